This design comes from an exercise in tuning for small area on the open sky130 flow, not from production work.
Where RTL was checked, it was by simulation tests only, not by an equivalence proof against the original.
The runs stand in the order in which they began. Some may have run side by side, so a run need not build on the results above it, and the first need not be the original design.
Some runs may be left out. An edit can pass the tests and still lose a function that they never use.
No functional check of the RTL was part of runs 2 to 5.
Power figures rest on the tool's default switching activity, not on a simulated workload.

## flow/run.sh

```bash
#!/bin/bash
# synth_recipe.tcl (not shown) runs the flow's synth.tcl, then flattens the netlist and writes it again
# the make line also repeats each setting of config.mk as NAME=value (left out here)
make -C /OpenROAD-flow-scripts/flow DESIGN_CONFIG=/design/flow/config.mk WORK_HOME=/design/flow/orfs CLKGATE_MAP_FILE= SYNTH_SCRIPT=/design/flow/synth_recipe.tcl finish
```

## flow/config.mk

```make
export PLATFORM = sky130hd
export DESIGN_NAME = Graficos
export DESIGN_NICKNAME = Graficos
export VERILOG_FILES = /design/flow/design.v
export SDC_FILE = /design/flow/constraint.sdc
export NUM_CORES = 4
export LEC_CHECK = 0
export ABC_AREA = 1
export CAP_MARGIN = 20
export CORE_MARGIN = 2
export CORE_UTILIZATION = 25
export PLACE_DENSITY = 0.35
export SLEW_MARGIN = 20
export SYNTH_MEMORY_MAX_BITS = 262144
```

## flow/constraint.sdc

```tcl
create_clock -name core_clock -period 10.0 [get_ports {reloj}]
set_input_delay 2.0000 -clock core_clock [delete_from_list [all_inputs] [get_ports {reloj}]]
set_output_delay 2.0000 -clock core_clock [all_outputs]
set_load 0.01 [all_outputs]
```

## flow/design.v

```verilog
`timescale 1ns / 1ps
module Graficos(
    input [1:0] Contador_pos_f,
    input [1:0] Contador_pos_h,
    input [1:0] Contador_pos_cr,
    input bit_alarma,
    input [23:0] ALARMA,
    input [7:0] DIR_DATO,
    input [3:0] POSICION,
    input READ,
    input P_FECHA,
    input P_HORA,
    input P_CRONO,
    input reloj,
    input resetM,
    output reg H_Syncreg,
    output reg V_Syncreg,
    output [3:0] R,
    output [3:0] G,
    output [3:0] B
    );
  reg [1:0] ph;         
  reg [9:0] Qh, Qv;
  reg       enV;
  reg       E;          
  always @(posedge reloj) begin
    enV <= 1'b0;
    if (resetM) begin
      ph <= 2'd0;
      Qh <= 10'd0;
    end else begin
      ph <= ph + 2'd1;
      if (Qh == 10'd800) begin
        Qh <= 10'd0;
        enV <= 1'b1;
      end else if (ph == 2'd3)
        Qh <= Qh + 10'd1;
    end
    if (resetM)
      Qv <= 10'd0;
    else if (Qv == 10'd525)
      Qv <= 10'd0;
    else if (enV)
      Qv <= Qv + 10'd1;
    H_Syncreg <= (Qh <= 10'd704);
    V_Syncreg <= (Qv <= 10'd523);
    E <= (Qh >= 10'd49) && (Qh <= 10'd688) && (Qv >= 10'd34) && (Qv <= 10'd513);
  end
  wire st = (ph != 2'd3);    
  reg B123, BVH;
  always @(posedge reloj) begin
    B123 <= ((Qv >= 10'd39 && Qv < 10'd240) && ((Qh >= 10'd260 && Qh < 10'd262) || (Qh >= 10'd464 && Qh < 10'd466)))
          | ((Qv >= 10'd240 && Qv < 10'd242) && ((Qh >= 10'd48 && Qh < 10'd262) || (Qh >= 10'd464 && Qh < 10'd688)))
          | ((Qv >= 10'd330 && Qv < 10'd332) && (Qh >= 10'd48 && Qh < 10'd688));
    BVH <= E & (((Qh >= 10'd48 && Qh < 10'd52) || (Qh >= 10'd684 && Qh < 10'd688))
             | ((Qv >= 10'd35 && Qv < 10'd39) || (Qv >= 10'd511 && Qv < 10'd514)));
  end
  reg [3:0] DC, UNI;
  reg [6:0] P1, P2, P3, P4, P5, P6, P7, P8, P9, PC1, PC2, PC3;
  wire src_al = P_CRONO & ((POSICION == 4'd6) | (POSICION == 4'd7) | (POSICION == 4'd8));
  wire [7:0] src = ~src_al ? {DC, UNI} :
                   (POSICION == 4'd8) ? ALARMA[23:16] : (POSICION == 4'd7) ? ALARMA[15:8] : ALARMA[7:0];
  wire [6:0] ecode;
  pair_enc u_enc(.d(src), .c(ecode));
  wire [6:0] nb = resetM ? 7'd0 : ecode;
  wire rd = READ & ~resetM;
  always @(posedge reloj) begin
    if (resetM | READ) {DC, UNI} <= resetM ? 8'h00 : DIR_DATO;
    if (resetM | (rd & POSICION == 4'd5)) P1 <= nb;
    if (resetM | (rd & POSICION == 4'd4)) P2 <= nb;
    if (resetM | (rd & POSICION == 4'd3)) P3 <= nb;
    if (resetM | (rd & POSICION == 4'd8 & ~P_CRONO)) P4 <= nb;
    if (resetM | (rd & POSICION == 4'd7 & ~P_CRONO)) P5 <= nb;
    if (resetM | (rd & POSICION == 4'd6 & ~P_CRONO)) P6 <= nb;
    if (resetM | (rd & POSICION == 4'd0)) P7 <= nb;
    if (resetM | (rd & POSICION == 4'd1)) P8 <= nb;
    if (resetM | (rd & POSICION == 4'd2)) P9 <= nb;
    if (resetM | (rd & POSICION == 4'd8 & P_CRONO)) PC1 <= nb;
    if (resetM | (rd & POSICION == 4'd7 & P_CRONO)) PC2 <= nb;
    if (resetM | (rd & POSICION == 4'd6 & P_CRONO)) PC3 <= nb;
  end
  wire [6:0] Mh = Qh[9:3];
  wire [5:0] Mv = Qv[9:4];
  reg [6:0] psel;
  reg       pon;        
  reg       tens;       
  reg [3:0] cval;       
  always @* begin
    psel = 7'd0; pon = 1'b1; tens = 1'b0; cval = 4'd10;
    if (Mv == 6'd12) begin
      case (Mh)
        7'd10, 7'd11: begin psel = P1; tens = 1'b1; end
        7'd12, 7'd13: psel = P1;
        7'd16, 7'd17: begin psel = P2; tens = 1'b1; end
        7'd18, 7'd19: psel = P2;
        7'd22, 7'd23: begin psel = P3; tens = 1'b1; end
        7'd24, 7'd25: psel = P3;
        7'd66, 7'd67: begin psel = P_CRONO ? PC1 : P4; tens = 1'b1; end
        7'd68, 7'd69: psel = P_CRONO ? PC1 : P4;
        7'd72, 7'd73: begin psel = P_CRONO ? PC2 : P5; tens = 1'b1; end
        7'd74, 7'd75: psel = P_CRONO ? PC2 : P5;
        7'd78, 7'd79: begin psel = P_CRONO ? PC3 : P6; tens = 1'b1; end
        7'd80, 7'd81: psel = P_CRONO ? PC3 : P6;
        default: pon = 1'b0;
      endcase
    end else if (Mv == 6'd17) begin
      case (Mh)
        7'd34, 7'd35: begin psel = P7; tens = 1'b1; end
        7'd36, 7'd37: psel = P7;
        7'd42, 7'd43: begin psel = P8; tens = 1'b1; end
        7'd44, 7'd45: psel = P8;
        7'd52, 7'd53: begin psel = P9; tens = 1'b1; end
        7'd54, 7'd55: psel = P9;
        7'd48, 7'd49: begin pon = 1'b0; cval = 4'd2; end
        7'd50, 7'd51: begin pon = 1'b0; cval = 4'd0; end
        default: pon = 1'b0;
      endcase
    end else
      pon = 1'b0;
  end
  wire [7:0] pdig;
  pair_dec u_dec(.c(psel), .d(pdig));
  wire [3:0] dsel = pon ? (tens ? pdig[7:4] : pdig[3:0]) : cval;
  reg [3:0] g1, g2, g3;
  always @(posedge reloj) begin
    g1 <= dsel;
    g2 <= g1;
    g3 <= g2;
  end
  wire npix;
  n_fn u_n(.g(g3), .r(Qv[3:0]), .c(Qh[3:0]), .o(npix));
  reg hl;
  always @(posedge reloj)
    hl <= ((Mv == 6'd12) && (
             (Mh >= 7'd10 && Mh < 7'd14 && Contador_pos_h == 2'd2 && P_HORA) ||
             (Mh >= 7'd16 && Mh < 7'd20 && Contador_pos_h == 2'd1 && P_HORA) ||
             (Mh >= 7'd22 && Mh < 7'd26 && Contador_pos_h == 2'd0 && P_HORA) ||
             (Mh >= 7'd66 && Mh < 7'd70 && Contador_pos_cr == 2'd2 && P_CRONO) ||
             (Mh >= 7'd72 && Mh < 7'd76 && Contador_pos_cr == 2'd1 && P_CRONO) ||
             (Mh >= 7'd78 && Mh < 7'd82 && Contador_pos_cr == 2'd0 && P_CRONO)))
        || ((Mv == 6'd17) && (
             (Mh >= 7'd34 && Mh < 7'd38 && Contador_pos_f == 2'd0 && P_FECHA) ||
             (Mh >= 7'd42 && Mh < 7'd46 && Contador_pos_f == 2'd1 && P_FECHA) ||
             (Mh >= 7'd52 && Mh < 7'd56 && Contador_pos_f == 2'd2 && P_FECHA)));
  wire CamCo = hl & ((P_HORA & ~P_FECHA & ~P_CRONO) | (~P_HORA & P_FECHA & ~P_CRONO) | (~P_HORA & ~P_FECHA & P_CRONO));
  wire spix;
  s_fn u_s(.Qh(Qh), .Qv(Qv), .st(st), .o(spix));
  reg ad;
  always @(posedge reloj)
    ad <= bit_alarma & ~resetM & (Qh[9:8] == 2'b01) & (Qv[9:8] == 2'b00);
  wire ipix;
  img_fn u_img(.x(Qh[7:0]), .y(Qv[7:0]), .o(ipix));
  wire apix = ad & ipix;
  reg [19:0] cnt;
  reg cambio;
  wire [19:0] cnt_step = {cnt[18:0], ~(cnt[19] ^ cnt[16])};
  localparam [19:0] LFSR_HALF = 20'hb2514, LFSR_FULL = 20'h875ea;
  always @(posedge reloj) begin
    if (cnt == LFSR_FULL) begin
      cnt <= 20'd0;
      cambio <= 1'b0;
    end else begin
      cnt <= bit_alarma ? cnt_step : 20'd0;
      if (cnt == LFSR_HALF)
        cambio <= 1'b1;
      else if (!bit_alarma)
        cambio <= 1'b0;
    end
  end
  wire BF = bit_alarma ? apix : (spix | npix);
  wire Bordes = B123 | BVH;
  reg [11:0] color;
  reg [11:0] rgb;
  always @(posedge reloj) begin
    if (resetM)
      color <= 12'h000;
    else if (!E)
      color <= 12'h000;
    else if (!bit_alarma)
      case ({Bordes, BF, CamCo})
        3'b000, 3'b001: color <= 12'h001;
        3'b010: color <= 12'h063;
        3'b011: color <= 12'hcfc;
        3'b100, 3'b101: color <= 12'h066;
        default: color <= 12'h000;
      endcase
    else
      case ({BVH, BF, cambio})
        3'b000, 3'b011, 3'b101: color <= 12'hfff;
        3'b001, 3'b010, 3'b100: color <= 12'h007;
        default: ;
      endcase
    if (!resetM)
      rgb <= color;
  end
  assign R = rgb[11:8];
  assign G = rgb[7:4];
  assign B = rgb[3:0];
endmodule
module s_fn(input [9:0] Qh, input [9:0] Qv, input st, output o);
  wire w_new_n100;
  wire w_new_n1000;
  wire w_new_n1001;
  wire w_new_n1002;
  wire w_new_n1003;
  wire w_new_n1004;
  wire w_new_n1005;
  wire w_new_n1006;
  wire w_new_n1007;
  wire w_new_n1008;
  wire w_new_n1009;
  wire w_new_n101;
  wire w_new_n1010;
  wire w_new_n1011;
  wire w_new_n1012;
  wire w_new_n1013;
  wire w_new_n1014;
  wire w_new_n1015;
  wire w_new_n1016;
  wire w_new_n1017;
  wire w_new_n1018;
  wire w_new_n1019;
  wire w_new_n102;
  wire w_new_n1020;
  wire w_new_n1021;
  wire w_new_n1022;
  wire w_new_n1023;
  wire w_new_n1024;
  wire w_new_n1025;
  wire w_new_n1026;
  wire w_new_n1027;
  wire w_new_n1028;
  wire w_new_n1029;
  wire w_new_n103;
  wire w_new_n1030;
  wire w_new_n1031;
  wire w_new_n1032;
  wire w_new_n1033;
  wire w_new_n1034;
  wire w_new_n1035;
  wire w_new_n1036;
  wire w_new_n1037;
  wire w_new_n1038;
  wire w_new_n1039;
  wire w_new_n104;
  wire w_new_n1040;
  wire w_new_n1041;
  wire w_new_n1042;
  wire w_new_n1043;
  wire w_new_n1044;
  wire w_new_n1045;
  wire w_new_n1046;
  wire w_new_n1047;
  wire w_new_n1048;
  wire w_new_n1049;
  wire w_new_n105;
  wire w_new_n1050;
  wire w_new_n1051;
  wire w_new_n1052;
  wire w_new_n1053;
  wire w_new_n1054;
  wire w_new_n1055;
  wire w_new_n1056;
  wire w_new_n1057;
  wire w_new_n1058;
  wire w_new_n1059;
  wire w_new_n106;
  wire w_new_n1060;
  wire w_new_n1061;
  wire w_new_n1062;
  wire w_new_n1063;
  wire w_new_n1064;
  wire w_new_n1065;
  wire w_new_n1066;
  wire w_new_n1067;
  wire w_new_n1068;
  wire w_new_n1069;
  wire w_new_n107;
  wire w_new_n1070;
  wire w_new_n1071;
  wire w_new_n1072;
  wire w_new_n1073;
  wire w_new_n1074;
  wire w_new_n1075;
  wire w_new_n1076;
  wire w_new_n1077;
  wire w_new_n1078;
  wire w_new_n1079;
  wire w_new_n108;
  wire w_new_n1080;
  wire w_new_n1081;
  wire w_new_n1082;
  wire w_new_n1083;
  wire w_new_n1084;
  wire w_new_n1085;
  wire w_new_n1086;
  wire w_new_n1087;
  wire w_new_n1088;
  wire w_new_n1089;
  wire w_new_n109;
  wire w_new_n1090;
  wire w_new_n1091;
  wire w_new_n1092;
  wire w_new_n1093;
  wire w_new_n1094;
  wire w_new_n1095;
  wire w_new_n1096;
  wire w_new_n1097;
  wire w_new_n1098;
  wire w_new_n1099;
  wire w_new_n110;
  wire w_new_n1100;
  wire w_new_n1101;
  wire w_new_n1102;
  wire w_new_n1103;
  wire w_new_n1104;
  wire w_new_n1105;
  wire w_new_n1106;
  wire w_new_n1107;
  wire w_new_n1108;
  wire w_new_n1109;
  wire w_new_n111;
  wire w_new_n1110;
  wire w_new_n1111;
  wire w_new_n1112;
  wire w_new_n1113;
  wire w_new_n1114;
  wire w_new_n1115;
  wire w_new_n1116;
  wire w_new_n1117;
  wire w_new_n1118;
  wire w_new_n1119;
  wire w_new_n112;
  wire w_new_n1120;
  wire w_new_n1121;
  wire w_new_n1122;
  wire w_new_n1123;
  wire w_new_n1124;
  wire w_new_n1125;
  wire w_new_n1126;
  wire w_new_n1127;
  wire w_new_n1128;
  wire w_new_n1129;
  wire w_new_n113;
  wire w_new_n1130;
  wire w_new_n1131;
  wire w_new_n1132;
  wire w_new_n1133;
  wire w_new_n1134;
  wire w_new_n1135;
  wire w_new_n1136;
  wire w_new_n1137;
  wire w_new_n1138;
  wire w_new_n1139;
  wire w_new_n114;
  wire w_new_n1140;
  wire w_new_n1141;
  wire w_new_n1142;
  wire w_new_n1143;
  wire w_new_n1144;
  wire w_new_n1145;
  wire w_new_n1146;
  wire w_new_n1147;
  wire w_new_n1148;
  wire w_new_n1149;
  wire w_new_n115;
  wire w_new_n1150;
  wire w_new_n1151;
  wire w_new_n1152;
  wire w_new_n1153;
  wire w_new_n1154;
  wire w_new_n1155;
  wire w_new_n1156;
  wire w_new_n1157;
  wire w_new_n1158;
  wire w_new_n1159;
  wire w_new_n116;
  wire w_new_n1160;
  wire w_new_n1161;
  wire w_new_n1162;
  wire w_new_n1163;
  wire w_new_n1164;
  wire w_new_n1165;
  wire w_new_n1166;
  wire w_new_n1167;
  wire w_new_n1168;
  wire w_new_n1169;
  wire w_new_n117;
  wire w_new_n1170;
  wire w_new_n1171;
  wire w_new_n1172;
  wire w_new_n1173;
  wire w_new_n1174;
  wire w_new_n1175;
  wire w_new_n1176;
  wire w_new_n1177;
  wire w_new_n1178;
  wire w_new_n1179;
  wire w_new_n118;
  wire w_new_n1180;
  wire w_new_n1181;
  wire w_new_n1182;
  wire w_new_n1183;
  wire w_new_n1184;
  wire w_new_n1185;
  wire w_new_n1186;
  wire w_new_n1187;
  wire w_new_n1188;
  wire w_new_n1189;
  wire w_new_n119;
  wire w_new_n1190;
  wire w_new_n1191;
  wire w_new_n1192;
  wire w_new_n1193;
  wire w_new_n1194;
  wire w_new_n1195;
  wire w_new_n1196;
  wire w_new_n1197;
  wire w_new_n1198;
  wire w_new_n1199;
  wire w_new_n120;
  wire w_new_n1200;
  wire w_new_n1201;
  wire w_new_n1202;
  wire w_new_n1203;
  wire w_new_n1204;
  wire w_new_n1205;
  wire w_new_n1206;
  wire w_new_n1207;
  wire w_new_n1208;
  wire w_new_n1209;
  wire w_new_n121;
  wire w_new_n1210;
  wire w_new_n1211;
  wire w_new_n1212;
  wire w_new_n1213;
  wire w_new_n1214;
  wire w_new_n1215;
  wire w_new_n1216;
  wire w_new_n1217;
  wire w_new_n1218;
  wire w_new_n1219;
  wire w_new_n122;
  wire w_new_n1220;
  wire w_new_n1221;
  wire w_new_n1222;
  wire w_new_n1223;
  wire w_new_n1224;
  wire w_new_n1225;
  wire w_new_n1226;
  wire w_new_n1227;
  wire w_new_n1228;
  wire w_new_n1229;
  wire w_new_n123;
  wire w_new_n1230;
  wire w_new_n1231;
  wire w_new_n1232;
  wire w_new_n1233;
  wire w_new_n1234;
  wire w_new_n1235;
  wire w_new_n1236;
  wire w_new_n1237;
  wire w_new_n1238;
  wire w_new_n1239;
  wire w_new_n124;
  wire w_new_n1240;
  wire w_new_n1241;
  wire w_new_n1242;
  wire w_new_n1243;
  wire w_new_n1244;
  wire w_new_n1245;
  wire w_new_n1246;
  wire w_new_n1247;
  wire w_new_n1248;
  wire w_new_n1249;
  wire w_new_n125;
  wire w_new_n1250;
  wire w_new_n1251;
  wire w_new_n1252;
  wire w_new_n1253;
  wire w_new_n1254;
  wire w_new_n1255;
  wire w_new_n1256;
  wire w_new_n1257;
  wire w_new_n1258;
  wire w_new_n1259;
  wire w_new_n126;
  wire w_new_n1260;
  wire w_new_n1261;
  wire w_new_n1262;
  wire w_new_n1263;
  wire w_new_n1264;
  wire w_new_n1265;
  wire w_new_n1266;
  wire w_new_n1267;
  wire w_new_n1268;
  wire w_new_n1269;
  wire w_new_n127;
  wire w_new_n1270;
  wire w_new_n1271;
  wire w_new_n1272;
  wire w_new_n1273;
  wire w_new_n1274;
  wire w_new_n1275;
  wire w_new_n1276;
  wire w_new_n1277;
  wire w_new_n1278;
  wire w_new_n1279;
  wire w_new_n128;
  wire w_new_n1280;
  wire w_new_n1281;
  wire w_new_n1282;
  wire w_new_n1283;
  wire w_new_n1284;
  wire w_new_n1285;
  wire w_new_n1286;
  wire w_new_n1287;
  wire w_new_n1288;
  wire w_new_n1289;
  wire w_new_n129;
  wire w_new_n1290;
  wire w_new_n1291;
  wire w_new_n1292;
  wire w_new_n1293;
  wire w_new_n1294;
  wire w_new_n1295;
  wire w_new_n1296;
  wire w_new_n1297;
  wire w_new_n1298;
  wire w_new_n1299;
  wire w_new_n130;
  wire w_new_n1300;
  wire w_new_n1301;
  wire w_new_n1302;
  wire w_new_n1303;
  wire w_new_n1304;
  wire w_new_n1305;
  wire w_new_n1306;
  wire w_new_n1307;
  wire w_new_n1308;
  wire w_new_n1309;
  wire w_new_n131;
  wire w_new_n1310;
  wire w_new_n1311;
  wire w_new_n1312;
  wire w_new_n1313;
  wire w_new_n1314;
  wire w_new_n1315;
  wire w_new_n1316;
  wire w_new_n1317;
  wire w_new_n1318;
  wire w_new_n1319;
  wire w_new_n132;
  wire w_new_n1320;
  wire w_new_n1321;
  wire w_new_n1322;
  wire w_new_n1323;
  wire w_new_n1324;
  wire w_new_n1325;
  wire w_new_n1326;
  wire w_new_n1327;
  wire w_new_n1328;
  wire w_new_n1329;
  wire w_new_n133;
  wire w_new_n1330;
  wire w_new_n1331;
  wire w_new_n1332;
  wire w_new_n1333;
  wire w_new_n1334;
  wire w_new_n1335;
  wire w_new_n1336;
  wire w_new_n1337;
  wire w_new_n1338;
  wire w_new_n1339;
  wire w_new_n134;
  wire w_new_n1340;
  wire w_new_n1341;
  wire w_new_n1342;
  wire w_new_n1343;
  wire w_new_n1344;
  wire w_new_n1345;
  wire w_new_n1346;
  wire w_new_n1347;
  wire w_new_n1348;
  wire w_new_n1349;
  wire w_new_n135;
  wire w_new_n1350;
  wire w_new_n1351;
  wire w_new_n1352;
  wire w_new_n1353;
  wire w_new_n1354;
  wire w_new_n1355;
  wire w_new_n1356;
  wire w_new_n1357;
  wire w_new_n1358;
  wire w_new_n1359;
  wire w_new_n136;
  wire w_new_n1360;
  wire w_new_n1361;
  wire w_new_n1362;
  wire w_new_n1363;
  wire w_new_n1364;
  wire w_new_n1365;
  wire w_new_n1366;
  wire w_new_n1367;
  wire w_new_n1368;
  wire w_new_n1369;
  wire w_new_n137;
  wire w_new_n1370;
  wire w_new_n1371;
  wire w_new_n1372;
  wire w_new_n1373;
  wire w_new_n1374;
  wire w_new_n1375;
  wire w_new_n1376;
  wire w_new_n1377;
  wire w_new_n1378;
  wire w_new_n1379;
  wire w_new_n138;
  wire w_new_n1380;
  wire w_new_n1381;
  wire w_new_n1382;
  wire w_new_n1383;
  wire w_new_n1384;
  wire w_new_n1385;
  wire w_new_n1386;
  wire w_new_n1387;
  wire w_new_n1388;
  wire w_new_n1389;
  wire w_new_n139;
  wire w_new_n1390;
  wire w_new_n1391;
  wire w_new_n1392;
  wire w_new_n1393;
  wire w_new_n1394;
  wire w_new_n1395;
  wire w_new_n1396;
  wire w_new_n1397;
  wire w_new_n1398;
  wire w_new_n1399;
  wire w_new_n140;
  wire w_new_n1400;
  wire w_new_n1401;
  wire w_new_n1402;
  wire w_new_n1403;
  wire w_new_n1404;
  wire w_new_n1405;
  wire w_new_n1406;
  wire w_new_n1407;
  wire w_new_n1408;
  wire w_new_n1409;
  wire w_new_n141;
  wire w_new_n1410;
  wire w_new_n1411;
  wire w_new_n1412;
  wire w_new_n1413;
  wire w_new_n1414;
  wire w_new_n1415;
  wire w_new_n1416;
  wire w_new_n1417;
  wire w_new_n142;
  wire w_new_n143;
  wire w_new_n144;
  wire w_new_n145;
  wire w_new_n146;
  wire w_new_n147;
  wire w_new_n148;
  wire w_new_n149;
  wire w_new_n150;
  wire w_new_n151;
  wire w_new_n152;
  wire w_new_n153;
  wire w_new_n154;
  wire w_new_n155;
  wire w_new_n156;
  wire w_new_n157;
  wire w_new_n158;
  wire w_new_n159;
  wire w_new_n160;
  wire w_new_n161;
  wire w_new_n162;
  wire w_new_n163;
  wire w_new_n164;
  wire w_new_n165;
  wire w_new_n166;
  wire w_new_n167;
  wire w_new_n168;
  wire w_new_n169;
  wire w_new_n170;
  wire w_new_n171;
  wire w_new_n172;
  wire w_new_n173;
  wire w_new_n174;
  wire w_new_n175;
  wire w_new_n176;
  wire w_new_n177;
  wire w_new_n178;
  wire w_new_n179;
  wire w_new_n180;
  wire w_new_n181;
  wire w_new_n182;
  wire w_new_n183;
  wire w_new_n184;
  wire w_new_n185;
  wire w_new_n186;
  wire w_new_n187;
  wire w_new_n188;
  wire w_new_n189;
  wire w_new_n190;
  wire w_new_n191;
  wire w_new_n192;
  wire w_new_n193;
  wire w_new_n194;
  wire w_new_n195;
  wire w_new_n196;
  wire w_new_n197;
  wire w_new_n198;
  wire w_new_n199;
  wire w_new_n200;
  wire w_new_n201;
  wire w_new_n202;
  wire w_new_n203;
  wire w_new_n204;
  wire w_new_n205;
  wire w_new_n206;
  wire w_new_n207;
  wire w_new_n208;
  wire w_new_n209;
  wire w_new_n210;
  wire w_new_n211;
  wire w_new_n212;
  wire w_new_n213;
  wire w_new_n214;
  wire w_new_n215;
  wire w_new_n216;
  wire w_new_n217;
  wire w_new_n218;
  wire w_new_n219;
  wire w_new_n220;
  wire w_new_n221;
  wire w_new_n222;
  wire w_new_n223;
  wire w_new_n224;
  wire w_new_n225;
  wire w_new_n226;
  wire w_new_n227;
  wire w_new_n228;
  wire w_new_n229;
  wire w_new_n23;
  wire w_new_n230;
  wire w_new_n231;
  wire w_new_n232;
  wire w_new_n233;
  wire w_new_n234;
  wire w_new_n235;
  wire w_new_n236;
  wire w_new_n237;
  wire w_new_n238;
  wire w_new_n239;
  wire w_new_n24;
  wire w_new_n240;
  wire w_new_n241;
  wire w_new_n242;
  wire w_new_n243;
  wire w_new_n244;
  wire w_new_n245;
  wire w_new_n246;
  wire w_new_n247;
  wire w_new_n248;
  wire w_new_n249;
  wire w_new_n25;
  wire w_new_n250;
  wire w_new_n251;
  wire w_new_n252;
  wire w_new_n253;
  wire w_new_n254;
  wire w_new_n255;
  wire w_new_n256;
  wire w_new_n257;
  wire w_new_n258;
  wire w_new_n259;
  wire w_new_n26;
  wire w_new_n260;
  wire w_new_n261;
  wire w_new_n262;
  wire w_new_n263;
  wire w_new_n264;
  wire w_new_n265;
  wire w_new_n266;
  wire w_new_n267;
  wire w_new_n268;
  wire w_new_n269;
  wire w_new_n27;
  wire w_new_n270;
  wire w_new_n271;
  wire w_new_n272;
  wire w_new_n273;
  wire w_new_n274;
  wire w_new_n275;
  wire w_new_n276;
  wire w_new_n277;
  wire w_new_n278;
  wire w_new_n279;
  wire w_new_n28;
  wire w_new_n280;
  wire w_new_n281;
  wire w_new_n282;
  wire w_new_n283;
  wire w_new_n284;
  wire w_new_n285;
  wire w_new_n286;
  wire w_new_n287;
  wire w_new_n288;
  wire w_new_n289;
  wire w_new_n29;
  wire w_new_n290;
  wire w_new_n291;
  wire w_new_n292;
  wire w_new_n293;
  wire w_new_n294;
  wire w_new_n295;
  wire w_new_n296;
  wire w_new_n297;
  wire w_new_n298;
  wire w_new_n299;
  wire w_new_n30;
  wire w_new_n300;
  wire w_new_n301;
  wire w_new_n302;
  wire w_new_n303;
  wire w_new_n304;
  wire w_new_n305;
  wire w_new_n306;
  wire w_new_n307;
  wire w_new_n308;
  wire w_new_n309;
  wire w_new_n31;
  wire w_new_n310;
  wire w_new_n311;
  wire w_new_n312;
  wire w_new_n313;
  wire w_new_n314;
  wire w_new_n315;
  wire w_new_n316;
  wire w_new_n317;
  wire w_new_n318;
  wire w_new_n319;
  wire w_new_n32;
  wire w_new_n320;
  wire w_new_n321;
  wire w_new_n322;
  wire w_new_n323;
  wire w_new_n324;
  wire w_new_n325;
  wire w_new_n326;
  wire w_new_n327;
  wire w_new_n328;
  wire w_new_n329;
  wire w_new_n33;
  wire w_new_n330;
  wire w_new_n331;
  wire w_new_n332;
  wire w_new_n333;
  wire w_new_n334;
  wire w_new_n335;
  wire w_new_n336;
  wire w_new_n337;
  wire w_new_n338;
  wire w_new_n339;
  wire w_new_n34;
  wire w_new_n340;
  wire w_new_n341;
  wire w_new_n342;
  wire w_new_n343;
  wire w_new_n344;
  wire w_new_n345;
  wire w_new_n346;
  wire w_new_n347;
  wire w_new_n348;
  wire w_new_n349;
  wire w_new_n35;
  wire w_new_n350;
  wire w_new_n351;
  wire w_new_n352;
  wire w_new_n353;
  wire w_new_n354;
  wire w_new_n355;
  wire w_new_n356;
  wire w_new_n357;
  wire w_new_n358;
  wire w_new_n359;
  wire w_new_n36;
  wire w_new_n360;
  wire w_new_n361;
  wire w_new_n362;
  wire w_new_n363;
  wire w_new_n364;
  wire w_new_n365;
  wire w_new_n366;
  wire w_new_n367;
  wire w_new_n368;
  wire w_new_n369;
  wire w_new_n37;
  wire w_new_n370;
  wire w_new_n371;
  wire w_new_n372;
  wire w_new_n373;
  wire w_new_n374;
  wire w_new_n375;
  wire w_new_n376;
  wire w_new_n377;
  wire w_new_n378;
  wire w_new_n379;
  wire w_new_n38;
  wire w_new_n380;
  wire w_new_n381;
  wire w_new_n382;
  wire w_new_n383;
  wire w_new_n384;
  wire w_new_n385;
  wire w_new_n386;
  wire w_new_n387;
  wire w_new_n388;
  wire w_new_n389;
  wire w_new_n39;
  wire w_new_n390;
  wire w_new_n391;
  wire w_new_n392;
  wire w_new_n393;
  wire w_new_n394;
  wire w_new_n395;
  wire w_new_n396;
  wire w_new_n397;
  wire w_new_n398;
  wire w_new_n399;
  wire w_new_n40;
  wire w_new_n400;
  wire w_new_n401;
  wire w_new_n402;
  wire w_new_n403;
  wire w_new_n404;
  wire w_new_n405;
  wire w_new_n406;
  wire w_new_n407;
  wire w_new_n408;
  wire w_new_n409;
  wire w_new_n41;
  wire w_new_n410;
  wire w_new_n411;
  wire w_new_n412;
  wire w_new_n413;
  wire w_new_n414;
  wire w_new_n415;
  wire w_new_n416;
  wire w_new_n417;
  wire w_new_n418;
  wire w_new_n419;
  wire w_new_n42;
  wire w_new_n420;
  wire w_new_n421;
  wire w_new_n422;
  wire w_new_n423;
  wire w_new_n424;
  wire w_new_n425;
  wire w_new_n426;
  wire w_new_n427;
  wire w_new_n428;
  wire w_new_n429;
  wire w_new_n43;
  wire w_new_n430;
  wire w_new_n431;
  wire w_new_n432;
  wire w_new_n433;
  wire w_new_n434;
  wire w_new_n435;
  wire w_new_n436;
  wire w_new_n437;
  wire w_new_n438;
  wire w_new_n439;
  wire w_new_n44;
  wire w_new_n440;
  wire w_new_n441;
  wire w_new_n442;
  wire w_new_n443;
  wire w_new_n444;
  wire w_new_n445;
  wire w_new_n446;
  wire w_new_n447;
  wire w_new_n448;
  wire w_new_n449;
  wire w_new_n45;
  wire w_new_n450;
  wire w_new_n451;
  wire w_new_n452;
  wire w_new_n453;
  wire w_new_n454;
  wire w_new_n455;
  wire w_new_n456;
  wire w_new_n457;
  wire w_new_n458;
  wire w_new_n459;
  wire w_new_n46;
  wire w_new_n460;
  wire w_new_n461;
  wire w_new_n462;
  wire w_new_n463;
  wire w_new_n464;
  wire w_new_n465;
  wire w_new_n466;
  wire w_new_n467;
  wire w_new_n468;
  wire w_new_n469;
  wire w_new_n47;
  wire w_new_n470;
  wire w_new_n471;
  wire w_new_n472;
  wire w_new_n473;
  wire w_new_n474;
  wire w_new_n475;
  wire w_new_n476;
  wire w_new_n477;
  wire w_new_n478;
  wire w_new_n479;
  wire w_new_n48;
  wire w_new_n480;
  wire w_new_n481;
  wire w_new_n482;
  wire w_new_n483;
  wire w_new_n484;
  wire w_new_n485;
  wire w_new_n486;
  wire w_new_n487;
  wire w_new_n488;
  wire w_new_n489;
  wire w_new_n49;
  wire w_new_n490;
  wire w_new_n491;
  wire w_new_n492;
  wire w_new_n493;
  wire w_new_n494;
  wire w_new_n495;
  wire w_new_n496;
  wire w_new_n497;
  wire w_new_n498;
  wire w_new_n499;
  wire w_new_n50;
  wire w_new_n500;
  wire w_new_n501;
  wire w_new_n502;
  wire w_new_n503;
  wire w_new_n504;
  wire w_new_n505;
  wire w_new_n506;
  wire w_new_n507;
  wire w_new_n508;
  wire w_new_n509;
  wire w_new_n51;
  wire w_new_n510;
  wire w_new_n511;
  wire w_new_n512;
  wire w_new_n513;
  wire w_new_n514;
  wire w_new_n515;
  wire w_new_n516;
  wire w_new_n517;
  wire w_new_n518;
  wire w_new_n519;
  wire w_new_n52;
  wire w_new_n520;
  wire w_new_n521;
  wire w_new_n522;
  wire w_new_n523;
  wire w_new_n524;
  wire w_new_n525;
  wire w_new_n526;
  wire w_new_n527;
  wire w_new_n528;
  wire w_new_n529;
  wire w_new_n53;
  wire w_new_n530;
  wire w_new_n531;
  wire w_new_n532;
  wire w_new_n533;
  wire w_new_n534;
  wire w_new_n535;
  wire w_new_n536;
  wire w_new_n537;
  wire w_new_n538;
  wire w_new_n539;
  wire w_new_n54;
  wire w_new_n540;
  wire w_new_n541;
  wire w_new_n542;
  wire w_new_n543;
  wire w_new_n544;
  wire w_new_n545;
  wire w_new_n546;
  wire w_new_n547;
  wire w_new_n548;
  wire w_new_n549;
  wire w_new_n55;
  wire w_new_n550;
  wire w_new_n551;
  wire w_new_n552;
  wire w_new_n553;
  wire w_new_n554;
  wire w_new_n555;
  wire w_new_n556;
  wire w_new_n557;
  wire w_new_n558;
  wire w_new_n559;
  wire w_new_n56;
  wire w_new_n560;
  wire w_new_n561;
  wire w_new_n562;
  wire w_new_n563;
  wire w_new_n564;
  wire w_new_n565;
  wire w_new_n566;
  wire w_new_n567;
  wire w_new_n568;
  wire w_new_n569;
  wire w_new_n57;
  wire w_new_n570;
  wire w_new_n571;
  wire w_new_n572;
  wire w_new_n573;
  wire w_new_n574;
  wire w_new_n575;
  wire w_new_n576;
  wire w_new_n577;
  wire w_new_n578;
  wire w_new_n579;
  wire w_new_n58;
  wire w_new_n580;
  wire w_new_n581;
  wire w_new_n582;
  wire w_new_n583;
  wire w_new_n584;
  wire w_new_n585;
  wire w_new_n586;
  wire w_new_n587;
  wire w_new_n588;
  wire w_new_n589;
  wire w_new_n59;
  wire w_new_n590;
  wire w_new_n591;
  wire w_new_n592;
  wire w_new_n593;
  wire w_new_n594;
  wire w_new_n595;
  wire w_new_n596;
  wire w_new_n597;
  wire w_new_n598;
  wire w_new_n599;
  wire w_new_n60;
  wire w_new_n600;
  wire w_new_n601;
  wire w_new_n602;
  wire w_new_n603;
  wire w_new_n604;
  wire w_new_n605;
  wire w_new_n606;
  wire w_new_n607;
  wire w_new_n608;
  wire w_new_n609;
  wire w_new_n61;
  wire w_new_n610;
  wire w_new_n611;
  wire w_new_n612;
  wire w_new_n613;
  wire w_new_n614;
  wire w_new_n615;
  wire w_new_n616;
  wire w_new_n617;
  wire w_new_n618;
  wire w_new_n619;
  wire w_new_n62;
  wire w_new_n620;
  wire w_new_n621;
  wire w_new_n622;
  wire w_new_n623;
  wire w_new_n624;
  wire w_new_n625;
  wire w_new_n626;
  wire w_new_n627;
  wire w_new_n628;
  wire w_new_n629;
  wire w_new_n63;
  wire w_new_n630;
  wire w_new_n631;
  wire w_new_n632;
  wire w_new_n633;
  wire w_new_n634;
  wire w_new_n635;
  wire w_new_n636;
  wire w_new_n637;
  wire w_new_n638;
  wire w_new_n639;
  wire w_new_n64;
  wire w_new_n640;
  wire w_new_n641;
  wire w_new_n642;
  wire w_new_n643;
  wire w_new_n644;
  wire w_new_n645;
  wire w_new_n646;
  wire w_new_n647;
  wire w_new_n648;
  wire w_new_n649;
  wire w_new_n65;
  wire w_new_n650;
  wire w_new_n651;
  wire w_new_n652;
  wire w_new_n653;
  wire w_new_n654;
  wire w_new_n655;
  wire w_new_n656;
  wire w_new_n657;
  wire w_new_n658;
  wire w_new_n659;
  wire w_new_n66;
  wire w_new_n660;
  wire w_new_n661;
  wire w_new_n662;
  wire w_new_n663;
  wire w_new_n664;
  wire w_new_n665;
  wire w_new_n666;
  wire w_new_n667;
  wire w_new_n668;
  wire w_new_n669;
  wire w_new_n67;
  wire w_new_n670;
  wire w_new_n671;
  wire w_new_n672;
  wire w_new_n673;
  wire w_new_n674;
  wire w_new_n675;
  wire w_new_n676;
  wire w_new_n677;
  wire w_new_n678;
  wire w_new_n679;
  wire w_new_n68;
  wire w_new_n680;
  wire w_new_n681;
  wire w_new_n682;
  wire w_new_n683;
  wire w_new_n684;
  wire w_new_n685;
  wire w_new_n686;
  wire w_new_n687;
  wire w_new_n688;
  wire w_new_n689;
  wire w_new_n69;
  wire w_new_n690;
  wire w_new_n691;
  wire w_new_n692;
  wire w_new_n693;
  wire w_new_n694;
  wire w_new_n695;
  wire w_new_n696;
  wire w_new_n697;
  wire w_new_n698;
  wire w_new_n699;
  wire w_new_n70;
  wire w_new_n700;
  wire w_new_n701;
  wire w_new_n702;
  wire w_new_n703;
  wire w_new_n704;
  wire w_new_n705;
  wire w_new_n706;
  wire w_new_n707;
  wire w_new_n708;
  wire w_new_n709;
  wire w_new_n71;
  wire w_new_n710;
  wire w_new_n711;
  wire w_new_n712;
  wire w_new_n713;
  wire w_new_n714;
  wire w_new_n715;
  wire w_new_n716;
  wire w_new_n717;
  wire w_new_n718;
  wire w_new_n719;
  wire w_new_n72;
  wire w_new_n720;
  wire w_new_n721;
  wire w_new_n722;
  wire w_new_n723;
  wire w_new_n724;
  wire w_new_n725;
  wire w_new_n726;
  wire w_new_n727;
  wire w_new_n728;
  wire w_new_n729;
  wire w_new_n73;
  wire w_new_n730;
  wire w_new_n731;
  wire w_new_n732;
  wire w_new_n733;
  wire w_new_n734;
  wire w_new_n735;
  wire w_new_n736;
  wire w_new_n737;
  wire w_new_n738;
  wire w_new_n739;
  wire w_new_n74;
  wire w_new_n740;
  wire w_new_n741;
  wire w_new_n742;
  wire w_new_n743;
  wire w_new_n744;
  wire w_new_n745;
  wire w_new_n746;
  wire w_new_n747;
  wire w_new_n748;
  wire w_new_n749;
  wire w_new_n75;
  wire w_new_n750;
  wire w_new_n751;
  wire w_new_n752;
  wire w_new_n753;
  wire w_new_n754;
  wire w_new_n755;
  wire w_new_n756;
  wire w_new_n757;
  wire w_new_n758;
  wire w_new_n759;
  wire w_new_n76;
  wire w_new_n760;
  wire w_new_n761;
  wire w_new_n762;
  wire w_new_n763;
  wire w_new_n764;
  wire w_new_n765;
  wire w_new_n766;
  wire w_new_n767;
  wire w_new_n768;
  wire w_new_n769;
  wire w_new_n77;
  wire w_new_n770;
  wire w_new_n771;
  wire w_new_n772;
  wire w_new_n773;
  wire w_new_n774;
  wire w_new_n775;
  wire w_new_n776;
  wire w_new_n777;
  wire w_new_n778;
  wire w_new_n779;
  wire w_new_n78;
  wire w_new_n780;
  wire w_new_n781;
  wire w_new_n782;
  wire w_new_n783;
  wire w_new_n784;
  wire w_new_n785;
  wire w_new_n786;
  wire w_new_n787;
  wire w_new_n788;
  wire w_new_n789;
  wire w_new_n79;
  wire w_new_n790;
  wire w_new_n791;
  wire w_new_n792;
  wire w_new_n793;
  wire w_new_n794;
  wire w_new_n795;
  wire w_new_n796;
  wire w_new_n797;
  wire w_new_n798;
  wire w_new_n799;
  wire w_new_n80;
  wire w_new_n800;
  wire w_new_n801;
  wire w_new_n802;
  wire w_new_n803;
  wire w_new_n804;
  wire w_new_n805;
  wire w_new_n806;
  wire w_new_n807;
  wire w_new_n808;
  wire w_new_n809;
  wire w_new_n81;
  wire w_new_n810;
  wire w_new_n811;
  wire w_new_n812;
  wire w_new_n813;
  wire w_new_n814;
  wire w_new_n815;
  wire w_new_n816;
  wire w_new_n817;
  wire w_new_n818;
  wire w_new_n819;
  wire w_new_n82;
  wire w_new_n820;
  wire w_new_n821;
  wire w_new_n822;
  wire w_new_n823;
  wire w_new_n824;
  wire w_new_n825;
  wire w_new_n826;
  wire w_new_n827;
  wire w_new_n828;
  wire w_new_n829;
  wire w_new_n83;
  wire w_new_n830;
  wire w_new_n831;
  wire w_new_n832;
  wire w_new_n833;
  wire w_new_n834;
  wire w_new_n835;
  wire w_new_n836;
  wire w_new_n837;
  wire w_new_n838;
  wire w_new_n839;
  wire w_new_n84;
  wire w_new_n840;
  wire w_new_n841;
  wire w_new_n842;
  wire w_new_n843;
  wire w_new_n844;
  wire w_new_n845;
  wire w_new_n846;
  wire w_new_n847;
  wire w_new_n848;
  wire w_new_n849;
  wire w_new_n85;
  wire w_new_n850;
  wire w_new_n851;
  wire w_new_n852;
  wire w_new_n853;
  wire w_new_n854;
  wire w_new_n855;
  wire w_new_n856;
  wire w_new_n857;
  wire w_new_n858;
  wire w_new_n859;
  wire w_new_n86;
  wire w_new_n860;
  wire w_new_n861;
  wire w_new_n862;
  wire w_new_n863;
  wire w_new_n864;
  wire w_new_n865;
  wire w_new_n866;
  wire w_new_n867;
  wire w_new_n868;
  wire w_new_n869;
  wire w_new_n87;
  wire w_new_n870;
  wire w_new_n871;
  wire w_new_n872;
  wire w_new_n873;
  wire w_new_n874;
  wire w_new_n875;
  wire w_new_n876;
  wire w_new_n877;
  wire w_new_n878;
  wire w_new_n879;
  wire w_new_n88;
  wire w_new_n880;
  wire w_new_n881;
  wire w_new_n882;
  wire w_new_n883;
  wire w_new_n884;
  wire w_new_n885;
  wire w_new_n886;
  wire w_new_n887;
  wire w_new_n888;
  wire w_new_n889;
  wire w_new_n89;
  wire w_new_n890;
  wire w_new_n891;
  wire w_new_n892;
  wire w_new_n893;
  wire w_new_n894;
  wire w_new_n895;
  wire w_new_n896;
  wire w_new_n897;
  wire w_new_n898;
  wire w_new_n899;
  wire w_new_n90;
  wire w_new_n900;
  wire w_new_n901;
  wire w_new_n902;
  wire w_new_n903;
  wire w_new_n904;
  wire w_new_n905;
  wire w_new_n906;
  wire w_new_n907;
  wire w_new_n908;
  wire w_new_n909;
  wire w_new_n91;
  wire w_new_n910;
  wire w_new_n911;
  wire w_new_n912;
  wire w_new_n913;
  wire w_new_n914;
  wire w_new_n915;
  wire w_new_n916;
  wire w_new_n917;
  wire w_new_n918;
  wire w_new_n919;
  wire w_new_n92;
  wire w_new_n920;
  wire w_new_n921;
  wire w_new_n922;
  wire w_new_n923;
  wire w_new_n924;
  wire w_new_n925;
  wire w_new_n926;
  wire w_new_n927;
  wire w_new_n928;
  wire w_new_n929;
  wire w_new_n93;
  wire w_new_n930;
  wire w_new_n931;
  wire w_new_n932;
  wire w_new_n933;
  wire w_new_n934;
  wire w_new_n935;
  wire w_new_n936;
  wire w_new_n937;
  wire w_new_n938;
  wire w_new_n939;
  wire w_new_n94;
  wire w_new_n940;
  wire w_new_n941;
  wire w_new_n942;
  wire w_new_n943;
  wire w_new_n944;
  wire w_new_n945;
  wire w_new_n946;
  wire w_new_n947;
  wire w_new_n948;
  wire w_new_n949;
  wire w_new_n95;
  wire w_new_n950;
  wire w_new_n951;
  wire w_new_n952;
  wire w_new_n953;
  wire w_new_n954;
  wire w_new_n955;
  wire w_new_n956;
  wire w_new_n957;
  wire w_new_n958;
  wire w_new_n959;
  wire w_new_n96;
  wire w_new_n960;
  wire w_new_n961;
  wire w_new_n962;
  wire w_new_n963;
  wire w_new_n964;
  wire w_new_n965;
  wire w_new_n966;
  wire w_new_n967;
  wire w_new_n968;
  wire w_new_n969;
  wire w_new_n97;
  wire w_new_n970;
  wire w_new_n971;
  wire w_new_n972;
  wire w_new_n973;
  wire w_new_n974;
  wire w_new_n975;
  wire w_new_n976;
  wire w_new_n977;
  wire w_new_n978;
  wire w_new_n979;
  wire w_new_n98;
  wire w_new_n980;
  wire w_new_n981;
  wire w_new_n982;
  wire w_new_n983;
  wire w_new_n984;
  wire w_new_n985;
  wire w_new_n986;
  wire w_new_n987;
  wire w_new_n988;
  wire w_new_n989;
  wire w_new_n99;
  wire w_new_n990;
  wire w_new_n991;
  wire w_new_n992;
  wire w_new_n993;
  wire w_new_n994;
  wire w_new_n995;
  wire w_new_n996;
  wire w_new_n997;
  wire w_new_n998;
  wire w_new_n999;
  assign w_new_n23 = (~Qv[1] & ~Qv[2]);
  assign w_new_n24 = (Qv[3] & ~w_new_n23);
  assign w_new_n25 = (Qv[4] & ~w_new_n24);
  assign w_new_n26 = (Qv[3] & ~Qv[4]);
  assign w_new_n27 = (~w_new_n23 & w_new_n26);
  assign w_new_n28 = (~w_new_n25 & ~w_new_n27);
  assign w_new_n29 = (~Qh[6] & Qh[7]);
  assign w_new_n30 = (~Qh[5] & w_new_n29);
  assign w_new_n31 = (Qv[7] & ~Qv[9]);
  assign w_new_n32 = (Qv[5] & ~Qv[8]);
  assign w_new_n33 = (w_new_n31 & w_new_n32);
  assign w_new_n34 = (~Qh[8] & ~Qv[6]);
  assign w_new_n35 = (w_new_n33 & w_new_n34);
  assign w_new_n36 = (w_new_n30 & w_new_n35);
  assign w_new_n37 = (Qh[9] & w_new_n36);
  assign w_new_n38 = (Qh[6] & Qh[7]);
  assign w_new_n39 = (Qh[8] & ~Qh[9]);
  assign w_new_n40 = (~Qv[6] & Qv[8]);
  assign w_new_n41 = (Qv[5] & w_new_n40);
  assign w_new_n42 = (w_new_n39 & w_new_n41);
  assign w_new_n43 = (~Qv[7] & ~Qv[9]);
  assign w_new_n44 = (w_new_n42 & w_new_n43);
  assign w_new_n45 = (~w_new_n38 & w_new_n44);
  assign w_new_n46 = (~w_new_n37 & ~w_new_n45);
  assign w_new_n47 = (~Qh[4] & ~w_new_n46);
  assign w_new_n48 = (Qh[6] & ~Qh[7]);
  assign w_new_n49 = (Qh[5] & w_new_n48);
  assign w_new_n50 = (Qh[4] & w_new_n49);
  assign w_new_n51 = (~Qh[4] & ~Qh[9]);
  assign w_new_n52 = (Qh[5] & ~w_new_n51);
  assign w_new_n53 = (w_new_n29 & ~w_new_n52);
  assign w_new_n54 = (~w_new_n50 & ~w_new_n53);
  assign w_new_n55 = (w_new_n35 & ~w_new_n54);
  assign w_new_n56 = (~Qh[5] & Qh[6]);
  assign w_new_n57 = (Qh[4] & w_new_n56);
  assign w_new_n58 = (Qh[5] & ~Qh[6]);
  assign w_new_n59 = (~w_new_n56 & ~w_new_n58);
  assign w_new_n60 = (~Qh[4] & w_new_n59);
  assign w_new_n61 = (~w_new_n57 & ~w_new_n60);
  assign w_new_n62 = (~Qh[7] & ~Qh[8]);
  assign w_new_n63 = (Qh[9] & w_new_n62);
  assign w_new_n64 = (w_new_n35 & w_new_n63);
  assign w_new_n65 = (w_new_n61 & w_new_n64);
  assign w_new_n66 = (Qh[7] & w_new_n58);
  assign w_new_n67 = (w_new_n44 & w_new_n66);
  assign w_new_n68 = (~w_new_n65 & ~w_new_n67);
  assign w_new_n69 = (~w_new_n55 & w_new_n68);
  assign w_new_n70 = (Qh[4] & ~Qh[6]);
  assign w_new_n71 = (w_new_n55 & ~w_new_n68);
  assign w_new_n72 = (~w_new_n70 & ~w_new_n71);
  assign w_new_n73 = (~w_new_n69 & w_new_n72);
  assign w_new_n74 = (w_new_n46 & ~w_new_n73);
  assign w_new_n75 = (~w_new_n47 & ~w_new_n74);
  assign w_new_n76 = (~Qh[7] & w_new_n44);
  assign w_new_n77 = (~w_new_n64 & ~w_new_n76);
  assign w_new_n78 = (w_new_n57 & ~w_new_n77);
  assign w_new_n79 = (~w_new_n75 & ~w_new_n78);
  assign w_new_n80 = (Qv[1] & Qv[2]);
  assign w_new_n81 = (w_new_n26 & ~w_new_n80);
  assign w_new_n82 = (~Qv[0] & ~Qv[1]);
  assign w_new_n83 = (Qv[2] & ~Qv[3]);
  assign w_new_n84 = (~Qv[4] & w_new_n83);
  assign w_new_n85 = (~w_new_n82 & w_new_n84);
  assign w_new_n86 = (~w_new_n81 & ~w_new_n85);
  assign w_new_n87 = (~w_new_n79 & ~w_new_n86);
  assign w_new_n88 = (Qh[4] & Qh[5]);
  assign w_new_n89 = (~Qh[6] & w_new_n88);
  assign w_new_n90 = (w_new_n64 & w_new_n89);
  assign w_new_n91 = (Qh[6] & Qv[4]);
  assign w_new_n92 = (~Qh[6] & ~Qv[4]);
  assign w_new_n93 = (~w_new_n91 & ~w_new_n92);
  assign w_new_n94 = (~w_new_n77 & ~w_new_n93);
  assign w_new_n95 = (~w_new_n75 & ~w_new_n94);
  assign w_new_n96 = (w_new_n44 & w_new_n58);
  assign w_new_n97 = (w_new_n95 & w_new_n96);
  assign w_new_n98 = (~w_new_n78 & ~w_new_n97);
  assign w_new_n99 = (~w_new_n90 & w_new_n98);
  assign w_new_n100 = (~Qv[4] & ~w_new_n99);
  assign w_new_n101 = (Qh[5] & Qh[6]);
  assign w_new_n102 = (~Qv[4] & ~w_new_n101);
  assign w_new_n103 = (Qh[5] & Qv[4]);
  assign w_new_n104 = (~w_new_n102 & ~w_new_n103);
  assign w_new_n105 = (~w_new_n75 & w_new_n104);
  assign w_new_n106 = (w_new_n59 & ~w_new_n77);
  assign w_new_n107 = (w_new_n75 & w_new_n106);
  assign w_new_n108 = (~w_new_n105 & ~w_new_n107);
  assign w_new_n109 = (~Qh[4] & ~Qh[5]);
  assign w_new_n110 = (~w_new_n46 & ~w_new_n109);
  assign w_new_n111 = (~w_new_n55 & ~w_new_n64);
  assign w_new_n112 = (~w_new_n110 & w_new_n111);
  assign w_new_n113 = (~w_new_n108 & ~w_new_n112);
  assign w_new_n114 = (~Qh[7] & ~w_new_n98);
  assign w_new_n115 = (~w_new_n113 & ~w_new_n114);
  assign w_new_n116 = (~w_new_n100 & w_new_n115);
  assign w_new_n117 = (w_new_n25 & w_new_n79);
  assign w_new_n118 = (~w_new_n116 & ~w_new_n117);
  assign w_new_n119 = (~w_new_n87 & w_new_n118);
  assign w_new_n120 = (~Qv[2] & ~Qv[3]);
  assign w_new_n121 = (~Qv[4] & ~w_new_n79);
  assign w_new_n122 = (~w_new_n120 & w_new_n121);
  assign w_new_n123 = (w_new_n116 & ~w_new_n122);
  assign w_new_n124 = (Qv[0] & Qv[1]);
  assign w_new_n125 = (Qv[2] & w_new_n124);
  assign w_new_n126 = (Qv[3] & w_new_n125);
  assign w_new_n127 = (~w_new_n123 & ~w_new_n126);
  assign w_new_n128 = (Qv[4] & w_new_n79);
  assign w_new_n129 = (~w_new_n112 & ~w_new_n128);
  assign w_new_n130 = (Qv[0] & ~Qv[1]);
  assign w_new_n131 = (~Qv[2] & Qv[3]);
  assign w_new_n132 = (w_new_n130 & w_new_n131);
  assign w_new_n133 = (~w_new_n129 & w_new_n132);
  assign w_new_n134 = (~w_new_n127 & ~w_new_n133);
  assign w_new_n135 = (~w_new_n119 & ~w_new_n134);
  assign w_new_n136 = (Qv[2] & ~Qv[4]);
  assign w_new_n137 = (Qv[1] & w_new_n136);
  assign w_new_n138 = (~Qv[3] & Qv[4]);
  assign w_new_n139 = (~w_new_n26 & ~w_new_n138);
  assign w_new_n140 = (~w_new_n137 & w_new_n139);
  assign w_new_n141 = (~w_new_n112 & ~w_new_n140);
  assign w_new_n142 = (~w_new_n135 & w_new_n141);
  assign w_new_n143 = (w_new_n28 & ~w_new_n142);
  assign w_new_n144 = (w_new_n120 & ~w_new_n124);
  assign w_new_n145 = (~w_new_n24 & ~w_new_n144);
  assign w_new_n146 = (~w_new_n79 & w_new_n145);
  assign w_new_n147 = (~w_new_n99 & ~w_new_n146);
  assign w_new_n148 = (~w_new_n143 & w_new_n147);
  assign w_new_n149 = (~Qh[6] & w_new_n75);
  assign w_new_n150 = (Qh[5] & ~w_new_n95);
  assign w_new_n151 = (~w_new_n149 & w_new_n150);
  assign w_new_n152 = (~w_new_n113 & w_new_n151);
  assign w_new_n153 = (w_new_n98 & ~w_new_n152);
  assign w_new_n154 = (~Qv[2] & w_new_n138);
  assign w_new_n155 = (w_new_n130 & w_new_n154);
  assign w_new_n156 = (w_new_n75 & w_new_n155);
  assign w_new_n157 = (w_new_n123 & ~w_new_n156);
  assign w_new_n158 = (~w_new_n121 & w_new_n129);
  assign w_new_n159 = (~Qv[0] & ~Qv[2]);
  assign w_new_n160 = (~Qv[1] & w_new_n159);
  assign w_new_n161 = (Qv[3] & Qv[4]);
  assign w_new_n162 = (w_new_n160 & w_new_n161);
  assign w_new_n163 = (w_new_n125 & w_new_n138);
  assign w_new_n164 = (w_new_n26 & w_new_n80);
  assign w_new_n165 = (~Qv[0] & w_new_n164);
  assign w_new_n166 = (~w_new_n163 & ~w_new_n165);
  assign w_new_n167 = (~w_new_n162 & w_new_n166);
  assign w_new_n168 = (w_new_n158 & ~w_new_n167);
  assign w_new_n169 = (~w_new_n133 & ~w_new_n168);
  assign w_new_n170 = (~w_new_n116 & w_new_n169);
  assign w_new_n171 = (~w_new_n157 & ~w_new_n170);
  assign w_new_n172 = (w_new_n82 & w_new_n84);
  assign w_new_n173 = (~w_new_n112 & w_new_n172);
  assign w_new_n174 = (~w_new_n171 & ~w_new_n173);
  assign w_new_n175 = (w_new_n153 & ~w_new_n174);
  assign w_new_n176 = (w_new_n44 & w_new_n50);
  assign w_new_n177 = (~w_new_n36 & ~w_new_n176);
  assign w_new_n178 = (w_new_n68 & w_new_n177);
  assign w_new_n179 = (~w_new_n100 & ~w_new_n178);
  assign w_new_n180 = (~Qh[0] & ~w_new_n179);
  assign w_new_n181 = (~Qv[4] & ~w_new_n120);
  assign w_new_n182 = (w_new_n79 & w_new_n181);
  assign w_new_n183 = (~w_new_n133 & ~w_new_n182);
  assign w_new_n184 = (~w_new_n165 & w_new_n183);
  assign w_new_n185 = (w_new_n68 & w_new_n152);
  assign w_new_n186 = (~w_new_n184 & w_new_n185);
  assign w_new_n187 = (w_new_n180 & ~w_new_n186);
  assign w_new_n188 = (~w_new_n175 & w_new_n187);
  assign w_new_n189 = (~w_new_n148 & w_new_n188);
  assign w_new_n190 = (w_new_n82 & w_new_n83);
  assign w_new_n191 = (~w_new_n25 & ~w_new_n190);
  assign w_new_n192 = (~w_new_n122 & w_new_n191);
  assign w_new_n193 = (~Qv[1] & w_new_n161);
  assign w_new_n194 = (~Qv[2] & w_new_n193);
  assign w_new_n195 = (~w_new_n172 & ~w_new_n194);
  assign w_new_n196 = (w_new_n119 & w_new_n195);
  assign w_new_n197 = (Qv[3] & ~w_new_n160);
  assign w_new_n198 = (Qv[4] & ~w_new_n197);
  assign w_new_n199 = (~w_new_n79 & w_new_n198);
  assign w_new_n200 = (~w_new_n182 & ~w_new_n199);
  assign w_new_n201 = (w_new_n116 & w_new_n200);
  assign w_new_n202 = (~w_new_n196 & ~w_new_n201);
  assign w_new_n203 = (~w_new_n164 & ~w_new_n194);
  assign w_new_n204 = (Qv[0] & ~w_new_n203);
  assign w_new_n205 = (w_new_n158 & w_new_n204);
  assign w_new_n206 = (~w_new_n172 & ~w_new_n205);
  assign w_new_n207 = (~w_new_n120 & ~w_new_n129);
  assign w_new_n208 = (w_new_n206 & ~w_new_n207);
  assign w_new_n209 = (~w_new_n202 & ~w_new_n208);
  assign w_new_n210 = (~w_new_n118 & ~w_new_n209);
  assign w_new_n211 = (~w_new_n192 & ~w_new_n210);
  assign w_new_n212 = (w_new_n121 & w_new_n197);
  assign w_new_n213 = (w_new_n116 & ~w_new_n212);
  assign w_new_n214 = (w_new_n84 & ~w_new_n124);
  assign w_new_n215 = (~w_new_n154 & ~w_new_n214);
  assign w_new_n216 = (w_new_n213 & w_new_n215);
  assign w_new_n217 = (~w_new_n211 & w_new_n216);
  assign w_new_n218 = (w_new_n99 & ~w_new_n151);
  assign w_new_n219 = (~w_new_n158 & w_new_n213);
  assign w_new_n220 = (w_new_n218 & ~w_new_n219);
  assign w_new_n221 = (~w_new_n194 & ~w_new_n214);
  assign w_new_n222 = (~w_new_n158 & ~w_new_n221);
  assign w_new_n223 = (~w_new_n23 & ~w_new_n159);
  assign w_new_n224 = (~w_new_n139 & w_new_n223);
  assign w_new_n225 = (w_new_n158 & w_new_n224);
  assign w_new_n226 = (~w_new_n163 & ~w_new_n225);
  assign w_new_n227 = (~w_new_n222 & w_new_n226);
  assign w_new_n228 = (~w_new_n116 & ~w_new_n172);
  assign w_new_n229 = (w_new_n227 & w_new_n228);
  assign w_new_n230 = (w_new_n220 & ~w_new_n229);
  assign w_new_n231 = (~w_new_n217 & w_new_n230);
  assign w_new_n232 = (Qv[2] & ~w_new_n82);
  assign w_new_n233 = (Qv[3] & w_new_n232);
  assign w_new_n234 = (w_new_n116 & ~w_new_n233);
  assign w_new_n235 = (~w_new_n23 & ~w_new_n125);
  assign w_new_n236 = (w_new_n128 & ~w_new_n235);
  assign w_new_n237 = (~w_new_n121 & ~w_new_n236);
  assign w_new_n238 = (~w_new_n234 & w_new_n237);
  assign w_new_n239 = (~w_new_n143 & w_new_n238);
  assign w_new_n240 = (w_new_n186 & ~w_new_n239);
  assign w_new_n241 = (Qv[3] & ~w_new_n82);
  assign w_new_n242 = (w_new_n79 & ~w_new_n241);
  assign w_new_n243 = (~w_new_n131 & ~w_new_n242);
  assign w_new_n244 = (~w_new_n133 & ~w_new_n243);
  assign w_new_n245 = (w_new_n148 & ~w_new_n244);
  assign w_new_n246 = (w_new_n23 & w_new_n138);
  assign w_new_n247 = (w_new_n151 & w_new_n246);
  assign w_new_n248 = (~w_new_n158 & w_new_n247);
  assign w_new_n249 = (Qh[0] & ~w_new_n179);
  assign w_new_n250 = (~w_new_n248 & w_new_n249);
  assign w_new_n251 = (~w_new_n245 & w_new_n250);
  assign w_new_n252 = (~w_new_n240 & w_new_n251);
  assign w_new_n253 = (~w_new_n231 & w_new_n252);
  assign w_new_n254 = (~w_new_n25 & ~w_new_n75);
  assign w_new_n255 = (~w_new_n26 & ~w_new_n85);
  assign w_new_n256 = (w_new_n75 & w_new_n255);
  assign w_new_n257 = (~w_new_n254 & ~w_new_n256);
  assign w_new_n258 = (w_new_n116 & w_new_n257);
  assign w_new_n259 = (~w_new_n204 & ~w_new_n214);
  assign w_new_n260 = (~w_new_n258 & ~w_new_n259);
  assign w_new_n261 = (w_new_n138 & w_new_n258);
  assign w_new_n262 = (~w_new_n260 & ~w_new_n261);
  assign w_new_n263 = (~w_new_n239 & w_new_n262);
  assign w_new_n264 = (Qh[0] & ~w_new_n263);
  assign w_new_n265 = (~w_new_n24 & w_new_n152);
  assign w_new_n266 = (w_new_n179 & ~w_new_n265);
  assign w_new_n267 = (~w_new_n113 & ~w_new_n120);
  assign w_new_n268 = (w_new_n206 & w_new_n267);
  assign w_new_n269 = (w_new_n138 & ~w_new_n232);
  assign w_new_n270 = (w_new_n79 & w_new_n269);
  assign w_new_n271 = (~w_new_n79 & w_new_n194);
  assign w_new_n272 = (~Qv[3] & ~w_new_n80);
  assign w_new_n273 = (~w_new_n241 & ~w_new_n272);
  assign w_new_n274 = (w_new_n136 & ~w_new_n273);
  assign w_new_n275 = (~w_new_n271 & ~w_new_n274);
  assign w_new_n276 = (~w_new_n270 & w_new_n275);
  assign w_new_n277 = (w_new_n183 & w_new_n276);
  assign w_new_n278 = (~Qh[0] & ~w_new_n277);
  assign w_new_n279 = (~w_new_n268 & w_new_n278);
  assign w_new_n280 = (w_new_n266 & ~w_new_n279);
  assign w_new_n281 = (~w_new_n264 & w_new_n280);
  assign w_new_n282 = (~Qh[3] & ~w_new_n281);
  assign w_new_n283 = (~w_new_n253 & w_new_n282);
  assign w_new_n284 = (~w_new_n189 & ~w_new_n283);
  assign w_new_n285 = (Qv[8] & w_new_n31);
  assign w_new_n286 = (~Qh[8] & ~Qh[9]);
  assign w_new_n287 = (~Qv[3] & w_new_n286);
  assign w_new_n288 = (w_new_n285 & w_new_n287);
  assign w_new_n289 = (~Qv[4] & ~Qv[5]);
  assign w_new_n290 = (Qv[6] & w_new_n289);
  assign w_new_n291 = (w_new_n288 & w_new_n290);
  assign w_new_n292 = (Qh[7] & w_new_n291);
  assign w_new_n293 = (~w_new_n89 & ~w_new_n109);
  assign w_new_n294 = (w_new_n292 & ~w_new_n293);
  assign w_new_n295 = (~Qv[3] & ~Qv[4]);
  assign w_new_n296 = (w_new_n31 & w_new_n295);
  assign w_new_n297 = (~Qh[6] & ~Qh[7]);
  assign w_new_n298 = (w_new_n42 & w_new_n297);
  assign w_new_n299 = (~Qv[6] & w_new_n288);
  assign w_new_n300 = (~Qv[5] & w_new_n38);
  assign w_new_n301 = (w_new_n299 & w_new_n300);
  assign w_new_n302 = (~w_new_n298 & ~w_new_n301);
  assign w_new_n303 = (w_new_n296 & ~w_new_n302);
  assign w_new_n304 = (~w_new_n61 & w_new_n303);
  assign w_new_n305 = (~w_new_n294 & ~w_new_n304);
  assign w_new_n306 = (~Qv[5] & ~Qv[6]);
  assign w_new_n307 = (w_new_n285 & w_new_n306);
  assign w_new_n308 = (w_new_n63 & w_new_n138);
  assign w_new_n309 = (w_new_n307 & w_new_n308);
  assign w_new_n310 = (~w_new_n291 & ~w_new_n299);
  assign w_new_n311 = (w_new_n48 & ~w_new_n310);
  assign w_new_n312 = (~w_new_n309 & ~w_new_n311);
  assign w_new_n313 = (w_new_n88 & ~w_new_n312);
  assign w_new_n314 = (Qh[7] & w_new_n299);
  assign w_new_n315 = (w_new_n56 & w_new_n314);
  assign w_new_n316 = (~Qh[4] & ~Qv[5]);
  assign w_new_n317 = (w_new_n315 & w_new_n316);
  assign w_new_n318 = (Qv[4] & Qv[5]);
  assign w_new_n319 = (w_new_n30 & w_new_n318);
  assign w_new_n320 = (w_new_n299 & w_new_n319);
  assign w_new_n321 = (~w_new_n317 & ~w_new_n320);
  assign w_new_n322 = (~w_new_n313 & w_new_n321);
  assign w_new_n323 = (w_new_n305 & w_new_n322);
  assign w_new_n324 = (~w_new_n56 & w_new_n314);
  assign w_new_n325 = (~w_new_n323 & ~w_new_n324);
  assign w_new_n326 = (~Qh[6] & w_new_n314);
  assign w_new_n327 = (~Qh[3] & Qh[4]);
  assign w_new_n328 = (Qh[5] & w_new_n311);
  assign w_new_n329 = (~Qh[4] & w_new_n328);
  assign w_new_n330 = (~Qv[4] & Qv[5]);
  assign w_new_n331 = (w_new_n314 & w_new_n330);
  assign w_new_n332 = (w_new_n101 & w_new_n331);
  assign w_new_n333 = (w_new_n30 & w_new_n291);
  assign w_new_n334 = (Qh[3] & ~w_new_n333);
  assign w_new_n335 = (~w_new_n332 & w_new_n334);
  assign w_new_n336 = (~w_new_n329 & w_new_n335);
  assign w_new_n337 = (~w_new_n327 & ~w_new_n336);
  assign w_new_n338 = (Qh[4] & Qh[6]);
  assign w_new_n339 = (w_new_n331 & w_new_n338);
  assign w_new_n340 = (w_new_n321 & ~w_new_n339);
  assign w_new_n341 = (w_new_n56 & w_new_n309);
  assign w_new_n342 = (~Qh[3] & ~w_new_n341);
  assign w_new_n343 = (w_new_n49 & w_new_n299);
  assign w_new_n344 = (~Qv[4] & w_new_n343);
  assign w_new_n345 = (w_new_n342 & ~w_new_n344);
  assign w_new_n346 = (~w_new_n318 & w_new_n326);
  assign w_new_n347 = (w_new_n345 & ~w_new_n346);
  assign w_new_n348 = (w_new_n340 & w_new_n347);
  assign w_new_n349 = (~w_new_n315 & ~w_new_n343);
  assign w_new_n350 = (w_new_n318 & ~w_new_n349);
  assign w_new_n351 = (w_new_n66 & w_new_n291);
  assign w_new_n352 = (~w_new_n350 & ~w_new_n351);
  assign w_new_n353 = (w_new_n348 & ~w_new_n352);
  assign w_new_n354 = (~w_new_n337 & w_new_n353);
  assign w_new_n355 = (w_new_n337 & ~w_new_n348);
  assign w_new_n356 = (~w_new_n354 & ~w_new_n355);
  assign w_new_n357 = (Qh[3] & w_new_n315);
  assign w_new_n358 = (w_new_n323 & w_new_n357);
  assign w_new_n359 = (~Qv[5] & w_new_n358);
  assign w_new_n360 = (Qh[3] & ~Qh[4]);
  assign w_new_n361 = (~w_new_n327 & ~w_new_n360);
  assign w_new_n362 = (Qh[7] & w_new_n361);
  assign w_new_n363 = (~w_new_n338 & ~w_new_n362);
  assign w_new_n364 = (~w_new_n38 & w_new_n291);
  assign w_new_n365 = (~w_new_n363 & w_new_n364);
  assign w_new_n366 = (w_new_n40 & w_new_n63);
  assign w_new_n367 = (w_new_n296 & w_new_n366);
  assign w_new_n368 = (~w_new_n331 & ~w_new_n367);
  assign w_new_n369 = (~Qh[3] & ~Qh[4]);
  assign w_new_n370 = (Qh[6] & w_new_n369);
  assign w_new_n371 = (~w_new_n368 & w_new_n370);
  assign w_new_n372 = (~w_new_n365 & ~w_new_n371);
  assign w_new_n373 = (Qh[5] & ~w_new_n372);
  assign w_new_n374 = (w_new_n56 & w_new_n327);
  assign w_new_n375 = (w_new_n331 & w_new_n374);
  assign w_new_n376 = (~Qh[4] & w_new_n309);
  assign w_new_n377 = (~w_new_n61 & ~w_new_n327);
  assign w_new_n378 = (~w_new_n360 & w_new_n367);
  assign w_new_n379 = (w_new_n377 & w_new_n378);
  assign w_new_n380 = (~w_new_n376 & ~w_new_n379);
  assign w_new_n381 = (Qh[6] & ~w_new_n380);
  assign w_new_n382 = (w_new_n109 & w_new_n303);
  assign w_new_n383 = (~w_new_n381 & ~w_new_n382);
  assign w_new_n384 = (Qh[3] & ~w_new_n383);
  assign w_new_n385 = (~w_new_n375 & ~w_new_n384);
  assign w_new_n386 = (~w_new_n373 & w_new_n385);
  assign w_new_n387 = (~w_new_n359 & w_new_n386);
  assign w_new_n388 = (w_new_n356 & w_new_n387);
  assign w_new_n389 = (w_new_n326 & w_new_n388);
  assign w_new_n390 = (~w_new_n325 & ~w_new_n389);
  assign w_new_n391 = (~Qh[3] & ~w_new_n390);
  assign w_new_n392 = (w_new_n50 & w_new_n299);
  assign w_new_n393 = (~w_new_n381 & ~w_new_n392);
  assign w_new_n394 = (~Qh[3] & ~Qv[5]);
  assign w_new_n395 = (~w_new_n318 & ~w_new_n394);
  assign w_new_n396 = (~w_new_n393 & w_new_n395);
  assign w_new_n397 = (~w_new_n91 & w_new_n369);
  assign w_new_n398 = (w_new_n56 & ~w_new_n289);
  assign w_new_n399 = (~w_new_n88 & ~w_new_n398);
  assign w_new_n400 = (~w_new_n397 & w_new_n399);
  assign w_new_n401 = (~w_new_n318 & ~w_new_n400);
  assign w_new_n402 = (w_new_n314 & ~w_new_n401);
  assign w_new_n403 = (w_new_n89 & w_new_n402);
  assign w_new_n404 = (Qh[3] & ~w_new_n403);
  assign w_new_n405 = (~w_new_n342 & ~w_new_n404);
  assign w_new_n406 = (Qh[3] & ~w_new_n292);
  assign w_new_n407 = (Qh[6] & w_new_n109);
  assign w_new_n408 = (~w_new_n406 & w_new_n407);
  assign w_new_n409 = (~w_new_n345 & w_new_n408);
  assign w_new_n410 = (~w_new_n56 & ~w_new_n327);
  assign w_new_n411 = (~w_new_n360 & ~w_new_n410);
  assign w_new_n412 = (w_new_n318 & ~w_new_n411);
  assign w_new_n413 = (~w_new_n58 & ~w_new_n361);
  assign w_new_n414 = (~w_new_n412 & ~w_new_n413);
  assign w_new_n415 = (w_new_n402 & w_new_n414);
  assign w_new_n416 = (w_new_n327 & w_new_n333);
  assign w_new_n417 = (Qh[3] & w_new_n89);
  assign w_new_n418 = (w_new_n367 & w_new_n417);
  assign w_new_n419 = (~w_new_n416 & ~w_new_n418);
  assign w_new_n420 = (~w_new_n415 & w_new_n419);
  assign w_new_n421 = (~w_new_n409 & w_new_n420);
  assign w_new_n422 = (~w_new_n405 & w_new_n421);
  assign w_new_n423 = (~w_new_n396 & w_new_n422);
  assign w_new_n424 = (~w_new_n358 & w_new_n423);
  assign w_new_n425 = (~w_new_n391 & w_new_n424);
  assign w_new_n426 = (Qv[1] & ~Qv[2]);
  assign w_new_n427 = (~Qv[2] & w_new_n124);
  assign w_new_n428 = (Qh[4] & w_new_n405);
  assign w_new_n429 = (~w_new_n61 & w_new_n346);
  assign w_new_n430 = (~Qh[3] & ~w_new_n306);
  assign w_new_n431 = (w_new_n328 & w_new_n430);
  assign w_new_n432 = (~w_new_n429 & ~w_new_n431);
  assign w_new_n433 = (~Qv[5] & w_new_n417);
  assign w_new_n434 = (w_new_n367 & w_new_n433);
  assign w_new_n435 = (~w_new_n318 & w_new_n398);
  assign w_new_n436 = (w_new_n314 & w_new_n435);
  assign w_new_n437 = (~w_new_n392 & ~w_new_n436);
  assign w_new_n438 = (~Qh[3] & ~w_new_n437);
  assign w_new_n439 = (~w_new_n434 & ~w_new_n438);
  assign w_new_n440 = (w_new_n432 & w_new_n439);
  assign w_new_n441 = (~w_new_n428 & w_new_n440);
  assign w_new_n442 = (w_new_n386 & w_new_n441);
  assign w_new_n443 = (~Qh[4] & w_new_n321);
  assign w_new_n444 = (w_new_n58 & w_new_n309);
  assign w_new_n445 = (~w_new_n410 & ~w_new_n444);
  assign w_new_n446 = (~w_new_n335 & ~w_new_n445);
  assign w_new_n447 = (~w_new_n443 & w_new_n446);
  assign w_new_n448 = (w_new_n442 & ~w_new_n447);
  assign w_new_n449 = (~w_new_n388 & w_new_n448);
  assign w_new_n450 = (~w_new_n427 & w_new_n449);
  assign w_new_n451 = (~Qv[1] & Qv[2]);
  assign w_new_n452 = (w_new_n311 & w_new_n374);
  assign w_new_n453 = (w_new_n388 & ~w_new_n452);
  assign w_new_n454 = (~w_new_n433 & w_new_n453);
  assign w_new_n455 = (~w_new_n316 & ~w_new_n318);
  assign w_new_n456 = (w_new_n343 & ~w_new_n455);
  assign w_new_n457 = (w_new_n340 & ~w_new_n456);
  assign w_new_n458 = (~w_new_n418 & w_new_n457);
  assign w_new_n459 = (w_new_n454 & ~w_new_n458);
  assign w_new_n460 = (~w_new_n309 & ~w_new_n459);
  assign w_new_n461 = (w_new_n451 & ~w_new_n460);
  assign w_new_n462 = (~Qv[0] & w_new_n451);
  assign w_new_n463 = (w_new_n448 & w_new_n462);
  assign w_new_n464 = (~Qv[2] & w_new_n130);
  assign w_new_n465 = (Qh[7] & w_new_n464);
  assign w_new_n466 = (w_new_n311 & w_new_n377);
  assign w_new_n467 = (w_new_n421 & ~w_new_n466);
  assign w_new_n468 = (~w_new_n447 & w_new_n467);
  assign w_new_n469 = (~w_new_n465 & ~w_new_n468);
  assign w_new_n470 = (~w_new_n463 & w_new_n469);
  assign w_new_n471 = (~w_new_n449 & w_new_n470);
  assign w_new_n472 = (~w_new_n461 & w_new_n471);
  assign w_new_n473 = (~w_new_n450 & ~w_new_n472);
  assign w_new_n474 = (~Qh[3] & w_new_n456);
  assign w_new_n475 = (~w_new_n447 & ~w_new_n474);
  assign w_new_n476 = (~w_new_n381 & w_new_n475);
  assign w_new_n477 = (~w_new_n405 & w_new_n457);
  assign w_new_n478 = (w_new_n453 & ~w_new_n477);
  assign w_new_n479 = (w_new_n476 & ~w_new_n478);
  assign w_new_n480 = (w_new_n124 & w_new_n479);
  assign w_new_n481 = (~Qv[2] & ~w_new_n82);
  assign w_new_n482 = (~w_new_n448 & w_new_n481);
  assign w_new_n483 = (~w_new_n480 & w_new_n482);
  assign w_new_n484 = (~w_new_n473 & ~w_new_n483);
  assign w_new_n485 = (~w_new_n160 & ~w_new_n457);
  assign w_new_n486 = (w_new_n468 & w_new_n485);
  assign w_new_n487 = (w_new_n454 & w_new_n486);
  assign w_new_n488 = (~w_new_n484 & ~w_new_n487);
  assign w_new_n489 = (w_new_n426 & ~w_new_n488);
  assign w_new_n490 = (~w_new_n388 & w_new_n476);
  assign w_new_n491 = (~w_new_n453 & ~w_new_n490);
  assign w_new_n492 = (~Qv[0] & w_new_n80);
  assign w_new_n493 = (~w_new_n448 & ~w_new_n492);
  assign w_new_n494 = (~w_new_n426 & ~w_new_n451);
  assign w_new_n495 = (~Qv[0] & w_new_n494);
  assign w_new_n496 = (~w_new_n427 & ~w_new_n495);
  assign w_new_n497 = (~w_new_n493 & ~w_new_n496);
  assign w_new_n498 = (w_new_n491 & w_new_n497);
  assign w_new_n499 = (w_new_n468 & ~w_new_n498);
  assign w_new_n500 = (w_new_n449 & w_new_n464);
  assign w_new_n501 = (w_new_n499 & ~w_new_n500);
  assign w_new_n502 = (w_new_n478 & ~w_new_n496);
  assign w_new_n503 = (~w_new_n367 & w_new_n495);
  assign w_new_n504 = (~w_new_n448 & w_new_n503);
  assign w_new_n505 = (~w_new_n502 & ~w_new_n504);
  assign w_new_n506 = (w_new_n501 & w_new_n505);
  assign w_new_n507 = (w_new_n425 & ~w_new_n506);
  assign w_new_n508 = (~Qv[0] & w_new_n507);
  assign w_new_n509 = (~Qv[0] & Qv[2]);
  assign w_new_n510 = (w_new_n432 & w_new_n458);
  assign w_new_n511 = (w_new_n509 & ~w_new_n510);
  assign w_new_n512 = (w_new_n453 & w_new_n511);
  assign w_new_n513 = (~w_new_n508 & ~w_new_n512);
  assign w_new_n514 = (w_new_n499 & w_new_n513);
  assign w_new_n515 = (~w_new_n489 & w_new_n514);
  assign w_new_n516 = (~w_new_n448 & ~w_new_n496);
  assign w_new_n517 = (~w_new_n468 & ~w_new_n516);
  assign w_new_n518 = (~w_new_n80 & ~w_new_n448);
  assign w_new_n519 = (~w_new_n492 & ~w_new_n518);
  assign w_new_n520 = (~w_new_n475 & ~w_new_n519);
  assign w_new_n521 = (w_new_n517 & ~w_new_n520);
  assign w_new_n522 = (w_new_n453 & w_new_n458);
  assign w_new_n523 = (~w_new_n80 & w_new_n448);
  assign w_new_n524 = (w_new_n522 & w_new_n523);
  assign w_new_n525 = (w_new_n223 & w_new_n524);
  assign w_new_n526 = (w_new_n505 & ~w_new_n525);
  assign w_new_n527 = (w_new_n521 & w_new_n526);
  assign w_new_n528 = (~w_new_n515 & ~w_new_n527);
  assign w_new_n529 = (w_new_n425 & ~w_new_n528);
  assign w_new_n530 = (~w_new_n367 & ~w_new_n474);
  assign w_new_n531 = (~w_new_n432 & w_new_n509);
  assign w_new_n532 = (w_new_n432 & ~w_new_n509);
  assign w_new_n533 = (~w_new_n531 & ~w_new_n532);
  assign w_new_n534 = (~w_new_n530 & ~w_new_n533);
  assign w_new_n535 = (~w_new_n529 & w_new_n534);
  assign w_new_n536 = (w_new_n159 & ~w_new_n432);
  assign w_new_n537 = (w_new_n522 & w_new_n536);
  assign w_new_n538 = (~w_new_n468 & ~w_new_n490);
  assign w_new_n539 = (~w_new_n517 & ~w_new_n538);
  assign w_new_n540 = (~w_new_n537 & ~w_new_n539);
  assign w_new_n541 = (~w_new_n535 & w_new_n540);
  assign w_new_n542 = (Qh[7] & w_new_n235);
  assign w_new_n543 = (~w_new_n427 & ~w_new_n542);
  assign w_new_n544 = (w_new_n541 & ~w_new_n543);
  assign w_new_n545 = (Qh[5] & ~w_new_n530);
  assign w_new_n546 = (w_new_n427 & ~w_new_n545);
  assign w_new_n547 = (~w_new_n478 & w_new_n546);
  assign w_new_n548 = (~w_new_n476 & w_new_n495);
  assign w_new_n549 = (w_new_n468 & ~w_new_n548);
  assign w_new_n550 = (~w_new_n547 & w_new_n549);
  assign w_new_n551 = (~w_new_n426 & ~w_new_n462);
  assign w_new_n552 = (~w_new_n448 & ~w_new_n551);
  assign w_new_n553 = (w_new_n490 & w_new_n552);
  assign w_new_n554 = (w_new_n550 & ~w_new_n553);
  assign w_new_n555 = (~Qv[2] & w_new_n478);
  assign w_new_n556 = (Qv[2] & w_new_n479);
  assign w_new_n557 = (~w_new_n555 & ~w_new_n556);
  assign w_new_n558 = (w_new_n554 & w_new_n557);
  assign w_new_n559 = (~w_new_n442 & ~w_new_n558);
  assign w_new_n560 = (~w_new_n125 & w_new_n468);
  assign w_new_n561 = (~w_new_n559 & w_new_n560);
  assign w_new_n562 = (w_new_n82 & ~w_new_n448);
  assign w_new_n563 = (Qv[0] & ~Qv[2]);
  assign w_new_n564 = (~Qv[1] & ~w_new_n563);
  assign w_new_n565 = (~w_new_n427 & ~w_new_n564);
  assign w_new_n566 = (w_new_n479 & ~w_new_n565);
  assign w_new_n567 = (~w_new_n562 & ~w_new_n566);
  assign w_new_n568 = (w_new_n453 & ~w_new_n567);
  assign w_new_n569 = (w_new_n130 & w_new_n545);
  assign w_new_n570 = (w_new_n441 & ~w_new_n545);
  assign w_new_n571 = (~w_new_n550 & w_new_n570);
  assign w_new_n572 = (~w_new_n569 & ~w_new_n571);
  assign w_new_n573 = (~w_new_n453 & w_new_n567);
  assign w_new_n574 = (~w_new_n572 & w_new_n573);
  assign w_new_n575 = (~w_new_n568 & ~w_new_n574);
  assign w_new_n576 = (w_new_n561 & w_new_n575);
  assign w_new_n577 = (~w_new_n544 & ~w_new_n576);
  assign w_new_n578 = (~w_new_n425 & ~w_new_n577);
  assign w_new_n579 = (w_new_n457 & ~w_new_n491);
  assign w_new_n580 = (~Qv[1] & ~w_new_n579);
  assign w_new_n581 = (w_new_n514 & w_new_n580);
  assign w_new_n582 = (~w_new_n453 & ~w_new_n494);
  assign w_new_n583 = (~w_new_n130 & ~w_new_n582);
  assign w_new_n584 = (~w_new_n442 & ~w_new_n583);
  assign w_new_n585 = (w_new_n468 & ~w_new_n584);
  assign w_new_n586 = (w_new_n453 & w_new_n531);
  assign w_new_n587 = (w_new_n23 & w_new_n449);
  assign w_new_n588 = (~w_new_n478 & ~w_new_n587);
  assign w_new_n589 = (w_new_n495 & ~w_new_n588);
  assign w_new_n590 = (~w_new_n586 & ~w_new_n589);
  assign w_new_n591 = (w_new_n585 & w_new_n590);
  assign w_new_n592 = (~w_new_n581 & w_new_n591);
  assign w_new_n593 = (w_new_n23 & ~w_new_n448);
  assign w_new_n594 = (w_new_n491 & w_new_n593);
  assign w_new_n595 = (~w_new_n468 & ~w_new_n594);
  assign w_new_n596 = (~w_new_n517 & ~w_new_n595);
  assign w_new_n597 = (~Qv[0] & Qv[1]);
  assign w_new_n598 = (~w_new_n130 & ~w_new_n597);
  assign w_new_n599 = (w_new_n448 & ~w_new_n598);
  assign w_new_n600 = (w_new_n453 & w_new_n599);
  assign w_new_n601 = (~Qv[4] & ~w_new_n82);
  assign w_new_n602 = (~w_new_n509 & ~w_new_n601);
  assign w_new_n603 = (~w_new_n80 & ~w_new_n602);
  assign w_new_n604 = (~w_new_n432 & w_new_n603);
  assign w_new_n605 = (~w_new_n539 & w_new_n604);
  assign w_new_n606 = (~w_new_n600 & ~w_new_n605);
  assign w_new_n607 = (~w_new_n524 & ~w_new_n606);
  assign w_new_n608 = (~w_new_n596 & ~w_new_n607);
  assign w_new_n609 = (w_new_n425 & ~w_new_n608);
  assign w_new_n610 = (~w_new_n592 & w_new_n609);
  assign w_new_n611 = (w_new_n189 & ~w_new_n610);
  assign w_new_n612 = (~w_new_n578 & w_new_n611);
  assign w_new_n613 = (~w_new_n284 & ~w_new_n612);
  assign w_new_n614 = (~w_new_n524 & w_new_n595);
  assign w_new_n615 = (Qh[0] & w_new_n425);
  assign w_new_n616 = (~w_new_n125 & w_new_n449);
  assign w_new_n617 = (w_new_n468 & ~w_new_n616);
  assign w_new_n618 = (w_new_n615 & ~w_new_n617);
  assign w_new_n619 = (~w_new_n614 & w_new_n618);
  assign w_new_n620 = (Qh[1] & ~w_new_n619);
  assign w_new_n621 = (~w_new_n613 & w_new_n620);
  assign w_new_n622 = (~w_new_n127 & ~w_new_n156);
  assign w_new_n623 = (~Qv[3] & w_new_n239);
  assign w_new_n624 = (Qv[3] & ~w_new_n239);
  assign w_new_n625 = (w_new_n80 & ~w_new_n624);
  assign w_new_n626 = (~w_new_n623 & w_new_n625);
  assign w_new_n627 = (~Qv[1] & w_new_n131);
  assign w_new_n628 = (w_new_n113 & ~w_new_n627);
  assign w_new_n629 = (~w_new_n626 & w_new_n628);
  assign w_new_n630 = (~w_new_n622 & ~w_new_n629);
  assign w_new_n631 = (w_new_n84 & ~w_new_n112);
  assign w_new_n632 = (w_new_n153 & ~w_new_n631);
  assign w_new_n633 = (~w_new_n630 & w_new_n632);
  assign w_new_n634 = (~w_new_n153 & ~w_new_n182);
  assign w_new_n635 = (~w_new_n135 & w_new_n634);
  assign w_new_n636 = (~w_new_n633 & ~w_new_n635);
  assign w_new_n637 = (~w_new_n179 & ~w_new_n636);
  assign w_new_n638 = (Qv[3] & w_new_n509);
  assign w_new_n639 = (~w_new_n451 & ~w_new_n638);
  assign w_new_n640 = (w_new_n121 & ~w_new_n639);
  assign w_new_n641 = (w_new_n128 & w_new_n144);
  assign w_new_n642 = (~w_new_n640 & ~w_new_n641);
  assign w_new_n643 = (w_new_n206 & w_new_n642);
  assign w_new_n644 = (~w_new_n116 & ~w_new_n643);
  assign w_new_n645 = (~w_new_n163 & w_new_n221);
  assign w_new_n646 = (w_new_n75 & ~w_new_n645);
  assign w_new_n647 = (w_new_n182 & ~w_new_n205);
  assign w_new_n648 = (~w_new_n646 & ~w_new_n647);
  assign w_new_n649 = (w_new_n116 & ~w_new_n648);
  assign w_new_n650 = (w_new_n266 & ~w_new_n649);
  assign w_new_n651 = (~w_new_n644 & w_new_n650);
  assign w_new_n652 = (~Qh[3] & ~w_new_n651);
  assign w_new_n653 = (~w_new_n637 & w_new_n652);
  assign w_new_n654 = (w_new_n80 & ~w_new_n360);
  assign w_new_n655 = (w_new_n595 & ~w_new_n654);
  assign w_new_n656 = (~Qv[0] & ~w_new_n655);
  assign w_new_n657 = (w_new_n541 & ~w_new_n656);
  assign w_new_n658 = (~w_new_n461 & ~w_new_n513);
  assign w_new_n659 = (w_new_n501 & ~w_new_n658);
  assign w_new_n660 = (w_new_n425 & ~w_new_n659);
  assign w_new_n661 = (~w_new_n657 & w_new_n660);
  assign w_new_n662 = (~w_new_n82 & ~w_new_n478);
  assign w_new_n663 = (~w_new_n458 & w_new_n495);
  assign w_new_n664 = (w_new_n453 & ~w_new_n663);
  assign w_new_n665 = (w_new_n448 & ~w_new_n664);
  assign w_new_n666 = (~w_new_n491 & w_new_n665);
  assign w_new_n667 = (~Qh[9] & w_new_n598);
  assign w_new_n668 = (~w_new_n492 & ~w_new_n667);
  assign w_new_n669 = (~w_new_n453 & w_new_n668);
  assign w_new_n670 = (~w_new_n552 & ~w_new_n669);
  assign w_new_n671 = (~w_new_n666 & w_new_n670);
  assign w_new_n672 = (~w_new_n662 & w_new_n671);
  assign w_new_n673 = (w_new_n479 & w_new_n672);
  assign w_new_n674 = (w_new_n525 & ~w_new_n673);
  assign w_new_n675 = (~w_new_n525 & w_new_n673);
  assign w_new_n676 = (~w_new_n405 & w_new_n427);
  assign w_new_n677 = (w_new_n405 & w_new_n492);
  assign w_new_n678 = (~w_new_n676 & ~w_new_n677);
  assign w_new_n679 = (w_new_n468 & w_new_n678);
  assign w_new_n680 = (w_new_n453 & ~w_new_n679);
  assign w_new_n681 = (w_new_n572 & ~w_new_n680);
  assign w_new_n682 = (~w_new_n675 & w_new_n681);
  assign w_new_n683 = (~w_new_n674 & w_new_n682);
  assign w_new_n684 = (~Qh[7] & Qv[0]);
  assign w_new_n685 = (w_new_n454 & ~w_new_n684);
  assign w_new_n686 = (w_new_n426 & ~w_new_n685);
  assign w_new_n687 = (w_new_n470 & ~w_new_n686);
  assign w_new_n688 = (~w_new_n425 & ~w_new_n687);
  assign w_new_n689 = (~w_new_n683 & w_new_n688);
  assign w_new_n690 = (Qh[0] & ~Qh[1]);
  assign w_new_n691 = (~w_new_n689 & w_new_n690);
  assign w_new_n692 = (~w_new_n661 & w_new_n691);
  assign w_new_n693 = (~w_new_n653 & w_new_n692);
  assign w_new_n694 = (w_new_n478 & ~w_new_n597);
  assign w_new_n695 = (w_new_n672 & ~w_new_n694);
  assign w_new_n696 = (w_new_n554 & ~w_new_n695);
  assign w_new_n697 = (~w_new_n461 & ~w_new_n672);
  assign w_new_n698 = (w_new_n448 & ~w_new_n697);
  assign w_new_n699 = (Qv[4] & ~w_new_n598);
  assign w_new_n700 = (w_new_n483 & ~w_new_n699);
  assign w_new_n701 = (~w_new_n453 & w_new_n481);
  assign w_new_n702 = (~w_new_n468 & ~w_new_n701);
  assign w_new_n703 = (~w_new_n700 & w_new_n702);
  assign w_new_n704 = (~w_new_n698 & w_new_n703);
  assign w_new_n705 = (~w_new_n696 & ~w_new_n704);
  assign w_new_n706 = (~w_new_n425 & ~w_new_n705);
  assign w_new_n707 = (~w_new_n529 & ~w_new_n706);
  assign w_new_n708 = (Qv[4] & ~w_new_n120);
  assign w_new_n709 = (~Qv[4] & w_new_n120);
  assign w_new_n710 = (~w_new_n708 & ~w_new_n709);
  assign w_new_n711 = (~w_new_n202 & ~w_new_n710);
  assign w_new_n712 = (w_new_n116 & w_new_n172);
  assign w_new_n713 = (~w_new_n133 & ~w_new_n712);
  assign w_new_n714 = (~Qv[0] & w_new_n271);
  assign w_new_n715 = (w_new_n713 & ~w_new_n714);
  assign w_new_n716 = (w_new_n220 & w_new_n715);
  assign w_new_n717 = (~w_new_n711 & w_new_n716);
  assign w_new_n718 = (~w_new_n133 & ~w_new_n181);
  assign w_new_n719 = (~w_new_n99 & ~w_new_n718);
  assign w_new_n720 = (w_new_n152 & ~w_new_n192);
  assign w_new_n721 = (~w_new_n719 & ~w_new_n720);
  assign w_new_n722 = (w_new_n207 & ~w_new_n563);
  assign w_new_n723 = (~w_new_n721 & ~w_new_n722);
  assign w_new_n724 = (~w_new_n179 & ~w_new_n723);
  assign w_new_n725 = (~w_new_n717 & w_new_n724);
  assign w_new_n726 = (~w_new_n133 & w_new_n179);
  assign w_new_n727 = (~w_new_n202 & ~w_new_n258);
  assign w_new_n728 = (~w_new_n152 & ~w_new_n727);
  assign w_new_n729 = (w_new_n726 & ~w_new_n728);
  assign w_new_n730 = (~Qh[3] & ~w_new_n729);
  assign w_new_n731 = (~w_new_n725 & w_new_n730);
  assign w_new_n732 = (~Qh[0] & ~Qh[1]);
  assign w_new_n733 = (~w_new_n731 & w_new_n732);
  assign w_new_n734 = (~w_new_n707 & w_new_n733);
  assign w_new_n735 = (~w_new_n693 & ~w_new_n734);
  assign w_new_n736 = (~w_new_n621 & w_new_n735);
  assign w_new_n737 = (w_new_n129 & ~w_new_n153);
  assign w_new_n738 = (w_new_n211 & w_new_n737);
  assign w_new_n739 = (w_new_n83 & w_new_n277);
  assign w_new_n740 = (w_new_n26 & ~w_new_n232);
  assign w_new_n741 = (~Qv[3] & w_new_n125);
  assign w_new_n742 = (~w_new_n740 & ~w_new_n741);
  assign w_new_n743 = (~w_new_n739 & w_new_n742);
  assign w_new_n744 = (~w_new_n148 & w_new_n743);
  assign w_new_n745 = (~w_new_n152 & w_new_n179);
  assign w_new_n746 = (~Qh[0] & ~w_new_n113);
  assign w_new_n747 = (w_new_n745 & w_new_n746);
  assign w_new_n748 = (~w_new_n744 & w_new_n747);
  assign w_new_n749 = (~w_new_n738 & ~w_new_n748);
  assign w_new_n750 = (~w_new_n241 & ~w_new_n295);
  assign w_new_n751 = (~w_new_n601 & ~w_new_n750);
  assign w_new_n752 = (Qh[0] & Qh[5]);
  assign w_new_n753 = (~Qh[1] & Qh[3]);
  assign w_new_n754 = (~w_new_n752 & w_new_n753);
  assign w_new_n755 = (w_new_n751 & w_new_n754);
  assign w_new_n756 = (~w_new_n749 & w_new_n755);
  assign w_new_n757 = (Qh[0] & Qh[1]);
  assign w_new_n758 = (~w_new_n83 & ~w_new_n131);
  assign w_new_n759 = (Qv[4] & ~w_new_n758);
  assign w_new_n760 = (Qv[1] & w_new_n138);
  assign w_new_n761 = (~Qh[6] & ~w_new_n760);
  assign w_new_n762 = (~w_new_n759 & w_new_n761);
  assign w_new_n763 = (~Qv[2] & Qv[4]);
  assign w_new_n764 = (~Qv[1] & w_new_n763);
  assign w_new_n765 = (~w_new_n136 & ~w_new_n764);
  assign w_new_n766 = (w_new_n82 & w_new_n765);
  assign w_new_n767 = (~w_new_n295 & ~w_new_n766);
  assign w_new_n768 = (~w_new_n124 & w_new_n295);
  assign w_new_n769 = (~w_new_n767 & ~w_new_n768);
  assign w_new_n770 = (w_new_n82 & w_new_n138);
  assign w_new_n771 = (Qh[6] & ~w_new_n770);
  assign w_new_n772 = (~w_new_n769 & w_new_n771);
  assign w_new_n773 = (~w_new_n762 & ~w_new_n772);
  assign w_new_n774 = (w_new_n161 & w_new_n427);
  assign w_new_n775 = (w_new_n92 & w_new_n451);
  assign w_new_n776 = (~w_new_n190 & ~w_new_n775);
  assign w_new_n777 = (~w_new_n774 & w_new_n776);
  assign w_new_n778 = (Qv[4] & w_new_n462);
  assign w_new_n779 = (~Qh[6] & ~Qv[0]);
  assign w_new_n780 = (Qv[1] & ~Qv[4]);
  assign w_new_n781 = (w_new_n120 & w_new_n780);
  assign w_new_n782 = (~w_new_n779 & w_new_n781);
  assign w_new_n783 = (~w_new_n778 & ~w_new_n782);
  assign w_new_n784 = (w_new_n777 & w_new_n783);
  assign w_new_n785 = (~w_new_n773 & w_new_n784);
  assign w_new_n786 = (~w_new_n757 & w_new_n785);
  assign w_new_n787 = (Qv[6] & w_new_n32);
  assign w_new_n788 = (w_new_n43 & w_new_n787);
  assign w_new_n789 = (w_new_n30 & w_new_n286);
  assign w_new_n790 = (w_new_n788 & w_new_n789);
  assign w_new_n791 = (w_new_n56 & w_new_n63);
  assign w_new_n792 = (w_new_n788 & w_new_n791);
  assign w_new_n793 = (~w_new_n790 & ~w_new_n792);
  assign w_new_n794 = (Qv[2] & w_new_n26);
  assign w_new_n795 = (~w_new_n138 & ~w_new_n794);
  assign w_new_n796 = (~Qh[6] & ~w_new_n795);
  assign w_new_n797 = (~Qv[0] & w_new_n154);
  assign w_new_n798 = (~w_new_n796 & ~w_new_n797);
  assign w_new_n799 = (Qh[1] & ~w_new_n798);
  assign w_new_n800 = (~w_new_n793 & ~w_new_n799);
  assign w_new_n801 = (w_new_n786 & ~w_new_n800);
  assign w_new_n802 = (w_new_n39 & w_new_n49);
  assign w_new_n803 = (w_new_n307 & w_new_n802);
  assign w_new_n804 = (Qv[4] & ~w_new_n760);
  assign w_new_n805 = (Qv[0] & ~w_new_n804);
  assign w_new_n806 = (~w_new_n193 & ~w_new_n780);
  assign w_new_n807 = (w_new_n758 & w_new_n806);
  assign w_new_n808 = (~w_new_n805 & w_new_n807);
  assign w_new_n809 = (w_new_n803 & ~w_new_n808);
  assign w_new_n810 = (~w_new_n690 & ~w_new_n809);
  assign w_new_n811 = (~w_new_n786 & w_new_n810);
  assign w_new_n812 = (~w_new_n763 & ~w_new_n794);
  assign w_new_n813 = (~w_new_n598 & ~w_new_n812);
  assign w_new_n814 = (~Qv[3] & w_new_n451);
  assign w_new_n815 = (w_new_n790 & ~w_new_n814);
  assign w_new_n816 = (~w_new_n233 & w_new_n708);
  assign w_new_n817 = (~Qv[3] & w_new_n427);
  assign w_new_n818 = (~Qv[4] & w_new_n817);
  assign w_new_n819 = (~w_new_n816 & ~w_new_n818);
  assign w_new_n820 = (w_new_n815 & w_new_n819);
  assign w_new_n821 = (~w_new_n813 & w_new_n820);
  assign w_new_n822 = (~w_new_n154 & ~w_new_n781);
  assign w_new_n823 = (w_new_n792 & w_new_n822);
  assign w_new_n824 = (~w_new_n769 & w_new_n823);
  assign w_new_n825 = (~w_new_n821 & ~w_new_n824);
  assign w_new_n826 = (Qh[0] & ~w_new_n803);
  assign w_new_n827 = (w_new_n825 & w_new_n826);
  assign w_new_n828 = (~w_new_n811 & ~w_new_n827);
  assign w_new_n829 = (w_new_n203 & w_new_n820);
  assign w_new_n830 = (w_new_n125 & w_new_n295);
  assign w_new_n831 = (w_new_n792 & ~w_new_n830);
  assign w_new_n832 = (~w_new_n829 & ~w_new_n831);
  assign w_new_n833 = (w_new_n269 & w_new_n792);
  assign w_new_n834 = (Qv[3] & w_new_n451);
  assign w_new_n835 = (~Qh[6] & w_new_n427);
  assign w_new_n836 = (~w_new_n834 & ~w_new_n835);
  assign w_new_n837 = (~Qh[6] & w_new_n834);
  assign w_new_n838 = (Qv[4] & ~w_new_n837);
  assign w_new_n839 = (~w_new_n836 & w_new_n838);
  assign w_new_n840 = (Qh[1] & ~w_new_n839);
  assign w_new_n841 = (~w_new_n833 & w_new_n840);
  assign w_new_n842 = (~w_new_n832 & w_new_n841);
  assign w_new_n843 = (~w_new_n828 & ~w_new_n842);
  assign w_new_n844 = (~w_new_n801 & ~w_new_n843);
  assign w_new_n845 = (Qv[6] & w_new_n33);
  assign w_new_n846 = (w_new_n802 & w_new_n845);
  assign w_new_n847 = (~Qv[1] & w_new_n846);
  assign w_new_n848 = (w_new_n26 & w_new_n847);
  assign w_new_n849 = (~w_new_n809 & ~w_new_n848);
  assign w_new_n850 = (w_new_n26 & w_new_n451);
  assign w_new_n851 = (~w_new_n849 & ~w_new_n850);
  assign w_new_n852 = (Qv[2] & Qv[3]);
  assign w_new_n853 = (~Qv[1] & ~w_new_n295);
  assign w_new_n854 = (~w_new_n852 & w_new_n853);
  assign w_new_n855 = (~w_new_n80 & ~w_new_n854);
  assign w_new_n856 = (~w_new_n164 & ~w_new_n855);
  assign w_new_n857 = (w_new_n795 & ~w_new_n856);
  assign w_new_n858 = (~w_new_n139 & ~w_new_n494);
  assign w_new_n859 = (Qv[4] & ~w_new_n131);
  assign w_new_n860 = (~w_new_n858 & w_new_n859);
  assign w_new_n861 = (w_new_n846 & ~w_new_n860);
  assign w_new_n862 = (~w_new_n857 & w_new_n861);
  assign w_new_n863 = (~Qh[1] & w_new_n862);
  assign w_new_n864 = (w_new_n84 & w_new_n846);
  assign w_new_n865 = (w_new_n360 & ~w_new_n864);
  assign w_new_n866 = (~w_new_n863 & w_new_n865);
  assign w_new_n867 = (~w_new_n851 & w_new_n866);
  assign w_new_n868 = (~w_new_n844 & w_new_n867);
  assign w_new_n869 = (Qv[4] & w_new_n803);
  assign w_new_n870 = (Qv[3] & w_new_n80);
  assign w_new_n871 = (w_new_n82 & w_new_n120);
  assign w_new_n872 = (~w_new_n870 & ~w_new_n871);
  assign w_new_n873 = (w_new_n869 & w_new_n872);
  assign w_new_n874 = (Qh[1] & ~w_new_n862);
  assign w_new_n875 = (~w_new_n83 & ~w_new_n763);
  assign w_new_n876 = (~w_new_n82 & ~w_new_n875);
  assign w_new_n877 = (~w_new_n131 & ~w_new_n759);
  assign w_new_n878 = (~w_new_n876 & w_new_n877);
  assign w_new_n879 = (Qv[3] & w_new_n699);
  assign w_new_n880 = (w_new_n803 & ~w_new_n879);
  assign w_new_n881 = (~w_new_n878 & w_new_n880);
  assign w_new_n882 = (~w_new_n131 & ~w_new_n269);
  assign w_new_n883 = (~w_new_n214 & w_new_n882);
  assign w_new_n884 = (w_new_n792 & ~w_new_n883);
  assign w_new_n885 = (~w_new_n881 & ~w_new_n884);
  assign w_new_n886 = (w_new_n874 & w_new_n885);
  assign w_new_n887 = (~Qh[0] & ~w_new_n886);
  assign w_new_n888 = (~w_new_n873 & ~w_new_n887);
  assign w_new_n889 = (~w_new_n125 & ~w_new_n233);
  assign w_new_n890 = (Qv[1] & ~w_new_n120);
  assign w_new_n891 = (w_new_n889 & w_new_n890);
  assign w_new_n892 = (w_new_n861 & ~w_new_n891);
  assign w_new_n893 = (w_new_n760 & w_new_n803);
  assign w_new_n894 = (w_new_n732 & ~w_new_n893);
  assign w_new_n895 = (~w_new_n28 & w_new_n792);
  assign w_new_n896 = (w_new_n803 & w_new_n816);
  assign w_new_n897 = (~w_new_n895 & ~w_new_n896);
  assign w_new_n898 = (w_new_n894 & w_new_n897);
  assign w_new_n899 = (~w_new_n892 & w_new_n898);
  assign w_new_n900 = (~w_new_n888 & ~w_new_n899);
  assign w_new_n901 = (w_new_n136 & w_new_n846);
  assign w_new_n902 = (Qv[4] & ~w_new_n130);
  assign w_new_n903 = (w_new_n24 & w_new_n902);
  assign w_new_n904 = (~w_new_n124 & w_new_n709);
  assign w_new_n905 = (w_new_n872 & ~w_new_n904);
  assign w_new_n906 = (~w_new_n903 & w_new_n905);
  assign w_new_n907 = (w_new_n803 & w_new_n906);
  assign w_new_n908 = (~w_new_n901 & ~w_new_n907);
  assign w_new_n909 = (~w_new_n794 & w_new_n889);
  assign w_new_n910 = (~w_new_n601 & ~w_new_n909);
  assign w_new_n911 = (~w_new_n120 & ~w_new_n124);
  assign w_new_n912 = (~w_new_n80 & w_new_n911);
  assign w_new_n913 = (~Qv[4] & ~w_new_n912);
  assign w_new_n914 = (w_new_n889 & w_new_n913);
  assign w_new_n915 = (~w_new_n194 & w_new_n792);
  assign w_new_n916 = (~w_new_n914 & w_new_n915);
  assign w_new_n917 = (~w_new_n910 & w_new_n916);
  assign w_new_n918 = (w_new_n908 & ~w_new_n917);
  assign w_new_n919 = (w_new_n874 & w_new_n918);
  assign w_new_n920 = (Qh[0] & ~w_new_n919);
  assign w_new_n921 = (~w_new_n790 & ~w_new_n920);
  assign w_new_n922 = (w_new_n85 & ~w_new_n793);
  assign w_new_n923 = (~Qh[1] & ~w_new_n922);
  assign w_new_n924 = (Qh[6] & ~w_new_n163);
  assign w_new_n925 = (w_new_n161 & ~w_new_n223);
  assign w_new_n926 = (w_new_n81 & ~w_new_n160);
  assign w_new_n927 = (~w_new_n925 & ~w_new_n926);
  assign w_new_n928 = (w_new_n924 & w_new_n927);
  assign w_new_n929 = (~w_new_n793 & ~w_new_n928);
  assign w_new_n930 = (~w_new_n892 & ~w_new_n929);
  assign w_new_n931 = (w_new_n923 & w_new_n930);
  assign w_new_n932 = (~w_new_n921 & ~w_new_n931);
  assign w_new_n933 = (w_new_n369 & ~w_new_n932);
  assign w_new_n934 = (~w_new_n900 & w_new_n933);
  assign w_new_n935 = (w_new_n26 & w_new_n124);
  assign w_new_n936 = (w_new_n138 & w_new_n232);
  assign w_new_n937 = (~w_new_n137 & ~w_new_n834);
  assign w_new_n938 = (~w_new_n273 & w_new_n937);
  assign w_new_n939 = (~w_new_n936 & w_new_n938);
  assign w_new_n940 = (~w_new_n935 & w_new_n939);
  assign w_new_n941 = (w_new_n792 & ~w_new_n940);
  assign w_new_n942 = (Qv[3] & w_new_n869);
  assign w_new_n943 = (~w_new_n565 & w_new_n942);
  assign w_new_n944 = (~Qh[0] & Qh[1]);
  assign w_new_n945 = (~w_new_n943 & w_new_n944);
  assign w_new_n946 = (~w_new_n941 & w_new_n945);
  assign w_new_n947 = (Qv[1] & ~w_new_n509);
  assign w_new_n948 = (w_new_n942 & ~w_new_n947);
  assign w_new_n949 = (~Qv[3] & w_new_n939);
  assign w_new_n950 = (w_new_n26 & ~w_new_n426);
  assign w_new_n951 = (~w_new_n834 & ~w_new_n950);
  assign w_new_n952 = (~w_new_n936 & w_new_n951);
  assign w_new_n953 = (w_new_n136 & w_new_n598);
  assign w_new_n954 = (~w_new_n774 & ~w_new_n953);
  assign w_new_n955 = (w_new_n952 & w_new_n954);
  assign w_new_n956 = (w_new_n792 & ~w_new_n955);
  assign w_new_n957 = (~w_new_n949 & w_new_n956);
  assign w_new_n958 = (w_new_n83 & w_new_n846);
  assign w_new_n959 = (w_new_n757 & ~w_new_n790);
  assign w_new_n960 = (~w_new_n958 & w_new_n959);
  assign w_new_n961 = (~w_new_n957 & w_new_n960);
  assign w_new_n962 = (~w_new_n948 & w_new_n961);
  assign w_new_n963 = (~w_new_n946 & ~w_new_n962);
  assign w_new_n964 = (w_new_n83 & w_new_n869);
  assign w_new_n965 = (~w_new_n124 & ~w_new_n601);
  assign w_new_n966 = (w_new_n83 & ~w_new_n965);
  assign w_new_n967 = (w_new_n790 & ~w_new_n966);
  assign w_new_n968 = (~w_new_n964 & ~w_new_n967);
  assign w_new_n969 = (w_new_n131 & w_new_n965);
  assign w_new_n970 = (~w_new_n968 & ~w_new_n969);
  assign w_new_n971 = (w_new_n846 & w_new_n856);
  assign w_new_n972 = (~w_new_n893 & ~w_new_n971);
  assign w_new_n973 = (~w_new_n970 & w_new_n972);
  assign w_new_n974 = (~w_new_n963 & w_new_n973);
  assign w_new_n975 = (~w_new_n144 & ~w_new_n233);
  assign w_new_n976 = (Qv[4] & w_new_n846);
  assign w_new_n977 = (~w_new_n975 & w_new_n976);
  assign w_new_n978 = (~w_new_n83 & w_new_n130);
  assign w_new_n979 = (w_new_n873 & ~w_new_n978);
  assign w_new_n980 = (~w_new_n977 & ~w_new_n979);
  assign w_new_n981 = (Qh[0] & ~w_new_n980);
  assign w_new_n982 = (w_new_n793 & ~w_new_n881);
  assign w_new_n983 = (w_new_n598 & w_new_n858);
  assign w_new_n984 = (w_new_n975 & ~w_new_n983);
  assign w_new_n985 = (~Qh[6] & ~w_new_n984);
  assign w_new_n986 = (Qh[0] & ~w_new_n985);
  assign w_new_n987 = (~w_new_n982 & ~w_new_n986);
  assign w_new_n988 = (Qv[4] & w_new_n82);
  assign w_new_n989 = (~w_new_n232 & ~w_new_n988);
  assign w_new_n990 = (w_new_n28 & w_new_n989);
  assign w_new_n991 = (w_new_n124 & w_new_n161);
  assign w_new_n992 = (w_new_n792 & ~w_new_n991);
  assign w_new_n993 = (~w_new_n770 & w_new_n992);
  assign w_new_n994 = (~w_new_n990 & w_new_n993);
  assign w_new_n995 = (w_new_n699 & w_new_n852);
  assign w_new_n996 = (w_new_n120 & ~w_new_n598);
  assign w_new_n997 = (~Qv[4] & ~w_new_n597);
  assign w_new_n998 = (~w_new_n24 & w_new_n997);
  assign w_new_n999 = (~w_new_n996 & ~w_new_n998);
  assign w_new_n1000 = (~w_new_n995 & w_new_n999);
  assign w_new_n1001 = (w_new_n846 & ~w_new_n1000);
  assign w_new_n1002 = (~Qh[1] & ~w_new_n1001);
  assign w_new_n1003 = (~w_new_n994 & w_new_n1002);
  assign w_new_n1004 = (~w_new_n987 & w_new_n1003);
  assign w_new_n1005 = (~w_new_n981 & w_new_n1004);
  assign w_new_n1006 = (~w_new_n767 & ~w_new_n876);
  assign w_new_n1007 = (w_new_n992 & ~w_new_n996);
  assign w_new_n1008 = (~w_new_n1006 & w_new_n1007);
  assign w_new_n1009 = (~Qv[4] & w_new_n494);
  assign w_new_n1010 = (~Qv[0] & w_new_n120);
  assign w_new_n1011 = (~w_new_n154 & ~w_new_n1010);
  assign w_new_n1012 = (~w_new_n233 & w_new_n1011);
  assign w_new_n1013 = (~w_new_n1009 & w_new_n1012);
  assign w_new_n1014 = (~Qh[9] & ~w_new_n1013);
  assign w_new_n1015 = (w_new_n732 & ~w_new_n793);
  assign w_new_n1016 = (~w_new_n1014 & w_new_n1015);
  assign w_new_n1017 = (~w_new_n1008 & w_new_n1016);
  assign w_new_n1018 = (~w_new_n1005 & ~w_new_n1017);
  assign w_new_n1019 = (~w_new_n974 & w_new_n1018);
  assign w_new_n1020 = (w_new_n327 & ~w_new_n1019);
  assign w_new_n1021 = (Qh[3] & Qh[4]);
  assign w_new_n1022 = (~w_new_n223 & w_new_n942);
  assign w_new_n1023 = (w_new_n792 & ~w_new_n795);
  assign w_new_n1024 = (~w_new_n269 & ~w_new_n935);
  assign w_new_n1025 = (w_new_n1023 & ~w_new_n1024);
  assign w_new_n1026 = (~w_new_n494 & w_new_n976);
  assign w_new_n1027 = (Qh[0] & ~w_new_n1026);
  assign w_new_n1028 = (~w_new_n1025 & w_new_n1027);
  assign w_new_n1029 = (~w_new_n1022 & w_new_n1028);
  assign w_new_n1030 = (w_new_n481 & w_new_n942);
  assign w_new_n1031 = (w_new_n161 & ~w_new_n639);
  assign w_new_n1032 = (~w_new_n82 & w_new_n154);
  assign w_new_n1033 = (~w_new_n1031 & ~w_new_n1032);
  assign w_new_n1034 = (w_new_n846 & ~w_new_n1033);
  assign w_new_n1035 = (w_new_n732 & ~w_new_n1023);
  assign w_new_n1036 = (~w_new_n1034 & w_new_n1035);
  assign w_new_n1037 = (~w_new_n1030 & w_new_n1036);
  assign w_new_n1038 = (w_new_n627 & w_new_n869);
  assign w_new_n1039 = (w_new_n975 & w_new_n976);
  assign w_new_n1040 = (Qh[1] & ~w_new_n1039);
  assign w_new_n1041 = (~w_new_n1038 & w_new_n1040);
  assign w_new_n1042 = (~w_new_n1037 & ~w_new_n1041);
  assign w_new_n1043 = (~w_new_n1029 & w_new_n1042);
  assign w_new_n1044 = (~w_new_n790 & ~w_new_n1043);
  assign w_new_n1045 = (~w_new_n757 & ~w_new_n1044);
  assign w_new_n1046 = (w_new_n1021 & ~w_new_n1045);
  assign w_new_n1047 = (~w_new_n1020 & ~w_new_n1046);
  assign w_new_n1048 = (~w_new_n934 & w_new_n1047);
  assign w_new_n1049 = (~w_new_n868 & w_new_n1048);
  assign w_new_n1050 = (Qh[2] & ~w_new_n1049);
  assign w_new_n1051 = (~w_new_n756 & w_new_n1050);
  assign w_new_n1052 = (~w_new_n736 & w_new_n1051);
  assign w_new_n1053 = (~Qv[3] & w_new_n23);
  assign w_new_n1054 = (~w_new_n870 & ~w_new_n1053);
  assign w_new_n1055 = (~w_new_n165 & ~w_new_n1054);
  assign w_new_n1056 = (w_new_n803 & ~w_new_n1055);
  assign w_new_n1057 = (~w_new_n797 & w_new_n1056);
  assign w_new_n1058 = (Qh[0] & ~w_new_n1057);
  assign w_new_n1059 = (~w_new_n941 & w_new_n1058);
  assign w_new_n1060 = (~Qh[0] & ~w_new_n1056);
  assign w_new_n1061 = (~w_new_n956 & w_new_n1060);
  assign w_new_n1062 = (~w_new_n1059 & ~w_new_n1061);
  assign w_new_n1063 = (Qh[0] & ~w_new_n858);
  assign w_new_n1064 = (w_new_n975 & w_new_n1063);
  assign w_new_n1065 = (w_new_n790 & ~w_new_n1064);
  assign w_new_n1066 = (w_new_n131 & w_new_n847);
  assign w_new_n1067 = (~Qh[1] & ~w_new_n1066);
  assign w_new_n1068 = (~w_new_n1065 & w_new_n1067);
  assign w_new_n1069 = (~w_new_n1062 & w_new_n1068);
  assign w_new_n1070 = (~w_new_n82 & w_new_n131);
  assign w_new_n1071 = (w_new_n820 & ~w_new_n1070);
  assign w_new_n1072 = (~w_new_n994 & ~w_new_n1071);
  assign w_new_n1073 = (~Qh[0] & ~w_new_n1072);
  assign w_new_n1074 = (~w_new_n427 & ~w_new_n462);
  assign w_new_n1075 = (~w_new_n759 & w_new_n1074);
  assign w_new_n1076 = (w_new_n815 & w_new_n1075);
  assign w_new_n1077 = (~w_new_n1008 & ~w_new_n1076);
  assign w_new_n1078 = (Qh[0] & ~w_new_n1077);
  assign w_new_n1079 = (~w_new_n809 & w_new_n874);
  assign w_new_n1080 = (~w_new_n1078 & w_new_n1079);
  assign w_new_n1081 = (~w_new_n1073 & w_new_n1080);
  assign w_new_n1082 = (~w_new_n1069 & ~w_new_n1081);
  assign w_new_n1083 = (w_new_n865 & ~w_new_n1082);
  assign w_new_n1084 = (~w_new_n551 & w_new_n942);
  assign w_new_n1085 = (~w_new_n598 & w_new_n977);
  assign w_new_n1086 = (w_new_n757 & ~w_new_n895);
  assign w_new_n1087 = (~w_new_n1085 & w_new_n1086);
  assign w_new_n1088 = (~w_new_n1084 & w_new_n1087);
  assign w_new_n1089 = (~w_new_n768 & w_new_n917);
  assign w_new_n1090 = (w_new_n869 & w_new_n911);
  assign w_new_n1091 = (Qv[0] & w_new_n893);
  assign w_new_n1092 = (w_new_n732 & ~w_new_n1091);
  assign w_new_n1093 = (~w_new_n1090 & w_new_n1092);
  assign w_new_n1094 = (~w_new_n1089 & w_new_n1093);
  assign w_new_n1095 = (~Qv[1] & w_new_n942);
  assign w_new_n1096 = (w_new_n792 & ~w_new_n882);
  assign w_new_n1097 = (w_new_n690 & ~w_new_n1096);
  assign w_new_n1098 = (~w_new_n964 & w_new_n1097);
  assign w_new_n1099 = (~w_new_n1095 & w_new_n1098);
  assign w_new_n1100 = (~w_new_n1094 & ~w_new_n1099);
  assign w_new_n1101 = (~w_new_n1088 & w_new_n1100);
  assign w_new_n1102 = (~w_new_n790 & ~w_new_n1101);
  assign w_new_n1103 = (Qv[1] & w_new_n964);
  assign w_new_n1104 = (~w_new_n929 & ~w_new_n977);
  assign w_new_n1105 = (~w_new_n1103 & w_new_n1104);
  assign w_new_n1106 = (w_new_n945 & w_new_n1105);
  assign w_new_n1107 = (~w_new_n1102 & ~w_new_n1106);
  assign w_new_n1108 = (~w_new_n26 & ~w_new_n870);
  assign w_new_n1109 = (w_new_n765 & w_new_n1108);
  assign w_new_n1110 = (~Qh[1] & ~w_new_n164);
  assign w_new_n1111 = (~w_new_n1109 & w_new_n1110);
  assign w_new_n1112 = (~w_new_n194 & ~w_new_n1111);
  assign w_new_n1113 = (Qh[0] & w_new_n190);
  assign w_new_n1114 = (w_new_n846 & ~w_new_n1113);
  assign w_new_n1115 = (~w_new_n1112 & w_new_n1114);
  assign w_new_n1116 = (w_new_n1021 & ~w_new_n1115);
  assign w_new_n1117 = (~w_new_n1107 & w_new_n1116);
  assign w_new_n1118 = (~w_new_n1083 & ~w_new_n1117);
  assign w_new_n1119 = (~w_new_n260 & ~w_new_n729);
  assign w_new_n1120 = (w_new_n199 & ~w_new_n871);
  assign w_new_n1121 = (~w_new_n116 & w_new_n1120);
  assign w_new_n1122 = (~w_new_n272 & ~w_new_n852);
  assign w_new_n1123 = (~Qv[4] & w_new_n1122);
  assign w_new_n1124 = (~w_new_n1121 & ~w_new_n1123);
  assign w_new_n1125 = (Qh[0] & w_new_n1124);
  assign w_new_n1126 = (~w_new_n1119 & w_new_n1125);
  assign w_new_n1127 = (w_new_n79 & w_new_n172);
  assign w_new_n1128 = (~w_new_n648 & ~w_new_n1127);
  assign w_new_n1129 = (~w_new_n75 & ~w_new_n139);
  assign w_new_n1130 = (~Qh[0] & ~w_new_n194);
  assign w_new_n1131 = (~w_new_n1129 & w_new_n1130);
  assign w_new_n1132 = (~w_new_n1128 & w_new_n1131);
  assign w_new_n1133 = (~w_new_n1126 & ~w_new_n1132);
  assign w_new_n1134 = (w_new_n116 & ~w_new_n1133);
  assign w_new_n1135 = (~w_new_n84 & ~w_new_n1121);
  assign w_new_n1136 = (Qh[0] & ~Qv[1]);
  assign w_new_n1137 = (w_new_n84 & ~w_new_n1136);
  assign w_new_n1138 = (~w_new_n627 & ~w_new_n1137);
  assign w_new_n1139 = (w_new_n26 & w_new_n159);
  assign w_new_n1140 = (~w_new_n741 & ~w_new_n1139);
  assign w_new_n1141 = (w_new_n1138 & w_new_n1140);
  assign w_new_n1142 = (~w_new_n1135 & w_new_n1141);
  assign w_new_n1143 = (~w_new_n172 & ~w_new_n936);
  assign w_new_n1144 = (~w_new_n199 & w_new_n1143);
  assign w_new_n1145 = (~Qh[0] & ~w_new_n1144);
  assign w_new_n1146 = (~w_new_n158 & ~w_new_n1141);
  assign w_new_n1147 = (~w_new_n1145 & ~w_new_n1146);
  assign w_new_n1148 = (~w_new_n116 & w_new_n1147);
  assign w_new_n1149 = (~w_new_n1142 & w_new_n1148);
  assign w_new_n1150 = (w_new_n745 & ~w_new_n1149);
  assign w_new_n1151 = (~w_new_n1134 & w_new_n1150);
  assign w_new_n1152 = (~w_new_n213 & w_new_n870);
  assign w_new_n1153 = (~w_new_n116 & ~w_new_n212);
  assign w_new_n1154 = (Qh[5] & ~w_new_n1053);
  assign w_new_n1155 = (~w_new_n158 & w_new_n1154);
  assign w_new_n1156 = (Qh[9] & ~w_new_n1154);
  assign w_new_n1157 = (w_new_n158 & w_new_n1156);
  assign w_new_n1158 = (~w_new_n1155 & ~w_new_n1157);
  assign w_new_n1159 = (~w_new_n1153 & w_new_n1158);
  assign w_new_n1160 = (~w_new_n1152 & ~w_new_n1159);
  assign w_new_n1161 = (~w_new_n136 & w_new_n139);
  assign w_new_n1162 = (~w_new_n116 & ~w_new_n1161);
  assign w_new_n1163 = (~w_new_n142 & ~w_new_n1162);
  assign w_new_n1164 = (w_new_n218 & ~w_new_n1163);
  assign w_new_n1165 = (w_new_n25 & ~w_new_n79);
  assign w_new_n1166 = (w_new_n721 & ~w_new_n1165);
  assign w_new_n1167 = (~w_new_n1164 & w_new_n1166);
  assign w_new_n1168 = (~w_new_n1160 & ~w_new_n1167);
  assign w_new_n1169 = (w_new_n172 & ~w_new_n227);
  assign w_new_n1170 = (w_new_n218 & ~w_new_n1169);
  assign w_new_n1171 = (~w_new_n132 & ~w_new_n1139);
  assign w_new_n1172 = (~w_new_n85 & w_new_n1171);
  assign w_new_n1173 = (w_new_n158 & ~w_new_n1172);
  assign w_new_n1174 = (~w_new_n170 & ~w_new_n1173);
  assign w_new_n1175 = (~Qh[4] & w_new_n160);
  assign w_new_n1176 = (~w_new_n1070 & ~w_new_n1161);
  assign w_new_n1177 = (~w_new_n1175 & w_new_n1176);
  assign w_new_n1178 = (w_new_n227 & ~w_new_n1177);
  assign w_new_n1179 = (~w_new_n1174 & ~w_new_n1178);
  assign w_new_n1180 = (w_new_n1170 & w_new_n1179);
  assign w_new_n1181 = (~w_new_n1168 & ~w_new_n1180);
  assign w_new_n1182 = (w_new_n180 & ~w_new_n1181);
  assign w_new_n1183 = (w_new_n116 & ~w_new_n1173);
  assign w_new_n1184 = (~w_new_n190 & ~w_new_n1032);
  assign w_new_n1185 = (~Qh[4] & ~w_new_n1184);
  assign w_new_n1186 = (Qh[4] & w_new_n246);
  assign w_new_n1187 = (~w_new_n1185 & ~w_new_n1186);
  assign w_new_n1188 = (w_new_n1153 & w_new_n1187);
  assign w_new_n1189 = (~w_new_n1183 & ~w_new_n1188);
  assign w_new_n1190 = (w_new_n153 & ~w_new_n1189);
  assign w_new_n1191 = (w_new_n199 & w_new_n267);
  assign w_new_n1192 = (~Qh[4] & ~w_new_n83);
  assign w_new_n1193 = (Qh[4] & ~w_new_n26);
  assign w_new_n1194 = (~w_new_n137 & w_new_n1193);
  assign w_new_n1195 = (~w_new_n269 & w_new_n1194);
  assign w_new_n1196 = (~w_new_n1192 & ~w_new_n1195);
  assign w_new_n1197 = (w_new_n113 & w_new_n1196);
  assign w_new_n1198 = (~w_new_n1191 & ~w_new_n1197);
  assign w_new_n1199 = (w_new_n1190 & w_new_n1198);
  assign w_new_n1200 = (~w_new_n133 & ~w_new_n249);
  assign w_new_n1201 = (w_new_n25 & ~w_new_n120);
  assign w_new_n1202 = (w_new_n139 & w_new_n765);
  assign w_new_n1203 = (~w_new_n79 & ~w_new_n1202);
  assign w_new_n1204 = (~w_new_n1201 & ~w_new_n1203);
  assign w_new_n1205 = (w_new_n152 & w_new_n1204);
  assign w_new_n1206 = (w_new_n99 & w_new_n1205);
  assign w_new_n1207 = (~w_new_n99 & ~w_new_n182);
  assign w_new_n1208 = (~w_new_n205 & w_new_n1207);
  assign w_new_n1209 = (w_new_n1124 & w_new_n1208);
  assign w_new_n1210 = (~w_new_n1206 & ~w_new_n1209);
  assign w_new_n1211 = (w_new_n249 & ~w_new_n1210);
  assign w_new_n1212 = (~w_new_n1200 & ~w_new_n1211);
  assign w_new_n1213 = (~w_new_n1199 & w_new_n1212);
  assign w_new_n1214 = (~Qh[1] & ~w_new_n1213);
  assign w_new_n1215 = (~w_new_n1182 & w_new_n1214);
  assign w_new_n1216 = (~w_new_n1151 & w_new_n1215);
  assign w_new_n1217 = (w_new_n180 & w_new_n1210);
  assign w_new_n1218 = (~w_new_n1190 & w_new_n1217);
  assign w_new_n1219 = (w_new_n75 & w_new_n269);
  assign w_new_n1220 = (~w_new_n133 & ~w_new_n1219);
  assign w_new_n1221 = (w_new_n213 & w_new_n1220);
  assign w_new_n1222 = (~w_new_n183 & ~w_new_n852);
  assign w_new_n1223 = (~w_new_n116 & ~w_new_n1222);
  assign w_new_n1224 = (w_new_n745 & ~w_new_n1223);
  assign w_new_n1225 = (~w_new_n1221 & w_new_n1224);
  assign w_new_n1226 = (Qh[1] & ~w_new_n1225);
  assign w_new_n1227 = (~w_new_n1218 & w_new_n1226);
  assign w_new_n1228 = (w_new_n749 & w_new_n1227);
  assign w_new_n1229 = (~w_new_n1216 & ~w_new_n1228);
  assign w_new_n1230 = (~w_new_n1118 & ~w_new_n1229);
  assign w_new_n1231 = (~w_new_n893 & ~w_new_n1023);
  assign w_new_n1232 = (Qh[0] & ~w_new_n1231);
  assign w_new_n1233 = (~w_new_n1025 & ~w_new_n1091);
  assign w_new_n1234 = (~w_new_n1232 & w_new_n1233);
  assign w_new_n1235 = (Qh[1] & ~w_new_n1234);
  assign w_new_n1236 = (~Qh[1] & ~w_new_n1161);
  assign w_new_n1237 = (w_new_n1138 & ~w_new_n1236);
  assign w_new_n1238 = (w_new_n846 & ~w_new_n1237);
  assign w_new_n1239 = (~w_new_n790 & ~w_new_n896);
  assign w_new_n1240 = (~w_new_n1238 & w_new_n1239);
  assign w_new_n1241 = (~w_new_n732 & ~w_new_n1240);
  assign w_new_n1242 = (w_new_n369 & ~w_new_n1241);
  assign w_new_n1243 = (~w_new_n1235 & w_new_n1242);
  assign w_new_n1244 = (~w_new_n793 & ~w_new_n817);
  assign w_new_n1245 = (w_new_n785 & w_new_n1244);
  assign w_new_n1246 = (w_new_n757 & ~w_new_n1034);
  assign w_new_n1247 = (~w_new_n1245 & w_new_n1246);
  assign w_new_n1248 = (~w_new_n847 & ~w_new_n908);
  assign w_new_n1249 = (w_new_n1247 & ~w_new_n1248);
  assign w_new_n1250 = (w_new_n699 & w_new_n792);
  assign w_new_n1251 = (w_new_n1010 & w_new_n1250);
  assign w_new_n1252 = (~Qv[2] & w_new_n792);
  assign w_new_n1253 = (w_new_n988 & ~w_new_n1252);
  assign w_new_n1254 = (~w_new_n1251 & ~w_new_n1253);
  assign w_new_n1255 = (~w_new_n832 & w_new_n1254);
  assign w_new_n1256 = (~w_new_n839 & w_new_n1255);
  assign w_new_n1257 = (w_new_n1039 & w_new_n1074);
  assign w_new_n1258 = (w_new_n732 & ~w_new_n809);
  assign w_new_n1259 = (~w_new_n1257 & w_new_n1258);
  assign w_new_n1260 = (~w_new_n1256 & w_new_n1259);
  assign w_new_n1261 = (~w_new_n155 & w_new_n1255);
  assign w_new_n1262 = (~Qh[1] & ~w_new_n1039);
  assign w_new_n1263 = (w_new_n1058 & w_new_n1262);
  assign w_new_n1264 = (~w_new_n1261 & w_new_n1263);
  assign w_new_n1265 = (Qh[1] & ~w_new_n1250);
  assign w_new_n1266 = (~w_new_n1026 & w_new_n1265);
  assign w_new_n1267 = (w_new_n1060 & w_new_n1266);
  assign w_new_n1268 = (w_new_n825 & w_new_n1267);
  assign w_new_n1269 = (~w_new_n1264 & ~w_new_n1268);
  assign w_new_n1270 = (~w_new_n1260 & w_new_n1269);
  assign w_new_n1271 = (~w_new_n1249 & w_new_n1270);
  assign w_new_n1272 = (w_new_n901 & ~w_new_n1247);
  assign w_new_n1273 = (w_new_n327 & ~w_new_n848);
  assign w_new_n1274 = (~w_new_n1272 & w_new_n1273);
  assign w_new_n1275 = (~w_new_n1271 & w_new_n1274);
  assign w_new_n1276 = (~w_new_n1243 & ~w_new_n1275);
  assign w_new_n1277 = (~w_new_n1230 & w_new_n1276);
  assign w_new_n1278 = (~Qh[4] & ~Qv[1]);
  assign w_new_n1279 = (~w_new_n545 & ~w_new_n1278);
  assign w_new_n1280 = (~w_new_n544 & ~w_new_n1279);
  assign w_new_n1281 = (~w_new_n232 & w_new_n453);
  assign w_new_n1282 = (~w_new_n1280 & w_new_n1281);
  assign w_new_n1283 = (w_new_n130 & ~w_new_n665);
  assign w_new_n1284 = (w_new_n521 & w_new_n1283);
  assign w_new_n1285 = (~Qh[3] & w_new_n597);
  assign w_new_n1286 = (w_new_n665 & w_new_n1285);
  assign w_new_n1287 = (w_new_n595 & ~w_new_n1286);
  assign w_new_n1288 = (~w_new_n1284 & w_new_n1287);
  assign w_new_n1289 = (~w_new_n1282 & w_new_n1288);
  assign w_new_n1290 = (~w_new_n125 & ~w_new_n671);
  assign w_new_n1291 = (w_new_n468 & ~w_new_n1290);
  assign w_new_n1292 = (w_new_n615 & ~w_new_n1291);
  assign w_new_n1293 = (~w_new_n1289 & w_new_n1292);
  assign w_new_n1294 = (~Qh[0] & ~w_new_n56);
  assign w_new_n1295 = (w_new_n79 & ~w_new_n713);
  assign w_new_n1296 = (~w_new_n1121 & ~w_new_n1295);
  assign w_new_n1297 = (w_new_n745 & ~w_new_n1296);
  assign w_new_n1298 = (~w_new_n276 & ~w_new_n601);
  assign w_new_n1299 = (~w_new_n116 & w_new_n1298);
  assign w_new_n1300 = (~w_new_n27 & ~w_new_n1201);
  assign w_new_n1301 = (~Qh[6] & ~w_new_n1300);
  assign w_new_n1302 = (w_new_n158 & w_new_n1301);
  assign w_new_n1303 = (w_new_n218 & ~w_new_n1302);
  assign w_new_n1304 = (~w_new_n1299 & w_new_n1303);
  assign w_new_n1305 = (~w_new_n179 & ~w_new_n1304);
  assign w_new_n1306 = (w_new_n211 & w_new_n1305);
  assign w_new_n1307 = (~w_new_n1297 & ~w_new_n1306);
  assign w_new_n1308 = (~w_new_n745 & ~w_new_n751);
  assign w_new_n1309 = (~Qh[3] & ~w_new_n1308);
  assign w_new_n1310 = (~w_new_n1307 & w_new_n1309);
  assign w_new_n1311 = (~w_new_n1294 & w_new_n1310);
  assign w_new_n1312 = (~w_new_n80 & ~w_new_n340);
  assign w_new_n1313 = (w_new_n453 & w_new_n1312);
  assign w_new_n1314 = (~w_new_n495 & ~w_new_n1313);
  assign w_new_n1315 = (w_new_n617 & w_new_n1314);
  assign w_new_n1316 = (w_new_n586 & w_new_n1314);
  assign w_new_n1317 = (~w_new_n484 & ~w_new_n551);
  assign w_new_n1318 = (~w_new_n468 & w_new_n543);
  assign w_new_n1319 = (~w_new_n1317 & w_new_n1318);
  assign w_new_n1320 = (Qh[0] & ~w_new_n425);
  assign w_new_n1321 = (~w_new_n1319 & w_new_n1320);
  assign w_new_n1322 = (~w_new_n1316 & ~w_new_n1321);
  assign w_new_n1323 = (~w_new_n1315 & ~w_new_n1322);
  assign w_new_n1324 = (~Qh[1] & ~w_new_n1323);
  assign w_new_n1325 = (~w_new_n1311 & w_new_n1324);
  assign w_new_n1326 = (~w_new_n1293 & w_new_n1325);
  assign w_new_n1327 = (w_new_n218 & w_new_n1305);
  assign w_new_n1328 = (~w_new_n218 & ~w_new_n427);
  assign w_new_n1329 = (w_new_n179 & w_new_n1328);
  assign w_new_n1330 = (~w_new_n1124 & w_new_n1329);
  assign w_new_n1331 = (~w_new_n1225 & ~w_new_n1330);
  assign w_new_n1332 = (~w_new_n1327 & w_new_n1331);
  assign w_new_n1333 = (w_new_n1307 & w_new_n1332);
  assign w_new_n1334 = (~Qh[3] & ~w_new_n1333);
  assign w_new_n1335 = (~Qv[0] & ~w_new_n457);
  assign w_new_n1336 = (w_new_n517 & w_new_n1335);
  assign w_new_n1337 = (~w_new_n489 & w_new_n1336);
  assign w_new_n1338 = (w_new_n457 & w_new_n585);
  assign w_new_n1339 = (~w_new_n448 & w_new_n564);
  assign w_new_n1340 = (~w_new_n509 & ~w_new_n1339);
  assign w_new_n1341 = (w_new_n457 & ~w_new_n462);
  assign w_new_n1342 = (~w_new_n1340 & w_new_n1341);
  assign w_new_n1343 = (~w_new_n561 & ~w_new_n1342);
  assign w_new_n1344 = (~w_new_n1338 & ~w_new_n1343);
  assign w_new_n1345 = (w_new_n453 & ~w_new_n1344);
  assign w_new_n1346 = (~w_new_n1337 & w_new_n1345);
  assign w_new_n1347 = (w_new_n499 & ~w_new_n587);
  assign w_new_n1348 = (~w_new_n130 & ~w_new_n595);
  assign w_new_n1349 = (w_new_n494 & ~w_new_n598);
  assign w_new_n1350 = (w_new_n545 & w_new_n1349);
  assign w_new_n1351 = (~w_new_n1348 & ~w_new_n1350);
  assign w_new_n1352 = (~w_new_n1347 & ~w_new_n1351);
  assign w_new_n1353 = (~w_new_n447 & w_new_n504);
  assign w_new_n1354 = (~w_new_n453 & ~w_new_n1353);
  assign w_new_n1355 = (~w_new_n1352 & w_new_n1354);
  assign w_new_n1356 = (w_new_n425 & ~w_new_n1355);
  assign w_new_n1357 = (~w_new_n1346 & w_new_n1356);
  assign w_new_n1358 = (~w_new_n125 & ~w_new_n425);
  assign w_new_n1359 = (w_new_n488 & w_new_n1358);
  assign w_new_n1360 = (~Qh[0] & ~w_new_n1359);
  assign w_new_n1361 = (~w_new_n1357 & w_new_n1360);
  assign w_new_n1362 = (~w_new_n1334 & w_new_n1361);
  assign w_new_n1363 = (~w_new_n726 & ~w_new_n1167);
  assign w_new_n1364 = (Qh[8] & ~Qv[0]);
  assign w_new_n1365 = (~w_new_n627 & ~w_new_n850);
  assign w_new_n1366 = (w_new_n1364 & ~w_new_n1365);
  assign w_new_n1367 = (~w_new_n763 & w_new_n1122);
  assign w_new_n1368 = (w_new_n84 & ~w_new_n1364);
  assign w_new_n1369 = (~w_new_n1367 & ~w_new_n1368);
  assign w_new_n1370 = (~w_new_n1366 & w_new_n1369);
  assign w_new_n1371 = (w_new_n118 & ~w_new_n1370);
  assign w_new_n1372 = (~w_new_n75 & ~w_new_n765);
  assign w_new_n1373 = (w_new_n140 & ~w_new_n1372);
  assign w_new_n1374 = (~w_new_n118 & ~w_new_n1373);
  assign w_new_n1375 = (w_new_n745 & w_new_n1374);
  assign w_new_n1376 = (~w_new_n1371 & ~w_new_n1375);
  assign w_new_n1377 = (~w_new_n1363 & w_new_n1376);
  assign w_new_n1378 = (~Qh[3] & ~w_new_n1377);
  assign w_new_n1379 = (~Qv[0] & w_new_n417);
  assign w_new_n1380 = (~w_new_n80 & w_new_n684);
  assign w_new_n1381 = (~w_new_n1379 & ~w_new_n1380);
  assign w_new_n1382 = (~w_new_n468 & w_new_n1381);
  assign w_new_n1383 = (~w_new_n673 & w_new_n1382);
  assign w_new_n1384 = (w_new_n494 & ~w_new_n665);
  assign w_new_n1385 = (~w_new_n1314 & w_new_n1384);
  assign w_new_n1386 = (w_new_n550 & ~w_new_n1385);
  assign w_new_n1387 = (~w_new_n425 & ~w_new_n1386);
  assign w_new_n1388 = (~w_new_n1383 & w_new_n1387);
  assign w_new_n1389 = (~Qv[2] & Qv[5]);
  assign w_new_n1390 = (Qv[0] & ~w_new_n1389);
  assign w_new_n1391 = (Qv[5] & w_new_n159);
  assign w_new_n1392 = (~Qv[1] & ~w_new_n1391);
  assign w_new_n1393 = (~w_new_n1390 & w_new_n1392);
  assign w_new_n1394 = (w_new_n348 & w_new_n1393);
  assign w_new_n1395 = (~w_new_n80 & ~w_new_n475);
  assign w_new_n1396 = (w_new_n598 & ~w_new_n1395);
  assign w_new_n1397 = (w_new_n449 & ~w_new_n1396);
  assign w_new_n1398 = (~w_new_n1394 & ~w_new_n1397);
  assign w_new_n1399 = (~w_new_n539 & w_new_n1398);
  assign w_new_n1400 = (~w_new_n656 & w_new_n1399);
  assign w_new_n1401 = (w_new_n507 & ~w_new_n1400);
  assign w_new_n1402 = (w_new_n757 & ~w_new_n1401);
  assign w_new_n1403 = (~w_new_n1388 & w_new_n1402);
  assign w_new_n1404 = (~w_new_n1378 & w_new_n1403);
  assign w_new_n1405 = (~w_new_n1362 & ~w_new_n1404);
  assign w_new_n1406 = (~w_new_n1326 & w_new_n1405);
  assign w_new_n1407 = (~w_new_n1277 & ~w_new_n1406);
  assign w_new_n1408 = (w_new_n350 & w_new_n462);
  assign w_new_n1409 = (~w_new_n1310 & ~w_new_n1408);
  assign w_new_n1410 = (~Qh[7] & st);
  assign w_new_n1411 = (w_new_n732 & w_new_n1410);
  assign w_new_n1412 = (~w_new_n61 & w_new_n1411);
  assign w_new_n1413 = (~w_new_n1409 & w_new_n1412);
  assign w_new_n1414 = (~w_new_n1407 & ~w_new_n1413);
  assign w_new_n1415 = (w_new_n1407 & w_new_n1413);
  assign w_new_n1416 = (~Qh[2] & ~w_new_n1415);
  assign w_new_n1417 = (~w_new_n1414 & w_new_n1416);
  assign o = (~w_new_n1052 & ~w_new_n1417);
endmodule
module img_fn(input [7:0] x, input [7:0] y, output o);
  wire w_new_n100;
  wire w_new_n1000;
  wire w_new_n1001;
  wire w_new_n1002;
  wire w_new_n1003;
  wire w_new_n1004;
  wire w_new_n1005;
  wire w_new_n1006;
  wire w_new_n1007;
  wire w_new_n1008;
  wire w_new_n1009;
  wire w_new_n101;
  wire w_new_n1010;
  wire w_new_n1011;
  wire w_new_n1012;
  wire w_new_n1013;
  wire w_new_n1014;
  wire w_new_n1015;
  wire w_new_n1016;
  wire w_new_n1017;
  wire w_new_n1018;
  wire w_new_n1019;
  wire w_new_n102;
  wire w_new_n1020;
  wire w_new_n1021;
  wire w_new_n1022;
  wire w_new_n1023;
  wire w_new_n1024;
  wire w_new_n1025;
  wire w_new_n1026;
  wire w_new_n1027;
  wire w_new_n1028;
  wire w_new_n1029;
  wire w_new_n103;
  wire w_new_n1030;
  wire w_new_n1031;
  wire w_new_n1032;
  wire w_new_n1033;
  wire w_new_n1034;
  wire w_new_n1035;
  wire w_new_n1036;
  wire w_new_n1037;
  wire w_new_n1038;
  wire w_new_n1039;
  wire w_new_n104;
  wire w_new_n1040;
  wire w_new_n1041;
  wire w_new_n1042;
  wire w_new_n1043;
  wire w_new_n1044;
  wire w_new_n1045;
  wire w_new_n1046;
  wire w_new_n1047;
  wire w_new_n1048;
  wire w_new_n1049;
  wire w_new_n105;
  wire w_new_n1050;
  wire w_new_n1051;
  wire w_new_n1052;
  wire w_new_n1053;
  wire w_new_n1054;
  wire w_new_n1055;
  wire w_new_n1056;
  wire w_new_n1057;
  wire w_new_n1058;
  wire w_new_n1059;
  wire w_new_n106;
  wire w_new_n1060;
  wire w_new_n1061;
  wire w_new_n1062;
  wire w_new_n1063;
  wire w_new_n1064;
  wire w_new_n1065;
  wire w_new_n1066;
  wire w_new_n1067;
  wire w_new_n1068;
  wire w_new_n1069;
  wire w_new_n107;
  wire w_new_n1070;
  wire w_new_n1071;
  wire w_new_n1072;
  wire w_new_n1073;
  wire w_new_n1074;
  wire w_new_n1075;
  wire w_new_n1076;
  wire w_new_n1077;
  wire w_new_n1078;
  wire w_new_n1079;
  wire w_new_n108;
  wire w_new_n1080;
  wire w_new_n1081;
  wire w_new_n1082;
  wire w_new_n1083;
  wire w_new_n1084;
  wire w_new_n1085;
  wire w_new_n1086;
  wire w_new_n1087;
  wire w_new_n1088;
  wire w_new_n1089;
  wire w_new_n109;
  wire w_new_n1090;
  wire w_new_n1091;
  wire w_new_n1092;
  wire w_new_n1093;
  wire w_new_n1094;
  wire w_new_n1095;
  wire w_new_n1096;
  wire w_new_n1097;
  wire w_new_n1098;
  wire w_new_n1099;
  wire w_new_n110;
  wire w_new_n1100;
  wire w_new_n1101;
  wire w_new_n1102;
  wire w_new_n1103;
  wire w_new_n1104;
  wire w_new_n1105;
  wire w_new_n1106;
  wire w_new_n1107;
  wire w_new_n1108;
  wire w_new_n1109;
  wire w_new_n111;
  wire w_new_n1110;
  wire w_new_n1111;
  wire w_new_n1112;
  wire w_new_n1113;
  wire w_new_n1114;
  wire w_new_n1115;
  wire w_new_n1116;
  wire w_new_n1117;
  wire w_new_n1118;
  wire w_new_n1119;
  wire w_new_n112;
  wire w_new_n1120;
  wire w_new_n1121;
  wire w_new_n1122;
  wire w_new_n1123;
  wire w_new_n1124;
  wire w_new_n1125;
  wire w_new_n1126;
  wire w_new_n1127;
  wire w_new_n1128;
  wire w_new_n1129;
  wire w_new_n113;
  wire w_new_n1130;
  wire w_new_n1131;
  wire w_new_n1132;
  wire w_new_n1133;
  wire w_new_n1134;
  wire w_new_n1135;
  wire w_new_n1136;
  wire w_new_n1137;
  wire w_new_n1138;
  wire w_new_n1139;
  wire w_new_n114;
  wire w_new_n1140;
  wire w_new_n1141;
  wire w_new_n1142;
  wire w_new_n1143;
  wire w_new_n1144;
  wire w_new_n1145;
  wire w_new_n1146;
  wire w_new_n1147;
  wire w_new_n1148;
  wire w_new_n1149;
  wire w_new_n115;
  wire w_new_n1150;
  wire w_new_n1151;
  wire w_new_n1152;
  wire w_new_n1153;
  wire w_new_n1154;
  wire w_new_n1155;
  wire w_new_n1156;
  wire w_new_n1157;
  wire w_new_n1158;
  wire w_new_n1159;
  wire w_new_n116;
  wire w_new_n1160;
  wire w_new_n1161;
  wire w_new_n1162;
  wire w_new_n1163;
  wire w_new_n1164;
  wire w_new_n1165;
  wire w_new_n1166;
  wire w_new_n1167;
  wire w_new_n1168;
  wire w_new_n1169;
  wire w_new_n117;
  wire w_new_n1170;
  wire w_new_n1171;
  wire w_new_n1172;
  wire w_new_n1173;
  wire w_new_n1174;
  wire w_new_n1175;
  wire w_new_n1176;
  wire w_new_n1177;
  wire w_new_n1178;
  wire w_new_n1179;
  wire w_new_n118;
  wire w_new_n1180;
  wire w_new_n1181;
  wire w_new_n1182;
  wire w_new_n1183;
  wire w_new_n1184;
  wire w_new_n1185;
  wire w_new_n1186;
  wire w_new_n1187;
  wire w_new_n1188;
  wire w_new_n1189;
  wire w_new_n119;
  wire w_new_n1190;
  wire w_new_n1191;
  wire w_new_n1192;
  wire w_new_n1193;
  wire w_new_n1194;
  wire w_new_n1195;
  wire w_new_n1196;
  wire w_new_n1197;
  wire w_new_n1198;
  wire w_new_n1199;
  wire w_new_n120;
  wire w_new_n1200;
  wire w_new_n1201;
  wire w_new_n1202;
  wire w_new_n1203;
  wire w_new_n1204;
  wire w_new_n1205;
  wire w_new_n1206;
  wire w_new_n1207;
  wire w_new_n1208;
  wire w_new_n1209;
  wire w_new_n121;
  wire w_new_n1210;
  wire w_new_n1211;
  wire w_new_n1212;
  wire w_new_n1213;
  wire w_new_n1214;
  wire w_new_n1215;
  wire w_new_n1216;
  wire w_new_n1217;
  wire w_new_n1218;
  wire w_new_n1219;
  wire w_new_n122;
  wire w_new_n1220;
  wire w_new_n1221;
  wire w_new_n1222;
  wire w_new_n1223;
  wire w_new_n1224;
  wire w_new_n1225;
  wire w_new_n1226;
  wire w_new_n1227;
  wire w_new_n1228;
  wire w_new_n1229;
  wire w_new_n123;
  wire w_new_n1230;
  wire w_new_n1231;
  wire w_new_n1232;
  wire w_new_n1233;
  wire w_new_n1234;
  wire w_new_n1235;
  wire w_new_n1236;
  wire w_new_n1237;
  wire w_new_n1238;
  wire w_new_n1239;
  wire w_new_n124;
  wire w_new_n1240;
  wire w_new_n1241;
  wire w_new_n1242;
  wire w_new_n1243;
  wire w_new_n1244;
  wire w_new_n1245;
  wire w_new_n1246;
  wire w_new_n1247;
  wire w_new_n1248;
  wire w_new_n1249;
  wire w_new_n125;
  wire w_new_n1250;
  wire w_new_n1251;
  wire w_new_n1252;
  wire w_new_n1253;
  wire w_new_n1254;
  wire w_new_n1255;
  wire w_new_n1256;
  wire w_new_n1257;
  wire w_new_n1258;
  wire w_new_n1259;
  wire w_new_n126;
  wire w_new_n1260;
  wire w_new_n1261;
  wire w_new_n1262;
  wire w_new_n1263;
  wire w_new_n1264;
  wire w_new_n1265;
  wire w_new_n1266;
  wire w_new_n1267;
  wire w_new_n1268;
  wire w_new_n1269;
  wire w_new_n127;
  wire w_new_n1270;
  wire w_new_n1271;
  wire w_new_n1272;
  wire w_new_n1273;
  wire w_new_n1274;
  wire w_new_n1275;
  wire w_new_n1276;
  wire w_new_n1277;
  wire w_new_n1278;
  wire w_new_n1279;
  wire w_new_n128;
  wire w_new_n1280;
  wire w_new_n1281;
  wire w_new_n1282;
  wire w_new_n1283;
  wire w_new_n1284;
  wire w_new_n1285;
  wire w_new_n1286;
  wire w_new_n1287;
  wire w_new_n1288;
  wire w_new_n1289;
  wire w_new_n129;
  wire w_new_n1290;
  wire w_new_n1291;
  wire w_new_n1292;
  wire w_new_n1293;
  wire w_new_n1294;
  wire w_new_n1295;
  wire w_new_n1296;
  wire w_new_n1297;
  wire w_new_n1298;
  wire w_new_n1299;
  wire w_new_n130;
  wire w_new_n1300;
  wire w_new_n1301;
  wire w_new_n1302;
  wire w_new_n1303;
  wire w_new_n1304;
  wire w_new_n1305;
  wire w_new_n1306;
  wire w_new_n1307;
  wire w_new_n1308;
  wire w_new_n1309;
  wire w_new_n131;
  wire w_new_n1310;
  wire w_new_n1311;
  wire w_new_n1312;
  wire w_new_n1313;
  wire w_new_n1314;
  wire w_new_n1315;
  wire w_new_n1316;
  wire w_new_n1317;
  wire w_new_n1318;
  wire w_new_n1319;
  wire w_new_n132;
  wire w_new_n1320;
  wire w_new_n1321;
  wire w_new_n1322;
  wire w_new_n1323;
  wire w_new_n1324;
  wire w_new_n1325;
  wire w_new_n1326;
  wire w_new_n1327;
  wire w_new_n1328;
  wire w_new_n1329;
  wire w_new_n133;
  wire w_new_n1330;
  wire w_new_n1331;
  wire w_new_n1332;
  wire w_new_n1333;
  wire w_new_n1334;
  wire w_new_n1335;
  wire w_new_n1336;
  wire w_new_n1337;
  wire w_new_n1338;
  wire w_new_n1339;
  wire w_new_n134;
  wire w_new_n1340;
  wire w_new_n1341;
  wire w_new_n1342;
  wire w_new_n1343;
  wire w_new_n1344;
  wire w_new_n1345;
  wire w_new_n1346;
  wire w_new_n1347;
  wire w_new_n1348;
  wire w_new_n1349;
  wire w_new_n135;
  wire w_new_n1350;
  wire w_new_n1351;
  wire w_new_n1352;
  wire w_new_n1353;
  wire w_new_n1354;
  wire w_new_n1355;
  wire w_new_n1356;
  wire w_new_n1357;
  wire w_new_n1358;
  wire w_new_n1359;
  wire w_new_n136;
  wire w_new_n1360;
  wire w_new_n1361;
  wire w_new_n1362;
  wire w_new_n1363;
  wire w_new_n1364;
  wire w_new_n1365;
  wire w_new_n1366;
  wire w_new_n1367;
  wire w_new_n1368;
  wire w_new_n1369;
  wire w_new_n137;
  wire w_new_n1370;
  wire w_new_n1371;
  wire w_new_n1372;
  wire w_new_n1373;
  wire w_new_n1374;
  wire w_new_n1375;
  wire w_new_n1376;
  wire w_new_n1377;
  wire w_new_n1378;
  wire w_new_n1379;
  wire w_new_n138;
  wire w_new_n1380;
  wire w_new_n1381;
  wire w_new_n1382;
  wire w_new_n1383;
  wire w_new_n1384;
  wire w_new_n1385;
  wire w_new_n1386;
  wire w_new_n1387;
  wire w_new_n1388;
  wire w_new_n1389;
  wire w_new_n139;
  wire w_new_n1390;
  wire w_new_n1391;
  wire w_new_n1392;
  wire w_new_n1393;
  wire w_new_n1394;
  wire w_new_n1395;
  wire w_new_n1396;
  wire w_new_n1397;
  wire w_new_n1398;
  wire w_new_n1399;
  wire w_new_n140;
  wire w_new_n1400;
  wire w_new_n1401;
  wire w_new_n1402;
  wire w_new_n1403;
  wire w_new_n1404;
  wire w_new_n1405;
  wire w_new_n1406;
  wire w_new_n1407;
  wire w_new_n1408;
  wire w_new_n1409;
  wire w_new_n141;
  wire w_new_n1410;
  wire w_new_n1411;
  wire w_new_n1412;
  wire w_new_n1413;
  wire w_new_n1414;
  wire w_new_n1415;
  wire w_new_n1416;
  wire w_new_n1417;
  wire w_new_n1418;
  wire w_new_n1419;
  wire w_new_n142;
  wire w_new_n1420;
  wire w_new_n1421;
  wire w_new_n1422;
  wire w_new_n1423;
  wire w_new_n1424;
  wire w_new_n1425;
  wire w_new_n1426;
  wire w_new_n1427;
  wire w_new_n1428;
  wire w_new_n1429;
  wire w_new_n143;
  wire w_new_n1430;
  wire w_new_n1431;
  wire w_new_n1432;
  wire w_new_n1433;
  wire w_new_n1434;
  wire w_new_n1435;
  wire w_new_n1436;
  wire w_new_n1437;
  wire w_new_n1438;
  wire w_new_n1439;
  wire w_new_n144;
  wire w_new_n1440;
  wire w_new_n1441;
  wire w_new_n1442;
  wire w_new_n1443;
  wire w_new_n1444;
  wire w_new_n1445;
  wire w_new_n1446;
  wire w_new_n1447;
  wire w_new_n1448;
  wire w_new_n1449;
  wire w_new_n145;
  wire w_new_n1450;
  wire w_new_n1451;
  wire w_new_n1452;
  wire w_new_n1453;
  wire w_new_n1454;
  wire w_new_n1455;
  wire w_new_n1456;
  wire w_new_n1457;
  wire w_new_n1458;
  wire w_new_n1459;
  wire w_new_n146;
  wire w_new_n1460;
  wire w_new_n1461;
  wire w_new_n1462;
  wire w_new_n1463;
  wire w_new_n1464;
  wire w_new_n1465;
  wire w_new_n1466;
  wire w_new_n1467;
  wire w_new_n1468;
  wire w_new_n1469;
  wire w_new_n147;
  wire w_new_n1470;
  wire w_new_n1471;
  wire w_new_n1472;
  wire w_new_n1473;
  wire w_new_n1474;
  wire w_new_n1475;
  wire w_new_n1476;
  wire w_new_n1477;
  wire w_new_n1478;
  wire w_new_n1479;
  wire w_new_n148;
  wire w_new_n1480;
  wire w_new_n1481;
  wire w_new_n1482;
  wire w_new_n1483;
  wire w_new_n1484;
  wire w_new_n1485;
  wire w_new_n1486;
  wire w_new_n1487;
  wire w_new_n1488;
  wire w_new_n1489;
  wire w_new_n149;
  wire w_new_n1490;
  wire w_new_n1491;
  wire w_new_n1492;
  wire w_new_n1493;
  wire w_new_n1494;
  wire w_new_n1495;
  wire w_new_n1496;
  wire w_new_n1497;
  wire w_new_n1498;
  wire w_new_n1499;
  wire w_new_n150;
  wire w_new_n1500;
  wire w_new_n1501;
  wire w_new_n1502;
  wire w_new_n1503;
  wire w_new_n1504;
  wire w_new_n1505;
  wire w_new_n1506;
  wire w_new_n1507;
  wire w_new_n1508;
  wire w_new_n1509;
  wire w_new_n151;
  wire w_new_n1510;
  wire w_new_n1511;
  wire w_new_n1512;
  wire w_new_n1513;
  wire w_new_n1514;
  wire w_new_n1515;
  wire w_new_n1516;
  wire w_new_n1517;
  wire w_new_n1518;
  wire w_new_n1519;
  wire w_new_n152;
  wire w_new_n1520;
  wire w_new_n1521;
  wire w_new_n1522;
  wire w_new_n1523;
  wire w_new_n1524;
  wire w_new_n1525;
  wire w_new_n1526;
  wire w_new_n1527;
  wire w_new_n1528;
  wire w_new_n1529;
  wire w_new_n153;
  wire w_new_n1530;
  wire w_new_n1531;
  wire w_new_n1532;
  wire w_new_n1533;
  wire w_new_n1534;
  wire w_new_n1535;
  wire w_new_n1536;
  wire w_new_n1537;
  wire w_new_n1538;
  wire w_new_n1539;
  wire w_new_n154;
  wire w_new_n1540;
  wire w_new_n1541;
  wire w_new_n1542;
  wire w_new_n1543;
  wire w_new_n1544;
  wire w_new_n1545;
  wire w_new_n1546;
  wire w_new_n1547;
  wire w_new_n1548;
  wire w_new_n1549;
  wire w_new_n155;
  wire w_new_n1550;
  wire w_new_n156;
  wire w_new_n157;
  wire w_new_n158;
  wire w_new_n159;
  wire w_new_n160;
  wire w_new_n161;
  wire w_new_n162;
  wire w_new_n163;
  wire w_new_n164;
  wire w_new_n165;
  wire w_new_n166;
  wire w_new_n167;
  wire w_new_n168;
  wire w_new_n169;
  wire w_new_n170;
  wire w_new_n171;
  wire w_new_n172;
  wire w_new_n173;
  wire w_new_n174;
  wire w_new_n175;
  wire w_new_n176;
  wire w_new_n177;
  wire w_new_n178;
  wire w_new_n179;
  wire w_new_n18;
  wire w_new_n180;
  wire w_new_n181;
  wire w_new_n182;
  wire w_new_n183;
  wire w_new_n184;
  wire w_new_n185;
  wire w_new_n186;
  wire w_new_n187;
  wire w_new_n188;
  wire w_new_n189;
  wire w_new_n19;
  wire w_new_n190;
  wire w_new_n191;
  wire w_new_n192;
  wire w_new_n193;
  wire w_new_n194;
  wire w_new_n195;
  wire w_new_n196;
  wire w_new_n197;
  wire w_new_n198;
  wire w_new_n199;
  wire w_new_n20;
  wire w_new_n200;
  wire w_new_n201;
  wire w_new_n202;
  wire w_new_n203;
  wire w_new_n204;
  wire w_new_n205;
  wire w_new_n206;
  wire w_new_n207;
  wire w_new_n208;
  wire w_new_n209;
  wire w_new_n21;
  wire w_new_n210;
  wire w_new_n211;
  wire w_new_n212;
  wire w_new_n213;
  wire w_new_n214;
  wire w_new_n215;
  wire w_new_n216;
  wire w_new_n217;
  wire w_new_n218;
  wire w_new_n219;
  wire w_new_n22;
  wire w_new_n220;
  wire w_new_n221;
  wire w_new_n222;
  wire w_new_n223;
  wire w_new_n224;
  wire w_new_n225;
  wire w_new_n226;
  wire w_new_n227;
  wire w_new_n228;
  wire w_new_n229;
  wire w_new_n23;
  wire w_new_n230;
  wire w_new_n231;
  wire w_new_n232;
  wire w_new_n233;
  wire w_new_n234;
  wire w_new_n235;
  wire w_new_n236;
  wire w_new_n237;
  wire w_new_n238;
  wire w_new_n239;
  wire w_new_n24;
  wire w_new_n240;
  wire w_new_n241;
  wire w_new_n242;
  wire w_new_n243;
  wire w_new_n244;
  wire w_new_n245;
  wire w_new_n246;
  wire w_new_n247;
  wire w_new_n248;
  wire w_new_n249;
  wire w_new_n25;
  wire w_new_n250;
  wire w_new_n251;
  wire w_new_n252;
  wire w_new_n253;
  wire w_new_n254;
  wire w_new_n255;
  wire w_new_n256;
  wire w_new_n257;
  wire w_new_n258;
  wire w_new_n259;
  wire w_new_n26;
  wire w_new_n260;
  wire w_new_n261;
  wire w_new_n262;
  wire w_new_n263;
  wire w_new_n264;
  wire w_new_n265;
  wire w_new_n266;
  wire w_new_n267;
  wire w_new_n268;
  wire w_new_n269;
  wire w_new_n27;
  wire w_new_n270;
  wire w_new_n271;
  wire w_new_n272;
  wire w_new_n273;
  wire w_new_n274;
  wire w_new_n275;
  wire w_new_n276;
  wire w_new_n277;
  wire w_new_n278;
  wire w_new_n279;
  wire w_new_n28;
  wire w_new_n280;
  wire w_new_n281;
  wire w_new_n282;
  wire w_new_n283;
  wire w_new_n284;
  wire w_new_n285;
  wire w_new_n286;
  wire w_new_n287;
  wire w_new_n288;
  wire w_new_n289;
  wire w_new_n29;
  wire w_new_n290;
  wire w_new_n291;
  wire w_new_n292;
  wire w_new_n293;
  wire w_new_n294;
  wire w_new_n295;
  wire w_new_n296;
  wire w_new_n297;
  wire w_new_n298;
  wire w_new_n299;
  wire w_new_n30;
  wire w_new_n300;
  wire w_new_n301;
  wire w_new_n302;
  wire w_new_n303;
  wire w_new_n304;
  wire w_new_n305;
  wire w_new_n306;
  wire w_new_n307;
  wire w_new_n308;
  wire w_new_n309;
  wire w_new_n31;
  wire w_new_n310;
  wire w_new_n311;
  wire w_new_n312;
  wire w_new_n313;
  wire w_new_n314;
  wire w_new_n315;
  wire w_new_n316;
  wire w_new_n317;
  wire w_new_n318;
  wire w_new_n319;
  wire w_new_n32;
  wire w_new_n320;
  wire w_new_n321;
  wire w_new_n322;
  wire w_new_n323;
  wire w_new_n324;
  wire w_new_n325;
  wire w_new_n326;
  wire w_new_n327;
  wire w_new_n328;
  wire w_new_n329;
  wire w_new_n33;
  wire w_new_n330;
  wire w_new_n331;
  wire w_new_n332;
  wire w_new_n333;
  wire w_new_n334;
  wire w_new_n335;
  wire w_new_n336;
  wire w_new_n337;
  wire w_new_n338;
  wire w_new_n339;
  wire w_new_n34;
  wire w_new_n340;
  wire w_new_n341;
  wire w_new_n342;
  wire w_new_n343;
  wire w_new_n344;
  wire w_new_n345;
  wire w_new_n346;
  wire w_new_n347;
  wire w_new_n348;
  wire w_new_n349;
  wire w_new_n35;
  wire w_new_n350;
  wire w_new_n351;
  wire w_new_n352;
  wire w_new_n353;
  wire w_new_n354;
  wire w_new_n355;
  wire w_new_n356;
  wire w_new_n357;
  wire w_new_n358;
  wire w_new_n359;
  wire w_new_n36;
  wire w_new_n360;
  wire w_new_n361;
  wire w_new_n362;
  wire w_new_n363;
  wire w_new_n364;
  wire w_new_n365;
  wire w_new_n366;
  wire w_new_n367;
  wire w_new_n368;
  wire w_new_n369;
  wire w_new_n37;
  wire w_new_n370;
  wire w_new_n371;
  wire w_new_n372;
  wire w_new_n373;
  wire w_new_n374;
  wire w_new_n375;
  wire w_new_n376;
  wire w_new_n377;
  wire w_new_n378;
  wire w_new_n379;
  wire w_new_n38;
  wire w_new_n380;
  wire w_new_n381;
  wire w_new_n382;
  wire w_new_n383;
  wire w_new_n384;
  wire w_new_n385;
  wire w_new_n386;
  wire w_new_n387;
  wire w_new_n388;
  wire w_new_n389;
  wire w_new_n39;
  wire w_new_n390;
  wire w_new_n391;
  wire w_new_n392;
  wire w_new_n393;
  wire w_new_n394;
  wire w_new_n395;
  wire w_new_n396;
  wire w_new_n397;
  wire w_new_n398;
  wire w_new_n399;
  wire w_new_n40;
  wire w_new_n400;
  wire w_new_n401;
  wire w_new_n402;
  wire w_new_n403;
  wire w_new_n404;
  wire w_new_n405;
  wire w_new_n406;
  wire w_new_n407;
  wire w_new_n408;
  wire w_new_n409;
  wire w_new_n41;
  wire w_new_n410;
  wire w_new_n411;
  wire w_new_n412;
  wire w_new_n413;
  wire w_new_n414;
  wire w_new_n415;
  wire w_new_n416;
  wire w_new_n417;
  wire w_new_n418;
  wire w_new_n419;
  wire w_new_n42;
  wire w_new_n420;
  wire w_new_n421;
  wire w_new_n422;
  wire w_new_n423;
  wire w_new_n424;
  wire w_new_n425;
  wire w_new_n426;
  wire w_new_n427;
  wire w_new_n428;
  wire w_new_n429;
  wire w_new_n43;
  wire w_new_n430;
  wire w_new_n431;
  wire w_new_n432;
  wire w_new_n433;
  wire w_new_n434;
  wire w_new_n435;
  wire w_new_n436;
  wire w_new_n437;
  wire w_new_n438;
  wire w_new_n439;
  wire w_new_n44;
  wire w_new_n440;
  wire w_new_n441;
  wire w_new_n442;
  wire w_new_n443;
  wire w_new_n444;
  wire w_new_n445;
  wire w_new_n446;
  wire w_new_n447;
  wire w_new_n448;
  wire w_new_n449;
  wire w_new_n45;
  wire w_new_n450;
  wire w_new_n451;
  wire w_new_n452;
  wire w_new_n453;
  wire w_new_n454;
  wire w_new_n455;
  wire w_new_n456;
  wire w_new_n457;
  wire w_new_n458;
  wire w_new_n459;
  wire w_new_n46;
  wire w_new_n460;
  wire w_new_n461;
  wire w_new_n462;
  wire w_new_n463;
  wire w_new_n464;
  wire w_new_n465;
  wire w_new_n466;
  wire w_new_n467;
  wire w_new_n468;
  wire w_new_n469;
  wire w_new_n47;
  wire w_new_n470;
  wire w_new_n471;
  wire w_new_n472;
  wire w_new_n473;
  wire w_new_n474;
  wire w_new_n475;
  wire w_new_n476;
  wire w_new_n477;
  wire w_new_n478;
  wire w_new_n479;
  wire w_new_n48;
  wire w_new_n480;
  wire w_new_n481;
  wire w_new_n482;
  wire w_new_n483;
  wire w_new_n484;
  wire w_new_n485;
  wire w_new_n486;
  wire w_new_n487;
  wire w_new_n488;
  wire w_new_n489;
  wire w_new_n49;
  wire w_new_n490;
  wire w_new_n491;
  wire w_new_n492;
  wire w_new_n493;
  wire w_new_n494;
  wire w_new_n495;
  wire w_new_n496;
  wire w_new_n497;
  wire w_new_n498;
  wire w_new_n499;
  wire w_new_n50;
  wire w_new_n500;
  wire w_new_n501;
  wire w_new_n502;
  wire w_new_n503;
  wire w_new_n504;
  wire w_new_n505;
  wire w_new_n506;
  wire w_new_n507;
  wire w_new_n508;
  wire w_new_n509;
  wire w_new_n51;
  wire w_new_n510;
  wire w_new_n511;
  wire w_new_n512;
  wire w_new_n513;
  wire w_new_n514;
  wire w_new_n515;
  wire w_new_n516;
  wire w_new_n517;
  wire w_new_n518;
  wire w_new_n519;
  wire w_new_n52;
  wire w_new_n520;
  wire w_new_n521;
  wire w_new_n522;
  wire w_new_n523;
  wire w_new_n524;
  wire w_new_n525;
  wire w_new_n526;
  wire w_new_n527;
  wire w_new_n528;
  wire w_new_n529;
  wire w_new_n53;
  wire w_new_n530;
  wire w_new_n531;
  wire w_new_n532;
  wire w_new_n533;
  wire w_new_n534;
  wire w_new_n535;
  wire w_new_n536;
  wire w_new_n537;
  wire w_new_n538;
  wire w_new_n539;
  wire w_new_n54;
  wire w_new_n540;
  wire w_new_n541;
  wire w_new_n542;
  wire w_new_n543;
  wire w_new_n544;
  wire w_new_n545;
  wire w_new_n546;
  wire w_new_n547;
  wire w_new_n548;
  wire w_new_n549;
  wire w_new_n55;
  wire w_new_n550;
  wire w_new_n551;
  wire w_new_n552;
  wire w_new_n553;
  wire w_new_n554;
  wire w_new_n555;
  wire w_new_n556;
  wire w_new_n557;
  wire w_new_n558;
  wire w_new_n559;
  wire w_new_n56;
  wire w_new_n560;
  wire w_new_n561;
  wire w_new_n562;
  wire w_new_n563;
  wire w_new_n564;
  wire w_new_n565;
  wire w_new_n566;
  wire w_new_n567;
  wire w_new_n568;
  wire w_new_n569;
  wire w_new_n57;
  wire w_new_n570;
  wire w_new_n571;
  wire w_new_n572;
  wire w_new_n573;
  wire w_new_n574;
  wire w_new_n575;
  wire w_new_n576;
  wire w_new_n577;
  wire w_new_n578;
  wire w_new_n579;
  wire w_new_n58;
  wire w_new_n580;
  wire w_new_n581;
  wire w_new_n582;
  wire w_new_n583;
  wire w_new_n584;
  wire w_new_n585;
  wire w_new_n586;
  wire w_new_n587;
  wire w_new_n588;
  wire w_new_n589;
  wire w_new_n59;
  wire w_new_n590;
  wire w_new_n591;
  wire w_new_n592;
  wire w_new_n593;
  wire w_new_n594;
  wire w_new_n595;
  wire w_new_n596;
  wire w_new_n597;
  wire w_new_n598;
  wire w_new_n599;
  wire w_new_n60;
  wire w_new_n600;
  wire w_new_n601;
  wire w_new_n602;
  wire w_new_n603;
  wire w_new_n604;
  wire w_new_n605;
  wire w_new_n606;
  wire w_new_n607;
  wire w_new_n608;
  wire w_new_n609;
  wire w_new_n61;
  wire w_new_n610;
  wire w_new_n611;
  wire w_new_n612;
  wire w_new_n613;
  wire w_new_n614;
  wire w_new_n615;
  wire w_new_n616;
  wire w_new_n617;
  wire w_new_n618;
  wire w_new_n619;
  wire w_new_n62;
  wire w_new_n620;
  wire w_new_n621;
  wire w_new_n622;
  wire w_new_n623;
  wire w_new_n624;
  wire w_new_n625;
  wire w_new_n626;
  wire w_new_n627;
  wire w_new_n628;
  wire w_new_n629;
  wire w_new_n63;
  wire w_new_n630;
  wire w_new_n631;
  wire w_new_n632;
  wire w_new_n633;
  wire w_new_n634;
  wire w_new_n635;
  wire w_new_n636;
  wire w_new_n637;
  wire w_new_n638;
  wire w_new_n639;
  wire w_new_n64;
  wire w_new_n640;
  wire w_new_n641;
  wire w_new_n642;
  wire w_new_n643;
  wire w_new_n644;
  wire w_new_n645;
  wire w_new_n646;
  wire w_new_n647;
  wire w_new_n648;
  wire w_new_n649;
  wire w_new_n65;
  wire w_new_n650;
  wire w_new_n651;
  wire w_new_n652;
  wire w_new_n653;
  wire w_new_n654;
  wire w_new_n655;
  wire w_new_n656;
  wire w_new_n657;
  wire w_new_n658;
  wire w_new_n659;
  wire w_new_n66;
  wire w_new_n660;
  wire w_new_n661;
  wire w_new_n662;
  wire w_new_n663;
  wire w_new_n664;
  wire w_new_n665;
  wire w_new_n666;
  wire w_new_n667;
  wire w_new_n668;
  wire w_new_n669;
  wire w_new_n67;
  wire w_new_n670;
  wire w_new_n671;
  wire w_new_n672;
  wire w_new_n673;
  wire w_new_n674;
  wire w_new_n675;
  wire w_new_n676;
  wire w_new_n677;
  wire w_new_n678;
  wire w_new_n679;
  wire w_new_n68;
  wire w_new_n680;
  wire w_new_n681;
  wire w_new_n682;
  wire w_new_n683;
  wire w_new_n684;
  wire w_new_n685;
  wire w_new_n686;
  wire w_new_n687;
  wire w_new_n688;
  wire w_new_n689;
  wire w_new_n69;
  wire w_new_n690;
  wire w_new_n691;
  wire w_new_n692;
  wire w_new_n693;
  wire w_new_n694;
  wire w_new_n695;
  wire w_new_n696;
  wire w_new_n697;
  wire w_new_n698;
  wire w_new_n699;
  wire w_new_n70;
  wire w_new_n700;
  wire w_new_n701;
  wire w_new_n702;
  wire w_new_n703;
  wire w_new_n704;
  wire w_new_n705;
  wire w_new_n706;
  wire w_new_n707;
  wire w_new_n708;
  wire w_new_n709;
  wire w_new_n71;
  wire w_new_n710;
  wire w_new_n711;
  wire w_new_n712;
  wire w_new_n713;
  wire w_new_n714;
  wire w_new_n715;
  wire w_new_n716;
  wire w_new_n717;
  wire w_new_n718;
  wire w_new_n719;
  wire w_new_n72;
  wire w_new_n720;
  wire w_new_n721;
  wire w_new_n722;
  wire w_new_n723;
  wire w_new_n724;
  wire w_new_n725;
  wire w_new_n726;
  wire w_new_n727;
  wire w_new_n728;
  wire w_new_n729;
  wire w_new_n73;
  wire w_new_n730;
  wire w_new_n731;
  wire w_new_n732;
  wire w_new_n733;
  wire w_new_n734;
  wire w_new_n735;
  wire w_new_n736;
  wire w_new_n737;
  wire w_new_n738;
  wire w_new_n739;
  wire w_new_n74;
  wire w_new_n740;
  wire w_new_n741;
  wire w_new_n742;
  wire w_new_n743;
  wire w_new_n744;
  wire w_new_n745;
  wire w_new_n746;
  wire w_new_n747;
  wire w_new_n748;
  wire w_new_n749;
  wire w_new_n75;
  wire w_new_n750;
  wire w_new_n751;
  wire w_new_n752;
  wire w_new_n753;
  wire w_new_n754;
  wire w_new_n755;
  wire w_new_n756;
  wire w_new_n757;
  wire w_new_n758;
  wire w_new_n759;
  wire w_new_n76;
  wire w_new_n760;
  wire w_new_n761;
  wire w_new_n762;
  wire w_new_n763;
  wire w_new_n764;
  wire w_new_n765;
  wire w_new_n766;
  wire w_new_n767;
  wire w_new_n768;
  wire w_new_n769;
  wire w_new_n77;
  wire w_new_n770;
  wire w_new_n771;
  wire w_new_n772;
  wire w_new_n773;
  wire w_new_n774;
  wire w_new_n775;
  wire w_new_n776;
  wire w_new_n777;
  wire w_new_n778;
  wire w_new_n779;
  wire w_new_n78;
  wire w_new_n780;
  wire w_new_n781;
  wire w_new_n782;
  wire w_new_n783;
  wire w_new_n784;
  wire w_new_n785;
  wire w_new_n786;
  wire w_new_n787;
  wire w_new_n788;
  wire w_new_n789;
  wire w_new_n79;
  wire w_new_n790;
  wire w_new_n791;
  wire w_new_n792;
  wire w_new_n793;
  wire w_new_n794;
  wire w_new_n795;
  wire w_new_n796;
  wire w_new_n797;
  wire w_new_n798;
  wire w_new_n799;
  wire w_new_n80;
  wire w_new_n800;
  wire w_new_n801;
  wire w_new_n802;
  wire w_new_n803;
  wire w_new_n804;
  wire w_new_n805;
  wire w_new_n806;
  wire w_new_n807;
  wire w_new_n808;
  wire w_new_n809;
  wire w_new_n81;
  wire w_new_n810;
  wire w_new_n811;
  wire w_new_n812;
  wire w_new_n813;
  wire w_new_n814;
  wire w_new_n815;
  wire w_new_n816;
  wire w_new_n817;
  wire w_new_n818;
  wire w_new_n819;
  wire w_new_n82;
  wire w_new_n820;
  wire w_new_n821;
  wire w_new_n822;
  wire w_new_n823;
  wire w_new_n824;
  wire w_new_n825;
  wire w_new_n826;
  wire w_new_n827;
  wire w_new_n828;
  wire w_new_n829;
  wire w_new_n83;
  wire w_new_n830;
  wire w_new_n831;
  wire w_new_n832;
  wire w_new_n833;
  wire w_new_n834;
  wire w_new_n835;
  wire w_new_n836;
  wire w_new_n837;
  wire w_new_n838;
  wire w_new_n839;
  wire w_new_n84;
  wire w_new_n840;
  wire w_new_n841;
  wire w_new_n842;
  wire w_new_n843;
  wire w_new_n844;
  wire w_new_n845;
  wire w_new_n846;
  wire w_new_n847;
  wire w_new_n848;
  wire w_new_n849;
  wire w_new_n85;
  wire w_new_n850;
  wire w_new_n851;
  wire w_new_n852;
  wire w_new_n853;
  wire w_new_n854;
  wire w_new_n855;
  wire w_new_n856;
  wire w_new_n857;
  wire w_new_n858;
  wire w_new_n859;
  wire w_new_n86;
  wire w_new_n860;
  wire w_new_n861;
  wire w_new_n862;
  wire w_new_n863;
  wire w_new_n864;
  wire w_new_n865;
  wire w_new_n866;
  wire w_new_n867;
  wire w_new_n868;
  wire w_new_n869;
  wire w_new_n87;
  wire w_new_n870;
  wire w_new_n871;
  wire w_new_n872;
  wire w_new_n873;
  wire w_new_n874;
  wire w_new_n875;
  wire w_new_n876;
  wire w_new_n877;
  wire w_new_n878;
  wire w_new_n879;
  wire w_new_n88;
  wire w_new_n880;
  wire w_new_n881;
  wire w_new_n882;
  wire w_new_n883;
  wire w_new_n884;
  wire w_new_n885;
  wire w_new_n886;
  wire w_new_n887;
  wire w_new_n888;
  wire w_new_n889;
  wire w_new_n89;
  wire w_new_n890;
  wire w_new_n891;
  wire w_new_n892;
  wire w_new_n893;
  wire w_new_n894;
  wire w_new_n895;
  wire w_new_n896;
  wire w_new_n897;
  wire w_new_n898;
  wire w_new_n899;
  wire w_new_n90;
  wire w_new_n900;
  wire w_new_n901;
  wire w_new_n902;
  wire w_new_n903;
  wire w_new_n904;
  wire w_new_n905;
  wire w_new_n906;
  wire w_new_n907;
  wire w_new_n908;
  wire w_new_n909;
  wire w_new_n91;
  wire w_new_n910;
  wire w_new_n911;
  wire w_new_n912;
  wire w_new_n913;
  wire w_new_n914;
  wire w_new_n915;
  wire w_new_n916;
  wire w_new_n917;
  wire w_new_n918;
  wire w_new_n919;
  wire w_new_n92;
  wire w_new_n920;
  wire w_new_n921;
  wire w_new_n922;
  wire w_new_n923;
  wire w_new_n924;
  wire w_new_n925;
  wire w_new_n926;
  wire w_new_n927;
  wire w_new_n928;
  wire w_new_n929;
  wire w_new_n93;
  wire w_new_n930;
  wire w_new_n931;
  wire w_new_n932;
  wire w_new_n933;
  wire w_new_n934;
  wire w_new_n935;
  wire w_new_n936;
  wire w_new_n937;
  wire w_new_n938;
  wire w_new_n939;
  wire w_new_n94;
  wire w_new_n940;
  wire w_new_n941;
  wire w_new_n942;
  wire w_new_n943;
  wire w_new_n944;
  wire w_new_n945;
  wire w_new_n946;
  wire w_new_n947;
  wire w_new_n948;
  wire w_new_n949;
  wire w_new_n95;
  wire w_new_n950;
  wire w_new_n951;
  wire w_new_n952;
  wire w_new_n953;
  wire w_new_n954;
  wire w_new_n955;
  wire w_new_n956;
  wire w_new_n957;
  wire w_new_n958;
  wire w_new_n959;
  wire w_new_n96;
  wire w_new_n960;
  wire w_new_n961;
  wire w_new_n962;
  wire w_new_n963;
  wire w_new_n964;
  wire w_new_n965;
  wire w_new_n966;
  wire w_new_n967;
  wire w_new_n968;
  wire w_new_n969;
  wire w_new_n97;
  wire w_new_n970;
  wire w_new_n971;
  wire w_new_n972;
  wire w_new_n973;
  wire w_new_n974;
  wire w_new_n975;
  wire w_new_n976;
  wire w_new_n977;
  wire w_new_n978;
  wire w_new_n979;
  wire w_new_n98;
  wire w_new_n980;
  wire w_new_n981;
  wire w_new_n982;
  wire w_new_n983;
  wire w_new_n984;
  wire w_new_n985;
  wire w_new_n986;
  wire w_new_n987;
  wire w_new_n988;
  wire w_new_n989;
  wire w_new_n99;
  wire w_new_n990;
  wire w_new_n991;
  wire w_new_n992;
  wire w_new_n993;
  wire w_new_n994;
  wire w_new_n995;
  wire w_new_n996;
  wire w_new_n997;
  wire w_new_n998;
  wire w_new_n999;
  assign w_new_n18 = (~y[6] & ~y[7]);
  assign w_new_n19 = (~y[1] & ~y[2]);
  assign w_new_n20 = (~y[4] & w_new_n19);
  assign w_new_n21 = (y[4] & ~w_new_n19);
  assign w_new_n22 = (~w_new_n20 & ~w_new_n21);
  assign w_new_n23 = (~y[3] & ~y[4]);
  assign w_new_n24 = (~y[2] & ~y[3]);
  assign w_new_n25 = (y[4] & ~w_new_n24);
  assign w_new_n26 = (~w_new_n23 & ~w_new_n25);
  assign w_new_n27 = (y[5] & w_new_n26);
  assign w_new_n28 = (w_new_n22 & w_new_n27);
  assign w_new_n29 = (y[3] & ~y[4]);
  assign w_new_n30 = (~y[0] & ~y[1]);
  assign w_new_n31 = (~y[2] & w_new_n30);
  assign w_new_n32 = (y[2] & ~w_new_n30);
  assign w_new_n33 = (~w_new_n31 & ~w_new_n32);
  assign w_new_n34 = (w_new_n29 & w_new_n33);
  assign w_new_n35 = (w_new_n28 & ~w_new_n34);
  assign w_new_n36 = (w_new_n18 & ~w_new_n35);
  assign w_new_n37 = (y[6] & ~y[7]);
  assign w_new_n38 = (~w_new_n36 & ~w_new_n37);
  assign w_new_n39 = (y[0] & y[1]);
  assign w_new_n40 = (~y[2] & ~w_new_n39);
  assign w_new_n41 = (y[1] & y[2]);
  assign w_new_n42 = (~y[3] & y[4]);
  assign w_new_n43 = (y[5] & w_new_n42);
  assign w_new_n44 = (~w_new_n41 & w_new_n43);
  assign w_new_n45 = (~w_new_n40 & w_new_n44);
  assign w_new_n46 = (w_new_n37 & w_new_n45);
  assign w_new_n47 = (~w_new_n38 & ~w_new_n46);
  assign w_new_n48 = (~y[5] & y[6]);
  assign w_new_n49 = (y[3] & y[4]);
  assign w_new_n50 = (~w_new_n23 & ~w_new_n49);
  assign w_new_n51 = (w_new_n32 & ~w_new_n50);
  assign w_new_n52 = (y[3] & w_new_n20);
  assign w_new_n53 = (~w_new_n51 & ~w_new_n52);
  assign w_new_n54 = (~w_new_n34 & w_new_n53);
  assign w_new_n55 = (w_new_n48 & ~w_new_n54);
  assign w_new_n56 = (x[0] & ~x[1]);
  assign w_new_n57 = (y[3] & ~w_new_n31);
  assign w_new_n58 = (~w_new_n23 & w_new_n32);
  assign w_new_n59 = (y[5] & ~y[6]);
  assign w_new_n60 = (y[2] & w_new_n39);
  assign w_new_n61 = (~y[3] & ~w_new_n32);
  assign w_new_n62 = (y[4] & w_new_n61);
  assign w_new_n63 = (~w_new_n60 & ~w_new_n62);
  assign w_new_n64 = (~w_new_n52 & w_new_n63);
  assign w_new_n65 = (w_new_n59 & ~w_new_n64);
  assign w_new_n66 = (~w_new_n58 & w_new_n65);
  assign w_new_n67 = (~w_new_n57 & w_new_n66);
  assign w_new_n68 = (w_new_n56 & ~w_new_n67);
  assign w_new_n69 = (~y[5] & w_new_n23);
  assign w_new_n70 = (~w_new_n40 & ~w_new_n41);
  assign w_new_n71 = (w_new_n69 & w_new_n70);
  assign w_new_n72 = (w_new_n68 & ~w_new_n71);
  assign w_new_n73 = (~y[4] & w_new_n41);
  assign w_new_n74 = (y[5] & w_new_n73);
  assign w_new_n75 = (~y[3] & w_new_n74);
  assign w_new_n76 = (~y[6] & ~w_new_n75);
  assign w_new_n77 = (~x[0] & x[1]);
  assign w_new_n78 = (y[4] & ~w_new_n31);
  assign w_new_n79 = (w_new_n61 & w_new_n78);
  assign w_new_n80 = (w_new_n77 & ~w_new_n79);
  assign w_new_n81 = (w_new_n76 & w_new_n80);
  assign w_new_n82 = (~w_new_n72 & ~w_new_n81);
  assign w_new_n83 = (~w_new_n55 & ~w_new_n82);
  assign w_new_n84 = (x[0] & x[1]);
  assign w_new_n85 = (~w_new_n83 & ~w_new_n84);
  assign w_new_n86 = (~y[3] & ~y[6]);
  assign w_new_n87 = (w_new_n74 & w_new_n86);
  assign w_new_n88 = (y[4] & w_new_n59);
  assign w_new_n89 = (y[2] & ~y[3]);
  assign w_new_n90 = (~y[1] & w_new_n89);
  assign w_new_n91 = (w_new_n88 & w_new_n90);
  assign w_new_n92 = (~w_new_n87 & ~w_new_n91);
  assign w_new_n93 = (y[1] & w_new_n88);
  assign w_new_n94 = (w_new_n24 & w_new_n93);
  assign w_new_n95 = (w_new_n92 & ~w_new_n94);
  assign w_new_n96 = (~w_new_n83 & ~w_new_n95);
  assign w_new_n97 = (~y[2] & w_new_n39);
  assign w_new_n98 = (~y[4] & y[5]);
  assign w_new_n99 = (y[3] & w_new_n98);
  assign w_new_n100 = (~y[6] & w_new_n99);
  assign w_new_n101 = (w_new_n97 & w_new_n100);
  assign w_new_n102 = (y[7] & ~w_new_n101);
  assign w_new_n103 = (~w_new_n96 & w_new_n102);
  assign w_new_n104 = (~w_new_n85 & w_new_n103);
  assign w_new_n105 = (~y[6] & y[7]);
  assign w_new_n106 = (~y[1] & y[2]);
  assign w_new_n107 = (w_new_n99 & ~w_new_n106);
  assign w_new_n108 = (~w_new_n32 & w_new_n43);
  assign w_new_n109 = (~w_new_n98 & ~w_new_n108);
  assign w_new_n110 = (~w_new_n63 & ~w_new_n109);
  assign w_new_n111 = (~w_new_n107 & ~w_new_n110);
  assign w_new_n112 = (w_new_n105 & w_new_n111);
  assign w_new_n113 = (w_new_n24 & w_new_n98);
  assign w_new_n114 = (w_new_n30 & w_new_n113);
  assign w_new_n115 = (y[6] & ~w_new_n114);
  assign w_new_n116 = (x[0] & y[7]);
  assign w_new_n117 = (y[2] & w_new_n69);
  assign w_new_n118 = (~w_new_n116 & ~w_new_n117);
  assign w_new_n119 = (w_new_n115 & w_new_n118);
  assign w_new_n120 = (~w_new_n112 & ~w_new_n119);
  assign w_new_n121 = (w_new_n29 & w_new_n40);
  assign w_new_n122 = (w_new_n41 & w_new_n49);
  assign w_new_n123 = (y[0] & w_new_n122);
  assign w_new_n124 = (~w_new_n121 & ~w_new_n123);
  assign w_new_n125 = (w_new_n48 & ~w_new_n124);
  assign w_new_n126 = (~x[1] & ~w_new_n125);
  assign w_new_n127 = (~w_new_n120 & w_new_n126);
  assign w_new_n128 = (y[6] & y[7]);
  assign w_new_n129 = (y[3] & w_new_n73);
  assign w_new_n130 = (~y[5] & ~w_new_n129);
  assign w_new_n131 = (y[3] & w_new_n60);
  assign w_new_n132 = (w_new_n130 & ~w_new_n131);
  assign w_new_n133 = (w_new_n128 & ~w_new_n132);
  assign w_new_n134 = (w_new_n32 & w_new_n37);
  assign w_new_n135 = (~w_new_n133 & ~w_new_n134);
  assign w_new_n136 = (y[0] & w_new_n73);
  assign w_new_n137 = (y[2] & y[3]);
  assign w_new_n138 = (~y[5] & ~w_new_n29);
  assign w_new_n139 = (~w_new_n137 & w_new_n138);
  assign w_new_n140 = (~w_new_n136 & w_new_n139);
  assign w_new_n141 = (w_new_n135 & ~w_new_n140);
  assign w_new_n142 = (w_new_n77 & ~w_new_n141);
  assign w_new_n143 = (~x[2] & ~x[3]);
  assign w_new_n144 = (~w_new_n142 & w_new_n143);
  assign w_new_n145 = (~w_new_n127 & w_new_n144);
  assign w_new_n146 = (~w_new_n104 & w_new_n145);
  assign w_new_n147 = (~y[2] & w_new_n100);
  assign w_new_n148 = (~w_new_n94 & ~w_new_n147);
  assign w_new_n149 = (w_new_n39 & ~w_new_n148);
  assign w_new_n150 = (~x[1] & y[7]);
  assign w_new_n151 = (w_new_n92 & w_new_n150);
  assign w_new_n152 = (~x[0] & ~y[4]);
  assign w_new_n153 = (~w_new_n30 & w_new_n152);
  assign w_new_n154 = (w_new_n147 & ~w_new_n153);
  assign w_new_n155 = (~x[0] & ~x[1]);
  assign w_new_n156 = (y[7] & w_new_n155);
  assign w_new_n157 = (w_new_n39 & w_new_n87);
  assign w_new_n158 = (w_new_n26 & w_new_n59);
  assign w_new_n159 = (~w_new_n157 & ~w_new_n158);
  assign w_new_n160 = (w_new_n156 & ~w_new_n159);
  assign w_new_n161 = (w_new_n42 & w_new_n60);
  assign w_new_n162 = (~y[2] & w_new_n49);
  assign w_new_n163 = (~w_new_n161 & ~w_new_n162);
  assign w_new_n164 = (~y[2] & w_new_n23);
  assign w_new_n165 = (~y[5] & ~w_new_n164);
  assign w_new_n166 = (~w_new_n113 & ~w_new_n165);
  assign w_new_n167 = (w_new_n116 & ~w_new_n166);
  assign w_new_n168 = (~y[5] & w_new_n41);
  assign w_new_n169 = (w_new_n49 & w_new_n168);
  assign w_new_n170 = (~y[6] & ~w_new_n169);
  assign w_new_n171 = (~y[1] & w_new_n24);
  assign w_new_n172 = (w_new_n98 & w_new_n171);
  assign w_new_n173 = (w_new_n170 & ~w_new_n172);
  assign w_new_n174 = (w_new_n167 & ~w_new_n173);
  assign w_new_n175 = (~w_new_n163 & w_new_n174);
  assign w_new_n176 = (y[7] & ~w_new_n157);
  assign w_new_n177 = (~y[0] & w_new_n91);
  assign w_new_n178 = (x[1] & ~w_new_n177);
  assign w_new_n179 = (w_new_n176 & w_new_n178);
  assign w_new_n180 = (~x[0] & ~y[6]);
  assign w_new_n181 = (w_new_n75 & w_new_n180);
  assign w_new_n182 = (w_new_n179 & ~w_new_n181);
  assign w_new_n183 = (~w_new_n175 & w_new_n182);
  assign w_new_n184 = (~w_new_n160 & ~w_new_n183);
  assign w_new_n185 = (~w_new_n154 & ~w_new_n184);
  assign w_new_n186 = (~w_new_n151 & ~w_new_n185);
  assign w_new_n187 = (~w_new_n149 & ~w_new_n186);
  assign w_new_n188 = (x[2] & ~x[3]);
  assign w_new_n189 = (x[1] & w_new_n134);
  assign w_new_n190 = (w_new_n188 & ~w_new_n189);
  assign w_new_n191 = (~w_new_n187 & w_new_n190);
  assign w_new_n192 = (~w_new_n146 & ~w_new_n191);
  assign w_new_n193 = (~w_new_n47 & ~w_new_n192);
  assign w_new_n194 = (~y[0] & w_new_n129);
  assign w_new_n195 = (~y[4] & ~y[5]);
  assign w_new_n196 = (y[6] & ~w_new_n166);
  assign w_new_n197 = (~w_new_n195 & w_new_n196);
  assign w_new_n198 = (y[1] & w_new_n137);
  assign w_new_n199 = (w_new_n48 & w_new_n198);
  assign w_new_n200 = (~w_new_n197 & ~w_new_n199);
  assign w_new_n201 = (~w_new_n194 & ~w_new_n200);
  assign w_new_n202 = (x[0] & ~w_new_n39);
  assign w_new_n203 = (~w_new_n152 & ~w_new_n202);
  assign w_new_n204 = (x[0] & y[3]);
  assign w_new_n205 = (~w_new_n26 & ~w_new_n204);
  assign w_new_n206 = (w_new_n203 & w_new_n205);
  assign w_new_n207 = (w_new_n201 & ~w_new_n206);
  assign w_new_n208 = (~w_new_n47 & w_new_n135);
  assign w_new_n209 = (~w_new_n207 & w_new_n208);
  assign w_new_n210 = (w_new_n155 & ~w_new_n209);
  assign w_new_n211 = (w_new_n59 & w_new_n121);
  assign w_new_n212 = (~w_new_n94 & ~w_new_n211);
  assign w_new_n213 = (w_new_n176 & w_new_n212);
  assign w_new_n214 = (w_new_n180 & w_new_n213);
  assign w_new_n215 = (y[1] & w_new_n113);
  assign w_new_n216 = (y[6] & w_new_n215);
  assign w_new_n217 = (~w_new_n48 & ~w_new_n216);
  assign w_new_n218 = (y[5] & y[6]);
  assign w_new_n219 = (w_new_n23 & w_new_n40);
  assign w_new_n220 = (~w_new_n30 & w_new_n219);
  assign w_new_n221 = (w_new_n218 & w_new_n220);
  assign w_new_n222 = (w_new_n217 & ~w_new_n221);
  assign w_new_n223 = (y[4] & w_new_n32);
  assign w_new_n224 = (~w_new_n84 & ~w_new_n223);
  assign w_new_n225 = (~w_new_n222 & w_new_n224);
  assign w_new_n226 = (w_new_n201 & ~w_new_n225);
  assign w_new_n227 = (~y[7] & ~w_new_n32);
  assign w_new_n228 = (~w_new_n18 & ~w_new_n48);
  assign w_new_n229 = (~w_new_n227 & w_new_n228);
  assign w_new_n230 = (~w_new_n171 & ~w_new_n229);
  assign w_new_n231 = (w_new_n40 & w_new_n42);
  assign w_new_n232 = (w_new_n59 & w_new_n231);
  assign w_new_n233 = (w_new_n56 & ~w_new_n232);
  assign w_new_n234 = (~w_new_n230 & w_new_n233);
  assign w_new_n235 = (~w_new_n226 & w_new_n234);
  assign w_new_n236 = (~w_new_n214 & ~w_new_n235);
  assign w_new_n237 = (~w_new_n147 & ~w_new_n236);
  assign w_new_n238 = (~w_new_n38 & ~w_new_n44);
  assign w_new_n239 = (~w_new_n36 & ~w_new_n238);
  assign w_new_n240 = (y[0] & w_new_n215);
  assign w_new_n241 = (w_new_n197 & ~w_new_n240);
  assign w_new_n242 = (x[1] & w_new_n116);
  assign w_new_n243 = (~w_new_n128 & ~w_new_n242);
  assign w_new_n244 = (~w_new_n241 & ~w_new_n243);
  assign w_new_n245 = (y[5] & ~w_new_n227);
  assign w_new_n246 = (~y[0] & ~y[3]);
  assign w_new_n247 = (w_new_n19 & w_new_n246);
  assign w_new_n248 = (~w_new_n245 & ~w_new_n247);
  assign w_new_n249 = (y[3] & ~w_new_n19);
  assign w_new_n250 = (~y[1] & w_new_n246);
  assign w_new_n251 = (~w_new_n249 & ~w_new_n250);
  assign w_new_n252 = (w_new_n158 & ~w_new_n251);
  assign w_new_n253 = (~w_new_n172 & ~w_new_n252);
  assign w_new_n254 = (w_new_n77 & w_new_n253);
  assign w_new_n255 = (~w_new_n248 & w_new_n254);
  assign w_new_n256 = (~x[2] & x[3]);
  assign w_new_n257 = (~w_new_n255 & w_new_n256);
  assign w_new_n258 = (~w_new_n244 & w_new_n257);
  assign w_new_n259 = (w_new_n239 & w_new_n258);
  assign w_new_n260 = (~w_new_n237 & w_new_n259);
  assign w_new_n261 = (~w_new_n210 & w_new_n260);
  assign w_new_n262 = (x[4] & ~x[6]);
  assign w_new_n263 = (w_new_n197 & ~w_new_n248);
  assign w_new_n264 = (y[7] & ~w_new_n263);
  assign w_new_n265 = (~w_new_n199 & w_new_n264);
  assign w_new_n266 = (~w_new_n150 & ~w_new_n265);
  assign w_new_n267 = (~y[3] & w_new_n40);
  assign w_new_n268 = (~w_new_n137 & ~w_new_n267);
  assign w_new_n269 = (w_new_n201 & ~w_new_n268);
  assign w_new_n270 = (~x[0] & ~w_new_n269);
  assign w_new_n271 = (~w_new_n266 & w_new_n270);
  assign w_new_n272 = (w_new_n56 & w_new_n265);
  assign w_new_n273 = (x[1] & y[7]);
  assign w_new_n274 = (w_new_n61 & w_new_n98);
  assign w_new_n275 = (w_new_n29 & w_new_n168);
  assign w_new_n276 = (~w_new_n274 & ~w_new_n275);
  assign w_new_n277 = (y[4] & ~y[5]);
  assign w_new_n278 = (~w_new_n250 & w_new_n277);
  assign w_new_n279 = (w_new_n115 & ~w_new_n278);
  assign w_new_n280 = (x[0] & ~w_new_n279);
  assign w_new_n281 = (~w_new_n276 & ~w_new_n280);
  assign w_new_n282 = (w_new_n273 & ~w_new_n281);
  assign w_new_n283 = (~y[4] & ~w_new_n137);
  assign w_new_n284 = (y[5] & ~w_new_n283);
  assign w_new_n285 = (w_new_n18 & w_new_n284);
  assign w_new_n286 = (~w_new_n34 & w_new_n285);
  assign w_new_n287 = (~y[3] & ~w_new_n41);
  assign w_new_n288 = (y[4] & y[5]);
  assign w_new_n289 = (~w_new_n287 & w_new_n288);
  assign w_new_n290 = (~w_new_n18 & ~w_new_n289);
  assign w_new_n291 = (~w_new_n286 & ~w_new_n290);
  assign w_new_n292 = (x[2] & x[3]);
  assign w_new_n293 = (~w_new_n291 & w_new_n292);
  assign w_new_n294 = (~w_new_n282 & w_new_n293);
  assign w_new_n295 = (~w_new_n272 & w_new_n294);
  assign w_new_n296 = (~w_new_n271 & w_new_n295);
  assign w_new_n297 = (w_new_n262 & ~w_new_n296);
  assign w_new_n298 = (~w_new_n261 & w_new_n297);
  assign w_new_n299 = (~w_new_n193 & w_new_n298);
  assign w_new_n300 = (w_new_n197 & ~w_new_n215);
  assign w_new_n301 = (w_new_n48 & ~w_new_n287);
  assign w_new_n302 = (~w_new_n300 & ~w_new_n301);
  assign w_new_n303 = (~w_new_n130 & ~w_new_n302);
  assign w_new_n304 = (y[7] & w_new_n77);
  assign w_new_n305 = (~w_new_n158 & w_new_n304);
  assign w_new_n306 = (~w_new_n303 & w_new_n305);
  assign w_new_n307 = (w_new_n218 & w_new_n223);
  assign w_new_n308 = (w_new_n84 & w_new_n307);
  assign w_new_n309 = (~w_new_n66 & w_new_n242);
  assign w_new_n310 = (~w_new_n308 & ~w_new_n309);
  assign w_new_n311 = (~w_new_n306 & w_new_n310);
  assign w_new_n312 = (~w_new_n291 & ~w_new_n307);
  assign w_new_n313 = (~w_new_n130 & ~w_new_n222);
  assign w_new_n314 = (y[7] & ~w_new_n313);
  assign w_new_n315 = (w_new_n312 & ~w_new_n314);
  assign w_new_n316 = (w_new_n155 & ~w_new_n252);
  assign w_new_n317 = (~w_new_n315 & w_new_n316);
  assign w_new_n318 = (x[2] & ~w_new_n317);
  assign w_new_n319 = (w_new_n311 & w_new_n318);
  assign w_new_n320 = (w_new_n78 & w_new_n163);
  assign w_new_n321 = (w_new_n43 & w_new_n320);
  assign w_new_n322 = (w_new_n37 & ~w_new_n321);
  assign w_new_n323 = (w_new_n239 & ~w_new_n322);
  assign w_new_n324 = (w_new_n155 & ~w_new_n323);
  assign w_new_n325 = (~w_new_n319 & w_new_n324);
  assign w_new_n326 = (x[3] & ~w_new_n291);
  assign w_new_n327 = (~w_new_n325 & w_new_n326);
  assign w_new_n328 = (x[1] & x[2]);
  assign w_new_n329 = (~y[5] & ~w_new_n23);
  assign w_new_n330 = (w_new_n92 & ~w_new_n201);
  assign w_new_n331 = (~x[0] & w_new_n39);
  assign w_new_n332 = (~w_new_n330 & ~w_new_n331);
  assign w_new_n333 = (~w_new_n329 & ~w_new_n332);
  assign w_new_n334 = (x[0] & y[1]);
  assign w_new_n335 = (w_new_n40 & ~w_new_n334);
  assign w_new_n336 = (w_new_n330 & w_new_n335);
  assign w_new_n337 = (y[6] & ~w_new_n336);
  assign w_new_n338 = (~w_new_n333 & w_new_n337);
  assign w_new_n339 = (w_new_n328 & ~w_new_n338);
  assign w_new_n340 = (~w_new_n327 & ~w_new_n339);
  assign w_new_n341 = (~y[3] & w_new_n340);
  assign w_new_n342 = (w_new_n28 & ~w_new_n33);
  assign w_new_n343 = (~w_new_n115 & ~w_new_n342);
  assign w_new_n344 = (~y[5] & ~w_new_n194);
  assign w_new_n345 = (~w_new_n276 & ~w_new_n344);
  assign w_new_n346 = (y[7] & ~w_new_n345);
  assign w_new_n347 = (~w_new_n343 & ~w_new_n346);
  assign w_new_n348 = (~w_new_n19 & ~w_new_n41);
  assign w_new_n349 = (y[6] & ~w_new_n348);
  assign w_new_n350 = (~w_new_n322 & ~w_new_n349);
  assign w_new_n351 = (w_new_n347 & w_new_n350);
  assign w_new_n352 = (~w_new_n327 & ~w_new_n351);
  assign w_new_n353 = (~y[4] & w_new_n199);
  assign w_new_n354 = (~w_new_n100 & ~w_new_n232);
  assign w_new_n355 = (w_new_n30 & w_new_n147);
  assign w_new_n356 = (~w_new_n354 & ~w_new_n355);
  assign w_new_n357 = (~w_new_n221 & ~w_new_n356);
  assign w_new_n358 = (y[7] & w_new_n357);
  assign w_new_n359 = (~w_new_n353 & w_new_n358);
  assign w_new_n360 = (w_new_n56 & w_new_n359);
  assign w_new_n361 = (w_new_n319 & ~w_new_n360);
  assign w_new_n362 = (y[4] & y[6]);
  assign w_new_n363 = (~y[5] & w_new_n362);
  assign w_new_n364 = (y[3] & ~w_new_n40);
  assign w_new_n365 = (w_new_n48 & ~w_new_n171);
  assign w_new_n366 = (~w_new_n364 & w_new_n365);
  assign w_new_n367 = (w_new_n241 & ~w_new_n366);
  assign w_new_n368 = (~w_new_n241 & w_new_n301);
  assign w_new_n369 = (~w_new_n367 & ~w_new_n368);
  assign w_new_n370 = (w_new_n32 & w_new_n49);
  assign w_new_n371 = (~w_new_n29 & ~w_new_n60);
  assign w_new_n372 = (~w_new_n370 & w_new_n371);
  assign w_new_n373 = (~w_new_n369 & ~w_new_n372);
  assign w_new_n374 = (w_new_n264 & ~w_new_n373);
  assign w_new_n375 = (~w_new_n363 & w_new_n374);
  assign w_new_n376 = (x[1] & w_new_n314);
  assign w_new_n377 = (~w_new_n25 & w_new_n286);
  assign w_new_n378 = (w_new_n28 & w_new_n60);
  assign w_new_n379 = (~w_new_n44 & ~w_new_n378);
  assign w_new_n380 = (y[6] & ~w_new_n379);
  assign w_new_n381 = (y[7] & ~w_new_n69);
  assign w_new_n382 = (w_new_n56 & ~w_new_n381);
  assign w_new_n383 = (~w_new_n380 & w_new_n382);
  assign w_new_n384 = (~x[2] & ~w_new_n383);
  assign w_new_n385 = (~w_new_n377 & ~w_new_n384);
  assign w_new_n386 = (~w_new_n376 & ~w_new_n385);
  assign w_new_n387 = (~w_new_n375 & w_new_n386);
  assign w_new_n388 = (~w_new_n361 & ~w_new_n387);
  assign w_new_n389 = (~w_new_n352 & ~w_new_n388);
  assign w_new_n390 = (~w_new_n341 & w_new_n389);
  assign w_new_n391 = (~x[4] & x[6]);
  assign w_new_n392 = (~x[1] & x[2]);
  assign w_new_n393 = (~x[0] & w_new_n177);
  assign w_new_n394 = (w_new_n392 & ~w_new_n393);
  assign w_new_n395 = (~w_new_n87 & ~w_new_n177);
  assign w_new_n396 = (~x[1] & ~w_new_n158);
  assign w_new_n397 = (w_new_n395 & w_new_n396);
  assign w_new_n398 = (~w_new_n394 & ~w_new_n397);
  assign w_new_n399 = (~y[4] & ~w_new_n30);
  assign w_new_n400 = (~x[0] & ~w_new_n399);
  assign w_new_n401 = (x[2] & w_new_n48);
  assign w_new_n402 = (~w_new_n283 & w_new_n401);
  assign w_new_n403 = (~w_new_n400 & w_new_n402);
  assign w_new_n404 = (~w_new_n398 & ~w_new_n403);
  assign w_new_n405 = (~x[0] & ~w_new_n39);
  assign w_new_n406 = (w_new_n353 & ~w_new_n405);
  assign w_new_n407 = (~x[2] & w_new_n178);
  assign w_new_n408 = (~w_new_n406 & w_new_n407);
  assign w_new_n409 = (y[7] & ~w_new_n408);
  assign w_new_n410 = (~w_new_n404 & w_new_n409);
  assign w_new_n411 = (w_new_n158 & w_new_n304);
  assign w_new_n412 = (w_new_n46 & ~w_new_n189);
  assign w_new_n413 = (~w_new_n411 & ~w_new_n412);
  assign w_new_n414 = (~w_new_n410 & w_new_n413);
  assign w_new_n415 = (w_new_n340 & ~w_new_n414);
  assign w_new_n416 = (w_new_n391 & ~w_new_n415);
  assign w_new_n417 = (~w_new_n390 & w_new_n416);
  assign w_new_n418 = (w_new_n77 & w_new_n374);
  assign w_new_n419 = (y[1] & w_new_n48);
  assign w_new_n420 = (w_new_n418 & w_new_n419);
  assign w_new_n421 = (w_new_n170 & ~w_new_n177);
  assign w_new_n422 = (~w_new_n30 & w_new_n113);
  assign w_new_n423 = (y[6] & ~w_new_n422);
  assign w_new_n424 = (~w_new_n71 & w_new_n423);
  assign w_new_n425 = (w_new_n273 & ~w_new_n424);
  assign w_new_n426 = (~w_new_n421 & w_new_n425);
  assign w_new_n427 = (~w_new_n420 & w_new_n426);
  assign w_new_n428 = (~w_new_n117 & ~w_new_n422);
  assign w_new_n429 = (~w_new_n203 & ~w_new_n428);
  assign w_new_n430 = (y[6] & ~w_new_n113);
  assign w_new_n431 = (~w_new_n429 & w_new_n430);
  assign w_new_n432 = (w_new_n109 & w_new_n170);
  assign w_new_n433 = (w_new_n150 & ~w_new_n432);
  assign w_new_n434 = (~w_new_n431 & w_new_n433);
  assign w_new_n435 = (~x[2] & ~w_new_n434);
  assign w_new_n436 = (~w_new_n427 & w_new_n435);
  assign w_new_n437 = (w_new_n88 & ~w_new_n247);
  assign w_new_n438 = (~w_new_n364 & w_new_n437);
  assign w_new_n439 = (x[0] & ~y[0]);
  assign w_new_n440 = (w_new_n41 & ~w_new_n439);
  assign w_new_n441 = (w_new_n43 & ~w_new_n440);
  assign w_new_n442 = (~w_new_n36 & w_new_n441);
  assign w_new_n443 = (x[1] & ~w_new_n38);
  assign w_new_n444 = (~w_new_n442 & w_new_n443);
  assign w_new_n445 = (~w_new_n438 & w_new_n444);
  assign w_new_n446 = (w_new_n71 & w_new_n128);
  assign w_new_n447 = (~w_new_n177 & ~w_new_n446);
  assign w_new_n448 = (w_new_n155 & ~w_new_n447);
  assign w_new_n449 = (y[2] & w_new_n30);
  assign w_new_n450 = (~w_new_n97 & ~w_new_n449);
  assign w_new_n451 = (w_new_n23 & ~w_new_n450);
  assign w_new_n452 = (y[6] & ~w_new_n215);
  assign w_new_n453 = (~w_new_n451 & w_new_n452);
  assign w_new_n454 = (y[7] & ~w_new_n170);
  assign w_new_n455 = (~w_new_n453 & w_new_n454);
  assign w_new_n456 = (~w_new_n60 & ~w_new_n84);
  assign w_new_n457 = (w_new_n49 & ~w_new_n456);
  assign w_new_n458 = (w_new_n286 & ~w_new_n457);
  assign w_new_n459 = (x[0] & ~y[6]);
  assign w_new_n460 = (x[1] & w_new_n459);
  assign w_new_n461 = (w_new_n114 & w_new_n460);
  assign w_new_n462 = (x[2] & ~w_new_n461);
  assign w_new_n463 = (~w_new_n458 & w_new_n462);
  assign w_new_n464 = (~w_new_n455 & w_new_n463);
  assign w_new_n465 = (~w_new_n448 & w_new_n464);
  assign w_new_n466 = (~x[3] & ~w_new_n465);
  assign w_new_n467 = (~w_new_n445 & w_new_n466);
  assign w_new_n468 = (~w_new_n436 & w_new_n467);
  assign w_new_n469 = (~x[1] & ~w_new_n41);
  assign w_new_n470 = (~x[0] & ~w_new_n469);
  assign w_new_n471 = (~x[1] & ~w_new_n429);
  assign w_new_n472 = (~w_new_n470 & ~w_new_n471);
  assign w_new_n473 = (~w_new_n239 & w_new_n472);
  assign w_new_n474 = (~y[5] & ~w_new_n24);
  assign w_new_n475 = (~w_new_n449 & w_new_n474);
  assign w_new_n476 = (~w_new_n211 & ~w_new_n253);
  assign w_new_n477 = (w_new_n84 & ~w_new_n476);
  assign w_new_n478 = (~w_new_n475 & w_new_n477);
  assign w_new_n479 = (~y[4] & y[6]);
  assign w_new_n480 = (~w_new_n57 & w_new_n479);
  assign w_new_n481 = (~w_new_n478 & w_new_n480);
  assign w_new_n482 = (w_new_n354 & ~w_new_n481);
  assign w_new_n483 = (~w_new_n286 & ~w_new_n472);
  assign w_new_n484 = (~w_new_n482 & ~w_new_n483);
  assign w_new_n485 = (~w_new_n473 & w_new_n484);
  assign w_new_n486 = (y[6] & w_new_n23);
  assign w_new_n487 = (~w_new_n28 & ~w_new_n486);
  assign w_new_n488 = (y[6] & ~w_new_n219);
  assign w_new_n489 = (y[5] & ~w_new_n488);
  assign w_new_n490 = (~y[5] & ~w_new_n53);
  assign w_new_n491 = (~w_new_n489 & ~w_new_n490);
  assign w_new_n492 = (w_new_n304 & ~w_new_n491);
  assign w_new_n493 = (~w_new_n487 & w_new_n492);
  assign w_new_n494 = (~w_new_n485 & ~w_new_n493);
  assign w_new_n495 = (w_new_n292 & ~w_new_n494);
  assign w_new_n496 = (~x[4] & ~x[6]);
  assign w_new_n497 = (w_new_n196 & w_new_n302);
  assign w_new_n498 = (~x[0] & w_new_n71);
  assign w_new_n499 = (x[1] & ~w_new_n498);
  assign w_new_n500 = (~w_new_n377 & w_new_n499);
  assign w_new_n501 = (~w_new_n497 & w_new_n500);
  assign w_new_n502 = (w_new_n105 & ~w_new_n220);
  assign w_new_n503 = (~w_new_n432 & ~w_new_n502);
  assign w_new_n504 = (x[0] & ~w_new_n503);
  assign w_new_n505 = (~x[0] & y[7]);
  assign w_new_n506 = (w_new_n173 & w_new_n505);
  assign w_new_n507 = (~x[1] & w_new_n453);
  assign w_new_n508 = (w_new_n256 & ~w_new_n507);
  assign w_new_n509 = (~w_new_n506 & w_new_n508);
  assign w_new_n510 = (~w_new_n504 & w_new_n509);
  assign w_new_n511 = (~w_new_n238 & w_new_n510);
  assign w_new_n512 = (~w_new_n501 & w_new_n511);
  assign w_new_n513 = (w_new_n496 & ~w_new_n512);
  assign w_new_n514 = (~w_new_n495 & w_new_n513);
  assign w_new_n515 = (~w_new_n468 & w_new_n514);
  assign w_new_n516 = (y[4] & ~w_new_n171);
  assign w_new_n517 = (~w_new_n23 & ~w_new_n516);
  assign w_new_n518 = (~w_new_n200 & w_new_n517);
  assign w_new_n519 = (~w_new_n239 & ~w_new_n518);
  assign w_new_n520 = (~w_new_n355 & w_new_n395);
  assign w_new_n521 = (w_new_n150 & w_new_n520);
  assign w_new_n522 = (~w_new_n519 & ~w_new_n521);
  assign w_new_n523 = (~w_new_n57 & ~w_new_n61);
  assign w_new_n524 = (y[7] & ~w_new_n523);
  assign w_new_n525 = (~w_new_n200 & w_new_n524);
  assign w_new_n526 = (x[0] & ~w_new_n525);
  assign w_new_n527 = (~w_new_n522 & w_new_n526);
  assign w_new_n528 = (~w_new_n323 & ~w_new_n518);
  assign w_new_n529 = (x[1] & w_new_n528);
  assign w_new_n530 = (w_new_n95 & w_new_n523);
  assign w_new_n531 = (~w_new_n330 & ~w_new_n530);
  assign w_new_n532 = (w_new_n156 & ~w_new_n531);
  assign w_new_n533 = (~w_new_n130 & ~w_new_n217);
  assign w_new_n534 = (w_new_n247 & w_new_n363);
  assign w_new_n535 = (~w_new_n533 & ~w_new_n534);
  assign w_new_n536 = (~w_new_n106 & ~w_new_n364);
  assign w_new_n537 = (w_new_n25 & w_new_n536);
  assign w_new_n538 = (~w_new_n40 & w_new_n42);
  assign w_new_n539 = (~y[5] & ~w_new_n90);
  assign w_new_n540 = (~w_new_n538 & w_new_n539);
  assign w_new_n541 = (w_new_n537 & w_new_n540);
  assign w_new_n542 = (~w_new_n113 & ~w_new_n541);
  assign w_new_n543 = (w_new_n535 & w_new_n542);
  assign w_new_n544 = (y[6] & ~w_new_n543);
  assign w_new_n545 = (~x[0] & w_new_n212);
  assign w_new_n546 = (w_new_n179 & w_new_n545);
  assign w_new_n547 = (~w_new_n544 & w_new_n546);
  assign w_new_n548 = (w_new_n159 & w_new_n222);
  assign w_new_n549 = (~y[1] & w_new_n162);
  assign w_new_n550 = (w_new_n130 & ~w_new_n549);
  assign w_new_n551 = (~w_new_n548 & ~w_new_n550);
  assign w_new_n552 = (w_new_n242 & ~w_new_n551);
  assign w_new_n553 = (w_new_n155 & ~w_new_n312);
  assign w_new_n554 = (w_new_n188 & ~w_new_n553);
  assign w_new_n555 = (~w_new_n552 & w_new_n554);
  assign w_new_n556 = (~w_new_n547 & w_new_n555);
  assign w_new_n557 = (~w_new_n532 & w_new_n556);
  assign w_new_n558 = (~w_new_n529 & w_new_n557);
  assign w_new_n559 = (~w_new_n527 & w_new_n558);
  assign w_new_n560 = (~x[1] & ~w_new_n241);
  assign w_new_n561 = (y[1] & w_new_n89);
  assign w_new_n562 = (w_new_n155 & ~w_new_n247);
  assign w_new_n563 = (~w_new_n561 & w_new_n562);
  assign w_new_n564 = (~w_new_n560 & ~w_new_n563);
  assign w_new_n565 = (~w_new_n201 & w_new_n564);
  assign w_new_n566 = (~w_new_n303 & ~w_new_n564);
  assign w_new_n567 = (x[2] & ~w_new_n566);
  assign w_new_n568 = (~w_new_n565 & w_new_n567);
  assign w_new_n569 = (x[0] & w_new_n422);
  assign w_new_n570 = (w_new_n217 & ~w_new_n569);
  assign w_new_n571 = (w_new_n354 & w_new_n570);
  assign w_new_n572 = (w_new_n30 & w_new_n162);
  assign w_new_n573 = (~w_new_n161 & ~w_new_n572);
  assign w_new_n574 = (w_new_n344 & w_new_n573);
  assign w_new_n575 = (~x[1] & ~x[2]);
  assign w_new_n576 = (~w_new_n28 & w_new_n459);
  assign w_new_n577 = (w_new_n575 & ~w_new_n576);
  assign w_new_n578 = (~w_new_n574 & w_new_n577);
  assign w_new_n579 = (~w_new_n571 & w_new_n578);
  assign w_new_n580 = (w_new_n50 & w_new_n168);
  assign w_new_n581 = (~w_new_n489 & ~w_new_n580);
  assign w_new_n582 = (~w_new_n30 & ~w_new_n39);
  assign w_new_n583 = (w_new_n152 & ~w_new_n582);
  assign w_new_n584 = (x[2] & w_new_n84);
  assign w_new_n585 = (x[1] & y[6]);
  assign w_new_n586 = (~w_new_n584 & w_new_n585);
  assign w_new_n587 = (~w_new_n583 & w_new_n586);
  assign w_new_n588 = (~w_new_n581 & w_new_n587);
  assign w_new_n589 = (y[7] & ~w_new_n588);
  assign w_new_n590 = (~w_new_n579 & w_new_n589);
  assign w_new_n591 = (~w_new_n568 & w_new_n590);
  assign w_new_n592 = (x[3] & ~w_new_n528);
  assign w_new_n593 = (~w_new_n591 & w_new_n592);
  assign w_new_n594 = (~w_new_n61 & ~w_new_n249);
  assign w_new_n595 = (~w_new_n29 & ~w_new_n594);
  assign w_new_n596 = (w_new_n226 & w_new_n595);
  assign w_new_n597 = (w_new_n92 & w_new_n116);
  assign w_new_n598 = (~w_new_n596 & w_new_n597);
  assign w_new_n599 = (~w_new_n61 & ~w_new_n364);
  assign w_new_n600 = (~y[5] & w_new_n31);
  assign w_new_n601 = (~w_new_n599 & ~w_new_n600);
  assign w_new_n602 = (w_new_n241 & w_new_n601);
  assign w_new_n603 = (~w_new_n39 & ~w_new_n92);
  assign w_new_n604 = (w_new_n304 & ~w_new_n603);
  assign w_new_n605 = (~w_new_n602 & w_new_n604);
  assign w_new_n606 = (w_new_n156 & w_new_n395);
  assign w_new_n607 = (~w_new_n93 & w_new_n606);
  assign w_new_n608 = (w_new_n143 & ~w_new_n308);
  assign w_new_n609 = (~w_new_n291 & w_new_n608);
  assign w_new_n610 = (~w_new_n607 & w_new_n609);
  assign w_new_n611 = (~w_new_n605 & w_new_n610);
  assign w_new_n612 = (~w_new_n598 & w_new_n611);
  assign w_new_n613 = (x[4] & x[6]);
  assign w_new_n614 = (~w_new_n612 & w_new_n613);
  assign w_new_n615 = (~w_new_n593 & w_new_n614);
  assign w_new_n616 = (~w_new_n559 & w_new_n615);
  assign w_new_n617 = (~x[7] & ~w_new_n616);
  assign w_new_n618 = (~w_new_n515 & w_new_n617);
  assign w_new_n619 = (~w_new_n417 & w_new_n618);
  assign w_new_n620 = (~w_new_n299 & w_new_n619);
  assign w_new_n621 = (y[5] & ~w_new_n451);
  assign w_new_n622 = (y[6] & ~w_new_n621);
  assign w_new_n623 = (w_new_n344 & ~w_new_n537);
  assign w_new_n624 = (w_new_n622 & ~w_new_n623);
  assign w_new_n625 = (w_new_n179 & ~w_new_n624);
  assign w_new_n626 = (~w_new_n359 & ~w_new_n625);
  assign w_new_n627 = (~w_new_n535 & ~w_new_n626);
  assign w_new_n628 = (y[5] & ~w_new_n23);
  assign w_new_n629 = (~w_new_n73 & ~w_new_n287);
  assign w_new_n630 = (w_new_n628 & ~w_new_n629);
  assign w_new_n631 = (~y[7] & w_new_n630);
  assign w_new_n632 = (w_new_n287 & ~w_new_n538);
  assign w_new_n633 = (w_new_n167 & w_new_n632);
  assign w_new_n634 = (~w_new_n631 & ~w_new_n633);
  assign w_new_n635 = (~w_new_n115 & ~w_new_n158);
  assign w_new_n636 = (x[1] & ~w_new_n635);
  assign w_new_n637 = (~w_new_n634 & w_new_n636);
  assign w_new_n638 = (x[0] & ~w_new_n399);
  assign w_new_n639 = (~y[0] & w_new_n180);
  assign w_new_n640 = (~w_new_n362 & ~w_new_n639);
  assign w_new_n641 = (~w_new_n638 & w_new_n640);
  assign w_new_n642 = (~w_new_n61 & ~w_new_n641);
  assign w_new_n643 = (~x[1] & ~y[7]);
  assign w_new_n644 = (w_new_n137 & w_new_n218);
  assign w_new_n645 = (~w_new_n630 & ~w_new_n644);
  assign w_new_n646 = (w_new_n643 & ~w_new_n645);
  assign w_new_n647 = (~w_new_n642 & w_new_n646);
  assign w_new_n648 = (w_new_n188 & ~w_new_n647);
  assign w_new_n649 = (~w_new_n637 & w_new_n648);
  assign w_new_n650 = (~w_new_n627 & w_new_n649);
  assign w_new_n651 = (y[7] & ~w_new_n300);
  assign w_new_n652 = (y[0] & w_new_n94);
  assign w_new_n653 = (~w_new_n603 & ~w_new_n652);
  assign w_new_n654 = (w_new_n651 & w_new_n653);
  assign w_new_n655 = (~w_new_n29 & w_new_n654);
  assign w_new_n656 = (~y[4] & w_new_n218);
  assign w_new_n657 = (w_new_n249 & w_new_n656);
  assign w_new_n658 = (~w_new_n655 & ~w_new_n657);
  assign w_new_n659 = (w_new_n43 & w_new_n658);
  assign w_new_n660 = (w_new_n128 & ~w_new_n155);
  assign w_new_n661 = (~w_new_n240 & w_new_n660);
  assign w_new_n662 = (~w_new_n45 & w_new_n76);
  assign w_new_n663 = (~y[1] & y[3]);
  assign w_new_n664 = (w_new_n662 & ~w_new_n663);
  assign w_new_n665 = (~w_new_n661 & ~w_new_n664);
  assign w_new_n666 = (~w_new_n658 & w_new_n665);
  assign w_new_n667 = (w_new_n77 & ~w_new_n666);
  assign w_new_n668 = (~w_new_n659 & w_new_n667);
  assign w_new_n669 = (x[0] & ~y[7]);
  assign w_new_n670 = (~y[6] & w_new_n321);
  assign w_new_n671 = (~w_new_n40 & ~w_new_n60);
  assign w_new_n672 = (y[3] & y[6]);
  assign w_new_n673 = (w_new_n98 & w_new_n672);
  assign w_new_n674 = (w_new_n671 & w_new_n673);
  assign w_new_n675 = (x[1] & ~w_new_n674);
  assign w_new_n676 = (~w_new_n108 & w_new_n675);
  assign w_new_n677 = (~w_new_n378 & w_new_n676);
  assign w_new_n678 = (~w_new_n670 & w_new_n677);
  assign w_new_n679 = (y[6] & w_new_n34);
  assign w_new_n680 = (y[4] & w_new_n57);
  assign w_new_n681 = (y[6] & ~w_new_n283);
  assign w_new_n682 = (~w_new_n680 & ~w_new_n681);
  assign w_new_n683 = (~w_new_n679 & w_new_n682);
  assign w_new_n684 = (w_new_n27 & ~w_new_n683);
  assign w_new_n685 = (~w_new_n249 & w_new_n437);
  assign w_new_n686 = (~w_new_n675 & ~w_new_n685);
  assign w_new_n687 = (~w_new_n684 & w_new_n686);
  assign w_new_n688 = (~w_new_n678 & ~w_new_n687);
  assign w_new_n689 = (w_new_n669 & ~w_new_n688);
  assign w_new_n690 = (w_new_n88 & w_new_n89);
  assign w_new_n691 = (w_new_n50 & w_new_n469);
  assign w_new_n692 = (~w_new_n84 & ~w_new_n439);
  assign w_new_n693 = (~w_new_n691 & ~w_new_n692);
  assign w_new_n694 = (~w_new_n690 & w_new_n693);
  assign w_new_n695 = (~w_new_n211 & ~w_new_n438);
  assign w_new_n696 = (~y[2] & ~w_new_n30);
  assign w_new_n697 = (y[3] & w_new_n696);
  assign w_new_n698 = (~w_new_n97 & ~w_new_n250);
  assign w_new_n699 = (~w_new_n697 & w_new_n698);
  assign w_new_n700 = (~w_new_n695 & ~w_new_n699);
  assign w_new_n701 = (~w_new_n60 & w_new_n100);
  assign w_new_n702 = (~x[1] & ~w_new_n216);
  assign w_new_n703 = (~w_new_n701 & w_new_n702);
  assign w_new_n704 = (~w_new_n700 & w_new_n703);
  assign w_new_n705 = (~w_new_n694 & ~w_new_n704);
  assign w_new_n706 = (w_new_n176 & ~w_new_n705);
  assign w_new_n707 = (y[1] & y[7]);
  assign w_new_n708 = (~w_new_n231 & ~w_new_n707);
  assign w_new_n709 = (w_new_n218 & ~w_new_n708);
  assign w_new_n710 = (w_new_n643 & ~w_new_n709);
  assign w_new_n711 = (~w_new_n25 & ~w_new_n710);
  assign w_new_n712 = (~x[0] & ~w_new_n673);
  assign w_new_n713 = (~w_new_n438 & w_new_n712);
  assign w_new_n714 = (~w_new_n711 & w_new_n713);
  assign w_new_n715 = (~x[3] & ~w_new_n714);
  assign w_new_n716 = (~w_new_n706 & w_new_n715);
  assign w_new_n717 = (~w_new_n689 & w_new_n716);
  assign w_new_n718 = (~w_new_n668 & w_new_n717);
  assign w_new_n719 = (~w_new_n188 & ~w_new_n718);
  assign w_new_n720 = (w_new_n366 & w_new_n671);
  assign w_new_n721 = (y[7] & ~w_new_n720);
  assign w_new_n722 = (w_new_n200 & w_new_n721);
  assign w_new_n723 = (~w_new_n420 & w_new_n722);
  assign w_new_n724 = (w_new_n286 & ~w_new_n354);
  assign w_new_n725 = (w_new_n643 & ~w_new_n724);
  assign w_new_n726 = (~w_new_n380 & w_new_n725);
  assign w_new_n727 = (w_new_n256 & ~w_new_n726);
  assign w_new_n728 = (~w_new_n444 & w_new_n727);
  assign w_new_n729 = (~w_new_n723 & w_new_n728);
  assign w_new_n730 = (w_new_n28 & ~w_new_n696);
  assign w_new_n731 = (~y[7] & ~w_new_n730);
  assign w_new_n732 = (~w_new_n24 & ~w_new_n57);
  assign w_new_n733 = (~w_new_n561 & w_new_n732);
  assign w_new_n734 = (y[0] & w_new_n89);
  assign w_new_n735 = (w_new_n150 & ~w_new_n734);
  assign w_new_n736 = (~w_new_n733 & w_new_n735);
  assign w_new_n737 = (~w_new_n31 & ~w_new_n41);
  assign w_new_n738 = (w_new_n98 & ~w_new_n737);
  assign w_new_n739 = (~w_new_n99 & ~w_new_n108);
  assign w_new_n740 = (~w_new_n169 & w_new_n739);
  assign w_new_n741 = (~w_new_n738 & w_new_n740);
  assign w_new_n742 = (~w_new_n736 & ~w_new_n741);
  assign w_new_n743 = (~w_new_n731 & w_new_n742);
  assign w_new_n744 = (~w_new_n210 & w_new_n743);
  assign w_new_n745 = (~y[6] & ~w_new_n744);
  assign w_new_n746 = (y[6] & ~w_new_n19);
  assign w_new_n747 = (w_new_n321 & w_new_n746);
  assign w_new_n748 = (~y[4] & w_new_n137);
  assign w_new_n749 = (w_new_n59 & w_new_n748);
  assign w_new_n750 = (~y[7] & ~w_new_n749);
  assign w_new_n751 = (~w_new_n747 & w_new_n750);
  assign w_new_n752 = (~w_new_n479 & ~w_new_n751);
  assign w_new_n753 = (w_new_n84 & ~w_new_n752);
  assign w_new_n754 = (x[2] & ~w_new_n322);
  assign w_new_n755 = (~w_new_n215 & w_new_n606);
  assign w_new_n756 = (~w_new_n661 & ~w_new_n755);
  assign w_new_n757 = (w_new_n754 & w_new_n756);
  assign w_new_n758 = (~w_new_n753 & w_new_n757);
  assign w_new_n759 = (~w_new_n745 & w_new_n758);
  assign w_new_n760 = (~w_new_n729 & ~w_new_n759);
  assign w_new_n761 = (w_new_n719 & w_new_n760);
  assign w_new_n762 = (~w_new_n650 & ~w_new_n761);
  assign w_new_n763 = (x[4] & ~w_new_n762);
  assign w_new_n764 = (~w_new_n68 & ~w_new_n330);
  assign w_new_n765 = (w_new_n369 & ~w_new_n764);
  assign w_new_n766 = (~y[5] & ~w_new_n57);
  assign w_new_n767 = (y[4] & ~w_new_n41);
  assign w_new_n768 = (~w_new_n136 & ~w_new_n767);
  assign w_new_n769 = (~w_new_n766 & w_new_n768);
  assign w_new_n770 = (x[1] & ~w_new_n769);
  assign w_new_n771 = (~w_new_n765 & ~w_new_n770);
  assign w_new_n772 = (w_new_n100 & ~w_new_n678);
  assign w_new_n773 = (w_new_n88 & ~w_new_n699);
  assign w_new_n774 = (w_new_n116 & ~w_new_n773);
  assign w_new_n775 = (~w_new_n772 & w_new_n774);
  assign w_new_n776 = (~w_new_n771 & w_new_n775);
  assign w_new_n777 = (w_new_n60 & w_new_n100);
  assign w_new_n778 = (~y[0] & w_new_n87);
  assign w_new_n779 = (~w_new_n773 & ~w_new_n778);
  assign w_new_n780 = (~w_new_n171 & ~w_new_n779);
  assign w_new_n781 = (~w_new_n777 & ~w_new_n780);
  assign w_new_n782 = (w_new_n418 & w_new_n781);
  assign w_new_n783 = (w_new_n57 & w_new_n300);
  assign w_new_n784 = (~w_new_n61 & w_new_n88);
  assign w_new_n785 = (w_new_n84 & ~w_new_n784);
  assign w_new_n786 = (~w_new_n783 & w_new_n785);
  assign w_new_n787 = (~w_new_n656 & w_new_n786);
  assign w_new_n788 = (~w_new_n131 & w_new_n479);
  assign w_new_n789 = (w_new_n88 & ~w_new_n287);
  assign w_new_n790 = (~w_new_n84 & ~w_new_n789);
  assign w_new_n791 = (~w_new_n788 & w_new_n790);
  assign w_new_n792 = (w_new_n32 & w_new_n672);
  assign w_new_n793 = (~w_new_n86 & ~w_new_n792);
  assign w_new_n794 = (x[0] & y[0]);
  assign w_new_n795 = (~x[1] & ~w_new_n794);
  assign w_new_n796 = (~w_new_n793 & w_new_n795);
  assign w_new_n797 = (~w_new_n791 & ~w_new_n796);
  assign w_new_n798 = (~w_new_n787 & w_new_n797);
  assign w_new_n799 = (~w_new_n283 & w_new_n786);
  assign w_new_n800 = (w_new_n48 & ~w_new_n799);
  assign w_new_n801 = (~y[7] & ~w_new_n800);
  assign w_new_n802 = (~w_new_n798 & w_new_n801);
  assign w_new_n803 = (~w_new_n538 & ~w_new_n549);
  assign w_new_n804 = (~w_new_n302 & w_new_n803);
  assign w_new_n805 = (w_new_n438 & w_new_n737);
  assign w_new_n806 = (w_new_n155 & ~w_new_n701);
  assign w_new_n807 = (~w_new_n805 & w_new_n806);
  assign w_new_n808 = (w_new_n176 & w_new_n807);
  assign w_new_n809 = (~w_new_n804 & w_new_n808);
  assign w_new_n810 = (w_new_n256 & ~w_new_n809);
  assign w_new_n811 = (~w_new_n802 & w_new_n810);
  assign w_new_n812 = (~w_new_n782 & w_new_n811);
  assign w_new_n813 = (~w_new_n776 & w_new_n812);
  assign w_new_n814 = (~w_new_n75 & w_new_n782);
  assign w_new_n815 = (~x[1] & ~w_new_n320);
  assign w_new_n816 = (~x[0] & y[3]);
  assign w_new_n817 = (~w_new_n60 & w_new_n816);
  assign w_new_n818 = (w_new_n84 & w_new_n680);
  assign w_new_n819 = (~w_new_n817 & ~w_new_n818);
  assign w_new_n820 = (~w_new_n815 & w_new_n819);
  assign w_new_n821 = (~w_new_n113 & ~w_new_n820);
  assign w_new_n822 = (~w_new_n200 & ~w_new_n821);
  assign w_new_n823 = (~w_new_n663 & ~w_new_n779);
  assign w_new_n824 = (w_new_n156 & ~w_new_n823);
  assign w_new_n825 = (~w_new_n822 & w_new_n824);
  assign w_new_n826 = (~w_new_n286 & ~w_new_n700);
  assign w_new_n827 = (~w_new_n370 & w_new_n516);
  assign w_new_n828 = (~w_new_n826 & w_new_n827);
  assign w_new_n829 = (y[3] & ~w_new_n348);
  assign w_new_n830 = (~y[0] & ~w_new_n829);
  assign w_new_n831 = (y[7] & ~w_new_n830);
  assign w_new_n832 = (~y[6] & ~w_new_n831);
  assign w_new_n833 = (w_new_n98 & ~w_new_n287);
  assign w_new_n834 = (~w_new_n832 & w_new_n833);
  assign w_new_n835 = (w_new_n84 & ~w_new_n709);
  assign w_new_n836 = (~w_new_n834 & w_new_n835);
  assign w_new_n837 = (~w_new_n828 & w_new_n836);
  assign w_new_n838 = (y[7] & ~w_new_n779);
  assign w_new_n839 = (w_new_n286 & w_new_n354);
  assign w_new_n840 = (y[6] & ~w_new_n172);
  assign w_new_n841 = (~y[4] & ~y[7]);
  assign w_new_n842 = (~w_new_n365 & w_new_n841);
  assign w_new_n843 = (w_new_n840 & w_new_n842);
  assign w_new_n844 = (w_new_n30 & ~w_new_n42);
  assign w_new_n845 = (w_new_n218 & ~w_new_n844);
  assign w_new_n846 = (~w_new_n78 & w_new_n845);
  assign w_new_n847 = (w_new_n56 & ~w_new_n846);
  assign w_new_n848 = (~w_new_n843 & w_new_n847);
  assign w_new_n849 = (~w_new_n839 & w_new_n848);
  assign w_new_n850 = (~w_new_n838 & w_new_n849);
  assign w_new_n851 = (~w_new_n123 & w_new_n286);
  assign w_new_n852 = (~w_new_n28 & w_new_n851);
  assign w_new_n853 = (~x[0] & ~y[7]);
  assign w_new_n854 = (x[1] & w_new_n853);
  assign w_new_n855 = (~w_new_n113 & w_new_n486);
  assign w_new_n856 = (~w_new_n517 & ~w_new_n855);
  assign w_new_n857 = (w_new_n218 & ~w_new_n856);
  assign w_new_n858 = (w_new_n854 & ~w_new_n857);
  assign w_new_n859 = (~w_new_n852 & w_new_n858);
  assign w_new_n860 = (~w_new_n59 & ~w_new_n199);
  assign w_new_n861 = (w_new_n25 & ~w_new_n860);
  assign w_new_n862 = (~w_new_n18 & ~w_new_n362);
  assign w_new_n863 = (~w_new_n301 & w_new_n862);
  assign w_new_n864 = (w_new_n155 & ~w_new_n863);
  assign w_new_n865 = (~w_new_n861 & w_new_n864);
  assign w_new_n866 = (~w_new_n422 & w_new_n660);
  assign w_new_n867 = (w_new_n292 & ~w_new_n866);
  assign w_new_n868 = (~w_new_n865 & w_new_n867);
  assign w_new_n869 = (~w_new_n859 & w_new_n868);
  assign w_new_n870 = (~w_new_n850 & w_new_n869);
  assign w_new_n871 = (~w_new_n837 & w_new_n870);
  assign w_new_n872 = (~w_new_n825 & w_new_n871);
  assign w_new_n873 = (~w_new_n814 & w_new_n872);
  assign w_new_n874 = (~y[7] & w_new_n680);
  assign w_new_n875 = (y[7] & w_new_n40);
  assign w_new_n876 = (y[7] & ~w_new_n49);
  assign w_new_n877 = (~w_new_n875 & ~w_new_n876);
  assign w_new_n878 = (~w_new_n874 & w_new_n877);
  assign w_new_n879 = (w_new_n59 & ~w_new_n878);
  assign w_new_n880 = (~w_new_n329 & ~w_new_n475);
  assign w_new_n881 = (~w_new_n538 & ~w_new_n572);
  assign w_new_n882 = (~w_new_n880 & w_new_n881);
  assign w_new_n883 = (~w_new_n114 & w_new_n242);
  assign w_new_n884 = (~w_new_n882 & w_new_n883);
  assign w_new_n885 = (y[6] & ~w_new_n284);
  assign w_new_n886 = (~w_new_n884 & w_new_n885);
  assign w_new_n887 = (~w_new_n879 & ~w_new_n886);
  assign w_new_n888 = (~w_new_n523 & ~w_new_n767);
  assign w_new_n889 = (w_new_n539 & ~w_new_n888);
  assign w_new_n890 = (~x[0] & w_new_n30);
  assign w_new_n891 = (~w_new_n696 & ~w_new_n890);
  assign w_new_n892 = (w_new_n628 & ~w_new_n891);
  assign w_new_n893 = (w_new_n116 & ~w_new_n117);
  assign w_new_n894 = (~w_new_n892 & ~w_new_n893);
  assign w_new_n895 = (~x[1] & ~w_new_n894);
  assign w_new_n896 = (~w_new_n889 & w_new_n895);
  assign w_new_n897 = (~w_new_n60 & ~w_new_n89);
  assign w_new_n898 = (y[4] & ~w_new_n897);
  assign w_new_n899 = (~w_new_n880 & ~w_new_n898);
  assign w_new_n900 = (~w_new_n23 & w_new_n853);
  assign w_new_n901 = (w_new_n22 & w_new_n900);
  assign w_new_n902 = (~w_new_n161 & w_new_n304);
  assign w_new_n903 = (~w_new_n549 & w_new_n902);
  assign w_new_n904 = (~w_new_n901 & ~w_new_n903);
  assign w_new_n905 = (~w_new_n899 & ~w_new_n904);
  assign w_new_n906 = (~y[6] & ~w_new_n629);
  assign w_new_n907 = (~w_new_n156 & ~w_new_n906);
  assign w_new_n908 = (~w_new_n89 & ~w_new_n162);
  assign w_new_n909 = (w_new_n48 & ~w_new_n908);
  assign w_new_n910 = (y[4] & w_new_n696);
  assign w_new_n911 = (~w_new_n909 & ~w_new_n910);
  assign w_new_n912 = (~w_new_n907 & w_new_n911);
  assign w_new_n913 = (w_new_n188 & ~w_new_n912);
  assign w_new_n914 = (~w_new_n905 & w_new_n913);
  assign w_new_n915 = (~w_new_n896 & w_new_n914);
  assign w_new_n916 = (~w_new_n887 & w_new_n915);
  assign w_new_n917 = (~w_new_n267 & ~w_new_n707);
  assign w_new_n918 = (~y[4] & ~w_new_n917);
  assign w_new_n919 = (y[4] & w_new_n875);
  assign w_new_n920 = (~y[5] & ~w_new_n919);
  assign w_new_n921 = (~w_new_n918 & w_new_n920);
  assign w_new_n922 = (w_new_n56 & w_new_n253);
  assign w_new_n923 = (~w_new_n921 & w_new_n922);
  assign w_new_n924 = (w_new_n59 & w_new_n123);
  assign w_new_n925 = (w_new_n287 & w_new_n479);
  assign w_new_n926 = (~w_new_n924 & ~w_new_n925);
  assign w_new_n927 = (~x[0] & ~w_new_n24);
  assign w_new_n928 = (~w_new_n926 & ~w_new_n927);
  assign w_new_n929 = (~w_new_n48 & ~w_new_n928);
  assign w_new_n930 = (y[1] & ~w_new_n439);
  assign w_new_n931 = (w_new_n909 & ~w_new_n930);
  assign w_new_n932 = (y[1] & w_new_n42);
  assign w_new_n933 = (w_new_n155 & w_new_n218);
  assign w_new_n934 = (y[7] & ~w_new_n933);
  assign w_new_n935 = (~w_new_n932 & w_new_n934);
  assign w_new_n936 = (~w_new_n931 & w_new_n935);
  assign w_new_n937 = (~x[0] & w_new_n171);
  assign w_new_n938 = (w_new_n600 & w_new_n937);
  assign w_new_n939 = (~w_new_n155 & ~w_new_n938);
  assign w_new_n940 = (y[7] & ~w_new_n671);
  assign w_new_n941 = (w_new_n287 & w_new_n841);
  assign w_new_n942 = (~w_new_n123 & ~w_new_n941);
  assign w_new_n943 = (~w_new_n940 & w_new_n942);
  assign w_new_n944 = (~w_new_n939 & ~w_new_n943);
  assign w_new_n945 = (w_new_n143 & ~w_new_n944);
  assign w_new_n946 = (~w_new_n936 & w_new_n945);
  assign w_new_n947 = (~w_new_n929 & w_new_n946);
  assign w_new_n948 = (~w_new_n923 & w_new_n947);
  assign w_new_n949 = (w_new_n496 & ~w_new_n948);
  assign w_new_n950 = (~w_new_n916 & w_new_n949);
  assign w_new_n951 = (~w_new_n873 & w_new_n950);
  assign w_new_n952 = (~w_new_n813 & w_new_n951);
  assign w_new_n953 = (w_new_n92 & ~w_new_n303);
  assign w_new_n954 = (x[0] & ~w_new_n953);
  assign w_new_n955 = (w_new_n77 & ~w_new_n581);
  assign w_new_n956 = (~w_new_n662 & w_new_n955);
  assign w_new_n957 = (~x[1] & ~w_new_n574);
  assign w_new_n958 = (~w_new_n548 & w_new_n957);
  assign w_new_n959 = (x[0] & w_new_n349);
  assign w_new_n960 = (w_new_n246 & w_new_n277);
  assign w_new_n961 = (w_new_n959 & w_new_n960);
  assign w_new_n962 = (~w_new_n958 & ~w_new_n961);
  assign w_new_n963 = (~w_new_n956 & w_new_n962);
  assign w_new_n964 = (~w_new_n954 & w_new_n963);
  assign w_new_n965 = (w_new_n67 & ~w_new_n247);
  assign w_new_n966 = (w_new_n48 & ~w_new_n246);
  assign w_new_n967 = (w_new_n56 & ~w_new_n966);
  assign w_new_n968 = (~w_new_n220 & w_new_n967);
  assign w_new_n969 = (~w_new_n965 & w_new_n968);
  assign w_new_n970 = (w_new_n143 & ~w_new_n969);
  assign w_new_n971 = (~w_new_n964 & w_new_n970);
  assign w_new_n972 = (~w_new_n303 & w_new_n560);
  assign w_new_n973 = (~w_new_n332 & w_new_n972);
  assign w_new_n974 = (w_new_n77 & w_new_n330);
  assign w_new_n975 = (w_new_n520 & ~w_new_n652);
  assign w_new_n976 = (w_new_n84 & ~w_new_n197);
  assign w_new_n977 = (w_new_n975 & w_new_n976);
  assign w_new_n978 = (w_new_n188 & ~w_new_n977);
  assign w_new_n979 = (~w_new_n974 & w_new_n978);
  assign w_new_n980 = (~w_new_n973 & w_new_n979);
  assign w_new_n981 = (~w_new_n137 & ~w_new_n164);
  assign w_new_n982 = (~w_new_n29 & ~w_new_n981);
  assign w_new_n983 = (~w_new_n449 & ~w_new_n982);
  assign w_new_n984 = (~w_new_n330 & ~w_new_n983);
  assign w_new_n985 = (w_new_n148 & w_new_n155);
  assign w_new_n986 = (~w_new_n157 & w_new_n985);
  assign w_new_n987 = (~w_new_n984 & w_new_n986);
  assign w_new_n988 = (w_new_n77 & w_new_n357);
  assign w_new_n989 = (w_new_n56 & w_new_n423);
  assign w_new_n990 = (~w_new_n27 & w_new_n459);
  assign w_new_n991 = (w_new_n256 & ~w_new_n990);
  assign w_new_n992 = (~w_new_n989 & w_new_n991);
  assign w_new_n993 = (~w_new_n477 & w_new_n992);
  assign w_new_n994 = (~w_new_n988 & w_new_n993);
  assign w_new_n995 = (~w_new_n987 & w_new_n994);
  assign w_new_n996 = (~w_new_n980 & ~w_new_n995);
  assign w_new_n997 = (~w_new_n971 & w_new_n996);
  assign w_new_n998 = (y[7] & ~w_new_n997);
  assign w_new_n999 = (x[6] & ~w_new_n998);
  assign w_new_n1000 = (x[7] & ~w_new_n613);
  assign w_new_n1001 = (~w_new_n999 & w_new_n1000);
  assign w_new_n1002 = (~w_new_n952 & w_new_n1001);
  assign w_new_n1003 = (~w_new_n763 & w_new_n1002);
  assign w_new_n1004 = (~w_new_n620 & ~w_new_n1003);
  assign w_new_n1005 = (x[5] & ~w_new_n1004);
  assign w_new_n1006 = (~w_new_n171 & w_new_n981);
  assign w_new_n1007 = (w_new_n201 & ~w_new_n1006);
  assign w_new_n1008 = (~x[0] & ~w_new_n41);
  assign w_new_n1009 = (~w_new_n1007 & ~w_new_n1008);
  assign w_new_n1010 = (~x[0] & ~w_new_n241);
  assign w_new_n1011 = (~w_new_n1009 & ~w_new_n1010);
  assign w_new_n1012 = (x[2] & ~w_new_n1011);
  assign w_new_n1013 = (x[1] & ~x[2]);
  assign w_new_n1014 = (w_new_n137 & ~w_new_n202);
  assign w_new_n1015 = (~w_new_n287 & ~w_new_n1014);
  assign w_new_n1016 = (x[0] & ~y[3]);
  assign w_new_n1017 = (~w_new_n40 & w_new_n1016);
  assign w_new_n1018 = (~w_new_n1015 & ~w_new_n1017);
  assign w_new_n1019 = (w_new_n197 & ~w_new_n1018);
  assign w_new_n1020 = (w_new_n1013 & ~w_new_n1019);
  assign w_new_n1021 = (~y[5] & w_new_n370);
  assign w_new_n1022 = (w_new_n109 & ~w_new_n1021);
  assign w_new_n1023 = (~w_new_n41 & ~w_new_n50);
  assign w_new_n1024 = (w_new_n180 & ~w_new_n1023);
  assign w_new_n1025 = (~w_new_n1022 & w_new_n1024);
  assign w_new_n1026 = (~x[1] & ~w_new_n1025);
  assign w_new_n1027 = (~w_new_n1020 & ~w_new_n1026);
  assign w_new_n1028 = (~w_new_n177 & ~w_new_n1027);
  assign w_new_n1029 = (~w_new_n28 & w_new_n180);
  assign w_new_n1030 = (~w_new_n130 & w_new_n1013);
  assign w_new_n1031 = (~w_new_n1029 & w_new_n1030);
  assign w_new_n1032 = (~w_new_n1028 & ~w_new_n1031);
  assign w_new_n1033 = (~w_new_n1012 & w_new_n1032);
  assign w_new_n1034 = (y[7] & ~w_new_n392);
  assign w_new_n1035 = (~y[0] & ~y[4]);
  assign w_new_n1036 = (w_new_n937 & ~w_new_n1035);
  assign w_new_n1037 = (~w_new_n1034 & ~w_new_n1036);
  assign w_new_n1038 = (~w_new_n651 & w_new_n1037);
  assign w_new_n1039 = (~w_new_n1033 & ~w_new_n1038);
  assign w_new_n1040 = (~w_new_n751 & ~w_new_n1039);
  assign w_new_n1041 = (w_new_n391 & ~w_new_n1040);
  assign w_new_n1042 = (w_new_n48 & ~w_new_n982);
  assign w_new_n1043 = (w_new_n383 & ~w_new_n1042);
  assign w_new_n1044 = (x[1] & ~y[7]);
  assign w_new_n1045 = (~w_new_n630 & w_new_n1044);
  assign w_new_n1046 = (~w_new_n77 & ~w_new_n1045);
  assign w_new_n1047 = (~w_new_n37 & ~w_new_n105);
  assign w_new_n1048 = (~w_new_n788 & ~w_new_n1047);
  assign w_new_n1049 = (~w_new_n111 & w_new_n1048);
  assign w_new_n1050 = (~w_new_n1046 & ~w_new_n1049);
  assign w_new_n1051 = (~w_new_n1043 & ~w_new_n1050);
  assign w_new_n1052 = (~w_new_n377 & ~w_new_n1051);
  assign w_new_n1053 = (~w_new_n217 & w_new_n451);
  assign w_new_n1054 = (w_new_n242 & ~w_new_n1053);
  assign w_new_n1055 = (~w_new_n965 & w_new_n1054);
  assign w_new_n1056 = (~w_new_n26 & w_new_n459);
  assign w_new_n1057 = (y[7] & ~w_new_n1056);
  assign w_new_n1058 = (~w_new_n1029 & w_new_n1057);
  assign w_new_n1059 = (~w_new_n98 & ~w_new_n289);
  assign w_new_n1060 = (~w_new_n370 & w_new_n1059);
  assign w_new_n1061 = (w_new_n488 & w_new_n1060);
  assign w_new_n1062 = (w_new_n155 & ~w_new_n724);
  assign w_new_n1063 = (~w_new_n1061 & w_new_n1062);
  assign w_new_n1064 = (~w_new_n1058 & w_new_n1063);
  assign w_new_n1065 = (w_new_n150 & ~w_new_n158);
  assign w_new_n1066 = (w_new_n143 & ~w_new_n1065);
  assign w_new_n1067 = (~w_new_n1064 & w_new_n1066);
  assign w_new_n1068 = (~w_new_n1055 & w_new_n1067);
  assign w_new_n1069 = (~w_new_n1052 & w_new_n1068);
  assign w_new_n1070 = (y[7] & ~w_new_n497);
  assign w_new_n1071 = (~y[4] & ~w_new_n41);
  assign w_new_n1072 = (~y[6] & ~w_new_n1071);
  assign w_new_n1073 = (~w_new_n684 & ~w_new_n1072);
  assign w_new_n1074 = (~w_new_n370 & ~w_new_n1073);
  assign w_new_n1075 = (x[0] & ~w_new_n108);
  assign w_new_n1076 = (~w_new_n1074 & w_new_n1075);
  assign w_new_n1077 = (~w_new_n1070 & ~w_new_n1076);
  assign w_new_n1078 = (w_new_n113 & w_new_n180);
  assign w_new_n1079 = (x[1] & w_new_n92);
  assign w_new_n1080 = (~w_new_n1078 & ~w_new_n1079);
  assign w_new_n1081 = (~w_new_n39 & w_new_n1078);
  assign w_new_n1082 = (~w_new_n174 & ~w_new_n1081);
  assign w_new_n1083 = (~w_new_n1080 & w_new_n1082);
  assign w_new_n1084 = (~w_new_n1077 & w_new_n1083);
  assign w_new_n1085 = (~w_new_n40 & w_new_n99);
  assign w_new_n1086 = (~y[6] & ~w_new_n41);
  assign w_new_n1087 = (w_new_n853 & ~w_new_n1086);
  assign w_new_n1088 = (~w_new_n1085 & w_new_n1087);
  assign w_new_n1089 = (w_new_n56 & w_new_n130);
  assign w_new_n1090 = (~w_new_n165 & w_new_n853);
  assign w_new_n1091 = (~x[1] & w_new_n25);
  assign w_new_n1092 = (w_new_n1090 & w_new_n1091);
  assign w_new_n1093 = (~w_new_n1089 & ~w_new_n1092);
  assign w_new_n1094 = (~w_new_n890 & ~w_new_n1093);
  assign w_new_n1095 = (~w_new_n137 & ~w_new_n218);
  assign w_new_n1096 = (~w_new_n1094 & w_new_n1095);
  assign w_new_n1097 = (w_new_n644 & ~w_new_n890);
  assign w_new_n1098 = (~w_new_n100 & w_new_n643);
  assign w_new_n1099 = (~w_new_n1097 & w_new_n1098);
  assign w_new_n1100 = (~w_new_n1096 & w_new_n1099);
  assign w_new_n1101 = (~w_new_n1088 & ~w_new_n1100);
  assign w_new_n1102 = (~w_new_n43 & ~w_new_n1101);
  assign w_new_n1103 = (x[0] & w_new_n574);
  assign w_new_n1104 = (w_new_n1058 & ~w_new_n1103);
  assign w_new_n1105 = (~w_new_n40 & w_new_n288);
  assign w_new_n1106 = (~w_new_n74 & ~w_new_n1105);
  assign w_new_n1107 = (~w_new_n1104 & ~w_new_n1106);
  assign w_new_n1108 = (~w_new_n39 & w_new_n1053);
  assign w_new_n1109 = (w_new_n150 & ~w_new_n240);
  assign w_new_n1110 = (~w_new_n1108 & w_new_n1109);
  assign w_new_n1111 = (~w_new_n1107 & w_new_n1110);
  assign w_new_n1112 = (w_new_n188 & ~w_new_n291);
  assign w_new_n1113 = (~w_new_n1111 & w_new_n1112);
  assign w_new_n1114 = (~w_new_n1102 & w_new_n1113);
  assign w_new_n1115 = (~w_new_n1084 & w_new_n1114);
  assign w_new_n1116 = (~x[3] & ~w_new_n262);
  assign w_new_n1117 = (~w_new_n1115 & ~w_new_n1116);
  assign w_new_n1118 = (~w_new_n1069 & w_new_n1117);
  assign w_new_n1119 = (~w_new_n88 & w_new_n675);
  assign w_new_n1120 = (~x[1] & ~w_new_n670);
  assign w_new_n1121 = (~y[7] & ~w_new_n1120);
  assign w_new_n1122 = (y[6] & w_new_n342);
  assign w_new_n1123 = (~w_new_n875 & ~w_new_n1122);
  assign w_new_n1124 = (~w_new_n1121 & w_new_n1123);
  assign w_new_n1125 = (~w_new_n1119 & ~w_new_n1124);
  assign w_new_n1126 = (x[0] & ~w_new_n1125);
  assign w_new_n1127 = (x[0] & w_new_n670);
  assign w_new_n1128 = (w_new_n213 & ~w_new_n1127);
  assign w_new_n1129 = (~x[0] & w_new_n643);
  assign w_new_n1130 = (~w_new_n273 & ~w_new_n1129);
  assign w_new_n1131 = (~w_new_n100 & w_new_n631);
  assign w_new_n1132 = (~w_new_n1130 & ~w_new_n1131);
  assign w_new_n1133 = (w_new_n77 & ~w_new_n644);
  assign w_new_n1134 = (~w_new_n21 & ~w_new_n1133);
  assign w_new_n1135 = (y[3] & ~w_new_n78);
  assign w_new_n1136 = (~w_new_n31 & w_new_n42);
  assign w_new_n1137 = (~w_new_n1135 & ~w_new_n1136);
  assign w_new_n1138 = (w_new_n88 & ~w_new_n1137);
  assign w_new_n1139 = (~w_new_n1134 & ~w_new_n1138);
  assign w_new_n1140 = (x[2] & ~w_new_n1139);
  assign w_new_n1141 = (~w_new_n1132 & w_new_n1140);
  assign w_new_n1142 = (~w_new_n1128 & w_new_n1141);
  assign w_new_n1143 = (~w_new_n1126 & w_new_n1142);
  assign w_new_n1144 = (~w_new_n116 & ~w_new_n359);
  assign w_new_n1145 = (~w_new_n594 & ~w_new_n816);
  assign w_new_n1146 = (~y[5] & ~w_new_n63);
  assign w_new_n1147 = (w_new_n1145 & w_new_n1146);
  assign w_new_n1148 = (w_new_n840 & ~w_new_n1147);
  assign w_new_n1149 = (~w_new_n1144 & w_new_n1148);
  assign w_new_n1150 = (y[7] & w_new_n662);
  assign w_new_n1151 = (w_new_n39 & w_new_n180);
  assign w_new_n1152 = (~y[2] & w_new_n43);
  assign w_new_n1153 = (~w_new_n1151 & w_new_n1152);
  assign w_new_n1154 = (~y[7] & ~w_new_n777);
  assign w_new_n1155 = (~w_new_n1153 & w_new_n1154);
  assign w_new_n1156 = (w_new_n575 & ~w_new_n1155);
  assign w_new_n1157 = (~w_new_n1150 & w_new_n1156);
  assign w_new_n1158 = (~w_new_n1149 & w_new_n1157);
  assign w_new_n1159 = (~y[6] & w_new_n354);
  assign w_new_n1160 = (w_new_n61 & w_new_n277);
  assign w_new_n1161 = (~x[0] & ~w_new_n122);
  assign w_new_n1162 = (~w_new_n114 & w_new_n1161);
  assign w_new_n1163 = (y[7] & w_new_n1162);
  assign w_new_n1164 = (~w_new_n1160 & w_new_n1163);
  assign w_new_n1165 = (~w_new_n1159 & ~w_new_n1164);
  assign w_new_n1166 = (~w_new_n975 & ~w_new_n1165);
  assign w_new_n1167 = (w_new_n116 & w_new_n212);
  assign w_new_n1168 = (w_new_n278 & w_new_n908);
  assign w_new_n1169 = (w_new_n1167 & ~w_new_n1168);
  assign w_new_n1170 = (w_new_n1165 & ~w_new_n1169);
  assign w_new_n1171 = (~w_new_n1166 & ~w_new_n1170);
  assign w_new_n1172 = (y[1] & y[6]);
  assign w_new_n1173 = (y[4] & ~w_new_n1172);
  assign w_new_n1174 = (y[6] & w_new_n41);
  assign w_new_n1175 = (w_new_n84 & ~w_new_n1174);
  assign w_new_n1176 = (~w_new_n1173 & w_new_n1175);
  assign w_new_n1177 = (w_new_n628 & ~w_new_n817);
  assign w_new_n1178 = (~w_new_n1176 & w_new_n1177);
  assign w_new_n1179 = (~y[7] & ~w_new_n1178);
  assign w_new_n1180 = (~w_new_n289 & w_new_n1013);
  assign w_new_n1181 = (~w_new_n46 & w_new_n1180);
  assign w_new_n1182 = (~w_new_n1179 & w_new_n1181);
  assign w_new_n1183 = (~w_new_n1171 & w_new_n1182);
  assign w_new_n1184 = (w_new_n613 & ~w_new_n1183);
  assign w_new_n1185 = (~w_new_n1158 & w_new_n1184);
  assign w_new_n1186 = (~w_new_n1143 & w_new_n1185);
  assign w_new_n1187 = (~w_new_n423 & w_new_n1020);
  assign w_new_n1188 = (~w_new_n56 & ~w_new_n1187);
  assign w_new_n1189 = (y[3] & ~w_new_n41);
  assign w_new_n1190 = (w_new_n897 & ~w_new_n1189);
  assign w_new_n1191 = (w_new_n278 & ~w_new_n1190);
  assign w_new_n1192 = (~w_new_n88 & ~w_new_n113);
  assign w_new_n1193 = (~w_new_n1191 & w_new_n1192);
  assign w_new_n1194 = (~w_new_n421 & ~w_new_n1193);
  assign w_new_n1195 = (~w_new_n1188 & w_new_n1194);
  assign w_new_n1196 = (w_new_n287 & w_new_n450);
  assign w_new_n1197 = (~y[4] & ~w_new_n1196);
  assign w_new_n1198 = (~w_new_n432 & w_new_n460);
  assign w_new_n1199 = (~w_new_n1197 & w_new_n1198);
  assign w_new_n1200 = (w_new_n155 & w_new_n197);
  assign w_new_n1201 = (x[2] & w_new_n538);
  assign w_new_n1202 = (w_new_n1034 & ~w_new_n1201);
  assign w_new_n1203 = (~w_new_n1200 & w_new_n1202);
  assign w_new_n1204 = (~w_new_n1199 & w_new_n1203);
  assign w_new_n1205 = (~w_new_n1195 & w_new_n1204);
  assign w_new_n1206 = (~w_new_n178 & w_new_n459);
  assign w_new_n1207 = (~w_new_n1022 & w_new_n1206);
  assign w_new_n1208 = (x[2] & y[7]);
  assign w_new_n1209 = (~x[0] & ~w_new_n840);
  assign w_new_n1210 = (~w_new_n432 & w_new_n1209);
  assign w_new_n1211 = (w_new_n1208 & ~w_new_n1210);
  assign w_new_n1212 = (~w_new_n1207 & w_new_n1211);
  assign w_new_n1213 = (~w_new_n528 & ~w_new_n1212);
  assign w_new_n1214 = (~w_new_n1205 & w_new_n1213);
  assign w_new_n1215 = (w_new_n496 & ~w_new_n1214);
  assign w_new_n1216 = (~w_new_n1186 & ~w_new_n1215);
  assign w_new_n1217 = (~w_new_n1118 & w_new_n1216);
  assign w_new_n1218 = (~w_new_n1041 & w_new_n1217);
  assign w_new_n1219 = (w_new_n96 & ~w_new_n631);
  assign w_new_n1220 = (w_new_n95 & w_new_n631);
  assign w_new_n1221 = (w_new_n42 & w_new_n890);
  assign w_new_n1222 = (w_new_n400 & ~w_new_n1221);
  assign w_new_n1223 = (~w_new_n25 & ~w_new_n1222);
  assign w_new_n1224 = (~w_new_n200 & w_new_n1223);
  assign w_new_n1225 = (~w_new_n1220 & ~w_new_n1224);
  assign w_new_n1226 = (~w_new_n1219 & w_new_n1225);
  assign w_new_n1227 = (x[1] & ~w_new_n1226);
  assign w_new_n1228 = (~w_new_n67 & w_new_n314);
  assign w_new_n1229 = (~w_new_n36 & w_new_n56);
  assign w_new_n1230 = (~w_new_n1228 & w_new_n1229);
  assign w_new_n1231 = (~w_new_n1227 & ~w_new_n1230);
  assign w_new_n1232 = (w_new_n312 & ~w_new_n1231);
  assign w_new_n1233 = (w_new_n155 & w_new_n347);
  assign w_new_n1234 = (w_new_n239 & w_new_n1233);
  assign w_new_n1235 = (~w_new_n160 & w_new_n754);
  assign w_new_n1236 = (~w_new_n1234 & w_new_n1235);
  assign w_new_n1237 = (~w_new_n1232 & w_new_n1236);
  assign w_new_n1238 = (w_new_n133 & ~w_new_n302);
  assign w_new_n1239 = (w_new_n311 & w_new_n1238);
  assign w_new_n1240 = (y[3] & w_new_n643);
  assign w_new_n1241 = (~w_new_n155 & ~w_new_n1240);
  assign w_new_n1242 = (~w_new_n1239 & w_new_n1241);
  assign w_new_n1243 = (w_new_n351 & w_new_n1242);
  assign w_new_n1244 = (~w_new_n265 & ~w_new_n751);
  assign w_new_n1245 = (~w_new_n1242 & w_new_n1244);
  assign w_new_n1246 = (y[6] & w_new_n345);
  assign w_new_n1247 = (~w_new_n254 & ~w_new_n354);
  assign w_new_n1248 = (~w_new_n1246 & ~w_new_n1247);
  assign w_new_n1249 = (~w_new_n22 & ~w_new_n42);
  assign w_new_n1250 = (w_new_n197 & w_new_n1249);
  assign w_new_n1251 = (w_new_n242 & ~w_new_n355);
  assign w_new_n1252 = (~y[2] & w_new_n1251);
  assign w_new_n1253 = (w_new_n1250 & ~w_new_n1252);
  assign w_new_n1254 = (~w_new_n304 & ~w_new_n1251);
  assign w_new_n1255 = (w_new_n395 & ~w_new_n1254);
  assign w_new_n1256 = (~w_new_n1253 & w_new_n1255);
  assign w_new_n1257 = (~w_new_n1248 & w_new_n1256);
  assign w_new_n1258 = (~w_new_n754 & ~w_new_n1257);
  assign w_new_n1259 = (~w_new_n1245 & w_new_n1258);
  assign w_new_n1260 = (~w_new_n1243 & w_new_n1259);
  assign w_new_n1261 = (~w_new_n1237 & ~w_new_n1260);
  assign w_new_n1262 = (w_new_n391 & ~w_new_n1261);
  assign w_new_n1263 = (~w_new_n239 & w_new_n584);
  assign w_new_n1264 = (w_new_n307 & w_new_n1013);
  assign w_new_n1265 = (~w_new_n291 & ~w_new_n1264);
  assign w_new_n1266 = (~w_new_n1263 & w_new_n1265);
  assign w_new_n1267 = (~y[4] & ~w_new_n364);
  assign w_new_n1268 = (~w_new_n1249 & ~w_new_n1267);
  assign w_new_n1269 = (w_new_n48 & w_new_n1268);
  assign w_new_n1270 = (~w_new_n1266 & w_new_n1269);
  assign w_new_n1271 = (~w_new_n697 & ~w_new_n1136);
  assign w_new_n1272 = (w_new_n214 & w_new_n1271);
  assign w_new_n1273 = (w_new_n1057 & ~w_new_n1272);
  assign w_new_n1274 = (~w_new_n32 & ~w_new_n1145);
  assign w_new_n1275 = (~w_new_n89 & ~w_new_n1017);
  assign w_new_n1276 = (~w_new_n1274 & w_new_n1275);
  assign w_new_n1277 = (w_new_n843 & ~w_new_n1276);
  assign w_new_n1278 = (x[1] & ~w_new_n1277);
  assign w_new_n1279 = (~w_new_n1273 & w_new_n1278);
  assign w_new_n1280 = (w_new_n56 & w_new_n975);
  assign w_new_n1281 = (~w_new_n349 & ~w_new_n1162);
  assign w_new_n1282 = (~w_new_n370 & w_new_n681);
  assign w_new_n1283 = (~x[1] & ~w_new_n1282);
  assign w_new_n1284 = (~w_new_n1281 & w_new_n1283);
  assign w_new_n1285 = (w_new_n395 & w_new_n1284);
  assign w_new_n1286 = (~w_new_n1280 & ~w_new_n1285);
  assign w_new_n1287 = (w_new_n59 & ~w_new_n1286);
  assign w_new_n1288 = (x[0] & w_new_n73);
  assign w_new_n1289 = (~w_new_n517 & ~w_new_n1288);
  assign w_new_n1290 = (y[5] & ~w_new_n1289);
  assign w_new_n1291 = (w_new_n643 & ~w_new_n1290);
  assign w_new_n1292 = (w_new_n669 & ~w_new_n788);
  assign w_new_n1293 = (~w_new_n128 & ~w_new_n1292);
  assign w_new_n1294 = (w_new_n166 & ~w_new_n1293);
  assign w_new_n1295 = (~x[2] & ~w_new_n432);
  assign w_new_n1296 = (~w_new_n1294 & w_new_n1295);
  assign w_new_n1297 = (~w_new_n1291 & w_new_n1296);
  assign w_new_n1298 = (~w_new_n1287 & w_new_n1297);
  assign w_new_n1299 = (~w_new_n1279 & w_new_n1298);
  assign w_new_n1300 = (x[0] & w_new_n582);
  assign w_new_n1301 = (~y[2] & w_new_n1300);
  assign w_new_n1302 = (~w_new_n359 & ~w_new_n1301);
  assign w_new_n1303 = (w_new_n217 & ~w_new_n1302);
  assign w_new_n1304 = (w_new_n23 & w_new_n933);
  assign w_new_n1305 = (w_new_n671 & w_new_n1304);
  assign w_new_n1306 = (~w_new_n150 & ~w_new_n1305);
  assign w_new_n1307 = (~w_new_n358 & w_new_n1306);
  assign w_new_n1308 = (w_new_n32 & w_new_n277);
  assign w_new_n1309 = (x[2] & ~w_new_n1308);
  assign w_new_n1310 = (~w_new_n540 & w_new_n1309);
  assign w_new_n1311 = (~w_new_n1307 & w_new_n1310);
  assign w_new_n1312 = (~w_new_n1303 & w_new_n1311);
  assign w_new_n1313 = (w_new_n262 & ~w_new_n1312);
  assign w_new_n1314 = (~w_new_n1299 & w_new_n1313);
  assign w_new_n1315 = (~w_new_n1270 & w_new_n1314);
  assign w_new_n1316 = (x[1] & ~w_new_n829);
  assign w_new_n1317 = (~w_new_n226 & ~w_new_n1316);
  assign w_new_n1318 = (w_new_n525 & ~w_new_n1317);
  assign w_new_n1319 = (w_new_n84 & w_new_n536);
  assign w_new_n1320 = (w_new_n843 & w_new_n1319);
  assign w_new_n1321 = (~w_new_n201 & w_new_n1320);
  assign w_new_n1322 = (w_new_n116 & w_new_n602);
  assign w_new_n1323 = (~w_new_n23 & ~w_new_n122);
  assign w_new_n1324 = (w_new_n1072 & w_new_n1323);
  assign w_new_n1325 = (~w_new_n679 & ~w_new_n1324);
  assign w_new_n1326 = (y[4] & ~w_new_n137);
  assign w_new_n1327 = (~x[0] & ~w_new_n1326);
  assign w_new_n1328 = (y[5] & w_new_n643);
  assign w_new_n1329 = (~w_new_n1327 & w_new_n1328);
  assign w_new_n1330 = (~w_new_n1325 & w_new_n1329);
  assign w_new_n1331 = (x[1] & w_new_n285);
  assign w_new_n1332 = (~w_new_n854 & ~w_new_n901);
  assign w_new_n1333 = (y[2] & ~w_new_n469);
  assign w_new_n1334 = (w_new_n673 & ~w_new_n1333);
  assign w_new_n1335 = (~w_new_n1332 & w_new_n1334);
  assign w_new_n1336 = (~w_new_n1331 & ~w_new_n1335);
  assign w_new_n1337 = (~w_new_n1330 & w_new_n1336);
  assign w_new_n1338 = (~w_new_n1322 & w_new_n1337);
  assign w_new_n1339 = (~w_new_n1321 & w_new_n1338);
  assign w_new_n1340 = (~w_new_n1318 & w_new_n1339);
  assign w_new_n1341 = (~x[2] & ~w_new_n1340);
  assign w_new_n1342 = (~x[0] & ~w_new_n525);
  assign w_new_n1343 = (w_new_n491 & w_new_n855);
  assign w_new_n1344 = (w_new_n93 & w_new_n137);
  assign w_new_n1345 = (~w_new_n128 & ~w_new_n1344);
  assign w_new_n1346 = (~w_new_n1343 & w_new_n1345);
  assign w_new_n1347 = (~w_new_n1342 & ~w_new_n1346);
  assign w_new_n1348 = (w_new_n218 & ~w_new_n594);
  assign w_new_n1349 = (w_new_n1090 & ~w_new_n1348);
  assign w_new_n1350 = (w_new_n312 & w_new_n1349);
  assign w_new_n1351 = (~w_new_n1347 & ~w_new_n1350);
  assign w_new_n1352 = (w_new_n116 & w_new_n543);
  assign w_new_n1353 = (w_new_n392 & ~w_new_n1352);
  assign w_new_n1354 = (~w_new_n1351 & w_new_n1353);
  assign w_new_n1355 = (w_new_n548 & w_new_n1104);
  assign w_new_n1356 = (~w_new_n30 & ~w_new_n405);
  assign w_new_n1357 = (w_new_n89 & w_new_n479);
  assign w_new_n1358 = (~w_new_n1356 & w_new_n1357);
  assign w_new_n1359 = (~w_new_n1104 & ~w_new_n1358);
  assign w_new_n1360 = (~w_new_n334 & w_new_n550);
  assign w_new_n1361 = (w_new_n328 & ~w_new_n1360);
  assign w_new_n1362 = (~w_new_n1359 & w_new_n1361);
  assign w_new_n1363 = (~w_new_n1355 & w_new_n1362);
  assign w_new_n1364 = (w_new_n613 & ~w_new_n1363);
  assign w_new_n1365 = (~w_new_n1354 & w_new_n1364);
  assign w_new_n1366 = (~w_new_n1341 & w_new_n1365);
  assign w_new_n1367 = (~w_new_n153 & ~w_new_n1221);
  assign w_new_n1368 = (~w_new_n594 & w_new_n1367);
  assign w_new_n1369 = (y[5] & w_new_n1368);
  assign w_new_n1370 = (~y[5] & ~w_new_n1368);
  assign w_new_n1371 = (w_new_n1268 & ~w_new_n1370);
  assign w_new_n1372 = (~w_new_n1369 & w_new_n1371);
  assign w_new_n1373 = (~x[1] & ~w_new_n1372);
  assign w_new_n1374 = (~x[0] & w_new_n1137);
  assign w_new_n1375 = (x[2] & ~w_new_n164);
  assign w_new_n1376 = (w_new_n1060 & w_new_n1375);
  assign w_new_n1377 = (~w_new_n1374 & w_new_n1376);
  assign w_new_n1378 = (~w_new_n1373 & w_new_n1377);
  assign w_new_n1379 = (w_new_n30 & ~w_new_n84);
  assign w_new_n1380 = (w_new_n748 & ~w_new_n1379);
  assign w_new_n1381 = (~w_new_n19 & w_new_n155);
  assign w_new_n1382 = (w_new_n231 & ~w_new_n1381);
  assign w_new_n1383 = (~w_new_n1380 & ~w_new_n1382);
  assign w_new_n1384 = (~w_new_n218 & ~w_new_n1383);
  assign w_new_n1385 = (~w_new_n31 & w_new_n108);
  assign w_new_n1386 = (~w_new_n1384 & ~w_new_n1385);
  assign w_new_n1387 = (~w_new_n1378 & w_new_n1386);
  assign w_new_n1388 = (~y[7] & ~w_new_n36);
  assign w_new_n1389 = (~w_new_n1387 & w_new_n1388);
  assign w_new_n1390 = (w_new_n328 & w_new_n749);
  assign w_new_n1391 = (w_new_n1300 & w_new_n1390);
  assign w_new_n1392 = (w_new_n496 & ~w_new_n1391);
  assign w_new_n1393 = (~w_new_n1389 & w_new_n1392);
  assign w_new_n1394 = (x[3] & ~w_new_n1393);
  assign w_new_n1395 = (~w_new_n1366 & w_new_n1394);
  assign w_new_n1396 = (~w_new_n1315 & w_new_n1395);
  assign w_new_n1397 = (~w_new_n1262 & w_new_n1396);
  assign w_new_n1398 = (~w_new_n1218 & ~w_new_n1397);
  assign w_new_n1399 = (x[7] & ~w_new_n1398);
  assign w_new_n1400 = (~w_new_n198 & w_new_n362);
  assign w_new_n1401 = (w_new_n474 & w_new_n1400);
  assign w_new_n1402 = (w_new_n1167 & ~w_new_n1401);
  assign w_new_n1403 = (w_new_n179 & w_new_n1402);
  assign w_new_n1404 = (w_new_n280 & ~w_new_n662);
  assign w_new_n1405 = (w_new_n575 & ~w_new_n1404);
  assign w_new_n1406 = (~w_new_n1403 & ~w_new_n1405);
  assign w_new_n1407 = (~w_new_n47 & w_new_n1406);
  assign w_new_n1408 = (~w_new_n959 & w_new_n1405);
  assign w_new_n1409 = (~w_new_n654 & w_new_n1408);
  assign w_new_n1410 = (w_new_n323 & w_new_n1409);
  assign w_new_n1411 = (~w_new_n1407 & ~w_new_n1410);
  assign w_new_n1412 = (~w_new_n213 & w_new_n944);
  assign w_new_n1413 = (y[0] & y[4]);
  assign w_new_n1414 = (~w_new_n56 & ~w_new_n1413);
  assign w_new_n1415 = (~w_new_n348 & ~w_new_n1035);
  assign w_new_n1416 = (~w_new_n1414 & w_new_n1415);
  assign w_new_n1417 = (w_new_n158 & w_new_n1416);
  assign w_new_n1418 = (w_new_n1208 & ~w_new_n1417);
  assign w_new_n1419 = (~w_new_n1412 & w_new_n1418);
  assign w_new_n1420 = (w_new_n48 & w_new_n516);
  assign w_new_n1421 = (w_new_n19 & w_new_n100);
  assign w_new_n1422 = (w_new_n304 & ~w_new_n1421);
  assign w_new_n1423 = (~w_new_n1420 & w_new_n1422);
  assign w_new_n1424 = (w_new_n975 & w_new_n1423);
  assign w_new_n1425 = (x[3] & ~w_new_n1424);
  assign w_new_n1426 = (~w_new_n1419 & w_new_n1425);
  assign w_new_n1427 = (~w_new_n1411 & w_new_n1426);
  assign w_new_n1428 = (w_new_n95 & ~w_new_n207);
  assign w_new_n1429 = (x[2] & ~w_new_n1189);
  assign w_new_n1430 = (~w_new_n1428 & w_new_n1429);
  assign w_new_n1431 = (~x[1] & ~w_new_n19);
  assign w_new_n1432 = (w_new_n1246 & w_new_n1431);
  assign w_new_n1433 = (~w_new_n158 & ~w_new_n622);
  assign w_new_n1434 = (w_new_n1031 & ~w_new_n1433);
  assign w_new_n1435 = (w_new_n1034 & ~w_new_n1434);
  assign w_new_n1436 = (~w_new_n1432 & w_new_n1435);
  assign w_new_n1437 = (~w_new_n1430 & w_new_n1436);
  assign w_new_n1438 = (x[0] & w_new_n518);
  assign w_new_n1439 = (~x[0] & w_new_n65);
  assign w_new_n1440 = (w_new_n150 & ~w_new_n533);
  assign w_new_n1441 = (x[2] & ~w_new_n534);
  assign w_new_n1442 = (w_new_n1440 & w_new_n1441);
  assign w_new_n1443 = (~w_new_n1439 & w_new_n1442);
  assign w_new_n1444 = (~w_new_n1438 & w_new_n1443);
  assign w_new_n1445 = (~w_new_n965 & w_new_n1444);
  assign w_new_n1446 = (~x[3] & ~w_new_n1445);
  assign w_new_n1447 = (w_new_n1266 & w_new_n1446);
  assign w_new_n1448 = (~w_new_n1437 & w_new_n1447);
  assign w_new_n1449 = (~x[4] & ~w_new_n1448);
  assign w_new_n1450 = (~w_new_n1427 & w_new_n1449);
  assign w_new_n1451 = (x[6] & ~w_new_n1450);
  assign w_new_n1452 = (~x[3] & x[4]);
  assign w_new_n1453 = (~w_new_n788 & w_new_n1452);
  assign w_new_n1454 = (w_new_n174 & w_new_n1453);
  assign w_new_n1455 = (~w_new_n1250 & w_new_n1454);
  assign w_new_n1456 = (w_new_n672 & w_new_n1300);
  assign w_new_n1457 = (~w_new_n21 & w_new_n180);
  assign w_new_n1458 = (x[3] & x[4]);
  assign w_new_n1459 = (y[7] & w_new_n1458);
  assign w_new_n1460 = (~w_new_n1457 & w_new_n1459);
  assign w_new_n1461 = (~w_new_n1456 & w_new_n1460);
  assign w_new_n1462 = (~w_new_n432 & w_new_n1461);
  assign w_new_n1463 = (~w_new_n491 & w_new_n1462);
  assign w_new_n1464 = (~w_new_n1455 & ~w_new_n1463);
  assign w_new_n1465 = (w_new_n328 & ~w_new_n1464);
  assign w_new_n1466 = (w_new_n450 & ~w_new_n982);
  assign w_new_n1467 = (w_new_n83 & w_new_n1466);
  assign w_new_n1468 = (~w_new_n88 & w_new_n90);
  assign w_new_n1469 = (~w_new_n24 & w_new_n392);
  assign w_new_n1470 = (y[1] & ~w_new_n1469);
  assign w_new_n1471 = (w_new_n439 & w_new_n1013);
  assign w_new_n1472 = (~w_new_n392 & ~w_new_n1471);
  assign w_new_n1473 = (~w_new_n1470 & ~w_new_n1472);
  assign w_new_n1474 = (~w_new_n1468 & w_new_n1473);
  assign w_new_n1475 = (~w_new_n1358 & w_new_n1474);
  assign w_new_n1476 = (~w_new_n421 & w_new_n1475);
  assign w_new_n1477 = (~w_new_n1467 & w_new_n1476);
  assign w_new_n1478 = (~w_new_n155 & w_new_n683);
  assign w_new_n1479 = (~w_new_n1284 & w_new_n1295);
  assign w_new_n1480 = (~w_new_n1478 & w_new_n1479);
  assign w_new_n1481 = (~w_new_n1477 & ~w_new_n1480);
  assign w_new_n1482 = (w_new_n166 & w_new_n1464);
  assign w_new_n1483 = (w_new_n1459 & ~w_new_n1482);
  assign w_new_n1484 = (~w_new_n1481 & w_new_n1483);
  assign w_new_n1485 = (~w_new_n1465 & ~w_new_n1484);
  assign w_new_n1486 = (~w_new_n1451 & w_new_n1485);
  assign w_new_n1487 = (~y[7] & ~w_new_n286);
  assign w_new_n1488 = (~w_new_n22 & w_new_n158);
  assign w_new_n1489 = (~w_new_n87 & ~w_new_n1488);
  assign w_new_n1490 = (w_new_n84 & ~w_new_n1489);
  assign w_new_n1491 = (w_new_n197 & ~w_new_n1368);
  assign w_new_n1492 = (~w_new_n92 & w_new_n1368);
  assign w_new_n1493 = (w_new_n1440 & ~w_new_n1492);
  assign w_new_n1494 = (~w_new_n1491 & w_new_n1493);
  assign w_new_n1495 = (~w_new_n625 & ~w_new_n839);
  assign w_new_n1496 = (~w_new_n1494 & w_new_n1495);
  assign w_new_n1497 = (~w_new_n1490 & ~w_new_n1496);
  assign w_new_n1498 = (w_new_n188 & ~w_new_n1497);
  assign w_new_n1499 = (w_new_n155 & w_new_n623);
  assign w_new_n1500 = (w_new_n1093 & ~w_new_n1499);
  assign w_new_n1501 = (w_new_n163 & ~w_new_n1500);
  assign w_new_n1502 = (y[4] & ~w_new_n441);
  assign w_new_n1503 = (~w_new_n397 & ~w_new_n1502);
  assign w_new_n1504 = (~w_new_n622 & ~w_new_n1503);
  assign w_new_n1505 = (w_new_n256 & ~w_new_n1504);
  assign w_new_n1506 = (~w_new_n32 & w_new_n49);
  assign w_new_n1507 = (w_new_n77 & ~w_new_n1506);
  assign w_new_n1508 = (~w_new_n533 & w_new_n1507);
  assign w_new_n1509 = (w_new_n826 & w_new_n1508);
  assign w_new_n1510 = (~w_new_n31 & ~w_new_n1189);
  assign w_new_n1511 = (w_new_n277 & ~w_new_n1510);
  assign w_new_n1512 = (~w_new_n177 & ~w_new_n1511);
  assign w_new_n1513 = (w_new_n1251 & w_new_n1512);
  assign w_new_n1514 = (~w_new_n313 & w_new_n1513);
  assign w_new_n1515 = (~w_new_n1509 & ~w_new_n1514);
  assign w_new_n1516 = (w_new_n1505 & w_new_n1515);
  assign w_new_n1517 = (~w_new_n1501 & w_new_n1516);
  assign w_new_n1518 = (~w_new_n1498 & ~w_new_n1517);
  assign w_new_n1519 = (~w_new_n1487 & ~w_new_n1518);
  assign w_new_n1520 = (~w_new_n247 & ~w_new_n1325);
  assign w_new_n1521 = (w_new_n84 & ~w_new_n1520);
  assign w_new_n1522 = (w_new_n851 & ~w_new_n1521);
  assign w_new_n1523 = (~y[7] & ~w_new_n1522);
  assign w_new_n1524 = (w_new_n292 & ~w_new_n1256);
  assign w_new_n1525 = (~w_new_n1523 & w_new_n1524);
  assign w_new_n1526 = (~w_new_n200 & ~w_new_n732);
  assign w_new_n1527 = (~w_new_n176 & ~w_new_n1139);
  assign w_new_n1528 = (w_new_n155 & ~w_new_n355);
  assign w_new_n1529 = (~w_new_n1527 & w_new_n1528);
  assign w_new_n1530 = (~w_new_n1526 & w_new_n1529);
  assign w_new_n1531 = (~w_new_n240 & w_new_n525);
  assign w_new_n1532 = (~y[7] & ~w_new_n51);
  assign w_new_n1533 = (w_new_n56 & ~w_new_n87);
  assign w_new_n1534 = (~w_new_n1532 & w_new_n1533);
  assign w_new_n1535 = (~w_new_n1531 & w_new_n1534);
  assign w_new_n1536 = (~w_new_n1530 & ~w_new_n1535);
  assign w_new_n1537 = (w_new_n1525 & w_new_n1536);
  assign w_new_n1538 = (~w_new_n155 & w_new_n822);
  assign w_new_n1539 = (~w_new_n286 & ~w_new_n1129);
  assign w_new_n1540 = (~w_new_n1538 & w_new_n1539);
  assign w_new_n1541 = (~w_new_n134 & w_new_n143);
  assign w_new_n1542 = (~w_new_n47 & w_new_n1541);
  assign w_new_n1543 = (~w_new_n1540 & w_new_n1542);
  assign w_new_n1544 = (w_new_n613 & ~w_new_n1543);
  assign w_new_n1545 = (~w_new_n1537 & w_new_n1544);
  assign w_new_n1546 = (~w_new_n1519 & w_new_n1545);
  assign w_new_n1547 = (~x[7] & ~w_new_n1546);
  assign w_new_n1548 = (~w_new_n1486 & w_new_n1547);
  assign w_new_n1549 = (~w_new_n1399 & ~w_new_n1548);
  assign w_new_n1550 = (~x[5] & ~w_new_n1549);
  assign o = (~w_new_n1005 & ~w_new_n1550);
endmodule
module n_fn(input [3:0] g, input [3:0] r, input [3:0] c, output o);
  wire w_new_n100;
  wire w_new_n101;
  wire w_new_n102;
  wire w_new_n103;
  wire w_new_n104;
  wire w_new_n105;
  wire w_new_n106;
  wire w_new_n107;
  wire w_new_n108;
  wire w_new_n109;
  wire w_new_n110;
  wire w_new_n111;
  wire w_new_n112;
  wire w_new_n113;
  wire w_new_n114;
  wire w_new_n115;
  wire w_new_n116;
  wire w_new_n117;
  wire w_new_n118;
  wire w_new_n119;
  wire w_new_n120;
  wire w_new_n121;
  wire w_new_n122;
  wire w_new_n123;
  wire w_new_n124;
  wire w_new_n125;
  wire w_new_n126;
  wire w_new_n127;
  wire w_new_n128;
  wire w_new_n129;
  wire w_new_n130;
  wire w_new_n131;
  wire w_new_n132;
  wire w_new_n133;
  wire w_new_n134;
  wire w_new_n135;
  wire w_new_n136;
  wire w_new_n137;
  wire w_new_n138;
  wire w_new_n139;
  wire w_new_n14;
  wire w_new_n140;
  wire w_new_n141;
  wire w_new_n142;
  wire w_new_n143;
  wire w_new_n144;
  wire w_new_n145;
  wire w_new_n146;
  wire w_new_n147;
  wire w_new_n148;
  wire w_new_n149;
  wire w_new_n15;
  wire w_new_n150;
  wire w_new_n151;
  wire w_new_n152;
  wire w_new_n153;
  wire w_new_n154;
  wire w_new_n155;
  wire w_new_n156;
  wire w_new_n157;
  wire w_new_n158;
  wire w_new_n159;
  wire w_new_n16;
  wire w_new_n160;
  wire w_new_n161;
  wire w_new_n162;
  wire w_new_n163;
  wire w_new_n164;
  wire w_new_n165;
  wire w_new_n166;
  wire w_new_n167;
  wire w_new_n168;
  wire w_new_n169;
  wire w_new_n17;
  wire w_new_n170;
  wire w_new_n171;
  wire w_new_n172;
  wire w_new_n173;
  wire w_new_n174;
  wire w_new_n175;
  wire w_new_n176;
  wire w_new_n177;
  wire w_new_n178;
  wire w_new_n179;
  wire w_new_n18;
  wire w_new_n180;
  wire w_new_n181;
  wire w_new_n182;
  wire w_new_n183;
  wire w_new_n184;
  wire w_new_n185;
  wire w_new_n186;
  wire w_new_n187;
  wire w_new_n188;
  wire w_new_n189;
  wire w_new_n19;
  wire w_new_n190;
  wire w_new_n191;
  wire w_new_n192;
  wire w_new_n193;
  wire w_new_n194;
  wire w_new_n195;
  wire w_new_n196;
  wire w_new_n197;
  wire w_new_n198;
  wire w_new_n199;
  wire w_new_n20;
  wire w_new_n200;
  wire w_new_n201;
  wire w_new_n202;
  wire w_new_n203;
  wire w_new_n204;
  wire w_new_n205;
  wire w_new_n206;
  wire w_new_n207;
  wire w_new_n208;
  wire w_new_n209;
  wire w_new_n21;
  wire w_new_n210;
  wire w_new_n211;
  wire w_new_n212;
  wire w_new_n213;
  wire w_new_n214;
  wire w_new_n215;
  wire w_new_n216;
  wire w_new_n217;
  wire w_new_n218;
  wire w_new_n219;
  wire w_new_n22;
  wire w_new_n220;
  wire w_new_n221;
  wire w_new_n222;
  wire w_new_n223;
  wire w_new_n224;
  wire w_new_n225;
  wire w_new_n226;
  wire w_new_n227;
  wire w_new_n228;
  wire w_new_n229;
  wire w_new_n23;
  wire w_new_n230;
  wire w_new_n231;
  wire w_new_n232;
  wire w_new_n233;
  wire w_new_n234;
  wire w_new_n235;
  wire w_new_n236;
  wire w_new_n237;
  wire w_new_n238;
  wire w_new_n239;
  wire w_new_n24;
  wire w_new_n240;
  wire w_new_n241;
  wire w_new_n242;
  wire w_new_n243;
  wire w_new_n244;
  wire w_new_n245;
  wire w_new_n246;
  wire w_new_n247;
  wire w_new_n248;
  wire w_new_n249;
  wire w_new_n25;
  wire w_new_n250;
  wire w_new_n251;
  wire w_new_n252;
  wire w_new_n253;
  wire w_new_n254;
  wire w_new_n255;
  wire w_new_n256;
  wire w_new_n257;
  wire w_new_n258;
  wire w_new_n259;
  wire w_new_n26;
  wire w_new_n260;
  wire w_new_n261;
  wire w_new_n262;
  wire w_new_n263;
  wire w_new_n264;
  wire w_new_n265;
  wire w_new_n266;
  wire w_new_n267;
  wire w_new_n268;
  wire w_new_n269;
  wire w_new_n27;
  wire w_new_n270;
  wire w_new_n271;
  wire w_new_n272;
  wire w_new_n273;
  wire w_new_n274;
  wire w_new_n275;
  wire w_new_n276;
  wire w_new_n277;
  wire w_new_n278;
  wire w_new_n279;
  wire w_new_n28;
  wire w_new_n280;
  wire w_new_n281;
  wire w_new_n282;
  wire w_new_n283;
  wire w_new_n284;
  wire w_new_n285;
  wire w_new_n286;
  wire w_new_n287;
  wire w_new_n288;
  wire w_new_n289;
  wire w_new_n29;
  wire w_new_n290;
  wire w_new_n291;
  wire w_new_n292;
  wire w_new_n293;
  wire w_new_n294;
  wire w_new_n295;
  wire w_new_n296;
  wire w_new_n297;
  wire w_new_n298;
  wire w_new_n299;
  wire w_new_n30;
  wire w_new_n300;
  wire w_new_n301;
  wire w_new_n302;
  wire w_new_n303;
  wire w_new_n304;
  wire w_new_n305;
  wire w_new_n306;
  wire w_new_n307;
  wire w_new_n308;
  wire w_new_n309;
  wire w_new_n31;
  wire w_new_n310;
  wire w_new_n311;
  wire w_new_n312;
  wire w_new_n313;
  wire w_new_n314;
  wire w_new_n315;
  wire w_new_n316;
  wire w_new_n317;
  wire w_new_n318;
  wire w_new_n319;
  wire w_new_n32;
  wire w_new_n320;
  wire w_new_n321;
  wire w_new_n322;
  wire w_new_n323;
  wire w_new_n324;
  wire w_new_n325;
  wire w_new_n326;
  wire w_new_n33;
  wire w_new_n34;
  wire w_new_n35;
  wire w_new_n36;
  wire w_new_n37;
  wire w_new_n38;
  wire w_new_n39;
  wire w_new_n40;
  wire w_new_n41;
  wire w_new_n42;
  wire w_new_n43;
  wire w_new_n44;
  wire w_new_n45;
  wire w_new_n46;
  wire w_new_n47;
  wire w_new_n48;
  wire w_new_n49;
  wire w_new_n50;
  wire w_new_n51;
  wire w_new_n52;
  wire w_new_n53;
  wire w_new_n54;
  wire w_new_n55;
  wire w_new_n56;
  wire w_new_n57;
  wire w_new_n58;
  wire w_new_n59;
  wire w_new_n60;
  wire w_new_n61;
  wire w_new_n62;
  wire w_new_n63;
  wire w_new_n64;
  wire w_new_n65;
  wire w_new_n66;
  wire w_new_n67;
  wire w_new_n68;
  wire w_new_n69;
  wire w_new_n70;
  wire w_new_n71;
  wire w_new_n72;
  wire w_new_n73;
  wire w_new_n74;
  wire w_new_n75;
  wire w_new_n76;
  wire w_new_n77;
  wire w_new_n78;
  wire w_new_n79;
  wire w_new_n80;
  wire w_new_n81;
  wire w_new_n82;
  wire w_new_n83;
  wire w_new_n84;
  wire w_new_n85;
  wire w_new_n86;
  wire w_new_n87;
  wire w_new_n88;
  wire w_new_n89;
  wire w_new_n90;
  wire w_new_n91;
  wire w_new_n92;
  wire w_new_n93;
  wire w_new_n94;
  wire w_new_n95;
  wire w_new_n96;
  wire w_new_n97;
  wire w_new_n98;
  wire w_new_n99;
  assign w_new_n14 = (~r[2] & r[3]);
  assign w_new_n15 = (g[0] & r[3]);
  assign w_new_n16 = (r[1] & r[2]);
  assign w_new_n17 = (~r[2] & ~r[3]);
  assign w_new_n18 = (~r[1] & w_new_n17);
  assign w_new_n19 = (~w_new_n16 & ~w_new_n18);
  assign w_new_n20 = (g[0] & ~r[0]);
  assign w_new_n21 = (w_new_n19 & ~w_new_n20);
  assign w_new_n22 = (~g[0] & ~r[2]);
  assign w_new_n23 = (g[0] & r[2]);
  assign w_new_n24 = (r[3] & ~w_new_n16);
  assign w_new_n25 = (~w_new_n23 & ~w_new_n24);
  assign w_new_n26 = (~w_new_n22 & ~w_new_n25);
  assign w_new_n27 = (~w_new_n21 & ~w_new_n26);
  assign w_new_n28 = (r[2] & ~r[3]);
  assign w_new_n29 = (~r[0] & ~r[1]);
  assign w_new_n30 = (~r[2] & ~w_new_n29);
  assign w_new_n31 = (~w_new_n28 & ~w_new_n30);
  assign w_new_n32 = (r[2] & w_new_n29);
  assign w_new_n33 = (w_new_n31 & ~w_new_n32);
  assign w_new_n34 = (~w_new_n27 & ~w_new_n33);
  assign w_new_n35 = (~w_new_n15 & w_new_n34);
  assign w_new_n36 = (~w_new_n14 & ~w_new_n35);
  assign w_new_n37 = (~c[0] & ~w_new_n36);
  assign w_new_n38 = (~g[1] & ~g[2]);
  assign w_new_n39 = (g[3] & w_new_n38);
  assign w_new_n40 = (w_new_n35 & w_new_n39);
  assign w_new_n41 = (g[0] & g[1]);
  assign w_new_n42 = (~w_new_n15 & ~w_new_n16);
  assign w_new_n43 = (~w_new_n14 & ~w_new_n28);
  assign w_new_n44 = (r[0] & r[1]);
  assign w_new_n45 = (~r[2] & w_new_n44);
  assign w_new_n46 = (~w_new_n43 & ~w_new_n45);
  assign w_new_n47 = (~w_new_n42 & ~w_new_n46);
  assign w_new_n48 = (w_new_n41 & w_new_n47);
  assign w_new_n49 = (~g[0] & ~g[1]);
  assign w_new_n50 = (~r[2] & ~w_new_n44);
  assign w_new_n51 = (w_new_n49 & ~w_new_n50);
  assign w_new_n52 = (g[2] & ~w_new_n51);
  assign w_new_n53 = (~w_new_n48 & ~w_new_n52);
  assign w_new_n54 = (r[3] & w_new_n44);
  assign w_new_n55 = (g[0] & w_new_n29);
  assign w_new_n56 = (g[0] & ~r[3]);
  assign w_new_n57 = (~w_new_n55 & ~w_new_n56);
  assign w_new_n58 = (r[3] & w_new_n22);
  assign w_new_n59 = (~r[3] & w_new_n16);
  assign w_new_n60 = (~w_new_n58 & ~w_new_n59);
  assign w_new_n61 = (w_new_n57 & w_new_n60);
  assign w_new_n62 = (~w_new_n54 & w_new_n61);
  assign w_new_n63 = (g[2] & w_new_n41);
  assign w_new_n64 = (~w_new_n18 & w_new_n63);
  assign w_new_n65 = (r[2] & w_new_n44);
  assign w_new_n66 = (r[3] & w_new_n65);
  assign w_new_n67 = (~g[3] & ~w_new_n66);
  assign w_new_n68 = (~w_new_n64 & w_new_n67);
  assign w_new_n69 = (~w_new_n62 & w_new_n68);
  assign w_new_n70 = (~w_new_n53 & w_new_n69);
  assign w_new_n71 = (~w_new_n40 & ~w_new_n70);
  assign w_new_n72 = (~c[0] & ~w_new_n71);
  assign w_new_n73 = (c[0] & w_new_n71);
  assign w_new_n74 = (~w_new_n18 & ~w_new_n59);
  assign w_new_n75 = (~r[0] & ~r[3]);
  assign w_new_n76 = (w_new_n30 & ~w_new_n75);
  assign w_new_n77 = (~r[0] & w_new_n28);
  assign w_new_n78 = (~g[2] & ~w_new_n77);
  assign w_new_n79 = (~w_new_n76 & w_new_n78);
  assign w_new_n80 = (w_new_n74 & ~w_new_n79);
  assign w_new_n81 = (~w_new_n73 & w_new_n80);
  assign w_new_n82 = (g[0] & ~r[2]);
  assign w_new_n83 = (c[0] & ~w_new_n82);
  assign w_new_n84 = (r[1] & ~w_new_n75);
  assign w_new_n85 = (~w_new_n23 & w_new_n84);
  assign w_new_n86 = (~w_new_n83 & w_new_n85);
  assign w_new_n87 = (~g[0] & r[3]);
  assign w_new_n88 = (w_new_n44 & w_new_n87);
  assign w_new_n89 = (w_new_n39 & ~w_new_n88);
  assign w_new_n90 = (w_new_n23 & ~w_new_n84);
  assign w_new_n91 = (~r[1] & w_new_n75);
  assign w_new_n92 = (~w_new_n90 & ~w_new_n91);
  assign w_new_n93 = (w_new_n89 & w_new_n92);
  assign w_new_n94 = (~w_new_n86 & w_new_n93);
  assign w_new_n95 = (~w_new_n81 & w_new_n94);
  assign w_new_n96 = (~w_new_n72 & ~w_new_n95);
  assign w_new_n97 = (w_new_n37 & ~w_new_n96);
  assign w_new_n98 = (~w_new_n37 & ~w_new_n41);
  assign w_new_n99 = (g[2] & ~g[3]);
  assign w_new_n100 = (~w_new_n98 & w_new_n99);
  assign w_new_n101 = (g[1] & ~w_new_n87);
  assign w_new_n102 = (w_new_n43 & w_new_n49);
  assign w_new_n103 = (~w_new_n101 & ~w_new_n102);
  assign w_new_n104 = (~w_new_n80 & ~w_new_n103);
  assign w_new_n105 = (g[0] & w_new_n16);
  assign w_new_n106 = (~g[1] & g[2]);
  assign w_new_n107 = (~w_new_n82 & w_new_n106);
  assign w_new_n108 = (~w_new_n105 & w_new_n107);
  assign w_new_n109 = (~w_new_n104 & ~w_new_n108);
  assign w_new_n110 = (~g[1] & ~g[3]);
  assign w_new_n111 = (~w_new_n44 & w_new_n110);
  assign w_new_n112 = (~w_new_n109 & w_new_n111);
  assign w_new_n113 = (~w_new_n37 & w_new_n112);
  assign w_new_n114 = (~w_new_n100 & ~w_new_n113);
  assign w_new_n115 = (~w_new_n97 & w_new_n114);
  assign w_new_n116 = (~c[0] & ~w_new_n44);
  assign w_new_n117 = (r[1] & ~w_new_n116);
  assign w_new_n118 = (w_new_n17 & w_new_n117);
  assign w_new_n119 = (r[3] & ~w_new_n29);
  assign w_new_n120 = (w_new_n50 & w_new_n119);
  assign w_new_n121 = (~w_new_n118 & ~w_new_n120);
  assign w_new_n122 = (~g[0] & ~w_new_n121);
  assign w_new_n123 = (w_new_n108 & ~w_new_n122);
  assign w_new_n124 = (g[1] & r[2]);
  assign w_new_n125 = (g[0] & ~w_new_n117);
  assign w_new_n126 = (g[2] & w_new_n43);
  assign w_new_n127 = (~w_new_n125 & w_new_n126);
  assign w_new_n128 = (~w_new_n124 & ~w_new_n127);
  assign w_new_n129 = (r[3] & w_new_n41);
  assign w_new_n130 = (c[1] & ~w_new_n129);
  assign w_new_n131 = (w_new_n128 & w_new_n130);
  assign w_new_n132 = (~w_new_n123 & w_new_n131);
  assign w_new_n133 = (~w_new_n115 & w_new_n132);
  assign w_new_n134 = (~w_new_n24 & ~w_new_n59);
  assign w_new_n135 = (w_new_n98 & ~w_new_n134);
  assign w_new_n136 = (~w_new_n44 & w_new_n49);
  assign w_new_n137 = (~r[3] & w_new_n41);
  assign w_new_n138 = (g[2] & ~w_new_n137);
  assign w_new_n139 = (~w_new_n136 & w_new_n138);
  assign w_new_n140 = (~r[1] & ~r[2]);
  assign w_new_n141 = (~w_new_n16 & ~w_new_n140);
  assign w_new_n142 = (~w_new_n139 & w_new_n141);
  assign w_new_n143 = (~w_new_n54 & ~w_new_n77);
  assign w_new_n144 = (~g[1] & ~w_new_n143);
  assign w_new_n145 = (~r[1] & w_new_n56);
  assign w_new_n146 = (w_new_n29 & w_new_n87);
  assign w_new_n147 = (~w_new_n49 & ~w_new_n146);
  assign w_new_n148 = (~w_new_n145 & w_new_n147);
  assign w_new_n149 = (~w_new_n144 & w_new_n148);
  assign w_new_n150 = (~w_new_n142 & w_new_n149);
  assign w_new_n151 = (~w_new_n135 & w_new_n150);
  assign w_new_n152 = (r[3] & w_new_n55);
  assign w_new_n153 = (~w_new_n120 & ~w_new_n152);
  assign w_new_n154 = (r[1] & w_new_n56);
  assign w_new_n155 = (w_new_n83 & ~w_new_n154);
  assign w_new_n156 = (w_new_n153 & w_new_n155);
  assign w_new_n157 = (~g[1] & ~w_new_n56);
  assign w_new_n158 = (~w_new_n75 & ~w_new_n137);
  assign w_new_n159 = (~w_new_n157 & w_new_n158);
  assign w_new_n160 = (w_new_n156 & ~w_new_n159);
  assign w_new_n161 = (w_new_n99 & ~w_new_n160);
  assign w_new_n162 = (~w_new_n151 & w_new_n161);
  assign w_new_n163 = (~w_new_n29 & ~w_new_n87);
  assign w_new_n164 = (~w_new_n31 & ~w_new_n163);
  assign w_new_n165 = (~w_new_n55 & ~w_new_n82);
  assign w_new_n166 = (~g[0] & ~w_new_n44);
  assign w_new_n167 = (~w_new_n65 & ~w_new_n166);
  assign w_new_n168 = (w_new_n165 & w_new_n167);
  assign w_new_n169 = (~w_new_n164 & ~w_new_n168);
  assign w_new_n170 = (~c[0] & ~w_new_n169);
  assign w_new_n171 = (c[0] & w_new_n47);
  assign w_new_n172 = (~g[0] & ~c[0]);
  assign w_new_n173 = (w_new_n17 & w_new_n29);
  assign w_new_n174 = (~w_new_n172 & w_new_n173);
  assign w_new_n175 = (w_new_n39 & ~w_new_n174);
  assign w_new_n176 = (~w_new_n171 & w_new_n175);
  assign w_new_n177 = (~w_new_n170 & w_new_n176);
  assign w_new_n178 = (~w_new_n162 & ~w_new_n177);
  assign w_new_n179 = (~w_new_n66 & ~w_new_n178);
  assign w_new_n180 = (w_new_n36 & w_new_n61);
  assign w_new_n181 = (~w_new_n101 & ~w_new_n180);
  assign w_new_n182 = (~g[2] & ~g[3]);
  assign w_new_n183 = (~w_new_n65 & w_new_n182);
  assign w_new_n184 = (c[0] & ~w_new_n19);
  assign w_new_n185 = (~w_new_n33 & ~w_new_n184);
  assign w_new_n186 = (g[1] & r[1]);
  assign w_new_n187 = (~c[0] & ~w_new_n186);
  assign w_new_n188 = (g[0] & ~w_new_n187);
  assign w_new_n189 = (g[1] & ~r[3]);
  assign w_new_n190 = (~w_new_n188 & ~w_new_n189);
  assign w_new_n191 = (~w_new_n185 & ~w_new_n190);
  assign w_new_n192 = (w_new_n183 & ~w_new_n191);
  assign w_new_n193 = (~w_new_n181 & w_new_n192);
  assign w_new_n194 = (c[3] & ~w_new_n193);
  assign w_new_n195 = (~w_new_n179 & w_new_n194);
  assign w_new_n196 = (~c[1] & ~w_new_n195);
  assign w_new_n197 = (~w_new_n133 & ~w_new_n196);
  assign w_new_n198 = (c[0] & ~w_new_n71);
  assign w_new_n199 = (~c[3] & ~w_new_n198);
  assign w_new_n200 = (~w_new_n197 & ~w_new_n199);
  assign w_new_n201 = (c[1] & ~c[3]);
  assign w_new_n202 = (r[0] & ~w_new_n172);
  assign w_new_n203 = (~r[1] & ~w_new_n202);
  assign w_new_n204 = (c[0] & ~w_new_n140);
  assign w_new_n205 = (~g[1] & ~w_new_n204);
  assign w_new_n206 = (~w_new_n203 & ~w_new_n205);
  assign w_new_n207 = (w_new_n128 & ~w_new_n206);
  assign w_new_n208 = (w_new_n183 & ~w_new_n207);
  assign w_new_n209 = (w_new_n162 & ~w_new_n206);
  assign w_new_n210 = (~w_new_n208 & ~w_new_n209);
  assign w_new_n211 = (~w_new_n87 & ~w_new_n154);
  assign w_new_n212 = (g[1] & ~w_new_n211);
  assign w_new_n213 = (~w_new_n43 & ~w_new_n212);
  assign w_new_n214 = (~c[0] & w_new_n105);
  assign w_new_n215 = (w_new_n41 & w_new_n44);
  assign w_new_n216 = (~w_new_n49 & ~w_new_n215);
  assign w_new_n217 = (~w_new_n214 & w_new_n216);
  assign w_new_n218 = (~w_new_n213 & w_new_n217);
  assign w_new_n219 = (~w_new_n210 & w_new_n218);
  assign w_new_n220 = (~g[1] & w_new_n203);
  assign w_new_n221 = (w_new_n28 & ~w_new_n41);
  assign w_new_n222 = (~w_new_n220 & w_new_n221);
  assign w_new_n223 = (~r[3] & ~w_new_n44);
  assign w_new_n224 = (~w_new_n49 & ~w_new_n54);
  assign w_new_n225 = (~w_new_n223 & w_new_n224);
  assign w_new_n226 = (w_new_n156 & w_new_n225);
  assign w_new_n227 = (~w_new_n222 & ~w_new_n226);
  assign w_new_n228 = (w_new_n99 & ~w_new_n227);
  assign w_new_n229 = (w_new_n96 & ~w_new_n228);
  assign w_new_n230 = (~w_new_n219 & w_new_n229);
  assign w_new_n231 = (w_new_n201 & ~w_new_n230);
  assign w_new_n232 = (~w_new_n200 & ~w_new_n231);
  assign w_new_n233 = (~c[2] & ~w_new_n232);
  assign w_new_n234 = (~c[0] & c[3]);
  assign w_new_n235 = (r[2] & c[1]);
  assign w_new_n236 = (~r[0] & ~w_new_n235);
  assign w_new_n237 = (w_new_n15 & ~w_new_n236);
  assign w_new_n238 = (w_new_n34 & ~w_new_n237);
  assign w_new_n239 = (~c[0] & ~c[1]);
  assign w_new_n240 = (~w_new_n24 & ~w_new_n30);
  assign w_new_n241 = (~r[1] & w_new_n14);
  assign w_new_n242 = (~w_new_n240 & ~w_new_n241);
  assign w_new_n243 = (w_new_n239 & ~w_new_n242);
  assign w_new_n244 = (c[0] & c[1]);
  assign w_new_n245 = (~w_new_n54 & ~w_new_n154);
  assign w_new_n246 = (~w_new_n146 & w_new_n245);
  assign w_new_n247 = (~w_new_n244 & ~w_new_n246);
  assign w_new_n248 = (~w_new_n243 & w_new_n247);
  assign w_new_n249 = (w_new_n89 & ~w_new_n248);
  assign w_new_n250 = (~w_new_n238 & w_new_n249);
  assign w_new_n251 = (~w_new_n234 & ~w_new_n250);
  assign w_new_n252 = (w_new_n105 & w_new_n244);
  assign w_new_n253 = (~w_new_n251 & ~w_new_n252);
  assign w_new_n254 = (c[0] & w_new_n129);
  assign w_new_n255 = (~w_new_n49 & w_new_n119);
  assign w_new_n256 = (r[0] & c[0]);
  assign w_new_n257 = (~w_new_n145 & ~w_new_n256);
  assign w_new_n258 = (g[1] & ~w_new_n257);
  assign w_new_n259 = (~w_new_n255 & ~w_new_n258);
  assign w_new_n260 = (~w_new_n254 & ~w_new_n259);
  assign w_new_n261 = (w_new_n36 & w_new_n260);
  assign w_new_n262 = (~r[1] & ~r[3]);
  assign w_new_n263 = (~w_new_n170 & w_new_n262);
  assign w_new_n264 = (r[3] & w_new_n165);
  assign w_new_n265 = (w_new_n14 & w_new_n116);
  assign w_new_n266 = (~w_new_n56 & ~w_new_n265);
  assign w_new_n267 = (~w_new_n264 & w_new_n266);
  assign w_new_n268 = (~w_new_n263 & w_new_n267);
  assign w_new_n269 = (g[2] & ~w_new_n268);
  assign w_new_n270 = (w_new_n22 & ~w_new_n117);
  assign w_new_n271 = (r[2] & w_new_n119);
  assign w_new_n272 = (~g[2] & ~w_new_n105);
  assign w_new_n273 = (~w_new_n271 & w_new_n272);
  assign w_new_n274 = (~w_new_n270 & w_new_n273);
  assign w_new_n275 = (~w_new_n269 & ~w_new_n274);
  assign w_new_n276 = (g[1] & ~c[1]);
  assign w_new_n277 = (~w_new_n275 & w_new_n276);
  assign w_new_n278 = (~w_new_n45 & ~w_new_n55);
  assign w_new_n279 = (~w_new_n26 & w_new_n278);
  assign w_new_n280 = (w_new_n38 & ~w_new_n279);
  assign w_new_n281 = (w_new_n239 & w_new_n280);
  assign w_new_n282 = (g[2] & w_new_n145);
  assign w_new_n283 = (w_new_n109 & w_new_n244);
  assign w_new_n284 = (~w_new_n29 & ~w_new_n116);
  assign w_new_n285 = (w_new_n28 & ~w_new_n284);
  assign w_new_n286 = (~g[2] & ~w_new_n43);
  assign w_new_n287 = (~g[1] & ~c[1]);
  assign w_new_n288 = (~w_new_n286 & w_new_n287);
  assign w_new_n289 = (~w_new_n285 & w_new_n288);
  assign w_new_n290 = (~w_new_n274 & w_new_n289);
  assign w_new_n291 = (~w_new_n122 & w_new_n290);
  assign w_new_n292 = (~w_new_n283 & ~w_new_n291);
  assign w_new_n293 = (~w_new_n282 & ~w_new_n292);
  assign w_new_n294 = (~w_new_n281 & ~w_new_n293);
  assign w_new_n295 = (~w_new_n277 & w_new_n294);
  assign w_new_n296 = (~w_new_n261 & ~w_new_n295);
  assign w_new_n297 = (w_new_n67 & ~w_new_n296);
  assign w_new_n298 = (~w_new_n253 & ~w_new_n297);
  assign w_new_n299 = (~w_new_n45 & ~w_new_n181);
  assign w_new_n300 = (w_new_n139 & ~w_new_n262);
  assign w_new_n301 = (~w_new_n299 & w_new_n300);
  assign w_new_n302 = (~w_new_n32 & ~w_new_n186);
  assign w_new_n303 = (w_new_n142 & ~w_new_n302);
  assign w_new_n304 = (w_new_n28 & w_new_n166);
  assign w_new_n305 = (w_new_n153 & ~w_new_n304);
  assign w_new_n306 = (~g[2] & ~w_new_n305);
  assign w_new_n307 = (~w_new_n30 & w_new_n49);
  assign w_new_n308 = (g[2] & ~w_new_n87);
  assign w_new_n309 = (w_new_n124 & w_new_n308);
  assign w_new_n310 = (w_new_n74 & w_new_n309);
  assign w_new_n311 = (~w_new_n307 & ~w_new_n310);
  assign w_new_n312 = (~w_new_n306 & w_new_n311);
  assign w_new_n313 = (~w_new_n303 & w_new_n312);
  assign w_new_n314 = (~w_new_n301 & w_new_n313);
  assign w_new_n315 = (~c[0] & w_new_n201);
  assign w_new_n316 = (~w_new_n280 & w_new_n315);
  assign w_new_n317 = (~w_new_n250 & w_new_n316);
  assign w_new_n318 = (~w_new_n314 & w_new_n317);
  assign w_new_n319 = (c[1] & ~w_new_n46);
  assign w_new_n320 = (w_new_n49 & w_new_n182);
  assign w_new_n321 = (~w_new_n319 & w_new_n320);
  assign w_new_n322 = (~w_new_n243 & w_new_n321);
  assign w_new_n323 = (c[3] & ~w_new_n322);
  assign w_new_n324 = (c[2] & ~w_new_n323);
  assign w_new_n325 = (~w_new_n318 & w_new_n324);
  assign w_new_n326 = (~w_new_n298 & w_new_n325);
  assign o = ~((~w_new_n233 & ~w_new_n326));
endmodule
module pair_enc(input [7:0] d, output [6:0] c);
  wire w_new_n16;
  wire w_new_n17;
  wire w_new_n18;
  wire w_new_n19;
  wire w_new_n20;
  wire w_new_n21;
  wire w_new_n23;
  wire w_new_n24;
  wire w_new_n25;
  wire w_new_n26;
  wire w_new_n27;
  wire w_new_n28;
  wire w_new_n29;
  wire w_new_n31;
  wire w_new_n32;
  wire w_new_n34;
  wire w_new_n35;
  wire w_new_n36;
  wire w_new_n37;
  wire w_new_n38;
  wire w_new_n39;
  wire w_new_n40;
  wire w_new_n42;
  wire w_new_n43;
  wire w_new_n46;
  wire w_new_n47;
  assign w_new_n16 = (d[3] & ~d[7]);
  assign w_new_n17 = (d[4] & w_new_n16);
  assign w_new_n18 = (~d[1] & ~d[2]);
  assign w_new_n19 = (d[7] & w_new_n18);
  assign w_new_n20 = (d[3] & ~w_new_n19);
  assign w_new_n21 = (d[0] & ~w_new_n20);
  assign c[0] = ~((~w_new_n17 & ~w_new_n21));
  assign w_new_n23 = (~d[5] & ~d[6]);
  assign w_new_n24 = (d[3] & d[7]);
  assign w_new_n25 = (w_new_n23 & w_new_n24);
  assign w_new_n26 = (d[4] & w_new_n25);
  assign w_new_n27 = (d[5] & w_new_n16);
  assign w_new_n28 = (d[1] & ~d[3]);
  assign w_new_n29 = (~w_new_n27 & ~w_new_n28);
  assign c[1] = ~((~w_new_n26 & w_new_n29));
  assign w_new_n31 = (~d[6] & w_new_n16);
  assign w_new_n32 = (~d[2] & ~w_new_n20);
  assign c[2] = (~w_new_n31 & ~w_new_n32);
  assign w_new_n34 = (d[7] & ~w_new_n23);
  assign w_new_n35 = (d[4] & ~w_new_n34);
  assign w_new_n36 = (~d[3] & ~w_new_n35);
  assign w_new_n37 = (~d[0] & w_new_n18);
  assign w_new_n38 = (w_new_n16 & ~w_new_n37);
  assign w_new_n39 = (w_new_n18 & w_new_n38);
  assign w_new_n40 = (~w_new_n25 & ~w_new_n39);
  assign c[3] = (~w_new_n36 & w_new_n40);
  assign w_new_n42 = (~d[3] & ~d[5]);
  assign w_new_n43 = (~w_new_n34 & w_new_n42);
  assign c[4] = (~w_new_n38 & ~w_new_n43);
  assign c[6] = ~((~d[3] & ~d[7]));
  assign w_new_n46 = (d[6] & ~c[6]);
  assign w_new_n47 = (~w_new_n24 & ~w_new_n46);
  assign c[5] = ~((~w_new_n38 & w_new_n47));
endmodule
module pair_dec(input [6:0] c, output [7:0] d);
  wire w_new_n16;
  wire w_new_n17;
  wire w_new_n18;
  wire w_new_n19;
  wire w_new_n20;
  wire w_new_n21;
  wire w_new_n22;
  wire w_new_n23;
  wire w_new_n24;
  wire w_new_n25;
  wire w_new_n26;
  wire w_new_n27;
  wire w_new_n28;
  wire w_new_n29;
  wire w_new_n32;
  wire w_new_n35;
  wire w_new_n36;
  wire w_new_n37;
  wire w_new_n38;
  wire w_new_n39;
  wire w_new_n40;
  wire w_new_n41;
  wire w_new_n42;
  wire w_new_n44;
  wire w_new_n45;
  wire w_new_n47;
  wire w_new_n48;
  assign w_new_n16 = (c[3] & ~c[5]);
  assign w_new_n17 = (c[6] & w_new_n16);
  assign w_new_n18 = (c[4] & ~w_new_n17);
  assign w_new_n19 = (c[5] & c[6]);
  assign w_new_n20 = (~c[4] & ~w_new_n19);
  assign w_new_n21 = (~w_new_n18 & ~w_new_n20);
  assign w_new_n22 = (~c[0] & ~w_new_n21);
  assign w_new_n23 = (~c[1] & c[4]);
  assign w_new_n24 = (c[3] & ~w_new_n23);
  assign w_new_n25 = (c[2] & c[4]);
  assign w_new_n26 = (~w_new_n24 & ~w_new_n25);
  assign w_new_n27 = (w_new_n19 & ~w_new_n26);
  assign w_new_n28 = (c[4] & w_new_n17);
  assign w_new_n29 = (~w_new_n27 & ~w_new_n28);
  assign d[0] = (~w_new_n22 & w_new_n29);
  assign d[3] = ~((~w_new_n19 & ~w_new_n28));
  assign w_new_n32 = (c[1] & ~d[3]);
  assign d[1] = ~((~w_new_n27 & ~w_new_n32));
  assign d[2] = (c[2] & ~d[3]);
  assign w_new_n35 = (c[3] & ~d[3]);
  assign w_new_n36 = (c[0] & w_new_n21);
  assign w_new_n37 = (c[0] & c[2]);
  assign w_new_n38 = (~c[3] & c[4]);
  assign w_new_n39 = (w_new_n19 & w_new_n38);
  assign w_new_n40 = (~w_new_n37 & w_new_n39);
  assign w_new_n41 = (c[1] & w_new_n40);
  assign w_new_n42 = (~w_new_n36 & ~w_new_n41);
  assign d[4] = ~((~w_new_n35 & w_new_n42));
  assign w_new_n44 = (~c[1] & ~w_new_n18);
  assign w_new_n45 = (~w_new_n20 & ~w_new_n40);
  assign d[5] = (~w_new_n44 & w_new_n45);
  assign w_new_n47 = (c[2] & w_new_n21);
  assign w_new_n48 = (c[5] & ~c[6]);
  assign d[6] = ~((~w_new_n47 & ~w_new_n48));
  assign d[7] = (c[6] & ~w_new_n21);
endmodule
```

==> qor.yml, run 1 <==
floorplan:
  coreArea_um2: 77700
  initial_utilization_pct: 25.3
  row_count: 102
  ios: 63
  die_area_um2: 80900
  chipHeight_um: 285
  die_w_um: 285
sta:
  rsz0062_at_grt: "false"
  tns_ns: 0
  hold_viol: 0
  finalSetupViolCount: 0
  period_share_pct: 83.7
  clock.fmax_ghz: 0.119
  slew_violations: 0
  max_slew_margin_pct: 17.5
  clock_skew_ns: 0.0550
  tightest_slew_ns: 1.23
  period_minus_slack_ns: 8.37
clocking:
  cts_tree: "built"
  ctsHoldBuffers: 0
  clock_latency_ns: 0.51
  postCtsSetupRepairBufs: 0
  htreeDepth: 4
  cts.clk_slew.worst_paths_ns: 0.12
  cts_buffer_depth: 2
  clock_tree.root_cell: "clkbuf_16"
  ctsResizeCount: 0
  clock_sinks: 167
  cts_buffers: 17
routing:
  drt-vias-per-instance: 6.43
  top_layer: "met5"
  m1WireLength_um: 62800
  drc_errors: 0
  wl_per_cell_um: 38.0
  postRouteAntennaNets: 0
  routed-wl-met2_um: 68500
  drt_pass1_iterations: 8
  wl_met3_um: 22500
  vias: 28042
  dr.first_iter.drc_count: 5078
  wirelength_um: 166000
logic_synthesis:
  synth_warnings: 1
  synth_largest_type_area_fraction_pct: 15.0
  synth_ff_type: "edfxtp_1"
  synth.largest_area_cell: "edfxtp_1"
  ys_seq_area_share_pct: 22.0
  syn_inst: 3250
  syn_area_per_cell_um2: 6.05
  synth_edf_count: 98
  syn_nets: 3353
  ys_top_cells_by_area: "edfxtp_1, nand2_1, nor2_1, inv_1, dfxtp_1"
  async_reset_ff_share_pct: 0
  ys_ff_latch: 167
  synth_area_um2: 19700
  synthDistinctLibCells: 82
place:
  place_congestion: 1.17
  placement.io_buffers: 62
  place_inst: 4323
  dp_hpwl_um: 128000
power_and_ir_drop:
  vdd_drop_max_mv: 0.158
  cellPowerDensity_nw_per_um2: 74.2
  leakagePower_nw: 9.61
global_routing:
  grt_max_degree: 36
  grt_antenna_before_repair: 15
  grt_pass1_wl_um: 223000
  first_global_vias: 26584
  globalRouteOverflowTotal: 0
  track_usage_pct: 39.4
critical_path:
  crit_top_cell: "nand2_1"
  crit_arrival_ns: 8.73
  cp-end-kind: "flip-flop"
  worstPathRequired_ns: 10.36
  crit_fanout: 21
  rrSetupSlack_ns: 1.63
  critPathKind: "flip-flop to flip-flop"
  startpoint_type: "flip-flop"
  slowest_stage: "o21ai_0"
  max_stage_delay_ns: 0.73
finish:
  finalNonFillerCells: 4362
  drive_gt1_share_pct: 8.33
  nNetsFinal: 3405
  syn_to_final_growth_pct: 14.2
run_status:
  status: "timing/DRC/antenna clean"
hold_path:
  hold_class: "flip-flop to flip-flop"
job:
  cap_violations: 0
worst max-delay path, delay by kind of cell, from the launching register on:
family	cells	cell delay [ns]
DFF	1	0.35
AOI/OAI and AO/OA	8	2.25
adders and majority gates	2	0.82
buffers and inverters	7	1.88
and+or+nand+nor	14	2.84
cell families after synthesis:
| family | synth area share (%) |
|---|---|
| AOI/OAI and AO/OA | 26.4 |
| muxes | 0.356 |
| DFF | 22.0 |
| buffers and inverters | 12.0 |
| and+or+nand+nor | 35.4 |
| adders and majority gates | 3.49 |
| xor gates and xnor gates | 0.401 |
final timing paths:
| kind | from | to | cells past startpoint |
|---|---|---|---|
| max | Qv[1] | color[6] | 31 |
| min | g2[3] | g3[3] | 0 |
| max reg2reg | Qv[1] | color[6] | 31 |
| min reg2reg | g2[3] | g3[3] | 0 |
placed cells by master (no fill, tap or decap), types with 14 or more instances in the layout:
cell type	synthesis	layout
clkdlybuf4s50_1	0	62
ha_1	54	54
nor4_1	22	22
nand2_1	692	692
inv_2	30	30
o211ai_1	60	60
a211oi_1	20	20
inv_1	403	403
o31ai_1	26	26
buf_4	15	116
a221oi_1	20	20
clkinv_1	14	14
nor2_1	453	453
o21ai_0	260	259
edfxtp_1	98	98
o2111ai_1	34	34
o311ai_0	15	15
nor3_1	72	72
clkbuf_16	0	17
o221ai_1	14	14
a21oi_1	182	181
a31oi_1	42	42
o22ai_1	37	37
nand4_1	70	70
nand3_1	191	191
o21ai_1	19	20
nand2_2	17	17
dfxtp_1	69	65
state kept, by name, indices dropped and copies added, names as in the netlist, 6 cells and up:
register	cells
Qv	10
rgb	6
P5	7
PC1	7
P8	7
PC2	7
P3	7
PC3	7
P1	7
P9	7
cnt	20
color	6
P6	7
P2	7
P7	7
Qh	10
P4	7
metrics by stage:
| stage | area [um2] | power [W] | hold slack [ns] | util, % | worst slack [ns] |
|---|---|---|---|---|---|
| after global placement | 21800 | 0.000972 | 0.312 | 28.1 | 1.81 |
| after global routing | 22500 | 0.00172 | 0.309 | 28.9 | 1.71 |
| after detailed placement | 21800 | 0.000971 | 0.312 | 28.1 | 2.22 |
| final | 22500 | 0.00167 | 0.295 | 28.9 | 1.63 |
| after CTS | 22400 | 0.00169 | 0.301 | 28.9 | 2.10 |
| after floorplan | 19700 | 0.000877 | 0.310 | - | 4.66 |
power by group:
| group | switching [W] | leakage, nW | internal (W) |
|---|---|---|---|
| clock network | 0.000369 | 0.286 | 0.000339 |
| logic | 0.000121 | 7.75 | 0.0000538 |
| registers | 0.0000114 | 1.58 | 0.000774 |
synthesized netlist by cell type (22+ instances only):
library cell and number:
o2111ai_1 34, inv_2 30, nand3_1 191, nand4_1 70, o21ai_0 260, nor4_1 22
o22ai_1 37, a21oi_1 182, clkbuf_1 93, ha_1 54, o211ai_1 60, nor3_1 72
nand2_1 692, dfxtp_1 69, nor2_1 453, edfxtp_1 98, a31oi_1 42, inv_1 403
buf_1 22, o31ai_1 26
cell type report:
type	instances	area, um2
Fill cell	8875	55300
Clock buffer	17	425
Sequential cell	167	4330
Antenna cell	7	17.5
Timing Repair Buffer	179	1500
Inverter	450	1700
Clock inverter	15	174
Tap cell	1040	1300
Multi-Input combinational cell	2487	13000
layer usage:
metal | vias to the layer above | GRT usage [%]
li1 | 11320 | -
met1 | 13507 | 48.3
met5 | - | 0
met2 | 2524 | 58.5
met3 | 681 | 15.2
met4 | 10 | 23.1
==> run 2, diff against run 1 <==
--- a/flow/design.v
+++ b/flow/design.v
@@ -169,33 +169,46 @@
   end
   wire BF = bit_alarma ? apix : (spix | npix);
   wire Bordes = B123 | BVH;
-  reg [11:0] color;
-  reg [11:0] rgb;
+  reg [2:0] color;
+  reg [2:0] rgb;
   always @(posedge reloj) begin
     if (resetM)
-      color <= 12'h000;
+      color <= 3'd0;
     else if (!E)
-      color <= 12'h000;
+      color <= 3'd0;
     else if (!bit_alarma)
       case ({Bordes, BF, CamCo})
-        3'b000, 3'b001: color <= 12'h001;
-        3'b010: color <= 12'h063;
-        3'b011: color <= 12'hcfc;
-        3'b100, 3'b101: color <= 12'h066;
-        default: color <= 12'h000;
+        3'b000, 3'b001: color <= 3'd1;
+        3'b010: color <= 3'd2;
+        3'b011: color <= 3'd7;
+        3'b100, 3'b101: color <= 3'd3;
+        default: color <= 3'd0;
       endcase
     else
       case ({BVH, BF, cambio})
-        3'b000, 3'b011, 3'b101: color <= 12'hfff;
-        3'b001, 3'b010, 3'b100: color <= 12'h007;
+        3'b000, 3'b011, 3'b101: color <= 3'd6;
+        3'b001, 3'b010, 3'b100: color <= 3'd5;
         default: ;
       endcase
     if (!resetM)
       rgb <= color;
   end
-  assign R = rgb[11:8];
-  assign G = rgb[7:4];
-  assign B = rgb[3:0];
+  reg [11:0] rgbv;
+  always @* begin
+    case (rgb)
+      3'd1: rgbv = 12'h001;
+      3'd2: rgbv = 12'h063;
+      3'd7: rgbv = 12'hcfc;
+      3'd3: rgbv = 12'h066;
+      3'd6: rgbv = 12'hfff;
+      3'd5: rgbv = 12'h007;
+      3'd0: rgbv = 12'h000;
+      default: rgbv = 12'h000;
+    endcase
+  end
+  assign R = rgbv[11:8];
+  assign G = rgbv[7:4];
+  assign B = rgbv[3:0];
 endmodule
 module s_fn(input [9:0] Qh, input [9:0] Qv, input st, output o);
   wire w_new_n100;
==> flow/flow/run.sh (new file) <==
#!/bin/bash
# Layout flow: the standard flow (standard.sh, unchanged synthesis), with the input and
# output ports buffered by the smallest buffer, sky130_fd_sc_hd__buf_1, and clock tree synthesis
# without dummy loads. The full output of the flow goes to standard.log.
set -e
export BUFFER_PORTS_ARGS="-buffer_cell sky130_fd_sc_hd__buf_1"
export CTS_ARGS="-sink_clustering_enable -repair_clock_nets -dont_use_dummy_load"
bash standard.sh > standard.log 2>&1
==> flow/standard.sh (new file) <==
#!/bin/bash
# synth_recipe.tcl (not shown) runs the flow's synth.tcl, then flattens the netlist and writes it again
# the make line also repeats each setting of config.mk as NAME=value (left out here)
make -C /OpenROAD-flow-scripts/flow DESIGN_CONFIG=/design/flow/config.mk WORK_HOME=/design/flow/orfs CLKGATE_MAP_FILE= SYNTH_SCRIPT=/design/flow/synth_recipe.tcl "${@:-finish}"
removed: flow/run.sh
==> run 2 against run 1 <==
Against the previous run:
- still clean
- worst setup slack improved by 0.44 ns
- non-clock buffer count is 5 lower
- maximum frequency increased by 5.5%
- synthesized cell count up 1.7%
- clock-buffer cell count did not move
- cell area is 1.2% lower
- total power shrank 13%
- clock skew decreased by 0.029 ns
- routed wire length grew 4.3%
- highest routed layer unchanged
==> qor.yml, run 2 <==
routing:
  drt_pass1_iterations: 8  # unchanged
  postRouteAntennaNets: 0  # unchanged
  dr.first_iter.drc_count: 4944  # -2.6%
  wl_per_cell_um: 39.1  # +2.9%
  wirelength_um: 173000  # +4.3%
  vias: 28499  # +1.6%
  drt-vias-per-instance: 6.45  # +0.30%
  drc_errors: 0  # unchanged
critical_path:
  startpoint_type: "flip-flop"
  critPathKind: "flip-flop to flip-flop"
  cp-end-kind: "flip-flop"
  worstPathRequired_ns: 10.35  # about the same
  slowest_stage: "a21oi_1"
  crit_fanout: 23  # +9.5%
  crit_buf_inv: 6  # -1
  crit_family: "compound AO/OA/AOI/OAI gates"
  max_stage_delay_ns: 0.81  # +0.08 ns
  crit_arrival_ns: 8.29  # -0.44 ns
  crit_top_cell: "nand2_1"
finish:
  largest_reg_flops: 20  # unchanged
  regMostFlops: "cnt"
  nNetsFinal: 3460  # +1.6%
  design_area_um2: 22200  # -1.2%
  syn_to_final_growth_pct: 11.4
  final_common_cell: "nand2_1"
  final_cell_mix: "nand2_1, nor2_1, inv_1"
  multiInputGateArea_um2: 13400  # +2.9%
  postLayoutCoreUtil_pct: 28.1  # -0.82 points
  reg_top3: "cnt: 20 flops, Qh: 10 flops, Qv: 10 flops"
  regArea_um2: 4180  # -3.4%
  drive_gt1_share_pct: 9.19  # +0.87 points
  num-fill-cells: 9152  # +3.1%
logic_synthesis:
  ys_seq_area_share_pct: 20.9  # -1.0 points
  synthDistinctLibCells: 75  # -8.5%
  synth_edf_count: 95  # -3.1%
  synth.largest_area_cell: "edfxtp_1"
  synth_warnings: 1  # unchanged
  syn_area_per_cell_um2: 6.03  # -0.40%
  netlist_top_cells_count: "nand2_1, nor2_1, inv_1"
  yosysMostFrequentCell: "nand2_1"
  synth_area_um2: 19900  # +1.3%
  ys_ff_latch: 161  # -3.6%
  async_reset_ff_share_pct: 0  # unchanged
  syn_nets: 3414  # +1.8%
  synth_largest_type_area_fraction_pct: 14.3  # -0.65 points
  syn_inst: 3306  # +1.7%
  ys_top_cells_by_area: "edfxtp_1, nand2_1, nor2_1, inv_1, o21ai_0"
  synth_ff_type: "edfxtp_1"
clocking:
  cts_buffers: 17  # unchanged
  clock_sinks: 161  # -3.6%
  postCtsSetupRepairBufs: 0  # unchanged
  ctsHoldBuffers: 0  # unchanged
  ctsResizeCount: 0  # unchanged
  clock_latency_ns: 0.45  # -0.06 ns
  clock_tree.root_cell: "clkbuf_16"
  cts_tree: "built"
  htreeDepth: 4  # unchanged
  cts.clk_slew.worst_paths_ns: 0.07  # -0.05 ns
  cts_buffer_depth: 2  # unchanged
floorplan:
  initial_utilization_pct: 25.2  # -0.081 points
  chipHeight_um: 286  # +0.65%
  row_count: 103  # +0.98%
  die_area_um2: 82000  # +1.3%
  coreArea_um2: 79000  # +1.6%
  ios: 63  # unchanged
  die_w_um: 286  # +0.65%
global_routing:
  grt_max_degree: 44  # +22%
  grt_pass1_wl_um: 231000  # +3.6%
  grt_antenna_before_repair: 22  # +7
  globalRouteOverflowTotal: 0  # unchanged
  first_global_vias: 26857  # +1.0%
  track_usage_pct: 40.8  # +1.4 points
sta:
  clock_skew_ns: 0.0263  # -0.0286 ns
  period_minus_slack_ns: 7.93  # -0.436 ns
  hold-worst-slack_ns: 0.317  # +0.0219 ns
  tightest_slew_ns: 1.12  # -0.109 ns
  slew_violations: 0  # unchanged
  rsz0062_at_grt: "false"
  hold_viol: 0  # unchanged
  period_share_pct: 79.3  # -4.4 points
  clock.fmax_ghz: 0.126  # +5.5%
  max_slew_margin_pct: 25.3  # +7.9 points
  tns_ns: 0  # unchanged
  finalSetupViolCount: 0  # unchanged
power_and_ir_drop:
  vdd_drop_max_mv: 0.122  # -23%
  finalPower_w: 0.00145  # -13%
  cellPowerDensity_nw_per_um2: 65.5  # -12%
  leakagePower_nw: 9.50  # -1.2%
place:
  place_area_um2: 21700  # -0.70%
  dp_hpwl_um: 133000  # +3.5%
  placement.io_buffers: 62  # unchanged
  place_congestion: 1.12  # -3.9%
hold_path:
  hold_class: "flip-flop to flip-flop"
job:
  cap_violations: 0  # unchanged
run_status:
  status: "timing/DRC/antenna clean"
-- run 2: cell count changes in the layout (fill, tap and decap cells not counted), moves of 13 or more --
cell / delta
diode_2: +13
clkdlybuf4s50_1: -62
buf_1: +62
nand3_1: +15
nor2_1: -14
nand2_1: +14
-- run 2: where the power goes --
group | leakage, nW | switching, W | internal, W | total (W)
combinational | 7.77 | 0.000118 | 0.0000377 | 0.000156
sequential | 1.52 | 0.0000107 | 0.000749 | 0.000760
clock | 0.210 | 0.000244 | 0.000295 | 0.000538
-- run 2: metal layers --
layer	share of wire (%)	global-route usage (%)	wire length, um
met3	13	14.7	22900
met5	0.076	0	132
met1	39	51.1	66700
met4	7.8	27.0	13500
met2	40	58.5	69500
-- run 2: path summary, 6_finish.rpt --
check | start | end | slack (ns) | cells past startpoint
max | Qv[1] | color[1] | 2.07 | 28
min | g2[2] | g3[2] | 0.32 | 0
max reg2reg | Qv[1] | color[1] | 2.07 | 28
min reg2reg | g2[2] | g3[2] | 0.32 | 0
-- run 2: logic make-up (layout without fill, tap and decap cells) --
kind of cell    count (synthesis)  count (layout)  synth area share [%]
compound gates                840             840                  26.4
mux                             8               8                 0.402
other cells                     0              20                     0
xor+xnor                        8               8                 0.352
simple gates                 1621            1621                  36.2
flops                         161             161                  20.9
fa+ha+maj                      59              59                  3.70
buf+inv                       609             653                  12.0
-- run 2: final cells by class --
cell class / instances / share of cell area, %
flip-flops and latches: 161 / 18.8
inverters: 462 / 7.85
multi-input cells: 2536 / 60.4
clock buffers: 17 / 1.92
well taps: 1050 / 5.92
diodes: 20 / 0.225
repair buffers: 174 / 4.84
-- run 2: per-stage QoR --
stage	cells	setup WS [ns]
4_1_cts	4400	2.26
3_5_place_dp	4383	2.28
5_1_grt	4401	2.23
3_3_place_gp	4383	1.98
2_1_floorplan	3306	5.32
6_report	4420	2.07
-- run 2: worst register-to-register path, delay by kind of cell, from the launching register on --
kind / cells / cell delay (ns)
DFF: 1 / 0.33
and+or+nand+nor: 13 / 2.43
AOI/OAI and AO/OA: 7 / 2.88
adders and majority gates: 2 / 0.96
buffers and inverters: 6 / 1.26
==> run 3, diff against run 2 <==
--- a/flow/design.v
+++ b/flow/design.v
@@ -42,18 +42,19 @@
       Qv <= 10'd0;
     else if (enV)
       Qv <= Qv + 10'd1;
-    H_Syncreg <= (Qh <= 10'd704);
-    V_Syncreg <= (Qv <= 10'd523);
-    E <= (Qh >= 10'd49) && (Qh <= 10'd688) && (Qv >= 10'd34) && (Qv <= 10'd513);
+    H_Syncreg <= hs_n;
+    V_Syncreg <= vs_n;
+    E <= e_n;
   end
   wire st = (ph != 2'd3);    
+  wire hs_n, vs_n, e_n, b123_n, bvh_n, hl_n;
+  ctl_fn u_ctl(.Qh(Qh), .Qv(Qv), .E(E), .P_HORA(P_HORA), .P_FECHA(P_FECHA), .P_CRONO(P_CRONO),
+               .Contador_pos_h(Contador_pos_h), .Contador_pos_f(Contador_pos_f), .Contador_pos_cr(Contador_pos_cr),
+               .hs_n(hs_n), .vs_n(vs_n), .e_n(e_n), .b123_n(b123_n), .bvh_n(bvh_n), .hl_n(hl_n));
   reg B123, BVH;
   always @(posedge reloj) begin
-    B123 <= ((Qv >= 10'd39 && Qv < 10'd240) && ((Qh >= 10'd260 && Qh < 10'd262) || (Qh >= 10'd464 && Qh < 10'd466)))
-          | ((Qv >= 10'd240 && Qv < 10'd242) && ((Qh >= 10'd48 && Qh < 10'd262) || (Qh >= 10'd464 && Qh < 10'd688)))
-          | ((Qv >= 10'd330 && Qv < 10'd332) && (Qh >= 10'd48 && Qh < 10'd688));
-    BVH <= E & (((Qh >= 10'd48 && Qh < 10'd52) || (Qh >= 10'd684 && Qh < 10'd688))
-             | ((Qv >= 10'd35 && Qv < 10'd39) || (Qv >= 10'd511 && Qv < 10'd514)));
+    B123 <= b123_n;
+    BVH <= bvh_n;
   end
   reg [3:0] DC, UNI;
   reg [6:0] P1, P2, P3, P4, P5, P6, P7, P8, P9, PC1, PC2, PC3;
@@ -131,17 +132,7 @@
   n_fn u_n(.g(g3), .r(Qv[3:0]), .c(Qh[3:0]), .o(npix));
   reg hl;
   always @(posedge reloj)
-    hl <= ((Mv == 6'd12) && (
-             (Mh >= 7'd10 && Mh < 7'd14 && Contador_pos_h == 2'd2 && P_HORA) ||
-             (Mh >= 7'd16 && Mh < 7'd20 && Contador_pos_h == 2'd1 && P_HORA) ||
-             (Mh >= 7'd22 && Mh < 7'd26 && Contador_pos_h == 2'd0 && P_HORA) ||
-             (Mh >= 7'd66 && Mh < 7'd70 && Contador_pos_cr == 2'd2 && P_CRONO) ||
-             (Mh >= 7'd72 && Mh < 7'd76 && Contador_pos_cr == 2'd1 && P_CRONO) ||
-             (Mh >= 7'd78 && Mh < 7'd82 && Contador_pos_cr == 2'd0 && P_CRONO)))
-        || ((Mv == 6'd17) && (
-             (Mh >= 7'd34 && Mh < 7'd38 && Contador_pos_f == 2'd0 && P_FECHA) ||
-             (Mh >= 7'd42 && Mh < 7'd46 && Contador_pos_f == 2'd1 && P_FECHA) ||
-             (Mh >= 7'd52 && Mh < 7'd56 && Contador_pos_f == 2'd2 && P_FECHA)));
+    hl <= hl_n;
   wire CamCo = hl & ((P_HORA & ~P_FECHA & ~P_CRONO) | (~P_HORA & P_FECHA & ~P_CRONO) | (~P_HORA & ~P_FECHA & P_CRONO));
   wire spix;
   s_fn u_s(.Qh(Qh), .Qv(Qv), .st(st), .o(spix));
@@ -6826,3 +6817,291 @@
   assign d[6] = ~((~w_new_n47 & ~w_new_n48));
   assign d[7] = (c[6] & ~w_new_n21);
 endmodule
+module ctl_fn(input [9:0] Qh, input [9:0] Qv, input E, input P_HORA, input P_FECHA, input P_CRONO, input [1:0] Contador_pos_h, input [1:0] Contador_pos_f, input [1:0] Contador_pos_cr, output hs_n, output vs_n, output e_n, output b123_n, output bvh_n, output hl_n);
+  wire w_new_n100;
+  wire w_new_n101;
+  wire w_new_n102;
+  wire w_new_n103;
+  wire w_new_n104;
+  wire w_new_n105;
+  wire w_new_n106;
+  wire w_new_n107;
+  wire w_new_n108;
+  wire w_new_n109;
+  wire w_new_n110;
+  wire w_new_n111;
+  wire w_new_n112;
+  wire w_new_n113;
+  wire w_new_n114;
+  wire w_new_n115;
+  wire w_new_n116;
+  wire w_new_n117;
+  wire w_new_n118;
+  wire w_new_n120;
+  wire w_new_n121;
+  wire w_new_n122;
+  wire w_new_n123;
+  wire w_new_n124;
+  wire w_new_n125;
+  wire w_new_n126;
+  wire w_new_n127;
+  wire w_new_n128;
+  wire w_new_n129;
+  wire w_new_n130;
+  wire w_new_n131;
+  wire w_new_n132;
+  wire w_new_n133;
+  wire w_new_n134;
+  wire w_new_n135;
+  wire w_new_n136;
+  wire w_new_n137;
+  wire w_new_n138;
+  wire w_new_n140;
+  wire w_new_n141;
+  wire w_new_n142;
+  wire w_new_n143;
+  wire w_new_n144;
+  wire w_new_n145;
+  wire w_new_n146;
+  wire w_new_n147;
+  wire w_new_n148;
+  wire w_new_n149;
+  wire w_new_n150;
+  wire w_new_n151;
+  wire w_new_n152;
+  wire w_new_n153;
+  wire w_new_n154;
+  wire w_new_n155;
+  wire w_new_n156;
+  wire w_new_n157;
+  wire w_new_n158;
+  wire w_new_n159;
+  wire w_new_n160;
+  wire w_new_n161;
+  wire w_new_n162;
+  wire w_new_n163;
+  wire w_new_n164;
+  wire w_new_n165;
+  wire w_new_n166;
+  wire w_new_n167;
+  wire w_new_n168;
+  wire w_new_n169;
+  wire w_new_n170;
+  wire w_new_n171;
+  wire w_new_n172;
+  wire w_new_n173;
+  wire w_new_n174;
+  wire w_new_n175;
+  wire w_new_n176;
+  wire w_new_n177;
+  wire w_new_n178;
+  wire w_new_n179;
+  wire w_new_n180;
+  wire w_new_n181;
+  wire w_new_n37;
+  wire w_new_n38;
+  wire w_new_n39;
+  wire w_new_n40;
+  wire w_new_n41;
+  wire w_new_n42;
+  wire w_new_n43;
+  wire w_new_n44;
+  wire w_new_n45;
+  wire w_new_n46;
+  wire w_new_n48;
+  wire w_new_n49;
+  wire w_new_n50;
+  wire w_new_n51;
+  wire w_new_n52;
+  wire w_new_n53;
+  wire w_new_n55;
+  wire w_new_n56;
+  wire w_new_n57;
+  wire w_new_n58;
+  wire w_new_n59;
+  wire w_new_n60;
+  wire w_new_n61;
+  wire w_new_n62;
+  wire w_new_n63;
+  wire w_new_n64;
+  wire w_new_n65;
+  wire w_new_n66;
+  wire w_new_n67;
+  wire w_new_n68;
+  wire w_new_n69;
+  wire w_new_n70;
+  wire w_new_n71;
+  wire w_new_n72;
+  wire w_new_n73;
+  wire w_new_n74;
+  wire w_new_n75;
+  wire w_new_n76;
+  wire w_new_n77;
+  wire w_new_n78;
+  wire w_new_n80;
+  wire w_new_n81;
+  wire w_new_n82;
+  wire w_new_n83;
+  wire w_new_n84;
+  wire w_new_n85;
+  wire w_new_n86;
+  wire w_new_n87;
+  wire w_new_n88;
+  wire w_new_n89;
+  wire w_new_n90;
+  wire w_new_n91;
+  wire w_new_n92;
+  wire w_new_n93;
+  wire w_new_n94;
+  wire w_new_n95;
+  wire w_new_n96;
+  wire w_new_n97;
+  wire w_new_n98;
+  wire w_new_n99;
+  assign w_new_n37 = (Qh[6] & Qh[7]);
+  assign w_new_n38 = (~Qh[4] & ~Qh[5]);
+  assign w_new_n39 = (w_new_n37 & ~w_new_n38);
+  assign w_new_n40 = (~Qh[8] & ~w_new_n37);
+  assign w_new_n41 = (~Qh[2] & ~Qh[3]);
+  assign w_new_n42 = (~Qh[1] & w_new_n41);
+  assign w_new_n43 = (~Qh[0] & w_new_n42);
+  assign w_new_n44 = (~Qh[8] & w_new_n43);
+  assign w_new_n45 = (~w_new_n40 & ~w_new_n44);
+  assign w_new_n46 = (~w_new_n39 & ~w_new_n45);
+  assign hs_n = ~((Qh[9] & ~w_new_n46));
+  assign w_new_n48 = (~Qv[4] & ~Qv[5]);
+  assign w_new_n49 = (~Qv[6] & ~Qv[7]);
+  assign w_new_n50 = (~Qv[8] & w_new_n49);
+  assign w_new_n51 = (w_new_n48 & w_new_n50);
+  assign w_new_n52 = (Qv[2] & Qv[3]);
+  assign w_new_n53 = (w_new_n51 & ~w_new_n52);
+  assign vs_n = ~((Qv[9] & ~w_new_n53));
+  assign w_new_n55 = (Qh[4] & Qh[5]);
+  assign w_new_n56 = (Qh[7] & w_new_n55);
+  assign w_new_n57 = (w_new_n40 & ~w_new_n56);
+  assign w_new_n58 = (Qh[9] & ~w_new_n57);
+  assign w_new_n59 = (~Qh[6] & w_new_n44);
+  assign w_new_n60 = (w_new_n58 & ~w_new_n59);
+  assign w_new_n61 = (~Qv[1] & ~Qv[2]);
+  assign w_new_n62 = (~Qv[3] & w_new_n61);
+  assign w_new_n63 = (w_new_n51 & w_new_n62);
+  assign w_new_n64 = (Qv[9] & ~w_new_n63);
+  assign w_new_n65 = (~Qh[6] & ~Qh[7]);
+  assign w_new_n66 = (~Qh[8] & ~Qh[9]);
+  assign w_new_n67 = (w_new_n65 & w_new_n66);
+  assign w_new_n68 = (w_new_n43 & w_new_n67);
+  assign w_new_n69 = (~w_new_n55 & w_new_n67);
+  assign w_new_n70 = (Qv[4] & Qv[5]);
+  assign w_new_n71 = (w_new_n49 & ~w_new_n70);
+  assign w_new_n72 = (~Qv[8] & ~Qv[9]);
+  assign w_new_n73 = (w_new_n71 & w_new_n72);
+  assign w_new_n74 = (Qv[5] & ~w_new_n62);
+  assign w_new_n75 = (w_new_n73 & ~w_new_n74);
+  assign w_new_n76 = (~w_new_n69 & ~w_new_n75);
+  assign w_new_n77 = (~w_new_n68 & w_new_n76);
+  assign w_new_n78 = (~w_new_n64 & w_new_n77);
+  assign e_n = (~w_new_n60 & w_new_n78);
+  assign w_new_n80 = (~Qh[3] & ~Qh[9]);
+  assign w_new_n81 = (w_new_n38 & w_new_n80);
+  assign w_new_n82 = (Qh[1] & Qh[2]);
+  assign w_new_n83 = (w_new_n65 & ~w_new_n82);
+  assign w_new_n84 = (w_new_n81 & w_new_n83);
+  assign w_new_n85 = (Qv[6] & Qv[7]);
+  assign w_new_n86 = (w_new_n72 & w_new_n85);
+  assign w_new_n87 = (w_new_n62 & w_new_n70);
+  assign w_new_n88 = (w_new_n86 & w_new_n87);
+  assign w_new_n89 = (w_new_n84 & w_new_n88);
+  assign w_new_n90 = (Qh[8] & ~w_new_n39);
+  assign w_new_n91 = (w_new_n88 & ~w_new_n90);
+  assign w_new_n92 = (Qv[8] & ~Qv[9]);
+  assign w_new_n93 = (Qv[3] & w_new_n92);
+  assign w_new_n94 = (Qv[1] & ~Qv[2]);
+  assign w_new_n95 = (Qv[6] & ~Qv[7]);
+  assign w_new_n96 = (w_new_n94 & w_new_n95);
+  assign w_new_n97 = (w_new_n48 & w_new_n96);
+  assign w_new_n98 = (w_new_n93 & w_new_n97);
+  assign w_new_n99 = (~w_new_n91 & ~w_new_n98);
+  assign w_new_n100 = (~w_new_n58 & ~w_new_n99);
+  assign w_new_n101 = (~w_new_n89 & ~w_new_n100);
+  assign w_new_n102 = (~w_new_n69 & ~w_new_n101);
+  assign w_new_n103 = (Qv[0] & Qv[1]);
+  assign w_new_n104 = (Qv[2] & w_new_n103);
+  assign w_new_n105 = (~Qv[3] & ~w_new_n104);
+  assign w_new_n106 = (Qv[5] & ~w_new_n105);
+  assign w_new_n107 = (w_new_n73 & ~w_new_n106);
+  assign w_new_n108 = (Qh[8] & ~Qh[9]);
+  assign w_new_n109 = (~Qh[5] & w_new_n108);
+  assign w_new_n110 = (w_new_n39 & w_new_n109);
+  assign w_new_n111 = (w_new_n42 & w_new_n110);
+  assign w_new_n112 = (Qh[2] & Qh[8]);
+  assign w_new_n113 = (w_new_n84 & w_new_n112);
+  assign w_new_n114 = (~w_new_n111 & ~w_new_n113);
+  assign w_new_n115 = (w_new_n70 & w_new_n85);
+  assign w_new_n116 = (w_new_n72 & ~w_new_n115);
+  assign w_new_n117 = (~w_new_n114 & w_new_n116);
+  assign w_new_n118 = (~w_new_n107 & w_new_n117);
+  assign b123_n = ~((~w_new_n102 & ~w_new_n118));
+  assign w_new_n120 = (~Qv[2] & ~w_new_n103);
+  assign w_new_n121 = (Qv[5] & ~w_new_n120);
+  assign w_new_n122 = (w_new_n107 & w_new_n121);
+  assign w_new_n123 = (Qv[9] & w_new_n63);
+  assign w_new_n124 = (w_new_n93 & w_new_n115);
+  assign w_new_n125 = (w_new_n104 & w_new_n124);
+  assign w_new_n126 = (~Qh[6] & Qh[7]);
+  assign w_new_n127 = (Qh[5] & w_new_n126);
+  assign w_new_n128 = (~Qh[8] & Qh[9]);
+  assign w_new_n129 = (Qh[2] & Qh[3]);
+  assign w_new_n130 = (~Qh[4] & w_new_n129);
+  assign w_new_n131 = (w_new_n128 & w_new_n130);
+  assign w_new_n132 = (w_new_n127 & w_new_n131);
+  assign w_new_n133 = (w_new_n41 & w_new_n55);
+  assign w_new_n134 = (w_new_n67 & w_new_n133);
+  assign w_new_n135 = (~w_new_n132 & ~w_new_n134);
+  assign w_new_n136 = (~w_new_n125 & w_new_n135);
+  assign w_new_n137 = (~w_new_n123 & w_new_n136);
+  assign w_new_n138 = (~w_new_n122 & w_new_n137);
+  assign bvh_n = (E & ~w_new_n138);
+  assign w_new_n140 = (~Contador_pos_h[0] & ~w_new_n55);
+  assign w_new_n141 = (w_new_n126 & ~w_new_n140);
+  assign w_new_n142 = (w_new_n37 & w_new_n38);
+  assign w_new_n143 = (~Contador_pos_h[1] & ~w_new_n142);
+  assign w_new_n144 = (~w_new_n141 & w_new_n143);
+  assign w_new_n145 = (Qh[6] & ~Qh[7]);
+  assign w_new_n146 = (~w_new_n38 & ~w_new_n55);
+  assign w_new_n147 = (w_new_n145 & w_new_n146);
+  assign w_new_n148 = (Contador_pos_h[1] & ~w_new_n147);
+  assign w_new_n149 = (~Qh[5] & w_new_n126);
+  assign w_new_n150 = (Contador_pos_h[0] & ~w_new_n149);
+  assign w_new_n151 = (P_HORA & w_new_n66);
+  assign w_new_n152 = (~w_new_n150 & w_new_n151);
+  assign w_new_n153 = (~w_new_n148 & w_new_n152);
+  assign w_new_n154 = (~w_new_n144 & w_new_n153);
+  assign w_new_n155 = (~Contador_pos_cr[0] & ~w_new_n55);
+  assign w_new_n156 = (w_new_n145 & ~w_new_n155);
+  assign w_new_n157 = (w_new_n38 & w_new_n126);
+  assign w_new_n158 = (~Contador_pos_cr[1] & ~w_new_n157);
+  assign w_new_n159 = (~w_new_n156 & w_new_n158);
+  assign w_new_n160 = (w_new_n65 & w_new_n146);
+  assign w_new_n161 = (Contador_pos_cr[1] & ~w_new_n160);
+  assign w_new_n162 = (~Qh[5] & Qh[6]);
+  assign w_new_n163 = (Contador_pos_cr[0] & ~w_new_n162);
+  assign w_new_n164 = (P_CRONO & w_new_n128);
+  assign w_new_n165 = (~w_new_n163 & w_new_n164);
+  assign w_new_n166 = (~w_new_n161 & w_new_n165);
+  assign w_new_n167 = (~w_new_n159 & w_new_n166);
+  assign w_new_n168 = (~w_new_n154 & ~w_new_n167);
+  assign w_new_n169 = (w_new_n48 & w_new_n86);
+  assign w_new_n170 = (~w_new_n168 & w_new_n169);
+  assign w_new_n171 = (Contador_pos_f[0] & w_new_n147);
+  assign w_new_n172 = (~Contador_pos_f[1] & ~w_new_n160);
+  assign w_new_n173 = (~Contador_pos_f[0] & ~w_new_n172);
+  assign w_new_n174 = (~w_new_n171 & ~w_new_n173);
+  assign w_new_n175 = (Contador_pos_f[1] & ~w_new_n127);
+  assign w_new_n176 = (Qv[4] & P_FECHA);
+  assign w_new_n177 = (w_new_n92 & w_new_n176);
+  assign w_new_n178 = (w_new_n108 & w_new_n177);
+  assign w_new_n179 = (w_new_n71 & w_new_n178);
+  assign w_new_n180 = (~w_new_n175 & w_new_n179);
+  assign w_new_n181 = (~w_new_n174 & w_new_n180);
+  assign hl_n = ~((~w_new_n170 & ~w_new_n181));
+endmodule
--- a/flow/config.mk
+++ b/flow/config.mk
@@ -6,9 +6,9 @@
 export NUM_CORES = 4
 export LEC_CHECK = 0
 export ABC_AREA = 1
-export CAP_MARGIN = 20
+export CAP_MARGIN = 5
 export CORE_MARGIN = 2
 export CORE_UTILIZATION = 25
 export PLACE_DENSITY = 0.35
-export SLEW_MARGIN = 20
+export SLEW_MARGIN = 5
 export SYNTH_MEMORY_MAX_BITS = 262144
==> run 3 against run 2 <==
Against the previous run:
- final cell count fell by 3.3%
- cell area fell by 3.5%
- worst setup slack improved by 0.60 ns
- synthesized cell count fell by 3.4%
- clock skew rose by 0.025 ns
- via count fell by 3.5%
- still clean on timing, DRC and antenna
- total power rose by 1.3%
==> qor.yml, run 3 <==
sta:
  tns_ns: 0  # unchanged
  period_share_pct: 73.4  # -6.0 points
  clock.fmax_ghz: 0.136  # +8.2%
  tightest_slew_ns: 1.43  # +0.315 ns
  max_slew_margin_pct: 4.61  # -21 points
  slew_violations: 0  # unchanged
  finalSetupViolCount: 0  # unchanged
  clock_skew_ns: 0.0516  # +0.0253 ns
  hold_viol: 0  # unchanged
  rsz0062_at_grt: "false"
  period_minus_slack_ns: 7.34  # -0.599 ns
hold_path:
  hold_class: "flip-flop to flip-flop"
  hp-start: "g2[2]"
critical_path:
  crit_fanout: 34  # +48%
  startpoint_type: "flip-flop"
  critPathKind: "flip-flop to flip-flop"
  critPathLaunch: "Qv[0]"
  cp-end-kind: "flip-flop"
  r2r-start: "Qv[0]"
  crit_arrival_ns: 7.66  # -0.63 ns
  worstPathRequired_ns: 10.32  # -0.03 ns
clocking:
  cts_buffers: 17  # unchanged
  cts_buffer_depth: 2  # unchanged
  clock_latency_ns: 0.46  # about the same
  ctsResizeCount: 0  # unchanged
  cts.clk_slew.worst_paths_ns: 0.06  # about the same
  clock_tree.root_cell: "clkbuf_16"
  postCtsSetupRepairBufs: 0  # unchanged
  htreeDepth: 4  # unchanged
  ctsHoldBuffers: 0  # unchanged
  clock_sinks: 161  # unchanged
  cts_tree: "built"
finish:
  regMostFlops: "cnt"
  largest_reg_flops: 20  # unchanged
  syn_to_final_growth_pct: 11.5  # about the same
  final_cell_mix: "nand2_1, nor2_1, inv_1"
  reg_top3: "cnt: 20 flops, Qh: 10 flops, Qv: 10 flops"
  nNetsFinal: 3344  # -3.4%
  drive_gt1_share_pct: 7.42  # -1.8 points
  final_common_cell: "nand2_1"
  finalNonFillerCells: 4276  # -3.3%
place:
  place_congestion: 1.18  # +4.7%
  dp_hpwl_um: 126000  # -4.9%
  placement.io_buffers: 62  # unchanged
  place_inst: 4249  # -3.1%
logic_synthesis:
  yosysMostFrequentCell: "nand2_1"
  synth_edf_count: 95  # unchanged
  synth_largest_type_area_fraction_pct: 14.9  # +0.54 points
  ys_ff_latch: 161  # unchanged
  netlist_top_cells_count: "nand2_1, nor2_1, inv_1"
  synthDistinctLibCells: 71  # -5.3%
  syn_area_per_cell_um2: 6.02  # -0.18%
  ys_top_cells_by_area: "edfxtp_1, nand2_1, nor2_1, inv_1, dfxtp_1"
  syn_nets: 3298  # -3.4%
  synth_area_um2: 19200  # -3.6%
  async_reset_ff_share_pct: 0  # unchanged
  ys_seq_area_share_pct: 21.7  # +0.79 points
  syn_inst: 3192  # -3.4%
  synth_ff_type: "edfxtp_1"
  synth.largest_area_cell: "edfxtp_1"
  synth_warnings: 1  # unchanged
routing:
  postRouteAntennaNets: 0  # unchanged
  drt-vias-per-instance: 6.43  # -0.27%
  wirelength_um: 163000  # -5.4%
  drc_errors: 0  # unchanged
  vias: 27495  # -3.5%
  drt_pass1_iterations: 9  # +1
  dr.first_iter.drc_count: 4473  # -9.5%
  wl_per_cell_um: 38.2  # -2.2%
floorplan:
  initial_utilization_pct: 25.3  # +0.063 points
  coreArea_um2: 75900  # -3.9%
  die_w_um: 281  # -1.8%
  chipHeight_um: 281  # -1.8%
  ios: 63  # unchanged
  die_area_um2: 79100  # -3.6%
  row_count: 101  # -1.9%
global_routing:
  globalRouteOverflowTotal: 0  # unchanged
  grt_antenna_before_repair: 12  # -45%
  track_usage_pct: 40.4  # -0.38 points
  first_global_vias: 25873  # -3.7%
  grt_max_degree: 62  # +41%
  grt_pass1_wl_um: 220000  # -4.7%
power_and_ir_drop:
  leakagePower_nw: 9.00  # -5.3%
  cellPowerDensity_nw_per_um2: 68.8  # +5.0%
  vdd_drop_max_mv: 0.0851  # -30%
job:
  cap_violations: 0  # unchanged
run_status:
  status: "timing/DRC/antenna clean"
run 3: cell count changes after synthesis, sizes merged, moves of 13 or more:
cell | previous run | this run
nor2 | 473 | 459
inv | 449 | 434
nor3 | 64 | 81
nand3 | 223 | 201
o211ai | 64 | 51
nand2 | 741 | 703
run 3: per-layer routing:
layer  up-vias  routed length (um)  global-route usage (%)
met4        14               11800                    23.5
met1     13171               62800                    49.7
met3       707               22000                    15.9
met2      2527               66800                    59.4
met5         -                  89                       0
li1      11076                   -                       -
run 3: per-stage QoR:
| stage | power [W] | hold WS (ns) | util, % | setup WS [ns] | area, um2 |
|---|---|---|---|---|---|
| final | 0.00147 | 0.321 | 28.2 | 2.66 | 21400 |
| after global placement | 0.000926 | 0.311 | 27.6 | 2.89 | 20900 |
| after floorplan | 0.000845 | 0.310 | - | 5.23 | 19200 |
| after detailed placement | 0.000927 | 0.313 | 27.6 | 3.18 | 21000 |
| after CTS | 0.00149 | 0.319 | 28.2 | 3.12 | 21400 |
| after global routing | 0.00153 | 0.333 | 28.2 | 2.71 | 21400 |
run 3: kinds of logic after synthesis:
family          synth area share, %
simple gates                   35.1
buf+inv                        12.2
xor+xnor                      0.274
fa+ha+maj                      3.71
mux                           0.547
flops                          21.7
compound gates                 26.5
run 3: cell type report:
type,count,area [um2]
diodes,10,25.0
clock buffers,17,425
fillers,8798,54500
inverters,448,1690
multi-input cells,2438,12700
flip-flops and latches,161,4180
well taps,1030,1290
repair buffers,172,1070
run 3: power by group:
part           total (W)  switching (W)  internal [W]
logic           0.000159       0.000120     0.0000385
clock network   0.000556       0.000260      0.000296
registers       0.000758     0.00000981      0.000748
total            0.00147       0.000390       0.00108
run 3: final timing paths:
kind / end / slack [ns] / cells after the start
min: g3[2] / 0.32 / 0
max reg2reg: color[0] / 2.66 / 24
max: color[0] / 2.66 / 24
min reg2reg: g3[2] / 0.32 / 0
run 3: critical path, cell delays in order (launching register included):
cell and delay [ns]:
dfxtp_1 0.30, buf_4 0.30, inv_1 0.14, ha_1 0.84, inv_1 0.66, ha_1 0.40, inv_1 0.18, nand2_1 0.23
o21ai_0 0.67, o21ai_0 0.36, a21oi_1 0.42, nand2_1 0.25, nor2_1 0.51, o221ai_1 0.30, nand3_1 0.26, nand3_1 0.17
a21oi_1 0.24, a31oi_1 0.07, o21ai_1 0.24, nand2_1 0.14, nand4_1 0.13, nor2_1 0.06, inv_1 0.09, o21ai_0 0.09
a21oi_1 0.15
==> run 4, diff against run 3 <==
--- a/flow/config.mk
+++ b/flow/config.mk
@@ -6,9 +6,9 @@
 export NUM_CORES = 4
 export LEC_CHECK = 0
 export ABC_AREA = 1
-export CAP_MARGIN = 5
+export CAP_MARGIN = 20
 export CORE_MARGIN = 2
 export CORE_UTILIZATION = 25
 export PLACE_DENSITY = 0.35
-export SLEW_MARGIN = 5
+export SLEW_MARGIN = 20
 export SYNTH_MEMORY_MAX_BITS = 262144
==> run 4 against run 3 <==
Against the previous run:
- sequential power about the same
- sequential share of layout area about the same
- cell area hardly changed
- routed wire length is 0.30% higher
- critical path type unchanged
==> qor.yml, run 4 <==
run_status:
  status: "timing/DRC/antenna clean"
global_routing:
  grt_pass1_wl_um: 221000  # +0.11%
  grt_antenna_before_repair: 14  # +2
  first_global_vias: 25669  # -0.79%
  grt_max_degree: 62  # unchanged
  globalRouteOverflowTotal: 0  # unchanged
  track_usage_pct: 40.6  # +0.15 points
floorplan:
  initial_utilization_pct: 25.3  # unchanged
  coreArea_um2: 75900  # unchanged
  die_area_um2: 79100  # unchanged
  row_count: 101  # unchanged
  die_w_um: 281  # unchanged
  chipHeight_um: 281  # unchanged
  ios: 63  # unchanged
clocking:
  htreeDepth: 4  # unchanged
  cts_tree: "built"
  postCtsSetupRepairBufs: 0  # unchanged
  clock_tree.root_cell: "clkbuf_16"
  cts.clk_slew.worst_paths_ns: 0.07  # about the same
  cts_buffers: 17  # unchanged
  ctsHoldBuffers: 0  # unchanged
  cts_buffer_depth: 2  # unchanged
  clock_sinks: 161  # unchanged
  clock_latency_ns: 0.46  # about the same
  ctsResizeCount: 0  # unchanged
hold_path:
  hold_end: "g3[2]"
  whs_path_depth: 0  # unchanged
  hp-start: "g2[2]"
  hold_class: "flip-flop to flip-flop"
place:
  dpl_worst_slack_ns: 3.16  # -0.0236 ns
  dp_hpwl_um: 126000  # about the same
  placement.io_buffers: 62  # unchanged
  place_congestion: 1.18  # unchanged
  place_area_um2: 21000  # about the same
  place_inst: 4247  # -0.047%
sta:
  period_minus_slack_ns: 7.40  # +0.0620 ns
  clock_skew_ns: 0.0499  # -0.00175 ns
  finalWorstSetupSlack_ns: 2.60  # -0.0620 ns
  slew_violations: 0  # unchanged
  max_slew_margin_pct: 18.0  # +13 points
  hold_viol: 0  # unchanged
  rsz0062_at_grt: "false"
  clock.fmax_ghz: 0.135  # -0.84%
  tns_ns: 0  # unchanged
  tightest_slew_ns: 1.22  # -0.211 ns
  period_share_pct: 74.0  # +0.62 points
  finalSetupViolCount: 0  # unchanged
logic_synthesis:
  synth.largest_area_cell: "edfxtp_1"
  synth_area_um2: 19200  # unchanged
  ys_ff_latch: 161  # unchanged
  ys_seq_area_share_pct: 21.7  # unchanged
  synth_edf_count: 95  # unchanged
  syn_nets: 3298  # unchanged
  syn_inst: 3192  # unchanged
  synth_warnings: 1  # unchanged
  synth_largest_type_area_fraction_pct: 14.9  # unchanged
  syn_area_per_cell_um2: 6.02  # unchanged
  netlist_top_cells_count: "nand2_1, nor2_1, inv_1"
  synthDistinctLibCells: 71  # unchanged
  async_reset_ff_share_pct: 0  # unchanged
  synth_ff_type: "edfxtp_1"
  ys_top_cells_by_area: "edfxtp_1, nand2_1, nor2_1, inv_1, dfxtp_1"
  yosysMostFrequentCell: "nand2_1"
routing:
  drt-vias-per-instance: 6.37  # -1.0%
  drc_errors: 0  # unchanged
  wl_per_cell_um: 38.4  # +0.41%
  dr.first_iter.drc_count: 4726  # +5.7%
  drt_pass1_iterations: 7  # -2
  vias: 27185  # -1.1%
  wirelength_um: 164000  # +0.30%
  postRouteAntennaNets: 0  # unchanged
finish:
  nNetsFinal: 3343  # -0.030%
  final_common_cell: "nand2_1"
  finalNonFillerCells: 4271  # -0.12%
  syn_to_final_growth_pct: 11.5  # about the same
  regMostFlops: "cnt"
  reg_top3: "cnt: 20 flops, Qh: 10 flops, Qv: 10 flops"
  largest_reg_flops: 20  # unchanged
  drive_gt1_share_pct: 7.48  # +0.064 points
  final_cell_mix: "nand2_1, nor2_1, inv_1"
  design_area_um2: 21400  # about the same
  num-fill-cells: 8735  # -0.72%
power_and_ir_drop:
  leakagePower_nw: 9.02  # +0.24%
  vdd_drop_max_mv: 0.0755  # -11%
  cellPowerDensity_nw_per_um2: 68.8  # about the same
critical_path:
  critPathLaunch: "Qv[0]"
  crit_top_cell: "inv_1"
  cp-end-kind: "flip-flop"
  critPathKind: "flip-flop to flip-flop"
  max_stage_delay_ns: 0.84  # about the same
  crit_arrival_ns: 7.74  # +0.08 ns
  ff2ff_path_depth: 24  # unchanged
  rrSetupSlack_ns: 2.60  # -0.06 ns
  startpoint_type: "flip-flop"
  slowest_stage: "ha_1"
  crit_chain: "buf_4 -> inv_1 -> ha_1 -> inv_1 -> ha_1 -> inv_1 -> nand2_1 -> o21ai_0 -> o21ai_0 -> a21oi_1 -> nand2_1 -> nor2_1 -> o221ai_1 -> nand3_1 -> nand3_1 -> a21oi_1 -> a31oi_1 -> o21ai_1 -> nand2_1 -> nand4_1 -> nor2_1 -> inv_1 -> o21ai_0 -> a21oi_1"
  r2r-start: "Qv[0]"
  worstPathRequired_ns: 10.34  # +0.02 ns
  crit_fanout: 34  # unchanged
  regToRegEndpoint: "color[0]"
job:
  cap_violations: 0  # unchanged
## run 4: cell counts after synthesis
No cell type changed its count.
## run 4: power by group
part	total (W)	internal [W]	leakage, nW	switching (W)
Sequential	0.000758	0.000748	1.52	0.00000978
Clock	0.000557	0.000296	0.210	0.000261
Combinational	0.000158	0.0000387	7.29	0.000120
Total	0.00147	0.00108	9.02	0.000391
## run 4: worst max path at each step
stage	to	depth (start not counted)	slack (ns)
floorplan	color[2]	35	5.23
global placement	color[0]	24	2.89
detailed placement	color[0]	31	3.16
CTS	color[0]	22	3.10
global route	color[0]	24	2.61
finish	color[0]	24	2.60
## run 4: stage by stage
step                power [W]  hold WS (ns)  util [%]
floorplan            0.000845         0.310         -
global placement     0.000926         0.311      27.6
detailed placement   0.000926         0.312      27.6
CTS                   0.00149         0.318      28.1
global route          0.00152         0.331      28.2
finish                0.00147         0.320      28.2
## run 4: critical path, delay by kind of cell (launching register included)
family          cells  cell delay, ns
buf+inv             5            1.41
fa+ha+maj           2            1.26
flops               1            0.30
compound gates      9            2.58
simple gates        8            1.70
## run 4: cell type report
| cell class | count | area [um2] | area share, % |
|---|---|---|---|
| timing repair buffer | 171 | 1060 | 4.97 |
| tap | 1030 | 1290 | 6.02 |
| inverter | 448 | 1690 | 7.91 |
| multi-input combinational | 2438 | 12800 | 59.5 |
| clock buffer | 17 | 425 | 1.99 |
| sequential | 161 | 4180 | 19.5 |
| antenna | 6 | 15.0 | 0.0701 |
## run 4: metal layers
| metal | part of all wire (%) | global-route usage (%) | vias up |
|---|---|---|---|
| met1 | 38 | 49.5 | 13033 |
| met4 | 6.8 | 22.1 | 20 |
| met3 | 14 | 16.9 | 667 |
| met2 | 41 | 60.0 | 2412 |
| li1 | - | - | 11053 |
| met5 | 0.15 | 0.813 | - |
## run 4: logic make-up (layout without fill, tap and decap cells)
group | count (synthesis) | after routing | synth area share (%)
xor gates and xnor gates | 6 | 6 | 0.274
adders and majority gates | 57 | 57 | 3.71
other | 0 | 6 | 0
buffers and inverters | 593 | 636 | 12.2
muxes | 10 | 10 | 0.547
DFF | 161 | 161 | 21.7
AOI/OAI and AO/OA | 821 | 821 | 26.5
and+or+nand+nor | 1544 | 1544 | 35.1
==> run 5, diff against run 4 <==
==> flow/flow/run.sh (replaced) <==
#!/bin/bash
# Layout flow: the standard flow (standard.sh) with three changes:
#  - synthesis maps the logic with an area-oriented ABC script (flow/abc_area.script, used
#    through ABC_AREA=1) in place of ORFS's abc_area.script; registers are untouched;
#  - input and output ports are buffered with the smallest buffer, sky130_fd_sc_hd__buf_1;
#  - clock tree synthesis inserts no dummy loads.
# The full output of the flow goes to standard.log.
set -e
SD=$PWD/orfs_scripts
rm -rf "$SD"
cp -r "$FLOW_HOME/scripts" "$SD"
cp flow/abc_area.script "$SD/abc_area.script"
export SCRIPTS_DIR="$SD"
export BUFFER_PORTS_ARGS="-buffer_cell sky130_fd_sc_hd__buf_1"
export CTS_ARGS="-sink_clustering_enable -repair_clock_nets -dont_use_dummy_load"
bash standard.sh > standard.log 2>&1
==> flow/flow/abc_area.script (new file) <==
strash
&get -n
&dch -f
&nf -p -F 10 -A 4 -R 1000
&put
==> run 5 against run 4 <==
Against the previous run:
- clock power is 0.9% lower
- via count is 4.4% lower
- synthesized cell count is 22% lower
- die area is 9.4% lower
- combinational power is 6% lower
- sequential cell count stayed put
- critical path type unchanged
==> qor.yml, run 5 <==
logic_synthesis:
  synth_warnings: 1  # unchanged
  ys_seq_area_share_pct: 24.0  # +2.3 points
  async_reset_ff_share_pct: 0  # unchanged
  netlist_top_cells_count: "nand2_1, nor2_1, a21oi_1"
  synth_area_um2: 17400  # -9.6%
  synth_edf_count: 95  # unchanged
  synth.largest_area_cell: "edfxtp_1"
  syn_inst: 2492  # -22%
  synthDistinctLibCells: 73  # +2.8%
  ys_top_cells_by_area: "edfxtp_1, nand2_1, dfxtp_1, a21oi_1, nor2_1"
  ys_ff_latch: 161  # unchanged
  syn_nets: 2598  # -21%
  syn_area_per_cell_um2: 6.97  # +16%
  yosysMostFrequentCell: "nand2_1"
  synth_ff_type: "edfxtp_1"
  synth_largest_type_area_fraction_pct: 16.4  # +1.6 points
power_and_ir_drop:
  p_sw_share_pct: 25.8  # -0.69 points
  switching_power_w: 0.000378  # -3.3%
  leakagePower_nw: 7.01  # -22%
  finalPower_w: 0.00146  # -0.69%
  vdd_drop_max_mv: 0.107  # +42%
  cellPowerDensity_nw_per_um2: 71.3  # +3.7%
  clkPwrFrac_pct: 37.7  # about the same
  combPwrFrac_pct: 10.2  # -0.5 points
  seqPwrFrac_pct: 52.1  # +0.6 points
  power.internal_w: 0.00109  # +0.25%
floorplan:
  die_area_um2: 71600  # -9.4%
  ios: 63  # unchanged
  chipHeight_um: 268  # -4.8%
  die_w_um: 268  # -4.8%
  row_count: 96  # -5.0%
  coreArea_um2: 68700  # -9.5%
  initial_utilization_pct: 25.3  # about the same
finish:
  drive_gt1_share_pct: 7.24  # -0.24 points
  final_cell_mix: "nand2_1, nor2_1, a21oi_1"
  regMostFlops: "cnt"
  finalNonFillerCells: 3683  # -14%
  nNetsFinal: 2828  # -15%
  final_common_cell: "nand2_1"
  syn_to_final_growth_pct: 18.1
  reg_top3: "cnt: 20 flops, Qh: 10 flops, Qv: 10 flops"
  largest_reg_flops: 20  # unchanged
critical_path:
  startpoint_type: "flip-flop"
  critPathKind: "flip-flop to flip-flop"
  crit_fanout: 17  # -50%
  ff2ff_path_depth: 28  # +17%
  slowest_stage: "ha_1"
  worstPathRequired_ns: 10.33  # about the same
  crit_top_cell: "a21oi_1"
  cp-end-kind: "flip-flop"
  max_stage_delay_ns: 0.57  # -0.27 ns
  crit_arrival_ns: 8.81  # +1.07 ns
sta:
  finalSetupViolCount: 0  # unchanged
  hold_viol: 0  # unchanged
  max_slew_margin_pct: 22.5  # +4.5 points
  rsz0062_at_grt: "false"
  slew_violations: 0  # unchanged
  period_share_pct: 84.7  # +11 points
  period_minus_slack_ns: 8.47  # +1.08 ns
  tightest_slew_ns: 1.16  # -0.0578 ns
  clock_skew_ns: 0.0331  # -0.0168 ns
  tns_ns: 0  # unchanged
  clock.fmax_ghz: 0.118  # -13%
routing:
  wl_per_cell_um: 41.8  # +8.8%
  vias: 25987  # -4.4%
  drc_errors: 0  # unchanged
  wirelength_um: 154000  # -6.2%
  drt_pass1_iterations: 8  # +1
  drt-vias-per-instance: 7.06  # +11%
  postRouteAntennaNets: 0  # unchanged
  dr.first_iter.drc_count: 4507  # -4.6%
place:
  placement.io_buffers: 62  # unchanged
  place_inst: 3631  # -15%
  place_congestion: 1.11  # -5.5%
  dp_hpwl_um: 109000  # -14%
clocking:
  clock_sinks: 161  # unchanged
  cts_buffers: 17  # unchanged
  clock_latency_ns: 0.46  # about the same
  cts.clk_slew.worst_paths_ns: 0.07  # about the same
  postCtsSetupRepairBufs: 0  # unchanged
  htreeDepth: 4  # unchanged
  clock_tree.root_cell: "clkbuf_16"
  cts_buffer_depth: 2  # unchanged
  cts_tree: "built"
  ctsResizeCount: 0  # unchanged
  ctsHoldBuffers: 0  # unchanged
run_status:
  status: "timing/DRC/antenna clean"
global_routing:
  met3_usage_pct: 22.4  # +5.5 points
  grt_max_degree: 61  # -1.6%
  first_global_vias: 24254  # -5.5%
  globalRouteMet2Util_pct: 61.1  # +1.1 points
  grt_pass1_wl_um: 210000  # -4.7%
  grt_busiest_layer: "met2"
  grt_antenna_before_repair: 33  # +19
  grtUsageMet1_pct: 46.9  # -2.6 points
  globalRouteOverflowTotal: 0  # unchanged
  track_usage_pct: 42.9  # +2.3 points
hold_path:
  whs_path_depth: 0  # unchanged
  hold_class: "flip-flop to flip-flop"
job:
  cap_violations: 0  # unchanged
## run 5: changes by cell type after synthesis, moves of 22 or more
cell      change
mux2i_1      +32
inv_1       -410
nand4_1      -26
a21oi_1      +77
o21ai_1      -30
clkbuf_1     -95
and3_1       +23
and2_0       +22
nor2b_1      +65
clkinv_1     +57
nor2_1       -97
nand2_1     -317
nand3_1      -69
nand2b_1     +31
## run 5: layout make-up
cell class / instances / area [um2]
multi-input combinational: 2253 / 12900
timing repair buffer: 218 / 1440
inverter: 71 / 267
sequential: 161 / 4190
antenna: 32 / 80.1
tap: 931 / 1160
fill: 7812 / 48200
clock buffer: 17 / 425
## run 5: layer usage
metal  wire length, um  vias up
met1             54100    12419
met3             20600      917
li1                  -    10208
met4             15600       24
met5               163        -
met2             63400     2419
## run 5: worst paths after layout
kind | start | to | slack (ns)
setup / recovery | Qh[5] | color[1] | 1.53
hold / removal | g2[1] | g3[1] | 0.30
setup reg to reg | Qh[5] | color[1] | 1.53
hold reg to reg | g2[1] | g3[1] | 0.30
## run 5: through the flow
| stage | hold slack [ns] | util (%) | setup slack (ns) | area [um2] |
|---|---|---|---|---|
| after floorplan | 0.310 | - | 2.31 | 17400 |
| after global placement | 0.312 | 29.0 | 2.19 | 19900 |
| after detailed placement | 0.312 | 29.0 | 2.19 | 19900 |
| after CTS | 0.306 | 29.6 | 2.11 | 20400 |
| after global routing | 0.318 | 29.8 | 1.10 | 20400 |
| final | 0.304 | 29.9 | 1.53 | 20500 |
## run 5: power groups by stage
stage	logic (W)	clock network, W	registers (W)
6_report	0.000149	0.000552	0.000762
5_1_grt	0.000158	0.000593	0.000766
4_1_cts	0.000144	0.000572	0.000762
3_5_place_dp	0.000144	0	0.000776
3_3_place_gp	0.000145	0	0.000776
2_1_floorplan	0.0000689	0	0.000774
## run 5: cells by family after synthesis
group                      Yosys count  share of synthesized area, %
and+or+nand+nor                   1164                          30.9
AOI/OAI and AO/OA                  974                          35.9
DFF                                161                          24.0
buffers and inverters               78                          1.82
adders and majority gates           60                          4.28
muxes                               40                          2.32
xor gates and xnor gates            15                         0.756
## run 5: worst max-delay path: cells and delay by family, from the launching register on
family          cells  cell delay, ns
compound gates     17            4.41
simple gates        7            2.09
fa+ha+maj           1            0.57
mux                 1            0.51
flops               1            0.33
buf+inv             1            0.24
xor+xnor            1            0.20
--- run 6: outline of the changes from run 5 ---
flow/design.v: 7107 -> 6808 lines; modules unchanged: 5
  s_fn: edited, 2793 -> 2797 lines, shown in part
  t1_fn: new, 949 lines, not shown
  t2_fn: new, 1811 lines, not shown
  img_fn: edited, 3069 -> 6 lines
==> module s_fn as of run 6, first 88 of 2797 lines <==
module s_fn(input [9:0] Qh, input [9:0] Qv, input st, output o);
  wire w_new_n100;
  wire w_new_n1000;
  wire w_new_n1001;
  wire w_new_n1002;
  wire w_new_n1003;
  wire w_new_n1004;
  wire w_new_n1005;
  wire w_new_n1006;
  wire w_new_n1007;
  wire w_new_n1008;
  wire w_new_n1009;
  wire w_new_n101;
  wire w_new_n1010;
  wire w_new_n1011;
  wire w_new_n1012;
  wire w_new_n1013;
  wire w_new_n1014;
  wire w_new_n1015;
  wire w_new_n1016;
  wire w_new_n1017;
  wire w_new_n1018;
  wire w_new_n1019;
  wire w_new_n102;
  wire w_new_n1020;
  wire w_new_n1021;
  wire w_new_n1022;
  wire w_new_n1023;
  wire w_new_n1024;
  wire w_new_n1025;
  wire w_new_n1026;
  wire w_new_n1027;
  wire w_new_n1028;
  wire w_new_n1029;
  wire w_new_n103;
  wire w_new_n1030;
  wire w_new_n1031;
  wire w_new_n1032;
  wire w_new_n1033;
  wire w_new_n1034;
  wire w_new_n1035;
  wire w_new_n1036;
  wire w_new_n1037;
  wire w_new_n1038;
  wire w_new_n1039;
  wire w_new_n104;
  wire w_new_n1040;
  wire w_new_n1041;
  wire w_new_n1042;
  wire w_new_n1043;
  wire w_new_n1044;
  wire w_new_n1045;
  wire w_new_n1046;
  wire w_new_n1047;
  wire w_new_n1048;
  wire w_new_n1049;
  wire w_new_n105;
  wire w_new_n1050;
  wire w_new_n1051;
  wire w_new_n1052;
  wire w_new_n1053;
  wire w_new_n1054;
  wire w_new_n1055;
  wire w_new_n1056;
  wire w_new_n1057;
  wire w_new_n1058;
  wire w_new_n1059;
  wire w_new_n106;
  wire w_new_n1060;
  wire w_new_n1061;
  wire w_new_n1062;
  wire w_new_n1063;
  wire w_new_n1064;
  wire w_new_n1065;
  wire w_new_n1066;
  wire w_new_n1067;
  wire w_new_n1068;
  wire w_new_n1069;
  wire w_new_n107;
  wire w_new_n1070;
  wire w_new_n1071;
  wire w_new_n1072;
  wire w_new_n1073;
  wire w_new_n1074;
  wire w_new_n1075;
  wire w_new_n1076;
  wire w_new_n1077;
  wire w_new_n1078;
==> module img_fn as of run 6 <==
module img_fn(input [7:0] x, input [7:0] y, output o);
  wire a, b;
  t1_fn u1(.x(x), .y(y), .o(a));
  t2_fn u2(.x(x), .y(y), .o(b));
  assign o = ~(a | b);
endmodule
--- a/flow/config.mk
+++ b/flow/config.mk
@@ -8,7 +8,7 @@
 export ABC_AREA = 1
 export CAP_MARGIN = 20
 export CORE_MARGIN = 2
-export CORE_UTILIZATION = 25
-export PLACE_DENSITY = 0.35
+export CORE_UTILIZATION = 30
+export PLACE_DENSITY = 0.5
 export SLEW_MARGIN = 20
 export SYNTH_MEMORY_MAX_BITS = 262144
==> run 6 against run 5 <==
Against the previous run:
- clock skew is 0.0025 ns lower
- sequential cell count stayed put
- clock-buffer cell count stayed put
- worst setup slack worse by 0.30 ns
- critical endpoint unchanged
- highest routed layer unchanged
- largest power group unchanged
==> qor.yml, run 6 <==
run_status:
  status: "timing/DRC/antenna clean"
sta:
  slew_violations: 0  # unchanged
  period_minus_slack_ns: 8.77  # +0.297 ns
  tns_ns: 0  # unchanged
  tightest_slew_ns: 1.09  # -0.0737 ns
  rsz0062_at_grt: "false"
  hold-worst-slack_ns: 0.318  # +0.0144 ns
  clock.fmax_ghz: 0.114  # -3.4%
  max_slew_margin_pct: 27.2  # +4.6 points
  hold_viol: 0  # unchanged
  period_share_pct: 87.7  # +3.0 points
  finalSetupViolCount: 0  # unchanged
  clock_skew_ns: 0.0305  # -0.00252 ns
floorplan:
  coreArea_um2: 55100  # -20%
  die_w_um: 240  # -10%
  chipHeight_um: 240  # -10%
  row_count: 86  # -10%
  die_area_um2: 57500  # -20%
  ios: 63  # unchanged
  initial_utilization_pct: 30.3  # +5.0 points
global_routing:
  grt_antenna_before_repair: 8  # -76%
  track_usage_pct: 38.1  # -4.8 points
  grt_pass1_wl_um: 159000  # -25%
  grt_max_degree: 78  # +28%
  globalRouteOverflowTotal: 0  # unchanged
  first_global_vias: 22191  # -8.5%
critical_path:
  slowest_stage: "dfxtp_1"
  worstPathRequired_ns: 10.38  # +0.05 ns
  crit_top_cell: "a21oi_1"
  startpoint_type: "flip-flop"
  crit_fanout: 17  # unchanged
  critPathLaunch: "Qv[7]"
  r2r-start: "Qv[7]"
  rrSetupSlack_ns: 1.23  # -0.30 ns
  ff2ff_path_depth: 31  # +11%
  max_stage_delay_ns: 0.77  # +0.20 ns
  critPathCapture: "color[1]"
  crit_arrival_ns: 9.16  # +0.35 ns
  regToRegEndpoint: "color[1]"
  cp-end-kind: "flip-flop"
  critPathKind: "flip-flop to flip-flop"
job:
  cap_violations: 0  # unchanged
logic_synthesis:
  synth_warnings: 1  # unchanged
  yosys.area_share.simple_pct: 29.7  # -1.1 points
  synthAdderAreaFrac_pct: 3.51  # -0.77 points
  yosysMostFrequentCell: "nand2_1"
  netlist_top_cells_count: "nand2_1, nor2_1, a21oi_1"
  synth_edf_count: 95  # unchanged
  async_reset_ff_share_pct: 0  # unchanged
  syn_nets: 2459  # -5.4%
  synth-compound-area-share_pct: 37.0  # +1.0 points
  synth_ff_type: "edfxtp_1"
  synth_area_um2: 16700  # -3.9%
  syn_area_per_cell_um2: 7.06  # +1.3%
  synth_top_family_by_area: "compound AO/OA/AOI/OAI gates"
  synth.largest_area_cell: "edfxtp_1"
  synth.mux.area_fraction_pct: 2.34  # +0.020 points
  ys_seq_area_share_pct: 25.0  # +0.98 points
  syn_inst: 2364  # -5.1%
  synth_xor_area_share_pct: 0.945  # +0.19 points
  ys_ff_latch: 161  # unchanged
  ys_top_cells_by_area: "edfxtp_1, a21oi_1, dfxtp_1, nand2_1, o21ai_0"
  synthDistinctLibCells: 72  # -1.4%
  synth_largest_type_area_fraction_pct: 17.1  # +0.67 points
finish:
  finalNonFillerCells: 3307  # -10%
  syn_to_final_growth_pct: 15.2
  final_common_cell: "nand2_1"
  final_cell_mix: "nand2_1, nor2_1, a21oi_1"
  regMostFlops: "cnt"
  largest_reg_flops: 20  # unchanged
  reg_top3: "cnt: 20 flops, Qh: 10 flops, Qv: 10 flops"
  nNetsFinal: 2655  # -6.1%
  drive_gt1_share_pct: 6.10  # -1.1 points
clocking:
  clock_tree.root_cell: "clkbuf_16"
  ctsHoldBuffers: 0  # unchanged
  clock_sinks: 161  # unchanged
  cts_buffer_depth: 2  # unchanged
  cts_buffers: 17  # unchanged
  htreeDepth: 4  # unchanged
  cts_tree: "built"
  clock_latency_ns: 0.48  # +0.02 ns
  ctsResizeCount: 0  # unchanged
  postCtsSetupRepairBufs: 0  # unchanged
  cts.clk_slew.worst_paths_ns: 0.06  # about the same
routing:
  wirelength_um: 112000  # -27%
  drt_pass1_iterations: 9  # +1
  wl_per_cell_um: 33.8  # -19%
  postRouteAntennaNets: 0  # unchanged
  dr.first_iter.drc_count: 4471  # -0.80%
  drc_errors: 0  # unchanged
  drt-vias-per-instance: 7.14  # +1.2%
  vias: 23604  # -9.2%
power_and_ir_drop:
  cellPowerDensity_nw_per_um2: 75.0  # +5.1%
  vdd_drop_max_mv: 0.0976  # -9.0%
  leakagePower_nw: 6.47  # -7.7%
place:
  placement.io_buffers: 62  # unchanged
  place_inst: 3288  # -9.4%
  place_congestion: 1.12  # +0.34%
  dp_hpwl_um: 79900  # -26%
hold_path:
  hold_class: "flip-flop to flip-flop"
-- run 6: where the power goes --
part           switching, W  leakage, nW  total (W)  internal, W
Clock              0.000248        0.210   0.000541     0.000294
Combinational      0.000100         4.74   0.000139    0.0000388
Sequential        0.0000130         1.53   0.000762     0.000749
-- run 6: worst min path at each step --
stage,startpoint,to,slack (ns),depth (start not counted)
6_report,g2[0],g3[0],0.32,0
5_1_grt,g2[2],g3[2],0.33,0
4_1_cts,g2[0],g3[0],0.32,0
3_5_place_dp,g2[1],g3[1],0.31,0
3_3_place_gp,g1[1],g2[1],0.31,0
2_1_floorplan,g1[0],g2[0],0.31,0
-- run 6: kinds of logic after synthesis --
group / Yosys count
adders and majority gates: 47
DFF: 161
xor gates and xnor gates: 18
buffers and inverters: 60
and+or+nand+nor: 1072
AOI/OAI and AO/OA: 968
muxes: 38
-- run 6: final cells by class --
class | instances | area (um2)
antenna | 1 | 2.50
fill | 6055 | 35900
tap | 748 | 936
multi-input combinational | 2143 | 12300
clock buffer | 17 | 425
sequential | 161 | 4190
inverter | 53 | 199
timing repair buffer | 184 | 1170
-- run 6: per-layer routing --
layer	vias up	wire, um	GRT usage [%]
met2	2213	45000	54.6
met3	661	16400	15.3
li1	9647	-	-
met5	-	95	0
met1	11069	41600	47.1
met4	14	8670	24.7
-- run 6: per-stage QoR --
stage	total power, W	util (%)	area, um2	setup WS (ns)
after floorplan	0.000842	-	16700	1.83
after global placement	0.000906	34.1	18800	1.51
after detailed placement	0.000909	34.1	18800	1.59
after CTS	0.00146	34.9	19200	1.56
after global routing	0.00149	34.9	19200	0.514
final	0.00144	34.9	19200	1.23
-- run 6: critical path, delay by kind of cell, from the launching register on --
| kind | cells | cell delay [ns] |
|---|---|---|
| DFF | 1 | 0.77 |
| AOI/OAI and AO/OA | 16 | 3.83 |
| and+or+nand+nor | 13 | 3.75 |
| xor gates and xnor gates | 2 | 0.36 |
==> run 7, diff against run 6 <==
--- a/flow/config.mk
+++ b/flow/config.mk
@@ -9,6 +9,8 @@
 export CAP_MARGIN = 20
 export CORE_MARGIN = 2
 export CORE_UTILIZATION = 30
+export GPL_TIMING_DRIVEN = 0
 export PLACE_DENSITY = 0.5
+export SETUP_SLACK_MARGIN = 0.3
 export SLEW_MARGIN = 20
 export SYNTH_MEMORY_MAX_BITS = 262144
==> run 7 against run 6 <==
Against the previous run:
- via count decreased by 4.1%
- total power down 2.0%
- hold slack better by 0.011 ns
- core utilization is 0.35 points lower
- final cell count down 2.4%
- maximum frequency decreased by 6.3%
- largest power group unchanged
==> qor.yml, run 7 <==
global_routing:
  grt_antenna_before_repair: 5  # -3
  track_usage_pct: 35.9  # -2.2 points
  globalRouteOverflowTotal: 0  # unchanged
  grt_pass1_wl_um: 152000  # -4.3%
  first_global_vias: 21535  # -3.0%
  grt_max_degree: 59  # -24%
place:
  place_congestion: 1.04  # -7.2%
  place_inst: 3201  # -2.6%
  placement.io_buffers: 62  # unchanged
  dp_hpwl_um: 74400  # -6.9%
  dpl_worst_slack_ns: -0.758  # -2.35 ns
clocking:
  cts_tree: "built"
  cts_buffers: 17  # unchanged
  clock_latency_ns: 0.43  # -0.05 ns
  cts.clk_slew.worst_paths_ns: 0.07  # about the same
  clock_tree.root_cell: "clkbuf_16"
  cts_buffer_depth: 2  # unchanged
  htreeDepth: 4  # unchanged
  ctsHoldBuffers: 0  # unchanged
  clock_sinks: 161  # unchanged
sta:
  clock_skew_ns: 0.0223  # -0.00828 ns
  rsz0062_at_grt: "false"
  hold_viol: 0  # unchanged
  tightest_slew_ns: 1.28  # +0.188 ns
  max_slew_margin_pct: 14.0  # -13 points
  clock.fmax_ghz: 0.107  # -6.3%
  period_share_pct: 93.6  # +5.9 points
  tns_ns: 0  # unchanged
  slew_violations: 0  # unchanged
  period_minus_slack_ns: 9.36  # +0.593 ns
  finalWorstSetupSlack_ns: 0.636  # -0.593 ns
  finalSetupViolCount: 0  # unchanged
logic_synthesis:
  synth.largest_area_cell: "edfxtp_1"
  syn_nets: 2459  # unchanged
  synth_edf_count: 95  # unchanged
  synth_ff_type: "edfxtp_1"
  async_reset_ff_share_pct: 0  # unchanged
  syn_inst: 2364  # unchanged
  yosysMostFrequentCell: "nand2_1"
  synth_area_um2: 16700  # unchanged
  ys_top_cells_by_area: "edfxtp_1, a21oi_1, dfxtp_1, nand2_1, o21ai_0"
  synth_largest_type_area_fraction_pct: 17.1  # unchanged
  synthDistinctLibCells: 72  # unchanged
  ys_ff_latch: 161  # unchanged
  netlist_top_cells_count: "nand2_1, nor2_1, a21oi_1"
  synth_warnings: 1  # unchanged
  ys_seq_area_share_pct: 25.0  # unchanged
  syn_area_per_cell_um2: 7.06  # unchanged
routing:
  postRouteAntennaNets: 0  # unchanged
  wl_per_cell_um: 32.8  # -3.0%
  drt-vias-per-instance: 7.02  # -1.6%
  drc_errors: 0  # unchanged
  wirelength_um: 106000  # -5.3%
  vias: 22648  # -4.1%
  drt_pass1_iterations: 7  # -2
  dr.first_iter.drc_count: 3419  # -24%
finish:
  num-fill-cells: 6038  # -0.28%
  largest_reg_flops: 20  # unchanged
  postLayoutCoreUtil_pct: 34.6  # -0.35 points
  nNetsFinal: 2573  # -3.1%
  final_cell_mix: "nand2_1, nor2_1, a21oi_1"
  regArea_um2: 4220  # +0.81%
  syn_to_final_growth_pct: 14.1
  drive_gt1_share_pct: 4.56  # -1.5 points
  reg_top3: "cnt: 20 flops, Qh: 10 flops, Qv: 10 flops"
  multiInputGateArea_um2: 12400  # +0.82%
  final_common_cell: "nand2_1"
  regMostFlops: "cnt"
  finalNonFillerCells: 3226  # -2.4%
floorplan:
  chipHeight_um: 240  # unchanged
  initial_utilization_pct: 30.3  # unchanged
  coreArea_um2: 55100  # unchanged
  die_w_um: 240  # unchanged
  die_area_um2: 57500  # unchanged
  ios: 63  # unchanged
  row_count: 86  # unchanged
critical_path:
  max_stage_delay_ns: 0.64  # -0.13 ns
  cp-end-kind: "flip-flop"
  crit_fanout: 24  # +7
  crit_arrival_ns: 9.70  # +0.54 ns
  slowest_stage: "dfxtp_4"
  startpoint_type: "flip-flop"
  critPathKind: "flip-flop to flip-flop"
  crit_top_cell: "a21oi_1"
  worstPathRequired_ns: 10.34  # -0.04 ns
power_and_ir_drop:
  vdd_drop_max_mv: 0.137  # +40%
  leakagePower_nw: 6.16  # -4.8%
  cellPowerDensity_nw_per_um2: 74.2  # -1.1%
  finalPower_w: 0.00141  # -2.0%
hold_path:
  hold_class: "flip-flop to flip-flop"
job:
  cap_violations: 0  # unchanged
run_status:
  status: "timing/DRC/antenna clean"
## run 7: area by class of cell
class | instances | area share, %
Antenna cell | 2 | 0.0263
Buffer | 7 | 0.256
Clock buffer | 17 | 2.23
Inverter | 53 | 1.13
Multi-Input combinational cell | 2143 | 65.2
Sequential cell | 161 | 22.2
Tap cell | 748 | 4.91
Timing Repair Buffer | 95 | 4.11
## run 7: repair_timing
item	4_1_cts	5_1_grt
setup buffers	0	4
setup endpoints to repair	3	3
resized for setup	6	13
cloned	0	0
hold endpoints to repair	0	0
## run 7: worst paths after layout
check	start	to	slack [ns]	cells past startpoint
setup / recovery	Qh[3]	color[1]	0.64	35
hold / removal	g1[0]	g2[0]	0.33	0
setup reg to reg	Qh[3]	color[1]	0.64	35
hold reg to reg	g1[0]	g2[0]	0.33	0
## run 7: worst max-delay path, delay by kind of cell (launching register included)
| family | cells | cell delay (ns) |
|---|---|---|
| AOI/OAI and AO/OA | 17 | 4.55 |
| xor gates and xnor gates | 2 | 0.42 |
| adders and majority gates | 1 | 0.49 |
| buffers and inverters | 1 | 0.39 |
| DFF | 1 | 0.64 |
| and+or+nand+nor | 14 | 2.74 |
## run 7: layer usage
| layer | track usage (%) | up-vias | share of wire (%) |
|---|---|---|---|
| li1 | - | 9495 | - |
| met3 | 8.51 | 543 | 12 |
| met4 | 24.1 | 2 | 8.0 |
| met1 | 44.4 | 10716 | 38 |
| met2 | 55.5 | 1892 | 43 |
| met5 | 0 | - | 0.0095 |
## run 7: report_power, final
group	internal, W	switching (W)
Sequential	0.000747	0.0000152
Combinational	0.0000390	0.0000919
Clock	0.000294	0.000226
## run 7: cells by family (layout without fill, tap and decap cells)
family / after synthesis / count (layout) / synth area share [%]
and+or+nand+nor: 1072 / 1072 / 29.7
adders and majority gates: 47 / 47 / 3.51
other: 0 / 2 / 0
xor gates and xnor gates: 18 / 18 / 0.945
muxes: 38 / 38 / 2.34
buffers and inverters: 60 / 172 / 1.48
AOI/OAI and AO/OA: 968 / 968 / 37.0
DFF: 161 / 161 / 25.0
## run 7: metrics by stage
step	cell area, um2	hold WS, ns
5_1_grt	19000	0.332
3_3_place_gp	17900	0.316
3_5_place_dp	18500	0.318
4_1_cts	18900	0.330
6_report	19000	0.329
2_1_floorplan	16700	0.310
==> run 8: too many edits to list; what changed since run 7 <==
flow/design.v: 6808 -> 6778 lines; modules unchanged: 7
  s_fn: edited, 2797 -> 2769 lines, shown in part
  t2_fn: edited, 1811 -> 1809 lines, not shown
==> module s_fn as of run 8, first 88 of 2769 lines <==
module s_fn(input [9:0] Qh, input [9:0] Qv, input st, output o);
  wire w_new_n100;
  wire w_new_n1000;
  wire w_new_n1001;
  wire w_new_n1002;
  wire w_new_n1003;
  wire w_new_n1004;
  wire w_new_n1005;
  wire w_new_n1006;
  wire w_new_n1007;
  wire w_new_n1008;
  wire w_new_n1009;
  wire w_new_n101;
  wire w_new_n1010;
  wire w_new_n1011;
  wire w_new_n1012;
  wire w_new_n1013;
  wire w_new_n1014;
  wire w_new_n1015;
  wire w_new_n1016;
  wire w_new_n1017;
  wire w_new_n1018;
  wire w_new_n1019;
  wire w_new_n102;
  wire w_new_n1020;
  wire w_new_n1021;
  wire w_new_n1022;
  wire w_new_n1023;
  wire w_new_n1024;
  wire w_new_n1025;
  wire w_new_n1026;
  wire w_new_n1027;
  wire w_new_n1028;
  wire w_new_n1029;
  wire w_new_n103;
  wire w_new_n1030;
  wire w_new_n1031;
  wire w_new_n1032;
  wire w_new_n1033;
  wire w_new_n1034;
  wire w_new_n1035;
  wire w_new_n1036;
  wire w_new_n1037;
  wire w_new_n1038;
  wire w_new_n1039;
  wire w_new_n104;
  wire w_new_n1040;
  wire w_new_n1041;
  wire w_new_n1042;
  wire w_new_n1043;
  wire w_new_n1044;
  wire w_new_n1045;
  wire w_new_n1046;
  wire w_new_n1047;
  wire w_new_n1048;
  wire w_new_n1049;
  wire w_new_n105;
  wire w_new_n1050;
  wire w_new_n1051;
  wire w_new_n1052;
  wire w_new_n1053;
  wire w_new_n1054;
  wire w_new_n1055;
  wire w_new_n1056;
  wire w_new_n1057;
  wire w_new_n1058;
  wire w_new_n1059;
  wire w_new_n106;
  wire w_new_n1060;
  wire w_new_n1061;
  wire w_new_n1062;
  wire w_new_n1063;
  wire w_new_n1064;
  wire w_new_n1065;
  wire w_new_n1066;
  wire w_new_n1067;
  wire w_new_n1068;
  wire w_new_n1069;
  wire w_new_n107;
  wire w_new_n1070;
  wire w_new_n1071;
  wire w_new_n1072;
  wire w_new_n1073;
  wire w_new_n1074;
  wire w_new_n1075;
  wire w_new_n1076;
  wire w_new_n1077;
  wire w_new_n1078;
==> flow/flow/run.sh (replaced) <==
#!/bin/bash
# Layout flow: the standard flow (standard.sh) with three changes:
#  - synthesis maps the logic with an area-oriented ABC script (flow/abc_area.script, used
#    through ABC_AREA=1) in place of ORFS's abc_area.script; registers are untouched;
#  - input and output ports are buffered with the smallest buffer, sky130_fd_sc_hd__buf_1;
#  - clock tree synthesis uses sky130_fd_sc_hd__clkbuf_8 and inserts no dummy loads.
# The full output of the flow goes to standard.log.
set -e
SD=$PWD/orfs_scripts
rm -rf "$SD"
cp -r "$FLOW_HOME/scripts" "$SD"
cp flow/abc_area.script "$SD/abc_area.script"
export SCRIPTS_DIR="$SD"
export BUFFER_PORTS_ARGS="-buffer_cell sky130_fd_sc_hd__buf_1"
export CTS_ARGS="-sink_clustering_enable -repair_clock_nets -dont_use_dummy_load -buf_list sky130_fd_sc_hd__clkbuf_8"
bash standard.sh > standard.log 2>&1
==> run 8 against run 7 <==
Against the previous run:
- clock power decreased by 33%
- worst setup slack worse by 0.055 ns
- critical path type unchanged
- combinational power grew 11%
- largest power group unchanged
- die area down 0.85%
- global-route usage is 2.1 points higher
- first-iteration DRC count rose by 6.4%
- maximum frequency fell by 0.58%
- still clean on timing, DRC and antenna
- final cell count is 0.65% lower
- clock-buffer cell count did not move
==> qor.yml, run 8 <==
power_and_ir_drop:
  combPwrFrac_pct: 11.6  # +2.3 points
  cellPowerDensity_nw_per_um2: 65.5  # -12%
  seqPwrFrac_pct: 60.5  # +6.6 points
  switching_power_w: 0.000315  # -5.6%
  vdd_drop_max_mv: 0.116  # -15%
  clkPwrFrac_pct: 27.9  # -8.9 points
  leakagePower_nw: 6.27  # +1.8%
  p_sw_share_pct: 25.1  # +1.5 points
  power.internal_w: 0.000937  # -13%
  finalPower_w: 0.00125  # -11%
sta:
  finalWorstSetupSlack_ns: 0.581  # -0.0549 ns
  slew_violations: 0  # unchanged
  period_minus_slack_ns: 9.42  # +0.0549 ns
  clock_skew_ns: 0.0403  # +0.0181 ns
  period_share_pct: 94.2  # +0.55 points
  clock.fmax_ghz: 0.106  # -0.58%
  finalSetupViolCount: 0  # unchanged
  tightest_slew_ns: 1.31  # +0.0288 ns
  max_slew_margin_pct: 13.0  # -1.0 points
  hold_viol: 0  # unchanged
  tns_ns: 0  # unchanged
  rsz0062_at_grt: "false"
place:
  dpl_worst_slack_ns: -2.18  # -1.42 ns
  place_area_um2: 18400  # -0.66%
  place_congestion: 1.02  # -1.8%
  dp_hpwl_um: 79600  # +7.0%
  placement.io_buffers: 62  # unchanged
hold_path:
  hold_end: "g2[0]"
  whs_path_depth: 0  # unchanged
  hold_class: "flip-flop to flip-flop"
  hp-start: "g1[0]"
finish:
  drive_gt1_share_pct: 7.21  # +2.6 points
  reg_top3: "cnt: 20 flops, Qh: 10 flops, Qv: 10 flops"
  regMostFlops: "cnt"
  final_cell_mix: "nand2_1, nor2_1, a21oi_1"
  nNetsFinal: 2596  # +0.89%
  num-fill-cells: 5992  # -0.76%
  largest_reg_flops: 20  # unchanged
  regArea_um2: 4230  # +0.18%
  final_common_cell: "nand2_1"
  multiInputGateArea_um2: 12400  # +0.24%
  design_area_um2: 19100  # +0.34%
  syn_to_final_growth_pct: 15.5
critical_path:
  r2r-start: "Qv[5]"
  rrSetupSlack_ns: 0.58  # -0.05 ns
  cp-end-kind: "flip-flop"
  critPathKind: "flip-flop to flip-flop"
  crit_top_cell: "nor2_1"
  crit_fanout: 25  # +4.2%
  crit_arrival_ns: 9.78  # +0.08 ns
  max_stage_delay_ns: 0.62  # -0.02 ns
  regToRegEndpoint: "color[1]"
  startpoint_type: "flip-flop"
  slowest_stage: "a311oi_4"
  worstPathRequired_ns: 10.36  # +0.02 ns
  ff2ff_path_depth: 42  # +20%
logic_synthesis:
  synth_area_um2: 16500  # -0.87%
  netlist_top_cells_count: "nand2_1, nor2_1, a21oi_1"
  synth_edf_count: 95  # unchanged
  syn_inst: 2366  # +0.085%
  ys_ff_latch: 161  # unchanged
  async_reset_ff_share_pct: 0  # unchanged
  synth_ff_type: "edfxtp_1"
  synthDistinctLibCells: 69  # -4.2%
  synth.largest_area_cell: "edfxtp_1"
  ys_seq_area_share_pct: 25.2  # +0.22 points
  ys_top_cells_by_area: "edfxtp_1, a21oi_1, dfxtp_1, o21ai_0, nand2_1"
  synth_largest_type_area_fraction_pct: 17.2  # +0.15 points
  synth_warnings: 1  # unchanged
  yosysMostFrequentCell: "nand2_1"
  syn_nets: 2462  # +0.12%
  syn_area_per_cell_um2: 6.99  # -0.95%
floorplan:
  die_w_um: 239  # -0.43%
  coreArea_um2: 54800  # -0.59%
  initial_utilization_pct: 30.2  # -0.086 points
  row_count: 86  # unchanged
  ios: 63  # unchanged
  die_area_um2: 57000  # -0.85%
  chipHeight_um: 239  # -0.43%
routing:
  vias: 23031  # +1.7%
  postRouteAntennaNets: 0  # unchanged
  drc_errors: 0  # unchanged
  wl_per_cell_um: 35.0  # +6.6%
  drt_pass1_iterations: 6  # -1
  dr.first_iter.drc_count: 3638  # +6.4%
  wirelength_um: 112000  # +5.9%
  drt-vias-per-instance: 7.19  # +2.4%
clocking:
  cts_buffers: 17  # unchanged
  cts.clk_slew.worst_paths_ns: 0.10  # +0.03 ns
  clock_tree.root_cell: "clkbuf_8"
  clock_sinks: 161  # unchanged
  cts_buffer_depth: 2  # unchanged
  ctsHoldBuffers: 0  # unchanged
  htreeDepth: 4  # unchanged
  cts_tree: "built"
  clock_latency_ns: 0.46  # +0.03 ns
global_routing:
  grt_pass1_wl_um: 158000  # +4.0%
  first_global_vias: 21421  # -0.53%
  grt_antenna_before_repair: 5  # unchanged
  track_usage_pct: 38.0  # +2.1 points
  globalRouteOverflowTotal: 0  # unchanged
  grt_max_degree: 57  # -3.4%
job:
  cap_violations: 0  # unchanged
run_status:
  status: "timing/DRC/antenna clean"
run 8: cell types whose count changed after synthesis, sizes merged, moves of 10 or more:
cell    delta
nor2      +23
a22o      -11
o221ai    +11
o21a      -11
nand3     -20
a21oi     +20
o21ai     +10
clkinv    +16
run 8: final cells by class:
| type | instances | share of cell area, % |
|---|---|---|
| Tap cell | 704 | 4.61 |
| Sequential cell | 161 | 22.1 |
| Clock buffer | 17 | 1.22 |
| Buffer | 7 | 0.255 |
| Antenna cell | 3 | 0.0393 |
| Timing Repair Buffer | 115 | 4.96 |
| Inverter | 69 | 1.68 |
| Multi-Input combinational cell | 2129 | 65.1 |
run 8: kinds of logic (layout without fill, tap and decap cells):
kind of cell | after synthesis | in the layout | synth area share [%]
flip-flops | 161 | 161 | 25.2
multiplexers | 35 | 35 | 2.13
other | 0 | 3 | 0
AO/OA/AOI/OAI | 975 | 975 | 37.0
buffers and inverters | 76 | 208 | 1.86
adder cells (fa/ha/maj) | 49 | 49 | 3.68
AND/OR/NAND/NOR | 1051 | 1051 | 29.1
XOR/XNOR | 19 | 19 | 1.01
run 8: worst max-delay path by stage:
stage | startpoint | endpoint | cells after the start
detailed placement | Qv[3] | color[1] | 41
CTS | Qh[8] | color[1] | 41
global placement | Qv[3] | color[1] | 41
finish | Qv[5] | color[1] | 42
floorplan | Qv[3] | color[1] | 41
global route | Qv[4] | color[1] | 43
run 8: worst max-delay path: cells and delay by family (launching register included):
family / cells / cell delay [ns]
AOI/OAI and AO/OA: 19 / 4.66
xor gates and xnor gates: 2 / 0.38
buffers and inverters: 2 / 0.40
DFF: 1 / 0.38
and+or+nand+nor: 19 / 3.44
run 8: power by group through the flow:
stage / Combinational, W / Sequential [W] / Clock, W
2_1_floorplan: 0.0000689 / 0.000775 / 0
3_3_place_gp: 0.000125 / 0.000783 / 0
3_5_place_dp: 0.000141 / 0.000773 / 0
4_1_cts: 0.000142 / 0.000757 / 0.000359
5_1_grt: 0.000154 / 0.000761 / 0.000383
6_report: 0.000145 / 0.000757 / 0.000350
run 8: layer usage:
layer / share of wire, % / global-route usage (%)
met2: 42 / 57.4
met4: 6.5 / 20.2
met5: 0.024 / 0
met3: 13 / 11.8
met1: 38 / 48.3
run 8: stage by stage:
step                std cells  hold slack [ns]  utilization, %
detailed placement       3161            0.313            33.5
floorplan                2366            0.310               -
finish                   3205            0.322            34.9
global placement         3132            0.312            32.2
CTS                      3180            0.326            34.3
global route             3202            0.332            34.9
run 8: repair_timing:
action                                  CTS  global route
setup buffers                             2            20
pin swaps                                 3            11
endpoints found under the setup margin    3             3
resized for setup                        53            31
==> run 9, diff against run 8 <==
--- a/flow/config.mk
+++ b/flow/config.mk
@@ -8,9 +8,9 @@
 export ABC_AREA = 1
 export CAP_MARGIN = 20
 export CORE_MARGIN = 2
-export CORE_UTILIZATION = 30
+export CORE_UTILIZATION = 35
 export GPL_TIMING_DRIVEN = 0
-export PLACE_DENSITY = 0.5
+export PLACE_DENSITY = 0.6
 export SETUP_SLACK_MARGIN = 0.3
 export SLEW_MARGIN = 20
 export SYNTH_MEMORY_MAX_BITS = 262144
==> run 9 against run 8 <==
Against the previous run:
- still clean
- sequential cell count unchanged
- clock skew rose by 0.0067 ns
- routed wire length grew 0.31%
==> qor.yml, run 9 <==
run_status:
  status: "timing/DRC/antenna clean"
global_routing:
  first_global_vias: 21642  # +1.0%
  grt_antenna_before_repair: 7  # +2
  globalRouteOverflowTotal: 0  # unchanged
  grt_pass1_wl_um: 158000  # about the same
  grt_max_degree: 54  # -5.3%
  track_usage_pct: 43.6  # +5.6 points
finish:
  final_cell_mix: "nand2_1, nor2_1, a21oi_1"
  regMostFlops: "cnt"
  nNetsFinal: 2586  # -0.39%
  drive_gt1_share_pct: 6.39  # -0.82 points
  largest_reg_flops: 20  # unchanged
  syn_to_final_growth_pct: 14.2
  reg_top3: "cnt: 20 flops, Qh: 10 flops, Qv: 10 flops"
  postLayoutCoreUtil_pct: 40.6  # +5.7 points
  design_area_um2: 18900  # -1.2%
  final_common_cell: "nand2_1"
logic_synthesis:
  syn_nets: 2462  # unchanged
  ys_top_cells_by_area: "edfxtp_1, a21oi_1, dfxtp_1, o21ai_0, nand2_1"
  netlist_top_cells_count: "nand2_1, nor2_1, a21oi_1"
  synth_edf_count: 95  # unchanged
  synth.largest_area_cell: "edfxtp_1"
  async_reset_ff_share_pct: 0  # unchanged
  ys_seq_area_share_pct: 25.2  # unchanged
  synth_largest_type_area_fraction_pct: 17.2  # unchanged
  synth_ff_type: "edfxtp_1"
  syn_area_per_cell_um2: 6.99  # unchanged
  syn_inst: 2366  # unchanged
  ys_ff_latch: 161  # unchanged
  synth_area_um2: 16500  # unchanged
  yosysMostFrequentCell: "nand2_1"
  synth_warnings: 1  # unchanged
  synthDistinctLibCells: 69  # unchanged
place:
  place_congestion: 1.06  # +4.5%
  placement.io_buffers: 62  # unchanged
  place_area_um2: 18100  # -1.4%
  dp_hpwl_um: 78300  # -1.6%
sta:
  tns_ns: 0  # unchanged
  hold-worst-slack_ns: 0.324  # +0.00196 ns
  clock_skew_ns: 0.0471  # +0.00672 ns
  period_share_pct: 93.1  # -1.0 points
  period_minus_slack_ns: 9.31  # -0.104 ns
  clock.fmax_ghz: 0.107  # +1.1%
  finalSetupViolCount: 0  # unchanged
  max_slew_margin_pct: 14.6  # +1.6 points
  tightest_slew_ns: 1.28  # -0.0294 ns
  rsz0062_at_grt: "false"
  slew_violations: 0  # unchanged
  hold_viol: 0  # unchanged
critical_path:
  crit_family: "compound AO/OA/AOI/OAI gates"
  cp-end-kind: "flip-flop"
  worstPathRequired_ns: 10.42  # +0.06 ns
  slowest_stage: "dfxtp_4"
  r2r-start: "Qv[4]"
  crit_top_cell: "nor2_1"
  critPathKind: "flip-flop to flip-flop"
  critPathLaunch: "Qv[4]"
  crit_arrival_ns: 9.73  # -0.05 ns
  crit_fanout: 28  # +12%
  ff2ff_path_depth: 41  # -2.4%
  crit_buf_inv: 2  # unchanged
  path_depth: 41  # -2.4%
  startpoint_type: "flip-flop"
  max_stage_delay_ns: 0.59  # -0.03 ns
hold_path:
  whs_path_depth: 0  # unchanged
  hp-start: "g2[3]"
  hold_class: "flip-flop to flip-flop"
routing:
  wl_per_cell_um: 36.3  # +3.7%
  drc_errors: 0  # unchanged
  wirelength_um: 112000  # +0.31%
  drt-vias-per-instance: 7.64  # +6.3%
  drt_pass1_iterations: 9  # +3
  dr.first_iter.drc_count: 4839  # +33%
  vias: 23671  # +2.8%
  postRouteAntennaNets: 0  # unchanged
clocking:
  clock_tree.root_cell: "clkbuf_8"
  clock_sinks: 161  # unchanged
  cts_buffers: 17  # unchanged
  cts_tree: "built"
  cts.clk_slew.worst_paths_ns: 0.09  # about the same
  clock_latency_ns: 0.53  # +0.07 ns
  htreeDepth: 4  # unchanged
  cts_buffer_depth: 2  # unchanged
floorplan:
  coreArea_um2: 46600  # -15%
  initial_utilization_pct: 35.5  # +5.3 points
  chipHeight_um: 221  # -7.3%
  ios: 63  # unchanged
  row_count: 79  # -8.1%
  die_area_um2: 49000  # -14%
  die_w_um: 221  # -7.3%
job:
  cap_violations: 0  # unchanged
power_and_ir_drop:
  finalPower_w: 0.00128  # +2.2%
  leakagePower_nw: 6.22  # -0.83%
  vdd_drop_max_mv: 0.123  # +6.5%
  cellPowerDensity_nw_per_um2: 67.8  # +3.5%
[run 9: cells by family (layout without fill, tap and decap cells)]
kind of cell	after synthesis	count (layout)	share of synthesized area, %
simple gates	1051	1051	29.1
compound gates	975	975	37.0
flops	161	161	25.2
buf+inv	76	198	1.86
fa+ha+maj	49	49	3.68
mux	35	35	2.13
xor+xnor	19	19	1.01
other cells	0	5	0
[run 9: layer usage]
metal	up-vias	GRT usage [%]	share of wire [%]
met4	6	24.7	7.4
li1	9484	-	-
met3	645	15.8	15
met1	11197	57.2	38
met2	2339	61.3	39
met5	-	0	0.034
[run 9: power by group]
part / internal [W] / switching (W)
Sequential: 0.000745 / 0.0000112
Clock: 0.000149 / 0.000231
Combinational: 0.0000412 / 0.000102
[run 9: cell type report]
type | count | area, um2
Sequential cell | 161 | 4230
Inverter | 69 | 307
Fill cell | 4955 | 27700
Clock buffer | 17 | 234
Multi-Input combinational cell | 2129 | 12400
Timing Repair Buffer | 105 | 903
Antenna cell | 5 | 12.5
Tap cell | 607 | 759
Buffer | 7 | 48.8
[run 9: worst paths after layout]
path              slack (ns)       end
hold / removal          0.32     g3[3]
hold reg to reg         0.32     g3[3]
setup reg to reg        0.69  color[1]
setup / recovery        0.69  color[1]
[run 9: timing repair]
action	CTS	global route
pin swaps	4	6
gates resized for setup	55	28
buffers inserted	6	12
gates cloned	0	1
hold buffers	0	0
setup endpoints to repair	3	3
[run 9: worst register-to-register path: cells and delay by family, from the launching register on]
family	cells	cell delay (ns)
xor gates and xnor gates	2	0.34
buffers and inverters	2	0.50
AOI/OAI and AO/OA	19	4.76
and+or+nand+nor	18	3.04
DFF	1	0.59
[run 9: metrics by stage]
step | std cells | worst slack [ns]
2_1_floorplan | 2366 | 0.685
3_3_place_gp | 3035 | -5.99
3_5_place_dp | 3057 | -2.60
4_1_cts | 3080 | 0.313
5_1_grt | 3096 | 0.289
6_report | 3100 | 0.685
==> run 10, diff against run 9 <==
==> flow/flow/run.sh (replaced) <==
#!/bin/bash
# Layout flow: the standard flow (standard.sh) with three changes:
#  - synthesis maps the logic with an area-oriented ABC script (flow/abc_area.script, used
#    through ABC_AREA=1) in place of ORFS's abc_area.script; registers are untouched;
#  - input and output ports are buffered with the smallest buffer, sky130_fd_sc_hd__buf_1;
#  - clock tree synthesis inserts no dummy loads.
# The full output of the flow goes to standard.log.
set -e
SD=$PWD/orfs_scripts
rm -rf "$SD"
cp -r "$FLOW_HOME/scripts" "$SD"
cp flow/abc_area.script "$SD/abc_area.script"
export SCRIPTS_DIR="$SD"
export BUFFER_PORTS_ARGS="-buffer_cell sky130_fd_sc_hd__buf_1"
export CTS_ARGS="-sink_clustering_enable -repair_clock_nets -dont_use_dummy_load"
bash standard.sh > standard.log 2>&1
--- a/flow/config.mk
+++ b/flow/config.mk
@@ -8,9 +8,10 @@
 export ABC_AREA = 1
 export CAP_MARGIN = 20
 export CORE_MARGIN = 2
-export CORE_UTILIZATION = 35
+export CORE_UTILIZATION = 30
+export CTS_BUF_LIST = sky130_fd_sc_hd__clkbuf_4 sky130_fd_sc_hd__clkbuf_8
 export GPL_TIMING_DRIVEN = 0
-export PLACE_DENSITY = 0.6
+export PLACE_DENSITY = 0.5
 export SETUP_SLACK_MARGIN = 0.3
 export SLEW_MARGIN = 20
 export SYNTH_MEMORY_MAX_BITS = 262144
==> run 10 against run 9 <==
Against the previous run:
- still clean on timing, DRC and antenna
- routed wire length down 0.38%
- sequential power hardly changed
- clock skew down 0.021 ns
- total power grew 11%
- worst setup slack worse by 0.24 ns
- sequential cell count unchanged
- non-clock buffer count is 8 higher
==> qor.yml, run 10 <==
logic_synthesis:
  synth.largest_area_cell: "edfxtp_1"
  synth_edf_count: 95  # unchanged
  synth_warnings: 1  # unchanged
  synth_area_um2: 16500  # unchanged
  syn_nets: 2462  # unchanged
  syn_area_per_cell_um2: 6.99  # unchanged
  ys_ff_latch: 161  # unchanged
  netlist_top_cells_count: "nand2_1, nor2_1, a21oi_1"
  synthDistinctLibCells: 69  # unchanged
  ys_seq_area_share_pct: 25.2  # unchanged
  yosysMostFrequentCell: "nand2_1"
  async_reset_ff_share_pct: 0  # unchanged
  syn_inst: 2366  # unchanged
  synth_ff_type: "edfxtp_1"
  synth_largest_type_area_fraction_pct: 17.2  # unchanged
  ys_top_cells_by_area: "edfxtp_1, a21oi_1, dfxtp_1, o21ai_0, nand2_1"
power_and_ir_drop:
  clkPwrFrac_pct: 36.4  # +6.7 points
  combPwrFrac_pct: 10.2  # -1.0 points
  vdd_drop_max_mv: 0.114  # -7.6%
  p_sw_share_pct: 23.7  # -3.2 points
  switching_power_w: 0.000336  # -2.4%
  leakagePower_nw: 6.35  # +2.0%
  finalPower_w: 0.00142  # +11%
  cellPowerDensity_nw_per_um2: 73.6  # +8.6%
  power.internal_w: 0.00108  # +16%
  seqPwrFrac_pct: 53.5  # -5.6 points
sta:
  finalSetupViolCount: 0  # unchanged
  hold-worst-slack_ns: 0.321  # -0.00215 ns
  tns_ns: 0  # unchanged
  clock.fmax_ghz: 0.105  # -2.5%
  clock_skew_ns: 0.0257  # -0.0213 ns
  tightest_slew_ns: 1.25  # -0.0218 ns
  period_minus_slack_ns: 9.55  # +0.237 ns
  rsz0062_at_grt: "false"
  max_slew_margin_pct: 16.4  # +1.8 points
  slew_violations: 0  # unchanged
  hold_viol: 0  # unchanged
  period_share_pct: 95.5  # +2.4 points
clocking:
  clock_sinks: 161  # unchanged
  cts_buffer_depth: 2  # unchanged
  ctsHoldBuffers: 0  # unchanged
  htreeDepth: 4  # unchanged
  cts_buffers: 17  # unchanged
  clock_latency_ns: 0.43  # -0.10 ns
  cts.clk_slew.worst_paths_ns: 0.07  # -0.02 ns
  clock_tree.root_cell: "clkbuf_16"
  cts_tree: "built"
routing:
  drc_errors: 0  # unchanged
  wirelength_um: 112000  # -0.38%
  vias: 22918  # -3.2%
  dr.first_iter.drc_count: 3566  # -26%
  postRouteAntennaNets: 0  # unchanged
  drt-vias-per-instance: 7.16  # -6.3%
  drt_pass1_iterations: 9  # unchanged
  wl_per_cell_um: 35.0  # -3.6%
critical_path:
  crit_arrival_ns: 9.88  # +0.15 ns
  startpoint_type: "flip-flop"
  crit_fanout: 24  # -14%
  max_stage_delay_ns: 0.64  # +0.05 ns
  crit_top_cell: "a21oi_1"
  cp-end-kind: "flip-flop"
  ff2ff_path_depth: 41  # unchanged
  worstPathRequired_ns: 10.32  # -0.10 ns
  slowest_stage: "dfxtp_4"
  critPathKind: "flip-flop to flip-flop"
floorplan:
  ios: 63  # unchanged
  die_area_um2: 57000  # +16%
  chipHeight_um: 239  # +7.9%
  coreArea_um2: 54800  # +18%
  die_w_um: 239  # +7.9%
  initial_utilization_pct: 30.2  # -5.3 points
  row_count: 86  # +8.9%
finish:
  largest_reg_flops: 20  # unchanged
  final_common_cell: "nand2_1"
  final_cell_mix: "nand2_1, nor2_1, a21oi_1"
  drive_gt1_share_pct: 7.09  # +0.70 points
  nNetsFinal: 2594  # +0.31%
  postLayoutCoreUtil_pct: 35.2  # -5.4 points
  regMostFlops: "cnt"
  syn_to_final_growth_pct: 16.5
  reg_top3: "cnt: 20 flops, Qh: 10 flops, Qv: 10 flops"
job:
  cap_violations: 0  # unchanged
global_routing:
  track_usage_pct: 38.1  # -5.5 points
  globalRouteOverflowTotal: 0  # unchanged
  first_global_vias: 21517  # -0.58%
  grt_pass1_wl_um: 158000  # +0.25%
  grt_antenna_before_repair: 5  # -2
  grt_max_degree: 57  # +5.6%
hold_path:
  whs_path_depth: 0  # unchanged
  hold_class: "flip-flop to flip-flop"
place:
  place_congestion: 1.02  # -4.3%
  placement.io_buffers: 62  # unchanged
  dp_hpwl_um: 79600  # +1.7%
run_status:
  status: "timing/DRC/antenna clean"
-- run 10: cell type report --
class	count	area (um2)
fillers	5971	35500
multi-input cells	2129	12400
flip-flops and latches	161	4230
repair buffers	113	933
well taps	704	881
clock buffers	17	425
inverters	69	315
plain buffers	7	48.8
diodes	3	7.51
-- run 10: worst paths after layout --
kind | slack (ns) | start | endpoint
hold reg to reg | 0.32 | g1[0] | g2[0]
setup / recovery | 0.45 | Qh[6] | color[1]
setup reg to reg | 0.45 | Qh[6] | color[1]
hold / removal | 0.32 | g1[0] | g2[0]
-- run 10: what timing repair did --
action	CTS	global route
buffers inserted	2	19
endpoints found under the setup margin	3	3
resized for setup	53	27
pin swaps	3	11
cloned	0	0
-- run 10: per-layer routing --
| layer | vias to the layer above | share of wire (%) | track usage (%) |
|---|---|---|---|
| li1 | 9475 | - | - |
| met1 | 10977 | 39 | 48.7 |
| met2 | 1941 | 42 | 57.9 |
| met3 | 519 | 13 | 11.5 |
| met4 | 6 | 6.4 | 19.2 |
| met5 | - | 0.044 | 0 |
-- run 10: worst max-delay path, delay by kind of cell (launching register included) --
family,cells,cell delay [ns]
AO/OA/AOI/OAI,20,4.49
XOR/XNOR,1,0.19
AND/OR/NAND/NOR,20,4.08
flip-flops,1,0.64
-- run 10: logic make-up (layout without fill, tap and decap cells) --
logic type	Yosys count	count (layout)	synth area share, %
AO/OA/AOI/OAI	975	975	37.0
XOR/XNOR	19	19	1.01
adder cells (fa/ha/maj)	49	49	3.68
buffers and inverters	76	206	1.86
flip-flops	161	161	25.2
multiplexers	35	35	2.13
other	0	3	0
AND/OR/NAND/NOR	1051	1051	29.1
-- run 10: power groups by stage --
stage               combinational, W  sequential [W]  clock [W]
floorplan                  0.0000689        0.000775          0
global placement            0.000125        0.000783          0
detailed placement          0.000141        0.000773          0
CTS                         0.000142        0.000758   0.000526
global route                0.000154        0.000762   0.000550
finish                      0.000144        0.000758   0.000516
-- run 10: metrics by stage --
stage | cells | instance area, um2 | setup WS, ns
final | 3203 | 19300 | 0.448
after global routing | 3200 | 19300 | 0.136
after CTS | 3180 | 19000 | 0.317
after detailed placement | 3161 | 18400 | -2.18
after global placement | 3132 | 17700 | -6.54
after floorplan | 2366 | 16500 | 0.685

-- afterwards: timing with drivers on the ports --
The flow's constraints put no driver on any port. The routed layouts listed below were extracted and timed again, unchanged, in two steps.
Step 1, drivers: a clkbuf_16 drives reloj and a buf_2 each remaining input, both assumed.
Step 2 also shifts input and output timing later by t, the mid clock arrival at the registers, as if the neighbouring blocks saw the same clock.
Three values: no drivers, after step 1, after step 2; two values: the first two.
| run | shift t [ns] | setup WS [ns] | worst setup path at the end | worst slew at a driven data input, ns |
|---|---|---|---|---|
| run 1 | 0.534 | 1.629 / 1.629 / 1.629 | register to register | 0.08 |
| run 2 | 0.481 | 2.065 / 2.065 / 2.065 | register to register | 0.05 |
| run 3 | 0.484 | 2.665 / 2.665 / 2.665 | register to register | 0.06 |
| run 4 | 0.494 | 2.603 / 2.603 / 2.603 | register to register | 0.06 |
| run 5 | 0.506 | 1.525 / 1.525 / 1.525 | register to register | 0.06 |
| run 6 | 0.526 | 1.229 / 1.229 / 1.229 | register to register | 0.04 |
| run 7 | 0.479 | 0.636 / 0.636 / 0.636 | register to register | 0.03 |
| run 8 | 0.487 | 0.581 / 0.581 / 0.581 | register to register | 0.08 |
| run 9 | 0.564 | 0.685 / 0.685 / 0.685 | register to register | 0.11 |
| run 10 | 0.468 | 0.448 / 0.447 / 0.447 | register to register | 0.08 |
After both steps setup and hold are still met in every run listed. The setup slack of run 10, which loses most, moves by -0.001 ns with the drivers and by -0.001 ns with both steps.
